Context: an optimization exercise on an open-source flow, tuned for small area. The choices shown serve that exercise and are no tape-out recipe.
RTL that was checked went through simulation tests only; none was proved equivalent to the original.
Runs are listed by start time; runs that overlapped did not see each other's results, and the first one shown may already differ from the original design.
Not every run is shown, and edits may drop behaviour that the tests do not exercise.
No functional check of the RTL was part of run 16.
The clock port is modelled as an ideal driver; clocking choices that lean on that would not hold on a real chip.

===== design.v =====
`timescale 1ns / 1ps
module skin_detection(
    input clk,
    input n_rst,
    input [23:0] i_vid_data,
    input i_vid_hsync,
    input i_vid_vsync,
    input i_vid_VDE,
    input [3:0] sw,
    output reg [23:0] o_vid_data,
    output reg o_vid_hsync,
    output reg o_vid_vsync,
    output reg o_vid_VDE
);
    localparam [7:0] skin_y = 8'd80;
    localparam [7:0] skin_cb_min = 8'd70;  
    localparam [7:0] skin_cb_max = 8'd135;  
    localparam [7:0] skin_cr_min = 8'd120;  
    localparam [7:0] skin_cr_max = 8'd180;   
    reg signed [8:0] y, ytemp;
    reg signed [8:0] cb;
    reg signed [8:0] cr;
    reg signed [8:0] rtemp,gtemp,btemp, rtemp2, gtemp2, btemp2;
    localparam [7:0] r  = 8'd255;
    localparam [7:0] g = 8'd0;
    localparam [7:0] b = 8'd255;
    wire [7:0] red, green, blue;
    assign {red, blue, green} = i_vid_data;
    wire hsync = i_vid_hsync;
    wire vsync = i_vid_vsync;
    wire VDE = i_vid_VDE;
    always @(posedge clk) begin
        if(sw == 4'd1) begin
        ytemp <= 16+ (256*red+green*645+blue*98)/1000;
        cb <= (577*(btemp-ytemp))/1000+128;
        cr <= (713*(rtemp-ytemp))/1000+128;
        y <= ytemp;
        rtemp <= red;
        gtemp <= green;
        btemp <= blue;
        rtemp2 <= rtemp;
        gtemp2 <= gtemp;
        btemp2 <= btemp;
        if(y > skin_y && skin_cb_min < cb && skin_cb_max > cb && skin_cr_min < cr && skin_cr_max > cr) begin
            o_vid_data[23:16] <= rtemp2;
            o_vid_data[15:8] <= btemp2;
            o_vid_data[7:0] <= gtemp2;
        end else begin
            o_vid_data[23:16] <= r;
            o_vid_data[15:8] <= b;
            o_vid_data[7:0] <= g;
        end
        o_vid_hsync <=  hsync;
        o_vid_vsync <=  vsync;
        o_vid_VDE <=  VDE;
    end
    end
endmodule
`timescale 1ns / 1ps
module inversion(
    input clk,
    input n_rst,
    input [23:0] i_vid_data,
    input i_vid_hsync,
    input i_vid_vsync,
    input i_vid_VDE,
    input [3:0] sw,
    output reg [23:0] o_vid_data,
    output reg o_vid_hsync,
    output reg o_vid_vsync,
    output reg o_vid_VDE
);
    wire [7:0] red, green, blue;
    assign {red, green, blue} = i_vid_data;
 always @(posedge clk) begin
        if(sw == 4'd2) begin
            o_vid_data[23:16] <= 255-red;
            o_vid_data[15:8] <= 255-green;
            o_vid_data[7:0] <= 255-blue;
        end
        o_vid_hsync <= i_vid_hsync;
        o_vid_vsync <=  i_vid_vsync;
        o_vid_VDE <=  i_vid_VDE;
        end
endmodule
`timescale 1ns / 1ps
module position(
input clk,
    input n_rst,
    input [23:0] i_vid_data,
    input i_vid_hsync,
    input i_vid_vsync,
    input i_vid_VDE,
    input [3:0] sw,
    output reg [23:0] o_vid_data,
    output reg o_vid_hsync,
    output reg o_vid_vsync,
    output reg o_vid_VDE
);
    wire [7:0] red, green, blue;
    reg [16:0] vcount, hcount;
    reg [16:0] vcount_q, hcount_q;
    assign {red, blue, green} = i_vid_data;
    always @* begin
        hcount = hcount_q;
        vcount = vcount_q;
        if(!n_rst) begin
            hcount = 0;
            vcount = 0;
        end else
            if(i_vid_VDE) begin
        if(hcount_q>=16'd1919) begin
            hcount = 0;
            if(vcount_q>=16'd1079)
                vcount =0;
         else vcount = vcount_q +1;
    end else hcount = hcount_q +1;
    end
    end
    always @(posedge clk) begin
        hcount_q <= hcount;
        vcount_q <= vcount;
    end
    wire [7:0] grey = (3*red)/100 + (59*green)/100 + (11*blue)/100;
     always @(posedge clk) begin
           if(sw == 4'd3) begin
             if (hcount > 200 && hcount < 800) begin
                o_vid_data[23:16] <= grey;
                 o_vid_data[15:8] <= grey; 
                 o_vid_data[7:0] <= grey;         
           end
           else
             o_vid_data <= i_vid_data;
           end
           o_vid_hsync <= i_vid_hsync;
           o_vid_vsync <=  i_vid_vsync;
           o_vid_VDE <=  i_vid_VDE;
           end
endmodule
`timescale 1ns / 1ps
module colour_change #
(
    parameter DATA_WIDTH = 24  
)
(
    input  wire                   clk,
    input  wire                   n_rst,
    input  wire [DATA_WIDTH-1:0] i_vid_data,
    input  wire                  i_vid_hsync,
    input  wire                  i_vid_vsync,
    input  wire                  i_vid_VDE,
    output reg [DATA_WIDTH-1:0] o_vid_data,
    output reg                  o_vid_hsync,
    output reg                  o_vid_vsync,
    output reg                  o_vid_VDE,
    input wire [3:0] btn,
    input wire [3:0] sw,
    output wire [3:0] led 
);
 assign led = 4'd0;
 wire [23:0] out1, out2,out3;
   wire hsync, vsync, vde, hsync2, vsync2, vde2, hsync3, vsync3, vde3;
   always@* begin
       case(sw)
           4'd1:begin o_vid_data=out1;
           o_vid_hsync = hsync;
           o_vid_vsync = vsync;
           o_vid_VDE = vde;
           end
           4'd2: begin 
            o_vid_data=out2;
            o_vid_hsync = hsync2;
            o_vid_vsync = vsync2;
            o_vid_VDE = vde2;
           end
           4'd3: begin 
           o_vid_data=out3;
           o_vid_hsync = hsync3;
           o_vid_vsync = vsync3;
           o_vid_VDE = vde3;
          end
          default: begin
           o_vid_data=i_vid_data;
           o_vid_hsync = i_vid_hsync;
           o_vid_vsync = i_vid_vsync;
           o_vid_VDE = i_vid_VDE;
           end
       endcase
   end
   skin_detection skin(.clk(clk), .n_rst(n_rst), .i_vid_data(i_vid_data), .i_vid_hsync(i_vid_hsync), .i_vid_vsync(i_vid_vsync), .i_vid_VDE(i_vid_VDE), .o_vid_data(out1), .o_vid_hsync(hsync), .o_vid_vsync(vsync), .o_vid_VDE(vde), .sw(sw));
   inversion inverse(.clk(clk), .n_rst(n_rst), .i_vid_data(i_vid_data), .i_vid_hsync(i_vid_hsync), .i_vid_vsync(i_vid_vsync), .i_vid_VDE(i_vid_VDE), .o_vid_data(out2), .o_vid_hsync(hsync2), .o_vid_vsync(vsync2), .o_vid_VDE(vde2), .sw(sw));
   position pos(.clk(clk), .n_rst(n_rst), .i_vid_data(i_vid_data), .i_vid_hsync(i_vid_hsync), .i_vid_vsync(i_vid_vsync), .i_vid_VDE(i_vid_VDE), .o_vid_data(out3), .o_vid_hsync(hsync3), .o_vid_vsync(vsync3), .o_vid_VDE(vde3), .sw(sw));
endmodule

===== constraint.sdc =====
create_clock -name core_clock -period 20.0 [get_ports {clk}]
set_input_delay 4.0000 -clock core_clock [delete_from_list [all_inputs] [get_ports {clk}]]
set_output_delay 4.0000 -clock core_clock [all_outputs]
set_load 0.01 [all_outputs]

===== config.mk =====
export PLATFORM = sky130hd
export DESIGN_NAME = colour_change
export DESIGN_NICKNAME = colour_change
export VERILOG_FILES = /design/flow/design.v
export SDC_FILE = /design/flow/constraint.sdc
export NUM_CORES = 4
export LEC_CHECK = 0
export CAP_MARGIN = 20
export CORE_MARGIN = 2
export CORE_UTILIZATION = 40
export SLEW_MARGIN = 20

===== run.sh =====
#!/bin/bash
# synth_recipe.tcl (not shown) runs the flow's synth.tcl, then flattens the netlist and writes it again
# the make line also repeats each setting of config.mk as NAME=value (left out here)
make -C /OpenROAD-flow-scripts/flow DESIGN_CONFIG=/design/flow/config.mk WORK_HOME=/design/flow/orfs CLKGATE_MAP_FILE= SYNTH_SCRIPT=/design/flow/synth_recipe.tcl finish

==> flow_summary_export.csv, run 1 <==
group,metric,value,unit
cts,clock_sinks,179,
global_routing,grt_overflow,0,
layout,drive_gt1_frac,0.0720,
timing,fin_crit_sh,0.889,
yosys,synth_cell_types,146,
cts,cts_buffer_depth,2,
worst_setup_path,crit_buf_inv,5,
global_routing,grt_pass1_wl,109000,microns
worst_setup_path,critPathArrivalTime,17970,ps
layout,antenna_cells,0,
routing,wl,66500,microns
timing,max_slew_margin,0.325,
outcome,status,"timing/DRC/antenna clean",
worst_setup_path,required,20200,ps
floorplan,start_util,0.405,
worst_setup_path,crit_fanout,12,
floorplan,core_area,64500,sq um
global_routing,grt_pass1_vias,21147,
layout,areaGrowthSynthToFinish,7.61,%
routing,antenna_left,0,
layout,fillers,6467,
yosys,yosysTopAreaCell,"edfxtp_1",
timing,whs,423,ps
cts,cts_root_buf,"clkbuf_16",
flow_run,cap_violations,0,
worst_setup_path,critPathTopFamily,"adder cells",
yosys,yosys-top-cells-area,"edfxtp_1 (18%), ha_1 (14%), xnor2_1 (5.9%), fa_1 (5.2%), nand2_1 (4.4%)",
yosys,synthCells,3106,
timing,setup_violations,0,
placed_design,place_congestion,0.867,
cts,h-tree-depth,4,
yosys,synthArstFlopShare,0,
worst_setup_path,cp-end-kind,"flip-flop",
global_routing,antenna_found_initial,1,
hold_path,hp-class,"reg -> reg",
placed_design,place_hpwl,52300,microns
timing,hold_viol,0,
cts,post_cts_resized,0,
global_routing,grt.total_usage,0.195,
worst_setup_path,slowest_stage,"clkdlybuf4s50_1",
yosys,ys_warn_count,4,
yosys,synth_edf_count,159,
cts,tritoncts,"done",
timing,fin_setup_tns,0,ps
cts,clk_latency,450,ps
floorplan,ios,68,
worst_setup_path,crit_type,"in -> reg",
yosys,synth_seq_area_share,0.198,
timing,rsz0062_at_grt,"no",
yosys,syn-cell-area,26100,sq um
routing,dr.pass1.iters,7,
routing,avgViaCountPerCell,5.70,
cts,clkSlewWorstSetupHoldPaths,70,ps
routing,wl_per_cell,16.7,microns
routing,drt-initial-drc-count,1673,
yosys,synth-seq-cells,179,
worst_setup_path,critPathLaunchType,"primary input",
layout,fin_area,28100,sq um
floorplan,die-width,260,microns
timing,finClkSkew,10.2,ps
worst_setup_path,cp_slowest_stage_delay,790,ps
routing,drc,0,
placed_design,port_buffers,59,
floorplan,dieArea,67400,sq um
timing,slew_viol_final,0,
timing,period_needed,17770,ps
timing,worst_pin_slew,1000,ps
layout,fin_nets,3516,
yosys,netlist.area_leader.share,0.183,
placed_design,dpl_cell_area,27500,sq um
yosys,avgSynthCellArea,8.41,sq um
floorplan,fp.dieH,260,microns
cts,cts.hold.buffers_added,0,
timing,clock.fmax,56.3,MHz
floorplan,placementRows,93,
cts,cts_inserted_buffers,17,
yosys,synth_flop_cell,"edfxtp_1",
routing,vias,22766,
global_routing,grt_start_max_net_pins,64,
cts,post_cts_buffers,0,
## cells by family (layout without fill, tap and decap cells)
| group | count (synthesis) | in the layout | synth area share |
|---|---|---|---|
| buffers and inverters | 333 | 362 | 0.0530 |
| xor gates and xnor gates | 249 | 249 | 0.0846 |
| muxes | 101 | 101 | 0.0407 |
| other | 1 | 4 | 0.000144 |
| AOI/OAI and AO/OA | 862 | 862 | 0.231 |
| and+or+nand+nor | 1001 | 1001 | 0.193 |
| adders and majority gates | 380 | 380 | 0.199 |
| DFF | 179 | 179 | 0.198 |
## per-stage QoR
step	worst slack (ps)	utilization	instances
after CTS	2250	0.436	3993
after floorplan	3530	-	3109
after detailed placement	1800	0.427	3962
after global placement	1880	0.427	3961
final	2230	0.436	3993
after global routing	958	0.436	3993
## per-layer routing
metal	wire length (microns)	global-route usage
met1	32100	0.268
met2	31500	0.338
met3	2090	0.0159
met4	771	0.0326
met5	0	0
## state kept, by name, indices dropped and copies added (netlist names), 9 cells and up
signal and count:
skin.cb 9, skin.y 9, skin.ytemp 9, pos.o_vid_data 24
pos.hcount_q 17, skin.cr 9, inverse.o_vid_data 24, skin.o_vid_data 24
## path summary, 6_finish.rpt
| kind | endpoint | slack, ps | depth (start not counted) | startpoint |
|---|---|---|---|---|
| hold / removal | skin.gtemp2[2] | 420 | 0 | skin.gtemp[2] |
| hold reg to reg | skin.gtemp2[2] | 420 | 0 | skin.gtemp[2] |
| setup / recovery | pos.o_vid_data[23] | 2230 | 57 | i_vid_data[2] |
| setup reg to reg | skin.cb[8] | 2380 | 58 | skin.btemp[0] |
## cell usage in the layout (no fill, tap or decap), types with 17 or more instances in the layout
cell type and count:
inv_1 251, nand2b_1 27, clkbuf_16 17, or3_1 24, o31ai_1 25, nor3_1 58
or2_2 46, o211ai_1 45, nor4_1 22, o21ai_1 22, a31oi_1 37, mux2i_1 76
nand3_1 67, nor2_1 229, and3_1 25, dfxtp_1 20, clkdlybuf4s50_1 58, o21bai_1 20
a21o_1 45, and2_1 32, fa_1 68, xor2_1 70, edfxtp_1 159, ha_1 285
xnor2_1 175, mux2_2 19, nand4_1 35, nor2b_1 26, nand2_1 304, buf_4 18
o21ai_0 161, maj3_1 25, a211oi_1 30, a21oi_1 171, a22oi_1 17, o22ai_1 28
## synthesized netlist by cell type, types with 15 or more instances
library cell,instances
a211o_1,16
a211oi_1,30
a21o_1,45
a21oi_1,171
a22oi_1,17
a31oi_1,37
and2_1,32
and3_1,25
clkbuf_1,46
dfxtp_1,20
edfxtp_1,159
fa_1,68
ha_1,285
inv_1,251
maj3_1,25
mux2_2,19
mux2i_1,76
nand2_1,304
nand2b_1,27
nand3_1,67
nand4_1,35
nor2_1,230
nor2b_1,27
nor3_1,58
nor4_1,22
o211ai_1,45
o21a_1,16
o21ai_0,163
o21ai_1,22
o21bai_1,20
o22ai_1,28
o31a_1,15
o31ai_1,25
or2_2,46
or3_1,24
or4_1,16
xnor2_1,175
xor2_1,70
## final cells by class
type                       count  area (sq um)  share of cell area
clock buffer                  17           425              0.0151
clock inverter                14           156             0.00556
inverter                     253           950              0.0338
multi-input combinational   2597         19600               0.697
sequential                   179          5170               0.184
tap                          855          1070              0.0381
timing repair buffer          78           736              0.0262
## worst reg2reg max path: cells and delay by family (launching register included)
family / cells / cell delay, ps
compound gates: 28 / 8870
buf+inv: 2 / 250
simple gates: 11 / 1860
flops: 1 / 380
xor+xnor: 4 / 1410
mux: 2 / 670
fa+ha+maj: 11 / 3900
Power of run 1 is left out: the tool's default activity adds up to more than one toggle a clock period on the data nets, which glitch-free logic cannot reach.
==> run 2, diff against run 1 <==
==> design.v (replaced) <==
module colour_change #
(
    parameter DATA_WIDTH = 24
)
(
    input  wire                  clk,
    input  wire                  n_rst,
    input  wire [DATA_WIDTH-1:0] i_vid_data,
    input  wire                  i_vid_hsync,
    input  wire                  i_vid_vsync,
    input  wire                  i_vid_VDE,
    output reg  [DATA_WIDTH-1:0] o_vid_data,
    output reg                   o_vid_hsync,
    output reg                   o_vid_vsync,
    output reg                   o_vid_VDE,
    input  wire [3:0]            btn,
    input  wire [3:0]            sw,
    output wire [3:0]            led
);
    assign led = 4'd0;
    wire [7:0] red   = i_vid_data[23:16];
    wire [7:0] blue  = i_vid_data[15:8];
    wire [7:0] green = i_vid_data[7:0];
    wire m1 = (sw == 4'd1);
    wire m2 = (sw == 4'd2);
    wire m3 = (sw == 4'd3);
    reg [23:0] d1, d2, d3;
    reg  [10:0] h;
    always @(posedge clk)
        if (!n_rst) h <= 11'd0;
        else if (i_vid_VDE) h <= (h >= 11'd1919) ? 11'd0 : h + 11'd1;
    wire signed [19:0] s1 = 256*red + 645*green + 98*blue;
    wire signed [19:0] s2 = s1 - 1000*blue;
    wire signed [19:0] s3 = s1 - 1000*red;
    wire skin = (s1 >= 65000) && (s1 < 240000) && (s2 < 85000) && (s2 >= -28000)
             && (s3 < -4000) && (s3 >= -88000);
    wire [23:0] skin_px = skin ? i_vid_data : 24'hFFFF00;
    wire [7:0] q_r = d1[23:16], q_b = d1[15:8], q_g = d1[7:0];
    wire [7:0] grey = (3*q_r)/100 + (59*q_g)/100 + (11*q_b)/100;
    wire band = (h > 11'd200) && (h < 11'd800);
    reg hs, vs, de;
    always @(posedge clk) begin
        if (m1) d1 <= skin_px;
        else if (m2) d1 <= ~i_vid_data;
        else d1 <= i_vid_data;
        d2 <= d1;
        d3 <= d2;
        hs <= i_vid_hsync;
        vs <= i_vid_vsync;
        de <= i_vid_VDE;
    end
    always @* begin
        o_vid_hsync = hs;
        o_vid_vsync = vs;
        o_vid_VDE   = de;
        case (sw)
            4'd1: o_vid_data = d3;
            4'd2: o_vid_data = d1;
            4'd3: o_vid_data = band ? {3{grey}} : d1;
            default: begin
                o_vid_data  = i_vid_data;
                o_vid_hsync = i_vid_hsync;
                o_vid_vsync = i_vid_vsync;
                o_vid_VDE   = i_vid_VDE;
            end
        endcase
    end
endmodule
==> run 2 against run 1 <==
Still clean. Via count down 46%. First-iteration DRC count down 67%. Count of clock-buffer cells in the layout down 8. Largest cell class unchanged.
==> flow_summary_export.csv, run 2 <==
group,metric,value,unit
outcome,status,"timing/DRC/antenna clean",
global_routing,grt_pass1_wl,60800,microns
routing,drt-initial-drc-count,553,
worst_setup_path,cp_common_cell,"fa_1",
yosys,synth_flop_cell,"dfxtp_1",
yosys,synth_cell_types,98,
timing,fin_crit_sh,0.857,
routing,wl_per_cell,16.0,microns
yosys,netlist.area_leader.share,0.216,
flow_run,cap_violations,0,
yosys,synth_edf_count,0,
cts,cts_buffer_depth,2,
timing,rsz0062_at_grt,"no",
yosys,ys_warn_count,1,
cts,clock_sinks,86,
worst_setup_path,cp-end-kind,"output pin",
worst_setup_path,critPathArrivalTime,13150,ps
layout,drive_gt1_frac,0.0448,
placed_design,dp_slack,3370,ps
layout,antenna_cells,0,
floorplan,dieArea,38000,sq um
yosys,synthArstFlopShare,0,
cts,clk_latency,340,ps
routing,vias,12303,
layout,fin_nets,2170,
timing,slew_viol_final,0,
timing,clock.fmax,58.3,MHz
timing,fin_setup_tns,0,ps
timing,setup_violations,0,
cts,cts.hold.buffers_added,0,
layout,areaGrowthSynthToFinish,9.62,%
global_routing,grt_overflow,0,
worst_setup_path,crit_fanout,8,
yosys,synth_most_common_cell,"inv_1",
worst_setup_path,critPathTopFamily,"compound AO/OA/AOI/OAI gates",
floorplan,placementRows,69,
routing,antenna_left,0,
floorplan,fp.dieH,195,microns
layout,multi_input_area,11700,sq um
cts,post_cts_buffers,0,
timing,period_needed,17150,ps
timing,whs,324,ps
worst_setup_path,cp_slowest_stage_delay,680,ps
global_routing,grt_start_max_net_pins,34,
yosys,synth-seq-cells,86,
yosys,avgSynthCellArea,8.40,sq um
yosys,synthTopCellsByCount,"inv_1 (255), ha_1 (252), a21oi_1 (120)",
global_routing,antenna_found_initial,0,
timing,max_slew_margin,0.328,
cts,clkSlewWorstSetupHoldPaths,70,ps
placed_design,place_congestion,0.873,
placed_design,port_buffers,59,
routing,drc,0,
cts,post_cts_resized,0,
cts,cts_inserted_buffers,9,
routing,wl,36000,microns
timing,fin_ws,2850,ps
worst_setup_path,crit_buf_inv,5,
hold_path,hp-class,"reg -> reg",
timing,worst_pin_slew,1000,ps
worst_setup_path,crit_type,"reg -> out",
worst_setup_path,startpoint,"d1[3]",
global_routing,grt.total_usage,0.194,
layout,final_cell_mix,"inv_1 (255), ha_1 (252), a21oi_1 (120)",
worst_setup_path,critPathLaunchType,"flip-flop",
yosys,yosysTopAreaCell,"ha_1",
worst_setup_path,slowest_stage,"o311ai_0",
worst_setup_path,r2r_start,"h[2]",
layout,seqCellArea,1720,sq um
yosys,syn-cell-area,14600,sq um
routing,dr.pass1.iters,5,
floorplan,core_area,35700,sq um
floorplan,ios,68,
yosys,synth_seq_area_share,0.118,
layout,largestRegisters,"d1: 24 flops, d2: 24 flops, d3: 24 flops",
worst_setup_path,required,16000,ps
routing,avgViaCountPerCell,5.48,
layout,final_common_cell,"inv_1",
cts,h-tree-depth,3,
hold_path,min_from,"d2[0]",
yosys,synthCells,1734,
layout,fillers,3537,
yosys,yosys-top-cells-area,"ha_1 (22%), fa_1 (14%), dfxtp_1 (12%), inv_1 (6.6%), xnor2_1 (4.5%)",
floorplan,die-width,195,microns
placed_design,place_hpwl,29700,microns
cts,tritoncts,"done",
floorplan,start_util,0.407,
global_routing,grt_pass1_vias,12150,
timing,hold_viol,0,
cts,cts_root_buf,"clkbuf_16",
timing,finClkSkew,8.23,ps
run 2: changes by cell type after synthesis, sizes merged, moves of 54 or more:
cell	before	now
o21ai	192	109
nand2	305	102
edfxtp	159	0
xnor2	177	77
dfxtp	20	86
a21oi	176	122
nor2	232	100
run 2: worst paths after layout:
path	endpoint	slack, ps	cells after the start
worst max register to register	h[0]	18250	5
worst min register to register	d3[0]	320	0
worst max-delay path	o_vid_data[7]	2850	44
worst min-delay path	d3[0]	320	0
run 2: per-layer routing:
metal | up-vias | routed length (microns) | GRT usage | part of all wire
li1 | 6145 | - | - | -
met1 | 5903 | 17600 | 0.267 | 0.49
met2 | 225 | 16700 | 0.332 | 0.47
met3 | 30 | 1110 | 0.0193 | 0.031
met4 | 0 | 503 | 0.0314 | 0.014
met5 | - | 0 | 0 | 0
run 2: cell type report:
cell class	count	area share
Timing Repair Buffer	70	0.0422
Clock buffer	9	0.0141
Sequential cell	86	0.108
Clock inverter	7	0.00478
Tap cell	461	0.0361
Inverter	260	0.0611
Multi-Input combinational cell	1353	0.734
run 2: per-stage QoR:
stage	util	cell area, sq um	std cells
3_3_place_gp	0.438	15700	2230
5_1_grt	0.447	16000	2246
3_5_place_dp	0.438	15700	2230
6_report	0.447	16000	2246
4_1_cts	0.447	16000	2246
2_1_floorplan	-	14600	1737
run 2: logic make-up (layout without fill, tap and decap cells):
family / after synthesis / in the layout / share of synthesized area
flip-flops: 86 / 86 / 0.118
other: 1 / 4 / 0.000257
adder cells (fa/ha/maj): 358 / 358 / 0.359
XOR/XNOR: 116 / 116 / 0.0708
buffers and inverters: 298 / 346 / 0.0791
AO/OA/AOI/OAI: 482 / 482 / 0.225
multiplexers: 46 / 46 / 0.0336
AND/OR/NAND/NOR: 347 / 347 / 0.114
Power of run 2 is left out for the same reason.
==> run 3, diff against run 2 <==
==> design.v (replaced) <==
module skin_detection(input [23:0] px, output skin);
    wire sk_0 = px[1] & px[8];
    wire sk_1 = sk_0 ^ px[0] ^ px[2];
    wire sk_2 = (sk_0 & px[0]) | (sk_0 & px[2]) | (px[0] & px[2]);
    wire sk_3 = px[9] & sk_1;
    wire sk_4 = ~(sk_2 ^ sk_3);
    wire sk_5 = sk_2 | sk_3;
    wire sk_6 = px[1] ^ px[3] ^ px[10];
    wire sk_7 = (px[1] & px[3]) | (px[1] & px[10]) | (px[3] & px[10]);
    wire sk_8 = sk_4 ^ sk_6;
    wire sk_9 = sk_4 & sk_6;
    wire sk_10 = ~(sk_5 ^ sk_7);
    wire sk_11 = sk_5 | sk_7;
    wire sk_12 = sk_9 ^ px[2] ^ px[4];
    wire sk_13 = (sk_9 & px[2]) | (sk_9 & px[4]) | (px[2] & px[4]);
    wire sk_14 = px[11] ^ sk_10 ^ sk_12;
    wire sk_15 = (px[11] & sk_10) | (px[11] & sk_12) | (sk_10 & sk_12);
    wire sk_16 = sk_11 ^ sk_13 ^ sk_15;
    wire sk_17 = (sk_11 & sk_13) | (sk_11 & sk_15) | (sk_13 & sk_15);
    wire sk_18 = px[3] ^ px[5] ^ px[8];
    wire sk_19 = (px[3] & px[5]) | (px[3] & px[8]) | (px[5] & px[8]);
    wire sk_20 = px[12] ^ sk_16 ^ sk_18;
    wire sk_21 = (px[12] & sk_16) | (px[12] & sk_18) | (sk_16 & sk_18);
    wire sk_22 = sk_17 ^ sk_19 ^ sk_21;
    wire sk_23 = (sk_17 & sk_19) | (sk_17 & sk_21) | (sk_19 & sk_21);
    wire sk_24 = px[4] ^ px[6] ^ px[8];
    wire sk_25 = (px[4] & px[6]) | (px[4] & px[8]) | (px[6] & px[8]);
    wire sk_26 = px[9] ^ px[13] ^ sk_22;
    wire sk_27 = (px[9] & px[13]) | (px[9] & sk_22) | (px[13] & sk_22);
    wire sk_28 = sk_24 ^ sk_26;
    wire sk_29 = sk_24 & sk_26;
    wire sk_30 = sk_23 ^ sk_25 ^ sk_27;
    wire sk_31 = (sk_23 & sk_25) | (sk_23 & sk_27) | (sk_25 & sk_27);
    wire sk_32 = sk_29 ^ px[0] ^ px[5];
    wire sk_33 = (sk_29 & px[0]) | (sk_29 & px[5]) | (px[0] & px[5]);
    wire sk_34 = px[7] ^ px[9] ^ px[10];
    wire sk_35 = (px[7] & px[9]) | (px[7] & px[10]) | (px[9] & px[10]);
    wire sk_36 = px[14] ^ sk_30 ^ sk_32;
    wire sk_37 = (px[14] & sk_30) | (px[14] & sk_32) | (sk_30 & sk_32);
    wire sk_38 = sk_34 ^ sk_36;
    wire sk_39 = sk_34 & sk_36;
    wire sk_40 = sk_31 ^ sk_33 ^ sk_35;
    wire sk_41 = (sk_31 & sk_33) | (sk_31 & sk_35) | (sk_33 & sk_35);
    wire sk_42 = sk_37 ^ sk_39 ^ px[16];
    wire sk_43 = (sk_37 & sk_39) | (sk_37 & px[16]) | (sk_39 & px[16]);
    wire sk_44 = px[1] ^ px[6] ^ px[10];
    wire sk_45 = (px[1] & px[6]) | (px[1] & px[10]) | (px[6] & px[10]);
    wire sk_46 = px[11] ^ px[15] ^ sk_40;
    wire sk_47 = (px[11] & px[15]) | (px[11] & sk_40) | (px[15] & sk_40);
    wire sk_48 = sk_42 ^ sk_44 ^ sk_46;
    wire sk_49 = (sk_42 & sk_44) | (sk_42 & sk_46) | (sk_44 & sk_46);
    wire sk_50 = ~(sk_41 ^ sk_43);
    wire sk_51 = sk_41 | sk_43;
    wire sk_52 = sk_45 ^ sk_47 ^ sk_49;
    wire sk_53 = (sk_45 & sk_47) | (sk_45 & sk_49) | (sk_47 & sk_49);
    wire sk_54 = px[17] ^ px[0] ^ px[2];
    wire sk_55 = (px[17] & px[0]) | (px[17] & px[2]) | (px[0] & px[2]);
    wire sk_56 = px[7] ^ px[11] ^ px[12];
    wire sk_57 = (px[7] & px[11]) | (px[7] & px[12]) | (px[11] & px[12]);
    wire sk_58 = sk_50 ^ sk_52 ^ sk_54;
    wire sk_59 = (sk_50 & sk_52) | (sk_50 & sk_54) | (sk_52 & sk_54);
    wire sk_60 = sk_56 ^ sk_58;
    wire sk_61 = sk_56 & sk_58;
    wire sk_62 = sk_51 ^ sk_53 ^ sk_55;
    wire sk_63 = (sk_51 & sk_53) | (sk_51 & sk_55) | (sk_53 & sk_55);
    wire sk_64 = sk_57 ^ sk_59 ^ sk_61;
    wire sk_65 = (sk_57 & sk_59) | (sk_57 & sk_61) | (sk_59 & sk_61);
    wire sk_66 = px[18] ^ px[1] ^ px[3];
    wire sk_67 = (px[18] & px[1]) | (px[18] & px[3]) | (px[1] & px[3]);
    wire sk_68 = px[12] ^ px[13] ^ sk_62;
    wire sk_69 = (px[12] & px[13]) | (px[12] & sk_62) | (px[13] & sk_62);
    wire sk_70 = sk_64 ^ sk_66 ^ sk_68;
    wire sk_71 = (sk_64 & sk_66) | (sk_64 & sk_68) | (sk_66 & sk_68);
    wire sk_72 = sk_63 ^ sk_65 ^ sk_67;
    wire sk_73 = (sk_63 & sk_65) | (sk_63 & sk_67) | (sk_65 & sk_67);
    wire sk_74 = sk_69 ^ sk_71 ^ px[19];
    wire sk_75 = (sk_69 & sk_71) | (sk_69 & px[19]) | (sk_71 & px[19]);
    wire sk_76 = px[2] ^ px[4] ^ px[13];
    wire sk_77 = (px[2] & px[4]) | (px[2] & px[13]) | (px[4] & px[13]);
    wire sk_78 = px[14] ^ sk_72 ^ sk_74;
    wire sk_79 = (px[14] & sk_72) | (px[14] & sk_74) | (sk_72 & sk_74);
    wire sk_80 = sk_76 ^ sk_78;
    wire sk_81 = sk_76 & sk_78;
    wire sk_82 = sk_73 ^ sk_75 ^ sk_77;
    wire sk_83 = (sk_73 & sk_75) | (sk_73 & sk_77) | (sk_75 & sk_77);
    wire sk_84 = sk_79 ^ sk_81 ^ px[20];
    wire sk_85 = (sk_79 & sk_81) | (sk_79 & px[20]) | (sk_81 & px[20]);
    wire sk_86 = px[3] ^ px[5] ^ px[14];
    wire sk_87 = (px[3] & px[5]) | (px[3] & px[14]) | (px[5] & px[14]);
    wire sk_88 = px[15] ^ sk_82 ^ sk_84;
    wire sk_89 = (px[15] & sk_82) | (px[15] & sk_84) | (sk_82 & sk_84);
    wire sk_90 = sk_86 ^ sk_88;
    wire sk_91 = sk_86 & sk_88;
    wire sk_92 = sk_83 ^ sk_85 ^ sk_87;
    wire sk_93 = (sk_83 & sk_85) | (sk_83 & sk_87) | (sk_85 & sk_87);
    wire sk_94 = sk_89 ^ sk_91 ^ px[21];
    wire sk_95 = (sk_89 & sk_91) | (sk_89 & px[21]) | (sk_91 & px[21]);
    wire sk_96 = px[4] ^ px[6] ^ px[15];
    wire sk_97 = (px[4] & px[6]) | (px[4] & px[15]) | (px[6] & px[15]);
    wire sk_98 = sk_92 ^ sk_94 ^ sk_96;
    wire sk_99 = (sk_92 & sk_94) | (sk_92 & sk_96) | (sk_94 & sk_96);
    wire sk_100 = sk_93 ^ sk_95 ^ sk_97;
    wire sk_101 = (sk_93 & sk_95) | (sk_93 & sk_97) | (sk_95 & sk_97);
    wire sk_102 = sk_99 ^ px[22] ^ px[5];
    wire sk_103 = (sk_99 & px[22]) | (sk_99 & px[5]) | (px[22] & px[5]);
    wire sk_104 = px[7] ^ sk_100 ^ sk_102;
    wire sk_105 = (px[7] & sk_100) | (px[7] & sk_102) | (sk_100 & sk_102);
    wire sk_106 = sk_101 ^ sk_103 ^ sk_105;
    wire sk_107 = (sk_101 & sk_103) | (sk_101 & sk_105) | (sk_103 & sk_105);
    wire sk_108 = px[23] ^ px[6] ^ sk_106;
    wire sk_109 = (px[23] & px[6]) | (px[23] & sk_106) | (px[6] & sk_106);
    wire sk_110 = ~(sk_107 ^ sk_109);
    wire sk_111 = sk_107 | sk_109;
    wire sk_112 = px[7] ^ sk_110;
    wire sk_113 = px[7] & sk_110;
    wire sk_114 = ~(sk_111 ^ sk_113);
    wire sk_115 = sk_111 | sk_113;
    wire sk_116 = ~sk_115;
    wire sk_117 = sk_8 ^ ~px[8];
    wire sk_118 = sk_8 & ~px[8];
    wire sk_119 = ~(sk_118 ^ sk_14);
    wire sk_120 = sk_118 | sk_14;
    wire sk_121 = ~px[9] ^ sk_119;
    wire sk_122 = ~px[9] & sk_119;
    wire sk_123 = sk_120 ^ sk_122 ^ sk_20;
    wire sk_124 = (sk_120 & sk_122) | (sk_120 & sk_20) | (sk_122 & sk_20);
    wire sk_125 = px[8] ^ ~px[10] ^ sk_123;
    wire sk_126 = (px[8] & ~px[10]) | (px[8] & sk_123) | (~px[10] & sk_123);
    wire sk_127 = ~(sk_124 ^ sk_126);
    wire sk_128 = sk_124 | sk_126;
    wire sk_129 = sk_28 ^ px[9] ^ ~px[11];
    wire sk_130 = (sk_28 & px[9]) | (sk_28 & ~px[11]) | (px[9] & ~px[11]);
    wire sk_131 = sk_127 ^ sk_129;
    wire sk_132 = sk_127 & sk_129;
    wire sk_133 = sk_128 ^ sk_130 ^ sk_132;
    wire sk_134 = (sk_128 & sk_130) | (sk_128 & sk_132) | (sk_130 & sk_132);
    wire sk_135 = sk_38 ^ px[10] ^ ~px[12];
    wire sk_136 = (sk_38 & px[10]) | (sk_38 & ~px[12]) | (px[10] & ~px[12]);
    wire sk_137 = sk_133 ^ sk_135;
    wire sk_138 = sk_133 & sk_135;
    wire sk_139 = ~(sk_134 ^ sk_136);
    wire sk_140 = sk_134 | sk_136;
    wire sk_141 = sk_138 ^ sk_48 ^ px[11];
    wire sk_142 = (sk_138 & sk_48) | (sk_138 & px[11]) | (sk_48 & px[11]);
    wire sk_143 = ~px[13] ^ sk_139 ^ sk_141;
    wire sk_144 = (~px[13] & sk_139) | (~px[13] & sk_141) | (sk_139 & sk_141);
    wire sk_145 = ~(sk_140 ^ sk_142);
    wire sk_146 = sk_140 | sk_142;
    wire sk_147 = sk_144 ^ sk_60 ^ px[12];
    wire sk_148 = (sk_144 & sk_60) | (sk_144 & px[12]) | (sk_60 & px[12]);
    wire sk_149 = ~px[14] ^ sk_145 ^ sk_147;
    wire sk_150 = (~px[14] & sk_145) | (~px[14] & sk_147) | (sk_145 & sk_147);
    wire sk_151 = ~(sk_146 ^ sk_148);
    wire sk_152 = sk_146 | sk_148;
    wire sk_153 = sk_150 ^ sk_70 ^ ~px[8];
    wire sk_154 = (sk_150 & sk_70) | (sk_150 & ~px[8]) | (sk_70 & ~px[8]);
    wire sk_155 = px[13] ^ ~px[15] ^ sk_151;
    wire sk_156 = (px[13] & ~px[15]) | (px[13] & sk_151) | (~px[15] & sk_151);
    wire sk_157 = sk_153 ^ sk_155;
    wire sk_158 = sk_153 & sk_155;
    wire sk_159 = sk_152 ^ sk_154 ^ sk_156;
    wire sk_160 = (sk_152 & sk_154) | (sk_152 & sk_156) | (sk_154 & sk_156);
    wire sk_161 = sk_158 ^ sk_80 ^ ~px[9];
    wire sk_162 = (sk_158 & sk_80) | (sk_158 & ~px[9]) | (sk_80 & ~px[9]);
    wire sk_163 = px[14] ^ sk_159 ^ sk_161;
    wire sk_164 = (px[14] & sk_159) | (px[14] & sk_161) | (sk_159 & sk_161);
    wire sk_165 = sk_160 ^ sk_162 ^ sk_164;
    wire sk_166 = (sk_160 & sk_162) | (sk_160 & sk_164) | (sk_162 & sk_164);
    wire sk_167 = sk_90 ^ ~px[10] ^ px[15];
    wire sk_168 = (sk_90 & ~px[10]) | (sk_90 & px[15]) | (~px[10] & px[15]);
    wire sk_169 = sk_165 ^ sk_167;
    wire sk_170 = sk_165 & sk_167;
    wire sk_171 = ~(sk_166 ^ sk_168);
    wire sk_172 = sk_166 | sk_168;
    wire sk_173 = sk_170 ^ sk_98 ^ ~px[11];
    wire sk_174 = (sk_170 & sk_98) | (sk_170 & ~px[11]) | (sk_98 & ~px[11]);
    wire sk_175 = sk_171 ^ sk_173;
    wire sk_176 = sk_171 & sk_173;
    wire sk_177 = ~(sk_172 ^ sk_174);
    wire sk_178 = sk_172 | sk_174;
    wire sk_179 = sk_176 ^ sk_104 ^ ~px[12];
    wire sk_180 = (sk_176 & sk_104) | (sk_176 & ~px[12]) | (sk_104 & ~px[12]);
    wire sk_181 = sk_177 ^ sk_179;
    wire sk_182 = sk_177 & sk_179;
    wire sk_183 = sk_178 ^ sk_180 ^ sk_182;
    wire sk_184 = (sk_178 & sk_180) | (sk_178 & sk_182) | (sk_180 & sk_182);
    wire sk_185 = sk_108 ^ ~px[13] ^ sk_183;
    wire sk_186 = (sk_108 & ~px[13]) | (sk_108 & sk_183) | (~px[13] & sk_183);
    wire sk_187 = ~(sk_184 ^ sk_186);
    wire sk_188 = sk_184 | sk_186;
    wire sk_189 = sk_112 ^ ~px[14] ^ sk_187;
    wire sk_190 = (sk_112 & ~px[14]) | (sk_112 & sk_187) | (~px[14] & sk_187);
    wire sk_191 = sk_188 ^ sk_190 ^ sk_114;
    wire sk_192 = (sk_188 & sk_190) | (sk_188 & sk_114) | (sk_190 & sk_114);
    wire sk_193 = ~px[15] ^ sk_191;
    wire sk_194 = ~px[15] & sk_191;
    wire sk_195 = sk_192 ^ sk_194 ^ ~sk_116;
    wire sk_196 = (sk_192 & sk_194) | (sk_192 & ~sk_116) | (sk_194 & ~sk_116);
    wire sk_197 = ~sk_196;
    wire sk_198 = sk_8 ^ ~px[16];
    wire sk_199 = sk_8 & ~px[16];
    wire sk_200 = ~(sk_199 ^ sk_14);
    wire sk_201 = sk_199 | sk_14;
    wire sk_202 = ~px[17] ^ sk_200;
    wire sk_203 = ~px[17] & sk_200;
    wire sk_204 = ~(sk_201 ^ sk_203);
    wire sk_205 = sk_201 | sk_203;
    wire sk_206 = sk_20 ^ px[16] ^ ~px[18];
    wire sk_207 = (sk_20 & px[16]) | (sk_20 & ~px[18]) | (px[16] & ~px[18]);
    wire sk_208 = sk_204 ^ sk_206;
    wire sk_209 = sk_204 & sk_206;
    wire sk_210 = sk_205 ^ sk_207 ^ sk_209;
    wire sk_211 = (sk_205 & sk_207) | (sk_205 & sk_209) | (sk_207 & sk_209);
    wire sk_212 = sk_28 ^ px[17] ^ ~px[19];
    wire sk_213 = (sk_28 & px[17]) | (sk_28 & ~px[19]) | (px[17] & ~px[19]);
    wire sk_214 = sk_210 ^ sk_212;
    wire sk_215 = sk_210 & sk_212;
    wire sk_216 = ~(sk_211 ^ sk_213);
    wire sk_217 = sk_211 | sk_213;
    wire sk_218 = sk_215 ^ sk_38 ^ px[18];
    wire sk_219 = (sk_215 & sk_38) | (sk_215 & px[18]) | (sk_38 & px[18]);
    wire sk_220 = ~px[20] ^ sk_216 ^ sk_218;
    wire sk_221 = (~px[20] & sk_216) | (~px[20] & sk_218) | (sk_216 & sk_218);
    wire sk_222 = ~(sk_217 ^ sk_219);
    wire sk_223 = sk_217 | sk_219;
    wire sk_224 = sk_221 ^ sk_48 ^ px[19];
    wire sk_225 = (sk_221 & sk_48) | (sk_221 & px[19]) | (sk_48 & px[19]);
    wire sk_226 = ~px[21] ^ sk_222 ^ sk_224;
    wire sk_227 = (~px[21] & sk_222) | (~px[21] & sk_224) | (sk_222 & sk_224);
    wire sk_228 = sk_223 ^ sk_225 ^ sk_227;
    wire sk_229 = (sk_223 & sk_225) | (sk_223 & sk_227) | (sk_225 & sk_227);
    wire sk_230 = sk_60 ^ px[20] ^ ~px[22];
    wire sk_231 = (sk_60 & px[20]) | (sk_60 & ~px[22]) | (px[20] & ~px[22]);
    wire sk_232 = sk_228 ^ sk_230;
    wire sk_233 = sk_228 & sk_230;
    wire sk_234 = sk_229 ^ sk_231 ^ sk_233;
    wire sk_235 = (sk_229 & sk_231) | (sk_229 & sk_233) | (sk_231 & sk_233);
    wire sk_236 = sk_70 ^ ~px[16] ^ px[21];
    wire sk_237 = (sk_70 & ~px[16]) | (sk_70 & px[21]) | (~px[16] & px[21]);
    wire sk_238 = ~px[23] ^ sk_234 ^ sk_236;
    wire sk_239 = (~px[23] & sk_234) | (~px[23] & sk_236) | (sk_234 & sk_236);
    wire sk_240 = sk_235 ^ sk_237 ^ sk_239;
    wire sk_241 = (sk_235 & sk_237) | (sk_235 & sk_239) | (sk_237 & sk_239);
    wire sk_242 = sk_80 ^ ~px[17] ^ px[22];
    wire sk_243 = (sk_80 & ~px[17]) | (sk_80 & px[22]) | (~px[17] & px[22]);
    wire sk_244 = sk_240 ^ sk_242;
    wire sk_245 = sk_240 & sk_242;
    wire sk_246 = ~(sk_241 ^ sk_243);
    wire sk_247 = sk_241 | sk_243;
    wire sk_248 = sk_245 ^ sk_90 ^ ~px[18];
    wire sk_249 = (sk_245 & sk_90) | (sk_245 & ~px[18]) | (sk_90 & ~px[18]);
    wire sk_250 = px[23] ^ sk_246 ^ sk_248;
    wire sk_251 = (px[23] & sk_246) | (px[23] & sk_248) | (sk_246 & sk_248);
    wire sk_252 = sk_247 ^ sk_249 ^ sk_251;
    wire sk_253 = (sk_247 & sk_249) | (sk_247 & sk_251) | (sk_249 & sk_251);
    wire sk_254 = sk_98 ^ ~px[19] ^ sk_252;
    wire sk_255 = (sk_98 & ~px[19]) | (sk_98 & sk_252) | (~px[19] & sk_252);
    wire sk_256 = ~(sk_253 ^ sk_255);
    wire sk_257 = sk_253 | sk_255;
    wire sk_258 = sk_104 ^ ~px[20] ^ sk_256;
    wire sk_259 = (sk_104 & ~px[20]) | (sk_104 & sk_256) | (~px[20] & sk_256);
    wire sk_260 = sk_257 ^ sk_259 ^ sk_108;
    wire sk_261 = (sk_257 & sk_259) | (sk_257 & sk_108) | (sk_259 & sk_108);
    wire sk_262 = ~px[21] ^ sk_260;
    wire sk_263 = ~px[21] & sk_260;
    wire sk_264 = sk_261 ^ sk_263 ^ sk_112;
    wire sk_265 = (sk_261 & sk_263) | (sk_261 & sk_112) | (sk_263 & sk_112);
    wire sk_266 = ~px[22] ^ sk_264;
    wire sk_267 = ~px[22] & sk_264;
    wire sk_268 = ~(sk_265 ^ sk_267);
    wire sk_269 = sk_265 | sk_267;
    wire sk_270 = sk_114 ^ ~px[23] ^ sk_268;
    wire sk_271 = (sk_114 & ~px[23]) | (sk_114 & sk_268) | (~px[23] & sk_268);
    wire sk_272 = sk_269 ^ sk_271 ^ ~sk_116;
    wire sk_273 = (sk_269 & sk_271) | (sk_269 & ~sk_116) | (sk_271 & ~sk_116);
    wire sk_274 = ~sk_273;
    assign skin = (~sk_116 & (~sk_114 | (~sk_112 & (~sk_108 | (~sk_104 & (~sk_98 | (~sk_90 & (~sk_80 | (~sk_70 & (~sk_60 | (~sk_48 | (~sk_38 | (~sk_28 & (~sk_20 & (~sk_14 | ~sk_8))))))))))))))) & (~sk_197 & (~sk_195 & (~sk_193 & (~sk_189 | (~sk_185 | (~sk_181 & (~sk_175 | (~sk_169 | (~sk_163 | (~sk_157 & (~sk_149 & (~sk_143 | (~sk_137 & (~sk_131 | (~sk_125 | (~sk_121 & ~sk_117)))))))))))))))) & (~sk_274 & (~sk_272 & (~sk_270 & (~sk_266 | (~sk_262 & (~sk_258 | (~sk_254 & (~sk_250 & (~sk_244 | (~sk_238 & (~sk_232 & (~sk_226 & (~sk_220 & (~sk_214 & ~sk_208))))))))))))));
endmodule
module position(input [23:0] px, output [7:0] grey);
    wire gr_0 = ~px[16] & ~px[17];
    wire gr_1 = ~(gr_0 ^ ~px[16]);
    wire gr_2 = gr_0 | ~px[16];
    wire gr_3 = ~px[18] & gr_1;
    wire gr_4 = gr_2 ^ gr_3 ^ ~px[17];
    wire gr_5 = (gr_2 & gr_3) | (gr_2 & ~px[17]) | (gr_3 & ~px[17]);
    wire gr_6 = ~px[19] & gr_4;
    wire gr_7 = gr_5 ^ gr_6 ^ ~px[18];
    wire gr_8 = (gr_5 & gr_6) | (gr_5 & ~px[18]) | (gr_6 & ~px[18]);
    wire gr_9 = ~px[20] & gr_7;
    wire gr_10 = gr_8 ^ gr_9 ^ ~px[19];
    wire gr_11 = (gr_8 & gr_9) | (gr_8 & ~px[19]) | (gr_9 & ~px[19]);
    wire gr_12 = ~px[21] & gr_10;
    wire gr_13 = gr_11 ^ gr_12 ^ ~px[20];
    wire gr_14 = (gr_11 & gr_12) | (gr_11 & ~px[20]) | (gr_12 & ~px[20]);
    wire gr_15 = ~px[22] & gr_13;
    wire gr_16 = gr_14 ^ gr_15 ^ px[16];
    wire gr_17 = (gr_14 & gr_15) | (gr_14 & px[16]) | (gr_15 & px[16]);
    wire gr_18 = (~px[21] & ~px[23]) | (~px[21] & gr_16) | (~px[23] & gr_16);
    wire gr_19 = ~(gr_17 ^ gr_18);
    wire gr_20 = gr_17 | gr_18;
    wire gr_21 = (px[17] & ~px[22]) | (px[17] & gr_19) | (~px[22] & gr_19);
    wire gr_22 = ~(gr_20 ^ gr_21);
    wire gr_23 = gr_20 | gr_21;
    wire gr_24 = (px[18] & ~px[23]) | (px[18] & gr_22) | (~px[23] & gr_22);
    wire gr_25 = (gr_23 & gr_24) | (gr_23 & px[19]) | (gr_24 & px[19]);
    wire gr_26 = gr_25 | px[20];
    wire gr_27 = px[3] | px[4];
    wire gr_28 = (gr_27 & ~px[0]) | (gr_27 & px[5]) | (~px[0] & px[5]);
    wire gr_29 = ~(gr_28 ^ ~px[1]);
    wire gr_30 = gr_28 | ~px[1];
    wire gr_31 = px[6] & gr_29;
    wire gr_32 = gr_30 ^ gr_31 ^ ~px[2];
    wire gr_33 = (gr_30 & gr_31) | (gr_30 & ~px[2]) | (gr_31 & ~px[2]);
    wire gr_34 = px[7] & gr_32;
    wire gr_35 = gr_33 ^ gr_34 ^ px[0];
    wire gr_36 = (gr_33 & gr_34) | (gr_33 & px[0]) | (gr_34 & px[0]);
    wire gr_37 = ~px[3] & gr_35;
    wire gr_38 = gr_36 ^ gr_37 ^ px[0];
    wire gr_39 = (gr_36 & gr_37) | (gr_36 & px[0]) | (gr_37 & px[0]);
    wire gr_40 = (px[1] & ~px[4]) | (px[1] & gr_38) | (~px[4] & gr_38);
    wire gr_41 = gr_39 ^ gr_40 ^ px[1];
    wire gr_42 = (gr_39 & gr_40) | (gr_39 & px[1]) | (gr_40 & px[1]);
    wire gr_43 = (px[2] & ~px[5]) | (px[2] & gr_41) | (~px[5] & gr_41);
    wire gr_44 = gr_42 ^ gr_43 ^ px[2];
    wire gr_45 = (gr_42 & gr_43) | (gr_42 & px[2]) | (gr_43 & px[2]);
    wire gr_46 = (px[3] & ~px[6]) | (px[3] & gr_44) | (~px[6] & gr_44);
    wire gr_47 = gr_45 ^ gr_46 ^ px[0];
    wire gr_48 = (gr_45 & gr_46) | (gr_45 & px[0]) | (gr_46 & px[0]);
    wire gr_49 = px[3] ^ px[4] ^ ~px[7];
    wire gr_50 = (px[3] & px[4]) | (px[3] & ~px[7]) | (px[4] & ~px[7]);
    wire gr_51 = gr_47 & gr_49;
    wire gr_52 = px[8] & px[10];
    wire gr_53 = ~(gr_52 ^ px[9]);
    wire gr_54 = gr_52 | px[9];
    wire gr_55 = px[11] & gr_53;
    wire gr_56 = ~(gr_54 ^ gr_55);
    wire gr_57 = gr_54 | gr_55;
    wire gr_58 = (px[10] & px[12]) | (px[10] & gr_56) | (px[12] & gr_56);
    wire gr_59 = gr_57 ^ gr_58 ^ px[11];
    wire gr_60 = (gr_57 & gr_58) | (gr_57 & px[11]) | (gr_58 & px[11]);
    wire gr_61 = px[13] & gr_59;
    wire gr_62 = gr_60 ^ gr_61 ^ px[12];
    wire gr_63 = (gr_60 & gr_61) | (gr_60 & px[12]) | (gr_61 & px[12]);
    wire gr_64 = px[14] & gr_62;
    wire gr_65 = ~(gr_63 ^ gr_64);
    wire gr_66 = gr_63 | gr_64;
    wire gr_67 = ~px[8] ^ px[13] ^ px[15];
    wire gr_68 = (~px[8] & px[13]) | (~px[8] & px[15]) | (px[13] & px[15]);
    wire gr_69 = gr_65 & gr_67;
    wire gr_70 = gr_66 ^ gr_68 ^ gr_69;
    wire gr_71 = (gr_66 & gr_68) | (gr_66 & gr_69) | (gr_68 & gr_69);
    wire gr_72 = (~px[9] & px[14]) | (~px[9] & gr_70) | (px[14] & gr_70);
    wire gr_73 = gr_71 ^ gr_72 ^ ~px[10];
    wire gr_74 = (gr_71 & gr_72) | (gr_71 & ~px[10]) | (gr_72 & ~px[10]);
    wire gr_75 = px[15] & gr_73;
    wire gr_76 = gr_74 ^ gr_75 ^ px[8];
    wire gr_77 = (gr_74 & gr_75) | (gr_74 & px[8]) | (gr_75 & px[8]);
    wire gr_78 = ~px[11] & gr_76;
    wire gr_79 = gr_77 ^ gr_78 ^ px[9];
    wire gr_80 = (gr_77 & gr_78) | (gr_77 & px[9]) | (gr_78 & px[9]);
    wire gr_81 = ~px[12] & gr_79;
    wire gr_82 = gr_80 ^ gr_81 ^ px[10];
    wire gr_83 = (gr_80 & gr_81) | (gr_80 & px[10]) | (gr_81 & px[10]);
    wire gr_84 = ~px[13] & gr_82;
    wire gr_85 = gr_26 ^ px[21] ^ gr_48;
    wire gr_86 = (gr_26 & px[21]) | (gr_26 & gr_48) | (px[21] & gr_48);
    wire gr_87 = gr_50 ^ gr_51 ^ px[1];
    wire gr_88 = (gr_50 & gr_51) | (gr_50 & px[1]) | (gr_51 & px[1]);
    wire gr_89 = px[4] ^ px[5] ^ gr_83;
    wire gr_90 = (px[4] & px[5]) | (px[4] & gr_83) | (px[5] & gr_83);
    wire gr_91 = gr_84 ^ px[11] ^ ~px[14];
    wire gr_92 = (gr_84 & px[11]) | (gr_84 & ~px[14]) | (px[11] & ~px[14]);
    wire gr_93 = gr_85 ^ gr_87 ^ gr_89;
    wire gr_94 = (gr_85 & gr_87) | (gr_85 & gr_89) | (gr_87 & gr_89);
    wire gr_95 = gr_91 ^ gr_93;
    wire gr_96 = gr_91 & gr_93;
    wire gr_97 = ~(gr_86 ^ gr_88);
    wire gr_98 = gr_86 | gr_88;
    wire gr_99 = gr_90 ^ gr_92 ^ gr_94;
    wire gr_100 = (gr_90 & gr_92) | (gr_90 & gr_94) | (gr_92 & gr_94);
    wire gr_101 = gr_96 ^ px[22] ^ px[2];
    wire gr_102 = (gr_96 & px[22]) | (gr_96 & px[2]) | (px[22] & px[2]);
    wire gr_103 = px[5] ^ px[6] ^ px[12];
    wire gr_104 = (px[5] & px[6]) | (px[5] & px[12]) | (px[6] & px[12]);
    wire gr_105 = ~px[15] ^ gr_97 ^ gr_99;
    wire gr_106 = (~px[15] & gr_97) | (~px[15] & gr_99) | (gr_97 & gr_99);
    wire gr_107 = gr_101 ^ gr_103 ^ gr_105;
    wire gr_108 = (gr_101 & gr_103) | (gr_101 & gr_105) | (gr_103 & gr_105);
    wire gr_109 = gr_98 ^ gr_100 ^ gr_102;
    wire gr_110 = (gr_98 & gr_100) | (gr_98 & gr_102) | (gr_100 & gr_102);
    wire gr_111 = gr_104 ^ gr_106 ^ gr_108;
    wire gr_112 = (gr_104 & gr_106) | (gr_104 & gr_108) | (gr_106 & gr_108);
    wire gr_113 = px[23] ^ px[3] ^ px[6];
    wire gr_114 = (px[23] & px[3]) | (px[23] & px[6]) | (px[3] & px[6]);
    wire gr_115 = px[7] ^ px[13] ^ gr_109;
    wire gr_116 = (px[7] & px[13]) | (px[7] & gr_109) | (px[13] & gr_109);
    wire gr_117 = gr_111 ^ gr_113 ^ gr_115;
    wire gr_118 = (gr_111 & gr_113) | (gr_111 & gr_115) | (gr_113 & gr_115);
    wire gr_119 = ~(gr_110 ^ gr_112);
    wire gr_120 = gr_110 | gr_112;
    wire gr_121 = gr_114 ^ gr_116 ^ gr_118;
    wire gr_122 = (gr_114 & gr_116) | (gr_114 & gr_118) | (gr_116 & gr_118);
    wire gr_123 = px[4] ^ px[7] ^ px[14];
    wire gr_124 = (px[4] & px[7]) | (px[4] & px[14]) | (px[7] & px[14]);
    wire gr_125 = gr_119 ^ gr_121 ^ gr_123;
    wire gr_126 = (gr_119 & gr_121) | (gr_119 & gr_123) | (gr_121 & gr_123);
    wire gr_127 = ~(gr_120 ^ gr_122);
    wire gr_128 = gr_120 | gr_122;
    wire gr_129 = gr_124 ^ gr_126 ^ px[5];
    wire gr_130 = (gr_124 & gr_126) | (gr_124 & px[5]) | (gr_126 & px[5]);
    wire gr_131 = px[15] ^ gr_127 ^ gr_129;
    wire gr_132 = (px[15] & gr_127) | (px[15] & gr_129) | (gr_127 & gr_129);
    wire gr_133 = ~(gr_128 ^ gr_130);
    wire gr_134 = gr_128 | gr_130;
    wire gr_135 = gr_132 ^ px[6] ^ gr_133;
    wire gr_136 = (gr_132 & px[6]) | (gr_132 & gr_133) | (px[6] & gr_133);
    wire gr_137 = ~(gr_134 ^ gr_136);
    wire gr_138 = gr_134 | gr_136;
    wire gr_139 = px[7] ^ gr_137;
    wire gr_140 = px[7] & gr_137;
    wire gr_141 = ~(gr_138 ^ gr_140);
    assign grey = {gr_141, gr_139, gr_135, gr_131, gr_125, gr_117, gr_107, gr_95};
endmodule
module colour_change #
(
    parameter DATA_WIDTH = 24
)
(
    input  wire                  clk,
    input  wire                  n_rst,
    input  wire [DATA_WIDTH-1:0] i_vid_data,
    input  wire                  i_vid_hsync,
    input  wire                  i_vid_vsync,
    input  wire                  i_vid_VDE,
    output reg  [DATA_WIDTH-1:0] o_vid_data,
    output reg                   o_vid_hsync,
    output reg                   o_vid_vsync,
    output reg                   o_vid_VDE,
    input  wire [3:0]            btn,
    input  wire [3:0]            sw,
    output wire [3:0]            led
);
    assign led = 4'd0;
    reg [23:0] d1, d2, d3;
    reg hs, vs, de;
    wire skin;
    skin_detection u_skin(.px(d1), .skin(skin));
    wire [7:0] grey;
    position u_grey(.px(d1), .grey(grey));
    reg  [10:0] h;
    wire [11:0] hc;
    wire [10:0] hinc;
    assign hc[0] = i_vid_VDE;
    genvar i;
    generate for (i = 0; i < 11; i = i + 1) begin : g_inc
        assign hinc[i]  = h[i] ^ hc[i];
        assign hc[i+1]  = h[i] & hc[i];
    end endgenerate
    wire wrap = hc[7] & h[8] & h[9] & h[10];    
    wire hclr = ~n_rst | wrap;
    always @(posedge clk)
        h <= hclr ? 11'd0 : hinc;
    wire band = (h > 11'd200) && (h < 11'd800);
    always @(posedge clk) begin
        d1 <= i_vid_data;
        d2 <= skin ? d1 : 24'hFFFF00;
        d3 <= d2;
        hs <= i_vid_hsync;
        vs <= i_vid_vsync;
        de <= i_vid_VDE;
    end
    always @* begin
        o_vid_hsync = hs;
        o_vid_vsync = vs;
        o_vid_VDE   = de;
        case (sw)
            4'd1: o_vid_data = d3;
            4'd2: o_vid_data = ~d1;
            4'd3: o_vid_data = band ? {3{grey}} : d1;
            default: begin
                o_vid_data  = i_vid_data;
                o_vid_hsync = i_vid_hsync;
                o_vid_vsync = i_vid_vsync;
                o_vid_VDE   = i_vid_VDE;
            end
        endcase
    end
endmodule
==> run 3 against run 2 <==
Sequential share of layout area rose by 8.6 points. Wire length decreased by 43%. Setup slack worse by 1400 ps. Die area fell by 46%. Non-clock buffer count grew 3. Count of clock-buffer cells in the layout increased by 1. Synthesized area decreased by 47%.
==> flow_summary_export.csv, run 3 <==
group,metric,value,unit
routing,vias,5570,
layout,areaGrowthSynthToFinish,15.1,%
hold_path,hp-class,"reg -> reg",
layout,drive_gt1_frac,0.0559,
timing,hold_viol,0,
yosys,netlist.area_leader.share,0.321,
cts,cts_root_buf,"clkbuf_16",
routing,avgViaCountPerCell,5.23,
cts,post_cts_buffers,0,
yosys,synthTopCellsByCount,"inv_1 (173), fa_1 (124), dfxtp_1 (86)",
layout,final_common_cell,"inv_1",
worst_setup_path,startpoint,"d1[2]",
layout,fin_nets,1036,
worst_setup_path,r2r_cells,69,
yosys,synthCells,746,
cts,cts_inserted_buffers,9,
worst_setup_path,cp_common_cell,"fa_1",
yosys,yosys-top-cells-area,"fa_1 (32%), dfxtp_1 (22%), ha_1 (12%), inv_1 (8.4%), o311ai_0 (2.4%)",
cts,post_cts_resized,0,
timing,fin_setup_tns,0,ps
yosys,ys_warn_count,1,
placed_design,port_buffers,59,
worst_setup_path,reg2reg_slack,1440,ps
placed_design,place_hpwl,15300,microns
timing,fin_crit_sh,0.928,
worst_setup_path,required,20180,ps
timing,rsz0062_at_grt,"no",
worst_setup_path,crit_type,"reg -> reg",
floorplan,ios,68,
timing,clock.fmax,53.9,MHz
floorplan,fp.dieH,143,microns
cts,clkSlewWorstSetupHoldPaths,60,ps
worst_setup_path,critPathLaunchType,"flip-flop",
global_routing,grt_pass1_vias,5804,
floorplan,die-width,143,microns
layout,final_cell_mix,"inv_1 (173), fa_1 (124), dfxtp_1 (86)",
yosys,syn-cell-area,7730,sq um
flow_run,cap_violations,0,
worst_setup_path,crit_fanout,24,
yosys,synth_edf_count,0,
routing,dr.pass1.iters,5,
global_routing,grt_pass1_wl,32700,microns
layout,largestRegisters,"d1: 24 flops, d2: 24 flops, d3: 24 flops",
routing,wl,20300,microns
floorplan,core_area,18800,sq um
worst_setup_path,critPathArrivalTime,18740,ps
worst_setup_path,cp-end-kind,"flip-flop",
layout,antenna_cells,0,
placed_design,place_congestion,0.871,
cts,clock_sinks,86,
yosys,yosysTopAreaCell,"fa_1",
global_routing,grt.total_usage,0.212,
outcome,status,"timing/DRC/antenna clean",
floorplan,placementRows,50,
global_routing,antenna_found_initial,0,
timing,max_slew_margin,0.438,
worst_setup_path,slowest_stage,"dfxtp_1",
cts,clk_latency,340,ps
timing,worst_pin_slew,843,ps
timing,slew_viol_final,0,
yosys,synth-seq-cells,86,
cts,tritoncts,"done",
cts,h-tree-depth,3,
routing,drt-initial-drc-count,373,
global_routing,grt_overflow,0,
timing,period_needed,18560,ps
worst_setup_path,cp_slowest_stage_delay,630,ps
yosys,avgSynthCellArea,10.4,sq um
floorplan,dieArea,20500,sq um
timing,setup_violations,0,
cts,cts.hold.buffers_added,0,
worst_setup_path,r2r_start,"d1[2]",
yosys,synth_most_common_cell,"inv_1",
routing,drc,0,
routing,antenna_left,0,
cts,cts_buffer_depth,2,
routing,wl_per_cell,19.1,microns
timing,finClkSkew,7.49,ps
floorplan,start_util,0.410,
yosys,synth_cell_types,48,
worst_setup_path,crit_path_end,"d2[15]",
yosys,synth_seq_area_share,0.223,
worst_setup_path,reg2reg_to,"d2[15]",
yosys,synthArstFlopShare,0,
yosys,synth_flop_cell,"dfxtp_1",
global_routing,grt_start_max_net_pins,52,
==> run 3: kinds of logic after synthesis <==
| kind of cell | synth area share |
|---|---|
| adder cells (fa/ha/maj) | 0.453 |
| buffers and inverters | 0.105 |
| AO/OA/AOI/OAI | 0.125 |
| AND/OR/NAND/NOR | 0.0766 |
| flip-flops | 0.223 |
| XOR/XNOR | 0.0134 |
| multiplexers | 0.00437 |
| other | 0.000485 |
==> run 3: per-layer routing <==
metal	global-route usage	routed length [microns]
met2	0.345	9670
met4	0.0573	392
met1	0.295	8900
met5	0	0
met3	0.0355	1370
==> run 3: critical path, delay by kind of cell (launching register included) <==
family / cells / cell delay [ps]
adders and majority gates: 38 / 14470
buffers and inverters: 24 / 1860
and+or+nand+nor: 3 / 760
AOI/OAI and AO/OA: 4 / 640
DFF: 1 / 630
==> run 3: worst min-delay path by stage <==
stage / startpoint / endpoint / slack, ps / cells past startpoint
floorplan: d2[0] / d3[0] / 310 / 0
global placement: d2[3] / d3[3] / 310 / 0
detailed placement: d2[17] / d3[17] / 310 / 0
CTS: d2[3] / d3[3] / 330 / 0
global route: d2[13] / d3[13] / 330 / 0
finish: d2[3] / d3[3] / 320 / 0
==> run 3: final cells by class <==
type | instances | area, sq um
fill | 1799 | 9930
multi-input combinational | 457 | 5220
sequential | 86 | 1720
timing repair buffer | 73 | 703
inverter | 173 | 649
tap | 260 | 325
clock buffer | 10 | 229
clock inverter | 6 | 46.3
==> run 3: per-stage QoR <==
step           setup WS [ps]  std cells  cell area (sq um)  hold WS (ps)   util
6_report                1440       1065               8900           323  0.472
5_1_grt                  665       1065               8900           331  0.472
4_1_cts                 1410       1064               8880           326  0.472
3_5_place_dp            1420       1048               8610           312  0.457
3_3_place_gp            1610       1048               8610           310  0.457
2_1_floorplan           2470        749               7740           310      -
Power of run 3 is left out for the same reason.
==> run 4, diff against run 3 <==
==> design.v (replaced) <==
module skin_detection(input [23:0] px, output skin);
    wire sk0 = px[1] & px[8];
    wire sk1, sk2;
    fa sk1_i(sk0, px[0], px[2], sk1, sk2);
    wire sk3 = px[9] & sk1;
    wire sk4, sk5;
    fa sk4_i(sk2, sk3, px[1], sk4, sk5);
    wire sk6, sk7;
    fa sk6_i(px[3], px[10], sk4, sk6, sk7);
    wire sk8, sk9;
    fa sk8_i(sk5, sk7, sk6, sk8, sk9);
    wire sk10, sk11;
    fa sk10_i(px[2], px[4], px[11], sk10, sk11);
    wire sk12 = ~(sk10 ^ sk8);
    wire sk13 = sk10 & ~sk8;
    wire sk14, sk15;
    fa sk14_i(sk9, sk11, sk8, sk14, sk15);
    wire sk16, sk17;
    fa sk16_i(sk13, px[3], px[5], sk16, sk17);
    wire sk18, sk19;
    fa sk18_i(px[8], px[12], sk14, sk18, sk19);
    wire sk20, sk21;
    ha sk20_i(sk16, sk18, sk20, sk21);
    wire sk22, sk23;
    fa sk22_i(sk15, sk17, sk19, sk22, sk23);
    wire sk24, sk25;
    fa sk24_i(sk21, px[4], px[6], sk24, sk25);
    wire sk26, sk27;
    fa sk26_i(px[8], px[9], px[13], sk26, sk27);
    wire sk28, sk29;
    fa sk28_i(sk22, sk24, sk26, sk28, sk29);
    wire sk30, sk31;
    fa sk30_i(sk23, sk25, sk27, sk30, sk31);
    wire sk32, sk33;
    fa sk32_i(sk29, px[0], px[5], sk32, sk33);
    wire sk34, sk35;
    fa sk34_i(px[7], px[9], px[10], sk34, sk35);
    wire sk36, sk37;
    fa sk36_i(px[14], sk30, sk32, sk36, sk37);
    wire sk38, sk39;
    ha sk38_i(sk34, sk36, sk38, sk39);
    wire sk40, sk41;
    fa sk40_i(sk31, sk33, sk35, sk40, sk41);
    wire sk42, sk43;
    fa sk42_i(sk37, sk39, px[16], sk42, sk43);
    wire sk44, sk45;
    fa sk44_i(px[1], px[6], px[10], sk44, sk45);
    wire sk46, sk47;
    fa sk46_i(px[11], px[15], sk40, sk46, sk47);
    wire sk48, sk49;
    fa sk48_i(sk42, sk44, sk46, sk48, sk49);
    wire sk50, sk51;
    fa sk50_i(sk41, sk43, sk45, sk50, sk51);
    wire sk52, sk53;
    fa sk52_i(sk47, sk49, px[17], sk52, sk53);
    wire sk54, sk55;
    fa sk54_i(px[0], px[2], px[7], sk54, sk55);
    wire sk56, sk57;
    fa sk56_i(px[11], px[12], sk50, sk56, sk57);
    wire sk58, sk59;
    fa sk58_i(sk52, sk54, sk56, sk58, sk59);
    wire sk60, sk61;
    fa sk60_i(sk51, sk53, sk55, sk60, sk61);
    wire sk62, sk63;
    fa sk62_i(sk57, sk59, sk58, sk62, sk63);
    wire sk64, sk65;
    fa sk64_i(px[18], px[1], px[3], sk64, sk65);
    wire sk66, sk67;
    fa sk66_i(px[12], px[13], sk60, sk66, sk67);
    wire sk68, sk69;
    fa sk68_i(sk62, sk64, sk66, sk68, sk69);
    wire sk70, sk71;
    fa sk70_i(sk61, sk63, sk65, sk70, sk71);
    wire sk72, sk73;
    fa sk72_i(sk67, sk69, px[19], sk72, sk73);
    wire sk74, sk75;
    fa sk74_i(px[2], px[4], px[13], sk74, sk75);
    wire sk76, sk77;
    fa sk76_i(px[14], sk70, sk72, sk76, sk77);
    wire sk78, sk79;
    ha sk78_i(sk74, sk76, sk78, sk79);
    wire sk80, sk81;
    fa sk80_i(sk71, sk73, sk75, sk80, sk81);
    wire sk82, sk83;
    fa sk82_i(sk77, sk79, px[20], sk82, sk83);
    wire sk84, sk85;
    fa sk84_i(px[3], px[5], px[14], sk84, sk85);
    wire sk86, sk87;
    fa sk86_i(px[15], sk80, sk82, sk86, sk87);
    wire sk88, sk89;
    ha sk88_i(sk84, sk86, sk88, sk89);
    wire sk90, sk91;
    fa sk90_i(sk81, sk83, sk85, sk90, sk91);
    wire sk92, sk93;
    fa sk92_i(sk87, sk89, px[21], sk92, sk93);
    wire sk94, sk95;
    fa sk94_i(px[4], px[6], px[15], sk94, sk95);
    wire sk96, sk97;
    fa sk96_i(sk90, sk92, sk94, sk96, sk97);
    wire sk98, sk99;
    fa sk98_i(sk91, sk93, sk95, sk98, sk99);
    wire sk100, sk101;
    fa sk100_i(sk97, px[22], px[5], sk100, sk101);
    wire sk102, sk103;
    fa sk102_i(px[7], sk98, sk100, sk102, sk103);
    wire sk104, sk105;
    fa sk104_i(sk99, sk101, sk103, sk104, sk105);
    wire sk106, sk107;
    fa sk106_i(px[23], px[6], sk104, sk106, sk107);
    wire sk108, sk109;
    fa sk108_i(sk105, sk107, px[7], sk108, sk109);
    wire sk110 = ~(sk108 ^ sk109);
    wire sk111 = sk6 ^ px[8];
    wire sk112 = ~(sk6 | px[8]);
    wire sk113, sk114;
    fa sk113_i(sk112, sk12, px[9], sk113, sk114);
    wire sk115, sk116;
    fa sk115_i(sk114, sk20, px[8], sk115, sk116);
    wire sk117 = ~sk115;
    wire sk118, sk119;
    fa sk118_i(px[9], px[10], sk117, sk118, sk119);
    wire sk120, sk121;
    fa sk120_i(sk116, sk28, px[9], sk120, sk121);
    wire sk122, sk123;
    ha sk122_i(sk119, px[11], sk122, sk123);
    wire sk124 = ~(sk120 ^ sk122);
    wire sk125 = sk120 & ~sk122;
    wire sk126, sk127;
    fa sk126_i(sk121, sk125, sk38, sk126, sk127);
    wire sk128 = ~sk123;
    wire sk129, sk130;
    fa sk129_i(px[10], sk126, sk128, sk129, sk130);
    wire sk131 = ~(sk129 ^ px[12]);
    wire sk132 = sk129 & ~px[12];
    wire sk133, sk134;
    fa sk133_i(sk127, sk130, sk132, sk133, sk134);
    wire sk135, sk136;
    fa sk135_i(sk48, px[11], sk133, sk135, sk136);
    wire sk137, sk138;
    ha sk137_i(sk135, px[13], sk137, sk138);
    wire sk139, sk140;
    fa sk139_i(sk134, sk136, sk138, sk139, sk140);
    wire sk141, sk142;
    fa sk141_i(px[13], sk58, px[14], sk141, sk142);
    wire sk143, sk144;
    fa sk143_i(px[12], sk139, sk141, sk143, sk144);
    wire sk145, sk146;
    fa sk145_i(sk140, sk144, sk68, sk145, sk146);
    wire sk147, sk148;
    fa sk147_i(sk142, sk141, px[8], sk147, sk148);
    wire sk149, sk150;
    ha sk149_i(px[15], sk147, sk149, sk150);
    wire sk151 = ~sk149;
    wire sk152, sk153;
    fa sk152_i(px[13], sk145, sk151, sk152, sk153);
    wire sk154, sk155;
    fa sk154_i(sk146, sk153, sk78, sk154, sk155);
    wire sk156, sk157;
    fa sk156_i(sk148, sk150, px[9], sk156, sk157);
    wire sk158 = ~sk156;
    wire sk159, sk160;
    fa sk159_i(px[14], sk154, sk158, sk159, sk160);
    wire sk161, sk162;
    fa sk161_i(sk155, sk160, sk88, sk161, sk162);
    wire sk163 = ~sk157;
    wire sk164, sk165;
    fa sk164_i(px[15], sk161, sk163, sk164, sk165);
    wire sk166 = ~(sk164 ^ px[10]);
    wire sk167 = sk164 & ~px[10];
    wire sk168, sk169;
    fa sk168_i(sk162, sk165, sk167, sk168, sk169);
    wire sk170, sk171;
    fa sk170_i(sk96, sk168, px[11], sk170, sk171);
    wire sk172, sk173;
    fa sk172_i(sk169, sk171, sk102, sk172, sk173);
    wire sk174, sk175;
    ha sk174_i(px[11], px[12], sk174, sk175);
    wire sk176 = ~(sk172 ^ sk174);
    wire sk177 = sk172 & ~sk174;
    wire sk178, sk179;
    fa sk178_i(sk173, sk177, sk106, sk178, sk179);
    wire sk180 = ~sk178;
    wire sk181, sk182;
    fa sk181_i(sk175, px[13], sk180, sk181, sk182);
    wire sk183, sk184;
    fa sk183_i(sk182, sk108, px[14], sk183, sk184);
    wire sk185, sk186;
    ha sk185_i(sk179, sk183, sk185, sk186);
    wire sk187, sk188;
    fa sk187_i(sk184, sk183, px[15], sk187, sk188);
    wire sk189 = ~sk187;
    wire sk190, sk191;
    fa sk190_i(sk186, sk110, sk189, sk190, sk191);
    wire sk192 = sk191 ^ sk188;
    wire sk193 = sk6 ^ px[16];
    wire sk194 = ~(sk6 | px[16]);
    wire sk195, sk196;
    fa sk195_i(sk194, sk12, px[17], sk195, sk196);
    wire sk197, sk198;
    fa sk197_i(sk196, sk20, px[16], sk197, sk198);
    wire sk199, sk200;
    ha sk199_i(px[17], px[18], sk199, sk200);
    wire sk201 = ~(sk197 ^ sk199);
    wire sk202 = sk197 & ~sk199;
    wire sk203, sk204;
    fa sk203_i(sk198, sk202, sk28, sk203, sk204);
    wire sk205 = ~sk200;
    wire sk206, sk207;
    fa sk206_i(px[17], sk203, sk205, sk206, sk207);
    wire sk208 = ~(sk206 ^ px[19]);
    wire sk209 = sk206 & ~px[19];
    wire sk210, sk211;
    fa sk210_i(sk204, sk207, sk209, sk210, sk211);
    wire sk212, sk213;
    fa sk212_i(sk38, px[18], sk210, sk212, sk213);
    wire sk214, sk215;
    ha sk214_i(sk212, px[20], sk214, sk215);
    wire sk216, sk217;
    fa sk216_i(sk211, sk213, sk215, sk216, sk217);
    wire sk218, sk219;
    fa sk218_i(sk48, px[19], sk216, sk218, sk219);
    wire sk220, sk221;
    ha sk220_i(px[20], px[21], sk220, sk221);
    wire sk222 = ~(sk218 ^ sk220);
    wire sk223 = sk218 & ~sk220;
    wire sk224, sk225;
    fa sk224_i(sk217, sk219, sk223, sk224, sk225);
    wire sk226, sk227;
    fa sk226_i(sk221, sk58, px[22], sk226, sk227);
    wire sk228 = ~sk226;
    wire sk229, sk230;
    fa sk229_i(px[20], sk224, sk228, sk229, sk230);
    wire sk231, sk232;
    fa sk231_i(sk225, sk230, sk68, sk231, sk232);
    wire sk233, sk234;
    fa sk233_i(sk227, px[16], px[23], sk233, sk234);
    wire sk235 = ~sk233;
    wire sk236, sk237;
    fa sk236_i(px[21], sk231, sk235, sk236, sk237);
    wire sk238, sk239;
    fa sk238_i(sk232, sk237, sk78, sk238, sk239);
    wire sk240 = ~sk234;
    wire sk241, sk242;
    fa sk241_i(px[22], sk238, sk240, sk241, sk242);
    wire sk243 = ~(sk241 ^ px[17]);
    wire sk244 = sk241 & ~px[17];
    wire sk245, sk246;
    fa sk245_i(sk239, sk242, sk244, sk245, sk246);
    wire sk247, sk248;
    fa sk247_i(sk88, px[23], sk245, sk247, sk248);
    wire sk249, sk250;
    ha sk249_i(sk247, px[18], sk249, sk250);
    wire sk251, sk252;
    fa sk251_i(sk246, sk248, sk250, sk251, sk252);
    wire sk253 = ~px[18];
    wire sk254, sk255;
    fa sk254_i(sk96, sk251, sk253, sk254, sk255);
    wire sk256 = ~(sk254 ^ px[19]);
    wire sk257 = sk254 & ~px[19];
    wire sk258, sk259;
    fa sk258_i(sk252, sk255, sk257, sk258, sk259);
    wire sk260, sk261;
    fa sk260_i(sk102, sk258, px[20], sk260, sk261);
    wire sk262, sk263;
    fa sk262_i(sk259, sk261, sk106, sk262, sk263);
    wire sk264 = ~sk262;
    wire sk265, sk266;
    fa sk265_i(px[20], px[21], sk264, sk265, sk266);
    wire sk267, sk268;
    fa sk267_i(sk266, sk108, px[22], sk267, sk268);
    wire sk269 = ~(sk263 ^ sk267);
    wire sk270 = sk263 & ~sk267;
    wire sk271, sk272;
    ha sk271_i(sk268, px[23], sk271, sk272);
    wire sk273 = ~sk271;
    wire sk274, sk275;
    fa sk274_i(sk270, sk110, sk273, sk274, sk275);
    wire sk276 = sk275 ^ sk272;
    assign skin = (~(sk110) | (~(~sk108) & (~(sk106) | (~(sk102) & (~(sk96) | (~(sk88) & (~(sk78) | (~(sk68) & (~(~sk58) | (~(sk48) | (~(sk38) | (~(sk28) & (~(sk20) & (~(sk12) | ~(~sk6))))))))))))))) & (~(sk192) & (~(sk190) & (~(sk185) | (~(~sk181) | (~(sk176) & (~(sk170) | (~(sk166) | (~(sk159) | (~(sk152) & (~(sk143) & (~(sk137) | (~(sk131) & (~(sk124) | (~(~sk118) | (~(sk113) & ~(sk111)))))))))))))))) & (~(sk276) & (~(sk274) & (~(sk269) | (~(~sk265) & (~(sk260) | (~(sk256) & (~(sk249) & (~(sk243) | (~(sk236) & (~(sk229) & (~(sk222) & (~(sk214) & (~(sk208) & ~(sk201))))))))))))));
endmodule
module fa(input a, input b, input c, output s, output co);
    assign s = a ^ b ^ c;
    assign co = (a & b) | (a & c) | (b & c);
endmodule
module ha(input a, input b, output s, output co);
    assign s = a ^ b;
    assign co = a & b;
endmodule
module position(input [23:0] px, output [7:0] grey);
    wire gr0 = ~(px[19] | px[18]);
    wire gr1, gr2;
    ha gr1_i(px[19], px[21], gr1, gr2);
    wire gr3 = gr0 & ~gr1;
    wire gr4, gr5;
    ha gr4_i(gr2, px[22], gr4, gr5);
    wire gr6 = gr3 & ~gr4;
    wire gr7, gr8;
    fa gr7_i(gr5, px[21], px[23], gr7, gr8);
    wire gr9 = ~gr7;
    wire gr10 = (gr6 & px[16]) | (gr6 & gr9) | (px[16] & gr9);
    wire gr11, gr12;
    ha gr11_i(gr8, px[22], gr11, gr12);
    wire gr13 = ~gr11;
    wire gr14 = (gr10 & px[17]) | (gr10 & gr13) | (px[17] & gr13);
    wire gr15, gr16;
    ha gr15_i(gr12, px[23], gr15, gr16);
    wire gr17 = ~gr15;
    wire gr18 = (gr14 & px[18]) | (gr14 & gr17) | (px[18] & gr17);
    wire gr19 = ~gr16;
    wire gr20 = (gr18 & px[19]) | (gr18 & gr19) | (px[19] & gr19);
    wire gr21 = px[20] & ~gr20;
    wire gr22 = (px[6] & px[7]) | (px[6] & px[2]) | (px[7] & px[2]);
    wire gr23 = ~px[2];
    wire gr24, gr25;
    fa gr24_i(gr22, px[0], gr23, gr24, gr25);
    wire gr26 = gr24 & ~px[3];
    wire gr27, gr28;
    fa gr27_i(gr25, gr26, px[0], gr27, gr28);
    wire gr29 = ~px[4];
    wire gr30 = (px[1] & gr27) | (px[1] & gr29) | (gr27 & gr29);
    wire gr31, gr32;
    fa gr31_i(gr28, gr30, px[1], gr31, gr32);
    wire gr33 = ~px[5];
    wire gr34 = (px[2] & gr31) | (px[2] & gr33) | (gr31 & gr33);
    wire gr35, gr36;
    fa gr35_i(gr32, gr34, px[2], gr35, gr36);
    wire gr37 = ~px[6];
    wire gr38 = (px[3] & gr35) | (px[3] & gr37) | (gr35 & gr37);
    wire gr39, gr40;
    fa gr39_i(gr36, gr38, px[0], gr39, gr40);
    wire gr41, gr42;
    fa gr41_i(px[3], px[4], gr39, gr41, gr42);
    wire gr43 = gr41 & ~px[7];
    wire gr44 = px[14] & ~px[12];
    wire gr45, gr46;
    fa gr45_i(px[12], gr44, px[13], gr45, gr46);
    wire gr47 = (px[15] & gr45) | (px[15] & px[8]) | (gr45 & px[8]);
    wire gr48, gr49;
    fa gr48_i(gr46, gr47, px[14], gr48, gr49);
    wire gr50 = ~gr48;
    wire gr51 = (px[8] & px[9]) | (px[8] & gr50) | (px[9] & gr50);
    wire gr52 = ~gr51;
    wire gr53, gr54;
    fa gr53_i(gr49, px[15], gr52, gr53, gr54);
    wire gr55 = gr53 & ~px[10];
    wire gr56, gr57;
    fa gr56_i(gr54, gr55, px[8], gr56, gr57);
    wire gr58 = gr56 & ~px[11];
    wire gr59, gr60;
    fa gr59_i(gr57, gr58, px[9], gr59, gr60);
    wire gr61 = gr59 & ~px[12];
    wire gr62, gr63;
    fa gr62_i(gr60, gr61, px[10], gr62, gr63);
    wire gr64 = gr62 & ~px[13];
    wire gr65, gr66;
    fa gr65_i(gr20, gr21, px[21], gr65, gr66);
    wire gr67, gr68;
    fa gr67_i(gr40, gr42, gr43, gr67, gr68);
    wire gr69, gr70;
    fa gr69_i(px[1], px[4], px[5], gr69, gr70);
    wire gr71, gr72;
    fa gr71_i(gr63, gr64, px[11], gr71, gr72);
    wire gr73, gr74;
    fa gr73_i(gr65, gr67, gr69, gr73, gr74);
    wire gr75 = ~px[14];
    wire gr76, gr77;
    fa gr76_i(gr71, gr73, gr75, gr76, gr77);
    wire gr78, gr79;
    fa gr78_i(gr66, gr68, gr70, gr78, gr79);
    wire gr80, gr81;
    fa gr80_i(gr72, gr74, gr77, gr80, gr81);
    wire gr82, gr83;
    fa gr82_i(px[22], px[2], px[5], gr82, gr83);
    wire gr84, gr85;
    fa gr84_i(px[6], px[12], gr78, gr84, gr85);
    wire gr86, gr87;
    fa gr86_i(gr80, gr82, gr84, gr86, gr87);
    wire gr88, gr89;
    ha gr88_i(gr86, px[15], gr88, gr89);
    wire gr90, gr91;
    fa gr90_i(gr79, gr81, gr83, gr90, gr91);
    wire gr92, gr93;
    fa gr92_i(gr85, gr87, gr89, gr92, gr93);
    wire gr94, gr95;
    fa gr94_i(px[23], px[3], px[6], gr94, gr95);
    wire gr96, gr97;
    fa gr96_i(px[7], px[13], gr90, gr96, gr97);
    wire gr98, gr99;
    fa gr98_i(gr92, gr94, gr96, gr98, gr99);
    wire gr100 = ~(gr98 ^ px[15]);
    wire gr101 = gr98 & ~px[15];
    wire gr102, gr103;
    fa gr102_i(gr91, gr93, gr95, gr102, gr103);
    wire gr104, gr105;
    fa gr104_i(gr97, gr99, gr101, gr104, gr105);
    wire gr106, gr107;
    fa gr106_i(px[4], px[7], px[14], gr106, gr107);
    wire gr108, gr109;
    fa gr108_i(gr102, gr104, gr106, gr108, gr109);
    wire gr110, gr111;
    fa gr110_i(gr103, gr105, gr107, gr110, gr111);
    wire gr112, gr113;
    fa gr112_i(gr109, gr108, px[5], gr112, gr113);
    wire gr114, gr115;
    fa gr114_i(px[15], gr110, gr112, gr114, gr115);
    wire gr116, gr117;
    fa gr116_i(gr111, gr113, gr115, gr116, gr117);
    wire gr118, gr119;
    fa gr118_i(gr114, px[6], gr116, gr118, gr119);
    wire gr120, gr121;
    fa gr120_i(gr117, gr119, gr118, gr120, gr121);
    wire gr122 = ~(gr120 ^ px[7]);
    wire gr123 = gr120 & ~px[7];
    wire gr124 = gr121 ^ px[7] ^ gr123;
    assign grey = {~gr124, gr122, ~gr118, ~gr114, ~gr108, gr100, gr88, gr76};
endmodule
module colour_change #
(
    parameter DATA_WIDTH = 24
)
(
    input  wire                  clk,
    input  wire                  n_rst,
    input  wire [DATA_WIDTH-1:0] i_vid_data,
    input  wire                  i_vid_hsync,
    input  wire                  i_vid_vsync,
    input  wire                  i_vid_VDE,
    output reg  [DATA_WIDTH-1:0] o_vid_data,
    output reg                   o_vid_hsync,
    output reg                   o_vid_vsync,
    output reg                   o_vid_VDE,
    input  wire [3:0]            btn,
    input  wire [3:0]            sw,
    output wire [3:0]            led
);
    assign led = 4'd0;
    wire m1 = (sw == 4'd1);
    wire m2 = (sw == 4'd2);
    wire m3 = (sw == 4'd3);
    reg [23:0] d1, d2, d3;
    reg sk3;
    reg hs, vs, de;
    wire skin;
    skin_detection u_skin(.px(d2), .skin(skin));
    wire [7:0] grey;
    position u_grey(.px(d1), .grey(grey));
    reg  [10:0] h;
    wire [11:0] hc;
    wire [10:0] hinc;
    assign hc[0] = i_vid_VDE;
    genvar i;
    generate for (i = 0; i < 11; i = i + 1) begin : g_inc
        ha u_ha(.a(h[i]), .b(hc[i]), .s(hinc[i]), .co(hc[i+1]));
    end endgenerate
    wire wrap = hc[7] & h[8] & h[9] & h[10];    
    wire hkeep = n_rst & ~wrap;
    always @(posedge clk)
        h <= hinc & {11{hkeep}};
    wire band = (h > 11'd200) && (h < 11'd800);
    always @(posedge clk) begin
        d1 <= m2 ? ~i_vid_data : i_vid_data;
        d2 <= d1;
        d3 <= d2;
        sk3 <= skin;
        hs <= i_vid_hsync;
        vs <= i_vid_vsync;
        de <= i_vid_VDE;
    end
    always @* begin
        o_vid_hsync = hs;
        o_vid_vsync = vs;
        o_vid_VDE   = de;
        case (sw)
            4'd1: o_vid_data = sk3 ? d3 : 24'hFFFF00;
            4'd2: o_vid_data = d1;
            4'd3: o_vid_data = band ? {3{grey}} : d1;
            default: begin
                o_vid_data  = i_vid_data;
                o_vid_hsync = i_vid_hsync;
                o_vid_vsync = i_vid_vsync;
                o_vid_VDE   = i_vid_VDE;
            end
        endcase
    end
endmodule
--- a/config.mk
+++ b/config.mk
@@ -10,2 +10,3 @@
 export CORE_UTILIZATION = 40
 export SLEW_MARGIN = 20
+export SYNTH_HIERARCHICAL = 1
==> run 4 against run 3 <==
Count of clock-buffer cells in the layout shrank 1. Synthesized area decreased by 5.2%. Core utilization is 0.46 points lower. Non-clock buffer count down 10. First-iteration DRC count shrank 35%. Critical path type is now reg -> out. Wire length shrank 15%.
==> flow_summary_export.csv, run 4 <==
group,metric,value,unit
floorplan,dieArea,19400,sq um
timing,fin_crit_sh,0.927,
worst_setup_path,crit_fanout,8,
yosys,netlist.area_leader.share,0.385,
yosys,syn-cell-area,7330,sq um
hold_path,hp-class,"reg -> reg",
worst_setup_path,slowest_stage,"clkdlybuf4s50_1",
cts,tritoncts,"done",
cts,h-tree-depth,3,
cts,cts_root_buf,"clkbuf_16",
worst_setup_path,critPathLaunchType,"flip-flop",
timing,fin_setup_tns,0,ps
cts,cts_buffer_depth,2,
worst_setup_path,critPathArrivalTime,14540,ps
floorplan,core_area,18000,sq um
routing,wl_per_cell,19.4,microns
global_routing,grt_pass1_wl,29100,microns
routing,drt-initial-drc-count,242,
timing,rsz0062_at_grt,"no",
outcome,status,"timing/DRC/antenna clean",
worst_setup_path,required,16000,ps
timing,max_slew_margin,0.385,
worst_setup_path,crit_path_end,"o_vid_data[15]",
yosys,yosys-top-cells-area,"fa_1 (39%), dfxtp_1 (24%), ha_1 (7.5%), o211ai_2 (3.4%), xor2_1 (2.9%)",
floorplan,placementRows,49,
routing,drc,0,
placed_design,place_congestion,0.905,
layout,fin_nets,882,
worst_setup_path,r2r_start,"d2[8]",
placed_design,place_hpwl,13800,microns
layout,antenna_cells,0,
yosys,yosysTopAreaCell,"fa_1",
global_routing,grt_pass1_vias,5444,
global_routing,antenna_found_initial,0,
cts,cts_inserted_buffers,9,
timing,period_needed,18540,ps
yosys,synthTopCellsByCount,"fa_1 (141), dfxtp_1 (87), inv_1 (51)",
yosys,synthCells,614,
worst_setup_path,cp_common_cell,"fa_1",
timing,worst_pin_slew,922,ps
worst_setup_path,reg2reg_slack,1840,ps
worst_setup_path,crit_buf_inv,2,
layout,largestRegisters,"d1: 24 flops, d2: 24 flops, d3: 24 flops",
worst_setup_path,r2r_cells,44,
yosys,synth_seq_area_share,0.238,
worst_setup_path,startpoint,"d1[6]",
yosys,synthArstFlopShare,0,
global_routing,grt.total_usage,0.191,
layout,final_common_cell,"fa_1",
yosys,ys_warn_count,7,
timing,slew_viol_final,0,
cts,clock_sinks,87,
worst_setup_path,cp_num_cells,36,
cts,clk_latency,340,ps
timing,finClkSkew,6.89,ps
floorplan,ios,68,
global_routing,grt_start_max_net_pins,33,
routing,dr.pass1.iters,5,
layout,final_cell_mix,"fa_1 (141), dfxtp_1 (87), clkdlybuf4s50_1 (59)",
placed_design,port_buffers,59,
flow_run,cap_violations,0,
cts,cts.hold.buffers_added,0,
worst_setup_path,crit_type,"reg -> out",
routing,vias,4764,
yosys,synth-seq-cells,87,
cts,post_cts_resized,0,
cts,clkSlewWorstSetupHoldPaths,60,ps
timing,clock.fmax,53.9,MHz
layout,areaGrowthSynthToFinish,14.7,%
routing,antenna_left,0,
timing,setup_violations,0,
worst_setup_path,cp-end-kind,"output pin",
yosys,synth_flop_cell,"dfxtp_1",
timing,hold_viol,0,
worst_setup_path,critPathTopFamily,"adder cells",
yosys,avgSynthCellArea,11.9,sq um
routing,wl,17300,microns
floorplan,die-width,139,microns
worst_setup_path,cp_slowest_stage_delay,600,ps
global_routing,grt_overflow,0,
floorplan,fp.dieH,139,microns
layout,drive_gt1_frac,0.0812,
yosys,synth_most_common_cell,"fa_1",
worst_setup_path,reg2reg_to,"sk3",
yosys,synth_edf_count,0,
yosys,synth_cell_types,48,
routing,avgViaCountPerCell,5.33,
floorplan,start_util,0.408,
cts,post_cts_buffers,0,
run 4: final cells by class:
class	instances	area (sq um)
inverters	52	195
well taps	229	287
clock inverters	7	128
flip-flops and latches	87	1740
multi-input cells	447	5210
clock buffers	9	225
fillers	1659	9560
repair buffers	63	621
run 4: routing by layer:
| metal | global-route usage | vias to the layer above | wire length [microns] |
|---|---|---|---|
| met5 | 0 | - | 0 |
| met4 | 0.0516 | 0 | 252 |
| met3 | 0.0234 | 18 | 683 |
| met2 | 0.330 | 127 | 8660 |
| met1 | 0.254 | 2464 | 7740 |
| li1 | - | 2155 | - |
run 4: modules after synthesis (local to each module, per instance):
module / flops+latches / copies in the design / cells / cell area [sq um]
colour_change: 87 / 1 / 326 / 3340
skin_detection: 0 / 1 / 68 / 474
position: 0 / 1 / 49 / 322
fa: 0 / 141 / 1 / 20.0
ha: 0 / 30 / 1 / 12.5
run 4: cells by family (layout without fill, tap and decap cells):
group           Yosys count  after routing  synth area share
compound gates          126            126             0.127
xor+xnor                 29             29            0.0346
fa+ha+maj               190            190             0.467
buf+inv                  83            131            0.0534
flops                    87             87             0.238
mux                       3              3           0.00461
other cells               1              4          0.000512
simple gates             95             95            0.0753
run 4: through the flow:
stage	hold WS, ps	setup slack [ps]	instance area (sq um)	utilization	instances
after floorplan	367	2760	7340	-	617
after global placement	405	2030	8050	0.448	878
after detailed placement	405	1740	8050	0.448	878
after CTS	414	1480	8410	0.468	894
after global routing	425	996	8410	0.468	894
final	421	1460	8410	0.468	894
run 4: worst min-delay path by stage:
| stage | startpoint | end | cells past startpoint |
|---|---|---|---|
| 2_1_floorplan | d1[20] | d2[20] | 0 |
| 3_3_place_gp | d1[20] | d2[20] | 0 |
| 3_5_place_dp | d1[20] | d2[20] | 0 |
| 4_1_cts | d1[20] | d2[20] | 0 |
| 5_1_grt | d1[20] | d2[20] | 0 |
| 6_report | d1[20] | d2[20] | 0 |
Power of run 4 is left out for the same reason.
==> run 5, diff against run 4 <==
--- a/config.mk
+++ b/config.mk
@@ -9,4 +9,7 @@
 export CORE_MARGIN = 2
 export CORE_UTILIZATION = 40
+export CTS_BUF_LIST = sky130_fd_sc_hd__clkbuf_8
+export CTS_CLUSTER_DIAMETER = 100
+export CTS_CLUSTER_SIZE = 50
 export SLEW_MARGIN = 20
 export SYNTH_HIERARCHICAL = 1
==> run 5 against run 4 <==
Die area unchanged. Maximum frequency decreased by 0.14%. Clock skew increased by 3.8 ps. Core utilization decreased by 0.56 points. Critical path depth unchanged. Synthesized cell count unchanged. Global-route usage decreased by 0.092 points. Via count increased by 0.29%. Count of clock-buffer cells in the layout unchanged. Register-to-register slack improved by 30 ps. Setup slack got worse by 26 ps. Critical endpoint unchanged.
==> flow_summary_export.csv, run 5 <==
group,metric,value,unit
outcome,status,"timing/DRC/antenna clean",
global_routing,grt_pass1_vias,5398,
yosys,yosysTopAreaCell,"fa_1",
timing,clock.fmax,53.9,MHz
timing,slew_viol_final,0,
worst_setup_path,cp_num_cells,36,
hold_path,hp-class,"reg -> reg",
global_routing,grt.total_usage,0.190,
global_routing,grt_start_max_net_pins,33,
yosys,ys_warn_count,7,
routing,wl,17300,microns
global_routing,grt_overflow,0,
worst_setup_path,startpoint,"d1[6]",
yosys,netlist.area_leader.share,0.385,
floorplan,core_area,18000,sq um
yosys,syn-cell-area,7330,sq um
timing,finClkSkew,10.7,ps
global_routing,antenna_found_initial,0,
placed_design,numPlacedInstances,878,
timing,fin_setup_tns,0,ps
yosys,avgSynthCellArea,11.9,sq um
layout,drive_gt1_frac,0.0812,
timing,whs,420,ps
placed_design,place_congestion,0.905,
routing,vias,4778,
flow_run,cap_violations,0,
worst_setup_path,cp-end-kind,"output pin",
worst_setup_path,critPathTopFamily,"adder cells",
yosys,synth_flop_cell,"dfxtp_1",
timing,period_needed,18570,ps
yosys,yosys-top-cells-area,"fa_1 (39%), dfxtp_1 (24%), ha_1 (7.5%), o211ai_2 (3.4%), xor2_1 (2.9%)",
layout,largestRegisters,"d1: 24 flops, d2: 24 flops, d3: 24 flops",
yosys,synth_most_common_cell,"fa_1",
layout,final_common_cell,"fa_1",
layout,final_cell_mix,"fa_1 (141), dfxtp_1 (87), clkdlybuf4s50_1 (59)",
worst_setup_path,crit_buf_inv,2,
yosys,synthArstFlopShare,0,
worst_setup_path,cp_slowest_stage_delay,620,ps
layout,final_util,0.462,
yosys,synth_seq_area_share,0.238,
hold_path,min_from,"d1[20]",
worst_setup_path,r2r_start,"d2[8]",
cts,h-tree-depth,3,
yosys,synthTopCellsByCount,"fa_1 (141), dfxtp_1 (87), inv_1 (51)",
worst_setup_path,required,16000,ps
routing,drc,0,
placed_design,port_buffers,59,
floorplan,fp.dieH,139,microns
worst_setup_path,slowest_stage,"dfxtp_1",
floorplan,placementRows,49,
worst_setup_path,critPathLaunchType,"flip-flop",
layout,areaGrowthSynthToFinish,13.3,%
routing,avgViaCountPerCell,5.34,
cts,post_cts_resized,0,
floorplan,die-width,139,microns
routing,dr.pass1.iters,5,
worst_setup_path,cp_common_cell,"fa_1",
yosys,synth-seq-cells,87,
layout,antenna_cells,0,
timing,hold_viol,0,
floorplan,start_util,0.408,
layout,fin_nets,882,
worst_setup_path,crit_type,"reg -> out",
timing,rsz0062_at_grt,"no",
cts,clock_sinks,87,
yosys,synth_edf_count,0,
timing,setup_violations,0,
yosys,synthCells,614,
timing,worst_pin_slew,935,ps
cts,cts_root_buf,"clkbuf_8",
cts,tritoncts,"done",
global_routing,grt_pass1_wl,29000,microns
worst_setup_path,r2r_cells,44,
floorplan,ios,68,
timing,fin_crit_sh,0.928,
cts,cts_inserted_buffers,9,
floorplan,dieArea,19400,sq um
routing,drt-initial-drc-count,218,
hold_path,min_path_cells,0,
routing,wl_per_cell,19.3,microns
cts,clk_latency,360,ps
cts,cts.hold.buffers_added,0,
layout,finalNonFillerCells,894,
cts,cts_buffer_depth,2,
timing,max_slew_margin,0.377,
routing,antenna_left,0,
cts,post_cts_buffers,0,
cts,clkSlewWorstSetupHoldPaths,90,ps
worst_setup_path,critPathArrivalTime,14570,ps
yosys,synth_cell_types,48,
worst_setup_path,crit_fanout,8,
placed_design,place_hpwl,13800,microns
==> run 5: final timing paths <==
check | endpoint | slack [ps]
max reg2reg | sk3 | 1870
min reg2reg | d2[20] | 420
min | d2[20] | 420
max | o_vid_data[15] | 1430
==> run 5: layer usage <==
metal  up-vias  global-route usage  wire [microns]
met5         -                   0               0
met2       137               0.330            8610
met1      2471               0.256            7720
met4         0              0.0383             228
met3        16              0.0251             727
li1       2154                   -               -
==> run 5: per-module statistics from Yosys (local to each module, per instance) <==
| module | times used | flip-flops and latches |
|---|---|---|
| colour_change | 1 | 87 |
| fa | 141 | 0 |
| ha | 30 | 0 |
| position | 1 | 0 |
| skin_detection | 1 | 0 |
==> run 5: final cells by class <==
type	instances	area, sq um
flip-flops and latches	87	1740
inverters	52	195
well taps	229	287
multi-input cells	447	5210
repair buffers	63	621
clock buffers	9	124
clock inverters	7	128
fillers	1669	9660
==> run 5: through the flow <==
stage | cell area [sq um] | worst slack [ps]
2_1_floorplan | 7340 | 2760
3_3_place_gp | 8050 | 2030
4_1_cts | 8300 | 1440
6_report | 8300 | 1430
5_1_grt | 8300 | 948
3_5_place_dp | 8050 | 1740
==> run 5: logic make-up after synthesis <==
| kind of cell | Yosys count | share of synthesized area |
|---|---|---|
| compound gates | 126 | 0.127 |
| buf+inv | 83 | 0.0534 |
| xor+xnor | 29 | 0.0346 |
| mux | 3 | 0.00461 |
| flops | 87 | 0.238 |
| fa+ha+maj | 190 | 0.467 |
| simple gates | 95 | 0.0753 |
| other cells | 1 | 0.000512 |
Power of run 5 is left out for the same reason.
==> run 6, diff against run 5 <==
==> design.v (replaced) <==
module skin_detection(input [23:0] px, output skin);
    wire sk0 = px[1] & px[8];
    wire sk1, sk2;
    fa sk1_i(px[0], px[2], px[9], sk1, sk2);
    wire sk3 = sk0 & sk1;
    wire sk4, sk5;
    fa sk4_i(px[1], px[3], px[10], sk4, sk5);
    wire sk6, sk7;
    fa sk6_i(sk2, sk4, sk3, sk6, sk7);
    wire sk8, sk9;
    fa sk8_i(px[2], px[4], px[11], sk8, sk9);
    wire sk10, sk11;
    fa sk10_i(sk5, sk8, sk7, sk10, sk11);
    wire sk12 = ~(sk10 ^ sk6);
    wire sk13 = sk10 & ~sk6;
    wire sk14, sk15;
    fa sk14_i(px[3], px[5], px[8], sk14, sk15);
    wire sk16, sk17;
    fa sk16_i(px[12], sk9, sk14, sk16, sk17);
    wire sk18, sk19;
    fa sk18_i(sk16, sk6, sk11, sk18, sk19);
    wire sk20, sk21;
    ha sk20_i(sk13, sk18, sk20, sk21);
    wire sk22, sk23;
    fa sk22_i(px[4], px[6], px[8], sk22, sk23);
    wire sk24, sk25;
    fa sk24_i(px[9], px[13], sk15, sk24, sk25);
    wire sk26, sk27;
    fa sk26_i(sk22, sk17, sk24, sk26, sk27);
    wire sk28, sk29;
    fa sk28_i(sk26, sk19, sk21, sk28, sk29);
    wire sk30, sk31;
    fa sk30_i(px[0], px[5], px[7], sk30, sk31);
    wire sk32, sk33;
    fa sk32_i(px[9], px[10], px[14], sk32, sk33);
    wire sk34, sk35;
    fa sk34_i(sk23, sk30, sk32, sk34, sk35);
    wire sk36, sk37;
    fa sk36_i(sk25, sk34, sk27, sk36, sk37);
    wire sk38, sk39;
    ha sk38_i(sk36, sk29, sk38, sk39);
    wire sk40, sk41;
    fa sk40_i(px[16], px[1], px[6], sk40, sk41);
    wire sk42, sk43;
    fa sk42_i(px[10], px[11], px[15], sk42, sk43);
    wire sk44, sk45;
    fa sk44_i(sk31, sk33, sk40, sk44, sk45);
    wire sk46, sk47;
    fa sk46_i(sk42, sk35, sk44, sk46, sk47);
    wire sk48, sk49;
    fa sk48_i(sk46, sk37, sk39, sk48, sk49);
    wire sk50, sk51;
    fa sk50_i(px[17], px[0], px[2], sk50, sk51);
    wire sk52, sk53;
    fa sk52_i(px[7], px[11], px[12], sk52, sk53);
    wire sk54, sk55;
    fa sk54_i(sk41, sk43, sk50, sk54, sk55);
    wire sk56, sk57;
    fa sk56_i(sk52, sk45, sk54, sk56, sk57);
    wire sk58, sk59;
    fa sk58_i(sk47, sk56, sk49, sk58, sk59);
    wire sk60, sk61;
    fa sk60_i(px[18], px[1], px[3], sk60, sk61);
    wire sk62, sk63;
    fa sk62_i(px[12], px[13], sk51, sk62, sk63);
    wire sk64, sk65;
    fa sk64_i(sk53, sk60, sk55, sk64, sk65);
    wire sk66, sk67;
    fa sk66_i(sk62, sk57, sk64, sk66, sk67);
    wire sk68, sk69;
    fa sk68_i(sk66, sk59, sk58, sk68, sk69);
    wire sk70, sk71;
    fa sk70_i(px[19], px[2], px[4], sk70, sk71);
    wire sk72, sk73;
    fa sk72_i(px[13], px[14], sk61, sk72, sk73);
    wire sk74, sk75;
    fa sk74_i(sk70, sk63, sk72, sk74, sk75);
    wire sk76, sk77;
    fa sk76_i(sk65, sk74, sk67, sk76, sk77);
    wire sk78, sk79;
    ha sk78_i(sk76, sk69, sk78, sk79);
    wire sk80, sk81;
    fa sk80_i(px[20], px[3], px[5], sk80, sk81);
    wire sk82, sk83;
    fa sk82_i(px[14], px[15], sk71, sk82, sk83);
    wire sk84, sk85;
    fa sk84_i(sk80, sk73, sk82, sk84, sk85);
    wire sk86, sk87;
    fa sk86_i(sk75, sk84, sk77, sk86, sk87);
    wire sk88, sk89;
    ha sk88_i(sk86, sk79, sk88, sk89);
    wire sk90, sk91;
    fa sk90_i(px[21], px[4], px[6], sk90, sk91);
    wire sk92, sk93;
    fa sk92_i(px[15], sk81, sk90, sk92, sk93);
    wire sk94, sk95;
    fa sk94_i(sk83, sk92, sk85, sk94, sk95);
    wire sk96, sk97;
    fa sk96_i(sk94, sk87, sk89, sk96, sk97);
    wire sk98, sk99;
    fa sk98_i(px[22], px[5], px[7], sk98, sk99);
    wire sk100, sk101;
    fa sk100_i(sk91, sk98, sk93, sk100, sk101);
    wire sk102, sk103;
    fa sk102_i(sk100, sk95, sk97, sk102, sk103);
    wire sk104, sk105;
    fa sk104_i(px[23], px[6], sk99, sk104, sk105);
    wire sk106, sk107;
    fa sk106_i(sk104, sk101, sk103, sk106, sk107);
    wire sk108, sk109;
    fa sk108_i(px[7], sk105, sk107, sk108, sk109);
    wire sk110 = ~(sk108 ^ sk109);
    wire sk111 = px[8] ^ sk6;
    wire sk112 = ~(px[8] | sk6);
    wire sk113, sk114;
    fa sk113_i(px[9], sk112, sk12, sk113, sk114);
    wire sk115, sk116;
    fa sk115_i(px[8], sk114, sk20, sk115, sk116);
    wire sk117 = ~sk115;
    wire sk118, sk119;
    fa sk118_i(px[9], px[10], sk117, sk118, sk119);
    wire sk120, sk121;
    fa sk120_i(px[9], sk116, sk28, sk120, sk121);
    wire sk122, sk123;
    ha sk122_i(px[11], sk119, sk122, sk123);
    wire sk124 = ~(sk120 ^ sk122);
    wire sk125 = sk120 & ~sk122;
    wire sk126, sk127;
    fa sk126_i(px[10], sk38, sk121, sk126, sk127);
    wire sk128 = ~px[12];
    wire sk129, sk130;
    fa sk129_i(sk128, sk126, sk125, sk129, sk130);
    wire sk131 = ~(sk129 ^ sk123);
    wire sk132 = sk129 & ~sk123;
    wire sk133, sk134;
    fa sk133_i(px[11], sk48, sk127, sk133, sk134);
    wire sk135, sk136;
    fa sk135_i(sk133, sk130, sk132, sk135, sk136);
    wire sk137, sk138;
    ha sk137_i(px[13], sk135, sk137, sk138);
    wire sk139, sk140;
    fa sk139_i(px[13], px[14], sk58, sk139, sk140);
    wire sk141, sk142;
    fa sk141_i(px[12], sk134, sk136, sk141, sk142);
    wire sk143, sk144;
    fa sk143_i(sk139, sk138, sk141, sk143, sk144);
    wire sk145, sk146;
    fa sk145_i(px[8], px[15], sk140, sk145, sk146);
    wire sk147, sk148;
    fa sk147_i(px[13], sk68, sk142, sk147, sk148);
    wire sk149, sk150;
    ha sk149_i(sk139, sk145, sk149, sk150);
    wire sk151 = ~sk149;
    wire sk152, sk153;
    fa sk152_i(sk151, sk144, sk147, sk152, sk153);
    wire sk154, sk155;
    fa sk154_i(px[9], sk146, sk150, sk154, sk155);
    wire sk156, sk157;
    fa sk156_i(px[14], sk78, sk148, sk156, sk157);
    wire sk158 = ~sk154;
    wire sk159, sk160;
    fa sk159_i(sk158, sk153, sk156, sk159, sk160);
    wire sk161, sk162;
    fa sk161_i(px[15], sk88, sk157, sk161, sk162);
    wire sk163 = ~px[10];
    wire sk164, sk165;
    fa sk164_i(sk163, sk160, sk161, sk164, sk165);
    wire sk166 = ~(sk164 ^ sk155);
    wire sk167 = sk164 & ~sk155;
    wire sk168, sk169;
    fa sk168_i(sk96, sk162, sk165, sk168, sk169);
    wire sk170, sk171;
    fa sk170_i(px[11], sk167, sk168, sk170, sk171);
    wire sk172, sk173;
    fa sk172_i(sk102, sk169, sk171, sk172, sk173);
    wire sk174, sk175;
    ha sk174_i(px[11], px[12], sk174, sk175);
    wire sk176 = ~(sk172 ^ sk174);
    wire sk177 = sk172 & ~sk174;
    wire sk178, sk179;
    fa sk178_i(sk106, sk173, sk177, sk178, sk179);
    wire sk180 = ~sk178;
    wire sk181, sk182;
    fa sk181_i(px[13], sk175, sk180, sk181, sk182);
    wire sk183, sk184;
    fa sk183_i(px[14], sk108, sk182, sk183, sk184);
    wire sk185, sk186;
    ha sk185_i(sk179, sk183, sk185, sk186);
    wire sk187, sk188;
    fa sk187_i(px[15], sk184, sk183, sk187, sk188);
    wire sk189 = ~sk187;
    wire sk190, sk191;
    fa sk190_i(sk110, sk186, sk189, sk190, sk191);
    wire sk192 = sk188 ^ sk191;
    wire sk193 = px[16] ^ sk6;
    wire sk194 = ~(px[16] | sk6);
    wire sk195, sk196;
    fa sk195_i(px[17], sk194, sk12, sk195, sk196);
    wire sk197, sk198;
    fa sk197_i(px[16], sk196, sk20, sk197, sk198);
    wire sk199, sk200;
    ha sk199_i(px[17], px[18], sk199, sk200);
    wire sk201 = ~(sk197 ^ sk199);
    wire sk202 = sk197 & ~sk199;
    wire sk203, sk204;
    fa sk203_i(px[17], sk198, sk28, sk203, sk204);
    wire sk205 = ~px[19];
    wire sk206, sk207;
    fa sk206_i(sk205, sk202, sk203, sk206, sk207);
    wire sk208 = ~(sk206 ^ sk200);
    wire sk209 = sk206 & ~sk200;
    wire sk210, sk211;
    fa sk210_i(px[18], sk38, sk204, sk210, sk211);
    wire sk212, sk213;
    fa sk212_i(sk207, sk210, sk209, sk212, sk213);
    wire sk214, sk215;
    ha sk214_i(px[20], sk212, sk214, sk215);
    wire sk216, sk217;
    fa sk216_i(px[19], sk48, sk211, sk216, sk217);
    wire sk218, sk219;
    fa sk218_i(sk216, sk213, sk215, sk218, sk219);
    wire sk220, sk221;
    ha sk220_i(px[20], px[21], sk220, sk221);
    wire sk222 = ~(sk218 ^ sk220);
    wire sk223 = sk218 & ~sk220;
    wire sk224, sk225;
    fa sk224_i(px[22], sk221, sk58, sk224, sk225);
    wire sk226, sk227;
    fa sk226_i(px[20], sk217, sk219, sk226, sk227);
    wire sk228 = ~sk224;
    wire sk229, sk230;
    fa sk229_i(sk228, sk223, sk226, sk229, sk230);
    wire sk231, sk232;
    fa sk231_i(px[16], px[23], sk225, sk231, sk232);
    wire sk233, sk234;
    fa sk233_i(px[21], sk68, sk227, sk233, sk234);
    wire sk235 = ~sk231;
    wire sk236, sk237;
    fa sk236_i(sk235, sk230, sk233, sk236, sk237);
    wire sk238, sk239;
    fa sk238_i(px[22], sk78, sk234, sk238, sk239);
    wire sk240 = ~px[17];
    wire sk241, sk242;
    fa sk241_i(sk240, sk237, sk238, sk241, sk242);
    wire sk243 = ~(sk241 ^ sk232);
    wire sk244 = sk241 & ~sk232;
    wire sk245, sk246;
    fa sk245_i(px[23], sk88, sk239, sk245, sk246);
    wire sk247, sk248;
    fa sk247_i(sk242, sk245, sk244, sk247, sk248);
    wire sk249, sk250;
    ha sk249_i(px[18], sk247, sk249, sk250);
    wire sk251, sk252;
    fa sk251_i(sk96, sk246, sk248, sk251, sk252);
    wire sk253 = ~px[18];
    wire sk254, sk255;
    fa sk254_i(sk253, sk250, sk251, sk254, sk255);
    wire sk256 = ~(sk254 ^ px[19]);
    wire sk257 = sk254 & ~px[19];
    wire sk258, sk259;
    fa sk258_i(sk102, sk252, sk255, sk258, sk259);
    wire sk260, sk261;
    fa sk260_i(px[20], sk257, sk258, sk260, sk261);
    wire sk262, sk263;
    fa sk262_i(sk106, sk259, sk261, sk262, sk263);
    wire sk264 = ~sk262;
    wire sk265, sk266;
    fa sk265_i(px[20], px[21], sk264, sk265, sk266);
    wire sk267, sk268;
    fa sk267_i(px[22], sk108, sk266, sk267, sk268);
    wire sk269 = ~(sk263 ^ sk267);
    wire sk270 = sk263 & ~sk267;
    wire sk271, sk272;
    ha sk271_i(px[23], sk268, sk271, sk272);
    wire sk273 = ~sk271;
    wire sk274, sk275;
    fa sk274_i(sk110, sk270, sk273, sk274, sk275);
    wire sk276 = sk272 ^ sk275;
    assign skin = (~(sk110) | (~(~sk108) & (~(sk106) | (~(sk102) & (~(sk96) | (~(sk88) & (~(sk78) | (~(sk68) & (~(~sk58) | (~(sk48) | (~(sk38) | (~(sk28) & (~(sk20) & (~(sk12) | ~(~sk6))))))))))))))) & (~(sk192) & (~(sk190) & (~(sk185) | (~(~sk181) | (~(sk176) & (~(sk170) | (~(sk166) | (~(sk159) | (~(sk152) & (~(sk143) & (~(sk137) | (~(sk131) & (~(sk124) | (~(~sk118) | (~(sk113) & ~(sk111)))))))))))))))) & (~(sk276) & (~(sk274) & (~(sk269) | (~(~sk265) & (~(sk260) | (~(sk256) & (~(sk249) & (~(sk243) | (~(sk236) & (~(sk229) & (~(sk222) & (~(sk214) & (~(sk208) & ~(sk201))))))))))))));
endmodule
module fa(input a, input b, input c, output s, output co);
    assign s = a ^ b ^ c;
    assign co = (a & b) | (a & c) | (b & c);
endmodule
module ha(input a, input b, output s, output co);
    assign s = a ^ b;
    assign co = a & b;
endmodule
module position(input [23:0] px, output [7:0] grey);
    wire [2:0] gr_t3;
    grey_r3 u_t3(.r(px[23:16]), .q(gr_t3));
    wire gr0 = (px[6] & px[7]) | (px[6] & px[2]) | (px[7] & px[2]);
    wire gr1 = ~px[2];
    wire gr2, gr3;
    fa gr2_i(px[0], gr1, gr0, gr2, gr3);
    wire gr4 = gr2 & ~px[3];
    wire gr5, gr6;
    fa gr5_i(px[0], px[1], gr3, gr5, gr6);
    wire gr7 = ~px[4];
    wire gr8 = (gr7 & gr4) | (gr7 & gr5) | (gr4 & gr5);
    wire gr9, gr10;
    fa gr9_i(px[1], px[2], gr6, gr9, gr10);
    wire gr11 = ~px[5];
    wire gr12 = (gr11 & gr8) | (gr11 & gr9) | (gr8 & gr9);
    wire gr13, gr14;
    fa gr13_i(px[2], px[3], gr10, gr13, gr14);
    wire gr15 = ~px[6];
    wire gr16 = (gr15 & gr12) | (gr15 & gr13) | (gr12 & gr13);
    wire gr17, gr18;
    fa gr17_i(px[0], px[3], px[4], gr17, gr18);
    wire gr19, gr20;
    fa gr19_i(gr17, gr14, gr16, gr19, gr20);
    wire gr21 = gr19 & ~px[7];
    wire gr22 = px[14] & ~px[12];
    wire gr23, gr24;
    fa gr23_i(px[12], px[13], px[15], gr23, gr24);
    wire gr25 = (px[8] & gr22) | (px[8] & gr23) | (gr22 & gr23);
    wire gr26, gr27;
    fa gr26_i(px[14], gr24, gr25, gr26, gr27);
    wire gr28 = ~gr26;
    wire gr29 = (px[8] & px[9]) | (px[8] & gr28) | (px[9] & gr28);
    wire gr30 = ~px[10];
    wire gr31, gr32;
    fa gr31_i(px[15], gr30, gr27, gr31, gr32);
    wire gr33 = gr31 & ~gr29;
    wire gr34, gr35;
    fa gr34_i(px[8], gr32, gr33, gr34, gr35);
    wire gr36 = gr34 & ~px[11];
    wire gr37, gr38;
    fa gr37_i(px[9], gr35, gr36, gr37, gr38);
    wire gr39 = gr37 & ~px[12];
    wire gr40, gr41;
    fa gr40_i(px[10], gr38, gr39, gr40, gr41);
    wire gr42 = gr40 & ~px[13];
    wire gr43, gr44;
    fa gr43_i(px[1], px[4], px[5], gr43, gr44);
    wire gr45, gr46;
    fa gr45_i(px[11], gr18, gr43, gr45, gr46);
    wire gr47, gr48;
    fa gr47_i(gr45, gr_t3[0], gr20, gr47, gr48);
    wire gr49, gr50;
    fa gr49_i(gr21, gr47, gr41, gr49, gr50);
    wire gr51, gr52;
    fa gr51_i(px[14], gr42, gr49, gr51, gr52);
    wire gr53, gr54;
    fa gr53_i(px[2], px[5], px[6], gr53, gr54);
    wire gr55, gr56;
    fa gr55_i(px[12], gr44, gr53, gr55, gr56);
    wire gr57, gr58;
    fa gr57_i(gr46, gr55, gr_t3[1], gr57, gr58);
    wire gr59, gr60;
    fa gr59_i(gr57, gr48, gr50, gr59, gr60);
    wire gr61, gr62;
    ha gr61_i(px[14], px[15], gr61, gr62);
    wire gr63 = ~gr61;
    wire gr64, gr65;
    fa gr64_i(gr63, gr52, gr59, gr64, gr65);
    wire gr66, gr67;
    fa gr66_i(px[3], px[6], px[7], gr66, gr67);
    wire gr68, gr69;
    fa gr68_i(px[13], gr54, gr66, gr68, gr69);
    wire gr70, gr71;
    fa gr70_i(gr56, gr68, gr_t3[2], gr70, gr71);
    wire gr72, gr73;
    fa gr72_i(gr58, gr70, gr60, gr72, gr73);
    wire gr74 = ~gr62;
    wire gr75, gr76;
    fa gr75_i(gr74, gr65, gr72, gr75, gr76);
    wire gr77, gr78;
    fa gr77_i(px[4], px[7], px[14], gr77, gr78);
    wire gr79, gr80;
    fa gr79_i(gr67, gr77, gr69, gr79, gr80);
    wire gr81, gr82;
    fa gr81_i(gr79, gr71, gr73, gr81, gr82);
    wire gr83 = ~(gr81 ^ gr76);
    wire gr84 = gr81 & ~gr76;
    wire gr85, gr86;
    fa gr85_i(px[5], px[15], gr78, gr85, gr86);
    wire gr87, gr88;
    fa gr87_i(gr85, gr80, gr82, gr87, gr88);
    wire gr89, gr90;
    fa gr89_i(gr76, gr84, gr87, gr89, gr90);
    wire gr91, gr92;
    fa gr91_i(px[6], gr86, gr88, gr91, gr92);
    wire gr93, gr94;
    fa gr93_i(gr90, gr91, gr89, gr93, gr94);
    wire gr95, gr96;
    fa gr95_i(px[7], gr92, gr94, gr95, gr96);
    wire gr97 = ~(gr95 ^ gr93);
    wire gr98 = gr95 & ~gr93;
    wire gr99 = gr93 ^ gr96 ^ gr98;
    assign grey = {~gr99, gr97, ~gr93, ~gr89, gr83, gr75, gr64, gr51};
endmodule
module grey_r3(input [7:0] r, output reg [2:0] q);
    always @* case (r)
        8'd0: q = 3'd0;
        8'd1: q = 3'd0;
        8'd2: q = 3'd0;
        8'd3: q = 3'd0;
        8'd4: q = 3'd0;
        8'd5: q = 3'd0;
        8'd6: q = 3'd0;
        8'd7: q = 3'd0;
        8'd8: q = 3'd0;
        8'd9: q = 3'd0;
        8'd10: q = 3'd0;
        8'd11: q = 3'd0;
        8'd12: q = 3'd0;
        8'd13: q = 3'd0;
        8'd14: q = 3'd0;
        8'd15: q = 3'd0;
        8'd16: q = 3'd0;
        8'd17: q = 3'd0;
        8'd18: q = 3'd0;
        8'd19: q = 3'd0;
        8'd20: q = 3'd0;
        8'd21: q = 3'd0;
        8'd22: q = 3'd0;
        8'd23: q = 3'd0;
        8'd24: q = 3'd0;
        8'd25: q = 3'd0;
        8'd26: q = 3'd0;
        8'd27: q = 3'd0;
        8'd28: q = 3'd0;
        8'd29: q = 3'd0;
        8'd30: q = 3'd0;
        8'd31: q = 3'd0;
        8'd32: q = 3'd0;
        8'd33: q = 3'd0;
        8'd34: q = 3'd1;
        8'd35: q = 3'd1;
        8'd36: q = 3'd1;
        8'd37: q = 3'd1;
        8'd38: q = 3'd1;
        8'd39: q = 3'd1;
        8'd40: q = 3'd1;
        8'd41: q = 3'd1;
        8'd42: q = 3'd1;
        8'd43: q = 3'd1;
        8'd44: q = 3'd1;
        8'd45: q = 3'd1;
        8'd46: q = 3'd1;
        8'd47: q = 3'd1;
        8'd48: q = 3'd1;
        8'd49: q = 3'd1;
        8'd50: q = 3'd1;
        8'd51: q = 3'd1;
        8'd52: q = 3'd1;
        8'd53: q = 3'd1;
        8'd54: q = 3'd1;
        8'd55: q = 3'd1;
        8'd56: q = 3'd1;
        8'd57: q = 3'd1;
        8'd58: q = 3'd1;
        8'd59: q = 3'd1;
        8'd60: q = 3'd1;
        8'd61: q = 3'd1;
        8'd62: q = 3'd1;
        8'd63: q = 3'd1;
        8'd64: q = 3'd1;
        8'd65: q = 3'd1;
        8'd66: q = 3'd1;
        8'd67: q = 3'd2;
        8'd68: q = 3'd2;
        8'd69: q = 3'd2;
        8'd70: q = 3'd2;
        8'd71: q = 3'd2;
        8'd72: q = 3'd2;
        8'd73: q = 3'd2;
        8'd74: q = 3'd2;
        8'd75: q = 3'd2;
        8'd76: q = 3'd2;
        8'd77: q = 3'd2;
        8'd78: q = 3'd2;
        8'd79: q = 3'd2;
        8'd80: q = 3'd2;
        8'd81: q = 3'd2;
        8'd82: q = 3'd2;
        8'd83: q = 3'd2;
        8'd84: q = 3'd2;
        8'd85: q = 3'd2;
        8'd86: q = 3'd2;
        8'd87: q = 3'd2;
        8'd88: q = 3'd2;
        8'd89: q = 3'd2;
        8'd90: q = 3'd2;
        8'd91: q = 3'd2;
        8'd92: q = 3'd2;
        8'd93: q = 3'd2;
        8'd94: q = 3'd2;
        8'd95: q = 3'd2;
        8'd96: q = 3'd2;
        8'd97: q = 3'd2;
        8'd98: q = 3'd2;
        8'd99: q = 3'd2;
        8'd100: q = 3'd3;
        8'd101: q = 3'd3;
        8'd102: q = 3'd3;
        8'd103: q = 3'd3;
        8'd104: q = 3'd3;
        8'd105: q = 3'd3;
        8'd106: q = 3'd3;
        8'd107: q = 3'd3;
        8'd108: q = 3'd3;
        8'd109: q = 3'd3;
        8'd110: q = 3'd3;
        8'd111: q = 3'd3;
        8'd112: q = 3'd3;
        8'd113: q = 3'd3;
        8'd114: q = 3'd3;
        8'd115: q = 3'd3;
        8'd116: q = 3'd3;
        8'd117: q = 3'd3;
        8'd118: q = 3'd3;
        8'd119: q = 3'd3;
        8'd120: q = 3'd3;
        8'd121: q = 3'd3;
        8'd122: q = 3'd3;
        8'd123: q = 3'd3;
        8'd124: q = 3'd3;
        8'd125: q = 3'd3;
        8'd126: q = 3'd3;
        8'd127: q = 3'd3;
        8'd128: q = 3'd3;
        8'd129: q = 3'd3;
        8'd130: q = 3'd3;
        8'd131: q = 3'd3;
        8'd132: q = 3'd3;
        8'd133: q = 3'd3;
        8'd134: q = 3'd4;
        8'd135: q = 3'd4;
        8'd136: q = 3'd4;
        8'd137: q = 3'd4;
        8'd138: q = 3'd4;
        8'd139: q = 3'd4;
        8'd140: q = 3'd4;
        8'd141: q = 3'd4;
        8'd142: q = 3'd4;
        8'd143: q = 3'd4;
        8'd144: q = 3'd4;
        8'd145: q = 3'd4;
        8'd146: q = 3'd4;
        8'd147: q = 3'd4;
        8'd148: q = 3'd4;
        8'd149: q = 3'd4;
        8'd150: q = 3'd4;
        8'd151: q = 3'd4;
        8'd152: q = 3'd4;
        8'd153: q = 3'd4;
        8'd154: q = 3'd4;
        8'd155: q = 3'd4;
        8'd156: q = 3'd4;
        8'd157: q = 3'd4;
        8'd158: q = 3'd4;
        8'd159: q = 3'd4;
        8'd160: q = 3'd4;
        8'd161: q = 3'd4;
        8'd162: q = 3'd4;
        8'd163: q = 3'd4;
        8'd164: q = 3'd4;
        8'd165: q = 3'd4;
        8'd166: q = 3'd4;
        8'd167: q = 3'd5;
        8'd168: q = 3'd5;
        8'd169: q = 3'd5;
        8'd170: q = 3'd5;
        8'd171: q = 3'd5;
        8'd172: q = 3'd5;
        8'd173: q = 3'd5;
        8'd174: q = 3'd5;
        8'd175: q = 3'd5;
        8'd176: q = 3'd5;
        8'd177: q = 3'd5;
        8'd178: q = 3'd5;
        8'd179: q = 3'd5;
        8'd180: q = 3'd5;
        8'd181: q = 3'd5;
        8'd182: q = 3'd5;
        8'd183: q = 3'd5;
        8'd184: q = 3'd5;
        8'd185: q = 3'd5;
        8'd186: q = 3'd5;
        8'd187: q = 3'd5;
        8'd188: q = 3'd5;
        8'd189: q = 3'd5;
        8'd190: q = 3'd5;
        8'd191: q = 3'd5;
        8'd192: q = 3'd5;
        8'd193: q = 3'd5;
        8'd194: q = 3'd5;
        8'd195: q = 3'd5;
        8'd196: q = 3'd5;
        8'd197: q = 3'd5;
        8'd198: q = 3'd5;
        8'd199: q = 3'd5;
        8'd200: q = 3'd6;
        8'd201: q = 3'd6;
        8'd202: q = 3'd6;
        8'd203: q = 3'd6;
        8'd204: q = 3'd6;
        8'd205: q = 3'd6;
        8'd206: q = 3'd6;
        8'd207: q = 3'd6;
        8'd208: q = 3'd6;
        8'd209: q = 3'd6;
        8'd210: q = 3'd6;
        8'd211: q = 3'd6;
        8'd212: q = 3'd6;
        8'd213: q = 3'd6;
        8'd214: q = 3'd6;
        8'd215: q = 3'd6;
        8'd216: q = 3'd6;
        8'd217: q = 3'd6;
        8'd218: q = 3'd6;
        8'd219: q = 3'd6;
        8'd220: q = 3'd6;
        8'd221: q = 3'd6;
        8'd222: q = 3'd6;
        8'd223: q = 3'd6;
        8'd224: q = 3'd6;
        8'd225: q = 3'd6;
        8'd226: q = 3'd6;
        8'd227: q = 3'd6;
        8'd228: q = 3'd6;
        8'd229: q = 3'd6;
        8'd230: q = 3'd6;
        8'd231: q = 3'd6;
        8'd232: q = 3'd6;
        8'd233: q = 3'd6;
        8'd234: q = 3'd7;
        8'd235: q = 3'd7;
        8'd236: q = 3'd7;
        8'd237: q = 3'd7;
        8'd238: q = 3'd7;
        8'd239: q = 3'd7;
        8'd240: q = 3'd7;
        8'd241: q = 3'd7;
        8'd242: q = 3'd7;
        8'd243: q = 3'd7;
        8'd244: q = 3'd7;
        8'd245: q = 3'd7;
        8'd246: q = 3'd7;
        8'd247: q = 3'd7;
        8'd248: q = 3'd7;
        8'd249: q = 3'd7;
        8'd250: q = 3'd7;
        8'd251: q = 3'd7;
        8'd252: q = 3'd7;
        8'd253: q = 3'd7;
        8'd254: q = 3'd7;
        8'd255: q = 3'd7;
    endcase
endmodule
module colour_change #
(
    parameter DATA_WIDTH = 24
)
(
    input  wire                  clk,
    input  wire                  n_rst,
    input  wire [DATA_WIDTH-1:0] i_vid_data,
    input  wire                  i_vid_hsync,
    input  wire                  i_vid_vsync,
    input  wire                  i_vid_VDE,
    output wire [DATA_WIDTH-1:0] o_vid_data,
    output wire                  o_vid_hsync,
    output wire                  o_vid_vsync,
    output wire                  o_vid_VDE,
    input  wire [3:0]            btn,
    input  wire [3:0]            sw,
    output wire [3:0]            led
);
    assign led = 4'd0;
    wire m1 = (sw == 4'd1);
    wire m2 = (sw == 4'd2);
    wire m3 = (sw == 4'd3);
    wire fx = m1 | m2 | m3;           
    reg [23:0] d1, d2, d3;
    reg sk3;
    reg hs, vs, de;
    wire skin;
    skin_detection u_skin(.px(d2), .skin(skin));
    wire [7:0] grey;
    position u_grey(.px(d1), .grey(grey));
    reg  [10:0] h;
    wire [11:0] hc;
    wire [10:0] hinc;
    assign hc[0] = i_vid_VDE;
    genvar i;
    generate for (i = 0; i < 11; i = i + 1) begin : g_inc
        ha u_ha(.a(h[i]), .b(hc[i]), .s(hinc[i]), .co(hc[i+1]));
    end endgenerate
    wire wrap = hc[7] & h[8] & h[9] & h[10];    
    wire hkeep = n_rst & ~wrap;
    always @(posedge clk)
        h <= hinc & {11{hkeep}};
    wire band = (h > 11'd200) && (h < 11'd800);
    always @(posedge clk) begin
        d1 <= m2 ? ~i_vid_data : i_vid_data;
        d2 <= d1;
        d3 <= d2;
        sk3 <= skin;
        hs <= i_vid_hsync;
        vs <= i_vid_vsync;
        de <= i_vid_VDE;
    end
    wire s_d3  = m1 & sk3;                  
    wire s_ff  = m1 & ~sk3;                 
    wire s_d1  = m2 | (m3 & ~band);         
    wire s_gr  = m3 & band;                 
    wire s_in  = ~fx;                       
    wire [7:0] gx_n  = ~({8{s_gr}} & grey);            
    wire [7:0] gxf_n = ~(({8{s_gr}} & grey) | {8{s_ff}});  
    wire [23:0] x_n = {gxf_n, gxf_n, gx_n};
    generate for (i = 0; i < 24; i = i + 1) begin : g_out
        omux u_mux(.a1(s_d3), .a2(d3[i]), .b1(s_d1), .b2(d1[i]), .c1(s_in), .c2(i_vid_data[i]),
                   .xn(x_n[i]), .o(o_vid_data[i]));
    end endgenerate
    assign o_vid_hsync = fx ? hs : i_vid_hsync;
    assign o_vid_vsync = fx ? vs : i_vid_vsync;
    assign o_vid_VDE   = fx ? de : i_vid_VDE;
endmodule
module omux(input a1, input a2, input b1, input b2, input c1, input c2, input xn, output o);
    assign o = ~(~((a1 & a2) | (b1 & b2) | (c1 & c2)) & xn);
endmodule
==> run 6 against run 5 <==
Synthesized area is 7.5% lower. Still clean on timing, DRC and antenna. Critical path depth shrank 11. Sequential cell count did not move. Worst hold slack hardly changed. Synthesized cell count shrank 12%. Cell count is 7.8% lower. Sequential share of layout area is 1.4 points higher. Global-route usage down 0.74 points. Setup slack improved by 5300 ps. Count of clock-buffer cells in the layout unchanged.
==> flow_summary_export.csv, run 6 <==
group,metric,value,unit
timing,whs,420,ps
cts,clkSlewWorstSetupHoldPaths,90,ps
yosys,synth_compound_area_frac,0.0740,
timing,fin_crit_sh,0.665,
yosys,synth_cell_types,55,
global_routing,grt_start_max_net_pins,25,
yosys,yosys-mux-area-fraction,0.00498,
yosys,synth-seq-cells,87,
yosys,synth_seq_area_share,0.257,
hold_path,hp-class,"reg -> reg",
worst_setup_path,critPathArrivalTime,9290,ps
layout,final_cell_mix,"fa_1 (138), dfxtp_1 (87), clkdlybuf4s50_1 (59)",
yosys,synth_edf_count,0,
yosys,netlist.area_leader.share,0.407,
floorplan,fp.dieH,134,microns
timing,clock.fmax,75.2,MHz
global_routing,grt_pass1_vias,4750,
placed_design,place_congestion,0.835,
global_routing,grt.total_usage,0.182,
yosys,synthTopCellsByCount,"fa_1 (138), dfxtp_1 (87), inv_1 (43)",
yosys,ys_warn_count,8,
global_routing,top_usage_layer,"met2",
global_routing,grt_overflow,0,
timing,slew_viol_final,0,
timing,hold_viol,0,
layout,largestRegisters,"d1: 24 flops, d2: 24 flops, d3: 24 flops",
floorplan,placementRows,47,
layout,drive_gt1_frac,0.0695,
routing,avgViaCountPerCell,5.15,
timing,fin_setup_tns,0,ps
cts,cts.hold.buffers_added,0,
global_routing,antenna_found_initial,0,
timing,rsz0062_at_grt,"no",
floorplan,die-width,134,microns
cts,cts_buffer_depth,2,
placed_design,place_hpwl,12600,microns
layout,final_common_cell,"fa_1",
global_routing,grt.met2_usage,0.323,
floorplan,dieArea,18000,sq um
layout,fin_nets,816,
timing,worst_pin_slew,769,ps
routing,wl_per_cell,18.5,microns
yosys,synthArstFlopShare,0,
timing,setup_violations,0,
worst_setup_path,r2r_start,"d2[9]",
routing,vias,4243,
yosys,yosys-top-cells-area,"fa_1 (41%), dfxtp_1 (26%), ha_1 (7.6%), xor2_1 (3.1%), a22oi_1 (2.7%)",
worst_setup_path,crit_path_end,"o_vid_data[23]",
routing,dr.pass1.iters,4,
cts,clock_sinks,87,
layout,fin_area,7770,sq um
yosys,synthCells,539,
worst_setup_path,startpoint,"d1[15]",
yosys,yosys.area_share.adder,0.488,
worst_setup_path,r2r_cells,35,
routing,antenna_left,0,
yosys,synth_most_common_cell,"fa_1",
placed_design,port_buffers,59,
worst_setup_path,crit_type,"reg -> out",
cts,post_cts_buffers,0,
flow_run,cap_violations,0,
yosys,synthSimpleGateAreaFrac,0.0950,
yosys,syn-cell-area,6780,sq um
global_routing,grt_util_met1,0.237,
cts,h-tree-depth,3,
layout,areaGrowthSynthToFinish,14.6,%
cts,tritoncts,"done",
yosys,avgSynthCellArea,12.6,sq um
worst_setup_path,cp-end-kind,"output pin",
yosys,synth_flop_cell,"dfxtp_1",
yosys,synth_top_family_by_area,"adder cells",
worst_setup_path,critPathLaunchType,"flip-flop",
outcome,status,"timing/DRC/antenna clean",
yosys,yosysTopAreaCell,"fa_1",
cts,cts_inserted_buffers,9,
cts,post_cts_resized,0,
worst_setup_path,crit_fanout,6,
worst_setup_path,required,16000,ps
worst_setup_path,reg2reg_to,"sk3",
timing,finClkSkew,10.1,ps
routing,drc,0,
routing,wl,15300,microns
cts,cts_root_buf,"clkbuf_8",
global_routing,grt_pass1_wl,25200,microns
global_routing,met3_usage,0.0246,
placed_design,dpl_cell_area,7560,sq um
timing,period_needed,13290,ps
floorplan,core_area,16600,sq um
floorplan,ios,68,
layout,antenna_cells,0,
worst_setup_path,reg2reg_slack,7070,ps
cts,clk_latency,360,ps
routing,drt-initial-drc-count,198,
layout,final_util,0.469,
timing,max_slew_margin,0.486,
yosys,synthXorXnorAreaFrac,0.0375,
floorplan,start_util,0.409,
run 6: worst min path at each step:
stage / depth (start not counted) / slack (ps) / to / from
after floorplan: 0 / 360 / d2[16] / d1[16]
after global placement: 0 / 390 / d2[16] / d1[16]
after detailed placement: 0 / 400 / d2[16] / d1[16]
after CTS: 0 / 420 / d2[16] / d1[16]
after global routing: 0 / 450 / d2[16] / d1[16]
final: 0 / 420 / d2[16] / d1[16]
run 6: layer usage:
layer  part of all wire  vias up
met5                  0        -
met4              0.014        0
met3              0.037       17
met2               0.53       95
met1               0.42     2208
li1                   -     1923
run 6: cell families after synthesis:
family                   count (synthesis)
AO/OA/AOI/OAI                           64
XOR/XNOR                                29
adder cells (fa/ha/maj)                182
buffers and inverters                   58
flip-flops                              87
multiplexers                             3
other                                    1
AND/OR/NAND/NOR                        115
run 6: layout make-up:
cell class | count | area, sq um
Clock buffer | 9 | 124
Clock inverter | 6 | 87.6
Fill cell | 1495 | 8810
Inverter | 43 | 161
Multi-Input combinational cell | 397 | 4770
Sequential cell | 87 | 1740
Tap cell | 220 | 275
Timing Repair Buffer | 62 | 613
run 6: Yosys stat by module, one instance, submodules excluded:
module | times used | cells inside
omux | 24 | 3
fa | 138 | 1
skin_detection | 1 | 69
position | 1 | 36
colour_change | 1 | 177
ha | 26 | 1
grey_r3 | 1 | 21
run 6: per-stage QoR:
| stage | std cells | setup slack [ps] |
|---|---|---|
| global route | 824 | 6400 |
| detailed placement | 809 | 7020 |
| CTS | 824 | 6720 |
| floorplan | 542 | 7860 |
| global placement | 809 | 7180 |
| finish | 824 | 6710 |
run 6: critical path, stage by stage, from the launching register on:
cell	delay (ps)
dfxtp_1	590
fa_1	500
maj3_2	310
fa_1	390
fa_1	440
nor2b_2	170
fa_1	470
nor2b_1	160
fa_1	430
nor2b_1	150
fa_1	390
fa_1	390
fa_1	380
fa_1	390
fa_1	400
fa_1	510
fa_1	440
fa_1	390
fa_1	480
ha_1	220
xnor2_1	160
xnor2_1	150
and4_2	250
a21oi_1	100
nand3_1	140
clkdlybuf4s50_1	550
Power of run 6 is left out for the same reason.
==> run 7, diff against run 6 <==
==> flow/run.sh (new file) <==
#!/bin/bash
# Standard ORFS layout (standard.sh) with two changes:
#  - port buffers use the smallest buffer cell instead of the default choice
#  - clock tree synthesis without dummy load cells
set -e
export BUFFER_PORTS_ARGS="-buffer_cell sky130_fd_sc_hd__buf_1"
export CTS_ARGS="-sink_clustering_enable -repair_clock_nets -dont_use_dummy_load -buf_list sky130_fd_sc_hd__clkbuf_8 -sink_clustering_size 50 -sink_clustering_max_diameter 100"
bash standard.sh > standard.log 2>&1
==> standard.sh (new file) <==
#!/bin/bash
# synth_recipe.tcl (not shown) runs the flow's synth.tcl, then flattens the netlist and writes it again
# the make line also repeats each setting of config.mk as NAME=value (left out here)
make -C /OpenROAD-flow-scripts/flow DESIGN_CONFIG=/design/flow/config.mk WORK_HOME=/design/flow/orfs CLKGATE_MAP_FILE= SYNTH_SCRIPT=/design/flow/synth_recipe.tcl "${@:-finish}"
removed: run.sh
==> run 7 against run 6 <==
Die area unchanged. Design area is 5.9% lower. Highest routed layer unchanged. Count of clock-buffer cells in the layout did not move. Sequential cell count did not move.
==> flow_summary_export.csv, run 7 <==
group,metric,value,unit
floorplan,ios,68,
cts,clkSlewWorstSetupHoldPaths,100,ps
timing,setup_violations,0,
layout,fin_nets,816,
worst_setup_path,cp-end-kind,"flip-flop",
timing,period_needed,12870,ps
global_routing,grt_pass1_vias,4770,
cts,cts_buffer_depth,2,
routing,dr.pass1.iters,4,
worst_setup_path,crit_fanout,8,
worst_setup_path,critPathTopFamily,"adder cells",
yosys,yosysTopAreaCell,"fa_1",
routing,vias,4183,
timing,hold_viol,0,
yosys,syn-cell-area,6780,sq um
global_routing,grt.met2_usage,0.317,
yosys,netlist.area_leader.share,0.407,
floorplan,dieArea,18000,sq um
yosys,synth_seq_area_share,0.257,
global_routing,antenna_found_initial,0,
routing,avgViaCountPerCell,5.11,
global_routing,grt_pass1_wl,24900,microns
global_routing,met3_usage,0.0242,
timing,max_slew_margin,0.517,
global_routing,grt_util_met1,0.233,
timing,worst_pin_slew,723,ps
yosys,synthCells,539,
layout,final_common_cell,"fa_1",
yosys,synth_flop_cell,"dfxtp_1",
cts,tritoncts,"done",
yosys,synth_most_common_cell,"fa_1",
timing,finClkSkew,27.9,ps
floorplan,die-width,134,microns
worst_setup_path,crit_type,"reg -> reg",
worst_setup_path,required,20210,ps
cts,h-tree-depth,3,
floorplan,fp.dieH,134,microns
timing,slew_viol_final,0,
layout,largestRegisters,"d1: 24 flops, d2: 24 flops, d3: 24 flops",
routing,wl_per_cell,18.5,microns
timing,rsz0062_at_grt,"no",
flow_run,cap_violations,0,
cts,post_cts_buffers,0,
cts,post_cts_resized,0,
yosys,synthTopCellsByCount,"fa_1 (138), dfxtp_1 (87), inv_1 (43)",
routing,wl,15100,microns
worst_setup_path,cp_common_cell,"fa_1",
layout,final_util,0.441,
yosys,synth-seq-cells,87,
worst_setup_path,cp_slowest_stage_delay,660,ps
worst_setup_path,crit_buf_inv,4,
placed_design,numPlacedInstances,809,
timing,fin_setup_tns,0,ps
hold_path,hp-class,"reg -> reg",
worst_setup_path,critPathArrivalTime,13070,ps
global_routing,grt_start_max_net_pins,25,
layout,drive_gt1_frac,0.0619,
floorplan,start_util,0.409,
yosys,ys_warn_count,8,
placed_design,dp_slack,7100,ps
yosys,yosys-top-cells-area,"fa_1 (41%), dfxtp_1 (26%), ha_1 (7.6%), xor2_1 (3.1%), a22oi_1 (2.7%)",
routing,drc,0,
yosys,synth_cell_types,55,
layout,areaGrowthSynthToFinish,7.86,%
placed_design,place_congestion,0.830,
cts,cts_root_buf,"clkbuf_8",
cts,cts.hold.buffers_added,0,
floorplan,core_area,16600,sq um
floorplan,placementRows,47,
outcome,status,"timing/DRC/antenna clean",
routing,drt-initial-drc-count,225,
global_routing,top_usage_layer,"met2",
yosys,synthArstFlopShare,0,
yosys,synth_edf_count,0,
timing,fin_ws,7130,ps
placed_design,port_buffers,59,
layout,finalNonFillerCells,818,
timing,fin_crit_sh,0.643,
timing,clock.fmax,77.7,MHz
routing,antenna_left,0,
cts,clock_sinks,87,
yosys,avgSynthCellArea,12.6,sq um
worst_setup_path,slowest_stage,"dfxtp_1",
cts,cts_inserted_buffers,9,
global_routing,grt.total_usage,0.182,
layout,final_cell_mix,"fa_1 (138), dfxtp_1 (87), buf_1 (59)",
placed_design,place_hpwl,12500,microns
worst_setup_path,critPathLaunchType,"flip-flop",
cts,clk_latency,360,ps
global_routing,grt_overflow,0,
layout,antenna_cells,0,
## run 7: cell counts after synthesis
Identical to the previous run, type by type.
## run 7: area by class of cell
class	instances	area, sq um
Tap cell	220	275
Sequential cell	87	1740
Fill cell	1574	9270
Multi-Input combinational cell	397	4770
Inverter	43	161
Clock buffer	9	124
Timing Repair Buffer	62	244
## run 7: final timing paths
path / slack (ps) / start / to / cells past startpoint
worst max-delay path: 7130 / d2[9] / sk3 / 35
worst min-delay path: 430 / d1[22] / d2[22] / 0
worst max register to register: 7130 / d2[9] / sk3 / 35
worst min register to register: 430 / d1[22] / d2[22] / 0
## run 7: through the flow
step / hold WS, ps / cell area, sq um
after floorplan: 364 / 6790
after global placement: 395 / 7190
after detailed placement: 406 / 7190
after CTS: 424 / 7310
after global routing: 442 / 7310
final: 426 / 7310
## run 7: kinds of logic after synthesis
kind of cell               count (synthesis)  synth area share
xor gates and xnor gates                  29            0.0375
buffers and inverters                     58            0.0432
and+or+nand+nor                          115            0.0950
other                                      1          0.000553
muxes                                      3           0.00498
AOI/OAI and AO/OA                         64            0.0740
DFF                                       87             0.257
adders and majority gates                182             0.488
## run 7: modules after synthesis, one instance, submodules excluded
module          flops+latches  area (sq um)
colour_change              87          2450
skin_detection              0           469
position                    0           245
grey_r3                     0           136
fa                          0          20.0
omux                        0          16.3
ha                          0          12.5
## run 7: worst register-to-register path: cells and delay by family (launching register included)
kind / cells / cell delay (ps)
AO/OA/AOI/OAI: 2 / 720
adder cells (fa/ha/maj): 27 / 10800
buffers and inverters: 4 / 210
flip-flops: 1 / 660
AND/OR/NAND/NOR: 2 / 350
## run 7: metal layers
| metal | vias up | routed length, microns |
|---|---|---|
| li1 | 1916 | - |
| met1 | 2160 | 6410 |
| met2 | 89 | 7820 |
| met3 | 18 | 485 |
| met4 | 0 | 429 |
| met5 | - | 0 |
Power of run 7 is left out for the same reason.
==> run 8, diff against run 7 <==
==> flow/run.sh (replaced) <==
#!/bin/bash
# Layout flow: the standard ORFS flow (standard.sh) with
#  1. port buffers of the smallest buffer cell (buffer_ports -buffer_cell buf_1);
#  2. clock tree synthesis without dummy load cells;
#  3. after the standard synthesis, the combinational cells other than the
#     adder cells are re-mapped by ABC for area (registers, adders and tie
#     cells are kept as they are, so every register keeps its name and cell).
# Each tool's output goes to a log file of its own in this folder.
set -euo pipefail
export BUFFER_PORTS_ARGS="-buffer_cell sky130_fd_sc_hd__buf_1"
export CTS_ARGS="-sink_clustering_enable -repair_clock_nets -dont_use_dummy_load -buf_list sky130_fd_sc_hd__clkbuf_8 -sink_clustering_size 50 -sink_clustering_max_diameter 100"

bash standard.sh synth > synth.log 2>&1

RES=orfs/results/$FLOW_PLATFORM/colour_change/base
LOGD=orfs/logs/$FLOW_PLATFORM/colour_change/base
LIB=$FLOW_HOME/platforms/$FLOW_PLATFORM/lib/sky130_fd_sc_hd__tt_025C_1v80.lib
YOSYS=$FLOW_HOME/../tools/install/yosys/bin/yosys
[ -x "$YOSYS" ] || YOSYS=yosys

cp $RES/1_2_yosys.v synth_netlist.v
KEEP='sky130_fd_sc_hd__(fa_1|ha_1|dfxtp_1|conb_1)$'
CELLS=$(grep -o 'sky130_fd_sc_hd__[a-z0-9_]*' synth_netlist.v | sort -u | grep -Ev "$KEEP" || true)
python3 flow/cellfuncs.py $LIB cellfuncs.v $CELLS > cellfuncs.log 2>&1
DONT_USE=$(grep -m1 '^abc -script' $LOGD/1_2_yosys.log | grep -o '\-dont_use [^ ]*' | tr '\n' ' ')
cat > resynth.ys <<EOT
read_liberty -lib $LIB
read_verilog -overwrite cellfuncs.v
read_verilog synth_netlist.v
hierarchy -top $FLOW_TOP
flatten
techmap
opt -fast
hierarchy -top $FLOW_TOP
abc -liberty $LIB $DONT_USE -script flow/resynth.abc
setundef -zero
splitnets
opt_clean -purge
hilomap -singleton -hicell sky130_fd_sc_hd__conb_1 HI -locell sky130_fd_sc_hd__conb_1 LO
opt_clean -purge
stat -liberty $LIB
write_verilog -noattr -noexpr -nohex -nodec resynth_netlist.v
EOT
$YOSYS -s resynth.ys > resynth.log 2>&1
cp resynth_netlist.v $RES/1_2_yosys.v
rm -f $RES/1_synth.odb

bash standard.sh > standard.log 2>&1
==> flow/cellfuncs.py (new file) <==
#!/usr/bin/env python3
"""Write Verilog models of the combinational single-output cells of a
liberty file (their 'function' attributes), so that Yosys can flatten a mapped
netlist back to plain logic.  Usage: cellfuncs.py LIB OUT.v [cells used...]"""
import re, sys
lib = open(sys.argv[1]).read()
used = set(sys.argv[3:])
out = []
for body in re.split(r'\n\s*cell\s*\(', lib)[1:]:
    name = re.match(r'\s*"?(\w+)"?', body).group(1)
    if used and name not in used:
        continue
    if re.search(r'\b(ff|latch|statetable)\s*\(', body):
        continue
    pins = re.findall(r'pin\s*\(\s*"?(\w+)"?\s*\)\s*\{(.*?)\n\s{8}\}', body, re.S)
    ins, outs = [], []
    for p, pb in pins:
        d = re.search(r'direction\s*:\s*"?(\w+)"?', pb)
        if not d:
            continue
        if d.group(1) == 'input':
            ins.append(p)
        elif d.group(1) == 'output':
            f = re.search(r'function\s*:\s*"([^"]*)"', pb)
            outs.append((p, f.group(1) if f else None))
    if len(outs) != 1 or outs[0][1] is None:
        continue
    o, f = outs[0]
    e = f.replace('!', '~').replace('*', '&').replace('+', '|')
    e = re.sub(r'(\w)\s+(?=[\w(~])', r'\1 & ', e)  # implicit AND by space
    e = re.sub(r'\)\s+(?=[\w(~])', r') & ', e)
    out.append("module %s(%s);\n  input %s;\n  output %s;\n  assign %s = %s;\nendmodule\n" % (
        name, ", ".join(ins + [o]), ", ".join(ins), o, o, e))
open(sys.argv[2], 'w').write("\n".join(out))
==> flow/resynth.abc (new file) <==
strash
dch -f
map -a
strash
dch -f
map -a
topo
==> run 8 against run 7 <==
Critical endpoint unchanged. Maximum frequency shrank 0.36%. Cell count up 1.7%. First-iteration DRC count decreased by 4.0%. Core utilization is 1.0 points higher. Die area is 4.5% lower. Register-to-register slack got worse by 50 ps. Count of clock-buffer cells in the layout unchanged. Wire length down 5.8%. Critical path depth grew 2. Design area fell by 2.3%. Synthesized cell count is 0.19% higher. Global-route usage hardly changed.
==> flow_summary_export.csv, run 8 <==
group,metric,value,unit
outcome,status,"timing/DRC/antenna clean",
layout,final_common_cell,"fa_1",
cts,clk_latency,360,ps
timing,rsz0062_at_grt,"no",
layout,final_cell_mix,"fa_1 (138), dfxtp_1 (87), clkinv_1 (64)",
worst_setup_path,critPathArrivalTime,13220,ps
floorplan,ios,68,
floorplan,fp.dieH,131,microns
yosys,synthCells,540,
cts,cts.hold.buffers_added,0,
floorplan,core_area,15800,sq um
global_routing,grt_start_max_net_pins,27,
routing,dr.pass1.iters,5,
routing,avgViaCountPerCell,4.92,
timing,slew_viol_final,0,
flow_run,cap_violations,0,
cts,cts_root_buf,"clkbuf_8",
layout,fin_nets,834,
placed_design,place_congestion,0.818,
yosys,avgSynthCellArea,12.0,sq um
layout,areaGrowthSynthToFinish,10.5,%
global_routing,antenna_found_initial,0,
timing,fin_setup_tns,0,ps
floorplan,dieArea,17200,sq um
cts,post_cts_buffers,0,
floorplan,die-width,131,microns
worst_setup_path,critPathLaunchType,"flip-flop",
cts,cts_inserted_buffers,9,
layout,drive_gt1_frac,0.0357,
worst_setup_path,reg2reg_to,"sk3",
layout,largestRegisters,"d1: 24 flops, d2: 24 flops, d3: 24 flops",
routing,wl,14300,microns
timing,worst_pin_slew,1060,ps
routing,antenna_left,0,
routing,drt-initial-drc-count,216,
worst_setup_path,crit_type,"reg -> reg",
timing,finClkSkew,27.9,ps
timing,hold_viol,0,
hold_path,min_from,"d1[19]",
global_routing,grt_overflow,0,
placed_design,place_hpwl,11700,microns
worst_setup_path,crit_fanout,8,
worst_setup_path,reg2reg_slack,7090,ps
routing,wl_per_cell,17.1,microns
worst_setup_path,cp_common_cell,"fa_1",
placed_design,port_buffers,59,
worst_setup_path,r2r_cells,37,
worst_setup_path,cp-end-kind,"flip-flop",
hold_path,min_path_cells,0,
yosys,syn-cell-area,6470,sq um
timing,fin_crit_sh,0.646,
cts,post_cts_resized,0,
layout,antenna_cells,0,
worst_setup_path,required,20310,ps
cts,tritoncts,"done",
routing,vias,4094,
floorplan,placementRows,46,
cts,clock_sinks,87,
hold_path,hp-class,"reg -> reg",
worst_setup_path,cp_slowest_stage_delay,700,ps
timing,max_slew_margin,0.287,
cts,cts_buffer_depth,2,
routing,drc,0,
timing,period_needed,12910,ps
worst_setup_path,slowest_stage,"dfxtp_1",
global_routing,grt_pass1_wl,24400,microns
timing,setup_violations,0,
worst_setup_path,r2r_start,"d2[9]",
hold_path,holdPathEnd,"d2[19]",
timing,clock.fmax,77.4,MHz
cts,h-tree-depth,3,
global_routing,grt.total_usage,0.182,
floorplan,start_util,0.409,
global_routing,grt_pass1_vias,4643,
yosys,ys_warn_count,8,
cts,clkSlewWorstSetupHoldPaths,90,ps
-- run 8: stage by stage --
stage	hold WS, ps	util	std cells	setup WS [ps]	instance area [sq um]
after floorplan	351	-	543	7800	6480
after global placement	359	0.444	823	7200	7020
after detailed placement	369	0.444	823	6970	7020
after CTS	379	0.451	832	6950	7140
after global routing	382	0.451	832	6480	7140
final	379	0.451	832	7090	7140
-- run 8: worst max path at each step --
stage / cells past startpoint / slack, ps / end / start
after floorplan: 37 / 7800 / sk3 / d2[9]
after global placement: 37 / 7200 / sk3 / d2[9]
after detailed placement: 37 / 6970 / sk3 / d2[9]
after CTS: 37 / 6950 / sk3 / d2[9]
after global routing: 37 / 6480 / sk3 / d2[9]
final: 37 / 7090 / sk3 / d2[9]
-- run 8: layer usage --
layer / track usage / wire, microns / vias up / part of all wire
met2: 0.290 / 6940 / 96 / 0.49
li1: - / - / 1909 / -
met1: 0.260 / 6390 / 2078 / 0.45
met5: 0 / 0 / - / 0
met4: 0.0386 / 158 / 0 / 0.011
met3: 0.0351 / 776 / 11 / 0.054
-- run 8: final cells by class --
| cell class | count | area [sq um] |
|---|---|---|
| clock buffer | 9 | 124 |
| fill | 1445 | 8680 |
| inverter | 64 | 240 |
| multi-input combinational | 392 | 4510 |
| sequential | 87 | 1740 |
| tap | 216 | 270 |
| timing repair buffer | 64 | 259 |
-- run 8: critical path, delay by kind of cell, from the launching register on --
kind / cells / cell delay, ps
and+or+nand+nor: 4 / 290
AOI/OAI and AO/OA: 2 / 750
buffers and inverters: 4 / 310
adders and majority gates: 27 / 10820
DFF: 1 / 700
Power of run 8 is left out for the same reason.
==> run 9, diff against run 8 <==
--- a/design.v
+++ b/design.v
@@ -1,281 +1,272 @@
 module skin_detection(input [23:0] px, output skin);
-    wire sk0 = px[1] & px[8];
-    wire sk1, sk2;
-    fa sk1_i(px[0], px[2], px[9], sk1, sk2);
-    wire sk3 = sk0 & sk1;
+    wire sk0, sk1;
+    ha sk0_i(px[0], px[2], sk0, sk1);
+    wire sk2, sk3;
+    fa sk2_i(px[1], px[3], sk1, sk2, sk3);
     wire sk4, sk5;
-    fa sk4_i(px[1], px[3], px[10], sk4, sk5);
+    fa sk4_i(px[2], px[4], sk3, sk4, sk5);
     wire sk6, sk7;
-    fa sk6_i(sk2, sk4, sk3, sk6, sk7);
+    fa sk6_i(px[3], px[5], sk5, sk6, sk7);
     wire sk8, sk9;
-    fa sk8_i(px[2], px[4], px[11], sk8, sk9);
+    fa sk8_i(px[4], px[6], sk7, sk8, sk9);
     wire sk10, sk11;
-    fa sk10_i(sk5, sk8, sk7, sk10, sk11);
-    wire sk12 = ~(sk10 ^ sk6);
-    wire sk13 = sk10 & ~sk6;
+    fa sk10_i(px[5], px[7], sk9, sk10, sk11);
+    wire sk12, sk13;
+    ha sk12_i(px[6], sk11, sk12, sk13);
     wire sk14, sk15;
-    fa sk14_i(px[3], px[5], px[8], sk14, sk15);
+    ha sk14_i(px[7], sk13, sk14, sk15);
     wire sk16, sk17;
-    fa sk16_i(px[12], sk9, sk14, sk16, sk17);
+    ha sk16_i(px[8], px[9], sk16, sk17);
     wire sk18, sk19;
-    fa sk18_i(sk16, sk6, sk11, sk18, sk19);
+    fa sk18_i(px[9], px[10], sk17, sk18, sk19);
     wire sk20, sk21;
-    ha sk20_i(sk13, sk18, sk20, sk21);
+    fa sk20_i(px[10], px[11], sk19, sk20, sk21);
     wire sk22, sk23;
-    fa sk22_i(px[4], px[6], px[8], sk22, sk23);
+    fa sk22_i(px[11], px[12], sk21, sk22, sk23);
     wire sk24, sk25;
-    fa sk24_i(px[9], px[13], sk15, sk24, sk25);
+    fa sk24_i(px[12], px[13], sk23, sk24, sk25);
     wire sk26, sk27;
-    fa sk26_i(sk22, sk17, sk24, sk26, sk27);
+    fa sk26_i(px[13], px[14], sk25, sk26, sk27);
     wire sk28, sk29;
-    fa sk28_i(sk26, sk19, sk21, sk28, sk29);
+    fa sk28_i(px[14], px[15], sk27, sk28, sk29);
     wire sk30, sk31;
-    fa sk30_i(px[0], px[5], px[7], sk30, sk31);
+    ha sk30_i(px[15], sk29, sk30, sk31);
     wire sk32, sk33;
-    fa sk32_i(px[9], px[10], px[14], sk32, sk33);
+    ha sk32_i(px[16], px[17], sk32, sk33);
     wire sk34, sk35;
-    fa sk34_i(sk23, sk30, sk32, sk34, sk35);
+    fa sk34_i(px[17], px[18], sk33, sk34, sk35);
     wire sk36, sk37;
-    fa sk36_i(sk25, sk34, sk27, sk36, sk37);
+    fa sk36_i(px[18], px[19], sk35, sk36, sk37);
     wire sk38, sk39;
-    ha sk38_i(sk36, sk29, sk38, sk39);
+    fa sk38_i(px[19], px[20], sk37, sk38, sk39);
     wire sk40, sk41;
-    fa sk40_i(px[16], px[1], px[6], sk40, sk41);
+    fa sk40_i(px[20], px[21], sk39, sk40, sk41);
     wire sk42, sk43;
-    fa sk42_i(px[10], px[11], px[15], sk42, sk43);
+    fa sk42_i(px[21], px[22], sk41, sk42, sk43);
     wire sk44, sk45;
-    fa sk44_i(sk31, sk33, sk40, sk44, sk45);
+    fa sk44_i(px[22], px[23], sk43, sk44, sk45);
     wire sk46, sk47;
-    fa sk46_i(sk42, sk35, sk44, sk46, sk47);
-    wire sk48, sk49;
-    fa sk48_i(sk46, sk37, sk39, sk48, sk49);
+    ha sk46_i(px[23], sk45, sk46, sk47);
+    wire sk48 = px[1] & px[8];
+    wire sk49 = (px[9] & sk48) | (px[9] & sk0) | (sk48 & sk0);
     wire sk50, sk51;
-    fa sk50_i(px[17], px[0], px[2], sk50, sk51);
+    fa sk50_i(px[10], sk49, sk2, sk50, sk51);
     wire sk52, sk53;
-    fa sk52_i(px[7], px[11], px[12], sk52, sk53);
-    wire sk54, sk55;
-    fa sk54_i(sk41, sk43, sk50, sk54, sk55);
+    fa sk52_i(px[11], sk51, sk4, sk52, sk53);
+    wire sk54 = ~(sk52 ^ sk50);
+    wire sk55 = sk52 & ~sk50;
     wire sk56, sk57;
-    fa sk56_i(sk52, sk45, sk54, sk56, sk57);
+    fa sk56_i(px[8], px[12], sk50, sk56, sk57);
     wire sk58, sk59;
-    fa sk58_i(sk47, sk56, sk49, sk58, sk59);
+    fa sk58_i(sk53, sk6, sk56, sk58, sk59);
     wire sk60, sk61;
-    fa sk60_i(px[18], px[1], px[3], sk60, sk61);
+    ha sk60_i(sk55, sk58, sk60, sk61);
     wire sk62, sk63;
-    fa sk62_i(px[12], px[13], sk51, sk62, sk63);
+    fa sk62_i(px[13], sk16, sk57, sk62, sk63);
     wire sk64, sk65;
-    fa sk64_i(sk53, sk60, sk55, sk64, sk65);
+    fa sk64_i(sk8, sk59, sk62, sk64, sk65);
     wire sk66, sk67;
-    fa sk66_i(sk62, sk57, sk64, sk66, sk67);
+    ha sk66_i(sk61, sk64, sk66, sk67);
     wire sk68, sk69;
-    fa sk68_i(sk66, sk59, sk58, sk68, sk69);
+    fa sk68_i(px[0], px[14], sk18, sk68, sk69);
     wire sk70, sk71;
-    fa sk70_i(px[19], px[2], px[4], sk70, sk71);
+    fa sk70_i(sk68, sk63, sk10, sk70, sk71);
     wire sk72, sk73;
-    fa sk72_i(px[13], px[14], sk61, sk72, sk73);
+    fa sk72_i(sk65, sk67, sk70, sk72, sk73);
     wire sk74, sk75;
-    fa sk74_i(sk70, sk63, sk72, sk74, sk75);
+    fa sk74_i(px[16], px[1], px[15], sk74, sk75);
     wire sk76, sk77;
-    fa sk76_i(sk65, sk74, sk67, sk76, sk77);
+    fa sk76_i(sk74, sk69, sk20, sk76, sk77);
     wire sk78, sk79;
-    ha sk78_i(sk76, sk69, sk78, sk79);
+    fa sk78_i(sk76, sk12, sk71, sk78, sk79);
     wire sk80, sk81;
-    fa sk80_i(px[20], px[3], px[5], sk80, sk81);
+    ha sk80_i(sk73, sk78, sk80, sk81);
     wire sk82, sk83;
-    fa sk82_i(px[14], px[15], sk71, sk82, sk83);
+    fa sk82_i(px[17], sk0, sk75, sk82, sk83);
     wire sk84, sk85;
-    fa sk84_i(sk80, sk73, sk82, sk84, sk85);
+    fa sk84_i(sk82, sk77, sk22, sk84, sk85);
     wire sk86, sk87;
-    fa sk86_i(sk75, sk84, sk77, sk86, sk87);
-    wire sk88, sk89;
-    ha sk88_i(sk86, sk79, sk88, sk89);
+    fa sk86_i(sk84, sk14, sk79, sk86, sk87);
+    wire sk88 = ~(sk86 ^ sk81);
+    wire sk89 = sk86 & ~sk81;
     wire sk90, sk91;
-    fa sk90_i(px[21], px[4], px[6], sk90, sk91);
+    fa sk90_i(px[18], sk2, sk83, sk90, sk91);
     wire sk92, sk93;
-    fa sk92_i(px[15], sk81, sk90, sk92, sk93);
+    fa sk92_i(sk90, sk24, sk85, sk92, sk93);
     wire sk94, sk95;
-    fa sk94_i(sk83, sk92, sk85, sk94, sk95);
+    fa sk94_i(sk92, sk15, sk81, sk94, sk95);
     wire sk96, sk97;
-    fa sk96_i(sk94, sk87, sk89, sk96, sk97);
+    fa sk96_i(sk87, sk89, sk94, sk96, sk97);
     wire sk98, sk99;
-    fa sk98_i(px[22], px[5], px[7], sk98, sk99);
+    fa sk98_i(px[19], sk4, sk91, sk98, sk99);
     wire sk100, sk101;
-    fa sk100_i(sk91, sk98, sk93, sk100, sk101);
+    fa sk100_i(sk98, sk26, sk93, sk100, sk101);
     wire sk102, sk103;
     fa sk102_i(sk100, sk95, sk97, sk102, sk103);
     wire sk104, sk105;
-    fa sk104_i(px[23], px[6], sk99, sk104, sk105);
+    fa sk104_i(px[20], sk6, sk99, sk104, sk105);
     wire sk106, sk107;
-    fa sk106_i(sk104, sk101, sk103, sk106, sk107);
+    fa sk106_i(sk104, sk28, sk101, sk106, sk107);
     wire sk108, sk109;
-    fa sk108_i(px[7], sk105, sk107, sk108, sk109);
-    wire sk110 = ~(sk108 ^ sk109);
-    wire sk111 = px[8] ^ sk6;
-    wire sk112 = ~(px[8] | sk6);
-    wire sk113, sk114;
-    fa sk113_i(px[9], sk112, sk12, sk113, sk114);
-    wire sk115, sk116;
-    fa sk115_i(px[8], sk114, sk20, sk115, sk116);
-    wire sk117 = ~sk115;
+    ha sk108_i(sk106, sk103, sk108, sk109);
+    wire sk110, sk111;
+    fa sk110_i(px[21], sk8, sk105, sk110, sk111);
+    wire sk112, sk113;
+    fa sk112_i(sk110, sk30, sk107, sk112, sk113);
+    wire sk114, sk115;
+    ha sk114_i(sk112, sk109, sk114, sk115);
+    wire sk116, sk117;
+    fa sk116_i(px[22], sk10, sk111, sk116, sk117);
     wire sk118, sk119;
-    fa sk118_i(px[9], px[10], sk117, sk118, sk119);
+    fa sk118_i(sk31, sk116, sk113, sk118, sk119);
     wire sk120, sk121;
-    fa sk120_i(px[9], sk116, sk28, sk120, sk121);
+    ha sk120_i(sk118, sk115, sk120, sk121);
     wire sk122, sk123;
-    ha sk122_i(px[11], sk119, sk122, sk123);
-    wire sk124 = ~(sk120 ^ sk122);
-    wire sk125 = sk120 & ~sk122;
+    fa sk122_i(px[23], sk12, sk117, sk122, sk123);
+    wire sk124, sk125;
+    fa sk124_i(sk122, sk119, sk121, sk124, sk125);
     wire sk126, sk127;
-    fa sk126_i(px[10], sk38, sk121, sk126, sk127);
-    wire sk128 = ~px[12];
+    fa sk126_i(sk14, sk123, sk125, sk126, sk127);
+    wire sk128 = sk15 ^ sk127 ^ sk126;
     wire sk129, sk130;
-    fa sk129_i(sk128, sk126, sk125, sk129, sk130);
-    wire sk131 = ~(sk129 ^ sk123);
-    wire sk132 = sk129 & ~sk123;
-    wire sk133, sk134;
-    fa sk133_i(px[11], sk48, sk127, sk133, sk134);
+    ha sk129_i(px[8], sk50, sk129, sk130);
+    wire sk131, sk132;
+    fa sk131_i(px[8], sk16, sk54, sk131, sk132);
+    wire sk133 = ~(sk130 ^ sk131);
+    wire sk134 = sk130 & ~sk131;
     wire sk135, sk136;
-    fa sk135_i(sk133, sk130, sk132, sk135, sk136);
+    fa sk135_i(sk18, sk132, sk60, sk135, sk136);
     wire sk137, sk138;
-    ha sk137_i(px[13], sk135, sk137, sk138);
+    ha sk137_i(sk134, sk135, sk137, sk138);
     wire sk139, sk140;
-    fa sk139_i(px[13], px[14], sk58, sk139, sk140);
-    wire sk141, sk142;
-    fa sk141_i(px[12], sk134, sk136, sk141, sk142);
-    wire sk143, sk144;
-    fa sk143_i(sk139, sk138, sk141, sk143, sk144);
-    wire sk145, sk146;
-    fa sk145_i(px[8], px[15], sk140, sk145, sk146);
-    wire sk147, sk148;
-    fa sk147_i(px[13], sk68, sk142, sk147, sk148);
-    wire sk149, sk150;
-    ha sk149_i(sk139, sk145, sk149, sk150);
-    wire sk151 = ~sk149;
+    fa sk139_i(sk20, sk136, sk66, sk139, sk140);
+    wire sk141 = ~sk138;
+    wire sk142, sk143;
+    fa sk142_i(sk135, sk141, sk139, sk142, sk143);
+    wire sk144, sk145;
+    fa sk144_i(sk22, sk140, sk72, sk144, sk145);
+    wire sk146 = sk143 ^ sk144;
+    wire sk147 = ~(sk143 | sk144);
+    wire sk148, sk149;
+    fa sk148_i(sk24, sk80, sk145, sk148, sk149);
+    wire sk150 = ~(sk147 ^ sk148);
+    wire sk151 = sk147 & ~sk148;
     wire sk152, sk153;
-    fa sk152_i(sk151, sk144, sk147, sk152, sk153);
+    fa sk152_i(sk26, sk88, sk149, sk152, sk153);
     wire sk154, sk155;
-    fa sk154_i(px[9], sk146, sk150, sk154, sk155);
+    ha sk154_i(sk151, sk152, sk154, sk155);
     wire sk156, sk157;
-    fa sk156_i(px[14], sk78, sk148, sk156, sk157);
-    wire sk158 = ~sk154;
-    wire sk159, sk160;
-    fa sk159_i(sk158, sk153, sk156, sk159, sk160);
+    fa sk156_i(sk28, sk96, sk153, sk156, sk157);
+    wire sk158, sk159;
+    ha sk158_i(sk152, sk156, sk158, sk159);
+    wire sk160 = ~sk158;
     wire sk161, sk162;
-    fa sk161_i(px[15], sk88, sk157, sk161, sk162);
-    wire sk163 = ~px[10];
-    wire sk164, sk165;
-    fa sk164_i(sk163, sk160, sk161, sk164, sk165);
-    wire sk166 = ~(sk164 ^ sk155);
-    wire sk167 = sk164 & ~sk155;
+    fa sk161_i(px[8], sk155, sk160, sk161, sk162);
+    wire sk163, sk164;
+    fa sk163_i(sk30, sk102, sk157, sk163, sk164);
+    wire sk165, sk166;
+    ha sk165_i(sk159, sk163, sk165, sk166);
+    wire sk167 = ~sk165;
     wire sk168, sk169;
-    fa sk168_i(sk96, sk162, sk165, sk168, sk169);
+    fa sk168_i(px[9], sk162, sk167, sk168, sk169);
     wire sk170, sk171;
-    fa sk170_i(px[11], sk167, sk168, sk170, sk171);
-    wire sk172, sk173;
-    fa sk172_i(sk102, sk169, sk171, sk172, sk173);
-    wire sk174, sk175;
-    ha sk174_i(px[11], px[12], sk174, sk175);
-    wire sk176 = ~(sk172 ^ sk174);
-    wire sk177 = sk172 & ~sk174;
-    wire sk178, sk179;
-    fa sk178_i(sk106, sk173, sk177, sk178, sk179);
-    wire sk180 = ~sk178;
-    wire sk181, sk182;
-    fa sk181_i(px[13], sk175, sk180, sk181, sk182);
+    fa sk170_i(sk31, sk108, sk164, sk170, sk171);
+    wire sk172 = ~sk166;
+    wire sk173, sk174;
+    fa sk173_i(px[10], sk172, sk169, sk173, sk174);
+    wire sk175 = ~(sk173 ^ sk170);
+    wire sk176 = sk173 & ~sk170;
+    wire sk177, sk178;
+    fa sk177_i(px[11], sk174, sk176, sk177, sk178);
+    wire sk179, sk180;
+    ha sk179_i(sk114, sk171, sk179, sk180);
+    wire sk181 = ~(sk177 ^ sk179);
+    wire sk182 = sk177 & ~sk179;
     wire sk183, sk184;
-    fa sk183_i(px[14], sk108, sk182, sk183, sk184);
-    wire sk185, sk186;
-    ha sk185_i(sk179, sk183, sk185, sk186);
-    wire sk187, sk188;
-    fa sk187_i(px[15], sk184, sk183, sk187, sk188);
-    wire sk189 = ~sk187;
-    wire sk190, sk191;
-    fa sk190_i(sk110, sk186, sk189, sk190, sk191);
-    wire sk192 = sk188 ^ sk191;
-    wire sk193 = px[16] ^ sk6;
-    wire sk194 = ~(px[16] | sk6);
+    fa sk183_i(px[12], sk178, sk182, sk183, sk184);
+    wire sk185 = ~sk183;
+    wire sk186, sk187;
+    fa sk186_i(sk120, sk180, sk185, sk186, sk187);
+    wire sk188 = ~sk124;
+    wire sk189, sk190;
+    fa sk189_i(px[13], sk188, sk184, sk189, sk190);
+    wire sk191 = ~(sk189 ^ sk187);
+    wire sk192 = sk189 & ~sk187;
+    wire sk193, sk194;
+    fa sk193_i(px[14], sk126, sk190, sk193, sk194);
     wire sk195, sk196;
-    fa sk195_i(px[17], sk194, sk12, sk195, sk196);
+    ha sk195_i(sk192, sk193, sk195, sk196);
     wire sk197, sk198;
-    fa sk197_i(px[16], sk196, sk20, sk197, sk198);
+    fa sk197_i(px[15], sk128, sk194, sk197, sk198);
     wire sk199, sk200;
-    ha sk199_i(px[17], px[18], sk199, sk200);
-    wire sk201 = ~(sk197 ^ sk199);
-    wire sk202 = sk197 & ~sk199;
-    wire sk203, sk204;
-    fa sk203_i(px[17], sk198, sk28, sk203, sk204);
-    wire sk205 = ~px[19];
-    wire sk206, sk207;
-    fa sk206_i(sk205, sk202, sk203, sk206, sk207);
-    wire sk208 = ~(sk206 ^ sk200);
-    wire sk209 = sk206 & ~sk200;
-    wire sk210, sk211;
-    fa sk210_i(px[18], sk38, sk204, sk210, sk211);
-    wire sk212, sk213;
-    fa sk212_i(sk207, sk210, sk209, sk212, sk213);
-    wire sk214, sk215;
-    ha sk214_i(px[20], sk212, sk214, sk215);
-    wire sk216, sk217;
-    fa sk216_i(px[19], sk48, sk211, sk216, sk217);
-    wire sk218, sk219;
-    fa sk218_i(sk216, sk213, sk215, sk218, sk219);
-    wire sk220, sk221;
-    ha sk220_i(px[20], px[21], sk220, sk221);
-    wire sk222 = ~(sk218 ^ sk220);
-    wire sk223 = sk218 & ~sk220;
+    ha sk199_i(sk196, sk197, sk199, sk200);
+    wire sk201 = ~(sk200 ^ sk198);
+    wire sk202 = ~(sk50 ^ px[16]);
+    wire sk203 = sk50 & ~px[16];
+    wire sk204 = ~sk203;
+    wire sk205, sk206;
+    fa sk205_i(sk32, sk204, sk54, sk205, sk206);
+    wire sk207, sk208;
+    fa sk207_i(sk34, sk206, sk60, sk207, sk208);
+    wire sk209, sk210;
+    fa sk209_i(sk36, sk208, sk66, sk209, sk210);
+    wire sk211, sk212;
+    fa sk211_i(sk38, sk210, sk72, sk211, sk212);
+    wire sk213, sk214;
+    fa sk213_i(sk40, sk80, sk212, sk213, sk214);
+    wire sk215 = sk211 ^ sk213;
+    wire sk216 = ~(sk211 | sk213);
+    wire sk217, sk218;
+    fa sk217_i(sk42, sk88, sk214, sk217, sk218);
+    wire sk219, sk220;
+    ha sk219_i(sk216, sk217, sk219, sk220);
+    wire sk221, sk222;
+    fa sk221_i(sk44, sk96, sk218, sk221, sk222);
+    wire sk223 = ~sk217;
     wire sk224, sk225;
-    fa sk224_i(px[22], sk221, sk58, sk224, sk225);
-    wire sk226, sk227;
-    fa sk226_i(px[20], sk217, sk219, sk226, sk227);
-    wire sk228 = ~sk224;
-    wire sk229, sk230;
-    fa sk229_i(sk228, sk223, sk226, sk229, sk230);
-    wire sk231, sk232;
-    fa sk231_i(px[16], px[23], sk225, sk231, sk232);
-    wire sk233, sk234;
-    fa sk233_i(px[21], sk68, sk227, sk233, sk234);
-    wire sk235 = ~sk231;
+    fa sk224_i(px[16], sk223, sk220, sk224, sk225);
+    wire sk226 = ~(sk224 ^ sk221);
+    wire sk227 = sk224 & ~sk221;
+    wire sk228, sk229;
+    fa sk228_i(sk46, sk102, sk222, sk228, sk229);
+    wire sk230, sk231;
+    fa sk230_i(px[17], sk225, sk227, sk230, sk231);
+    wire sk232 = ~(sk230 ^ sk228);
+    wire sk233 = sk230 & ~sk228;
+    wire sk234, sk235;
+    fa sk234_i(sk47, sk108, sk229, sk234, sk235);
     wire sk236, sk237;
-    fa sk236_i(sk235, sk230, sk233, sk236, sk237);
+    fa sk236_i(px[18], sk231, sk233, sk236, sk237);
     wire sk238, sk239;
-    fa sk238_i(px[22], sk78, sk234, sk238, sk239);
-    wire sk240 = ~px[17];
-    wire sk241, sk242;
-    fa sk241_i(sk240, sk237, sk238, sk241, sk242);
-    wire sk243 = ~(sk241 ^ sk232);
-    wire sk244 = sk241 & ~sk232;
-    wire sk245, sk246;
-    fa sk245_i(px[23], sk88, sk239, sk245, sk246);
-    wire sk247, sk248;
-    fa sk247_i(sk242, sk245, sk244, sk247, sk248);
-    wire sk249, sk250;
-    ha sk249_i(px[18], sk247, sk249, sk250);
-    wire sk251, sk252;
-    fa sk251_i(sk96, sk246, sk248, sk251, sk252);
-    wire sk253 = ~px[18];
+    ha sk238_i(sk234, sk236, sk238, sk239);
+    wire sk240, sk241;
+    fa sk240_i(sk114, sk235, sk234, sk240, sk241);
+    wire sk242, sk243;
+    fa sk242_i(px[19], sk237, sk239, sk242, sk243);
+    wire sk244 = ~(sk242 ^ sk240);
+    wire sk245 = sk242 & ~sk240;
+    wire sk246, sk247;
+    fa sk246_i(px[20], sk243, sk245, sk246, sk247);
+    wire sk248, sk249;
+    ha sk248_i(sk120, sk241, sk248, sk249);
+    wire sk250 = ~(sk246 ^ sk248);
+    wire sk251 = sk246 & ~sk248;
+    wire sk252, sk253;
+    fa sk252_i(px[21], sk247, sk251, sk252, sk253);
     wire sk254, sk255;
-    fa sk254_i(sk253, sk250, sk251, sk254, sk255);
-    wire sk256 = ~(sk254 ^ px[19]);
-    wire sk257 = sk254 & ~px[19];
+    ha sk254_i(sk124, sk249, sk254, sk255);
+    wire sk256 = ~(sk252 ^ sk254);
+    wire sk257 = sk252 & ~sk254;
     wire sk258, sk259;
-    fa sk258_i(sk102, sk252, sk255, sk258, sk259);
-    wire sk260, sk261;
-    fa sk260_i(px[20], sk257, sk258, sk260, sk261);
-    wire sk262, sk263;
-    fa sk262_i(sk106, sk259, sk261, sk262, sk263);
-    wire sk264 = ~sk262;
-    wire sk265, sk266;
-    fa sk265_i(px[20], px[21], sk264, sk265, sk266);
-    wire sk267, sk268;
-    fa sk267_i(px[22], sk108, sk266, sk267, sk268);
-    wire sk269 = ~(sk263 ^ sk267);
-    wire sk270 = sk263 & ~sk267;
-    wire sk271, sk272;
-    ha sk271_i(px[23], sk268, sk271, sk272);
-    wire sk273 = ~sk271;
-    wire sk274, sk275;
-    fa sk274_i(sk110, sk270, sk273, sk274, sk275);
-    wire sk276 = sk272 ^ sk275;
-    assign skin = (~(sk110) | (~(~sk108) & (~(sk106) | (~(sk102) & (~(sk96) | (~(sk88) & (~(sk78) | (~(sk68) & (~(~sk58) | (~(sk48) | (~(sk38) | (~(sk28) & (~(sk20) & (~(sk12) | ~(~sk6))))))))))))))) & (~(sk192) & (~(sk190) & (~(sk185) | (~(~sk181) | (~(sk176) & (~(sk170) | (~(sk166) | (~(sk159) | (~(sk152) & (~(sk143) & (~(sk137) | (~(sk131) & (~(sk124) | (~(~sk118) | (~(sk113) & ~(sk111)))))))))))))))) & (~(sk276) & (~(sk274) & (~(sk269) | (~(~sk265) & (~(sk260) | (~(sk256) & (~(sk249) & (~(sk243) | (~(sk236) & (~(sk229) & (~(sk222) & (~(sk214) & (~(sk208) & ~(sk201))))))))))))));
+    fa sk258_i(px[22], sk126, sk253, sk258, sk259);
+    wire sk260 = ~sk255;
+    wire sk261, sk262;
+    fa sk261_i(sk260, sk257, sk258, sk261, sk262);
+    wire sk263, sk264;
+    fa sk263_i(px[23], sk128, sk259, sk263, sk264);
+    wire sk265 = ~(sk263 ^ sk262);
+    wire sk266 = sk263 & ~sk262;
+    wire sk267 = sk264 ^ sk262 ^ sk266;
+    assign skin = (~(~sk128) | (~(~sk126) & (~(sk124) | (~(sk120) & (~(sk114) | (~(sk108) & (~(sk102) | (~(sk96) & (~(sk88) | (~(sk80) | (~(sk72) | (~(sk66) & (~(sk60) & (~(sk54) | ~(~sk50))))))))))))))) & (~(sk201) & (~(sk199) & (~(sk195) | (~(sk191) | (~(~sk186) & (~(sk181) | (~(sk175) | (~(sk168) | (~(sk161) & (~(sk154) & (~(sk150) | (~(sk146) & (~(~sk142) | (~(sk137) | (~(sk133) & ~(sk129)))))))))))))))) & (~(sk267) & (~(sk265) & (~(sk261) | (~(sk256) & (~(sk250) | (~(sk244) & (~(sk238) & (~(sk232) | (~(sk226) & (~(sk219) & (~(sk215) & (~(sk211) & (~(~sk209) & ~(~sk207))))))))))))));
 endmodule
 module fa(input a, input b, input c, output s, output co);
@@ -697,5 +688,5 @@
     wire band = (h > 11'd200) && (h < 11'd800);
     always @(posedge clk) begin
-        d1 <= m2 ? ~i_vid_data : i_vid_data;
+        d1 <= i_vid_data;
         d2 <= d1;
         d3 <= d2;
@@ -707,5 +698,6 @@
     wire s_d3  = m1 & sk3;                  
     wire s_ff  = m1 & ~sk3;                 
-    wire s_d1  = m2 | (m3 & ~band);         
+    wire s_d1  = m3 & ~band;                
+    wire s_nd1 = m2;                        
     wire s_gr  = m3 & band;                 
     wire s_in  = ~fx;                       
@@ -714,6 +706,6 @@
     wire [23:0] x_n = {gxf_n, gxf_n, gx_n};
     generate for (i = 0; i < 24; i = i + 1) begin : g_out
-        omux u_mux(.a1(s_d3), .a2(d3[i]), .b1(s_d1), .b2(d1[i]), .c1(s_in), .c2(i_vid_data[i]),
-                   .xn(x_n[i]), .o(o_vid_data[i]));
+        omux u_mux(.a1(s_d3), .a2(d3[i]), .c1(s_in), .c2(i_vid_data[i]),
+                   .d(d1[i]), .d1(s_d1), .d0(s_nd1), .xn(x_n[i]), .o(o_vid_data[i]));
     end endgenerate
     assign o_vid_hsync = fx ? hs : i_vid_hsync;
@@ -721,5 +713,5 @@
     assign o_vid_VDE   = fx ? de : i_vid_VDE;
 endmodule
-module omux(input a1, input a2, input b1, input b2, input c1, input c2, input xn, output o);
-    assign o = ~(~((a1 & a2) | (b1 & b2) | (c1 & c2)) & xn);
+module omux(input a1, input a2, input c1, input c2, input d, input d1, input d0, input xn, output o);
+    assign o = (a1 & a2) | (c1 & c2) | (d ? d1 : d0) | ~xn;
 endmodule
--- a/flow/run.sh
+++ b/flow/run.sh
@@ -4,6 +4,7 @@
 #  2. clock tree synthesis without dummy load cells;
 #  3. after the standard synthesis, the combinational cells other than the
-#     adder cells are re-mapped by ABC for area (registers, adders and tie
-#     cells are kept as they are, so every register keeps its name and cell).
+#     full-adder cells are re-mapped by ABC for area (registers, full adders
+#     and tie cells are kept as they are, so every register keeps its name
+#     and cell).
 # Each tool's output goes to a log file of its own in this folder.
 set -euo pipefail
@@ -20,5 +21,5 @@
 
 cp $RES/1_2_yosys.v synth_netlist.v
-KEEP='sky130_fd_sc_hd__(fa_1|ha_1|dfxtp_1|conb_1)$'
+KEEP='sky130_fd_sc_hd__(fa_1|dfxtp_1|conb_1)$'
 CELLS=$(grep -o 'sky130_fd_sc_hd__[a-z0-9_]*' synth_netlist.v | sort -u | grep -Ev "$KEEP" || true)
 python3 flow/cellfuncs.py $LIB cellfuncs.v $CELLS > cellfuncs.log 2>&1
--- a/flow/cellfuncs.py
+++ b/flow/cellfuncs.py
@@ -24,11 +24,14 @@
             f = re.search(r'function\s*:\s*"([^"]*)"', pb)
             outs.append((p, f.group(1) if f else None))
-    if len(outs) != 1 or outs[0][1] is None:
+    if not outs or any(f is None for o, f in outs):
         continue
-    o, f = outs[0]
-    e = f.replace('!', '~').replace('*', '&').replace('+', '|')
-    e = re.sub(r'(\w)\s+(?=[\w(~])', r'\1 & ', e)  # implicit AND by space
-    e = re.sub(r'\)\s+(?=[\w(~])', r') & ', e)
-    out.append("module %s(%s);\n  input %s;\n  output %s;\n  assign %s = %s;\nendmodule\n" % (
-        name, ", ".join(ins + [o]), ", ".join(ins), o, o, e))
+    assigns = []
+    for o, f in outs:
+        e = f.replace('!', '~').replace('*', '&').replace('+', '|')
+        e = re.sub(r'(\w)\s+(?=[\w(~])', r'\1 & ', e)  # implicit AND by space
+        e = re.sub(r'\)\s+(?=[\w(~])', r') & ', e)
+        assigns.append("  assign %s = %s;\n" % (o, e))
+    on = [o for o, f in outs]
+    out.append("module %s(%s);\n  input %s;\n  output %s;\n%sendmodule\n" % (
+        name, ", ".join(ins + on), ", ".join(ins), ", ".join(on), "".join(assigns)))
 open(sys.argv[2], 'w').write("\n".join(out))
==> flow/resynth.abc (replaced) <==
strash
dch -f
map -a
strash
dch -f
map -a
strash
dch -f
map -a
topo
==> run 9 against run 8 <==
Global-route usage increased by 0.64 points. Critical endpoint is now o_vid_data[23]. Synthesized cell count increased by 8.3%. Register-to-register slack improved by 1900 ps. Setup slack got worse by 96 ps. Count of clock-buffer cells in the layout unchanged. Still clean on timing, DRC and antenna. Critical path type is now reg -> out. First-iteration DRC count decreased by 6.9%. Worst hold slack got worse by 24 ps. Sequential share of layout area increased by 1.9 points. Sequential cell count unchanged.
==> flow_summary_export.csv, run 9 <==
group,metric,value,unit
yosys,avgSynthCellArea,10.3,sq um
outcome,status,"timing/DRC/antenna clean",
floorplan,core_area,14600,sq um
routing,wl_per_cell,17.0,microns
flow_run,cap_violations,0,
layout,fin_nets,817,
placed_design,place_hpwl,11800,microns
worst_setup_path,reg2reg_to,"sk3",
layout,largestRegisters,"d1: 24 flops, d2: 24 flops, d3: 24 flops",
yosys,syn-cell-area,6050,sq um
timing,fin_setup_tns,0,ps
timing,clock.fmax,76.9,MHz
timing,max_slew_margin,0.262,
timing,finClkSkew,17.4,ps
worst_setup_path,r2r_start,"d2[2]",
cts,cts.hold.buffers_added,0,
cts,tritoncts,"done",
routing,vias,4358,
yosys,synthCells,585,
timing,hold_viol,0,
timing,worst_pin_slew,1100,ps
cts,h-tree-depth,3,
worst_setup_path,cp_slowest_stage_delay,610,ps
global_routing,grt.total_usage,0.188,
routing,drt-initial-drc-count,201,
cts,cts_root_buf,"clkbuf_8",
hold_path,min_path_cells,0,
routing,dr.pass1.iters,5,
worst_setup_path,critPathArrivalTime,9010,ps
timing,slew_viol_final,0,
hold_path,hp-class,"reg -> reg",
layout,antenna_cells,0,
floorplan,start_util,0.413,
layout,drive_gt1_frac,0.0274,
cts,cts_inserted_buffers,9,
layout,final_common_cell,"fa_1",
worst_setup_path,cp-end-kind,"output pin",
worst_setup_path,startpoint,"d1[15]",
hold_path,holdPathEnd,"d2[16]",
worst_setup_path,r2r_cells,35,
floorplan,ios,68,
timing,setup_violations,0,
global_routing,grt_start_max_net_pins,28,
timing,fin_crit_sh,0.651,
floorplan,die-width,127,microns
cts,clk_latency,360,ps
worst_setup_path,crit_type,"reg -> out",
cts,post_cts_buffers,0,
routing,antenna_left,0,
floorplan,dieArea,16100,sq um
timing,rsz0062_at_grt,"no",
worst_setup_path,required,16000,ps
placed_design,port_buffers,59,
layout,seqCellArea,1740,sq um
placed_design,place_congestion,0.842,
routing,drc,0,
global_routing,grt_pass1_wl,23200,microns
worst_setup_path,reg2reg_slack,9000,ps
timing,period_needed,13010,ps
worst_setup_path,crit_fanout,8,
global_routing,grt_overflow,0,
layout,multi_input_area,4060,sq um
worst_setup_path,critPathLaunchType,"flip-flop",
cts,cts_buffer_depth,2,
global_routing,grt_pass1_vias,4578,
hold_path,min_from,"d1[16]",
routing,wl,14300,microns
floorplan,fp.dieH,127,microns
floorplan,placementRows,44,
cts,post_cts_resized,0,
layout,final_cell_mix,"fa_1 (122), nor2_1 (88), dfxtp_1 (87)",
layout,fillers,1402,
yosys,ys_warn_count,8,
layout,areaGrowthSynthToFinish,9.70,%
cts,clkSlewWorstSetupHoldPaths,80,ps
worst_setup_path,cp_common_cell,"fa_1",
cts,clock_sinks,87,
routing,avgViaCountPerCell,5.19,
global_routing,antenna_found_initial,0,
worst_setup_path,slowest_stage,"dfxtp_1",
[run 9: per-layer routing]
metal / global-route usage / vias up / routed length (microns)
met5: 0 / - / 0
met4: 0.0769 / 0 / 373
met3: 0.0270 / 22 / 652
met2: 0.311 / 128 / 6770
met1: 0.251 / 2124 / 6450
li1: - / 2084 / -
[run 9: worst max-delay path: cells and delay by family (launching register included)]
| kind | cells | cell delay [ps] |
|---|---|---|
| flip-flops | 1 | 610 |
| AO/OA/AOI/OAI | 4 | 570 |
| adder cells (fa/ha/maj) | 15 | 6380 |
| AND/OR/NAND/NOR | 5 | 690 |
| buffers and inverters | 4 | 400 |
[run 9: how the worst max path moves through the flow]
| stage | to | slack [ps] | depth (start not counted) |
|---|---|---|---|
| 2_1_floorplan | o_vid_data[23] | 8080 | 27 |
| 3_3_place_gp | o_vid_data[23] | 7510 | 28 |
| 3_5_place_dp | o_vid_data[23] | 7390 | 28 |
| 4_1_cts | o_vid_data[23] | 6980 | 28 |
| 5_1_grt | o_vid_data[15] | 6570 | 28 |
| 6_report | o_vid_data[23] | 6990 | 28 |
[run 9: cell type report]
class,instances,area share
Sequential cell,87,0.263
Tap cell,184,0.0347
Inverter,68,0.0385
Timing Repair Buffer,59,0.0334
Clock buffer,9,0.0187
Multi-Input combinational cell,433,0.612
[run 9: stage by stage]
| stage | instance area (sq um) | utilization | setup WS, ps | hold WS (ps) | instances |
|---|---|---|---|---|---|
| after floorplan | 6060 | - | 8080 | 338 | 588 |
| after global placement | 6510 | 0.445 | 7510 | 342 | 831 |
| after detailed placement | 6510 | 0.445 | 7390 | 345 | 831 |
| after CTS | 6630 | 0.453 | 6980 | 355 | 840 |
| after global routing | 6630 | 0.453 | 6570 | 360 | 840 |
| final | 6630 | 0.453 | 6990 | 355 | 840 |
Power of run 9 is left out for the same reason.
==> run 10, diff against run 9 <==
--- a/design.v
+++ b/design.v
@@ -279,6 +279,12 @@
 endmodule
 module position(input [23:0] px, output [7:0] grey);
-    wire [2:0] gr_t3;
-    grey_r3 u_t3(.r(px[23:16]), .q(gr_t3));
+    wire [2:0] t_r3;
+    grey_r3 u_r3(.x(px[23:16]), .q(t_r3));
+    wire [4:0] t_bh;
+    grey_bh u_bh(.x(px[15:12]), .q(t_bh));
+    wire [0:0] t_bl;
+    grey_bl u_bl(.x(px[11:8]), .q(t_bl));
+    wire [0:0] t_bc;
+    grey_bc u_bc(.x(px[15:8]), .q(t_bc));
     wire gr0 = (px[6] & px[7]) | (px[6] & px[2]) | (px[7] & px[2]);
     wire gr1 = ~px[2];
@@ -303,86 +309,61 @@
     fa gr19_i(gr17, gr14, gr16, gr19, gr20);
     wire gr21 = gr19 & ~px[7];
-    wire gr22 = px[14] & ~px[12];
-    wire gr23, gr24;
-    fa gr23_i(px[12], px[13], px[15], gr23, gr24);
-    wire gr25 = (px[8] & gr22) | (px[8] & gr23) | (gr22 & gr23);
+    wire gr22, gr23;
+    fa gr22_i(px[1], px[4], px[5], gr22, gr23);
+    wire gr24, gr25;
+    fa gr24_i(gr18, gr22, t_r3[0], gr24, gr25);
     wire gr26, gr27;
-    fa gr26_i(px[14], gr24, gr25, gr26, gr27);
-    wire gr28 = ~gr26;
-    wire gr29 = (px[8] & px[9]) | (px[8] & gr28) | (px[9] & gr28);
-    wire gr30 = ~px[10];
-    wire gr31, gr32;
-    fa gr31_i(px[15], gr30, gr27, gr31, gr32);
-    wire gr33 = gr31 & ~gr29;
+    fa gr26_i(t_bh[0], t_bl[0], t_bc[0], gr26, gr27);
+    wire gr28, gr29;
+    fa gr28_i(gr24, gr26, gr20, gr28, gr29);
+    wire gr30 = ~(gr28 ^ gr21);
+    wire gr31 = gr28 & ~gr21;
+    wire gr32, gr33;
+    fa gr32_i(px[2], px[5], px[6], gr32, gr33);
     wire gr34, gr35;
-    fa gr34_i(px[8], gr32, gr33, gr34, gr35);
-    wire gr36 = gr34 & ~px[11];
-    wire gr37, gr38;
-    fa gr37_i(px[9], gr35, gr36, gr37, gr38);
-    wire gr39 = gr37 & ~px[12];
+    fa gr34_i(gr23, gr32, t_r3[1], gr34, gr35);
+    wire gr36, gr37;
+    fa gr36_i(t_bh[1], gr25, gr27, gr36, gr37);
+    wire gr38, gr39;
+    fa gr38_i(gr34, gr36, gr21, gr38, gr39);
     wire gr40, gr41;
-    fa gr40_i(px[10], gr38, gr39, gr40, gr41);
-    wire gr42 = gr40 & ~px[13];
-    wire gr43, gr44;
-    fa gr43_i(px[1], px[4], px[5], gr43, gr44);
-    wire gr45, gr46;
-    fa gr45_i(px[11], gr18, gr43, gr45, gr46);
-    wire gr47, gr48;
-    fa gr47_i(gr45, gr_t3[0], gr20, gr47, gr48);
-    wire gr49, gr50;
-    fa gr49_i(gr21, gr47, gr41, gr49, gr50);
-    wire gr51, gr52;
-    fa gr51_i(px[14], gr42, gr49, gr51, gr52);
-    wire gr53, gr54;
-    fa gr53_i(px[2], px[5], px[6], gr53, gr54);
-    wire gr55, gr56;
-    fa gr55_i(px[12], gr44, gr53, gr55, gr56);
-    wire gr57, gr58;
-    fa gr57_i(gr46, gr55, gr_t3[1], gr57, gr58);
-    wire gr59, gr60;
-    fa gr59_i(gr57, gr48, gr50, gr59, gr60);
-    wire gr61, gr62;
-    ha gr61_i(px[14], px[15], gr61, gr62);
-    wire gr63 = ~gr61;
+    fa gr40_i(gr29, gr31, gr38, gr40, gr41);
+    wire gr42, gr43;
+    fa gr42_i(px[3], px[6], px[7], gr42, gr43);
+    wire gr44, gr45;
+    fa gr44_i(gr33, gr42, t_r3[2], gr44, gr45);
+    wire gr46, gr47;
+    fa gr46_i(t_bh[2], gr35, gr44, gr46, gr47);
+    wire gr48, gr49;
+    fa gr48_i(gr37, gr46, gr39, gr48, gr49);
+    wire gr50, gr51;
+    fa gr50_i(gr41, gr48, gr40, gr50, gr51);
+    wire gr52, gr53;
+    fa gr52_i(px[4], px[7], gr43, gr52, gr53);
+    wire gr54, gr55;
+    fa gr54_i(gr52, t_bh[3], gr45, gr54, gr55);
+    wire gr56, gr57;
+    fa gr56_i(gr47, gr54, gr49, gr56, gr57);
+    wire gr58, gr59;
+    fa gr58_i(gr56, gr51, gr50, gr58, gr59);
+    wire gr60, gr61;
+    fa gr60_i(px[5], gr53, t_bh[4], gr60, gr61);
+    wire gr62, gr63;
+    fa gr62_i(gr60, gr55, gr57, gr62, gr63);
     wire gr64, gr65;
-    fa gr64_i(gr63, gr52, gr59, gr64, gr65);
+    fa gr64_i(gr62, gr59, gr58, gr64, gr65);
     wire gr66, gr67;
-    fa gr66_i(px[3], px[6], px[7], gr66, gr67);
+    fa gr66_i(px[6], gr61, gr63, gr66, gr67);
     wire gr68, gr69;
-    fa gr68_i(px[13], gr54, gr66, gr68, gr69);
+    fa gr68_i(gr66, gr65, gr64, gr68, gr69);
     wire gr70, gr71;
-    fa gr70_i(gr56, gr68, gr_t3[2], gr70, gr71);
-    wire gr72, gr73;
-    fa gr72_i(gr58, gr70, gr60, gr72, gr73);
-    wire gr74 = ~gr62;
-    wire gr75, gr76;
-    fa gr75_i(gr74, gr65, gr72, gr75, gr76);
-    wire gr77, gr78;
-    fa gr77_i(px[4], px[7], px[14], gr77, gr78);
-    wire gr79, gr80;
-    fa gr79_i(gr67, gr77, gr69, gr79, gr80);
-    wire gr81, gr82;
-    fa gr81_i(gr79, gr71, gr73, gr81, gr82);
-    wire gr83 = ~(gr81 ^ gr76);
-    wire gr84 = gr81 & ~gr76;
-    wire gr85, gr86;
-    fa gr85_i(px[5], px[15], gr78, gr85, gr86);
-    wire gr87, gr88;
-    fa gr87_i(gr85, gr80, gr82, gr87, gr88);
-    wire gr89, gr90;
-    fa gr89_i(gr76, gr84, gr87, gr89, gr90);
-    wire gr91, gr92;
-    fa gr91_i(px[6], gr86, gr88, gr91, gr92);
-    wire gr93, gr94;
-    fa gr93_i(gr90, gr91, gr89, gr93, gr94);
-    wire gr95, gr96;
-    fa gr95_i(px[7], gr92, gr94, gr95, gr96);
-    wire gr97 = ~(gr95 ^ gr93);
-    wire gr98 = gr95 & ~gr93;
-    wire gr99 = gr93 ^ gr96 ^ gr98;
-    assign grey = {~gr99, gr97, ~gr93, ~gr89, gr83, gr75, gr64, gr51};
+    fa gr70_i(px[7], gr67, gr69, gr70, gr71);
+    wire gr72 = ~(gr70 ^ gr68);
+    wire gr73 = gr70 & ~gr68;
+    wire gr74 = gr68 ^ gr71 ^ gr73;
+    assign grey = {~gr74, gr72, ~gr68, ~gr64, ~gr58, ~gr50, ~gr40, gr30};
 endmodule
-module grey_r3(input [7:0] r, output reg [2:0] q);
-    always @* case (r)
+module grey_r3(input [7:0] x, output reg [2:0] q);
+    always @* case (x)
         8'd0: q = 3'd0;
         8'd1: q = 3'd0;
@@ -643,4 +624,304 @@
     endcase
 endmodule
+module grey_bh(input [3:0] x, output reg [4:0] q);
+    always @* case (x)
+        4'd0: q = 5'd0;
+        4'd1: q = 5'd1;
+        4'd2: q = 5'd3;
+        4'd3: q = 5'd5;
+        4'd4: q = 5'd7;
+        4'd5: q = 5'd8;
+        4'd6: q = 5'd10;
+        4'd7: q = 5'd12;
+        4'd8: q = 5'd14;
+        4'd9: q = 5'd15;
+        4'd10: q = 5'd17;
+        4'd11: q = 5'd19;
+        4'd12: q = 5'd21;
+        4'd13: q = 5'd22;
+        4'd14: q = 5'd24;
+        4'd15: q = 5'd26;
+    endcase
+endmodule
+module grey_bl(input [3:0] x, output reg [0:0] q);
+    always @* case (x)
+        4'd0: q = 1'd0;
+        4'd1: q = 1'd0;
+        4'd2: q = 1'd0;
+        4'd3: q = 1'd0;
+        4'd4: q = 1'd0;
+        4'd5: q = 1'd0;
+        4'd6: q = 1'd0;
+        4'd7: q = 1'd0;
+        4'd8: q = 1'd0;
+        4'd9: q = 1'd0;
+        4'd10: q = 1'd1;
+        4'd11: q = 1'd1;
+        4'd12: q = 1'd1;
+        4'd13: q = 1'd1;
+        4'd14: q = 1'd1;
+        4'd15: q = 1'd1;
+    endcase
+endmodule
+module grey_bc(input [7:0] x, output reg [0:0] q);
+    always @* case (x)
+        8'd0: q = 1'd0;
+        8'd1: q = 1'd0;
+        8'd2: q = 1'd0;
+        8'd3: q = 1'd0;
+        8'd4: q = 1'd0;
+        8'd5: q = 1'd0;
+        8'd6: q = 1'd0;
+        8'd7: q = 1'd0;
+        8'd8: q = 1'd0;
+        8'd9: q = 1'd0;
+        8'd10: q = 1'd0;
+        8'd11: q = 1'd0;
+        8'd12: q = 1'd0;
+        8'd13: q = 1'd0;
+        8'd14: q = 1'd0;
+        8'd15: q = 1'd0;
+        8'd16: q = 1'd0;
+        8'd17: q = 1'd0;
+        8'd18: q = 1'd0;
+        8'd19: q = 1'd1;
+        8'd20: q = 1'd1;
+        8'd21: q = 1'd1;
+        8'd22: q = 1'd1;
+        8'd23: q = 1'd1;
+        8'd24: q = 1'd1;
+        8'd25: q = 1'd1;
+        8'd26: q = 1'd0;
+        8'd27: q = 1'd0;
+        8'd28: q = 1'd1;
+        8'd29: q = 1'd1;
+        8'd30: q = 1'd1;
+        8'd31: q = 1'd1;
+        8'd32: q = 1'd0;
+        8'd33: q = 1'd0;
+        8'd34: q = 1'd0;
+        8'd35: q = 1'd0;
+        8'd36: q = 1'd0;
+        8'd37: q = 1'd1;
+        8'd38: q = 1'd1;
+        8'd39: q = 1'd1;
+        8'd40: q = 1'd1;
+        8'd41: q = 1'd1;
+        8'd42: q = 1'd0;
+        8'd43: q = 1'd0;
+        8'd44: q = 1'd0;
+        8'd45: q = 1'd0;
+        8'd46: q = 1'd1;
+        8'd47: q = 1'd1;
+        8'd48: q = 1'd0;
+        8'd49: q = 1'd0;
+        8'd50: q = 1'd0;
+        8'd51: q = 1'd0;
+        8'd52: q = 1'd0;
+        8'd53: q = 1'd0;
+        8'd54: q = 1'd0;
+        8'd55: q = 1'd1;
+        8'd56: q = 1'd1;
+        8'd57: q = 1'd1;
+        8'd58: q = 1'd0;
+        8'd59: q = 1'd0;
+        8'd60: q = 1'd0;
+        8'd61: q = 1'd0;
+        8'd62: q = 1'd0;
+        8'd63: q = 1'd0;
+        8'd64: q = 1'd0;
+        8'd65: q = 1'd0;
+        8'd66: q = 1'd0;
+        8'd67: q = 1'd0;
+        8'd68: q = 1'd0;
+        8'd69: q = 1'd0;
+        8'd70: q = 1'd0;
+        8'd71: q = 1'd0;
+        8'd72: q = 1'd0;
+        8'd73: q = 1'd1;
+        8'd74: q = 1'd0;
+        8'd75: q = 1'd0;
+        8'd76: q = 1'd0;
+        8'd77: q = 1'd0;
+        8'd78: q = 1'd0;
+        8'd79: q = 1'd0;
+        8'd80: q = 1'd0;
+        8'd81: q = 1'd0;
+        8'd82: q = 1'd1;
+        8'd83: q = 1'd1;
+        8'd84: q = 1'd1;
+        8'd85: q = 1'd1;
+        8'd86: q = 1'd1;
+        8'd87: q = 1'd1;
+        8'd88: q = 1'd1;
+        8'd89: q = 1'd1;
+        8'd90: q = 1'd0;
+        8'd91: q = 1'd1;
+        8'd92: q = 1'd1;
+        8'd93: q = 1'd1;
+        8'd94: q = 1'd1;
+        8'd95: q = 1'd1;
+        8'd96: q = 1'd0;
+        8'd97: q = 1'd0;
+        8'd98: q = 1'd0;
+        8'd99: q = 1'd0;
+        8'd100: q = 1'd1;
+        8'd101: q = 1'd1;
+        8'd102: q = 1'd1;
+        8'd103: q = 1'd1;
+        8'd104: q = 1'd1;
+        8'd105: q = 1'd1;
+        8'd106: q = 1'd0;
+        8'd107: q = 1'd0;
+        8'd108: q = 1'd0;
+        8'd109: q = 1'd0;
+        8'd110: q = 1'd1;
+        8'd111: q = 1'd1;
+        8'd112: q = 1'd0;
+        8'd113: q = 1'd0;
+        8'd114: q = 1'd0;
+        8'd115: q = 1'd0;
+        8'd116: q = 1'd0;
+        8'd117: q = 1'd0;
+        8'd118: q = 1'd0;
+        8'd119: q = 1'd1;
+        8'd120: q = 1'd1;
+        8'd121: q = 1'd1;
+        8'd122: q = 1'd0;
+        8'd123: q = 1'd0;
+        8'd124: q = 1'd0;
+        8'd125: q = 1'd0;
+        8'd126: q = 1'd0;
+        8'd127: q = 1'd0;
+        8'd128: q = 1'd0;
+        8'd129: q = 1'd0;
+        8'd130: q = 1'd0;
+        8'd131: q = 1'd0;
+        8'd132: q = 1'd0;
+        8'd133: q = 1'd0;
+        8'd134: q = 1'd0;
+        8'd135: q = 1'd0;
+        8'd136: q = 1'd0;
+        8'd137: q = 1'd1;
+        8'd138: q = 1'd0;
+        8'd139: q = 1'd0;
+        8'd140: q = 1'd0;
+        8'd141: q = 1'd0;
+        8'd142: q = 1'd0;
+        8'd143: q = 1'd0;
+        8'd144: q = 1'd0;
+        8'd145: q = 1'd0;
+        8'd146: q = 1'd1;
+        8'd147: q = 1'd1;
+        8'd148: q = 1'd1;
+        8'd149: q = 1'd1;
+        8'd150: q = 1'd1;
+        8'd151: q = 1'd1;
+        8'd152: q = 1'd1;
+        8'd153: q = 1'd1;
+        8'd154: q = 1'd0;
+        8'd155: q = 1'd1;
+        8'd156: q = 1'd1;
+        8'd157: q = 1'd1;
+        8'd158: q = 1'd1;
+        8'd159: q = 1'd1;
+        8'd160: q = 1'd0;
+        8'd161: q = 1'd0;
+        8'd162: q = 1'd0;
+        8'd163: q = 1'd0;
+        8'd164: q = 1'd1;
+        8'd165: q = 1'd1;
+        8'd166: q = 1'd1;
+        8'd167: q = 1'd1;
+        8'd168: q = 1'd1;
+        8'd169: q = 1'd1;
+        8'd170: q = 1'd0;
+        8'd171: q = 1'd0;
+        8'd172: q = 1'd0;
+        8'd173: q = 1'd1;
+        8'd174: q = 1'd1;
+        8'd175: q = 1'd1;
+        8'd176: q = 1'd0;
+        8'd177: q = 1'd0;
+        8'd178: q = 1'd0;
+        8'd179: q = 1'd0;
+        8'd180: q = 1'd0;
+        8'd181: q = 1'd0;
+        8'd182: q = 1'd1;
+        8'd183: q = 1'd1;
+        8'd184: q = 1'd1;
+        8'd185: q = 1'd1;
+        8'd186: q = 1'd0;
+        8'd187: q = 1'd0;
+        8'd188: q = 1'd0;
+        8'd189: q = 1'd0;
+        8'd190: q = 1'd0;
+        8'd191: q = 1'd1;
+        8'd192: q = 1'd0;
+        8'd193: q = 1'd0;
+        8'd194: q = 1'd0;
+        8'd195: q = 1'd0;
+        8'd196: q = 1'd0;
+        8'd197: q = 1'd0;
+        8'd198: q = 1'd0;
+        8'd199: q = 1'd0;
+        8'd200: q = 1'd1;
+        8'd201: q = 1'd1;
+        8'd202: q = 1'd0;
+        8'd203: q = 1'd0;
+        8'd204: q = 1'd0;
+        8'd205: q = 1'd0;
+        8'd206: q = 1'd0;
+        8'd207: q = 1'd0;
+        8'd208: q = 1'd0;
+        8'd209: q = 1'd0;
+        8'd210: q = 1'd1;
+        8'd211: q = 1'd1;
+        8'd212: q = 1'd1;
+        8'd213: q = 1'd1;
+        8'd214: q = 1'd1;
+        8'd215: q = 1'd1;
+        8'd216: q = 1'd1;
+        8'd217: q = 1'd1;
+        8'd218: q = 1'd0;
+        8'd219: q = 1'd1;
+        8'd220: q = 1'd1;
+        8'd221: q = 1'd1;
+        8'd222: q = 1'd1;
+        8'd223: q = 1'd1;
+        8'd224: q = 1'd0;
+        8'd225: q = 1'd0;
+        8'd226: q = 1'd0;
+        8'd227: q = 1'd0;
+        8'd228: q = 1'd1;
+        8'd229: q = 1'd1;
+        8'd230: q = 1'd1;
+        8'd231: q = 1'd1;
+        8'd232: q = 1'd1;
+        8'd233: q = 1'd1;
+        8'd234: q = 1'd0;
+        8'd235: q = 1'd0;
+        8'd236: q = 1'd0;
+        8'd237: q = 1'd1;
+        8'd238: q = 1'd1;
+        8'd239: q = 1'd1;
+        8'd240: q = 1'd0;
+        8'd241: q = 1'd0;
+        8'd242: q = 1'd0;
+        8'd243: q = 1'd0;
+        8'd244: q = 1'd0;
+        8'd245: q = 1'd0;
+        8'd246: q = 1'd1;
+        8'd247: q = 1'd1;
+        8'd248: q = 1'd1;
+        8'd249: q = 1'd1;
+        8'd250: q = 1'd0;
+        8'd251: q = 1'd0;
+        8'd252: q = 1'd0;
+        8'd253: q = 1'd0;
+        8'd254: q = 1'd0;
+        8'd255: q = 1'd1;
+    endcase
+endmodule
 module colour_change #
 (
--- a/flow/run.sh
+++ b/flow/run.sh
@@ -2,5 +2,6 @@
 # Layout flow: the standard ORFS flow (standard.sh) with
 #  1. port buffers of the smallest buffer cell (buffer_ports -buffer_cell buf_1);
-#  2. clock tree synthesis without dummy load cells;
+#  2. clock tree synthesis without dummy load cells, then smaller clock
+#     buffers where the clock slew allows (flow/post_cts.tcl);
 #  3. after the standard synthesis, the combinational cells other than the
 #     full-adder cells are re-mapped by ABC for area (registers, full adders
@@ -10,4 +11,5 @@
 set -euo pipefail
 export BUFFER_PORTS_ARGS="-buffer_cell sky130_fd_sc_hd__buf_1"
+export POST_CTS_TCL="$PWD/flow/post_cts.tcl"
 export CTS_ARGS="-sink_clustering_enable -repair_clock_nets -dont_use_dummy_load -buf_list sky130_fd_sc_hd__clkbuf_8 -sink_clustering_size 50 -sink_clustering_max_diameter 100"
 
==> flow/post_cts.tcl (new file) <==
set small sky130_fd_sc_hd__clkbuf_4
set limit 0.112
set block [ord::get_db_block]
if {![get_property [lindex [all_clocks] 0] is_propagated]} { set_propagated_clock [all_clocks] }
proc leaf_max_slew { net } {
  set worst 0
  foreach it [$net getITerms] {
    if {[[$it getMTerm] getName] != "CLK"} { continue }
    set pin [get_pins [[$it getInst] getName]/CLK]
    set s [get_property $pin slew_max]
    if {$s > $worst} { set worst $s }
  }
  return $worst
}
foreach inst [$block getInsts] {
  set m [[$inst getMaster] getName]
  if {![string match "sky130_fd_sc_hd__clkbuf_*" $m]} { continue }
  set onet [[$inst findITerm X] getNet]
  if {![string match "*leaf*" [$onet getName]]} { continue }
  set iname [$inst getName]
  replace_cell $iname $small
  estimate_parasitics -placement
  set s [leaf_max_slew $onet]
  if {$s > $limit} {
    replace_cell $iname $m
    estimate_parasitics -placement
    puts "post_cts: $iname kept as $m (slew [format %.3f $s] with $small)"
  } else {
    puts "post_cts: $iname -> $small (slew [format %.3f $s])"
  }
}

# the root buffer only drives the leaf buffers
foreach inst [$block getInsts] {
  set m [[$inst getMaster] getName]
  if {![string match "sky130_fd_sc_hd__clkbuf_*" $m]} { continue }
  set inet [[$inst findITerm A] getNet]
  if {[llength [$inet getBTerms]] == 0} { continue }
  set iname [$inst getName]
  replace_cell $iname $small
  estimate_parasitics -placement
  set worst 0
  foreach inst2 [$block getInsts] {
    if {![string match "sky130_fd_sc_hd__clkbuf_*" [[$inst2 getMaster] getName]] || $inst2 == $inst} { continue }
    set on [[$inst2 findITerm X] getNet]
    set s [leaf_max_slew $on]
    if {$s > $worst} { set worst $s }
  }
  if {$worst > $limit} {
    replace_cell $iname $m
    estimate_parasitics -placement
    puts "post_cts: root $iname kept as $m"
  } else {
    puts "post_cts: root $iname -> $small (worst sink slew [format %.3f $worst])"
  }
}
==> run 10 against run 9 <==
Clock skew increased by 6.1 ps. Non-clock buffer count unchanged. Worst hold slack improved by 46 ps. Register-to-register slack worse by 280 ps. Largest cell class unchanged. Wire length down 1.3%. Highest routed layer unchanged. Critical path type unchanged. Synthesized area fell by 0.54%. Core utilization is 0.25 points lower. First-iteration DRC count grew 7.0%. Still clean on timing, DRC and antenna.
==> flow_summary_export.csv, run 10 <==
group,metric,value,unit
yosys,synthCells,591,
placed_design,place_hpwl,11700,microns
routing,wl,14100,microns
worst_setup_path,r2r_cells,36,
routing,wl_per_cell,16.6,microns
timing,slew_viol_final,0,
floorplan,die-width,127,microns
flow_run,cap_violations,0,
cts,tritoncts,"done",
routing,dr.pass1.iters,5,
layout,final_cell_mix,"fa_1 (116), dfxtp_1 (87), nor2_1 (84)",
layout,largestRegisters,"d1: 24 flops, d2: 24 flops, d3: 24 flops",
timing,fin_setup_tns,0,ps
timing,fin_crit_sh,0.627,
cts,clk_latency,440,ps
timing,hold_viol,0,
floorplan,dieArea,16000,sq um
worst_setup_path,required,16000,ps
layout,seqCellArea,1740,sq um
yosys,syn-cell-area,6010,sq um
routing,avgViaCountPerCell,5.25,
floorplan,ios,68,
placed_design,port_buffers,59,
timing,finClkSkew,23.5,ps
worst_setup_path,critPathArrivalTime,8540,ps
worst_setup_path,critPathLaunchType,"flip-flop",
worst_setup_path,r2r_start,"d2[2]",
placed_design,place_congestion,0.896,
worst_setup_path,reg2reg_to,"sk3",
layout,areaGrowthSynthToFinish,9.28,%
yosys,avgSynthCellArea,10.2,sq um
global_routing,grt_pass1_wl,23300,microns
layout,fin_nets,817,
routing,drc,0,
worst_setup_path,crit_type,"reg -> out",
worst_setup_path,cp-end-kind,"output pin",
routing,antenna_left,0,
worst_setup_path,startpoint,"d1[7]",
timing,max_slew_margin,0.353,
hold_path,hp-class,"reg -> reg",
layout,final_common_cell,"fa_1",
cts,clock_sinks,87,
layout,drive_gt1_frac,0.0302,
timing,clock.fmax,79.7,MHz
outcome,status,"timing/DRC/antenna clean",
layout,multi_input_area,4030,sq um
routing,vias,4449,
global_routing,grt_overflow,0,
timing,period_needed,12540,ps
floorplan,core_area,14600,sq um
worst_setup_path,crit_fanout,8,
floorplan,placementRows,44,
cts,clkSlewWorstSetupHoldPaths,90,ps
yosys,ys_warn_count,11,
timing,setup_violations,0,
global_routing,grt_pass1_vias,4622,
global_routing,grt_start_max_net_pins,28,
timing,rsz0062_at_grt,"no",
routing,drt-initial-drc-count,215,
worst_setup_path,crit_path_end,"o_vid_data[15]",
worst_setup_path,reg2reg_slack,8720,ps
floorplan,start_util,0.412,
timing,worst_pin_slew,963,ps
layout,fillers,1402,
global_routing,grt.total_usage,0.186,
floorplan,fp.dieH,127,microns
global_routing,antenna_found_initial,1,
[run 10: cell count changes in the layout (fill, tap and decap cells not counted), sizes merged, moves of 2 or more]
cell,previous run,this run
a21oi,23,29
fa,122,116
nor2,88,84
o21ai,21,25
xnor2,3,7
xor2,9,5
o22ai,0,3
a221oi,5,3
a31oi,5,3
nand2,68,66
nand3,8,10
nor3b,0,2
o41ai,0,2
[run 10: area by class of cell]
cell class	count	area share
Multi-Input combinational cell	439	0.613
Sequential cell	87	0.265
Inverter	68	0.0388
Tap cell	184	0.0350
Timing Repair Buffer	59	0.0337
Clock buffer	9	0.0141
Antenna cell	1	0.000381
[run 10: metal layers]
metal / track usage / routed length [microns] / vias up
li1: - / - / 2127
met1: 0.245 / 6200 / 2193
met2: 0.318 / 7060 / 107
met3: 0.0198 / 453 / 22
met4: 0.0730 / 360 / 0
met5: 0 / 0 / -
[run 10: critical path: stages (launching register included)]
cell and delay [ps]:
dfxtp_1 440, maj3_1 430, fa_1 390, fa_1 390, fa_1 390, fa_1 460
a22oi_1 200, a21oi_1 110, fa_1 490, clkinv_1 60, nor2_1 250, fa_1 500
fa_1 540, fa_1 460, fa_1 540, fa_1 460, fa_1 400, fa_1 450
nor2_1 130, clkinv_1 100, or2_2 280, a21oi_1 220, nor2_1 120, o2111ai_1 140
buf_1 180
[run 10: through the flow]
stage / util / setup WS (ps) / area, sq um / std cells / hold WS [ps]
after floorplan: - / 8590 / 6030 / 594 / 375
after global placement: 0.444 / 7970 / 6480 / 837 / 395
after detailed placement: 0.444 / 7900 / 6480 / 837 / 404
after global routing: 0.451 / 7060 / 6570 / 847 / 420
final: 0.451 / 7460 / 6570 / 847 / 401
[run 10: how the worst min path moves through the flow]
stage | start | endpoint | slack, ps | depth (start not counted)
floorplan | d1[20] | d2[20] | 380 | 0
global placement | d1[16] | d2[16] | 400 | 0
detailed placement | d1[20] | d2[20] | 400 | 0
global route | d1[21] | d2[21] | 420 | 0
finish | d1[21] | d2[21] | 400 | 0
Power of run 10 is left out for the same reason.
==> run 11, diff against run 10 <==
--- a/design.v
+++ b/design.v
@@ -32,241 +32,240 @@
     wire sk30, sk31;
     ha sk30_i(px[15], sk29, sk30, sk31);
-    wire sk32, sk33;
-    ha sk32_i(px[16], px[17], sk32, sk33);
+    wire sk32 = px[1] & px[8];
+    wire sk33 = (px[9] & sk32) | (px[9] & sk0) | (sk32 & sk0);
     wire sk34, sk35;
-    fa sk34_i(px[17], px[18], sk33, sk34, sk35);
+    fa sk34_i(px[10], sk33, sk2, sk34, sk35);
     wire sk36, sk37;
-    fa sk36_i(px[18], px[19], sk35, sk36, sk37);
-    wire sk38, sk39;
-    fa sk38_i(px[19], px[20], sk37, sk38, sk39);
+    fa sk36_i(px[11], sk35, sk4, sk36, sk37);
+    wire sk38 = ~(sk36 ^ sk34);
+    wire sk39 = sk36 & ~sk34;
     wire sk40, sk41;
-    fa sk40_i(px[20], px[21], sk39, sk40, sk41);
+    fa sk40_i(px[8], px[12], sk34, sk40, sk41);
     wire sk42, sk43;
-    fa sk42_i(px[21], px[22], sk41, sk42, sk43);
+    fa sk42_i(sk37, sk6, sk40, sk42, sk43);
     wire sk44, sk45;
-    fa sk44_i(px[22], px[23], sk43, sk44, sk45);
+    ha sk44_i(sk39, sk42, sk44, sk45);
     wire sk46, sk47;
-    ha sk46_i(px[23], sk45, sk46, sk47);
-    wire sk48 = px[1] & px[8];
-    wire sk49 = (px[9] & sk48) | (px[9] & sk0) | (sk48 & sk0);
+    fa sk46_i(px[13], sk16, sk41, sk46, sk47);
+    wire sk48, sk49;
+    fa sk48_i(sk8, sk43, sk46, sk48, sk49);
     wire sk50, sk51;
-    fa sk50_i(px[10], sk49, sk2, sk50, sk51);
+    ha sk50_i(sk45, sk48, sk50, sk51);
     wire sk52, sk53;
-    fa sk52_i(px[11], sk51, sk4, sk52, sk53);
-    wire sk54 = ~(sk52 ^ sk50);
-    wire sk55 = sk52 & ~sk50;
+    fa sk52_i(px[0], px[14], sk18, sk52, sk53);
+    wire sk54, sk55;
+    fa sk54_i(sk52, sk47, sk10, sk54, sk55);
     wire sk56, sk57;
-    fa sk56_i(px[8], px[12], sk50, sk56, sk57);
+    fa sk56_i(sk49, sk51, sk54, sk56, sk57);
     wire sk58, sk59;
-    fa sk58_i(sk53, sk6, sk56, sk58, sk59);
+    fa sk58_i(px[16], px[1], px[15], sk58, sk59);
     wire sk60, sk61;
-    ha sk60_i(sk55, sk58, sk60, sk61);
+    fa sk60_i(sk58, sk53, sk20, sk60, sk61);
     wire sk62, sk63;
-    fa sk62_i(px[13], sk16, sk57, sk62, sk63);
+    fa sk62_i(sk60, sk12, sk55, sk62, sk63);
     wire sk64, sk65;
-    fa sk64_i(sk8, sk59, sk62, sk64, sk65);
+    ha sk64_i(sk57, sk62, sk64, sk65);
     wire sk66, sk67;
-    ha sk66_i(sk61, sk64, sk66, sk67);
+    fa sk66_i(px[17], sk0, sk59, sk66, sk67);
     wire sk68, sk69;
-    fa sk68_i(px[0], px[14], sk18, sk68, sk69);
+    fa sk68_i(sk66, sk61, sk22, sk68, sk69);
     wire sk70, sk71;
-    fa sk70_i(sk68, sk63, sk10, sk70, sk71);
-    wire sk72, sk73;
-    fa sk72_i(sk65, sk67, sk70, sk72, sk73);
+    fa sk70_i(sk68, sk14, sk63, sk70, sk71);
+    wire sk72 = ~(sk70 ^ sk65);
+    wire sk73 = sk70 & ~sk65;
     wire sk74, sk75;
-    fa sk74_i(px[16], px[1], px[15], sk74, sk75);
+    fa sk74_i(px[18], sk2, sk67, sk74, sk75);
     wire sk76, sk77;
-    fa sk76_i(sk74, sk69, sk20, sk76, sk77);
+    fa sk76_i(sk74, sk24, sk69, sk76, sk77);
     wire sk78, sk79;
-    fa sk78_i(sk76, sk12, sk71, sk78, sk79);
+    fa sk78_i(sk76, sk15, sk65, sk78, sk79);
     wire sk80, sk81;
-    ha sk80_i(sk73, sk78, sk80, sk81);
+    fa sk80_i(sk71, sk73, sk78, sk80, sk81);
     wire sk82, sk83;
-    fa sk82_i(px[17], sk0, sk75, sk82, sk83);
+    fa sk82_i(px[19], sk4, sk75, sk82, sk83);
     wire sk84, sk85;
-    fa sk84_i(sk82, sk77, sk22, sk84, sk85);
+    fa sk84_i(sk82, sk26, sk77, sk84, sk85);
     wire sk86, sk87;
-    fa sk86_i(sk84, sk14, sk79, sk86, sk87);
-    wire sk88 = ~(sk86 ^ sk81);
-    wire sk89 = sk86 & ~sk81;
+    fa sk86_i(sk84, sk79, sk81, sk86, sk87);
+    wire sk88, sk89;
+    fa sk88_i(px[20], sk6, sk83, sk88, sk89);
     wire sk90, sk91;
-    fa sk90_i(px[18], sk2, sk83, sk90, sk91);
+    fa sk90_i(sk88, sk28, sk85, sk90, sk91);
     wire sk92, sk93;
-    fa sk92_i(sk90, sk24, sk85, sk92, sk93);
+    ha sk92_i(sk90, sk87, sk92, sk93);
     wire sk94, sk95;
-    fa sk94_i(sk92, sk15, sk81, sk94, sk95);
+    fa sk94_i(px[21], sk8, sk89, sk94, sk95);
     wire sk96, sk97;
-    fa sk96_i(sk87, sk89, sk94, sk96, sk97);
+    fa sk96_i(sk94, sk30, sk91, sk96, sk97);
     wire sk98, sk99;
-    fa sk98_i(px[19], sk4, sk91, sk98, sk99);
+    ha sk98_i(sk96, sk93, sk98, sk99);
     wire sk100, sk101;
-    fa sk100_i(sk98, sk26, sk93, sk100, sk101);
+    fa sk100_i(px[22], sk10, sk95, sk100, sk101);
     wire sk102, sk103;
-    fa sk102_i(sk100, sk95, sk97, sk102, sk103);
+    fa sk102_i(sk31, sk100, sk97, sk102, sk103);
     wire sk104, sk105;
-    fa sk104_i(px[20], sk6, sk99, sk104, sk105);
+    ha sk104_i(sk102, sk99, sk104, sk105);
     wire sk106, sk107;
-    fa sk106_i(sk104, sk28, sk101, sk106, sk107);
+    fa sk106_i(px[23], sk12, sk101, sk106, sk107);
     wire sk108, sk109;
-    ha sk108_i(sk106, sk103, sk108, sk109);
+    fa sk108_i(sk106, sk103, sk105, sk108, sk109);
     wire sk110, sk111;
-    fa sk110_i(px[21], sk8, sk105, sk110, sk111);
-    wire sk112, sk113;
-    fa sk112_i(sk110, sk30, sk107, sk112, sk113);
-    wire sk114, sk115;
-    ha sk114_i(sk112, sk109, sk114, sk115);
-    wire sk116, sk117;
-    fa sk116_i(px[22], sk10, sk111, sk116, sk117);
-    wire sk118, sk119;
-    fa sk118_i(sk31, sk116, sk113, sk118, sk119);
-    wire sk120, sk121;
-    ha sk120_i(sk118, sk115, sk120, sk121);
-    wire sk122, sk123;
-    fa sk122_i(px[23], sk12, sk117, sk122, sk123);
-    wire sk124, sk125;
-    fa sk124_i(sk122, sk119, sk121, sk124, sk125);
+    fa sk110_i(sk14, sk107, sk109, sk110, sk111);
+    wire sk112 = sk15 ^ sk111 ^ sk110;
+    wire sk113, sk114;
+    ha sk113_i(px[8], sk34, sk113, sk114);
+    wire sk115, sk116;
+    fa sk115_i(px[8], sk16, sk38, sk115, sk116);
+    wire sk117 = ~(sk114 ^ sk115);
+    wire sk118 = sk114 & ~sk115;
+    wire sk119, sk120;
+    fa sk119_i(sk18, sk116, sk44, sk119, sk120);
+    wire sk121, sk122;
+    ha sk121_i(sk118, sk119, sk121, sk122);
+    wire sk123, sk124;
+    fa sk123_i(sk20, sk120, sk50, sk123, sk124);
+    wire sk125 = ~sk122;
     wire sk126, sk127;
-    fa sk126_i(sk14, sk123, sk125, sk126, sk127);
-    wire sk128 = sk15 ^ sk127 ^ sk126;
-    wire sk129, sk130;
-    ha sk129_i(px[8], sk50, sk129, sk130);
-    wire sk131, sk132;
-    fa sk131_i(px[8], sk16, sk54, sk131, sk132);
-    wire sk133 = ~(sk130 ^ sk131);
-    wire sk134 = sk130 & ~sk131;
-    wire sk135, sk136;
-    fa sk135_i(sk18, sk132, sk60, sk135, sk136);
-    wire sk137, sk138;
-    ha sk137_i(sk134, sk135, sk137, sk138);
-    wire sk139, sk140;
-    fa sk139_i(sk20, sk136, sk66, sk139, sk140);
-    wire sk141 = ~sk138;
+    fa sk126_i(sk119, sk125, sk123, sk126, sk127);
+    wire sk128, sk129;
+    fa sk128_i(sk22, sk124, sk56, sk128, sk129);
+    wire sk130 = sk127 ^ sk128;
+    wire sk131 = ~(sk127 | sk128);
+    wire sk132, sk133;
+    fa sk132_i(sk24, sk64, sk129, sk132, sk133);
+    wire sk134 = ~(sk131 ^ sk132);
+    wire sk135 = sk131 & ~sk132;
+    wire sk136, sk137;
+    fa sk136_i(sk26, sk72, sk133, sk136, sk137);
+    wire sk138, sk139;
+    ha sk138_i(sk135, sk136, sk138, sk139);
+    wire sk140, sk141;
+    fa sk140_i(sk28, sk80, sk137, sk140, sk141);
     wire sk142, sk143;
-    fa sk142_i(sk135, sk141, sk139, sk142, sk143);
-    wire sk144, sk145;
-    fa sk144_i(sk22, sk140, sk72, sk144, sk145);
-    wire sk146 = sk143 ^ sk144;
-    wire sk147 = ~(sk143 | sk144);
-    wire sk148, sk149;
-    fa sk148_i(sk24, sk80, sk145, sk148, sk149);
-    wire sk150 = ~(sk147 ^ sk148);
-    wire sk151 = sk147 & ~sk148;
+    ha sk142_i(sk136, sk140, sk142, sk143);
+    wire sk144 = ~sk142;
+    wire sk145, sk146;
+    fa sk145_i(px[8], sk139, sk144, sk145, sk146);
+    wire sk147, sk148;
+    fa sk147_i(sk30, sk86, sk141, sk147, sk148);
+    wire sk149, sk150;
+    ha sk149_i(sk143, sk147, sk149, sk150);
+    wire sk151 = ~sk149;
     wire sk152, sk153;
-    fa sk152_i(sk26, sk88, sk149, sk152, sk153);
+    fa sk152_i(px[9], sk146, sk151, sk152, sk153);
     wire sk154, sk155;
-    ha sk154_i(sk151, sk152, sk154, sk155);
-    wire sk156, sk157;
-    fa sk156_i(sk28, sk96, sk153, sk156, sk157);
-    wire sk158, sk159;
-    ha sk158_i(sk152, sk156, sk158, sk159);
-    wire sk160 = ~sk158;
+    fa sk154_i(sk31, sk92, sk148, sk154, sk155);
+    wire sk156 = ~sk150;
+    wire sk157, sk158;
+    fa sk157_i(px[10], sk156, sk153, sk157, sk158);
+    wire sk159 = ~(sk157 ^ sk154);
+    wire sk160 = sk157 & ~sk154;
     wire sk161, sk162;
-    fa sk161_i(px[8], sk155, sk160, sk161, sk162);
+    fa sk161_i(px[11], sk158, sk160, sk161, sk162);
     wire sk163, sk164;
-    fa sk163_i(sk30, sk102, sk157, sk163, sk164);
-    wire sk165, sk166;
-    ha sk165_i(sk159, sk163, sk165, sk166);
-    wire sk167 = ~sk165;
-    wire sk168, sk169;
-    fa sk168_i(px[9], sk162, sk167, sk168, sk169);
+    ha sk163_i(sk98, sk155, sk163, sk164);
+    wire sk165 = ~(sk161 ^ sk163);
+    wire sk166 = sk161 & ~sk163;
+    wire sk167, sk168;
+    fa sk167_i(px[12], sk162, sk166, sk167, sk168);
+    wire sk169 = ~sk167;
     wire sk170, sk171;
-    fa sk170_i(sk31, sk108, sk164, sk170, sk171);
-    wire sk172 = ~sk166;
+    fa sk170_i(sk104, sk164, sk169, sk170, sk171);
+    wire sk172 = ~sk108;
     wire sk173, sk174;
-    fa sk173_i(px[10], sk172, sk169, sk173, sk174);
-    wire sk175 = ~(sk173 ^ sk170);
-    wire sk176 = sk173 & ~sk170;
+    fa sk173_i(px[13], sk172, sk168, sk173, sk174);
+    wire sk175 = ~(sk173 ^ sk171);
+    wire sk176 = sk173 & ~sk171;
     wire sk177, sk178;
-    fa sk177_i(px[11], sk174, sk176, sk177, sk178);
+    fa sk177_i(px[14], sk110, sk174, sk177, sk178);
     wire sk179, sk180;
-    ha sk179_i(sk114, sk171, sk179, sk180);
-    wire sk181 = ~(sk177 ^ sk179);
-    wire sk182 = sk177 & ~sk179;
+    ha sk179_i(sk176, sk177, sk179, sk180);
+    wire sk181, sk182;
+    fa sk181_i(px[15], sk112, sk178, sk181, sk182);
     wire sk183, sk184;
-    fa sk183_i(px[12], sk178, sk182, sk183, sk184);
-    wire sk185 = ~sk183;
-    wire sk186, sk187;
-    fa sk186_i(sk120, sk180, sk185, sk186, sk187);
-    wire sk188 = ~sk124;
-    wire sk189, sk190;
-    fa sk189_i(px[13], sk188, sk184, sk189, sk190);
-    wire sk191 = ~(sk189 ^ sk187);
-    wire sk192 = sk189 & ~sk187;
-    wire sk193, sk194;
-    fa sk193_i(px[14], sk126, sk190, sk193, sk194);
-    wire sk195, sk196;
-    ha sk195_i(sk192, sk193, sk195, sk196);
-    wire sk197, sk198;
-    fa sk197_i(px[15], sk128, sk194, sk197, sk198);
-    wire sk199, sk200;
-    ha sk199_i(sk196, sk197, sk199, sk200);
-    wire sk201 = ~(sk200 ^ sk198);
-    wire sk202 = ~(sk50 ^ px[16]);
-    wire sk203 = sk50 & ~px[16];
-    wire sk204 = ~sk203;
-    wire sk205, sk206;
-    fa sk205_i(sk32, sk204, sk54, sk205, sk206);
-    wire sk207, sk208;
-    fa sk207_i(sk34, sk206, sk60, sk207, sk208);
-    wire sk209, sk210;
-    fa sk209_i(sk36, sk208, sk66, sk209, sk210);
-    wire sk211, sk212;
-    fa sk211_i(sk38, sk210, sk72, sk211, sk212);
-    wire sk213, sk214;
-    fa sk213_i(sk40, sk80, sk212, sk213, sk214);
-    wire sk215 = sk211 ^ sk213;
-    wire sk216 = ~(sk211 | sk213);
+    ha sk183_i(sk180, sk181, sk183, sk184);
+    wire sk185 = ~(sk184 ^ sk182);
+    wire sk186 = ~(sk34 ^ px[16]);
+    wire sk187 = sk34 & ~px[16];
+    wire sk188, sk189;
+    fa sk188_i(px[16], px[17], sk38, sk188, sk189);
+    wire sk190, sk191;
+    ha sk190_i(sk187, sk188, sk190, sk191);
+    wire sk192, sk193;
+    fa sk192_i(px[17], px[18], sk189, sk192, sk193);
+    wire sk194, sk195;
+    fa sk194_i(sk188, sk44, sk192, sk194, sk195);
+    wire sk196 = ~(sk191 ^ sk194);
+    wire sk197 = sk191 & ~sk194;
+    wire sk198, sk199;
+    fa sk198_i(px[18], px[19], sk193, sk198, sk199);
+    wire sk200, sk201;
+    fa sk200_i(sk50, sk195, sk198, sk200, sk201);
+    wire sk202 = ~(sk197 ^ sk200);
+    wire sk203 = sk197 & ~sk200;
+    wire sk204, sk205;
+    fa sk204_i(px[19], px[20], sk199, sk204, sk205);
+    wire sk206, sk207;
+    fa sk206_i(sk56, sk201, sk204, sk206, sk207);
+    wire sk208, sk209;
+    ha sk208_i(sk203, sk206, sk208, sk209);
+    wire sk210, sk211;
+    fa sk210_i(px[20], px[21], sk205, sk210, sk211);
+    wire sk212, sk213;
+    fa sk212_i(sk64, sk207, sk210, sk212, sk213);
+    wire sk214 = ~sk209;
+    wire sk215, sk216;
+    fa sk215_i(sk206, sk214, sk212, sk215, sk216);
     wire sk217, sk218;
-    fa sk217_i(sk42, sk88, sk214, sk217, sk218);
+    fa sk217_i(px[21], px[22], sk211, sk217, sk218);
     wire sk219, sk220;
-    ha sk219_i(sk216, sk217, sk219, sk220);
+    fa sk219_i(sk72, sk213, sk217, sk219, sk220);
     wire sk221, sk222;
-    fa sk221_i(sk44, sk96, sk218, sk221, sk222);
-    wire sk223 = ~sk217;
-    wire sk224, sk225;
-    fa sk224_i(px[16], sk223, sk220, sk224, sk225);
-    wire sk226 = ~(sk224 ^ sk221);
-    wire sk227 = sk224 & ~sk221;
+    ha sk221_i(sk216, sk219, sk221, sk222);
+    wire sk223, sk224;
+    fa sk223_i(px[22], px[23], sk218, sk223, sk224);
+    wire sk225, sk226;
+    fa sk225_i(sk80, sk220, sk223, sk225, sk226);
+    wire sk227 = ~px[16];
     wire sk228, sk229;
-    fa sk228_i(sk46, sk102, sk222, sk228, sk229);
+    fa sk228_i(sk227, sk222, sk225, sk228, sk229);
     wire sk230, sk231;
-    fa sk230_i(px[17], sk225, sk227, sk230, sk231);
-    wire sk232 = ~(sk230 ^ sk228);
-    wire sk233 = sk230 & ~sk228;
+    fa sk230_i(px[23], sk224, sk86, sk230, sk231);
+    wire sk232, sk233;
+    fa sk232_i(sk226, sk230, sk229, sk232, sk233);
     wire sk234, sk235;
-    fa sk234_i(sk47, sk108, sk229, sk234, sk235);
+    ha sk234_i(px[17], sk232, sk234, sk235);
     wire sk236, sk237;
-    fa sk236_i(px[18], sk231, sk233, sk236, sk237);
+    fa sk236_i(sk92, sk231, sk233, sk236, sk237);
     wire sk238, sk239;
-    ha sk238_i(sk234, sk236, sk238, sk239);
-    wire sk240, sk241;
-    fa sk240_i(sk114, sk235, sk234, sk240, sk241);
-    wire sk242, sk243;
-    fa sk242_i(px[19], sk237, sk239, sk242, sk243);
-    wire sk244 = ~(sk242 ^ sk240);
-    wire sk245 = sk242 & ~sk240;
+    ha sk238_i(sk232, sk236, sk238, sk239);
+    wire sk240 = ~sk238;
+    wire sk241, sk242;
+    fa sk241_i(px[18], sk235, sk240, sk241, sk242);
+    wire sk243, sk244;
+    fa sk243_i(sk98, sk237, sk239, sk243, sk244);
+    wire sk245 = ~sk243;
     wire sk246, sk247;
-    fa sk246_i(px[20], sk243, sk245, sk246, sk247);
+    fa sk246_i(px[19], sk242, sk245, sk246, sk247);
     wire sk248, sk249;
-    ha sk248_i(sk120, sk241, sk248, sk249);
-    wire sk250 = ~(sk246 ^ sk248);
-    wire sk251 = sk246 & ~sk248;
-    wire sk252, sk253;
-    fa sk252_i(px[21], sk247, sk251, sk252, sk253);
-    wire sk254, sk255;
-    ha sk254_i(sk124, sk249, sk254, sk255);
-    wire sk256 = ~(sk252 ^ sk254);
-    wire sk257 = sk252 & ~sk254;
+    ha sk248_i(sk104, sk244, sk248, sk249);
+    wire sk250 = ~sk248;
+    wire sk251, sk252;
+    fa sk251_i(px[20], sk250, sk247, sk251, sk252);
+    wire sk253, sk254;
+    ha sk253_i(sk108, sk249, sk253, sk254);
+    wire sk255 = ~sk253;
+    wire sk256, sk257;
+    fa sk256_i(px[21], sk255, sk252, sk256, sk257);
     wire sk258, sk259;
-    fa sk258_i(px[22], sk126, sk253, sk258, sk259);
-    wire sk260 = ~sk255;
-    wire sk261, sk262;
-    fa sk261_i(sk260, sk257, sk258, sk261, sk262);
-    wire sk263, sk264;
-    fa sk263_i(px[23], sk128, sk259, sk263, sk264);
-    wire sk265 = ~(sk263 ^ sk262);
-    wire sk266 = sk263 & ~sk262;
-    wire sk267 = sk264 ^ sk262 ^ sk266;
-    assign skin = (~(~sk128) | (~(~sk126) & (~(sk124) | (~(sk120) & (~(sk114) | (~(sk108) & (~(sk102) | (~(sk96) & (~(sk88) | (~(sk80) | (~(sk72) | (~(sk66) & (~(sk60) & (~(sk54) | ~(~sk50))))))))))))))) & (~(sk201) & (~(sk199) & (~(sk195) | (~(sk191) | (~(~sk186) & (~(sk181) | (~(sk175) | (~(sk168) | (~(sk161) & (~(sk154) & (~(sk150) | (~(sk146) & (~(~sk142) | (~(sk137) | (~(sk133) & ~(sk129)))))))))))))))) & (~(sk267) & (~(sk265) & (~(sk261) | (~(sk256) & (~(sk250) | (~(sk244) & (~(sk238) & (~(sk232) | (~(sk226) & (~(sk219) & (~(sk215) & (~(sk211) & (~(~sk209) & ~(~sk207))))))))))))));
+    fa sk258_i(px[22], sk110, sk257, sk258, sk259);
+    wire sk260 = ~(sk258 ^ sk254);
+    wire sk261 = sk258 & ~sk254;
+    wire sk262, sk263;
+    fa sk262_i(px[23], sk112, sk259, sk262, sk263);
+    wire sk264 = ~(sk262 ^ sk261);
+    wire sk265 = sk262 & ~sk261;
+    wire sk266 = sk261 ^ sk263 ^ sk265;
+    assign skin = (~(~sk112) | (~(~sk110) & (~(sk108) | (~(sk104) & (~(sk98) | (~(sk92) & (~(sk86) | (~(sk80) & (~(sk72) | (~(sk64) | (~(sk56) | (~(sk50) & (~(sk44) & (~(sk38) | ~(~sk34))))))))))))))) & (~(sk185) & (~(sk183) & (~(sk179) | (~(sk175) | (~(~sk170) & (~(sk165) | (~(sk159) | (~(sk152) | (~(sk145) & (~(sk138) & (~(sk134) | (~(sk130) & (~(~sk126) | (~(sk121) | (~(sk117) & ~(sk113)))))))))))))))) & (~(sk266) & (~(sk264) & (~(sk260) | (~(sk256) & (~(sk251) | (~(sk246) & (~(sk241) & (~(sk234) | (~(~sk228) & (~(~sk221) & (~(~sk215) & (~(sk208) & (~(sk202) & ~(sk196))))))))))))));
 endmodule
 module fa(input a, input b, input c, output s, output co);
@@ -287,80 +286,83 @@
     wire [0:0] t_bc;
     grey_bc u_bc(.x(px[15:8]), .q(t_bc));
-    wire gr0 = (px[6] & px[7]) | (px[6] & px[2]) | (px[7] & px[2]);
-    wire gr1 = ~px[2];
+    wire gr0 = ~px[7];
+    wire gr1 = (px[2] & px[6]) | (px[2] & gr0) | (px[6] & gr0);
     wire gr2, gr3;
-    fa gr2_i(px[0], gr1, gr0, gr2, gr3);
-    wire gr4 = gr2 & ~px[3];
+    fa gr2_i(px[0], px[3], gr1, gr2, gr3);
+    wire gr4 = ~(px[6] | gr2);
     wire gr5, gr6;
-    fa gr5_i(px[0], px[1], gr3, gr5, gr6);
-    wire gr7 = ~px[4];
-    wire gr8 = (gr7 & gr4) | (gr7 & gr5) | (gr4 & gr5);
+    fa gr5_i(px[1], px[4], gr3, gr5, gr6);
+    wire gr7 = ~gr5;
+    wire gr8 = (px[6] & gr4) | (px[6] & gr7) | (gr4 & gr7);
     wire gr9, gr10;
-    fa gr9_i(px[1], px[2], gr6, gr9, gr10);
-    wire gr11 = ~px[5];
-    wire gr12 = (gr11 & gr8) | (gr11 & gr9) | (gr8 & gr9);
+    fa gr9_i(px[2], px[5], gr6, gr9, gr10);
+    wire gr11 = ~gr9;
+    wire gr12 = (px[0] & gr8) | (px[0] & gr11) | (gr8 & gr11);
     wire gr13, gr14;
-    fa gr13_i(px[2], px[3], gr10, gr13, gr14);
-    wire gr15 = ~px[6];
-    wire gr16 = (gr15 & gr12) | (gr15 & gr13) | (gr12 & gr13);
+    fa gr13_i(px[3], px[6], gr10, gr13, gr14);
+    wire gr15 = ~gr13;
+    wire gr16 = (px[1] & gr12) | (px[1] & gr15) | (gr12 & gr15);
     wire gr17, gr18;
-    fa gr17_i(px[0], px[3], px[4], gr17, gr18);
+    fa gr17_i(px[4], px[7], gr14, gr17, gr18);
     wire gr19, gr20;
-    fa gr19_i(gr17, gr14, gr16, gr19, gr20);
-    wire gr21 = gr19 & ~px[7];
+    fa gr19_i(px[0], px[2], gr16, gr19, gr20);
+    wire gr21 = gr19 & ~gr17;
     wire gr22, gr23;
-    fa gr22_i(px[1], px[4], px[5], gr22, gr23);
+    fa gr22_i(px[1], px[3], t_r3[0], gr22, gr23);
     wire gr24, gr25;
-    fa gr24_i(gr18, gr22, t_r3[0], gr24, gr25);
+    fa gr24_i(t_bh[0], t_bl[0], t_bc[0], gr24, gr25);
     wire gr26, gr27;
-    fa gr26_i(t_bh[0], t_bl[0], t_bc[0], gr26, gr27);
+    fa gr26_i(gr22, gr24, gr20, gr26, gr27);
     wire gr28, gr29;
-    fa gr28_i(gr24, gr26, gr20, gr28, gr29);
-    wire gr30 = ~(gr28 ^ gr21);
-    wire gr31 = gr28 & ~gr21;
-    wire gr32, gr33;
-    fa gr32_i(px[2], px[5], px[6], gr32, gr33);
-    wire gr34, gr35;
-    fa gr34_i(gr23, gr32, t_r3[1], gr34, gr35);
-    wire gr36, gr37;
-    fa gr36_i(t_bh[1], gr25, gr27, gr36, gr37);
-    wire gr38, gr39;
-    fa gr38_i(gr34, gr36, gr21, gr38, gr39);
-    wire gr40, gr41;
-    fa gr40_i(gr29, gr31, gr38, gr40, gr41);
+    ha gr28_i(px[5], gr18, gr28, gr29);
+    wire gr30 = ~gr28;
+    wire gr31, gr32;
+    fa gr31_i(gr30, gr21, gr26, gr31, gr32);
+    wire gr33, gr34;
+    fa gr33_i(px[2], px[4], t_r3[1], gr33, gr34);
+    wire gr35, gr36;
+    fa gr35_i(t_bh[1], gr23, gr25, gr35, gr36);
+    wire gr37, gr38;
+    fa gr37_i(gr33, gr35, gr27, gr37, gr38);
+    wire gr39, gr40;
+    ha gr39_i(px[6], gr29, gr39, gr40);
+    wire gr41 = ~gr39;
     wire gr42, gr43;
-    fa gr42_i(px[3], px[6], px[7], gr42, gr43);
+    fa gr42_i(gr41, gr32, gr37, gr42, gr43);
     wire gr44, gr45;
-    fa gr44_i(gr33, gr42, t_r3[2], gr44, gr45);
+    fa gr44_i(px[3], px[5], t_r3[2], gr44, gr45);
     wire gr46, gr47;
-    fa gr46_i(t_bh[2], gr35, gr44, gr46, gr47);
+    fa gr46_i(t_bh[2], gr34, gr44, gr46, gr47);
     wire gr48, gr49;
-    fa gr48_i(gr37, gr46, gr39, gr48, gr49);
+    fa gr48_i(gr36, gr46, gr38, gr48, gr49);
     wire gr50, gr51;
-    fa gr50_i(gr41, gr48, gr40, gr50, gr51);
-    wire gr52, gr53;
-    fa gr52_i(px[4], px[7], gr43, gr52, gr53);
-    wire gr54, gr55;
-    fa gr54_i(gr52, t_bh[3], gr45, gr54, gr55);
-    wire gr56, gr57;
-    fa gr56_i(gr47, gr54, gr49, gr56, gr57);
-    wire gr58, gr59;
-    fa gr58_i(gr56, gr51, gr50, gr58, gr59);
-    wire gr60, gr61;
-    fa gr60_i(px[5], gr53, t_bh[4], gr60, gr61);
-    wire gr62, gr63;
-    fa gr62_i(gr60, gr55, gr57, gr62, gr63);
-    wire gr64, gr65;
-    fa gr64_i(gr62, gr59, gr58, gr64, gr65);
-    wire gr66, gr67;
-    fa gr66_i(px[6], gr61, gr63, gr66, gr67);
-    wire gr68, gr69;
-    fa gr68_i(gr66, gr65, gr64, gr68, gr69);
-    wire gr70, gr71;
-    fa gr70_i(px[7], gr67, gr69, gr70, gr71);
-    wire gr72 = ~(gr70 ^ gr68);
-    wire gr73 = gr70 & ~gr68;
-    wire gr74 = gr68 ^ gr71 ^ gr73;
-    assign grey = {~gr74, gr72, ~gr68, ~gr64, ~gr58, ~gr50, ~gr40, gr30};
+    ha gr50_i(px[7], gr40, gr50, gr51);
+    wire gr52 = ~gr50;
+    wire gr53, gr54;
+    fa gr53_i(gr52, gr43, gr48, gr53, gr54);
+    wire gr55, gr56;
+    fa gr55_i(px[4], px[6], t_bh[3], gr55, gr56);
+    wire gr57, gr58;
+    fa gr57_i(gr45, gr55, gr47, gr57, gr58);
+    wire gr59, gr60;
+    fa gr59_i(gr57, gr49, gr54, gr59, gr60);
+    wire gr61 = ~(gr59 ^ gr51);
+    wire gr62 = gr59 & ~gr51;
+    wire gr63, gr64;
+    fa gr63_i(px[5], px[7], t_bh[4], gr63, gr64);
+    wire gr65, gr66;
+    fa gr65_i(gr56, gr63, gr58, gr65, gr66);
+    wire gr67, gr68;
+    fa gr67_i(gr65, gr60, gr62, gr67, gr68);
+    wire gr69, gr70;
+    fa gr69_i(px[6], gr64, gr66, gr69, gr70);
+    wire gr71, gr72;
+    fa gr71_i(gr69, gr68, gr67, gr71, gr72);
+    wire gr73, gr74;
+    fa gr73_i(px[7], gr70, gr72, gr73, gr74);
+    wire gr75 = ~(gr73 ^ gr71);
+    wire gr76 = gr73 & ~gr71;
+    wire gr77 = gr71 ^ gr74 ^ gr76;
+    assign grey = {~gr77, gr75, ~gr71, ~gr67, gr61, gr53, gr42, gr31};
 endmodule
 module grey_r3(input [7:0] x, output reg [2:0] q);
--- a/flow/run.sh
+++ b/flow/run.sh
@@ -27,5 +27,8 @@
 python3 flow/cellfuncs.py $LIB cellfuncs.v $CELLS > cellfuncs.log 2>&1
 DONT_USE=$(grep -m1 '^abc -script' $LOGD/1_2_yosys.log | grep -o '\-dont_use [^ ]*' | tr '\n' ' ')
-cat > resynth.ys <<EOT
+# try a few ABC area scripts and keep the smallest result
+best=""; besta=0
+for n in 1 2 3; do
+cat > resynth$n.ys <<EOT
 read_liberty -lib $LIB
 read_verilog -overwrite cellfuncs.v
@@ -36,5 +39,5 @@
 opt -fast
 hierarchy -top $FLOW_TOP
-abc -liberty $LIB $DONT_USE -script flow/resynth.abc
+abc -liberty $LIB $DONT_USE -script flow/resynth$n.abc
 setundef -zero
 splitnets
@@ -42,9 +45,16 @@
 hilomap -singleton -hicell sky130_fd_sc_hd__conb_1 HI -locell sky130_fd_sc_hd__conb_1 LO
 opt_clean -purge
-stat -liberty $LIB
-write_verilog -noattr -noexpr -nohex -nodec resynth_netlist.v
+write_verilog -noattr -noexpr -nohex -nodec resynth_netlist$n.v
 EOT
-$YOSYS -s resynth.ys > resynth.log 2>&1
-cp resynth_netlist.v $RES/1_2_yosys.v
+if $YOSYS -s resynth$n.ys > resynth$n.log 2>&1; then
+  a=$(python3 flow/cellarea.py $LIB resynth_netlist$n.v)
+  echo "script $n: area $a" >> resynth_choice.log
+  if [ -z "$best" ] || python3 -c "import sys; sys.exit(0 if $a < $besta else 1)"; then
+    best=$n; besta=$a
+  fi
+fi
+done
+echo "chosen: $best" >> resynth_choice.log
+cp resynth_netlist$best.v $RES/1_2_yosys.v
 rm -f $RES/1_synth.odb
 
==> flow/cellarea.py (new file) <==
#!/usr/bin/env python3
"""Total liberty cell area of the instances in a mapped Verilog netlist.
Usage: cellarea.py LIB NETLIST"""
import re, sys
lib = open(sys.argv[1]).read()
area = {}
for body in re.split(r'\n\s*cell\s*\(', lib)[1:]:
    n = re.match(r'\s*"?(\w+)"?', body).group(1)
    a = re.search(r'area\s*:\s*([\d.]+)', body)
    if a:
        area[n] = float(a.group(1))
net = open(sys.argv[2]).read()
print("%.4f" % sum(area.get(c, 0.0) for c in re.findall(r'^\s*(sky130_\w+)\s', net, re.M)))
==> flow/resynth1.abc (new file) <==
strash
dch -f
map -a
strash
dch -f
map -a
strash
dch -f
map -a
topo
==> flow/resynth2.abc (new file) <==
strash
dch -f
map -a
strash
dch -f
map -a
strash
dch -f
map -a
strash
dch -f
amap
topo
==> flow/resynth3.abc (new file) <==
strash
dch -f
map -a
strash
dch -f
map -a
strash
dch -f
map -a
strash
dch -f
map -a
strash
dch -f
map -a
topo
removed: flow/resynth.abc
==> run 11 against run 10 <==
Still clean on timing, DRC and antenna. Sequential share of layout area rose by 0.45 points. Sequential cell count unchanged. Synthesized area shrank 2.5%. Design area decreased by 1.7%. Count of clock-buffer cells in the layout did not move. First-iteration DRC count grew 73%. Worst hold slack worse by 8.4 ps. Via count fell by 0.65%. Synthesized cell count shrank 5.4%. Critical endpoint is now o_vid_data[23]. Largest cell class unchanged.
==> flow_summary_export.csv, run 11 <==
group,metric,value,unit
worst_setup_path,reg2reg_to,"sk3",
cts,tritoncts,"done",
worst_setup_path,critPathLaunchType,"flip-flop",
yosys,avgSynthCellArea,10.5,sq um
outcome,status,"timing/DRC/antenna clean",
yosys,ys_warn_count,11,
worst_setup_path,required,16000,ps
worst_setup_path,critPathArrivalTime,8740,ps
timing,slew_viol_final,0,
timing,fin_setup_tns,0,ps
layout,fin_nets,785,
worst_setup_path,r2r_start,"d2[0]",
global_routing,grt_pass1_wl,24400,microns
layout,largestRegisters,"d1: 24 flops, d2: 24 flops, d3: 24 flops",
timing,clock.fmax,78.5,MHz
floorplan,fp.dieH,125,microns
global_routing,top_usage_layer,"met2",
routing,wl_per_cell,17.8,microns
worst_setup_path,crit_path_end,"o_vid_data[23]",
worst_setup_path,crit_type,"reg -> out",
routing,vias,4420,
timing,max_slew_margin,0.617,
placed_design,place_hpwl,12100,microns
layout,drive_gt1_frac,0.0237,
cts,clock_sinks,87,
global_routing,grt_start_max_net_pins,26,
worst_setup_path,cp-end-kind,"output pin",
placed_design,place_congestion,0.859,
floorplan,ios,68,
cts,clk_latency,430,ps
layout,areaGrowthSynthToFinish,10.2,%
global_routing,grt_overflow,0,
layout,final_cell_mix,"fa_1 (113), dfxtp_1 (87), nor2_1 (69)",
flow_run,cap_violations,0,
global_routing,grt.total_usage,0.198,
floorplan,core_area,14400,sq um
timing,period_needed,12740,ps
hold_path,hp-class,"reg -> reg",
floorplan,placementRows,44,
floorplan,start_util,0.407,
timing,fin_crit_sh,0.637,
layout,fillers,1420,
yosys,synthCells,559,
timing,setup_violations,0,
timing,worst_pin_slew,572,ps
cts,clkSlewWorstSetupHoldPaths,100,ps
global_routing,antenna_found_initial,0,
timing,hold_viol,0,
routing,drt-initial-drc-count,371,
layout,antenna_cells,0,
timing,finClkSkew,26.3,ps
timing,rsz0062_at_grt,"no",
worst_setup_path,crit_fanout,9,
global_routing,met3_usage,0.0449,
worst_setup_path,reg2reg_slack,9430,ps
layout,final_common_cell,"fa_1",
routing,drc,0,
routing,wl,14500,microns
global_routing,grt_util_met1,0.281,
floorplan,die-width,125,microns
routing,avgViaCountPerCell,5.41,
worst_setup_path,r2r_cells,33,
yosys,syn-cell-area,5870,sq um
floorplan,dieArea,15700,sq um
worst_setup_path,startpoint,"d1[7]",
global_routing,grt_pass1_vias,4662,
global_routing,grt.met2_usage,0.315,
routing,dr.pass1.iters,5,
placed_design,port_buffers,59,
routing,antenna_left,0,
## run 11: cell types whose count changed in the layout (fill, tap and decap cells not counted), moves of 6 or more
cell,previous run,this run
a22oi_1,22,3
and2_0,0,7
o22ai_1,3,10
clkinv_1,68,61
xnor2_1,7,0
and2_2,7,0
or2_0,0,6
a221oi_1,3,11
a222oi_1,0,6
nor2b_1,0,7
o2111ai_1,15,1
nor2_1,84,69
nand2_1,66,41
## run 11: layout make-up
type | instances | area (sq um) | share of cell area
clock buffers | 9 | 98.8 | 0.0153
inverters | 61 | 229 | 0.0354
multi-input cells | 414 | 3920 | 0.606
flip-flops and latches | 87 | 1740 | 0.270
well taps | 184 | 230 | 0.0356
repair buffers | 62 | 244 | 0.0378
## run 11: per-stage QoR
stage | std cells | setup slack (ps) | area, sq um | hold WS [ps] | utilization
3_5_place_dp | 808 | 7740 | 6360 | 369 | 0.441
2_1_floorplan | 562 | 8530 | 5880 | 355 | -
5_1_grt | 817 | 6770 | 6460 | 406 | 0.448
3_3_place_gp | 808 | 7810 | 6360 | 377 | 0.441
6_report | 817 | 7260 | 6460 | 393 | 0.448
## run 11: routing by layer
| layer | wire, microns | share of wire |
|---|---|---|
| met1 | 6620 | 0.45 |
| met2 | 6800 | 0.47 |
| met3 | 891 | 0.061 |
| met4 | 235 | 0.016 |
| met5 | 0 | 0 |
## run 11: how the worst min path moves through the flow
stage                 from  endpoint  slack, ps  cells past startpoint
finish              d1[18]    d2[18]        390                      0
global route        d1[16]    d2[16]        410                      0
detailed placement  d1[16]    d2[16]        370                      0
global placement    d1[16]    d2[16]        380                      0
floorplan           d1[16]    d2[16]        350                      0
## run 11: worst max-delay path: stages (launching register included)
cell and delay, ps:
dfxtp_1 560, clkinv_1 150, o21ai_0 200, o21ai_0 140, fa_1 400, fa_1 400
fa_1 390, fa_1 520, nor2_1 50, nor3_1 160, a21oi_1 80, fa_1 420
fa_1 470, fa_1 400, fa_1 420, fa_1 410, fa_1 500, and2_0 180
fa_1 470, fa_1 420, fa_1 460, nor2_1 190, nor2_1 60, a211oi_1 430
nor2_1 130, o211ai_1 130, buf_1 180
Power of run 11 is left out for the same reason.
==> run 12, diff against run 11 <==
--- a/config.mk
+++ b/config.mk
@@ -12,4 +12,5 @@
 export CTS_CLUSTER_DIAMETER = 100
 export CTS_CLUSTER_SIZE = 50
+export PLACE_DENSITY = 0.85
 export SLEW_MARGIN = 20
 export SYNTH_HIERARCHICAL = 1
==> run 12 against run 11 <==
Still clean. Register-to-register slack improved by 50 ps. Setup slack worse by 13 ps. Core utilization shrank 0.095 points. Count of clock-buffer cells in the layout did not move. Maximum frequency hardly changed. Clock skew increased by 0.72 ps. Critical endpoint unchanged.
==> flow_summary_export.csv, run 12 <==
group,metric,value,unit
outcome,status,"timing/DRC/antenna clean",
layout,final_common_cell,"fa_1",
routing,dr.pass1.iters,7,
global_routing,antenna_found_initial,0,
placed_design,dpl_cell_area,6360,sq um
timing,setup_violations,0,
timing,period_needed,12750,ps
timing,rsz0062_at_grt,"no",
placed_design,place_hpwl,12000,microns
routing,wl_per_cell,17.8,microns
cts,clock_sinks,87,
floorplan,start_util,0.407,
floorplan,die-width,125,microns
floorplan,fp.dieH,125,microns
global_routing,grt.total_usage,0.194,
placed_design,port_buffers,59,
layout,drive_gt1_frac,0.0221,
layout,final_cell_mix,"fa_1 (113), dfxtp_1 (87), nor2_1 (69)",
cts,clkSlewWorstSetupHoldPaths,80,ps
layout,fin_nets,785,
floorplan,core_area,14400,sq um
routing,antenna_left,0,
routing,vias,4531,
hold_path,hp-class,"reg -> reg",
worst_setup_path,crit_type,"reg -> out",
worst_setup_path,required,16000,ps
layout,fin_area,6450,sq um
layout,areaGrowthSynthToFinish,9.92,%
timing,worst_pin_slew,1040,ps
yosys,syn-cell-area,5870,sq um
routing,drc,0,
routing,wl,14500,microns
layout,seqCellArea,1740,sq um
timing,slew_viol_final,0,
global_routing,grt_pass1_vias,4669,
yosys,avgSynthCellArea,10.5,sq um
worst_setup_path,cp_common_cell,"fa_1",
global_routing,grt_start_max_net_pins,25,
yosys,ys_warn_count,11,
yosys,synthCells,559,
floorplan,placementRows,44,
timing,clock.fmax,78.4,MHz
floorplan,ios,68,
floorplan,dieArea,15700,sq um
global_routing,grt_pass1_wl,23900,microns
layout,fillers,1359,
timing,hold_viol,0,
worst_setup_path,cp_slowest_stage_delay,570,ps
timing,max_slew_margin,0.305,
timing,fin_crit_sh,0.637,
worst_setup_path,cp-end-kind,"output pin",
layout,largestRegisters,"d1: 24 flops, d2: 24 flops, d3: 24 flops",
worst_setup_path,slowest_stage,"dfxtp_1",
layout,multi_input_area,3920,sq um
worst_setup_path,critPathLaunchType,"flip-flop",
flow_run,cap_violations,0,
worst_setup_path,critPathArrivalTime,8750,ps
global_routing,grt_overflow,0,
placed_design,place_congestion,0.916,
cts,tritoncts,"done",
timing,finClkSkew,27.0,ps
timing,fin_setup_tns,0,ps
cts,clk_latency,430,ps
routing,avgViaCountPerCell,5.55,
routing,drt-initial-drc-count,367,
worst_setup_path,crit_fanout,9,
layout,antenna_cells,0,
run 12: stage by stage:
step / setup WS, ps / cells / hold slack (ps) / utilization
floorplan: 8530 / 562 / 355 / -
global placement: 7860 / 808 / 366 / 0.441
detailed placement: 7780 / 808 / 371 / 0.441
global route: 6800 / 817 / 387 / 0.447
finish: 7250 / 817 / 383 / 0.447
run 12: final timing paths:
kind,startpoint,endpoint,slack (ps),cells after the start
worst max-delay path,d1[7],o_vid_data[23],7250,26
worst min-delay path,d1[16],d2[16],380,0
worst max register to register,d2[2],sk3,9480,33
worst min register to register,d1[16],d2[16],380,0
run 12: routing by layer:
layer  vias up  global-route usage  part of all wire
met5         -                   0                 0
met4         0              0.0647             0.029
met3        29              0.0415             0.080
met2       225               0.312              0.47
met1      2190               0.262              0.42
li1       2087                   -                 -
run 12: layout make-up:
cell class / count / area share
clock buffer: 9 / 0.0134
timing repair buffer: 62 / 0.0378
tap: 184 / 0.0357
inverter: 61 / 0.0355
multi-input combinational: 414 / 0.607
sequential: 87 / 0.270
run 12: worst max-delay path, delay by kind of cell, from the launching register on:
family	cells	cell delay (ps)
compound gates	5	970
fa+ha+maj	13	5660
buf+inv	2	330
simple gates	6	790
flops	1	570
Power of run 12 is left out for the same reason.
==> run 13, diff against run 12 <==
--- a/design.v
+++ b/design.v
@@ -286,26 +286,26 @@
     wire [0:0] t_bc;
     grey_bc u_bc(.x(px[15:8]), .q(t_bc));
-    wire gr0 = ~px[7];
-    wire gr1 = (px[2] & px[6]) | (px[2] & gr0) | (px[6] & gr0);
-    wire gr2, gr3;
-    fa gr2_i(px[0], px[3], gr1, gr2, gr3);
-    wire gr4 = ~(px[6] | gr2);
-    wire gr5, gr6;
-    fa gr5_i(px[1], px[4], gr3, gr5, gr6);
-    wire gr7 = ~gr5;
-    wire gr8 = (px[6] & gr4) | (px[6] & gr7) | (gr4 & gr7);
-    wire gr9, gr10;
-    fa gr9_i(px[2], px[5], gr6, gr9, gr10);
-    wire gr11 = ~gr9;
-    wire gr12 = (px[0] & gr8) | (px[0] & gr11) | (gr8 & gr11);
-    wire gr13, gr14;
-    fa gr13_i(px[3], px[6], gr10, gr13, gr14);
-    wire gr15 = ~gr13;
-    wire gr16 = (px[1] & gr12) | (px[1] & gr15) | (gr12 & gr15);
-    wire gr17, gr18;
-    fa gr17_i(px[4], px[7], gr14, gr17, gr18);
+    wire gr0 = (px[6] & px[7]) | (px[6] & px[2]) | (px[7] & px[2]);
+    wire gr1, gr2;
+    fa gr1_i(px[2], px[0], px[3], gr1, gr2);
+    wire gr3 = gr0 & gr1;
+    wire gr4, gr5;
+    fa gr4_i(px[1], px[4], gr2, gr4, gr5);
+    wire gr6 = ~gr3;
+    wire gr7 = (gr1 & gr6) | (gr1 & gr4) | (gr6 & gr4);
+    wire gr8, gr9;
+    fa gr8_i(px[2], px[5], gr5, gr8, gr9);
+    wire gr10 = ~px[0];
+    wire gr11 = (gr10 & gr7) | (gr10 & gr8) | (gr7 & gr8);
+    wire gr12, gr13;
+    fa gr12_i(px[3], px[6], gr9, gr12, gr13);
+    wire gr14 = ~px[1];
+    wire gr15 = (gr14 & gr11) | (gr14 & gr12) | (gr11 & gr12);
+    wire gr16, gr17;
+    fa gr16_i(px[4], px[7], gr13, gr16, gr17);
+    wire gr18 = ~gr15;
     wire gr19, gr20;
-    fa gr19_i(px[0], px[2], gr16, gr19, gr20);
-    wire gr21 = gr19 & ~gr17;
+    fa gr19_i(px[0], px[2], gr18, gr19, gr20);
+    wire gr21 = gr19 & ~gr16;
     wire gr22, gr23;
     fa gr22_i(px[1], px[3], t_r3[0], gr22, gr23);
@@ -315,5 +315,5 @@
     fa gr26_i(gr22, gr24, gr20, gr26, gr27);
     wire gr28, gr29;
-    ha gr28_i(px[5], gr18, gr28, gr29);
+    ha gr28_i(px[5], gr17, gr28, gr29);
     wire gr30 = ~gr28;
     wire gr31, gr32;
--- a/flow/run.sh
+++ b/flow/run.sh
@@ -8,7 +8,9 @@
 #     and tie cells are kept as they are, so every register keeps its name
 #     and cell).
+#  4. the tie cell driving the constant led outputs is not duplicated per pin.
 # Each tool's output goes to a log file of its own in this folder.
 set -euo pipefail
 export BUFFER_PORTS_ARGS="-buffer_cell sky130_fd_sc_hd__buf_1"
+export SKIP_REPAIR_TIE_FANOUT=1
 export POST_CTS_TCL="$PWD/flow/post_cts.tcl"
 export CTS_ARGS="-sink_clustering_enable -repair_clock_nets -dont_use_dummy_load -buf_list sky130_fd_sc_hd__clkbuf_8 -sink_clustering_size 50 -sink_clustering_max_diameter 100"
--- a/flow/post_cts.tcl
+++ b/flow/post_cts.tcl
@@ -1,4 +1,4 @@
 set small sky130_fd_sc_hd__clkbuf_4
-set limit 0.112
+set limit 0.106
 set block [ord::get_db_block]
 if {![get_property [lindex [all_clocks] 0] is_propagated]} { set_propagated_clock [all_clocks] }
==> run 13 against run 12 <==
Clock skew grew 2.7 ps. Critical path depth shrank 2. Maximum frequency grew 2.4%. Design area grew 0.25%. Wire length grew 0.95%. Synthesized cell count grew 0.72%. Synthesized area grew 0.15%. First-iteration DRC count shrank 4.4%. Sequential cell count is the same. Die area grew 0.14%. Setup slack gained 290 ps. Global-route usage grew 0.22 points. Highest routed layer unchanged.
==> flow_summary_export.csv, run 13 <==
group,metric,value,unit
timing,rsz0062_at_grt,"no",
layout,fin_nets,786,
global_routing,grt_overflow,0,
yosys,synthCells,563,
placed_design,port_buffers,59,
yosys,ys_warn_count,11,
worst_setup_path,crit_type,"reg -> out",
yosys,syn-cell-area,5880,sq um
floorplan,die-width,125,microns
layout,drive_gt1_frac,0.0221,
global_routing,antenna_found_initial,0,
timing,setup_violations,0,
routing,drt-initial-drc-count,351,
layout,areaGrowthSynthToFinish,10.0,%
cts,clock_sinks,87,
cts,clk_latency,470,ps
worst_setup_path,cp_slowest_stage_delay,540,ps
floorplan,placementRows,44,
routing,wl,14700,microns
routing,avgViaCountPerCell,5.57,
timing,clock.fmax,80.3,MHz
timing,slew_viol_final,0,
layout,largestRegisters,"d1: 24 flops, d2: 24 flops, d3: 24 flops",
timing,fin_crit_sh,0.623,
routing,drc,0,
outcome,status,"timing/DRC/antenna clean",
floorplan,core_area,14400,sq um
timing,max_slew_margin,0.280,
timing,whs,359,ps
layout,final_common_cell,"fa_1",
flow_run,cap_violations,0,
hold_path,hp-class,"reg -> reg",
layout,antenna_cells,0,
floorplan,fp.dieH,125,microns
timing,worst_pin_slew,1080,ps
global_routing,grt_start_max_net_pins,30,
routing,antenna_left,0,
routing,dr.pass1.iters,6,
worst_setup_path,slowest_stage,"fa_1",
worst_setup_path,cp_common_cell,"fa_1",
worst_setup_path,crit_fanout,9,
timing,hold_viol,0,
floorplan,start_util,0.407,
floorplan,ios,68,
timing,finClkSkew,29.7,ps
worst_setup_path,critical_path.cell_chain,"fa_1 -> fa_1 -> fa_1 -> fa_1 -> o221ai_1 -> a21boi_0 -> fa_1 -> fa_1 -> fa_1 -> fa_1 -> fa_1 -> fa_1 -> and2_0 -> fa_1 -> fa_1 -> fa_1 -> nor2_1 -> nor2_1 -> a211oi_1 -> or2_0 -> a21oi_1 -> o21ai_0 -> a221o_1 -> buf_1",
worst_setup_path,critPathLaunchType,"flip-flop",
placed_design,place_congestion,0.904,
worst_setup_path,cp-end-kind,"output pin",
global_routing,grt.total_usage,0.196,
worst_setup_path,required,16000,ps
layout,final_cell_mix,"fa_1 (113), dfxtp_1 (87), clkinv_1 (68)",
cts,clkSlewWorstSetupHoldPaths,80,ps
cts,tritoncts,"done",
global_routing,grt_pass1_vias,4646,
timing,fin_setup_tns,0,ps
routing,vias,4553,
routing,wl_per_cell,17.9,microns
yosys,avgSynthCellArea,10.4,sq um
global_routing,grt_pass1_wl,23900,microns
floorplan,dieArea,15700,sq um
worst_setup_path,critPathArrivalTime,8450,ps
timing,period_needed,12450,ps
placed_design,place_hpwl,11900,microns
run 13: worst paths after layout:
kind	end	slack, ps	start	depth (start not counted)
min reg2reg	d2[21]	360	d1[21]	0
min	d2[21]	360	d1[21]	0
max reg2reg	sk3	8930	d2[0]	32
max	o_vid_data[23]	7550	d1[2]	24
run 13: routing by layer:
| metal | track usage | wire length, microns | part of all wire | vias up |
|---|---|---|---|---|
| met3 | 0.0445 | 1140 | 0.078 | 28 |
| met2 | 0.314 | 7000 | 0.48 | 196 |
| met1 | 0.265 | 6150 | 0.42 | 2236 |
| met4 | 0.0654 | 369 | 0.025 | 0 |
| met5 | 0 | 0 | 0 | - |
| li1 | - | - | - | 2093 |
run 13: layout make-up:
class / count / area (sq um)
Multi-Input combinational cell: 408 / 3890
Timing Repair Buffer: 62 / 244
Fill cell: 1414 / 7960
Tap cell: 184 / 230
Inverter: 68 / 255
Clock buffer: 9 / 105
Sequential cell: 87 / 1740
run 13: critical path: cells and delay by family (launching register included):
kind | cells | cell delay (ps)
buffers and inverters | 1 | 170
AND/OR/NAND/NOR | 4 | 660
adder cells (fa/ha/maj) | 13 | 5890
flip-flops | 1 | 450
AO/OA/AOI/OAI | 6 | 860
run 13: through the flow:
step                std cells  instance area [sq um]  utilization  setup WS [ps]
floorplan                 563                   5880            -           8680
global placement          809                   6360        0.441           8220
detailed placement        809                   6360        0.441           8050
global route              818                   6460        0.448           7110
finish                    818                   6460        0.448           7550
Power of run 13 is left out for the same reason.
==> run 14, diff against run 13 <==
--- a/design.v
+++ b/design.v
@@ -286,26 +286,26 @@
     wire [0:0] t_bc;
     grey_bc u_bc(.x(px[15:8]), .q(t_bc));
-    wire gr0 = (px[6] & px[7]) | (px[6] & px[2]) | (px[7] & px[2]);
-    wire gr1, gr2;
-    fa gr1_i(px[2], px[0], px[3], gr1, gr2);
-    wire gr3 = gr0 & gr1;
-    wire gr4, gr5;
-    fa gr4_i(px[1], px[4], gr2, gr4, gr5);
-    wire gr6 = ~gr3;
-    wire gr7 = (gr1 & gr6) | (gr1 & gr4) | (gr6 & gr4);
-    wire gr8, gr9;
-    fa gr8_i(px[2], px[5], gr5, gr8, gr9);
-    wire gr10 = ~px[0];
-    wire gr11 = (gr10 & gr7) | (gr10 & gr8) | (gr7 & gr8);
-    wire gr12, gr13;
-    fa gr12_i(px[3], px[6], gr9, gr12, gr13);
-    wire gr14 = ~px[1];
-    wire gr15 = (gr14 & gr11) | (gr14 & gr12) | (gr11 & gr12);
-    wire gr16, gr17;
-    fa gr16_i(px[4], px[7], gr13, gr16, gr17);
-    wire gr18 = ~gr15;
+    wire gr0 = ~px[7];
+    wire gr1 = (px[2] & px[6]) | (px[2] & gr0) | (px[6] & gr0);
+    wire gr2, gr3;
+    fa gr2_i(px[0], px[3], gr1, gr2, gr3);
+    wire gr4 = ~(px[6] | gr2);
+    wire gr5, gr6;
+    fa gr5_i(px[1], px[4], gr3, gr5, gr6);
+    wire gr7 = ~gr5;
+    wire gr8 = (px[6] & gr4) | (px[6] & gr7) | (gr4 & gr7);
+    wire gr9, gr10;
+    fa gr9_i(px[2], px[5], gr6, gr9, gr10);
+    wire gr11 = ~gr9;
+    wire gr12 = (px[0] & gr8) | (px[0] & gr11) | (gr8 & gr11);
+    wire gr13, gr14;
+    fa gr13_i(px[3], px[6], gr10, gr13, gr14);
+    wire gr15 = ~gr13;
+    wire gr16 = (px[1] & gr12) | (px[1] & gr15) | (gr12 & gr15);
+    wire gr17, gr18;
+    fa gr17_i(px[4], px[7], gr14, gr17, gr18);
     wire gr19, gr20;
-    fa gr19_i(px[0], px[2], gr18, gr19, gr20);
-    wire gr21 = gr19 & ~gr16;
+    fa gr19_i(px[0], px[2], gr16, gr19, gr20);
+    wire gr21 = gr19 & ~gr17;
     wire gr22, gr23;
     fa gr22_i(px[1], px[3], t_r3[0], gr22, gr23);
@@ -315,5 +315,5 @@
     fa gr26_i(gr22, gr24, gr20, gr26, gr27);
     wire gr28, gr29;
-    ha gr28_i(px[5], gr17, gr28, gr29);
+    ha gr28_i(px[5], gr18, gr28, gr29);
     wire gr30 = ~gr28;
     wire gr31, gr32;
--- a/flow/run.sh
+++ b/flow/run.sh
@@ -26,14 +26,17 @@
 cp $RES/1_2_yosys.v synth_netlist.v
 KEEP='sky130_fd_sc_hd__(fa_1|dfxtp_1|conb_1)$'
-CELLS=$(grep -o 'sky130_fd_sc_hd__[a-z0-9_]*' synth_netlist.v | sort -u | grep -Ev "$KEEP" || true)
-python3 flow/cellfuncs.py $LIB cellfuncs.v $CELLS > cellfuncs.log 2>&1
 DONT_USE=$(grep -m1 '^abc -script' $LOGD/1_2_yosys.log | grep -o '\-dont_use [^ ]*' | tr '\n' ' ')
-# try a few ABC area scripts and keep the smallest result
-best=""; besta=0
-for n in 1 2 3; do
-cat > resynth$n.ys <<EOT
+
+# resynth IN OUT SCRIPT TAG: flatten the cells of IN (other than KEEP) to
+# logic and map that logic again with ABC script SCRIPT
+resynth() {
+  local in=$1 out=$2 scr=$3 tag=$4
+  local cells
+  cells=$(grep -o 'sky130_fd_sc_hd__[a-z0-9_]*' $in | sort -u | grep -Ev "$KEEP" || true)
+  python3 flow/cellfuncs.py $LIB cellfuncs_$tag.v $cells > cellfuncs_$tag.log 2>&1
+  cat > resynth_$tag.ys <<EOT
 read_liberty -lib $LIB
-read_verilog -overwrite cellfuncs.v
-read_verilog synth_netlist.v
+read_verilog -overwrite cellfuncs_$tag.v
+read_verilog $in
 hierarchy -top $FLOW_TOP
 flatten
@@ -41,5 +44,5 @@
 opt -fast
 hierarchy -top $FLOW_TOP
-abc -liberty $LIB $DONT_USE -script flow/resynth$n.abc
+abc -liberty $LIB $DONT_USE -script $scr
 setundef -zero
 splitnets
@@ -47,16 +50,27 @@
 hilomap -singleton -hicell sky130_fd_sc_hd__conb_1 HI -locell sky130_fd_sc_hd__conb_1 LO
 opt_clean -purge
-write_verilog -noattr -noexpr -nohex -nodec resynth_netlist$n.v
+write_verilog -noattr -noexpr -nohex -nodec $out
 EOT
-if $YOSYS -s resynth$n.ys > resynth$n.log 2>&1; then
-  a=$(python3 flow/cellarea.py $LIB resynth_netlist$n.v)
-  echo "script $n: area $a" >> resynth_choice.log
-  if [ -z "$best" ] || python3 -c "import sys; sys.exit(0 if $a < $besta else 1)"; then
-    best=$n; besta=$a
-  fi
-fi
+  $YOSYS -s resynth_$tag.ys > resynth_$tag.log 2>&1
+}
+
+best=synth_netlist.v
+besta=$(python3 flow/cellarea.py $LIB synth_netlist.v)
+echo "standard synthesis: area $besta" > resynth_choice.log
+for pass in 1 2; do
+  src=$best
+  for n in 1 2 3 4; do
+    tag=p${pass}_s$n
+    if resynth $src resynth_$tag.v flow/resynth$n.abc $tag; then
+      a=$(python3 flow/cellarea.py $LIB resynth_$tag.v)
+      echo "pass $pass script $n: area $a" >> resynth_choice.log
+      if python3 -c "import sys; sys.exit(0 if $a < $besta else 1)"; then
+        best=resynth_$tag.v; besta=$a
+      fi
+    fi
+  done
 done
-echo "chosen: $best" >> resynth_choice.log
-cp resynth_netlist$best.v $RES/1_2_yosys.v
+echo "chosen: $best ($besta)" >> resynth_choice.log
+cp $best $RES/1_2_yosys.v
 rm -f $RES/1_synth.odb
 
==> flow/resynth4.abc (new file) <==
strash
dch -f
map -a
strash
dch -f
map -a
strash
dch -f
map -a
strash
dch -f
amap
strash
dch -f
amap
topo
--- a/config.mk
+++ b/config.mk
@@ -12,5 +12,4 @@
 export CTS_CLUSTER_DIAMETER = 100
 export CTS_CLUSTER_SIZE = 50
-export PLACE_DENSITY = 0.85
 export SLEW_MARGIN = 20
 export SYNTH_HIERARCHICAL = 1
==> run 14 against run 13 <==
Non-clock buffer count stayed put. Sequential share of layout area is 0.18 points higher. Largest cell class unchanged. First-iteration DRC count is 30% lower.
==> flow_summary_export.csv, run 14 <==
group,metric,value,unit
yosys,syn-cell-area,5840,sq um
global_routing,grt_overflow,0,
layout,final_cell_mix,"fa_1 (113), dfxtp_1 (87), nor2_1 (68)",
timing,rsz0062_at_grt,"no",
timing,max_slew_margin,0.388,
placed_design,place_congestion,0.928,
placed_design,place_hpwl,11900,microns
layout,areaGrowthSynthToFinish,9.96,%
timing,whs,388,ps
yosys,ys_warn_count,11,
layout,final_common_cell,"fa_1",
global_routing,grt_pass1_vias,4760,
timing,worst_pin_slew,913,ps
worst_setup_path,crit_path_end,"o_vid_data[22]",
routing,wl,14400,microns
timing,setup_violations,0,
routing,wl_per_cell,17.9,microns
timing,fin_crit_sh,0.643,
worst_setup_path,reg2reg_to,"sk3",
placed_design,port_buffers,59,
layout,fin_area,6420,sq um
worst_setup_path,critPathLaunchType,"flip-flop",
routing,avgViaCountPerCell,5.46,
cts,clk_latency,440,ps
layout,largestRegisters,"d1: 24 flops, d2: 24 flops, d3: 24 flops",
worst_setup_path,cp_common_cell,"fa_1",
worst_setup_path,cp-end-kind,"output pin",
timing,fin_setup_tns,0,ps
worst_setup_path,cp_num_cells,28,
cts,clkSlewWorstSetupHoldPaths,100,ps
layout,antenna_cells,0,
floorplan,die-width,125,microns
layout,drive_gt1_frac,0.0209,
global_routing,grt_start_max_net_pins,28,
routing,vias,4400,
timing,period_needed,12850,ps
worst_setup_path,r2r_start,"d2[0]",
worst_setup_path,slowest_stage,"dfxtp_1",
hold_path,hp-class,"reg -> reg",
routing,drc,0,
floorplan,placementRows,44,
worst_setup_path,crit_buf_inv,2,
floorplan,fp.dieH,125,microns
routing,drt-initial-drc-count,247,
outcome,status,"timing/DRC/antenna clean",
worst_setup_path,reg2reg_slack,9170,ps
placed_design,dpl_cell_area,6320,sq um
routing,dr.pass1.iters,5,
global_routing,antenna_found_initial,0,
global_routing,grt_pass1_wl,24400,microns
floorplan,start_util,0.405,
floorplan,dieArea,15600,sq um
timing,finClkSkew,18.9,ps
flow_run,cap_violations,0,
worst_setup_path,crit_type,"reg -> out",
yosys,synthCells,551,
timing,hold_viol,0,
worst_setup_path,cp_slowest_stage_delay,570,ps
yosys,avgSynthCellArea,10.6,sq um
cts,tritoncts,"done",
floorplan,ios,68,
timing,clock.fmax,77.8,MHz
worst_setup_path,crit_fanout,9,
global_routing,grt.total_usage,0.199,
worst_setup_path,r2r_cells,33,
cts,clock_sinks,87,
routing,antenna_left,0,
floorplan,core_area,14400,sq um
layout,fin_nets,774,
worst_setup_path,critPathTopFamily,"adder cells",
worst_setup_path,required,16000,ps
worst_setup_path,startpoint,"d1[7]",
timing,slew_viol_final,0,
worst_setup_path,critPathArrivalTime,8850,ps
## run 14: cell types whose count changed in the layout (fill, tap and decap cells not counted), sizes merged, moves of 5 or more
cell / before / now
o21ai: 26 / 38
nor2: 62 / 69
o22ai: 10 / 4
a21oi: 36 / 41
o2111ai: 8 / 2
a221o: 4 / 13
clkinv: 68 / 48
o221ai: 6 / 1
o21a: 0 / 5
nand2: 50 / 38
## run 14: worst min-delay path by stage
| stage | startpoint | end | slack (ps) | cells past startpoint |
|---|---|---|---|---|
| floorplan | d1[10] | d2[10] | 370 | 0 |
| global placement | d1[10] | d2[10] | 390 | 0 |
| detailed placement | d1[19] | d2[19] | 380 | 0 |
| global route | d1[20] | d2[20] | 400 | 0 |
| finish | d1[20] | d2[20] | 390 | 0 |
## run 14: layout make-up
class                           instances  area (sq um)
Timing Repair Buffer                   62           244
Inverter                               48           180
Multi-Input combinational cell        416          3920
Clock buffer                            9           105
Fill cell                            1370          8000
Sequential cell                        87          1740
Tap cell                              184           230
## run 14: routing by layer
layer	vias up	GRT usage	share of wire
li1	2055	-	-
met1	2168	0.260	0.44
met2	147	0.339	0.49
met3	30	0.0352	0.046
met4	0	0.0614	0.027
met5	-	0	0
## run 14: per-stage QoR
step | worst slack, ps | utilization | cells
global route | 6740 | 0.445 | 806
floorplan | 8380 | - | 551
detailed placement | 7610 | 0.438 | 797
finish | 7150 | 0.445 | 806
global placement | 7710 | 0.438 | 797
Power of run 14 is left out for the same reason.
==> run 15, diff against run 14 <==
--- a/config.mk
+++ b/config.mk
@@ -6,5 +6,5 @@
 export NUM_CORES = 4
 export LEC_CHECK = 0
-export CAP_MARGIN = 20
+export CAP_MARGIN = 0
 export CORE_MARGIN = 2
 export CORE_UTILIZATION = 40
@@ -12,4 +12,5 @@
 export CTS_CLUSTER_DIAMETER = 100
 export CTS_CLUSTER_SIZE = 50
-export SLEW_MARGIN = 20
+export GPL_TIMING_DRIVEN = 0
+export SLEW_MARGIN = 0
 export SYNTH_HIERARCHICAL = 1
==> run 15 against run 14 <==
Critical endpoint unchanged. Sequential cell count did not move. Maximum frequency fell by 0.44%. Via count fell by 2.2%. Synthesized area did not move. First-iteration DRC count fell by 30%. Synthesized cell count did not move. Still clean on timing, DRC and antenna.
==> flow_summary_export.csv, run 15 <==
group,metric,value,unit
outcome,status,"timing/DRC/antenna clean",
floorplan,ios,68,
floorplan,dieArea,15600,sq um
timing,hold_viol,0,
timing,finClkSkew,28.0,ps
placed_design,port_buffers,59,
floorplan,placementRows,44,
timing,whs,400,ps
worst_setup_path,r2r_start,"d2[0]",
placed_design,place_hpwl,11900,microns
timing,period_needed,12910,ps
routing,wl_per_cell,17.8,microns
timing,max_slew_margin,0.332,
global_routing,grt_pass1_wl,24000,microns
cts,clk_latency,460,ps
timing,fin_ws,7090,ps
routing,drt-initial-drc-count,173,
routing,wl,14300,microns
yosys,avgSynthCellArea,10.6,sq um
timing,worst_pin_slew,998,ps
layout,final_cell_mix,"fa_1 (113), dfxtp_1 (87), nor2_1 (67)",
timing,slew_viol_final,0,
worst_setup_path,startpoint,"d1[7]",
timing,rsz0062_at_grt,"no",
layout,fin_nets,773,
timing,clock.fmax,77.5,MHz
worst_setup_path,crit_path_end,"o_vid_data[22]",
layout,areaGrowthSynthToFinish,10.2,%
layout,final_util,0.446,
cts,tritoncts,"done",
timing,fin_crit_sh,0.646,
worst_setup_path,reg2reg_to,"sk3",
global_routing,grt.total_usage,0.196,
yosys,synthCells,551,
worst_setup_path,crit_type,"reg -> out",
worst_setup_path,required,16000,ps
layout,drive_gt1_frac,0.0209,
placed_design,dp_slack,7580,ps
worst_setup_path,slowest_stage,"dfxtp_1",
worst_setup_path,r2r_cells,33,
worst_setup_path,cp_slowest_stage_delay,580,ps
layout,fillers,1417,
floorplan,core_area,14400,sq um
worst_setup_path,reg2reg_slack,9310,ps
yosys,syn-cell-area,5840,sq um
floorplan,start_util,0.405,
timing,fin_setup_tns,0,ps
worst_setup_path,crit_fanout,9,
routing,vias,4305,
placed_design,place_congestion,0.898,
global_routing,grt_pass1_vias,4637,
worst_setup_path,critPathArrivalTime,8910,ps
cts,clkSlewWorstSetupHoldPaths,80,ps
layout,antenna_cells,0,
flow_run,cap_violations,0,
global_routing,grt_overflow,0,
timing,setup_violations,0,
yosys,ys_warn_count,11,
layout,final_common_cell,"fa_1",
worst_setup_path,cp-end-kind,"output pin",
floorplan,die-width,125,microns
global_routing,antenna_found_initial,0,
floorplan,fp.dieH,125,microns
worst_setup_path,cp_common_cell,"fa_1",
routing,dr.pass1.iters,6,
layout,largestRegisters,"d1: 24 flops, d2: 24 flops, d3: 24 flops",
cts,clock_sinks,87,
routing,avgViaCountPerCell,5.35,
hold_path,hp-class,"reg -> reg",
worst_setup_path,critPathLaunchType,"flip-flop",
routing,drc,0,
global_routing,grt_start_max_net_pins,28,
routing,antenna_left,0,
[run 15: changes by cell type in the layout (fill, tap and decap cells not counted), sizes merged]
cell,previous run,this run
buf,62,61
[run 15: layer usage]
| layer | share of wire | GRT usage | routed length, microns | vias up |
|---|---|---|---|---|
| met4 | 0.017 | 0.0556 | 237 | 0 |
| met1 | 0.44 | 0.262 | 6370 | 2134 |
| li1 | - | - | - | 2047 |
| met2 | 0.50 | 0.334 | 7200 | 110 |
| met5 | 0 | 0 | 0 | - |
| met3 | 0.038 | 0.0296 | 539 | 14 |
[run 15: critical path, delay by kind of cell, from the launching register on]
family,cells,cell delay [ps]
fa+ha+maj,13,5710
flops,1,580
compound gates,7,1110
simple gates,6,740
buf+inv,2,350
[run 15: through the flow]
stage	instances	instance area (sq um)
after global routing	805	6440
after detailed placement	796	6340
after floorplan	551	5840
after global placement	794	6290
final	805	6440
[run 15: worst min path at each step]
stage	start	to	slack [ps]	cells past startpoint
floorplan	d1[10]	d2[10]	370	0
global placement	d1[10]	d2[10]	390	0
detailed placement	d1[19]	d2[19]	390	0
global route	d1[13]	d2[13]	400	0
finish	d2[2]	d3[2]	400	0
[run 15: layout make-up]
type | count | area [sq um] | area share
Multi-Input combinational cell | 416 | 3920 | 0.609
Sequential cell | 87 | 1740 | 0.271
Timing Repair Buffer | 61 | 264 | 0.0410
Tap cell | 184 | 230 | 0.0358
Inverter | 48 | 180 | 0.0280
Clock buffer | 9 | 98.8 | 0.0154
Power of run 15 is left out for the same reason.
==> run 16, diff against run 15 <==
--- a/design.v
+++ b/design.v
@@ -951,8 +951,7 @@
     wire fx = m1 | m2 | m3;           
     reg [23:0] d1, d2, d3;
-    reg sk3;
     reg hs, vs, de;
     wire skin;
-    skin_detection u_skin(.px(d2), .skin(skin));
+    skin_detection u_skin(.px(d3), .skin(skin));
     wire [7:0] grey;
     position u_grey(.px(d1), .grey(grey));
@@ -974,11 +973,10 @@
         d2 <= d1;
         d3 <= d2;
-        sk3 <= skin;
         hs <= i_vid_hsync;
         vs <= i_vid_vsync;
         de <= i_vid_VDE;
     end
-    wire s_d3  = m1 & sk3;                  
-    wire s_ff  = m1 & ~sk3;                 
+    wire s_d3  = m1 & skin;                  
+    wire s_ff  = m1 & ~skin;                 
     wire s_d1  = m3 & ~band;                
     wire s_nd1 = m2;                        
--- a/config.mk
+++ b/config.mk
@@ -6,5 +6,5 @@
 export NUM_CORES = 4
 export LEC_CHECK = 0
-export CAP_MARGIN = 0
+export CAP_MARGIN = 20
 export CORE_MARGIN = 2
 export CORE_UTILIZATION = 40
@@ -12,5 +12,4 @@
 export CTS_CLUSTER_DIAMETER = 100
 export CTS_CLUSTER_SIZE = 50
-export GPL_TIMING_DRIVEN = 0
-export SLEW_MARGIN = 0
+export SLEW_MARGIN = 20
 export SYNTH_HIERARCHICAL = 1
==> run 16 against run 15 <==
Still clean. Core utilization is 0.16 points lower. Largest cell class unchanged. Die area is 0.16% higher. Global-route usage is 0.054 points higher. Critical path depth grew 9.
==> flow_summary_export.csv, run 16 <==
group,metric,value,unit
outcome,status,"timing/DRC/antenna clean",
routing,drt-initial-drc-count,338,
layout,finalNonFillerCells,813,
layout,drive_gt1_frac,0.0191,
worst_setup_path,cp_common_cell,"fa_1",
placed_design,place_hpwl,12100,microns
cts,clkSlewWorstSetupHoldPaths,100,ps
floorplan,ios,68,
hold_path,hp-class,"reg -> reg",
routing,wl_per_cell,17.9,microns
floorplan,core_area,14400,sq um
yosys,ys_warn_count,11,
timing,worst_pin_slew,1140,ps
worst_setup_path,critPathLaunchType,"flip-flop",
timing,rsz0062_at_grt,"no",
floorplan,die-width,125,microns
worst_setup_path,crit_path_end,"o_vid_data[11]",
layout,largestRegisters,"d1: 24 flops, d2: 24 flops, d3: 24 flops",
timing,fin_setup_tns,0,ps
placed_design,place_congestion,0.913,
cts,tritoncts,"done",
worst_setup_path,cp_slowest_stage_delay,520,ps
timing,period_needed,16620,ps
routing,drc,0,
floorplan,start_util,0.406,
worst_setup_path,r2r_cells,12,
floorplan,placementRows,44,
worst_setup_path,reg2reg_to,"h[8]",
flow_run,cap_violations,0,
routing,wl,14600,microns
global_routing,grt_pass1_wl,24300,microns
worst_setup_path,crit_fanout,20,
cts,clock_sinks,86,
layout,final_cell_mix,"fa_1 (113), dfxtp_1 (86), nor2_1 (68)",
global_routing,grt_start_max_net_pins,28,
hold_path,min_path_cells,0,
worst_setup_path,slowest_stage,"fa_1",
worst_setup_path,critPathTopFamily,"adder cells",
cts,clk_latency,430,ps
placed_design,numPlacedInstances,804,
yosys,avgSynthCellArea,10.4,sq um
timing,slew_viol_final,0,
worst_setup_path,cp_num_cells,37,
yosys,syn-cell-area,5850,sq um
timing,setup_violations,0,
worst_setup_path,critPathArrivalTime,12620,ps
layout,antenna_cells,0,
global_routing,grt_pass1_vias,4608,
layout,areaGrowthSynthToFinish,9.65,%
timing,clock.fmax,60.2,MHz
timing,finClkSkew,30.2,ps
yosys,synthCells,560,
routing,vias,4484,
worst_setup_path,crit_buf_inv,6,
layout,final_common_cell,"fa_1",
routing,antenna_left,0,
placed_design,port_buffers,59,
routing,dr.pass1.iters,7,
floorplan,dieArea,15600,sq um
global_routing,grt_overflow,0,
global_routing,grt.total_usage,0.197,
worst_setup_path,cp-end-kind,"output pin",
worst_setup_path,r2r_start,"h[0]",
floorplan,fp.dieH,125,microns
timing,hold_viol,0,
timing,max_slew_margin,0.236,
global_routing,antenna_found_initial,0,
worst_setup_path,required,16000,ps
worst_setup_path,startpoint,"d3[0]",
timing,fin_crit_sh,0.831,
routing,avgViaCountPerCell,5.52,
worst_setup_path,crit_type,"reg -> out",
layout,fin_nets,781,
worst_setup_path,reg2reg_slack,17570,ps
## run 16: final cells by class
class                           instances  area (sq um)
Sequential cell                        86          1720
Tap cell                              184           230
Multi-Input combinational cell        408          3890
Timing Repair Buffer                   60           229
Fill cell                            1427          8010
Inverter                               66           248
Clock buffer                            9          92.6
## run 16: metrics by stage
step                       util  instance area (sq um)  setup WS [ps]  hold WS (ps)
after floorplan               -                   5850           4870           310
final                     0.445                   6410           3380           299
after global routing      0.445                   6410           2720           296
after global placement    0.438                   6320           3980           310
after detailed placement  0.438                   6320           3790           312
## run 16: worst min path at each step
stage / start / to / slack, ps
6_report: d2[13] / d3[13] / 300
2_1_floorplan: d2[0] / d3[0] / 310
3_3_place_gp: d2[20] / d3[20] / 310
3_5_place_dp: d2[10] / d3[10] / 310
5_1_grt: d2[13] / d3[13] / 300
## run 16: layer usage
| metal | track usage | vias up | wire length (microns) |
|---|---|---|---|
| met3 | 0.0241 | 20 | 607 |
| met2 | 0.342 | 142 | 7570 |
| met1 | 0.264 | 2244 | 6220 |
| met5 | 0 | - | 0 |
| li1 | - | 2078 | - |
| met4 | 0.0484 | 0 | 193 |
Power of run 16 is left out for the same reason.
==> run 17, diff against run 16 <==
--- a/design.v
+++ b/design.v
@@ -951,7 +951,8 @@
     wire fx = m1 | m2 | m3;           
     reg [23:0] d1, d2, d3;
+    reg sk3;
     reg hs, vs, de;
     wire skin;
-    skin_detection u_skin(.px(d3), .skin(skin));
+    skin_detection u_skin(.px(d2), .skin(skin));
     wire [7:0] grey;
     position u_grey(.px(d1), .grey(grey));
@@ -973,10 +974,11 @@
         d2 <= d1;
         d3 <= d2;
+        sk3 <= skin;
         hs <= i_vid_hsync;
         vs <= i_vid_vsync;
         de <= i_vid_VDE;
     end
-    wire s_d3  = m1 & skin;                  
-    wire s_ff  = m1 & ~skin;                 
+    wire s_d3  = m1 & sk3;                  
+    wire s_ff  = m1 & ~sk3;                 
     wire s_d1  = m3 & ~band;                
     wire s_nd1 = m2;                        
--- a/config.mk
+++ b/config.mk
@@ -12,4 +12,5 @@
 export CTS_CLUSTER_DIAMETER = 100
 export CTS_CLUSTER_SIZE = 50
+export GPL_TIMING_DRIVEN = 0
 export SLEW_MARGIN = 20
 export SYNTH_HIERARCHICAL = 1
==> run 17 against run 16 <==
Still clean. Global-route usage fell by 0.093 points. Synthesized area fell by 0.17%. Via count fell by 4.1%. Critical path depth fell by 9. First-iteration DRC count fell by 36%. Design area barely moved. Cell count fell by 1.1%. Sequential share of layout area rose by 0.33 points. Core utilization barely moved. Setup slack improved by 3800 ps. Wire length fell by 1.8%. Critical path type unchanged. Critical endpoint is now o_vid_data[22].
==> flow_summary_export.csv, run 17 <==
group,metric,value,unit
cts,clk_latency,450,ps
hold_path,hp-class,"reg -> reg",
routing,drt-initial-drc-count,215,
floorplan,fp.dieH,125,microns
timing,max_slew_margin,0.318,
yosys,avgSynthCellArea,10.6,sq um
layout,fillers,1435,
floorplan,dieArea,15600,sq um
worst_setup_path,crit_buf_inv,2,
layout,drive_gt1_frac,0.0194,
routing,dr_wl_met2,7020,microns
timing,rsz0062_at_grt,"no",
layout,antenna_cells,0,
layout,multi_input_area,3930,sq um
worst_setup_path,cp_common_cell,"fa_1",
outcome,status,"timing/DRC/antenna clean",
timing,fin_ws,7160,ps
floorplan,core_area,14400,sq um
layout,seqCellArea,1740,sq um
timing,clock.fmax,77.9,MHz
global_routing,grt_start_max_net_pins,28,
routing,wl_met3,573,microns
timing,finClkSkew,24.7,ps
worst_setup_path,critPathLaunchType,"flip-flop",
worst_setup_path,cp_slowest_stage_delay,580,ps
placed_design,place_congestion,0.898,
floorplan,placementRows,44,
worst_setup_path,cp-end-kind,"output pin",
layout,final_common_cell,"fa_1",
worst_setup_path,critPathArrivalTime,8840,ps
routing,dr.pass1.iters,5,
layout,final_util,0.444,
layout,areaGrowthSynthToFinish,9.75,%
routing,antenna_left,0,
global_routing,antenna_found_initial,0,
routing,wl_met1,6290,microns
placed_design,place_hpwl,11900,microns
routing,drc,0,
floorplan,die-width,125,microns
worst_setup_path,required,16000,ps
timing,worst_pin_slew,1020,ps
floorplan,ios,68,
timing,setup_violations,0,
timing,hold_viol,0,
yosys,ys_warn_count,11,
layout,fin_nets,772,
global_routing,grt.total_usage,0.196,
routing,wl,14300,microns
global_routing,grt_pass1_wl,23900,microns
global_routing,grt_overflow,0,
worst_setup_path,crit_fanout,9,
timing,period_needed,12840,ps
floorplan,start_util,0.405,
yosys,synthCells,551,
yosys,syn-cell-area,5840,sq um
flow_run,cap_violations,0,
worst_setup_path,critPathTopFamily,"adder cells",
cts,tritoncts,"done",
routing,vias,4300,
timing,fin_setup_tns,0,ps
global_routing,grt_pass1_vias,4679,
placed_design,dp_slack,7580,ps
routing,top_layer_used,"met4",
timing,slew_viol_final,0,
layout,final_cell_mix,"fa_1 (113), dfxtp_1 (87), nor2_1 (67)",
timing,fin_crit_sh,0.642,
timing,whs,388,ps
routing,wl_per_cell,17.8,microns
cts,clock_sinks,87,
placed_design,port_buffers,59,
cts,clkSlewWorstSetupHoldPaths,100,ps
worst_setup_path,crit_type,"reg -> out",
routing,avgViaCountPerCell,5.35,
worst_setup_path,slowest_stage,"dfxtp_1",
layout,largestRegisters,"d1: 24 flops, d2: 24 flops, d3: 24 flops",
==> run 17: layer usage <==
layer  global-route usage  vias to the layer above
met3               0.0284                       29
li1                     -                     2051
met4               0.0712                        0
met1                0.258                     2105
met2                0.331                      115
met5                    0                        -
==> run 17: stage by stage <==
step,cells,instance area [sq um]
finish,804,6410
global route,804,6410
detailed placement,795,6320
global placement,794,6290
floorplan,551,5840
==> run 17: final cells by class <==
cell class | instances | share of cell area
clock buffers | 9 | 0.0144
flip-flops and latches | 87 | 0.272
well taps | 184 | 0.0359
repair buffers | 60 | 0.0369
multi-input cells | 416 | 0.613
inverters | 48 | 0.0281
==> run 17: final timing paths <==
| kind | endpoint | start | depth (start not counted) | slack [ps] |
|---|---|---|---|---|
| setup / recovery | o_vid_data[22] | d1[7] | 28 | 7160 |
| hold reg to reg | d3[2] | d2[2] | 0 | 390 |
| hold / removal | d3[2] | d2[2] | 0 | 390 |
| setup reg to reg | sk3 | d2[0] | 33 | 9220 |
Power of run 17 is left out for the same reason.

-- static timing again, ports no longer ideal --
In the flow no input, the clock included, has a driving cell. The finished layouts below were timed again as built, in two steps. Step 1 (the two cells are an assumption about what drives the block):
set clk [get_ports {clk}]
set_driving_cell -lib_cell sky130_fd_sc_hd__clkbuf_16 $clk
set_driving_cell -lib_cell sky130_fd_sc_hd__buf_2 [delete_from_list [all_inputs] $clk]
Step 2 also shifts input and output timing later by t, the mid clock arrival at the registers, as if the neighbouring blocks saw the same clock. Slacks: ideal ports / drivers / drivers and shift; pairs: ideal ports / drivers.
run	t (ns)	setup WS [ns]	worst hold slack (ns)	pins driven straight from the clock port
run 1	0.492	2.229 / 2.254 / 1.761	0.423 / 0.423 / 0.423	1
run 2	0.384	2.852 / 2.808 / 3.191	0.324 / 0.324 / 0.324	1
run 3	0.380	1.439 / 1.439 / 1.439	0.323 / 0.323 / 0.323	1
run 4	0.375	1.460 / 1.422 / 1.797	0.421 / 0.421 / 0.421	1
run 5	0.394	1.434 / 1.396 / 1.790	0.420 / 0.420 / 0.420	1
run 6	0.380	6.708 / 6.678 / 7.058	0.420 / 0.420 / 0.420	1
run 7	0.377	7.132 / 7.132 / 7.132	0.426 / 0.426 / 0.426	1
run 8	0.374	7.085 / 7.085 / 7.085	0.379 / 0.379 / 0.379	1
run 9	0.390	6.989 / 6.953 / 7.343	0.355 / 0.355 / 0.355	1
run 10	0.454	7.460 / 7.427 / 7.880	0.401 / 0.401 / 0.401	1
run 11	0.447	7.264 / 7.236 / 7.683	0.393 / 0.393 / 0.393	1
run 12	0.451	7.251 / 7.224 / 7.675	0.383 / 0.383 / 0.383	1
run 13	0.484	7.545 / 7.511 / 7.995	0.359 / 0.359 / 0.359	1
run 14	0.455	7.145 / 7.116 / 7.571	0.388 / 0.388 / 0.388	1
run 15	0.477	7.089 / 7.059 / 7.536	0.400 / 0.400 / 0.400	1
run 16	0.449	3.378 / 3.348 / 3.797	0.299 / 0.299 / 0.299	1
run 17	0.461	7.163 / 7.134 / 7.595	0.388 / 0.388 / 0.388	1
After both steps setup and hold are still met in every run listed. The setup slack of run 1, which loses most, moves by +0.025 ns with the drivers and by -0.468 ns with both steps.
